Background: an optimization exercise with open tools, aiming at small area and a short achievable clock period. Do not read the settings as production practice. RTL that was checked went through simulation tests only; none was proved equivalent to the original. Runs are listed by start time; runs that overlapped did not see each other's results, and the first one shown may already differ from the original design. Not every run is shown, and edits may drop behaviour that the tests do not exercise. Function not checked in runs 2 to 5, 12 to 17 and 25: the RTL went through the layout flow alone.

==> design.v <==
module synchronizer(
    input  logic clk,
    input  logic rst_n,
    input  logic data_in,
    output logic data_out
    );
    logic ff_1;
  always_ff @(posedge clk, negedge rst_n)
    if (~rst_n) ff_1 <= 1'b0;
    else        ff_1 <= data_in;
  always_ff @(posedge clk, negedge rst_n)
    if (~rst_n) data_out <= 1'b0;
    else        data_out <= ff_1;
endmodule
module edge_counter
  ( input  logic	    clk,
    input  logic	    rst_n,
    input  logic	    gpio_in,
    input  logic        enable,
    input  logic        trig_enable,
    input  logic	    trig_in,
    output logic	    trig_out,
    input  logic	    cfg_trig_out,
    input  logic	    cfg_in_inv,
    output logic [31:0] d1_count,
    output logic [31:0] d2_count,
    output logic [31:0] d3_count
    );
  logic gpio_in_pol_sync;
  logic gpio_in_pol;
  logic trig_done;
  logic non_trig_done;
  logic d1_count_done;
  logic d1_count_done_hold;
  logic d2_count_done;
  logic d2_count_done_hold;
  logic d3_count_done;
  logic d3_count_done_hold;
  logic pos_edge_trig_out;
  logic neg_edge_trig_out;
  logic trig_out_hold;
  assign gpio_in_pol = (cfg_in_inv) ? ~gpio_in : gpio_in;
  synchronizer u_synchronizer_gpio_in
    ( .clk      (clk),
      .rst_n    (rst_n),
      .data_in  (gpio_in_pol),
      .data_out (gpio_in_pol_sync)
     );
  assign trig_done     =   trig_enable  &&   gpio_in_pol_sync;
  assign non_trig_done = (!trig_enable) && (!gpio_in_pol_sync);
  assign d1_count_done = (d1_count != 32'd0) && (trig_done || non_trig_done);
  always_ff @(posedge clk, negedge rst_n)
    if (~rst_n)             d1_count_done_hold <= 1'b0;
    else if (!enable)       d1_count_done_hold <= 1'b0;
    else if (d1_count_done) d1_count_done_hold <= 1'b1;
  always_ff @(posedge clk, negedge rst_n)
    if (~rst_n)                                                                     d1_count <= 32'd0;
    else if (!enable)                                                               d1_count <= 32'd0;
    else if ((d1_count == '1) || d1_count_done || d1_count_done_hold)               d1_count <= d1_count;
    else if ((d1_count == 32'd0) && ((trig_in && trig_enable) || gpio_in_pol_sync)) d1_count <= 32'd1;
    else if ((d1_count != 32'd0) &&   trig_enable  && (!gpio_in_pol_sync))          d1_count <= d1_count + 32'd1;
    else if ((d1_count != 32'd0) && (!trig_enable) &&   gpio_in_pol_sync)           d1_count <= d1_count + 32'd1;
  assign d2_count_done = (d2_count != 32'd0) && ((trig_enable && (!gpio_in_pol_sync)) || ((!trig_enable) && gpio_in_pol_sync));
  always_ff @(posedge clk, negedge rst_n)
    if (~rst_n)             d2_count_done_hold <= 1'b0;
    else if (!enable)       d2_count_done_hold <= 1'b0;
    else if (d2_count_done) d2_count_done_hold <= 1'b1;
  always_ff @(posedge clk, negedge rst_n)
    if (~rst_n)                                                            d2_count <= 32'd0;
    else if (!enable)                                                      d2_count <= 32'd0;
    else if ((d2_count == '1) || d2_count_done || d2_count_done_hold)      d2_count <= d2_count;
    else if ((d2_count == 32'd0) && d1_count_done)                         d2_count <= 32'd1;
    else if ((d2_count != 32'd0) &&   trig_enable  &&   gpio_in_pol_sync)  d2_count <= d2_count + 32'd1;
    else if ((d2_count != 32'd0) && (!trig_enable) && (!gpio_in_pol_sync)) d2_count <= d2_count + 32'd1;
  assign d3_count_done = (d3_count != 32'd0) && ((trig_enable && gpio_in_pol_sync) || ((~trig_enable) && (~gpio_in_pol_sync)));
  always_ff @(posedge clk, negedge rst_n)
    if (~rst_n)             d3_count_done_hold <= 1'b0;
    else if (!enable)       d3_count_done_hold <= 1'b0;
    else if (d3_count_done) d3_count_done_hold <= 1'b1;
  always_ff @(posedge clk, negedge rst_n)
    if (~rst_n)                                                            d3_count <= 32'd0;
    else if (!enable)                                                      d3_count <= 32'd0;
    else if ((d3_count == '1) || d3_count_done || d3_count_done_hold)      d3_count <= d3_count;
    else if ((d3_count == 32'd0) && d2_count_done)                         d3_count <= 32'd1;
    else if ((d3_count != 32'd0) &&   trig_enable  && (!gpio_in_pol_sync)) d3_count <= d3_count + 32'd1;
    else if ((d3_count != 32'd0) && (!trig_enable) &&   gpio_in_pol_sync)  d3_count <= d3_count + 32'd1;
  assign pos_edge_trig_out = (!cfg_trig_out) && (d1_count == 32'd0) &&   gpio_in_pol_sync;
  assign neg_edge_trig_out =   cfg_trig_out  && (d1_count != 32'd0) && (!gpio_in_pol_sync);
  always_ff @(posedge clk, negedge rst_n)
    if (~rst_n)                                                          trig_out <= 1'b0;
    else if (!enable)                                                    trig_out <= 1'b0;
    else if (!trig_out_hold && (pos_edge_trig_out || neg_edge_trig_out)) trig_out <= 1'b1;
    else                                                                 trig_out <= 1'b0;
  always_ff @(posedge clk, negedge rst_n)
    if (~rst_n)        trig_out_hold <= 1'b0;
    else if (!enable)  trig_out_hold <= 1'b0;
    else if (trig_out) trig_out_hold <= 1'b1;
endmodule
module scarf_regmap_2_edge_counters
  ( input  logic	    clk,
    input  logic	    rst_n_sync,
    input  logic  [7:0] data_in,
    input  logic	    data_in_valid,
    input  logic	    data_in_finished,
    input  logic  [6:0] slave_id,
    input  logic        rnw,
    output logic  [7:0] read_data_out,
    output logic  [3:0] cfg_trig_out,
    output logic  [3:0] cfg_in_inv,
    output logic  [3:0] enable,
    output logic  [3:0] trig_enable,
    input  logic [31:0] d1_count_0,
    input  logic [31:0] d2_count_0,
    input  logic [31:0] d3_count_0,
    input  logic [31:0] d1_count_1,
    input  logic [31:0] d2_count_1,
    input  logic [31:0] d3_count_1
    );
    parameter SLAVE_ID    = 7'h03;
    parameter MAX_ADDRESS = 6'd25;  
    parameter NUM_WRITE_REGS = 2;
    logic [7:0] registers [1:0];
    logic [5:0] address;
    logic       first_byte;
    logic       final_byte;
    logic       valid_slave;
    logic       valid_read;
    logic       valid_write;
    logic       first_byte_slave_id;
    assign valid_slave = (slave_id == SLAVE_ID);
    always_ff @(posedge clk, negedge rst_n_sync)
      if (~rst_n_sync)                       first_byte <= 1'd1;
      else if (data_in_finished)             first_byte <= 1'd1;
      else if (data_in_valid && valid_slave) first_byte <= 1'd0;
    always_ff @(posedge clk, negedge rst_n_sync)
        if (~rst_n_sync)                                                  address <= 'd0;
        else if (data_in_finished)                                        address <= 'd0;
        else if (valid_slave && data_in_valid && first_byte)              address <= data_in[5:0];
        else if (valid_slave && data_in_valid && (address < MAX_ADDRESS)) address <= address + 1'b1;
    always_ff @(posedge clk, negedge rst_n_sync)
        if (~rst_n_sync)                                                                    final_byte <= 1'b0;
        else if (data_in_finished)                                                          final_byte <= 1'b0;
        else if (valid_slave && data_in_valid && (!first_byte) && (address == MAX_ADDRESS)) final_byte <= 1'b1;
    assign valid_read = valid_slave && rnw && (!first_byte) && (!final_byte);
    assign first_byte_slave_id = valid_slave && rnw && first_byte;
    always_comb
      if (first_byte_slave_id)                   read_data_out[7:0] = {1'b0,SLAVE_ID};
      else if (valid_read && (address == 6'd0))  read_data_out[7:0] = registers[0][7:0];
      else if (valid_read && (address == 6'd1))  read_data_out[7:0] = registers[1][7:0];
      else if (valid_read && (address == 6'd2))  read_data_out[7:0] = d1_count_0[7:0];
      else if (valid_read && (address == 6'd3))  read_data_out[7:0] = d1_count_0[15:8];
      else if (valid_read && (address == 6'd4))  read_data_out[7:0] = d1_count_0[23:16];
      else if (valid_read && (address == 6'd5))  read_data_out[7:0] = d1_count_0[31:24];
      else if (valid_read && (address == 6'd6))  read_data_out[7:0] = d2_count_0[7:0];
      else if (valid_read && (address == 6'd7))  read_data_out[7:0] = d2_count_0[15:8];
      else if (valid_read && (address == 6'd8))  read_data_out[7:0] = d2_count_0[23:16];
      else if (valid_read && (address == 6'd9))  read_data_out[7:0] = d2_count_0[31:24];
      else if (valid_read && (address == 6'd10)) read_data_out[7:0] = d3_count_0[7:0];
      else if (valid_read && (address == 6'd11)) read_data_out[7:0] = d3_count_0[15:8];
      else if (valid_read && (address == 6'd12)) read_data_out[7:0] = d3_count_0[23:16];
      else if (valid_read && (address == 6'd13)) read_data_out[7:0] = d3_count_0[31:24];
      else if (valid_read && (address == 6'd14)) read_data_out[7:0] = d1_count_1[7:0];
      else if (valid_read && (address == 6'd15)) read_data_out[7:0] = d1_count_1[15:8];
      else if (valid_read && (address == 6'd16)) read_data_out[7:0] = d1_count_1[23:16];
      else if (valid_read && (address == 6'd17)) read_data_out[7:0] = d1_count_1[31:24];
      else if (valid_read && (address == 6'd18)) read_data_out[7:0] = d2_count_1[7:0];
      else if (valid_read && (address == 6'd19)) read_data_out[7:0] = d2_count_1[15:8];
      else if (valid_read && (address == 6'd20)) read_data_out[7:0] = d2_count_1[23:16];
      else if (valid_read && (address == 6'd21)) read_data_out[7:0] = d2_count_1[31:24];
      else if (valid_read && (address == 6'd22)) read_data_out[7:0] = d3_count_1[7:0];
      else if (valid_read && (address == 6'd23)) read_data_out[7:0] = d3_count_1[15:8];
      else if (valid_read && (address == 6'd24)) read_data_out[7:0] = d3_count_1[23:16];
      else if (valid_read && (address == 6'd25)) read_data_out[7:0] = d3_count_1[31:24];
      else                                       read_data_out[7:0] = 8'd0;
    assign valid_write = valid_slave && (!rnw) && data_in_valid && (!first_byte) && (!final_byte);
    integer i;
    always_ff @(posedge clk, negedge rst_n_sync)
      if (~rst_n_sync) for (i=0; i<NUM_WRITE_REGS; i=i+1) registers[i]       <= 8'h00;
      else if (valid_write && (address < 6'd2))           registers[address] <= data_in;
    always_comb begin
      enable       = registers[0][3:0];
      trig_enable  = registers[0][7:4];
      cfg_in_inv   = registers[1][3:0];
      cfg_trig_out = registers[1][7:4];
    end
endmodule
module scarf_2_edge_counters
  ( input  logic        clk,
    input  logic        rst_n_sync,
    input  logic  [7:0] data_in,
    input  logic        data_in_valid,
    input  logic        data_in_finished,
    input  logic  [6:0] slave_id,
    input  logic        rnw,
    output logic  [7:0] read_data_out,
    input  logic        gpio_0_in,
    input  logic        gpio_1_in
    );
   parameter SLAVE_ID = 7'd03;
   logic        trig_out_0;
   logic        trig_out_1;
   logic  [3:0] cfg_trig_out;
   logic  [3:0] cfg_in_inv;
   logic  [3:0] enable;
   logic  [3:0] trig_enable;
   logic [31:0] d1_count_0;
   logic [31:0] d2_count_0;
   logic [31:0] d3_count_0;
   logic [31:0] d1_count_1;
   logic [31:0] d2_count_1;
   logic [31:0] d3_count_1;
   scarf_regmap_2_edge_counters 
   # ( .SLAVE_ID( SLAVE_ID ) )
   u_scarf_regmap_4_edge_counters
     ( .clk,                    
       .rst_n_sync,             
       .data_in,                
       .data_in_valid,          
       .data_in_finished,       
       .slave_id,               
       .rnw,                    
       .read_data_out,          
       .cfg_trig_out,           
       .cfg_in_inv,             
       .enable,                 
       .trig_enable,            
       .d1_count_0,             
       .d2_count_0,             
       .d3_count_0,             
       .d1_count_1,             
       .d2_count_1,             
       .d3_count_1              
      );
   edge_counter u_edge_counter_0
     ( .clk,                                    
       .rst_n               (rst_n_sync),       
       .gpio_in             (gpio_0_in),        
       .enable              (enable[0]),        
       .trig_enable         (trig_enable[0]),   
       .trig_in             (trig_out_1),       
       .trig_out            (trig_out_0),       
       .cfg_trig_out        (cfg_trig_out[0]),  
       .cfg_in_inv          (cfg_in_inv[0]),    
       .d1_count            (d1_count_0),       
       .d2_count            (d2_count_0),       
       .d3_count            (d3_count_0)        
       );
   edge_counter u_edge_counter_1
     ( .clk,                                    
       .rst_n               (rst_n_sync),       
       .gpio_in             (gpio_1_in),        
       .enable              (enable[1]),        
       .trig_enable         (trig_enable[1]),   
       .trig_in             (trig_out_0),       
       .trig_out            (trig_out_1),       
       .cfg_trig_out        (cfg_trig_out[1]),  
       .cfg_in_inv          (cfg_in_inv[1]),    
       .d1_count            (d1_count_1),       
       .d2_count            (d2_count_1),       
       .d3_count            (d3_count_1)        
       );
   endmodule
==> run.sh <==
#!/bin/bash
# synth_recipe.tcl (not shown) runs the flow's synth.tcl, then flattens the netlist and writes it again
# the make line also repeats each setting of config.mk as NAME=value (left out here)
make -C /OpenROAD-flow-scripts/flow DESIGN_CONFIG=/design/flow/config.mk WORK_HOME=/design/flow/orfs CLKGATE_MAP_FILE= SYNTH_SCRIPT=/design/flow/synth_recipe.tcl finish
==> config.mk <==
export PLATFORM = sky130hd
export DESIGN_NAME = scarf_2_edge_counters
export DESIGN_NICKNAME = scarf_2_edge_counters
export VERILOG_FILES = /design/flow/design.v
export SDC_FILE = /design/flow/constraint.sdc
export NUM_CORES = 4
export LEC_CHECK = 0
export CAP_MARGIN = 20
export CORE_MARGIN = 2
export CORE_UTILIZATION = 40
export SLEW_MARGIN = 20
==> constraint.sdc <==
create_clock -name core_clock -period 6.0 [get_ports {clk}]
set_input_delay 1.2000 -clock core_clock [delete_from_list [all_inputs] [get_ports {clk}]]
set_output_delay 1.2000 -clock core_clock [all_outputs]
set_load 0.01 [all_outputs]
==> results of run 1 <==
-- Yosys cell counts, drive strengths merged, types with 5 or more instances --
| cell | instances | area share |
|---|---|---|
| o21ai | 302 | 0.10 |
| dfrtp | 229 | 0.38 |
| nand2 | 209 | 0.052 |
| nor2 | 197 | 0.050 |
| nand3 | 104 | 0.034 |
| clkbuf | 90 | 0.022 |
| a21oi | 87 | 0.029 |
| and3 | 78 | 0.032 |
| nand4 | 78 | 0.032 |
| nor4 | 51 | 0.027 |
| nor3 | 44 | 0.015 |
| a31oi | 42 | 0.018 |
| o31ai | 37 | 0.018 |
| inv | 36 | 0.0089 |
| and2 | 24 | 0.0099 |
| buf | 24 | 0.0081 |
| xor2 | 19 | 0.011 |
| and4 | 17 | 0.0098 |
| ha | 17 | 0.014 |
| o221ai | 16 | 0.0093 |
| mux2 | 14 | 0.010 |
| nand2b | 13 | 0.0054 |
| o41ai | 12 | 0.0069 |
| a221oi | 11 | 0.0064 |
| nor2b | 11 | 0.0045 |
| a211oi | 10 | 0.0053 |
| o211ai | 10 | 0.0050 |
| or3 | 10 | 0.0041 |
| a22oi | 9 | 0.0045 |
| o22ai | 9 | 0.0037 |
| nor4b | 8 | 0.0050 |
| or4 | 8 | 0.0040 |
| or2 | 7 | 0.0029 |
| a32o | 6 | 0.0040 |
| xnor2 | 6 | 0.0035 |
| a21o | 5 | 0.0025 |
| nand3b | 5 | 0.0025 |
| o2111ai | 5 | 0.0029 |
-- flip-flops by register name, indices dropped and copies added, names as in the netlist, 6 cells and up --
name,flops
u_edge_counter_0.d1_count,32
u_edge_counter_0.d2_count,32
u_edge_counter_0.d3_count,32
u_edge_counter_1.d1_count,32
u_edge_counter_1.d2_count,32
u_edge_counter_1.d3_count,32
u_scarf_regmap_4_edge_counters.registers,16
u_scarf_regmap_4_edge_counters.address,6
-- routing by layer --
layer | vias to the layer above | part of all wire | routed length (um)
met4 | 2 | 0.028 | 1483
li1 | 7305 | - | -
met2 | 662 | 0.43 | 22790
met3 | 111 | 0.077 | 4104
met1 | 7742 | 0.47 | 24790
met5 | - | 0.00024 | 13
-- metrics by stage --
step           cells  setup WS [ns]  utilization  area, um2
2_1_floorplan   1919          1.343            -      15140
3_3_place_gp    2440        0.01079       0.4362      16350
3_5_place_dp    2440        0.04042       0.4362      16350
4_1_cts         2494       0.008026       0.4627      17350
5_1_grt         2496       0.001565       0.4640      17390
6_report        2496        0.09464       0.4640      17390
-- path summary, 6_finish.rpt --
check	startpoint	end
max	slave_id[2]	read_data_out[7]
min	u_edge_counter_0.u_synchronizer_gpio_in.ff_1$_DFF_PN0_	u_edge_counter_0.u_synchronizer_gpio_in.data_out$_DFF_PN0_
max reg2reg	u_edge_counter_0.d1_count[1]$_DFFE_PN0P_	u_edge_counter_0.d1_count[23]$_DFFE_PN0P_
min reg2reg	u_edge_counter_0.u_synchronizer_gpio_in.ff_1$_DFF_PN0_	u_edge_counter_0.u_synchronizer_gpio_in.data_out$_DFF_PN0_
max in group asynchronous	rst_n_sync	u_edge_counter_0.d2_count[14]$_DFFE_PN0P_
min in group asynchronous	rst_n_sync	u_edge_counter_1.d3_count[14]$_DFFE_PN0P_
-- cell families after synthesis --
| logic type | synth area share |
|---|---|
| and+or+nand+nor | 0.2988 |
| AOI/OAI and AO/OA | 0.2404 |
| DFF | 0.3802 |
| buffers and inverters | 0.03959 |
| xor gates and xnor gates | 0.01446 |
| muxes | 0.01240 |
| adders and majority gates | 0.01405 |
-- cell type report --
type,instances,area share
Multi-Input combinational cell,1538,0.5074
Sequential cell,230,0.3310
Timing Repair Buffer,126,0.05970
Clock buffer,35,0.04532
Tap cell,511,0.03676
Clock inverter,19,0.01187
Inverter,37,0.007984
-- repair_timing --
action / CTS / global route
endpoints found under the setup margin: 0 / 6
setup buffers: 0 / 2
gates resized for setup: 0 / 9
==> summary.md, run 1 <==
| Metric | Value |
|---|---|
| Status | no timing/DRC/antenna violations |
| Slew HR | 0.3606 |
| Die area | 0.03942 mm2 |
| Area growth from synthesis to layout | 14.89% |
| Max Cap Viol | 0 |
| Via count | 15820 |
| Fmax | 169.3 MHz |
| R2r setup slk | 2.34 ns |
| Die Y-Extent | 198.5 um |
| Min-Delay Path Class | reg2reg |
| GPL Wtd Cong | 0.9392 |
| CTS tree | yes |
| Layout cell share with drive strength beyond 1 | 0.1033 |
| Number of global-route vias before repair | 14780 |
| Yosys reg bits | 230 |
| Hold_buf cts | 0 |
| Layout Nets | 2001 |
| Async SR Flop Fraction | 1.000 |
| Sink Count | 230 |
| DR pass1 iterations | 6 |
| Most frequent cells in the layout | 296 x o21ai_0, 229 x dfrtp_1, 208 x nand2_1 |
| Critical Path Source Type | primary input |
| Most crowded layer after global routing | met1 |
| WL final | 53170 um |
| Total CTS buffers | 29 |
| N_diodes | 0 |
| YS warnings | 4 |
| GR met1 Demand/Resource | 0.4015 |
| Hold Crit Depth | 0 |
| Post-detailed-route count of antenna-violating nets | 0 |
| CP Class | in2out |
| Minimum clock period | 5.905 ns |
| Hold Worst Slack | 0.3503 ns |
| GRT met2 Usage | 0.3953 |
| Synth Area per Inst | 7.889 um2 |
| Crit-path leading delay family | buffers and inverters |
| Core ar. | 0.03749 mm2 |
| Total track usage | 0.2707 |
| RSZ-0062 raised after global routing | false |
| Wirelength per Cell | 21.30 um |
| Crit-path slowest cell | clkdlybuf4s50_1 |
| Largest net degree at the start of global routing | 102 |
| Global-route wire length before repair | 84520 um |
| CP Data Required Time | 4.80 ns |
| Clock Latency Late Sink | 0.58 ns |
| Top_reg_cell synth | dfrtp_1 |
| DP HPWL | 38730 um |
| # DRC | 0 |
| CP Capture Type | output pin |
| Post-route setup TNS | 0 ns |
| Clk root buf | clkbuf_16 |
| Seq/Total Area, Yosys | 0.3802 |
| Mapped Cells | 1919 |
| Die width | 198.5 um |
| Final worst-path cycle share | 0.9842 |
| Worst slew pin tran | 0.9487 ns |
| WP data arrival | 4.71 ns |
| Clk_skew | 0.03350 ns |
| Post-synth EDFFs | 0 |
| Commonest non-fill, non-tap cell in the layout | o21ai_0 |
| Grt ovf | 0 |
| Multi-input logic area | 0.008826 mm2 |
| Mapped Area | 0.01514 mm2 |
| Final Max Tran Viols | 0 |
| First-iteration detailed-routing DRC count | 1623 |
| Vias per std cell | 6.339 |
| CTS Buffer Depth | 3 |
| Cell variety after synth | 84 |
| Num rows | 71 |
| Antenna violations before repair | 1 |
| CP peak stage delay | 0.58 ns |
| Reg clk slew, reported paths | 0.06 ns |
| Critical path peak fanout | 6 |
| I/O pins | 30 |
| IO Port Bufs | 29 |
| # H-tree levels | 1 |
| FF-to-FF path depth | 12 |
| Final Hold Viols | 0 |
| Post-Syn Nets | 1958 |
| Critical path depth in cells | 13 |
| Sequential cell area | 0.005757 mm2 |
| Grt met3 use | 0.04781 |
| Setup-failing EPs final | 0 |
| FILL cells | 3777 |
| Initial core utilization | 0.4038 |
| Crit path buf inv count | 4 |
| Worst path cell trace | clkdlybuf4s50_1, or4_1, buf_4, nor4_4, buf_4, a32oi_1, o221ai_1, a21boi_0, a21oi_1, o221ai_1, a221o_1, a21oi_1, clkdlybuf4s50_1 |
Power of run 1 is not shown: the default activity estimate is doubtful for this run.
==> run 2: changes to the inputs <==
==> design.v (replaced) <==
module synchronizer(
    input  logic clk,
    input  logic rst_n,
    input  logic data_in,
    output logic data_out
    );
  logic ff_1;
  always_ff @(posedge clk) begin
    ff_1     <= rst_n & data_in;
    data_out <= rst_n & ff_1;
  end
endmodule
module edge_counter
  #( parameter W = 32 )
  ( input  logic	    clk,
    input  logic	    rst_n,
    input  logic	    gpio_in,
    input  logic        enable,
    input  logic        trig_enable,
    input  logic	    trig_in,
    output logic	    trig_out,
    input  logic	    cfg_trig_out,
    input  logic	    cfg_in_inv,
    output logic [W-1:0] d1_count,
    output logic [W-1:0] d2_count,
    output logic [W-1:0] d3_count,
    output logic [W-1:0] d1_next,    
    output logic [W-1:0] d2_next,
    output logic [W-1:0] d3_next
    );
  logic s;           
  logic act;         
  logic nz1, nz2, nz3, h3, trig_out_hold;
  logic start1, done1, done2;
  logic inc1, inc2, inc3;
  synchronizer u_synchronizer_gpio_in
    ( .clk      (clk),
      .rst_n    (rst_n),
      .data_in  (cfg_in_inv ^ gpio_in),
      .data_out (s)
     );
  assign act    = s ^ trig_enable;
  assign start1 = (trig_in & trig_enable) | s;
  assign done1  = nz1 & ~act;
  assign done2  = nz2 & act;
  assign inc1 = nz1 ? (act  & ~nz2 & ~(&d1_count)) : start1;
  assign inc2 = nz2 ? (~act & ~nz3 & ~(&d2_count)) : done1;
  assign inc3 = nz3 ? (act  & ~h3  & ~(&d3_count)) : done2;
  function automatic [W-1:0] incr(input [W-1:0] q, input logic c);
    logic [W-1:0] r;
    logic         k;
    k = c;
    for (int i = 0; i < W; i++) begin
      r[i] = q[i] ^ k;
      k    = k & q[i];
    end
    incr = r;
  endfunction
  assign d1_next = enable ? incr(d1_count, inc1) : '0;
  assign d2_next = enable ? incr(d2_count, inc2) : '0;
  assign d3_next = enable ? incr(d3_count, inc3) : '0;
  always_ff @(posedge clk) begin
    d1_count      <= rst_n ? d1_next : '0;
    d2_count      <= rst_n ? d2_next : '0;
    d3_count      <= rst_n ? d3_next : '0;
    nz1           <= rst_n & enable & (nz1 | start1);
    nz2           <= rst_n & enable & (nz2 | done1);
    nz3           <= rst_n & enable & (nz3 | done2);
    h3            <= rst_n & enable & (h3 | (nz3 & ~act));
    trig_out      <= rst_n & enable & ~trig_out_hold &
                     ((~cfg_trig_out & ~nz1 & s) | (cfg_trig_out & nz1 & ~s));
    trig_out_hold <= rst_n & enable & (trig_out_hold | trig_out);
  end
endmodule
module scarf_regmap_2_edge_counters
  ( input  logic	    clk,
    input  logic	    rst_n_sync,
    input  logic  [7:0] data_in,
    input  logic	    data_in_valid,
    input  logic	    data_in_finished,
    input  logic  [6:0] slave_id,
    input  logic        rnw,
    output logic  [7:0] read_data_out,
    output logic  [3:0] cfg_trig_out,
    output logic  [3:0] cfg_in_inv,
    output logic  [3:0] enable,
    output logic  [3:0] trig_enable,
    input  logic [31:0] d1_next_0,
    input  logic [31:0] d2_next_0,
    input  logic [31:0] d3_next_0,
    input  logic [31:0] d1_next_1,
    input  logic [31:0] d2_next_1,
    input  logic [31:0] d3_next_1
    );
    parameter SLAVE_ID    = 7'h03;
    parameter MAX_ADDRESS = 6'd25;
    logic [7:0] reg0, reg1, reg0_n, reg1_n;
    logic [5:0] address, address_n;
    logic       first_byte, first_n;
    logic       final_byte, final_n;
    logic [7:0] rd_q, rd_n, byte_n;
    logic       valid_slave, vb, valid_write;
    assign valid_slave = (slave_id == SLAVE_ID);
    assign vb          = valid_slave && data_in_valid;
    assign valid_write = vb && (!rnw) && (!first_byte) && (!final_byte);
    always_comb begin
      first_n   = first_byte;
      final_n   = final_byte;
      address_n = address;
      if (data_in_finished) begin
        first_n   = 1'b1;
        final_n   = 1'b0;
        address_n = 6'd0;
      end else if (vb) begin
        first_n = 1'b0;
        if (first_byte)                  address_n = data_in[5:0];
        else if (address < MAX_ADDRESS)  address_n = address + 1'b1;
        if (!first_byte && (address == MAX_ADDRESS)) final_n = 1'b1;
      end
    end
    assign reg0_n = (valid_write && (address == 6'd0)) ? data_in : reg0;
    assign reg1_n = (valid_write && (address == 6'd1)) ? data_in : reg1;
    always_comb
      case (address_n)
        6'd0:    byte_n = reg0_n;
        6'd1:    byte_n = reg1_n;
        6'd2:    byte_n = d1_next_0[7:0];
        6'd3:    byte_n = d1_next_0[15:8];
        6'd4:    byte_n = d1_next_0[23:16];
        6'd5:    byte_n = d1_next_0[31:24];
        6'd6:    byte_n = d2_next_0[7:0];
        6'd7:    byte_n = d2_next_0[15:8];
        6'd8:    byte_n = d2_next_0[23:16];
        6'd9:    byte_n = d2_next_0[31:24];
        6'd10:   byte_n = d3_next_0[7:0];
        6'd11:   byte_n = d3_next_0[15:8];
        6'd12:   byte_n = d3_next_0[23:16];
        6'd13:   byte_n = d3_next_0[31:24];
        6'd14:   byte_n = d1_next_1[7:0];
        6'd15:   byte_n = d1_next_1[15:8];
        6'd16:   byte_n = d1_next_1[23:16];
        6'd17:   byte_n = d1_next_1[31:24];
        6'd18:   byte_n = d2_next_1[7:0];
        6'd19:   byte_n = d2_next_1[15:8];
        6'd20:   byte_n = d2_next_1[23:16];
        6'd21:   byte_n = d2_next_1[31:24];
        6'd22:   byte_n = d3_next_1[7:0];
        6'd23:   byte_n = d3_next_1[15:8];
        6'd24:   byte_n = d3_next_1[23:16];
        6'd25:   byte_n = d3_next_1[31:24];
        default: byte_n = 8'd0;
      endcase
    assign rd_n = first_n ? {1'b0, SLAVE_ID} : (final_n ? 8'd0 : byte_n);
    always_ff @(posedge clk) begin
      first_byte <= !rst_n_sync || first_n;
      final_byte <= rst_n_sync && final_n;
      address    <= rst_n_sync ? address_n : 6'd0;
      reg0       <= rst_n_sync ? reg0_n : 8'd0;
      reg1       <= rst_n_sync ? reg1_n : 8'd0;
    end
    always_ff @(posedge clk, negedge rst_n_sync)
      if (~rst_n_sync) rd_q <= {1'b0, SLAVE_ID};
      else             rd_q <= rd_n;
    assign read_data_out = (valid_slave && rnw) ? rd_q : 8'd0;
    always_comb begin
      enable       = reg0[3:0];
      trig_enable  = reg0[7:4];
      cfg_in_inv   = reg1[3:0];
      cfg_trig_out = reg1[7:4];
    end
endmodule
module scarf_2_edge_counters
  ( input  logic        clk,
    input  logic        rst_n_sync,
    input  logic  [7:0] data_in,
    input  logic        data_in_valid,
    input  logic        data_in_finished,
    input  logic  [6:0] slave_id,
    input  logic        rnw,
    output logic  [7:0] read_data_out,
    input  logic        gpio_0_in,
    input  logic        gpio_1_in
    );
   parameter SLAVE_ID = 7'd03;
   logic        trig_out_0;
   logic        trig_out_1;
   logic  [3:0] cfg_trig_out;
   logic  [3:0] cfg_in_inv;
   logic  [3:0] enable;
   logic  [3:0] trig_enable;
   logic [31:0] d1_count_0, d2_count_0, d3_count_0;
   logic [31:0] d1_count_1, d2_count_1, d3_count_1;
   logic [31:0] d1_next_0, d2_next_0, d3_next_0;
   logic [31:0] d1_next_1, d2_next_1, d3_next_1;
   scarf_regmap_2_edge_counters
   # ( .SLAVE_ID( SLAVE_ID ) )
   u_scarf_regmap_4_edge_counters
     ( .clk,
       .rst_n_sync,
       .data_in,
       .data_in_valid,
       .data_in_finished,
       .slave_id,
       .rnw,
       .read_data_out,
       .cfg_trig_out,
       .cfg_in_inv,
       .enable,
       .trig_enable,
       .d1_next_0,
       .d2_next_0,
       .d3_next_0,
       .d1_next_1,
       .d2_next_1,
       .d3_next_1
      );
   edge_counter u_edge_counter_0
     ( .clk,
       .rst_n               (rst_n_sync),
       .gpio_in             (gpio_0_in),
       .enable              (enable[0]),
       .trig_enable         (trig_enable[0]),
       .trig_in             (trig_out_1),
       .trig_out            (trig_out_0),
       .cfg_trig_out        (cfg_trig_out[0]),
       .cfg_in_inv          (cfg_in_inv[0]),
       .d1_count            (d1_count_0),
       .d2_count            (d2_count_0),
       .d3_count            (d3_count_0),
       .d1_next             (d1_next_0),
       .d2_next             (d2_next_0),
       .d3_next             (d3_next_0)
       );
   edge_counter u_edge_counter_1
     ( .clk,
       .rst_n               (rst_n_sync),
       .gpio_in             (gpio_1_in),
       .enable              (enable[1]),
       .trig_enable         (trig_enable[1]),
       .trig_in             (trig_out_0),
       .trig_out            (trig_out_1),
       .cfg_trig_out        (cfg_trig_out[1]),
       .cfg_in_inv          (cfg_in_inv[1]),
       .d1_count            (d1_count_1),
       .d2_count            (d2_count_1),
       .d3_count            (d3_count_1),
       .d1_next             (d1_next_1),
       .d2_next             (d2_next_1),
       .d3_next             (d3_next_1)
       );
endmodule
--- a/config.mk
+++ b/config.mk
@@ -10,2 +10,3 @@
 export CORE_UTILIZATION = 40
+export SETUP_SLACK_MARGIN = 2.9
 export SLEW_MARGIN = 20
==> summary.md, run 2 <==
| Metric | Value |
|---|---|
| Clk root buf | clkbuf_16 |
| RSZ-0062 raised after global routing | true |
| Die Y-Extent | 179.0 um |
| GPL Wtd Cong | 0.9863 |
| Clk_skew | 0.009707 ns |
| CTS tree | yes |
| Post-Syn Nets | 1450 |
| Num rows | 64 |
| Worst slew pin tran | 1.087 ns |
| Post-route setup TNS | -12.77 ns |
| FF-to-FF path depth | 40 |
| N_diodes | 0 |
| Die area | 0.03204 mm2 |
| Setup-failing EPs final | 30 |
| Antenna violations before repair | 0 |
| Final worst-path cycle share | 1.190 |
| Reg clk slew, reported paths | 0.06 ns |
| Reg2reg end | u_scarf_regmap_4_edge_counters.rd_q[6]$_DFF_PN0_ |
| Global-route wire length before repair | 66430 um |
| Commonest non-fill, non-tap cell in the layout | buf_4 |
| Max Cap Viol | 0 |
| Clock Latency Late Sink | 0.54 ns |
| Post-synth EDFFs | 0 |
| Grt ovf | 0 |
| CP Data Required Time | 6.40 ns |
| Mapped Cells | 1238 |
| Via count | 11180 |
| Status | complete, but fails checks |
| Hold_buf cts | 0 |
| Hold path start | u_edge_counter_1.trig_out_hold$_DFF_P_ |
| CP Capture Type | flop |
| Async SR Flop Fraction | 0.03333 |
| Largest net degree at the start of global routing | 98 |
| Final Hold Viols | 0 |
| Final instance area | 0.01846 mm2 |
| Most frequent cells after synthesis | 232 x dfxtp_1, 190 x ha_1, 189 x and3_1 |
| Critical path peak fanout | 2 |
| Die width | 179.0 um |
| Cell variety after synth | 81 |
| First-iteration detailed-routing DRC count | 1192 |
| Cell taking the most area after synthesis | dfxtp_1 |
| Core ar. | 0.03035 mm2 |
| Minimum clock period | 7.141 ns |
| Dpl cell area | 0.01691 mm2 |
| Seq/Total Area, Yosys | 0.3957 |
| Synth Area per Inst | 9.895 um2 |
| DP HPWL | 33050 um |
| WL final | 43990 um |
| Blocking Checks | setup timing |
| Fmax | 140.0 MHz |
| Top cell by count, worst path | ha_4 |
| Most crowded layer after global routing | met2 |
| Setup slack after layout | -1.141 ns |
| Synth top area cells | dfxtp_1 38%, ha_1 19%, and3_1 9.7%, mux2i_1 2.9%, nand4_1 2.8% |
| Post-detailed-route count of antenna-violating nets | 0 |
| Min-Delay Endpoint | u_edge_counter_1.trig_out$_DFF_P_ |
| IO Port Bufs | 29 |
| GR met1 Demand/Resource | 0.4070 |
| Synth top area share | 0.3791 |
| Layout Nets | 1683 |
| CTS Buffer Depth | 3 |
| Wirelength per Cell | 23.31 um |
| Final Max Tran Viols | 0 |
| Yosys reg bits | 240 |
| Layout cell share with drive strength beyond 1 | 0.4775 |
| # DRC | 0 |
| I/O pins | 30 |
| Number of global-route vias before repair | 10840 |
| Count leader, synth | dfxtp_1 |
| DR pass1 iterations | 6 |
| Most frequent cells in the layout | 241 x buf_4, 180 x and3_1, 180 x ha_4 |
| # H-tree levels | 1 |
| YS warnings | 3 |
| Top_reg_cell synth | dfxtp_1 |
| Min-Delay Path Class | reg2reg |
| WP data arrival | 7.54 ns |
| Total CTS buffers | 28 |
| Area growth from synthesis to layout | 50.72% |
| Grt met3 use | 0.03159 |
| Pre-CTS WS | -1.202 ns |
| Slew HR | 0.2565 |
| CP peak stage delay | 0.33 ns |
| GRT met2 Usage | 0.4237 |
| Total track usage | 0.2754 |
| Sink Count | 240 |
| Mapped Area | 0.01225 mm2 |
| Hold Crit Depth | 1 |
| Vias per std cell | 5.926 |
| Critical Path Source Type | flop |
| Crit-path slowest cell | dfxtp_2 |
| Initial core utilization | 0.4037 |
| R2r startpoint | u_edge_counter_1.d3_count[29]$_SDFF_PN0_ |
| R2r setup slk | -1.14 ns |
| CP Class | reg2reg |
[run 2: changes by cell type after synthesis, moves of 31 or more]
cell      change
o31ai_1      -32
a21oi_1      -55
nand3_1      -77
dfxtp_1     +232
and3_1      +111
ha_1        +173
o21ai_0     -279
mux2i_1      +32
nor3_1       -33
clkbuf_1     -31
dfrtp_1     -223
nand2_1     -145
nor2_1      -118
[run 2: how the worst max path moves through the flow]
stage                                             startpoint                                          endpoint  slack [ns]  depth (start not counted)
finish              u_edge_counter_1.d3_count[29]$_SDFF_PN0_  u_scarf_regmap_4_edge_counters.rd_q[6]$_DFF_PN0_       -1.14                         40
global route        u_edge_counter_1.d3_count[29]$_SDFF_PN0_  u_scarf_regmap_4_edge_counters.rd_q[6]$_DFF_PN0_       -1.23                         40
CTS                 u_edge_counter_1.d3_count[24]$_SDFF_PN0_  u_scarf_regmap_4_edge_counters.rd_q[6]$_DFF_PN0_       -1.10                         40
detailed placement  u_edge_counter_0.d3_count[11]$_SDFF_PN0_  u_scarf_regmap_4_edge_counters.rd_q[7]$_DFF_PN0_       -1.20                         40
global placement    u_edge_counter_0.d3_count[13]$_SDFF_PN0_  u_scarf_regmap_4_edge_counters.rd_q[7]$_DFF_PN0_       -1.12                         40
floorplan           u_edge_counter_1.d3_count[29]$_SDFF_PN0_  u_scarf_regmap_4_edge_counters.rd_q[6]$_DFF_PN0_       -0.55                         39
[run 2: per-stage QoR]
stage | utilization | instances | hold WS (ns)
3_3_place_gp | 0.5571 | 1818 | 0.4164
6_report | 0.6084 | 1887 | 0.4291
2_1_floorplan | - | 1238 | 0.4019
4_1_cts | 0.6011 | 1884 | 0.4302
5_1_grt | 0.6084 | 1887 | 0.4432
3_5_place_dp | 0.5571 | 1818 | 0.4219
[run 2: layer usage]
| layer | part of all wire | wire, um |
|---|---|---|
| met5 | 0 | 0 |
| met4 | 0.027 | 1208 |
| met3 | 0.070 | 3085 |
| met2 | 0.44 | 19200 |
| met1 | 0.47 | 20490 |
[run 2: logic make-up (layout without fill, tap and decap cells)]
group / Yosys count / count (layout) / share of synthesized area
buf+inv: 84 / 337 / 0.02849
mux: 44 / 44 / 0.03718
xor+xnor: 12 / 12 / 0.008579
compound gates: 172 / 172 / 0.1052
fa+ha+maj: 190 / 190 / 0.1941
flops: 240 / 240 / 0.3957
simple gates: 496 / 496 / 0.2308
[run 2: worst max-delay path: cells and delay by family, from the launching register on]
family	cells	cell delay, ns
adders and majority gates	31	4.84
AOI/OAI and AO/OA	4	0.85
and+or+nand+nor	3	0.54
DFF	1	0.33
buffers and inverters	1	0.18
muxes	1	0.16
[run 2: timing repair]
| item | CTS | global route |
|---|---|---|
| cloned | 0 | 0 |
| pin swaps | 34 | 22 |
| resized for setup | 105 | 40 |
| endpoints found under the hold margin | 0 | 0 |
| endpoints found under the setup margin | 169 | 160 |
| buffers inserted | 16 | 3 |
[run 2: layout make-up]
class	instances	area, um2
Timing Repair Buffer	281	2235
Fill cell	2472	11890
Inverter	6	22.52
Multi-Input combinational cell	914	9759
Clock buffer	44	852.1
Tap cell	396	495.5
Clock inverter	6	111.4
Sequential cell	240	4989
Power of run 2 is not shown: the default activity estimate is doubtful for this run.
==> run 3: changes to the inputs <==
--- a/config.mk
+++ b/config.mk
@@ -10,3 +10,2 @@
 export CORE_UTILIZATION = 40
-export SETUP_SLACK_MARGIN = 2.9
 export SLEW_MARGIN = 20
==> summary.md, run 3 <==
| Metric | Value |
|---|---|
| Status | complete, but fails checks |
| Blocking Checks | setup timing |
| Layout Nets | 1661 |
| Fin util | 0.5968 |
| Synth Area in Simple Gates | 0.2308 |
| Min-Delay Path Class | reg2reg |
| Synth top area cells | dfxtp_1 38%, ha_1 19%, and3_1 9.7%, mux2i_1 2.9%, nand4_1 2.8% |
| DP HPWL | 32520 um |
| DR pass1 iterations | 6 |
| Post-synthesis compound-gate area fraction | 0.1052 |
| Area growth from synthesis to layout | 47.85% |
| Clk root buf | clkbuf_16 |
| CP Data Required Time | 6.40 ns |
| Worst slew pin tran | 1.120 ns |
| Die area | 0.03204 mm2 |
| Post-route setup TNS | -11.40 ns |
| Post-Syn Nets | 1450 |
| Most frequent cells in the layout | 230 x buf_4, 187 x and3_1, 180 x ha_4 |
| RSZ-0062 raised after global routing | true |
| Global-route wire length before repair | 65050 um |
| Antenna violations before repair | 0 |
| Mapped Cells | 1238 |
| Top_reg_cell synth | dfxtp_1 |
| Slew HR | 0.2503 |
| Top cell by count, worst path | ha_4 |
| Largest family of logic cells by synthesized area | simple AND/OR/NAND/NOR gates |
| Clk_skew | 0.01467 ns |
| Wirelength per Cell | 23.15 um |
| YS warnings | 3 |
| GPL Wtd Cong | 0.9934 |
| Setup-failing EPs final | 29 |
| Setup slack after layout | -1.116 ns |
| Hold path start | u_edge_counter_0.trig_out_hold$_DFF_P_ |
| First-iteration detailed-routing DRC count | 1144 |
| Critical path peak fanout | 2 |
| Fmax | 140.5 MHz |
| Sink Count | 240 |
| Yosys reg bits | 240 |
| WL final | 43210 um |
| Vias per std cell | 5.952 |
| Cell variety after synth | 81 |
| CTS Buffer Depth | 3 |
| Total track usage | 0.2698 |
| Post-synth EDFFs | 0 |
| Num rows | 64 |
| WP data arrival | 7.52 ns |
| Synth Area in XOR/XNOR | 0.008579 |
| Hold_buf cts | 0 |
| Initial core utilization | 0.4037 |
| CP Capture Type | flop |
| Mapped Area | 0.01225 mm2 |
| Final Max Tran Viols | 0 |
| Hold Worst Slack | 0.4388 ns |
| CP peak stage delay | 0.37 ns |
| Post-detailed-route count of antenna-violating nets | 0 |
| # H-tree levels | 1 |
| Largest net degree at the start of global routing | 87 |
| Synth top area share | 0.3791 |
| Critical Path Source Type | flop |
| Final Hold Viols | 0 |
| Final worst-path cycle share | 1.186 |
| Total CTS buffers | 28 |
| Cell taking the most area after synthesis | dfxtp_1 |
| Via count | 11110 |
| Synth Area per Inst | 9.895 um2 |
| Reg clk slew, reported paths | 0.06 ns |
| Most frequent cells after synthesis | 232 x dfxtp_1, 190 x ha_1, 189 x and3_1 |
| Number of global-route vias before repair | 10840 |
| Count leader, synth | dfxtp_1 |
| Die width | 179.0 um |
| R2r startpoint | u_edge_counter_1.d2_count[13]$_SDFF_PN0_ |
| Async SR Flop Fraction | 0.03333 |
| Post-Synth Adder-Cell Area | 0.1941 |
| Core ar. | 0.03035 mm2 |
| Clock Latency Late Sink | 0.55 ns |
| CP startpoint | u_edge_counter_1.d2_count[13]$_SDFF_PN0_ |
| Max Cap Viol | 0 |
| Die Y-Extent | 179.0 um |
| Layout cell share with drive strength beyond 1 | 0.4462 |
| Crit-path slowest cell | dfxtp_1 |
| Commonest non-fill, non-tap cell in the layout | buf_4 |
| # DRC | 0 |
| Seq/Total Area, Yosys | 0.3957 |
| Minimum clock period | 7.116 ns |
| Mux cell area share after synthesis | 0.03718 |
| IO Port Bufs | 29 |
| CTS tree | yes |
| CP Class | reg2reg |
| Grt ovf | 0 |
| I/O pins | 30 |
==> run 3: routing by layer <==
layer | up-vias | part of all wire | global-route usage | routed length [um]
met5 | - | 0 | 0 | 0
met2 | 511 | 0.42 | 0.3994 | 18230
met1 | 5337 | 0.45 | 0.3897 | 19420
li1 | 5130 | - | - | -
met3 | 128 | 0.088 | 0.04644 | 3818
met4 | 0 | 0.040 | 0.1020 | 1735
==> run 3: kinds of logic after synthesis <==
logic type,Yosys count
AO/OA/AOI/OAI,172
multiplexers,44
adder cells (fa/ha/maj),190
buffers and inverters,84
XOR/XNOR,12
AND/OR/NAND/NOR,496
flip-flops,240
==> run 3: final cells by class <==
| type | instances | area [um2] |
|---|---|---|
| sequential | 240 | 4990 |
| clock inverter | 4 | 95.09 |
| inverter | 6 | 22.52 |
| clock buffer | 45 | 825.8 |
| tap | 396 | 495.5 |
| timing repair buffer | 259 | 2018 |
| antenna | 2 | 5.005 |
| multi-input combinational | 914 | 9661 |
| fill | 2537 | 12240 |
==> run 3: path summary, 6_finish.rpt <==
kind                                                                     to  slack [ns]  depth (start not counted)
max                        u_scarf_regmap_4_edge_counters.rd_q[7]$_DFF_PN0_       -1.12                         42
min                                       u_edge_counter_0.trig_out$_DFF_P_        0.44                          1
max reg2reg                u_scarf_regmap_4_edge_counters.rd_q[7]$_DFF_PN0_       -1.12                         42
min reg2reg                               u_edge_counter_0.trig_out$_DFF_P_        0.44                          1
max in group asynchronous  u_scarf_regmap_4_edge_counters.rd_q[5]$_DFF_PN0_        4.13                          2
min in group asynchronous  u_scarf_regmap_4_edge_counters.rd_q[6]$_DFF_PN0_        1.28                          2
==> run 3: metrics by stage <==
stage,worst slack (ns),instances,instance area (um2)
after floorplan,-0.5542,1238,14600
after global placement,-1.125,1810,16750
after detailed placement,-1.221,1810,16750
after CTS,-1.075,1861,17920
after global routing,-1.416,1864,18110
final,-1.116,1866,18110
==> run 3: worst max-delay path, delay by kind of cell (launching register included) <==
| kind | cells | cell delay (ns) |
|---|---|---|
| adder cells (fa/ha/maj) | 31 | 4.84 |
| AND/OR/NAND/NOR | 7 | 1.18 |
| flip-flops | 1 | 0.37 |
| AO/OA/AOI/OAI | 2 | 0.21 |
| XOR/XNOR | 1 | 0.19 |
| multiplexers | 1 | 0.14 |
==> run 3: repair_timing <==
| item | in CTS | in global routing |
|---|---|---|
| pin swaps | 22 | 26 |
| buffers inserted | 2 | 3 |
| endpoints found under the setup margin | 33 | 38 |
| gates resized for setup | 39 | 43 |
Power of run 3 is not shown: the default activity estimate is doubtful for this run.
==> run 4: changes to the inputs <==
--- a/design.v
+++ b/design.v
@@ -50,7 +50,7 @@
     logic [W-1:0] r;
-    logic         k;
-    k = c;
+    logic [W-1:0] m;
     for (int i = 0; i < W; i++) begin
-      r[i] = q[i] ^ k;
-      k    = k & q[i];
+      m = '0;
+      for (int j = 0; j < i; j++) m[j] = 1'b1;
+      r[i] = q[i] ^ (c & (&(q | ~m)));
     end
--- a/config.mk
+++ b/config.mk
@@ -10,2 +10,3 @@
 export CORE_UTILIZATION = 40
+export SETUP_SLACK_MARGIN = 2.9
 export SLEW_MARGIN = 20
==> summary.md, run 4 <==
| Metric | Value |
|---|---|
| Synth top area cells | dfxtp_1 36%, nor2_1 8.0%, xor2_1 7.1%, xnor2_1 5.2%, nand4_1 3.6% |
| Final worst-path cycle share | 0.6166 |
| Die Y-Extent | 182.5 um |
| Post-synth EDFFs | 0 |
| Number of global-route vias before repair | 11820 |
| Most frequent cells in the layout | 261 x nor2_1, 231 x dfxtp_1, 103 x xor2_1 |
| First-iteration detailed-routing DRC count | 1463 |
| Grt ovf | 0 |
| Hold path start | u_edge_counter_0.trig_out_hold$_DFF_P_ |
| Multi-input logic area | 0.008448 mm2 |
| CP Data Required Time | 6.45 ns |
| CP Class | in2reg |
| CP Capture Type | flop |
| Mapped Area | 0.01274 mm2 |
| # H-tree levels | 1 |
| Worst slew pin tran | 1.086 ns |
| N_diodes | 0 |
| DR pass1 iterations | 8 |
| Post-Syn Nets | 1581 |
| RSZ-0062 raised after global routing | true |
| Fmax | 270.3 MHz |
| Post-route setup TNS | 0 ns |
| Hold Crit Depth | 1 |
| Final Max Tran Viols | 0 |
| Wirelength per Cell | 24.10 um |
| Antenna violations before repair | 0 |
| Clock Latency Late Sink | 0.57 ns |
| Min-Delay Endpoint | u_edge_counter_0.trig_out$_DFF_P_ |
| # DRC | 0 |
| Commonest non-fill, non-tap cell in the layout | nor2_1 |
| Min-Delay Path Class | reg2reg |
| Sequential cell area | 0.004848 mm2 |
| Minimum clock period | 3.699 ns |
| Count leader, synth | nor2_1 |
| CTS Buffer Depth | 3 |
| Max Cap Viol | 0 |
| I/O pins | 30 |
| Layout Nets | 1684 |
| Mapped Cells | 1549 |
| Async SR Flop Fraction | 0.03333 |
| Initial core utilization | 0.4048 |
| Cell variety after synth | 86 |
| Hold Worst Slack | 0.4281 ns |
| Global-route wire length before repair | 74460 um |
| DP HPWL | 37260 um |
| Yosys reg bits | 240 |
| Die area | 0.03329 mm2 |
| YS warnings | 3 |
| Total CTS buffers | 28 |
| Clk_skew | 0.03111 ns |
| Cell taking the most area after synthesis | dfxtp_1 |
| Core ar. | 0.03147 mm2 |
| Total track usage | 0.2951 |
| GPL Wtd Cong | 1.025 |
| Area growth from synthesis to layout | 25.85% |
| Setup slack after layout | 2.301 ns |
| Clk root buf | clkbuf_16 |
| R2r setup slk | 2.39 ns |
| Reg clk slew, reported paths | 0.06 ns |
| FF-to-FF path depth | 9 |
| Status | no timing/DRC/antenna violations |
| Die width | 182.5 um |
| Critical Path Source Type | primary input |
| Num rows | 65 |
| Via count | 12610 |
| FILL cells | 3014 |
| Most frequent cells after synthesis | 273 x nor2_1, 232 x dfxtp_1, 104 x xor2_1 |
| Final Hold Viols | 0 |
| Seq/Total Area, Yosys | 0.3805 |
| Slew HR | 0.2758 |
| Layout cell share with drive strength beyond 1 | 0.1794 |
| Synth top area share | 0.3646 |
| IO Port Bufs | 29 |
| Top_reg_cell synth | dfxtp_1 |
| Synth Area per Inst | 8.224 um2 |
| Sink Count | 240 |
| Pre-CTS WS | 1.060 ns |
| CTS tree | yes |
| WP data arrival | 4.15 ns |
| WL final | 49990 um |
| Hold_buf cts | 0 |
| Critical path peak fanout | 6 |
| Setup-failing EPs final | 0 |
| Reg2reg end | u_scarf_regmap_4_edge_counters.rd_q[6]$_DFF_PN0_ |
| R2r startpoint | u_scarf_regmap_4_edge_counters.reg0[5]$_SDFF_PN0_ |
| Post-detailed-route count of antenna-violating nets | 0 |
| Largest net degree at the start of global routing | 98 |
| Vias per std cell | 6.081 |
## run 4: layer usage
metal	track usage	wire length, um	vias to the layer above	share of wire
li1	-	-	5784	-
met1	0.3951	21480	6051	0.43
met2	0.4716	21770	578	0.44
met3	0.05628	4126	198	0.083
met4	0.1110	2618	0	0.052
met5	0	0	-	0
## run 4: cell type report
cell class / count / area share
inverters: 31 / 0.007258
multi-input cells: 1223 / 0.5269
clock inverters: 7 / 0.003902
well taps: 402 / 0.03137
clock buffers: 43 / 0.05416
repair buffers: 128 / 0.07398
flip-flops and latches: 240 / 0.3024
## run 4: worst max path at each step
stage,startpoint,end,slack (ns),cells past startpoint
floorplan,slave_id[3],u_scarf_regmap_4_edge_counters.rd_q[1]$_DFF_PN1_,2.30,10
global placement,slave_id[5],u_scarf_regmap_4_edge_counters.rd_q[7]$_DFF_PN0_,1.07,10
detailed placement,slave_id[5],u_scarf_regmap_4_edge_counters.rd_q[3]$_DFF_PN0_,1.06,11
CTS,slave_id[6],read_data_out[1],2.37,6
global route,slave_id[6],u_scarf_regmap_4_edge_counters.rd_q[6]$_DFF_PN0_,2.29,14
finish,slave_id[6],u_scarf_regmap_4_edge_counters.rd_q[6]$_DFF_PN0_,2.30,14
## run 4: cell families after synthesis
group,after synthesis,share of synthesized area
AO/OA/AOI/OAI,209,0.1190
adder cells (fa/ha/maj),10,0.009821
multiplexers,22,0.01758
XOR/XNOR,179,0.1231
buffers and inverters,86,0.02632
flip-flops,240,0.3805
AND/OR/NAND/NOR,803,0.3237
## run 4: critical path, stage by stage
cell       delay (ns)
buf_8            0.09
or4_4            0.55
buf_4            0.18
nor4_4           0.34
a2111oi_4        0.06
buf_6            0.17
buf_12           0.12
nor3_2           0.18
buf_4            0.21
nand3_4          0.12
or3_4            0.35
nand4b_1         0.29
nor4_2           0.10
a41oi_1          0.19
## run 4: per-stage QoR
stage	area [um2]	instances	util
2_1_floorplan	12870	1549	-
3_3_place_gp	13550	1941	0.4305
3_5_place_dp	13550	1941	0.4305
4_1_cts	15410	2045	0.4895
5_1_grt	16030	2074	0.5094
6_report	16030	2074	0.5094
## run 4: timing repair
item                       4_1_cts  5_1_grt
gates cloned                     1        0
setup buffers                   53       29
resized for setup              170       72
pin swaps                       44       43
setup endpoints to repair       27       18
Power of run 4 is not shown: the default activity estimate is doubtful for this run.
==> run 5: changes to the inputs <==
--- a/config.mk
+++ b/config.mk
@@ -10,3 +10,2 @@
 export CORE_UTILIZATION = 40
-export SETUP_SLACK_MARGIN = 2.9
 export SLEW_MARGIN = 20
==> summary.md, run 5 <==
| Metric | Value |
|---|---|
| First-iteration detailed-routing DRC count | 1236 |
| Most frequent cells in the layout | 273 x nor2_1, 232 x dfxtp_1, 104 x xor2_1 |
| DP HPWL | 37210 um |
| Final Hold Viols | 0 |
| Mapped Area | 0.01274 mm2 |
| CTS Buffer Depth | 3 |
| Critical Path Source Type | primary input |
| Cell variety after synth | 86 |
| Most frequent cells after synthesis | 273 x nor2_1, 232 x dfxtp_1, 104 x xor2_1 |
| Critical path peak fanout | 8 |
| Count leader, synth | nor2_1 |
| Top cell by count, worst path | clkdlybuf4s50_1 |
| Num rows | 65 |
| Global-route wire length before repair | 71750 um |
| Clk_skew | 0.01970 ns |
| Clk root buf | clkbuf_16 |
| Crit-path slowest cell | nor2_1 |
| Seq/Total Area, Yosys | 0.3805 |
| Wirelength per Cell | 23.87 um |
| GPL Wtd Cong | 1.079 |
| Final Max Tran Viols | 0 |
| Hold_buf cts | 0 |
| Hold Crit Depth | 1 |
| Synth top area cells | dfxtp_1 36%, nor2_1 8.0%, xor2_1 7.1%, xnor2_1 5.2%, nand4_1 3.6% |
| # DRC | 0 |
| Antenna violations before repair | 2 |
| Largest net degree at the start of global routing | 98 |
| Via count | 12100 |
| Core ar. | 0.03147 mm2 |
| IO Port Bufs | 29 |
| Max Cap Viol | 0 |
| Worst slew pin tran | 1.065 ns |
| Slew HR | 0.2901 |
| YS warnings | 3 |
| Top_reg_cell synth | dfxtp_1 |
| Layout cell share with drive strength beyond 1 | 0.05916 |
| FILL cells | 3109 |
| Mapped Cells | 1549 |
| Cell taking the most area after synthesis | dfxtp_1 |
| Post-Syn Nets | 1581 |
| Worst path cell trace | clkdlybuf4s50_1, or4_1, nor2_1, and3_1, clkdlybuf4s50_1 |
| Number of global-route vias before repair | 11420 |
| Post-synth EDFFs | 0 |
| Synth Area in XOR/XNOR | 0.1231 |
| CTS tree | yes |
| Layout Nets | 1600 |
| Largest family of logic cells by synthesized area | simple AND/OR/NAND/NOR gates |
| Total track usage | 0.2844 |
| Post-synthesis compound-gate area fraction | 0.1190 |
| Die area | 0.03329 mm2 |
| # H-tree levels | 1 |
| Final worst-path cycle share | 0.8508 |
| Synth top area share | 0.3646 |
| Post_cts resized | 0 |
| Die Y-Extent | 182.5 um |
| Sink Count | 240 |
| CP Capture Type | output pin |
| WL final | 47550 um |
| Post-Synth Adder-Cell Area | 0.009821 |
| FF-to-FF path depth | 9 |
| Area growth from synthesis to layout | 12.92% |
| Post-CTS Setup Bufs | 0 |
| Yosys reg bits | 240 |
| Async SR Flop Fraction | 0.03333 |
| Min-Delay Path Class | reg2reg |
| Initial core utilization | 0.4048 |
| Post-route setup TNS | 0 ns |
| Reg clk slew, reported paths | 0.06 ns |
| Fmax | 195.9 MHz |
| Die width | 182.5 um |
| I/O pins | 30 |
| Status | no timing/DRC/antenna violations |
| CP peak stage delay | 0.82 ns |
| Commonest non-fill, non-tap cell in the layout | nor2_1 |
| Mux cell area share after synthesis | 0.01758 |
| Total CTS buffers | 28 |
| Synth Area per Inst | 8.224 um2 |
| CP Data Required Time | 4.80 ns |
| Post-detailed-route count of antenna-violating nets | 0 |
| CP Class | in2out |
| DR pass1 iterations | 6 |
| Vias per std cell | 6.076 |
| Clock Latency Late Sink | 0.56 ns |
| Minimum clock period | 5.105 ns |
| RSZ-0062 raised after global routing | false |
| Setup-failing EPs final | 0 |
| Synth Area in Simple Gates | 0.3237 |
| Grt ovf | 0 |
| WP data arrival | 3.90 ns |
[run 5: cell types whose count changed in the layout (fill, tap and decap cells not counted), moves of 9 or more]
cell             delta
buf_6              -19
buf_4              -63
nor2_1             +12
clkdlybuf4s50_1    +19
and3_4             -10
nor4_1              +9
o22ai_1            +15
o22ai_2            -11
and3_1             +10
buf_12              -9
[run 5: layout make-up]
cell class	count	area, um2	share of cell area
diodes	1	2.502	0.0001739
clock buffers	35	768.2	0.05340
clock inverters	16	172.7	0.01200
inverters	31	116.4	0.008088
multi-input cells	1223	7574	0.5264
flip-flops and latches	240	4847	0.3369
well taps	402	503.0	0.03496
repair buffers	44	402.9	0.02800
[run 5: logic make-up (layout without fill, tap and decap cells)]
| group | count (synthesis) | count (layout) |
|---|---|---|
| compound gates | 209 | 209 |
| fa+ha+maj | 10 | 10 |
| other cells | 0 | 1 |
| mux | 22 | 22 |
| buf+inv | 86 | 126 |
| xor+xnor | 179 | 179 |
| flops | 240 | 240 |
| simple gates | 803 | 803 |
[run 5: path summary, 6_finish.rpt]
| kind | start | end | slack, ns |
|---|---|---|---|
| max in group asynchronous | rst_n_sync | u_scarf_regmap_4_edge_counters.rd_q[0]$_DFF_PN1_ | 4.06 |
| min | u_edge_counter_0.trig_out_hold$_DFF_P_ | u_edge_counter_0.trig_out$_DFF_P_ | 0.42 |
| max reg2reg | u_edge_counter_1.u_synchronizer_gpio_in.data_out$_DFF_P_ | u_scarf_regmap_4_edge_counters.rd_q[3]$_DFF_PN0_ | 2.06 |
| max | slave_id[5] | read_data_out[1] | 0.90 |
| min in group asynchronous | rst_n_sync | u_scarf_regmap_4_edge_counters.rd_q[3]$_DFF_PN0_ | 1.67 |
| min reg2reg | u_edge_counter_0.trig_out_hold$_DFF_P_ | u_edge_counter_0.trig_out$_DFF_P_ | 0.42 |
[run 5: metal layers]
metal  wire length (um)  global-route usage
met3               3360             0.03871
met4               2072              0.1058
met1              21120              0.3913
met5                 12                   0
met2              20980              0.4541
[run 5: metrics by stage]
step | util | hold WS, ns | worst slack, ns | instances | area [um2]
2_1_floorplan | - | 0.4019 | 2.160 | 1549 | 12740
3_3_place_gp | 0.4271 | 0.4129 | 0.9435 | 1940 | 13440
3_5_place_dp | 0.4271 | 0.4107 | 0.9586 | 1940 | 13440
4_1_cts | 0.4570 | 0.4192 | 0.9589 | 1991 | 14380
5_1_grt | 0.4570 | 0.4232 | 0.8782 | 1991 | 14380
6_report | 0.4571 | 0.4168 | 0.8953 | 1992 | 14390
[run 5: worst max-delay path, delay by kind of cell]
| family | cells | cell delay, ns |
|---|---|---|
| buf+inv | 2 | 1.00 |
| simple gates | 3 | 1.69 |
Power of run 5 is not shown: the default activity estimate is doubtful for this run.
==> run 6: changes to the inputs <==
--- a/design.v
+++ b/design.v
@@ -58,16 +58,18 @@
   endfunction
-  assign d1_next = enable ? incr(d1_count, inc1) : '0;
-  assign d2_next = enable ? incr(d2_count, inc2) : '0;
-  assign d3_next = enable ? incr(d3_count, inc3) : '0;
+  logic clear_n;
+  assign clear_n = rst_n & enable;
+  assign d1_next = clear_n ? incr(d1_count, inc1) : '0;
+  assign d2_next = clear_n ? incr(d2_count, inc2) : '0;
+  assign d3_next = clear_n ? incr(d3_count, inc3) : '0;
   always_ff @(posedge clk) begin
-    d1_count      <= rst_n ? d1_next : '0;
-    d2_count      <= rst_n ? d2_next : '0;
-    d3_count      <= rst_n ? d3_next : '0;
-    nz1           <= rst_n & enable & (nz1 | start1);
-    nz2           <= rst_n & enable & (nz2 | done1);
-    nz3           <= rst_n & enable & (nz3 | done2);
-    h3            <= rst_n & enable & (h3 | (nz3 & ~act));
-    trig_out      <= rst_n & enable & ~trig_out_hold &
+    d1_count      <= d1_next;
+    d2_count      <= d2_next;
+    d3_count      <= d3_next;
+    nz1           <= clear_n & (nz1 | start1);
+    nz2           <= clear_n & (nz2 | done1);
+    nz3           <= clear_n & (nz3 | done2);
+    h3            <= clear_n & (h3 | (nz3 & ~act));
+    trig_out      <= clear_n & ~trig_out_hold &
                      ((~cfg_trig_out & ~nz1 & s) | (cfg_trig_out & nz1 & ~s));
-    trig_out_hold <= rst_n & enable & (trig_out_hold | trig_out);
+    trig_out_hold <= clear_n & (trig_out_hold | trig_out);
   end
@@ -120,4 +122,4 @@
     end
-    assign reg0_n = (valid_write && (address == 6'd0)) ? data_in : reg0;
-    assign reg1_n = (valid_write && (address == 6'd1)) ? data_in : reg1;
+    assign reg0_n = !rst_n_sync ? 8'd0 : (valid_write && (address == 6'd0)) ? data_in : reg0;
+    assign reg1_n = !rst_n_sync ? 8'd0 : (valid_write && (address == 6'd1)) ? data_in : reg1;
     always_comb
@@ -157,4 +159,4 @@
       address    <= rst_n_sync ? address_n : 6'd0;
-      reg0       <= rst_n_sync ? reg0_n : 8'd0;
-      reg1       <= rst_n_sync ? reg1_n : 8'd0;
+      reg0       <= reg0_n;
+      reg1       <= reg1_n;
     end
--- a/config.mk
+++ b/config.mk
@@ -10,2 +10,3 @@
 export CORE_UTILIZATION = 40
+export SETUP_SLACK_MARGIN = 2.9
 export SLEW_MARGIN = 20
==> summary.md, run 6 <==
| Metric | Value |
|---|---|
| Yosys reg bits | 240 |
| Placed Cells incl. Taps | 1954 |
| Num rows | 65 |
| Wirelength per Cell | 23.16 um |
| Number of global-route vias before repair | 11780 |
| Synth top area cells | dfxtp_1 37%, nor2_1 8.4%, xnor2_1 6.1%, xor2_1 5.3%, nand2_1 4.0% |
| # H-tree levels | 1 |
| Clk root buf | clkbuf_16 |
| Layout Nets | 1670 |
| Worst path cell trace | buf_8, or3_4, or4_4, a21o_4, o21ai_4, a211oi_2, buf_4, a22o_1, or4_4, or4_4, a211oi_2, a41oi_1 |
| Reg clk slew, reported paths | 0.07 ns |
| YS warnings | 3 |
| # DRC | 0 |
| Crit path buf inv count | 2 |
| Most frequent cells after synthesis | 283 x nor2_1, 232 x dfxtp_1, 135 x nand2_1 |
| Antenna violations before repair | 0 |
| Top cell by count, worst path | or4_4 |
| Minimum clock period | 3.896 ns |
| Die Y-Extent | 181.7 um |
| Initial core utilization | 0.4032 |
| Grt ovf | 0 |
| Fin util | 0.4905 |
| Fin cells | 2060 |
| Cell taking the most area after synthesis | dfxtp_1 |
| Status | no timing/DRC/antenna violations |
| Post-Syn Nets | 1579 |
| Layout cell share with drive strength beyond 1 | 0.1502 |
| First-iteration detailed-routing DRC count | 1225 |
| Min-Delay Path Class | reg2reg |
| Total track usage | 0.2855 |
| Post-route setup TNS | 0 ns |
| CTS Buffer Depth | 3 |
| Commonest non-fill, non-tap cell in the layout | nor2_1 |
| Largest net degree at the start of global routing | 67 |
| Most frequent cells in the layout | 273 x nor2_1, 231 x dfxtp_1, 129 x nand2_1 |
| WL final | 47700 um |
| N_diodes | 0 |
| Seq/Total Area, Yosys | 0.3839 |
| Mapped Area | 0.01263 mm2 |
| Vias per std cell | 5.990 |
| Via count | 12340 |
| Core ar. | 0.03131 mm2 |
| DR pass1 iterations | 6 |
| Clock Latency Late Sink | 0.58 ns |
| Critical path peak fanout | 3 |
| Sink Count | 240 |
| I/O pins | 30 |
| Die area | 0.03300 mm2 |
| CP peak stage delay | 0.56 ns |
| CP Capture Type | flop |
| Grt met3 use | 0.05154 |
| Synth Area per Inst | 8.162 um2 |
| Final worst-path cycle share | 0.6493 |
| Fmax | 256.7 MHz |
| Slew HR | 0.4165 |
| CP Data Required Time | 6.44 ns |
| Mapped Cells | 1547 |
| Clk_skew | 0.03830 ns |
| Post-detailed-route count of antenna-violating nets | 0 |
| Final Max Tran Viols | 0 |
| Post-synth EDFFs | 0 |
| Count leader, synth | nor2_1 |
| Die width | 181.7 um |
| Final instance area | 0.01536 mm2 |
| Most crowded layer after global routing | met2 |
| Cell variety after synth | 87 |
| Dpl cell area | 0.01345 mm2 |
| GRT met2 Usage | 0.4444 |
| Final Hold Viols | 0 |
| Setup-failing EPs final | 0 |
| Crit-path slowest cell | or4_4 |
| Async SR Flop Fraction | 0.03333 |
| Global-route wire length before repair | 72010 um |
| Worst slew pin tran | 0.8730 ns |
| CP Class | in2reg |
| Total CTS buffers | 28 |
| WP data arrival | 4.34 ns |
| DP HPWL | 36150 um |
| IO Port Bufs | 29 |
| Critical Path Source Type | primary input |
| CTS tree | yes |
| RSZ-0062 raised after global routing | true |
| Synth top area share | 0.3679 |
| Max Cap Viol | 0 |
| Top_reg_cell synth | dfxtp_1 |
| Area growth from synthesis to layout | 21.63% |
| GPL Wtd Cong | 1.031 |
| GR met1 Demand/Resource | 0.3944 |
| Crit-path leading delay family | simple AND/OR/NAND/NOR gates |
[run 6: cell types whose count changed after synthesis, sizes merged, moves of 11 or more]
cell,previous run,this run
clkbuf,45,32
nand2,102,135
nand3,87,76
nor2b,45,10
nor3,48,60
o22ai,39,10
xnor2,75,88
xor2,104,76
[run 6: worst paths after layout]
kind                                                                 startpoint                                               end  slack (ns)  cells past startpoint
max                                                                 slave_id[2]  u_scarf_regmap_4_edge_counters.rd_q[2]$_DFF_PN0_        2.10                     12
min in group asynchronous                                            rst_n_sync  u_scarf_regmap_4_edge_counters.rd_q[5]$_DFF_PN0_        1.48                      2
max reg2reg                u_scarf_regmap_4_edge_counters.address[0]$_SDFF_PN0_  u_scarf_regmap_4_edge_counters.rd_q[2]$_DFF_PN0_        2.26                     13
max in group asynchronous                                            rst_n_sync  u_scarf_regmap_4_edge_counters.rd_q[1]$_DFF_PN1_        4.26                      2
min                                      u_edge_counter_1.trig_out_hold$_DFF_P_                 u_edge_counter_1.trig_out$_DFF_P_        0.43                      1
min reg2reg                              u_edge_counter_1.trig_out_hold$_DFF_P_                 u_edge_counter_1.trig_out$_DFF_P_        0.43                      1
[run 6: cell type report]
class	instances	area [um2]
timing repair buffer	107	948.4
clock buffer	36	790.8
sequential	240	4848
inverter	35	131.4
clock inverter	14	116.4
tap	402	503.0
fill	2997	15950
multi-input combinational	1226	8019
[run 6: repair_timing]
item,CTS,global route
gates resized for setup,166,21
endpoints found under the setup margin,22,17
setup buffers,43,12
pin swaps,42,18
hold buffers,0,0
cloned,1,0
hold endpoints to repair,0,0
[run 6: per-stage QoR]
step / hold slack [ns] / setup WS [ns]
6_report: 0.4256 / 2.104
3_3_place_gp: 0.4127 / 0.8318
5_1_grt: 0.4360 / 2.054
4_1_cts: 0.4264 / 2.063
3_5_place_dp: 0.4153 / 0.7590
2_1_floorplan: 0.4019 / 1.865
[run 6: logic make-up (layout without fill, tap and decap cells)]
group                      count (synthesis)  count (layout)  synth area share
and+or+nand+nor                          820             821            0.3248
DFF                                      240             240            0.3839
AOI/OAI and AO/OA                        212             212            0.1274
xor gates and xnor gates                 164             164            0.1138
buffers and inverters                     82             192           0.02507
muxes                                     19              19           0.01506
adders and majority gates                 10              10          0.009910
[run 6: layer usage]
layer | share of wire | up-vias
met5 | 0 | -
met3 | 0.075 | 128
met2 | 0.44 | 497
li1 | - | 5771
met4 | 0.042 | 0
met1 | 0.45 | 5944
Power of run 6 is not shown: the default activity estimate is doubtful for this run.
==> run 7: changes to the inputs <==
--- a/config.mk
+++ b/config.mk
@@ -10,3 +10,3 @@
 export CORE_UTILIZATION = 40
-export SETUP_SLACK_MARGIN = 2.9
+export SETUP_SLACK_MARGIN = 3.2
 export SLEW_MARGIN = 20
==> summary.md, run 7 <==
| Metric | Value |
|---|---|
| Status | no timing/DRC/antenna violations |
| CP Class | in2reg |
| Worst slew pin tran | 0.7653 ns |
| CTS Buffer Depth | 3 |
| CP Capture Type | flop |
| Final Hold Viols | 0 |
| Yosys reg bits | 240 |
| R2r setup slk | 2.25 ns |
| Slew HR | 0.4867 |
| Most frequent cells in the layout | 271 x nor2_1, 228 x dfxtp_1, 125 x nand2_1 |
| Post-synth EDFFs | 0 |
| Die area | 0.03300 mm2 |
| Antenna violations before repair | 1 |
| RSZ-0062 raised after global routing | true |
| FILL cells | 3003 |
| Mapped Area | 0.01263 mm2 |
| Synth top area share | 0.3679 |
| Total track usage | 0.2865 |
| Layout cell share with drive strength beyond 1 | 0.1610 |
| Dpl cell area | 0.01346 mm2 |
| Wirelength per Cell | 23.38 um |
| Die Y-Extent | 181.7 um |
| WL final | 48180 um |
| Grt ovf | 0 |
| Setup-failing EPs final | 0 |
| WP data arrival | 4.32 ns |
| Hold_buf cts | 0 |
| I/O pins | 30 |
| Async SR Flop Fraction | 0.03333 |
| Hold Worst Slack | 0.4269 ns |
| Commonest non-fill, non-tap cell in the layout | nor2_1 |
| IO Port Bufs | 29 |
| Min-Delay Path Class | reg2reg |
| # DRC | 0 |
| Global-route wire length before repair | 71920 um |
| Sink Count | 240 |
| Vias per std cell | 6.013 |
| Cell variety after synth | 87 |
| Critical path peak fanout | 4 |
| Fmax | 256.4 MHz |
| Num rows | 65 |
| DR pass1 iterations | 5 |
| Post-route setup TNS | 0 ns |
| Via count | 12390 |
| Clk_skew | 0.02201 ns |
| Die width | 181.7 um |
| Final instance area | 0.01543 mm2 |
| Clock Latency Late Sink | 0.57 ns |
| Mapped Cells | 1547 |
| Number of global-route vias before repair | 11680 |
| Core ar. | 0.03131 mm2 |
| CTS tree | yes |
| Post-detailed-route count of antenna-violating nets | 0 |
| Cell taking the most area after synthesis | dfxtp_1 |
| Synth Area per Inst | 8.162 um2 |
| Post-Syn Nets | 1579 |
| First-iteration detailed-routing DRC count | 1194 |
| Seq/Total Area, Yosys | 0.3839 |
| Reg clk slew, reported paths | 0.06 ns |
| Setup slack after layout | 2.100 ns |
| Max Cap Viol | 0 |
| Total CTS buffers | 27 |
| Minimum clock period | 3.900 ns |
| YS warnings | 3 |
| Count leader, synth | nor2_1 |
| Most frequent cells after synthesis | 283 x nor2_1, 232 x dfxtp_1, 135 x nand2_1 |
| Final Max Tran Viols | 0 |
| Area growth from synthesis to layout | 22.18% |
| Largest net degree at the start of global routing | 44 |
| Final worst-path cycle share | 0.6500 |
| Layout Nets | 1669 |
| Clk root buf | clkbuf_16 |
| DP HPWL | 36590 um |
| # H-tree levels | 1 |
| GPL Wtd Cong | 1.011 |
| Top_reg_cell synth | dfxtp_1 |
| Pre-CTS WS | 0.7085 ns |
| CP Data Required Time | 6.42 ns |
| Critical Path Source Type | primary input |
| Initial core utilization | 0.4032 |
| Synth top area cells | dfxtp_1 37%, nor2_1 8.4%, xnor2_1 6.1%, xor2_1 5.3%, nand2_1 4.0% |
[run 7: changes by cell type in the layout (fill, tap and decap cells not counted), sizes merged]
| cell | change |
|---|---|
| clkdlybuf4s50 | -2 |
| buf | -1 |
| bufinv | +1 |
| clkbuf | +1 |
| clkinv | -1 |
| clkinvlp | +1 |
| diode | +1 |
| nand2 | +1 |
[run 7: final timing paths]
kind | startpoint | to | cells past startpoint
min in group asynchronous | rst_n_sync | u_scarf_regmap_4_edge_counters.rd_q[7]$_DFF_PN0_ | 3
worst max register to register | u_scarf_regmap_4_edge_counters.first_byte$_DFF_P_ | u_scarf_regmap_4_edge_counters.rd_q[2]$_DFF_PN0_ | 11
worst min-delay path | u_edge_counter_0.trig_out_hold$_DFF_P_ | u_edge_counter_0.trig_out$_DFF_P_ | 1
worst max-delay path | slave_id[3] | u_scarf_regmap_4_edge_counters.rd_q[2]$_DFF_PN0_ | 12
max in group asynchronous | rst_n_sync | u_scarf_regmap_4_edge_counters.rd_q[1]$_DFF_PN1_ | 3
worst min register to register | u_edge_counter_0.trig_out_hold$_DFF_P_ | u_edge_counter_0.trig_out$_DFF_P_ | 1
[run 7: worst max-delay path, stage by stage]
cell      delay (ns)
buf_6           0.10
or3_4           0.40
or4_4           0.51
a21o_4          0.24
o21ai_4         0.10
a211oi_2        0.06
buf_4           0.15
a22o_1          0.20
or4_4           0.51
or4_4           0.56
a211oi_2        0.18
a41oi_2         0.12
[run 7: timing repair]
action,CTS,global route
setup endpoints to repair,92,51
resized for setup,157,54
cloned,1,1
pin swaps,28,21
setup buffers,35,18
[run 7: cell families (layout without fill, tap and decap cells)]
logic type | Yosys count | in the layout | share of synthesized area
xor gates and xnor gates | 164 | 164 | 0.1138
and+or+nand+nor | 820 | 822 | 0.3248
other | 0 | 1 | 0
buffers and inverters | 82 | 191 | 0.02507
DFF | 240 | 240 | 0.3839
adders and majority gates | 10 | 10 | 0.009910
muxes | 19 | 19 | 0.01506
AOI/OAI and AO/OA | 212 | 212 | 0.1274
[run 7: per-layer routing]
metal,part of all wire,track usage
met3,0.078,0.05696
met1,0.44,0.3907
met5,0,0
met4,0.041,0.1011
met2,0.44,0.4510
[run 7: layout make-up]
class / count / area [um2] / area share
clock inverters: 15 / 147.6 / 0.009571
multi-input cells: 1227 / 8157 / 0.5288
flip-flops and latches: 240 / 4852 / 0.3145
diodes: 1 / 2.502 / 0.0001622
well taps: 402 / 503.0 / 0.03261
repair buffers: 106 / 887.1 / 0.05751
inverters: 35 / 131.4 / 0.008517
clock buffers: 35 / 745.7 / 0.04834
[run 7: stage by stage]
stage	instances	util
floorplan	1547	-
global placement	1955	0.4297
detailed placement	1955	0.4299
CTS	2041	0.4810
global route	2061	0.4927
finish	2061	0.4927
Power of run 7 is not shown: the default activity estimate is doubtful for this run.
==> run 8: changes to the inputs <==
==> flow/run.sh (new file) <==
#!/bin/bash
# Standard layout, with slow wide OR cells (and for some versions other
# stacked cells) added to the don't-use list so that synthesis maps the
# read-data logic to faster gates. Each tool's output stays in orfs/logs.
set -euo pipefail
EXTRA=" sky130_fd_sc_hd__or4_1 sky130_fd_sc_hd__or4_2 sky130_fd_sc_hd__or4_4 sky130_fd_sc_hd__or4b_1 sky130_fd_sc_hd__or4b_2 sky130_fd_sc_hd__or4b_4 sky130_fd_sc_hd__or4bb_1 sky130_fd_sc_hd__or4bb_2 sky130_fd_sc_hd__or4bb_4 sky130_fd_sc_hd__or3_1 sky130_fd_sc_hd__or3_2 sky130_fd_sc_hd__or3_4 sky130_fd_sc_hd__or3b_1 sky130_fd_sc_hd__or3b_2 sky130_fd_sc_hd__or3b_4 sky130_fd_sc_hd__nor4_1 sky130_fd_sc_hd__nor4_2 sky130_fd_sc_hd__nor4_4 sky130_fd_sc_hd__nor4b_1 sky130_fd_sc_hd__nor4b_2 sky130_fd_sc_hd__nor4b_4 sky130_fd_sc_hd__nor4bb_1 sky130_fd_sc_hd__nor4bb_2 sky130_fd_sc_hd__nor4bb_4 sky130_fd_sc_hd__o2111ai_1 sky130_fd_sc_hd__o2111ai_2 sky130_fd_sc_hd__o2111ai_4 sky130_fd_sc_hd__o2111a_1 sky130_fd_sc_hd__o2111a_2 sky130_fd_sc_hd__o2111a_4 sky130_fd_sc_hd__a2111oi_0 sky130_fd_sc_hd__a2111oi_1 sky130_fd_sc_hd__a2111oi_2 sky130_fd_sc_hd__a2111oi_4 sky130_fd_sc_hd__a2111o_1 sky130_fd_sc_hd__a2111o_2 sky130_fd_sc_hd__a2111o_4"
PLATFORM_DONT_USE="sky130_fd_sc_hd__probe_p_8 sky130_fd_sc_hd__probec_p_8 sky130_fd_sc_hd__lpflow_bleeder_1 sky130_fd_sc_hd__lpflow_clkbufkapwr_1 sky130_fd_sc_hd__lpflow_clkbufkapwr_16 sky130_fd_sc_hd__lpflow_clkbufkapwr_2 sky130_fd_sc_hd__lpflow_clkbufkapwr_4 sky130_fd_sc_hd__lpflow_clkbufkapwr_8 sky130_fd_sc_hd__lpflow_clkinvkapwr_1 sky130_fd_sc_hd__lpflow_clkinvkapwr_16 sky130_fd_sc_hd__lpflow_clkinvkapwr_2 sky130_fd_sc_hd__lpflow_clkinvkapwr_4 sky130_fd_sc_hd__lpflow_clkinvkapwr_8 sky130_fd_sc_hd__lpflow_decapkapwr_12 sky130_fd_sc_hd__lpflow_decapkapwr_3 sky130_fd_sc_hd__lpflow_decapkapwr_4 sky130_fd_sc_hd__lpflow_decapkapwr_6 sky130_fd_sc_hd__lpflow_decapkapwr_8 sky130_fd_sc_hd__lpflow_inputiso0n_1 sky130_fd_sc_hd__lpflow_inputiso0p_1 sky130_fd_sc_hd__lpflow_inputiso1n_1 sky130_fd_sc_hd__lpflow_inputiso1p_1 sky130_fd_sc_hd__lpflow_inputisolatch_1 sky130_fd_sc_hd__lpflow_isobufsrc_1 sky130_fd_sc_hd__lpflow_isobufsrc_16 sky130_fd_sc_hd__lpflow_isobufsrc_2 sky130_fd_sc_hd__lpflow_isobufsrc_4 sky130_fd_sc_hd__lpflow_isobufsrc_8 sky130_fd_sc_hd__lpflow_isobufsrckapwr_16 sky130_fd_sc_hd__lpflow_lsbuf_lh_hl_isowell_tap_1 sky130_fd_sc_hd__lpflow_lsbuf_lh_hl_isowell_tap_2 sky130_fd_sc_hd__lpflow_lsbuf_lh_hl_isowell_tap_4 sky130_fd_sc_hd__lpflow_lsbuf_lh_isowell_4 sky130_fd_sc_hd__lpflow_lsbuf_lh_isowell_tap_1 sky130_fd_sc_hd__lpflow_lsbuf_lh_isowell_tap_2 sky130_fd_sc_hd__lpflow_lsbuf_lh_isowell_tap_4 "
bash standard.sh DONT_USE_CELLS="$PLATFORM_DONT_USE $EXTRA" finish > standard.log 2>&1
==> standard.sh (new file) <==
#!/bin/bash
# synth_recipe.tcl (not shown) runs the flow's synth.tcl, then flattens the netlist and writes it again
# the make line also repeats each setting of config.mk as NAME=value (left out here)
make -C /OpenROAD-flow-scripts/flow DESIGN_CONFIG=/design/flow/config.mk WORK_HOME=/design/flow/orfs CLKGATE_MAP_FILE= SYNTH_SCRIPT=/design/flow/synth_recipe.tcl "${@:-finish}"
--- a/config.mk
+++ b/config.mk
@@ -10,3 +10,3 @@
 export CORE_UTILIZATION = 40
-export SETUP_SLACK_MARGIN = 3.2
+export SETUP_SLACK_MARGIN = 2.9
 export SLEW_MARGIN = 20
removed: run.sh
==> summary.md, run 8 <==
| Metric | Value |
|---|---|
| Most frequent cells in the layout | 240 x nor2_1, 232 x dfxtp_1, 99 x nand2_1 |
| Global-route wire length before repair | 70050 um |
| Clock Latency Late Sink | 0.56 ns |
| Multi-input logic area | 0.008676 mm2 |
| Die area | 0.03437 mm2 |
| Mapped Area | 0.01316 mm2 |
| CTS tree | yes |
| Critical path peak fanout | 3 |
| I/O pins | 30 |
| First-iteration detailed-routing DRC count | 1360 |
| Largest net degree at the start of global routing | 32 |
| Minimum clock period | 3.519 ns |
| Number of global-route vias before repair | 11470 |
| Final instance area | 0.01633 mm2 |
| Placed Cells incl. Taps | 1979 |
| Clk root buf | clkbuf_16 |
| Reg clk slew, reported paths | 0.06 ns |
| # DRC | 0 |
| Min-Delay Path Class | reg2reg |
| Area growth from synthesis to layout | 24.06% |
| Cell variety after synth | 97 |
| # H-tree levels | 1 |
| Hold_buf cts | 0 |
| Core ar. | 0.03245 mm2 |
| Vias per std cell | 6.013 |
| WP data arrival | 2.32 ns |
| Via count | 12730 |
| Clk_skew | 0.01988 ns |
| Num rows | 66 |
| Die width | 185.4 um |
| CP Capture Type | output pin |
| IO Port Bufs | 29 |
| Synth Area per Inst | 8.490 um2 |
| CTS Buffer Depth | 3 |
| GPL Wtd Cong | 1.015 |
| CP Data Required Time | 4.80 ns |
| Critical Path Source Type | primary input |
| Count leader, synth | nor2_1 |
| Most frequent cells after synthesis | 251 x nor2_1, 232 x dfxtp_1, 109 x nand2_1 |
| DP HPWL | 35960 um |
| Post-synth EDFFs | 0 |
| Post-Syn Nets | 1582 |
| Status | no timing/DRC/antenna violations |
| Synth top area cells | dfxtp_1 35%, nor2_1 7.2%, xnor2_1 6.1%, xor2_1 4.7%, and4_1 3.9% |
| Mapped Cells | 1550 |
| Seq/Total Area, Yosys | 0.3683 |
| Worst slew pin tran | 0.8477 ns |
| RSZ-0062 raised after global routing | true |
| FF-to-FF path depth | 11 |
| FILL cells | 3052 |
| Cell taking the most area after synthesis | dfxtp_1 |
| Grt ovf | 0 |
| WL final | 49110 um |
| Wirelength per Cell | 23.20 um |
| Sequential cell area | 0.004847 mm2 |
| Synth top area share | 0.3529 |
| Fin cells | 2117 |
| DR pass1 iterations | 5 |
| Setup-failing EPs final | 0 |
| Yosys reg bits | 240 |
| Async SR Flop Fraction | 0.03333 |
| Total CTS buffers | 28 |
| Layout cell share with drive strength beyond 1 | 0.1928 |
| Final Hold Viols | 0 |
| Post-detailed-route count of antenna-violating nets | 0 |
| Initial core utilization | 0.4055 |
| Sink Count | 240 |
| Top_reg_cell synth | dfxtp_1 |
| Commonest non-fill, non-tap cell in the layout | nor2_1 |
| Post-route setup TNS | 0 ns |
| Layout Nets | 1685 |
| Hold Crit Depth | 1 |
| CP Class | in2out |
| Fmax | 284.1 MHz |
| YS warnings | 3 |
| Final Max Tran Viols | 0 |
| N_diodes | 0 |
| Antenna violations before repair | 1 |
| Dpl cell area | 0.01389 mm2 |
| Final worst-path cycle share | 0.5865 |
| Max Cap Viol | 0 |
| Total track usage | 0.2694 |
| Slew HR | 0.4341 |
| Die Y-Extent | 185.4 um |
==> run 8: layout make-up <==
class                      instances  share of cell area
tap                              442             0.03387
timing repair buffer             128             0.07388
clock buffer                      39             0.04912
clock inverter                    13            0.009579
sequential                       240              0.2969
multi-input combinational       1233              0.5314
inverter                          22            0.005288
==> run 8: worst paths after layout <==
kind	startpoint	to	slack, ns
max	slave_id[4]	read_data_out[4]	2.48
min reg2reg	u_edge_counter_0.trig_out_hold$_DFF_P_	u_edge_counter_0.trig_out$_DFF_P_	0.43
max in group asynchronous	rst_n_sync	u_scarf_regmap_4_edge_counters.rd_q[0]$_DFF_PN1_	4.67
min	u_edge_counter_0.trig_out_hold$_DFF_P_	u_edge_counter_0.trig_out$_DFF_P_	0.43
min in group asynchronous	rst_n_sync	u_scarf_regmap_4_edge_counters.rd_q[7]$_DFF_PN0_	1.06
max reg2reg	u_scarf_regmap_4_edge_counters.first_byte$_DFF_P_	u_scarf_regmap_4_edge_counters.rd_q[4]$_DFF_PN0_	2.65
==> run 8: layer usage <==
metal  up-vias  wire [um]  track usage
met1      6081      21210       0.3727
met4         0       2221      0.07460
met3       154       4335      0.04660
met2       650      21350       0.4306
li1       5844          -            -
met5         -          0            0
==> run 8: cells by family after synthesis <==
group / count (synthesis) / synth area share
mux: 20 / 0.01597
simple gates: 819 / 0.3365
compound gates: 219 / 0.1341
fa+ha+maj: 10 / 0.009508
xor+xnor: 162 / 0.1084
flops: 240 / 0.3683
buf+inv: 80 / 0.02729
==> run 8: what timing repair did <==
item / CTS / global route
setup buffers: 19 / 61
setup endpoints to repair: 16 / 17
pin swaps: 14 / 42
gates cloned: 0 / 6
resized for setup: 113 / 119
hold endpoints to repair: 0 / 0
==> run 8: worst max-delay path, cell delays in order <==
cell and delay (ns):
buf_6 0.09, and4bb_4 0.33, and3_4 0.26, buf_6 0.14, buf_6 0.09, and2_4 0.13, buf_6 0.09
==> run 8: per-stage QoR <==
stage	hold WS, ns	setup slack, ns	util
2_1_floorplan	0.4019	2.537	-
3_3_place_gp	0.4111	1.428	0.4281
3_5_place_dp	0.4157	1.383	0.4281
4_1_cts	0.4273	2.469	0.4685
5_1_grt	0.4488	2.468	0.5031
6_report	0.4264	2.481	0.5031
Power of run 8 is not shown: the default activity estimate is doubtful for this run.
==> run 9: changes to the inputs <==
==> flow/run.sh (replaced) <==
#!/bin/bash
# Standard layout, with slow wide OR cells (and for some versions other
# stacked cells) added to the don't-use list so that synthesis maps the
# read-data logic to faster gates. Each tool's output stays in orfs/logs.
set -euo pipefail
EXTRA=" sky130_fd_sc_hd__or4_1 sky130_fd_sc_hd__or4_2 sky130_fd_sc_hd__or4_4 sky130_fd_sc_hd__or4b_1 sky130_fd_sc_hd__or4b_2 sky130_fd_sc_hd__or4b_4 sky130_fd_sc_hd__or4bb_1 sky130_fd_sc_hd__or4bb_2 sky130_fd_sc_hd__or4bb_4 sky130_fd_sc_hd__or3_1 sky130_fd_sc_hd__or3_2 sky130_fd_sc_hd__or3_4 sky130_fd_sc_hd__or3b_1 sky130_fd_sc_hd__or3b_2 sky130_fd_sc_hd__or3b_4"
PLATFORM_DONT_USE="sky130_fd_sc_hd__probe_p_8 sky130_fd_sc_hd__probec_p_8 sky130_fd_sc_hd__lpflow_bleeder_1 sky130_fd_sc_hd__lpflow_clkbufkapwr_1 sky130_fd_sc_hd__lpflow_clkbufkapwr_16 sky130_fd_sc_hd__lpflow_clkbufkapwr_2 sky130_fd_sc_hd__lpflow_clkbufkapwr_4 sky130_fd_sc_hd__lpflow_clkbufkapwr_8 sky130_fd_sc_hd__lpflow_clkinvkapwr_1 sky130_fd_sc_hd__lpflow_clkinvkapwr_16 sky130_fd_sc_hd__lpflow_clkinvkapwr_2 sky130_fd_sc_hd__lpflow_clkinvkapwr_4 sky130_fd_sc_hd__lpflow_clkinvkapwr_8 sky130_fd_sc_hd__lpflow_decapkapwr_12 sky130_fd_sc_hd__lpflow_decapkapwr_3 sky130_fd_sc_hd__lpflow_decapkapwr_4 sky130_fd_sc_hd__lpflow_decapkapwr_6 sky130_fd_sc_hd__lpflow_decapkapwr_8 sky130_fd_sc_hd__lpflow_inputiso0n_1 sky130_fd_sc_hd__lpflow_inputiso0p_1 sky130_fd_sc_hd__lpflow_inputiso1n_1 sky130_fd_sc_hd__lpflow_inputiso1p_1 sky130_fd_sc_hd__lpflow_inputisolatch_1 sky130_fd_sc_hd__lpflow_isobufsrc_1 sky130_fd_sc_hd__lpflow_isobufsrc_16 sky130_fd_sc_hd__lpflow_isobufsrc_2 sky130_fd_sc_hd__lpflow_isobufsrc_4 sky130_fd_sc_hd__lpflow_isobufsrc_8 sky130_fd_sc_hd__lpflow_isobufsrckapwr_16 sky130_fd_sc_hd__lpflow_lsbuf_lh_hl_isowell_tap_1 sky130_fd_sc_hd__lpflow_lsbuf_lh_hl_isowell_tap_2 sky130_fd_sc_hd__lpflow_lsbuf_lh_hl_isowell_tap_4 sky130_fd_sc_hd__lpflow_lsbuf_lh_isowell_4 sky130_fd_sc_hd__lpflow_lsbuf_lh_isowell_tap_1 sky130_fd_sc_hd__lpflow_lsbuf_lh_isowell_tap_2 sky130_fd_sc_hd__lpflow_lsbuf_lh_isowell_tap_4 "
bash standard.sh DONT_USE_CELLS="$PLATFORM_DONT_USE $EXTRA" finish > standard.log 2>&1
==> summary.md, run 9 <==
| Metric | Value |
|---|---|
| Routed wl met3 | 4032 um |
| Slew HR | 0.4352 |
| Die area | 0.03383 mm2 |
| Worst slew pin tran | 0.8472 ns |
| Final Hold Viols | 0 |
| Post-route setup TNS | 0 ns |
| Largest net degree at the start of global routing | 56 |
| Top_reg_cell synth | dfxtp_1 |
| Async SR Flop Fraction | 0.03333 |
| Dpl cell area | 0.01372 mm2 |
| CP Capture Type | output pin |
| Total CTS buffers | 28 |
| Most frequent cells after synthesis | 243 x nor2_1, 232 x dfxtp_1, 127 x nand2_1 |
| Final worst-path cycle share | 0.5669 |
| Top layer in use | met5 |
| CP Data Required Time | 4.80 ns |
| Seq/Total Area, Yosys | 0.3743 |
| WL final | 46880 um |
| Final Max Tran Viols | 0 |
| I/O pins | 30 |
| Layout cell share with drive strength beyond 1 | 0.1705 |
| YS warnings | 3 |
| DP HPWL | 35150 um |
| WP data arrival | 2.20 ns |
| Mapped Area | 0.01295 mm2 |
| Minimum clock period | 3.401 ns |
| First-iteration detailed-routing DRC count | 1474 |
| Via count | 12520 |
| Post-detailed-route count of antenna-violating nets | 0 |
| Final instance area | 0.01562 mm2 |
| Met2 WL | 19780 um |
| Critical path peak fanout | 4 |
| IO Port Bufs | 29 |
| Clk root buf | clkbuf_16 |
| CTS tree | yes |
| Post-synth EDFFs | 0 |
| Max Cap Viol | 0 |
| Synth top area share | 0.3586 |
| Reg clk slew, reported paths | 0.06 ns |
| Mapped Cells | 1544 |
| Global-route wire length before repair | 70970 um |
| CP Class | in2out |
| Initial core utilization | 0.4083 |
| Cell taking the most area after synthesis | dfxtp_1 |
| Count leader, synth | nor2_1 |
| Post-Syn Nets | 1576 |
| Yosys reg bits | 240 |
| GPL Wtd Cong | 1.094 |
| DR pass1 iterations | 6 |
| Layout Nets | 1649 |
| Core ar. | 0.03172 mm2 |
| CTS Buffer Depth | 3 |
| N_diodes | 0 |
| RSZ-0062 raised after global routing | true |
| Total track usage | 0.2750 |
| Fmax | 294.0 MHz |
| Area growth from synthesis to layout | 20.62% |
| Die width | 183.9 um |
| Cell variety after synth | 99 |
| Clk_skew | 0.01518 ns |
| Status | no timing/DRC/antenna violations |
| # DRC | 0 |
| Clock Latency Late Sink | 0.55 ns |
| Die Y-Extent | 183.9 um |
| Most frequent cells in the layout | 236 x nor2_1, 225 x dfxtp_1, 120 x nand2_1 |
| Min-Delay Path Class | reg2reg |
| Vias per std cell | 6.141 |
| Grt ovf | 0 |
| # H-tree levels | 1 |
| Setup-failing EPs final | 0 |
| Number of global-route vias before repair | 11760 |
| Critical Path Source Type | primary input |
| Antenna violations before repair | 1 |
| Wirelength per Cell | 23.00 um |
| Met1 WL | 20640 um |
| Synth Area per Inst | 8.387 um2 |
| Sink Count | 240 |
| Num rows | 65 |
| Synth top area cells | dfxtp_1 36%, nor2_1 7.0%, xor2_1 6.2%, xnor2_1 4.7%, nand2_1 3.7% |
| Commonest non-fill, non-tap cell in the layout | nor2_1 |
==> run 9: changes by cell type after synthesis, moves of 9 or more <==
cell | before | now
and2_1 | 55 | 39
and3_1 | 64 | 51
and4_1 | 59 | 29
nand2_1 | 109 | 127
nand2b_1 | 13 | 4
nand4_1 | 55 | 68
nor2b_1 | 3 | 20
nor4_1 | 0 | 23
xnor2_1 | 91 | 70
xor2_1 | 70 | 92
==> run 9: per-layer routing <==
metal | track usage | up-vias
met5 | 0 | -
met4 | 0.1174 | 2
met3 | 0.04834 | 162
met2 | 0.4198 | 612
met1 | 0.3810 | 6011
li1 | - | 5728
==> run 9: metrics by stage <==
step | util | setup slack, ns | cells | hold slack (ns)
2_1_floorplan | - | 2.665 | 1544 | 0.4019
3_3_place_gp | 0.4325 | 1.058 | 1930 | 0.4101
3_5_place_dp | 0.4325 | 1.042 | 1930 | 0.4201
4_1_cts | 0.4836 | 2.598 | 2026 | 0.4260
5_1_grt | 0.4925 | 2.561 | 2038 | 0.4600
6_report | 0.4925 | 2.599 | 2038 | 0.4237
==> run 9: logic make-up after synthesis <==
group,after synthesis,share of synthesized area
AND/OR/NAND/NOR,801,0.3234
flip-flops,240,0.3743
AO/OA/AOI/OAI,222,0.1369
XOR/XNOR,164,0.1121
buffers and inverters,86,0.02734
multiplexers,21,0.01633
adder cells (fa/ha/maj),10,0.009662
==> run 9: final timing paths <==
path | start | endpoint | slack [ns] | cells after the start
min | u_edge_counter_0.trig_out_hold$_DFF_P_ | u_edge_counter_0.trig_out$_DFF_P_ | 0.42 | 1
min in group asynchronous | rst_n_sync | u_scarf_regmap_4_edge_counters.rd_q[2]$_DFF_PN0_ | 0.65 | 1
max in group asynchronous | rst_n_sync | u_scarf_regmap_4_edge_counters.rd_q[1]$_DFF_PN1_ | 4.58 | 2
max | slave_id[4] | read_data_out[4] | 2.60 | 6
max reg2reg | u_scarf_regmap_4_edge_counters.reg0[4]$_DFF_P_ | u_scarf_regmap_4_edge_counters.rd_q[7]$_DFF_PN0_ | 2.74 | 10
min reg2reg | u_edge_counter_0.trig_out_hold$_DFF_P_ | u_edge_counter_0.trig_out$_DFF_P_ | 0.42 | 1
==> run 9: repair_timing <==
action	4_1_cts	5_1_grt
gates resized for setup	172	43
pin swaps	42	25
setup endpoints to repair	16	16
buffers inserted	46	12
hold buffers	0	0
gates cloned	1	0
==> run 9: area by class of cell <==
type | instances | area (um2)
inverters | 30 | 116.4
clock inverters | 6 | 55.05
clock buffers | 43 | 808.3
repair buffers | 98 | 850.8
fillers | 3085 | 16100
multi-input cells | 1219 | 8431
well taps | 402 | 503.0
flip-flops and latches | 240 | 4856
==> run 9: worst max-delay path: stages <==
cell      delay, ns
buf_6          0.09
and4bb_4       0.33
and3_4         0.22
buf_6          0.13
and2_4         0.14
buf_6          0.09
Power of run 9 is not shown: the default activity estimate is doubtful for this run.
==> run 10: changes to the inputs <==
--- a/config.mk
+++ b/config.mk
@@ -9,3 +9,4 @@
 export CORE_MARGIN = 2
-export CORE_UTILIZATION = 40
+export CORE_UTILIZATION = 55
+export CTS_BUF_LIST = sky130_fd_sc_hd__clkbuf_8
 export SETUP_SLACK_MARGIN = 2.9
==> summary.md, run 10 <==
| Metric | Value |
|---|---|
| CTS Buffer Depth | 3 |
| Slew HR | 0.2653 |
| Yosys reg bits | 240 |
| Cell variety after synth | 99 |
| Antenna violations before repair | 0 |
| Post-synth EDFFs | 0 |
| WP data arrival | 2.33 ns |
| # DRC | 0 |
| Layout cell share with drive strength beyond 1 | 0.2006 |
| Crit-path leading delay family | simple AND/OR/NAND/NOR gates |
| Crit-path slowest cell | and4bb_4 |
| Crit path buf inv count | 4 |
| Max Cap Viol | 0 |
| CP peak stage delay | 0.32 ns |
| Critical path peak fanout | 4 |
| Die width | 157.4 um |
| Post-detailed-route count of antenna-violating nets | 0 |
| Largest net degree at the start of global routing | 48 |
| Top_reg_cell synth | dfxtp_1 |
| Clock Latency Late Sink | 0.56 ns |
| Final worst-path cycle share | 0.5882 |
| FILL cells | 1985 |
| Final Max Tran Viols | 0 |
| Most frequent cells after synthesis | 243 x nor2_1, 232 x dfxtp_1, 127 x nand2_1 |
| Number of global-route vias before repair | 11480 |
| Die Y-Extent | 157.4 um |
| Vias per std cell | 6.279 |
| CP Capture Type | output pin |
| Global-route wire length before repair | 69430 um |
| FF-to-FF path depth | 13 |
| Total track usage | 0.3723 |
| Seq/Total Area, Yosys | 0.3743 |
| Core ar. | 0.02326 mm2 |
| Post-Syn Nets | 1576 |
| YS warnings | 3 |
| Post-route setup TNS | 0 ns |
| N_diodes | 0 |
| Worst path cell trace | buf_6, and4bb_4, and3_4, buf_6, buf_6, and2_4, buf_6 |
| Die area | 0.02479 mm2 |
| DR pass1 iterations | 5 |
| Critical path depth in cells | 7 |
| Cell taking the most area after synthesis | dfxtp_1 |
| Worst slew pin tran | 1.095 ns |
| Hold Crit Depth | 1 |
| Area growth from synthesis to layout | 21.36% |
| CP Data Required Time | 4.80 ns |
| IO Port Bufs | 29 |
| Mapped Area | 0.01295 mm2 |
| Fmax | 283.3 MHz |
| WL final | 46580 um |
| Count leader, synth | nor2_1 |
| Sink Count | 240 |
| Synth Area per Inst | 8.387 um2 |
| Most frequent cells in the layout | 232 x nor2_1, 226 x dfxtp_1, 117 x nand2_1 |
| Total CTS buffers | 41 |
| Wirelength per Cell | 23.30 um |
| Clk_skew | 0.01445 ns |
| Commonest non-fill, non-tap cell in the layout | nor2_1 |
| GPL Wtd Cong | 1.039 |
| Num rows | 56 |
| Mapped Cells | 1544 |
| Via count | 12550 |
| CP Class | in2out |
| Top cell by count, worst path | buf_6 |
| Clk root buf | clkbuf_8 |
| Synth top area share | 0.3586 |
| Async SR Flop Fraction | 0.03333 |
| Final Hold Viols | 0 |
| Status | no timing/DRC/antenna violations |
| Reg clk slew, reported paths | 0.06 ns |
| Critical Path Source Type | primary input |
| I/O pins | 30 |
| DP HPWL | 34660 um |
| Grt ovf | 0 |
| Hold_buf cts | 0 |
| CTS tree | yes |
| Synth top area cells | dfxtp_1 36%, nor2_1 7.0%, xor2_1 6.2%, xnor2_1 4.7%, nand2_1 3.7% |
| Layout Nets | 1682 |
| Setup-failing EPs final | 0 |
| First-iteration detailed-routing DRC count | 1157 |
| Minimum clock period | 3.529 ns |
| Initial core utilization | 0.5567 |
| RSZ-0062 raised after global routing | true |
| Min-Delay Path Class | reg2reg |
| # H-tree levels | 2 |
## run 10: path summary, 6_finish.rpt
| kind | startpoint | to | slack [ns] |
|---|---|---|---|
| max reg2reg | u_scarf_regmap_4_edge_counters.address[0]$_SDFF_PN0_ | u_scarf_regmap_4_edge_counters.rd_q[2]$_DFF_PN0_ | 2.73 |
| max in group asynchronous | rst_n_sync | u_scarf_regmap_4_edge_counters.rd_q[0]$_DFF_PN1_ | 4.46 |
| min reg2reg | u_edge_counter_0.trig_out_hold$_DFF_P_ | u_edge_counter_0.trig_out$_DFF_P_ | 0.43 |
| min | u_edge_counter_0.trig_out_hold$_DFF_P_ | u_edge_counter_0.trig_out$_DFF_P_ | 0.43 |
| min in group asynchronous | rst_n_sync | u_scarf_regmap_4_edge_counters.rd_q[6]$_DFF_PN0_ | 0.75 |
| max | slave_id[4] | read_data_out[1] | 2.47 |
## run 10: cell type report
cell class / count / area (um2) / share of cell area
multi-input cells: 1219 / 8484 / 0.5398
flip-flops and latches: 240 / 4855 / 0.3089
repair buffers: 118 / 1013 / 0.06449
clock buffers: 56 / 770.7 / 0.04904
well taps: 319 / 399.1 / 0.02540
inverters: 30 / 116.4 / 0.007404
clock inverters: 17 / 77.57 / 0.004936
## run 10: worst reg2reg max path, stage by stage, from the launching register on
cell       delay [ns]
dfxtp_2          0.37
inv_1            0.18
ha_1             0.25
nand2b_4         0.08
a31oi_1          0.41
o2111ai_4        0.22
buf_6            0.19
a21oi_4          0.19
a311o_1          0.21
o2111a_1         0.21
a2111oi_2        0.04
a31o_2           0.31
a211o_4          0.34
a31oi_1          0.19
## run 10: cell families after synthesis
logic type      count (synthesis)  synth area share
buf+inv                        86           0.02734
xor+xnor                      164            0.1121
compound gates                222            0.1369
simple gates                  801            0.3234
mux                            21           0.01633
flops                         240            0.3743
fa+ha+maj                      10          0.009662
## run 10: per-layer routing
metal | global-route usage | part of all wire | vias up
met5 | 0 | 0 | -
li1 | - | - | 5820
met4 | 0.1511 | 0.049 | 0
met2 | 0.5951 | 0.45 | 563
met1 | 0.4989 | 0.42 | 6029
met3 | 0.06525 | 0.080 | 139
## run 10: per-stage QoR
stage / utilization / instance area, um2 / hold WS (ns) / instances / setup slack (ns)
after floorplan: - / 13090 / 0.4019 / 1544 / 2.665
after global placement: 0.5848 / 13600 / 0.4123 / 1845 / 1.076
after detailed placement: 0.5848 / 13600 / 0.4202 / 1845 / 1.098
after CTS: 0.6633 / 15430 / 0.4341 / 1983 / 2.494
after global routing: 0.6756 / 15720 / 0.4531 / 1999 / 2.467
final: 0.6756 / 15720 / 0.4316 / 1999 / 2.471
## run 10: repair_timing
action / 4_1_cts / 5_1_grt
setup endpoints to repair: 27 / 16
endpoints found under the hold margin: 0 / 0
resized for setup: 192 / 42
cloned: 3 / 1
pin swaps: 39 / 26
buffers inserted: 62 / 15
Power of run 10 is not shown: the default activity estimate is doubtful for this run.
==> run 11: changes to the inputs <==
--- a/config.mk
+++ b/config.mk
@@ -9,4 +9,4 @@
 export CORE_MARGIN = 2
-export CORE_UTILIZATION = 55
-export CTS_BUF_LIST = sky130_fd_sc_hd__clkbuf_8
+export CORE_UTILIZATION = 40
+export CTS_BUF_LIST = sky130_fd_sc_hd__clkbuf_4
 export SETUP_SLACK_MARGIN = 2.9
==> summary.md, run 11 <==
| Metric | Value |
|---|---|
| Max Cap Viol | 0 |
| Mapped Area | 0.01295 mm2 |
| Grt ovf | 0 |
| Clk root buf | clkbuf_4 |
| Final Max Tran Viols | 0 |
| Layout cell share with drive strength beyond 1 | 0.2402 |
| Status | no timing/DRC/antenna violations |
| Antenna violations before repair | 1 |
| Final Hold Viols | 0 |
| Setup slack after layout | 2.616 ns |
| Commonest non-fill, non-tap cell in the layout | nor2_1 |
| Final instance area | 0.01617 mm2 |
| GPL Wtd Cong | 1.094 |
| Post-synth EDFFs | 0 |
| Clk_skew | 0.04909 ns |
| Number of global-route vias before repair | 12230 |
| IO Port Bufs | 29 |
| Mapped Cells | 1544 |
| YS warnings | 3 |
| Core ar. | 0.03172 mm2 |
| Largest net degree at the start of global routing | 56 |
| Global-route wire length before repair | 72190 um |
| CTS tree | yes |
| Minimum clock period | 3.384 ns |
| WP data arrival | 2.18 ns |
| Setup-failing EPs final | 0 |
| Pre-CTS WS | 1.042 ns |
| # DRC | 0 |
| Die width | 183.9 um |
| Hold_buf cts | 0 |
| Initial core utilization | 0.4083 |
| Area growth from synthesis to layout | 24.90% |
| Dpl cell area | 0.01372 mm2 |
| Via count | 13100 |
| WL final | 48080 um |
| Cell taking the most area after synthesis | dfxtp_1 |
| Yosys reg bits | 240 |
| Post-detailed-route count of antenna-violating nets | 0 |
| Clock Latency Late Sink | 0.74 ns |
| Count leader, synth | nor2_1 |
| Die area | 0.03383 mm2 |
| Post-Syn Nets | 1576 |
| CTS Buffer Depth | 3 |
| Synth Area per Inst | 8.387 um2 |
| Post-route setup TNS | 0 ns |
| Placed Cells incl. Taps | 1930 |
| Min-Delay Path Class | reg2reg |
| Sink Count | 240 |
| Most frequent cells in the layout | 236 x nor2_1, 221 x dfxtp_1, 116 x nand2_1 |
| Die Y-Extent | 183.9 um |
| Seq/Total Area, Yosys | 0.3743 |
| Async SR Flop Fraction | 0.03333 |
| Fin cells | 2156 |
| Slew HR | 0.4289 |
| R2r setup slk | 2.85 ns |
| I/O pins | 30 |
| CP startpoint | slave_id[4] |
| Critical Path End | read_data_out[4] |
| DR pass1 iterations | 6 |
| RSZ-0062 raised after global routing | true |
| Total CTS buffers | 69 |
| CP Data Required Time | 4.80 ns |
| Top_reg_cell synth | dfxtp_1 |
| Reg clk slew, reported paths | 0.08 ns |
| Critical path peak fanout | 4 |
| Vias per std cell | 6.075 |
| DP HPWL | 35150 um |
| Worst slew pin tran | 0.8566 ns |
| Final worst-path cycle share | 0.5639 |
| Critical Path Source Type | primary input |
| CP Capture Type | output pin |
| FF-to-FF path depth | 11 |
| Synth top area share | 0.3586 |
| R2r startpoint | u_scarf_regmap_4_edge_counters.address[3]$_SDFF_PN0_ |
| First-iteration detailed-routing DRC count | 1383 |
| Synth top area cells | dfxtp_1 36%, nor2_1 7.0%, xor2_1 6.2%, xnor2_1 4.7%, nand2_1 3.7% |
| Cell variety after synth | 99 |
| Wirelength per Cell | 22.30 um |
| Fmax | 295.5 MHz |
| Num rows | 65 |
| Layout Nets | 1734 |
| # H-tree levels | 3 |
| CP Class | in2out |
| Reg2reg end | u_scarf_regmap_4_edge_counters.rd_q[5]$_DFF_PN0_ |
| Total track usage | 0.2823 |
| Most frequent cells after synthesis | 243 x nor2_1, 232 x dfxtp_1, 127 x nand2_1 |
==> run 11: cell counts after synthesis <==
Identical to the previous run, type by type.
==> run 11: worst min path at each step <==
stage / from / end / cells past startpoint
floorplan: u_edge_counter_1.trig_out_hold$_DFF_P_ / u_edge_counter_1.trig_out$_DFF_P_ / 1
global placement: u_edge_counter_1.trig_out_hold$_DFF_P_ / u_edge_counter_1.trig_out$_DFF_P_ / 1
detailed placement: u_edge_counter_0.trig_out_hold$_DFF_P_ / u_edge_counter_0.trig_out$_DFF_P_ / 1
CTS: rst_n_sync / u_scarf_regmap_4_edge_counters.rd_q[3]$_DFF_PN0_ / 1
global route: rst_n_sync / u_scarf_regmap_4_edge_counters.rd_q[3]$_DFF_PN0_ / 1
finish: u_edge_counter_0.trig_out_hold$_DFF_P_ / u_edge_counter_0.trig_out$_DFF_P_ / 1
==> run 11: cell type report <==
cell class,instances,area (um2)
Fill cell,3047,15540
Clock buffer,104,780.7
Inverter,30,116.4
Timing Repair Buffer,142,1202
Tap cell,402,503.0
Antenna cell,1,2.502
Multi-Input combinational cell,1219,8601
Sequential cell,240,4873
Clock inverter,18,95.09
==> run 11: what timing repair did <==
action | CTS | global route
pin swaps | 38 | 45
buffers inserted | 60 | 42
gates cloned | 1 | 0
gates resized for setup | 175 | 74
setup endpoints to repair | 16 | 16
==> run 11: critical path, stage by stage <==
cell	delay, ns
buf_6	0.09
and4bb_4	0.32
and3_4	0.21
buf_6	0.13
and2_4	0.14
buf_6	0.09
==> run 11: logic make-up after synthesis <==
logic type      synth area share
fa+ha+maj               0.009662
simple gates              0.3234
buf+inv                  0.02734
mux                      0.01633
flops                     0.3743
compound gates            0.1369
xor+xnor                  0.1121
==> run 11: per-stage QoR <==
step / hold slack (ns) / utilization
after floorplan: 0.4019 / -
after global placement: 0.4101 / 0.4325
after detailed placement: 0.4201 / 0.4325
after CTS: 0.4359 / 0.4890
after global routing: 0.4198 / 0.5099
final: 0.4336 / 0.5099
==> run 11: layer usage <==
metal,global-route usage,part of all wire,vias up
met2,0.4258,0.43,719
met3,0.07231,0.096,190
met4,0.1331,0.052,0
met5,0,0,-
li1,-,-,5962
met1,0.3763,0.43,6227
Power of run 11 is not shown: the default activity estimate is doubtful for this run.
==> run 12: changes to the inputs <==
--- a/design.v
+++ b/design.v
@@ -101,3 +101,2 @@
     logic       first_byte, first_n;
-    logic       final_byte, final_n;
     logic [7:0] rd_q, rd_n, byte_n;
@@ -106,6 +105,7 @@
     assign vb          = valid_slave && data_in_valid;
-    assign valid_write = vb && (!rnw) && (!first_byte) && (!final_byte);
+    assign valid_write = vb && (!rnw) && (!first_byte);
+    logic       in_range;    
+    assign in_range = (address <= 6'd23) || (address[5:1] == 5'b11111);
     always_comb begin
       first_n   = first_byte;
-      final_n   = final_byte;
       address_n = address;
@@ -113,48 +113,36 @@
         first_n   = 1'b1;
-        final_n   = 1'b0;
-        address_n = 6'd0;
       end else if (vb) begin
         first_n = 1'b0;
-        if (first_byte)                  address_n = data_in[5:0];
-        else if (address < MAX_ADDRESS)  address_n = address + 1'b1;
-        if (!first_byte && (address == MAX_ADDRESS)) final_n = 1'b1;
+        if (first_byte)    address_n = data_in[5:0] - 6'd2;
+        else if (in_range) address_n = address + 1'b1;
       end
     end
-    assign reg0_n = !rst_n_sync ? 8'd0 : (valid_write && (address == 6'd0)) ? data_in : reg0;
-    assign reg1_n = !rst_n_sync ? 8'd0 : (valid_write && (address == 6'd1)) ? data_in : reg1;
-    always_comb
-      case (address_n)
-        6'd0:    byte_n = reg0_n;
-        6'd1:    byte_n = reg1_n;
-        6'd2:    byte_n = d1_next_0[7:0];
-        6'd3:    byte_n = d1_next_0[15:8];
-        6'd4:    byte_n = d1_next_0[23:16];
-        6'd5:    byte_n = d1_next_0[31:24];
-        6'd6:    byte_n = d2_next_0[7:0];
-        6'd7:    byte_n = d2_next_0[15:8];
-        6'd8:    byte_n = d2_next_0[23:16];
-        6'd9:    byte_n = d2_next_0[31:24];
-        6'd10:   byte_n = d3_next_0[7:0];
-        6'd11:   byte_n = d3_next_0[15:8];
-        6'd12:   byte_n = d3_next_0[23:16];
-        6'd13:   byte_n = d3_next_0[31:24];
-        6'd14:   byte_n = d1_next_1[7:0];
-        6'd15:   byte_n = d1_next_1[15:8];
-        6'd16:   byte_n = d1_next_1[23:16];
-        6'd17:   byte_n = d1_next_1[31:24];
-        6'd18:   byte_n = d2_next_1[7:0];
-        6'd19:   byte_n = d2_next_1[15:8];
-        6'd20:   byte_n = d2_next_1[23:16];
-        6'd21:   byte_n = d2_next_1[31:24];
-        6'd22:   byte_n = d3_next_1[7:0];
-        6'd23:   byte_n = d3_next_1[15:8];
-        6'd24:   byte_n = d3_next_1[23:16];
-        6'd25:   byte_n = d3_next_1[31:24];
-        default: byte_n = 8'd0;
+    assign reg0_n = !rst_n_sync ? 8'd0 : (valid_write && (address == 6'd62)) ? data_in : reg0;
+    assign reg1_n = !rst_n_sync ? 8'd0 : (valid_write && (address == 6'd63)) ? data_in : reg1;
+    logic [31:0] word_n;
+    logic [7:0]  cbyte_n;
+    always_comb begin
+      case (address_n[4:2])
+        3'd0:    word_n = d1_next_0;
+        3'd1:    word_n = d2_next_0;
+        3'd2:    word_n = d3_next_0;
+        3'd3:    word_n = d1_next_1;
+        3'd4:    word_n = d2_next_1;
+        3'd5:    word_n = d3_next_1;
+        default: word_n = 32'd0;
       endcase
-    assign rd_n = first_n ? {1'b0, SLAVE_ID} : (final_n ? 8'd0 : byte_n);
+      case (address_n[1:0])
+        2'd0:    cbyte_n = word_n[7:0];
+        2'd1:    cbyte_n = word_n[15:8];
+        2'd2:    cbyte_n = word_n[23:16];
+        default: cbyte_n = word_n[31:24];
+      endcase
+      if (!address_n[5])                 byte_n = cbyte_n;
+      else if (address_n[4:1] == 4'hF)   byte_n = address_n[0] ? reg1_n : reg0_n;
+      else                               byte_n = 8'd0;
+    end
+    assign rd_n = first_n ? {1'b0, SLAVE_ID} : byte_n;
     always_ff @(posedge clk) begin
       first_byte <= !rst_n_sync || first_n;
-      final_byte <= rst_n_sync && final_n;
-      address    <= rst_n_sync ? address_n : 6'd0;
+      address    <= rst_n_sync ? address_n : 6'd62;
       reg0       <= reg0_n;
--- a/config.mk
+++ b/config.mk
@@ -10,4 +10,3 @@
 export CORE_UTILIZATION = 40
-export CTS_BUF_LIST = sky130_fd_sc_hd__clkbuf_4
-export SETUP_SLACK_MARGIN = 2.9
+export SETUP_SLACK_MARGIN = 2.6
 export SLEW_MARGIN = 20
==> summary.md, run 12 <==
| Metric | Value |
|---|---|
| Status | no timing/DRC/antenna violations |
| First-iteration detailed-routing DRC count | 1308 |
| Synth top area cells | dfxtp_1 35%, nor2_1 6.9%, xor2_1 5.6%, xnor2_1 5.0%, nand2_1 3.6% |
| Count leader, synth | nor2_1 |
| Sequential cell area | 0.004828 mm2 |
| Slew HR | 0.4422 |
| Layout cell share with drive strength beyond 1 | 0.1767 |
| Setup-failing EPs final | 0 |
| I/O pins | 30 |
| Die area | 0.03417 mm2 |
| Final worst-path cycle share | 0.6089 |
| Vias per std cell | 5.863 |
| DP HPWL | 36830 um |
| WL final | 49240 um |
| Most frequent cells after synthesis | 242 x nor2_1, 231 x dfxtp_1, 126 x nand2_1 |
| Sink Count | 239 |
| Clk_skew | 0.02287 ns |
| Most frequent cells in the layout | 230 x dfxtp_1, 229 x nor2_1, 118 x nand2_1 |
| Seq/Total Area, Yosys | 0.3689 |
| Synth top area share | 0.3534 |
| Yosys reg bits | 239 |
| DR pass1 iterations | 5 |
| YS warnings | 3 |
| CP Class | in2out |
| CP Data Required Time | 4.80 ns |
| Max Cap Viol | 0 |
| Min-Delay Path Class | reg2reg |
| FILL cells | 3159 |
| Commonest non-fill, non-tap cell in the layout | dfxtp_1 |
| Antenna violations before repair | 1 |
| N_diodes | 0 |
| WP data arrival | 2.45 ns |
| Cell taking the most area after synthesis | dfxtp_1 |
| Top_reg_cell synth | dfxtp_1 |
| Global-route wire length before repair | 72460 um |
| Fmax | 273.7 MHz |
| Post-detailed-route count of antenna-violating nets | 0 |
| Total CTS buffers | 27 |
| Area growth from synthesis to layout | 21.60% |
| Mapped Area | 0.01308 mm2 |
| Die width | 184.9 um |
| CP Capture Type | output pin |
| Final Hold Viols | 0 |
| Die Y-Extent | 184.9 um |
| # DRC | 0 |
| Minimum clock period | 3.654 ns |
| Post-synth EDFFs | 0 |
| Num rows | 66 |
| Post-route setup TNS | 0 ns |
| GPL Wtd Cong | 1.011 |
| RSZ-0062 raised after global routing | true |
| Via count | 12310 |
| Multi-input logic area | 0.008376 mm2 |
| Mapped Cells | 1553 |
| Post-Syn Nets | 1585 |
| Final Max Tran Viols | 0 |
| Async SR Flop Fraction | 0.03347 |
| CTS tree | yes |
| Clk root buf | clkbuf_16 |
| Grt ovf | 0 |
| Layout Nets | 1672 |
| Initial core utilization | 0.4042 |
| Reg clk slew, reported paths | 0.05 ns |
| Cell variety after synth | 99 |
| IO Port Bufs | 29 |
| CTS Buffer Depth | 3 |
| # H-tree levels | 1 |
| Core ar. | 0.03237 mm2 |
| Synth Area per Inst | 8.425 um2 |
| Clock Latency Late Sink | 0.55 ns |
| Wirelength per Cell | 23.45 um |
| Hold_buf cts | 0 |
| Worst slew pin tran | 0.8367 ns |
| Total track usage | 0.2845 |
| Largest net degree at the start of global routing | 43 |
| Number of global-route vias before repair | 11360 |
| Critical Path Source Type | primary input |
| Critical path peak fanout | 4 |
[run 12: logic make-up after synthesis]
family | count (synthesis) | synth area share
fa+ha+maj | 10 | 0.009563
mux | 42 | 0.03299
simple gates | 743 | 0.2943
buf+inv | 94 | 0.03098
xor+xnor | 160 | 0.1083
flops | 239 | 0.3689
compound gates | 265 | 0.1550
[run 12: area by class of cell]
type                       count  share of cell area
inverter                      23            0.005426
clock inverter                 9            0.009594
clock buffer                  38             0.04884
timing repair buffer         126             0.07148
multi-input combinational   1223              0.5264
tap                          442             0.03476
sequential                   239              0.3035
[run 12: worst max-delay path: stages]
cell and delay, ns:
buf_6 0.10, nor4_4 0.31, nand3_2 0.15, nor3b_4 0.23
buf_4 0.15, buf_6 0.09, and2_1 0.10, buf_2 0.13
[run 12: stage by stage]
step / utilization / hold slack (ns) / setup WS, ns / cells / area (um2)
after floorplan: - / 0.4019 / 2.601 / 1553 / 13100
after global placement: 0.4276 / 0.4065 / 1.157 / 1980 / 13840
after detailed placement: 0.4276 / 0.4144 / 1.134 / 1980 / 13840
after CTS: 0.4763 / 0.4243 / 2.370 / 2071 / 15420
after global routing: 0.4915 / 0.4445 / 2.282 / 2100 / 15910
final: 0.4915 / 0.4197 / 2.346 / 2100 / 15910
[run 12: path summary, 6_finish.rpt]
path,from,endpoint,slack (ns),cells past startpoint
min in group asynchronous,rst_n_sync,u_scarf_regmap_4_edge_counters.rd_q[4]$_DFF_PN0_,0.98,2
worst max-delay path,slave_id[6],read_data_out[7],2.35,8
worst max register to register,u_scarf_regmap_4_edge_counters.address[1]$_SDFF_PN1_,u_scarf_regmap_4_edge_counters.rd_q[2]$_DFF_PN0_,2.66,13
worst min-delay path,u_edge_counter_0.trig_out_hold$_DFF_P_,u_edge_counter_0.trig_out$_DFF_P_,0.42,1
worst min register to register,u_edge_counter_0.trig_out_hold$_DFF_P_,u_edge_counter_0.trig_out$_DFF_P_,0.42,1
max in group asynchronous,rst_n_sync,u_scarf_regmap_4_edge_counters.rd_q[1]$_DFF_PN1_,4.75,2
[run 12: routing by layer]
layer / track usage / vias to the layer above / wire [um]
li1: - / 5794 / -
met1: 0.4020 / 5972 / 22250
met2: 0.4481 / 445 / 21590
met3: 0.03972 / 101 / 3533
met4: 0.08857 / 0 / 1875
met5: 0 / - / 0
[run 12: repair_timing]
item | CTS | global route
setup endpoints to repair | 16 | 16
buffers inserted | 41 | 27
pin swaps | 24 | 21
gates cloned | 3 | 2
gates resized for setup | 134 | 67
Power of run 12 is not shown: the default activity estimate is doubtful for this run.
==> run 13: changes to the inputs <==
--- a/config.mk
+++ b/config.mk
@@ -10,3 +10,3 @@
 export CORE_UTILIZATION = 40
-export SETUP_SLACK_MARGIN = 2.6
+export SETUP_SLACK_MARGIN = 2.9
 export SLEW_MARGIN = 20
==> summary.md, run 13 <==
| Metric | Value |
|---|---|
| Minimum clock period | 3.670 ns |
| CP Data Required Time | 4.80 ns |
| Total CTS buffers | 27 |
| Post-Syn Nets | 1585 |
| Crit-path slowest cell | nor4_4 |
| Initial core utilization | 0.4042 |
| Fin util | 0.5098 |
| Final Hold Viols | 0 |
| Setup slack after layout | 2.330 ns |
| Grt ovf | 0 |
| IO Port Bufs | 29 |
| Clk root buf | clkbuf_16 |
| Layout Nets | 1697 |
| Critical path peak fanout | 4 |
| Dpl cell area | 0.01383 mm2 |
| Status | no timing/DRC/antenna violations |
| Post-route setup TNS | 0 ns |
| DP HPWL | 35830 um |
| Post-synth EDFFs | 0 |
| FILL cells | 3071 |
| WL final | 49600 um |
| Crit path buf inv count | 4 |
| I/O pins | 30 |
| Critical Path End | read_data_out[2] |
| Clock Latency Late Sink | 0.56 ns |
| Total track usage | 0.2876 |
| Num rows | 66 |
| First-iteration detailed-routing DRC count | 1109 |
| Top_reg_cell synth | dfxtp_1 |
| Clk_skew | 0.01511 ns |
| Count leader, synth | nor2_1 |
| Via count | 12410 |
| Final instance area | 0.01650 mm2 |
| Mapped Cells | 1553 |
| Critical path depth in cells | 8 |
| Top layer in use | met4 |
| FF-to-FF path depth | 10 |
| Worst path cell trace | buf_6, nor4_4, nand3_2, nor3b_4, buf_4, buf_6, and2_4, buf_6 |
| Met2 WL | 20980 um |
| WP data arrival | 2.47 ns |
| Reg clk slew, reported paths | 0.05 ns |
| Seq/Total Area, Yosys | 0.3689 |
| CP peak stage delay | 0.31 ns |
| R2r startpoint | u_edge_counter_1.nz3$_DFF_P_ |
| CP Class | in2out |
| GPL Wtd Cong | 1.056 |
| Min-Delay Path Class | reg2reg |
| CTS Buffer Depth | 3 |
| # DRC | 0 |
| Wirelength per Cell | 23.32 um |
| Most frequent cells in the layout | 230 x nor2_1, 228 x dfxtp_1, 117 x nand2_1 |
| Setup-failing EPs final | 0 |
| Worst slew pin tran | 0.7050 ns |
| Area growth from synthesis to layout | 26.13% |
| Die Y-Extent | 184.9 um |
| Reg2reg end | u_scarf_regmap_4_edge_counters.rd_q[7]$_DFF_PN0_ |
| Routed wl met3 | 3686 um |
| R2r setup slk | 2.69 ns |
| Sink Count | 239 |
| Max Cap Viol | 0 |
| CP startpoint | slave_id[6] |
| Crit-path leading delay family | simple AND/OR/NAND/NOR gates |
| Largest net degree at the start of global routing | 59 |
| Commonest non-fill, non-tap cell in the layout | nor2_1 |
| Die area | 0.03417 mm2 |
| Synth Area per Inst | 8.425 um2 |
| Vias per std cell | 5.833 |
| Fmax | 272.5 MHz |
| Mapped Area | 0.01308 mm2 |
| Core ar. | 0.03237 mm2 |
| # H-tree levels | 1 |
| Most frequent cells after synthesis | 242 x nor2_1, 231 x dfxtp_1, 126 x nand2_1 |
| Cell variety after synth | 99 |
| Yosys reg bits | 239 |
| Top cell by count, worst path | buf_6 |
| Pre-CTS WS | 1.175 ns |
| Synth top area cells | dfxtp_1 35%, nor2_1 6.9%, xor2_1 5.6%, xnor2_1 5.0%, nand2_1 3.6% |
| CTS tree | yes |
| Antenna violations before repair | 2 |
| Slew HR | 0.5264 |
| YS warnings | 3 |
| Critical Path Source Type | primary input |
| RSZ-0062 raised after global routing | true |
| Layout cell share with drive strength beyond 1 | 0.2061 |
| CP Capture Type | output pin |
| Met1 WL | 22240 um |
| Async SR Flop Fraction | 0.03347 |
| Post-detailed-route count of antenna-violating nets | 0 |
| Synth top area share | 0.3534 |
| Global-route wire length before repair | 73770 um |
| Number of global-route vias before repair | 11730 |
| Die width | 184.9 um |
| Final worst-path cycle share | 0.6117 |
| DR pass1 iterations | 7 |
| Cell taking the most area after synthesis | dfxtp_1 |
| Final Max Tran Viols | 0 |
run 13: cell counts after synthesis:
Identical to the previous run, type by type.
run 13: worst min path at each step:
| stage | from | endpoint | slack (ns) | cells past startpoint |
|---|---|---|---|---|
| final | u_edge_counter_0.trig_out_hold$_DFF_P_ | u_edge_counter_0.trig_out$_DFF_P_ | 0.43 | 1 |
| after global routing | u_edge_counter_1.trig_out_hold$_DFF_P_ | u_edge_counter_1.trig_out$_DFF_P_ | 0.46 | 1 |
| after CTS | u_edge_counter_0.trig_out_hold$_DFF_P_ | u_edge_counter_0.trig_out$_DFF_P_ | 0.42 | 1 |
| after detailed placement | u_edge_counter_0.trig_out_hold$_DFF_P_ | u_edge_counter_0.trig_out$_DFF_P_ | 0.41 | 1 |
| after global placement | u_edge_counter_0.trig_out_hold$_DFF_P_ | u_edge_counter_0.trig_out$_DFF_P_ | 0.40 | 1 |
| after floorplan | u_edge_counter_1.trig_out_hold$_DFF_P_ | u_edge_counter_1.trig_out$_DFF_P_ | 0.40 | 1 |
run 13: per-layer routing:
metal  track usage  vias to the layer above
met5             0                        -
met4        0.1222                        0
met3       0.04699                      155
met2        0.4379                      481
met1        0.4020                     5925
li1              -                     5846
run 13: repair_timing:
item | in CTS | in global routing
setup buffers | 68 | 30
hold buffers | 0 | 0
cloned | 6 | 1
pin swaps | 57 | 43
setup endpoints to repair | 21 | 16
resized for setup | 234 | 53
run 13: final cells by class:
cell class	instances	area, um2	area share
Sequential cell	239	4831	0.2927
Multi-Input combinational cell	1224	8690	0.5266
Inverter	23	86.33	0.005232
Timing Repair Buffer	150	1439	0.08719
Clock buffer	38	767.0	0.04648
Clock inverter	10	133.9	0.008113
Tap cell	442	553.0	0.03351
Antenna cell	1	2.502	0.0001516
run 13: cells by family after synthesis:
kind of cell,Yosys count,share of synthesized area
AND/OR/NAND/NOR,743,0.2943
AO/OA/AOI/OAI,265,0.1550
flip-flops,239,0.3689
XOR/XNOR,160,0.1083
buffers and inverters,94,0.03098
multiplexers,42,0.03299
adder cells (fa/ha/maj),10,0.009563
run 13: through the flow:
step | hold slack [ns] | instances
floorplan | 0.4019 | 1553
global placement | 0.4039 | 1973
detailed placement | 0.4134 | 1973
CTS | 0.4226 | 2095
global route | 0.4601 | 2126
finish | 0.4262 | 2127
run 13: worst register-to-register path, delay by kind of cell, from the launching register on:
| family | cells | cell delay, ns |
|---|---|---|
| AOI/OAI and AO/OA | 4 | 0.80 |
| and+or+nand+nor | 5 | 1.76 |
| muxes | 1 | 0.16 |
| DFF | 1 | 0.51 |
Power of run 13 is not shown: the default activity estimate is doubtful for this run.
==> run 14: changes to the inputs <==
--- a/design.v
+++ b/design.v
@@ -50,7 +50,12 @@
     logic [W-1:0] r;
-    logic [W-1:0] m;
+    logic [W/4-1:0] grp;
+    logic         k;
+    for (int g = 0; g < W/4; g++) grp[g] = &q[g*4 +: 4];
     for (int i = 0; i < W; i++) begin
-      m = '0;
-      for (int j = 0; j < i; j++) m[j] = 1'b1;
-      r[i] = q[i] ^ (c & (&(q | ~m)));
+      if (i % 4 == 0) begin
+        k = c;
+        for (int g = 0; g < i/4; g++) k = k & grp[g];
+      end
+      r[i] = q[i] ^ k;
+      k    = k & q[i];
     end
@@ -101,2 +106,3 @@
     logic       first_byte, first_n;
+    logic       final_byte, final_n;
     logic [7:0] rd_q, rd_n, byte_n;
@@ -105,7 +111,6 @@
     assign vb          = valid_slave && data_in_valid;
-    assign valid_write = vb && (!rnw) && (!first_byte);
-    logic       in_range;    
-    assign in_range = (address <= 6'd23) || (address[5:1] == 5'b11111);
+    assign valid_write = vb && (!rnw) && (!first_byte) && (!final_byte);
     always_comb begin
       first_n   = first_byte;
+      final_n   = final_byte;
       address_n = address;
@@ -113,36 +118,48 @@
         first_n   = 1'b1;
+        final_n   = 1'b0;
+        address_n = 6'd0;
       end else if (vb) begin
         first_n = 1'b0;
-        if (first_byte)    address_n = data_in[5:0] - 6'd2;
-        else if (in_range) address_n = address + 1'b1;
+        if (first_byte)                  address_n = data_in[5:0];
+        else if (address < MAX_ADDRESS)  address_n = address + 1'b1;
+        if (!first_byte && (address == MAX_ADDRESS)) final_n = 1'b1;
       end
     end
-    assign reg0_n = !rst_n_sync ? 8'd0 : (valid_write && (address == 6'd62)) ? data_in : reg0;
-    assign reg1_n = !rst_n_sync ? 8'd0 : (valid_write && (address == 6'd63)) ? data_in : reg1;
-    logic [31:0] word_n;
-    logic [7:0]  cbyte_n;
-    always_comb begin
-      case (address_n[4:2])
-        3'd0:    word_n = d1_next_0;
-        3'd1:    word_n = d2_next_0;
-        3'd2:    word_n = d3_next_0;
-        3'd3:    word_n = d1_next_1;
-        3'd4:    word_n = d2_next_1;
-        3'd5:    word_n = d3_next_1;
-        default: word_n = 32'd0;
+    assign reg0_n = !rst_n_sync ? 8'd0 : (valid_write && (address == 6'd0)) ? data_in : reg0;
+    assign reg1_n = !rst_n_sync ? 8'd0 : (valid_write && (address == 6'd1)) ? data_in : reg1;
+    always_comb
+      case (address_n)
+        6'd0:    byte_n = reg0_n;
+        6'd1:    byte_n = reg1_n;
+        6'd2:    byte_n = d1_next_0[7:0];
+        6'd3:    byte_n = d1_next_0[15:8];
+        6'd4:    byte_n = d1_next_0[23:16];
+        6'd5:    byte_n = d1_next_0[31:24];
+        6'd6:    byte_n = d2_next_0[7:0];
+        6'd7:    byte_n = d2_next_0[15:8];
+        6'd8:    byte_n = d2_next_0[23:16];
+        6'd9:    byte_n = d2_next_0[31:24];
+        6'd10:   byte_n = d3_next_0[7:0];
+        6'd11:   byte_n = d3_next_0[15:8];
+        6'd12:   byte_n = d3_next_0[23:16];
+        6'd13:   byte_n = d3_next_0[31:24];
+        6'd14:   byte_n = d1_next_1[7:0];
+        6'd15:   byte_n = d1_next_1[15:8];
+        6'd16:   byte_n = d1_next_1[23:16];
+        6'd17:   byte_n = d1_next_1[31:24];
+        6'd18:   byte_n = d2_next_1[7:0];
+        6'd19:   byte_n = d2_next_1[15:8];
+        6'd20:   byte_n = d2_next_1[23:16];
+        6'd21:   byte_n = d2_next_1[31:24];
+        6'd22:   byte_n = d3_next_1[7:0];
+        6'd23:   byte_n = d3_next_1[15:8];
+        6'd24:   byte_n = d3_next_1[23:16];
+        6'd25:   byte_n = d3_next_1[31:24];
+        default: byte_n = 8'd0;
       endcase
-      case (address_n[1:0])
-        2'd0:    cbyte_n = word_n[7:0];
-        2'd1:    cbyte_n = word_n[15:8];
-        2'd2:    cbyte_n = word_n[23:16];
-        default: cbyte_n = word_n[31:24];
-      endcase
-      if (!address_n[5])                 byte_n = cbyte_n;
-      else if (address_n[4:1] == 4'hF)   byte_n = address_n[0] ? reg1_n : reg0_n;
-      else                               byte_n = 8'd0;
-    end
-    assign rd_n = first_n ? {1'b0, SLAVE_ID} : byte_n;
+    assign rd_n = first_n ? {1'b0, SLAVE_ID} : (final_n ? 8'd0 : byte_n);
     always_ff @(posedge clk) begin
       first_byte <= !rst_n_sync || first_n;
-      address    <= rst_n_sync ? address_n : 6'd62;
+      final_byte <= rst_n_sync && final_n;
+      address    <= rst_n_sync ? address_n : 6'd0;
       reg0       <= reg0_n;
==> summary.md, run 14 <==
| Metric | Value |
|---|---|
| Post-route setup TNS | 0 ns |
| Post-synth EDFFs | 0 |
| CTS Buffer Depth | 3 |
| Async SR Flop Fraction | 0.03333 |
| Grt ovf | 0 |
| Top_reg_cell synth | dfxtp_1 |
| Reg clk slew, reported paths | 0.06 ns |
| Synth top area cells | dfxtp_1 38%, ha_1 15%, and3_1 7.1%, nor2_1 3.7%, xnor2_1 3.6% |
| FF-to-FF path depth | 17 |
| Synth top area share | 0.3801 |
| Count leader, synth | dfxtp_1 |
| Reg2reg end | u_scarf_regmap_4_edge_counters.rd_q[7]$_DFF_PN0_ |
| WL final | 42720 um |
| Most frequent cells in the layout | 212 x dfxtp_1, 131 x ha_1, 128 x and3_1 |
| Num rows | 63 |
| Final worst-path cycle share | 0.5973 |
| N_diodes | 0 |
| Final Hold Viols | 0 |
| Initial core utilization | 0.4090 |
| Fmax | 279.0 MHz |
| Critical Path Source Type | flop |
| Largest net degree at the start of global routing | 75 |
| RSZ-0062 raised after global routing | true |
| Layout cell share with drive strength beyond 1 | 0.2907 |
| First-iteration detailed-routing DRC count | 1166 |
| Sink Count | 240 |
| # DRC | 0 |
| Number of global-route vias before repair | 10560 |
| # H-tree levels | 1 |
| Mapped Cells | 1300 |
| Min-Delay Path Class | reg2reg |
| Hold path start | u_edge_counter_1.trig_out_hold$_DFF_P_ |
| Total track usage | 0.2670 |
| Wirelength per Cell | 22.98 um |
| R2r setup slk | 2.42 ns |
| WP data arrival | 3.97 ns |
| CP Capture Type | flop |
| Global-route wire length before repair | 64380 um |
| IO Port Bufs | 29 |
| DR pass1 iterations | 7 |
| Slew HR | 0.4367 |
| Via count | 10860 |
| CP Class | reg2reg |
| Status | no timing/DRC/antenna violations |
| R2r startpoint | u_edge_counter_1.d1_count[3]$_DFF_P_ |
| CP Data Required Time | 6.39 ns |
| Hold Crit Depth | 1 |
| CTS tree | yes |
| Mapped Area | 0.01222 mm2 |
| Vias per std cell | 5.843 |
| Critical path peak fanout | 3 |
| Total CTS buffers | 28 |
| I/O pins | 30 |
| Synth Area per Inst | 9.399 um2 |
| Cell taking the most area after synthesis | dfxtp_1 |
| Yosys reg bits | 240 |
| Layout Nets | 1617 |
| YS warnings | 3 |
| Die area | 0.03196 mm2 |
| Cell variety after synth | 82 |
| Clock Latency Late Sink | 0.55 ns |
| Antenna violations before repair | 0 |
| GPL Wtd Cong | 1.020 |
| Seq/Total Area, Yosys | 0.3967 |
| Minimum clock period | 3.584 ns |
| CP startpoint | u_edge_counter_1.d1_count[3]$_DFF_P_ |
| Worst slew pin tran | 0.8399 ns |
| Die Y-Extent | 178.8 um |
| Final Max Tran Viols | 0 |
| DP HPWL | 30170 um |
| Max Cap Viol | 0 |
| Min-Delay Endpoint | u_edge_counter_1.trig_out$_DFF_P_ |
| Core ar. | 0.02987 mm2 |
| Post-detailed-route count of antenna-violating nets | 0 |
| Post-Syn Nets | 1470 |
| Clk root buf | clkbuf_16 |
| Die width | 178.8 um |
| Area growth from synthesis to layout | 31.18% |
| Most frequent cells after synthesis | 232 x dfxtp_1, 148 x ha_1, 138 x and3_1 |
| Setup-failing EPs final | 0 |
| Clk_skew | 0.02228 ns |
| Commonest non-fill, non-tap cell in the layout | dfxtp_1 |
run 14: worst max path at each step:
stage	end	slack (ns)	cells after the start
global route	u_scarf_regmap_4_edge_counters.rd_q[2]$_DFF_PN0_	2.32	19
floorplan	u_scarf_regmap_4_edge_counters.rd_q[7]$_DFF_PN0_	2.64	10
detailed placement	u_scarf_regmap_4_edge_counters.rd_q[7]$_DFF_PN0_	1.11	9
global placement	u_scarf_regmap_4_edge_counters.rd_q[1]$_DFF_PN1_	1.09	10
finish	u_scarf_regmap_4_edge_counters.rd_q[7]$_DFF_PN0_	2.42	17
CTS	read_data_out[5]	2.45	7
run 14: layer usage:
| metal | track usage | wire length [um] | vias to the layer above | part of all wire |
|---|---|---|---|---|
| li1 | - | - | 5042 | - |
| met1 | 0.3711 | 18700 | 5263 | 0.44 |
| met2 | 0.4128 | 18530 | 431 | 0.43 |
| met3 | 0.04347 | 3391 | 127 | 0.079 |
| met4 | 0.1043 | 2104 | 0 | 0.049 |
| met5 | 0 | 0 | - | 0 |
run 14: timing repair:
item | in CTS | in global routing
cloned | 1 | 0
endpoints found under the setup margin | 54 | 16
buffers inserted | 102 | 39
hold buffers | 0 | 0
resized for setup | 284 | 64
pin swaps | 96 | 52
run 14: cell families after synthesis:
| logic type | count (synthesis) | share of synthesized area |
|---|---|---|
| and+or+nand+nor | 560 | 0.2472 |
| DFF | 240 | 0.3967 |
| AOI/OAI and AO/OA | 171 | 0.1084 |
| adders and majority gates | 148 | 0.1515 |
| buffers and inverters | 98 | 0.03338 |
| xor gates and xnor gates | 53 | 0.03799 |
| muxes | 30 | 0.02478 |
run 14: cell type report:
| cell class | instances | area (um2) |
|---|---|---|
| fill | 2621 | 13850 |
| timing repair buffer | 182 | 1603 |
| inverter | 32 | 122.6 |
| tap | 390 | 488.0 |
| clock inverter | 13 | 98.84 |
| clock buffer | 39 | 773.2 |
| sequential | 240 | 4872 |
| multi-input combinational | 963 | 8071 |
run 14: worst max-delay path: stages, from the launching register on:
cell,delay (ns)
dfxtp_1,0.35
nand4_1,0.27
nor3_4,0.38
a221oi_2,0.11
nor2b_2,0.17
a21oi_4,0.07
nand2b_1,0.15
inv_1,0.06
ha_2,0.19
ha_4,0.16
ha_4,0.15
xnor2_2,0.19
nor2_4,0.08
mux2i_2,0.26
nor3_2,0.10
a2111oi_2,0.30
o2111a_1,0.30
a41oi_2,0.11
run 14: stage by stage:
step | setup slack, ns | hold WS [ns] | instances | instance area (um2) | utilization
after detailed placement | 1.113 | 0.4131 | 1665 | 12810 | 0.4289
after floorplan | 2.638 | 0.4019 | 1300 | 12250 | -
after global routing | 2.322 | 0.4537 | 1859 | 16030 | 0.5365
after CTS | 2.450 | 0.4215 | 1820 | 15440 | 0.5167
after global placement | 1.094 | 0.4105 | 1665 | 12810 | 0.4289
final | 2.416 | 0.4250 | 1859 | 16030 | 0.5365
Power of run 14 is not shown: the default activity estimate is doubtful for this run.
==> run 15: changes to the inputs <==
--- a/design.v
+++ b/design.v
@@ -106,3 +106,2 @@
     logic       first_byte, first_n;
-    logic       final_byte, final_n;
     logic [7:0] rd_q, rd_n, byte_n;
@@ -111,6 +110,7 @@
     assign vb          = valid_slave && data_in_valid;
-    assign valid_write = vb && (!rnw) && (!first_byte) && (!final_byte);
+    assign valid_write = vb && (!rnw) && (!first_byte);
+    logic       in_range;    
+    assign in_range = (address <= 6'd23) || (address[5:1] == 5'b11111);
     always_comb begin
       first_n   = first_byte;
-      final_n   = final_byte;
       address_n = address;
@@ -118,48 +118,36 @@
         first_n   = 1'b1;
-        final_n   = 1'b0;
-        address_n = 6'd0;
       end else if (vb) begin
         first_n = 1'b0;
-        if (first_byte)                  address_n = data_in[5:0];
-        else if (address < MAX_ADDRESS)  address_n = address + 1'b1;
-        if (!first_byte && (address == MAX_ADDRESS)) final_n = 1'b1;
+        if (first_byte)    address_n = data_in[5:0] - 6'd2;
+        else if (in_range) address_n = address + 1'b1;
       end
     end
-    assign reg0_n = !rst_n_sync ? 8'd0 : (valid_write && (address == 6'd0)) ? data_in : reg0;
-    assign reg1_n = !rst_n_sync ? 8'd0 : (valid_write && (address == 6'd1)) ? data_in : reg1;
-    always_comb
-      case (address_n)
-        6'd0:    byte_n = reg0_n;
-        6'd1:    byte_n = reg1_n;
-        6'd2:    byte_n = d1_next_0[7:0];
-        6'd3:    byte_n = d1_next_0[15:8];
-        6'd4:    byte_n = d1_next_0[23:16];
-        6'd5:    byte_n = d1_next_0[31:24];
-        6'd6:    byte_n = d2_next_0[7:0];
-        6'd7:    byte_n = d2_next_0[15:8];
-        6'd8:    byte_n = d2_next_0[23:16];
-        6'd9:    byte_n = d2_next_0[31:24];
-        6'd10:   byte_n = d3_next_0[7:0];
-        6'd11:   byte_n = d3_next_0[15:8];
-        6'd12:   byte_n = d3_next_0[23:16];
-        6'd13:   byte_n = d3_next_0[31:24];
-        6'd14:   byte_n = d1_next_1[7:0];
-        6'd15:   byte_n = d1_next_1[15:8];
-        6'd16:   byte_n = d1_next_1[23:16];
-        6'd17:   byte_n = d1_next_1[31:24];
-        6'd18:   byte_n = d2_next_1[7:0];
-        6'd19:   byte_n = d2_next_1[15:8];
-        6'd20:   byte_n = d2_next_1[23:16];
-        6'd21:   byte_n = d2_next_1[31:24];
-        6'd22:   byte_n = d3_next_1[7:0];
-        6'd23:   byte_n = d3_next_1[15:8];
-        6'd24:   byte_n = d3_next_1[23:16];
-        6'd25:   byte_n = d3_next_1[31:24];
-        default: byte_n = 8'd0;
+    assign reg0_n = !rst_n_sync ? 8'd0 : (valid_write && (address == 6'd62)) ? data_in : reg0;
+    assign reg1_n = !rst_n_sync ? 8'd0 : (valid_write && (address == 6'd63)) ? data_in : reg1;
+    logic [31:0] word_n;
+    logic [7:0]  cbyte_n;
+    always_comb begin
+      case (address_n[4:2])
+        3'd0:    word_n = d1_next_0;
+        3'd1:    word_n = d2_next_0;
+        3'd2:    word_n = d3_next_0;
+        3'd3:    word_n = d1_next_1;
+        3'd4:    word_n = d2_next_1;
+        3'd5:    word_n = d3_next_1;
+        default: word_n = 32'd0;
       endcase
-    assign rd_n = first_n ? {1'b0, SLAVE_ID} : (final_n ? 8'd0 : byte_n);
+      case (address_n[1:0])
+        2'd0:    cbyte_n = word_n[7:0];
+        2'd1:    cbyte_n = word_n[15:8];
+        2'd2:    cbyte_n = word_n[23:16];
+        default: cbyte_n = word_n[31:24];
+      endcase
+      if (!address_n[5])                 byte_n = cbyte_n;
+      else if (address_n[4:1] == 4'hF)   byte_n = address_n[0] ? reg1_n : reg0_n;
+      else                               byte_n = 8'd0;
+    end
+    assign rd_n = first_n ? {1'b0, SLAVE_ID} : byte_n;
     always_ff @(posedge clk) begin
       first_byte <= !rst_n_sync || first_n;
-      final_byte <= rst_n_sync && final_n;
-      address    <= rst_n_sync ? address_n : 6'd0;
+      address    <= rst_n_sync ? address_n : 6'd62;
       reg0       <= reg0_n;
==> summary.md, run 15 <==
| Metric | Value |
|---|---|
| Status | no timing/DRC/antenna violations |
| R2r startpoint | u_edge_counter_1.d1_count[15]$_DFF_P_ |
| Die Y-Extent | 179.6 um |
| Area growth from synthesis to layout | 30.51% |
| CP Capture Type | flop |
| Total CTS buffers | 27 |
| Reg clk slew, reported paths | 0.06 ns |
| Critical Path Source Type | flop |
| CP Class | reg2reg |
| Synth Area in Simple Gates | 0.2286 |
| Max Cap Viol | 0 |
| N_diodes | 0 |
| Hold_buf cts | 0 |
| Top cell by count, worst path | ha_4 |
| Fmax | 274.8 MHz |
| Reg2reg end | u_scarf_regmap_4_edge_counters.rd_q[7]$_DFF_PN0_ |
| Die area | 0.03225 mm2 |
| Hold path start | u_edge_counter_1.trig_out_hold$_DFF_P_ |
| Antenna violations before repair | 0 |
| Clock Latency Late Sink | 0.54 ns |
| Final Max Tran Viols | 0 |
| CP peak stage delay | 0.36 ns |
| # H-tree levels | 1 |
| Layout cell share with drive strength beyond 1 | 0.2974 |
| IO Port Bufs | 29 |
| Count leader, synth | dfxtp_1 |
| First-iteration detailed-routing DRC count | 1030 |
| Setup-failing EPs final | 0 |
| Commonest non-fill, non-tap cell in the layout | dfxtp_1 |
| Minimum clock period | 3.639 ns |
| FF-to-FF path depth | 19 |
| YS warnings | 3 |
| Most frequent cells after synthesis | 231 x dfxtp_1, 150 x and3_1, 147 x ha_1 |
| Post-route setup TNS | 0 ns |
| CP Data Required Time | 6.41 ns |
| Setup slack after layout | 2.361 ns |
| Initial core utilization | 0.4042 |
| WP data arrival | 4.05 ns |
| DP HPWL | 27930 um |
| Wirelength per Cell | 23.50 um |
| Worst path cell trace | nand4_1, nor2_2, inv_2, nor4_4, a221o_1, a21oi_4, and2_4, nand2_4, nor3_2, ha_2, ha_4, ha_4, xnor2_2, nor2_1, mux2i_1, o32ai_2, a21oi_2, o211ai_1, a41o_1 |
| Async SR Flop Fraction | 0.03347 |
| Cell taking the most area after synthesis | dfxtp_1 |
| CP startpoint | u_edge_counter_1.d1_count[15]$_DFF_P_ |
| Clk_skew | 0.02219 ns |
| Pre-CTS WS | 1.334 ns |
| Mux cell area share after synthesis | 0.05601 |
| Post-synth EDFFs | 0 |
| Synth top area cells | dfxtp_1 38%, ha_1 15%, and3_1 7.6%, mux2i_1 5.1%, xnor2_1 3.6% |
| Post-Syn Nets | 1468 |
| Sink Count | 239 |
| Slew HR | 0.3973 |
| RSZ-0062 raised after global routing | true |
| Mapped Area | 0.01233 mm2 |
| Seq/Total Area, Yosys | 0.3915 |
| CTS Buffer Depth | 3 |
| Worst slew pin tran | 0.9019 ns |
| # DRC | 0 |
| Via count | 10880 |
| Critical path peak fanout | 3 |
| Layout Nets | 1559 |
| Die width | 179.6 um |
| Mapped Cells | 1299 |
| Largest family of logic cells by synthesized area | simple AND/OR/NAND/NOR gates |
| Most frequent cells in the layout | 199 x dfxtp_1, 130 x and3_1, 117 x ha_1 |
| Largest net degree at the start of global routing | 75 |
| R2r setup slk | 2.36 ns |
| Post-synthesis compound-gate area fraction | 0.1008 |
| Grt ovf | 0 |
| Critical Path End | u_scarf_regmap_4_edge_counters.rd_q[7]$_DFF_PN0_ |
| Synth Area in XOR/XNOR | 0.03978 |
| Clk root buf | clkbuf_16 |
| Yosys reg bits | 239 |
| Post-Synth Adder-Cell Area | 0.1492 |
| Total track usage | 0.2489 |
| GPL Wtd Cong | 0.9824 |
| Global-route wire length before repair | 62690 um |
| Synth top area share | 0.3750 |
| WL final | 42410 um |
| Post-detailed-route count of antenna-violating nets | 0 |
| Fin util | 0.5275 |
| FILL cells | 2665 |
| Top_reg_cell synth | dfxtp_1 |
| Final worst-path cycle share | 0.6065 |
| Final Hold Viols | 0 |
| Min-Delay Path Class | reg2reg |
| Dpl cell area | 0.01302 mm2 |
| Core ar. | 0.03051 mm2 |
| Synth Area per Inst | 9.492 um2 |
| Vias per std cell | 6.030 |
| Crit-path slowest cell | nor4_4 |
| Cell variety after synth | 80 |
| DR pass1 iterations | 8 |
| Number of global-route vias before repair | 10540 |
| CTS tree | yes |
| I/O pins | 30 |
| Final instance area | 0.01609 mm2 |
| Num rows | 64 |
-- run 15: changes by cell type after synthesis, sizes merged, moves of 8 or more --
cell,before,now
inv,32,15
nor3,42,31
nor4,16,6
a22o,11,1
nand3,43,18
a22oi,20,7
a21oi,25,47
buf,17,34
and3,138,150
nor2b,20,29
o21ai,28,15
nand2,76,68
mux2i,28,63
-- run 15: critical path: cells and delay by family, from the launching register on --
family                     cells  cell delay (ns)
DFF                            1             0.34
xor gates and xnor gates       1             0.14
AOI/OAI and AO/OA              6             1.05
buffers and inverters          1             0.08
adders and majority gates      3             0.51
and+or+nand+nor                7             1.11
muxes                          1             0.26
-- run 15: final cells by class --
cell class / instances / area (um2) / area share
clock inverter: 10 / 150.1 / 0.009330
clock buffer: 38 / 757.0 / 0.04704
tap: 396 / 495.5 / 0.03079
timing repair buffer: 136 / 1383 / 0.08591
inverter: 15 / 56.30 / 0.003499
multi-input combinational: 971 / 8384 / 0.5210
sequential: 239 / 4867 / 0.3024
-- run 15: how the worst min path moves through the flow --
stage | slack, ns | end | cells past startpoint
2_1_floorplan | 0.40 | u_edge_counter_0.trig_out$_DFF_P_ | 1
3_3_place_gp | 0.41 | u_edge_counter_0.trig_out$_DFF_P_ | 1
3_5_place_dp | 0.41 | u_edge_counter_1.trig_out$_DFF_P_ | 1
4_1_cts | 0.43 | u_edge_counter_1.trig_out$_DFF_P_ | 1
5_1_grt | 0.44 | u_edge_counter_1.trig_out$_DFF_P_ | 1
6_report | 0.42 | u_edge_counter_1.trig_out$_DFF_P_ | 1
-- run 15: cell families after synthesis --
logic type | count (synthesis)
AOI/OAI and AO/OA | 175
adders and majority gates | 147
DFF | 239
xor gates and xnor gates | 56
muxes | 68
and+or+nand+nor | 520
buffers and inverters | 94
-- run 15: per-stage QoR --
step,hold WS (ns),std cells
2_1_floorplan,0.4019,1299
3_3_place_gp,0.4076,1662
3_5_place_dp,0.4142,1662
4_1_cts,0.4264,1760
5_1_grt,0.4449,1805
6_report,0.4244,1805
-- run 15: per-layer routing --
metal,up-vias,share of wire,GRT usage
li1,4922,-,-
met1,5254,0.41,0.3330
met2,556,0.45,0.3959
met3,152,0.091,0.04599
met4,0,0.051,0.1024
met5,-,0,0
-- run 15: what timing repair did --
action                                  4_1_cts  5_1_grt
pin swaps                                    94       80
gates resized for setup                     273      107
endpoints found under the setup margin       56       16
cloned                                        7        2
buffers inserted                             43       43
Power of run 15 is not shown: the default activity estimate is doubtful for this run.
==> run 16: changes to the inputs <==
==> design.v: back to that of run 14 <==
--- a/config.mk
+++ b/config.mk
@@ -10,3 +10,4 @@
 export CORE_UTILIZATION = 40
-export SETUP_SLACK_MARGIN = 2.9
+export SETUP_SLACK_MARGIN = 2.6
 export SLEW_MARGIN = 20
+export TNS_END_PERCENT = 5
==> summary.md, run 16 <==
| Metric | Value |
|---|---|
| Synth Area per Inst | 9.399 um2 |
| Die width | 178.8 um |
| Seq/Total Area, Yosys | 0.3967 |
| Fmax | 276.7 MHz |
| Vias per std cell | 5.797 |
| Area growth from synthesis to layout | 23.78% |
| CP Data Required Time | 6.38 ns |
| Min-Delay Endpoint | u_edge_counter_0.trig_out$_DFF_P_ |
| Fin util | 0.5063 |
| Antenna violations before repair | 1 |
| RSZ-0062 raised after global routing | true |
| CP Class | reg2reg |
| Die Y-Extent | 178.8 um |
| CTS tree | yes |
| Most frequent cells in the layout | 209 x dfxtp_1, 129 x and3_1, 128 x ha_1 |
| Setup-failing EPs final | 0 |
| Total CTS buffers | 27 |
| Clk_skew | 0.01409 ns |
| Hold path start | u_edge_counter_0.trig_out_hold$_DFF_P_ |
| CP peak stage delay | 0.39 ns |
| Post-Syn Nets | 1470 |
| Total track usage | 0.2589 |
| Async SR Flop Fraction | 0.03333 |
| R2r setup slk | 2.39 ns |
| Status | no timing/DRC/antenna violations |
| Global-route wire length before repair | 61850 um |
| # DRC | 0 |
| Yosys reg bits | 240 |
| Initial core utilization | 0.4090 |
| YS warnings | 3 |
| Minimum clock period | 3.615 ns |
| Final worst-path cycle share | 0.6024 |
| Placed Cells incl. Taps | 1671 |
| DP HPWL | 30470 um |
| Reg clk slew, reported paths | 0.06 ns |
| Mapped Area | 0.01222 mm2 |
| Clock Latency Late Sink | 0.54 ns |
| Hold Crit Depth | 1 |
| DR pass1 iterations | 5 |
| Hold_buf cts | 0 |
| Grt ovf | 0 |
| Crit-path slowest cell | nor4_2 |
| Critical Path Source Type | flop |
| Met1 WL | 17920 um |
| WP data arrival | 3.99 ns |
| Worst path cell trace | nand4_1, buf_4, buf_4, buf_4, buf_4, buf_4, buf_4, buf_4, buf_4, buf_4, buf_6, buf_6, nor2_4, ha_4, ha_4, ha_4, and3_4, a22oi_2, o211ai_1, nor4_2, a41oi_2 |
| Worst slew pin tran | 0.8987 ns |
| CP Capture Type | flop |
| Layout cell share with drive strength beyond 1 | 0.2281 |
| Number of global-route vias before repair | 10160 |
| Final Hold Viols | 0 |
| Via count | 10390 |
| Fin cells | 1793 |
| Cell taking the most area after synthesis | dfxtp_1 |
| Synth top area share | 0.3801 |
| Final Max Tran Viols | 0 |
| WL final | 41400 um |
| Cell variety after synth | 82 |
| Min-Delay Path Class | reg2reg |
| Count leader, synth | dfxtp_1 |
| Wirelength per Cell | 23.09 um |
| GPL Wtd Cong | 1.042 |
| Synth top area cells | dfxtp_1 38%, ha_1 15%, and3_1 7.1%, nor2_1 3.7%, xnor2_1 3.6% |
| First-iteration detailed-routing DRC count | 1069 |
| Sink Count | 240 |
| Num rows | 63 |
| Largest net degree at the start of global routing | 74 |
| Post-detailed-route count of antenna-violating nets | 0 |
| Top layer in use | met4 |
| FF-to-FF path depth | 21 |
| Routed wl met3 | 3535 um |
| Critical path peak fanout | 2 |
| Max Cap Viol | 0 |
| N_diodes | 0 |
| R2r startpoint | u_edge_counter_1.d1_count[6]$_DFF_P_ |
| Top cell by count, worst path | buf_4 |
| Most frequent cells after synthesis | 232 x dfxtp_1, 148 x ha_1, 138 x and3_1 |
| Clk root buf | clkbuf_16 |
| Mapped Cells | 1300 |
| I/O pins | 30 |
| Core ar. | 0.02987 mm2 |
| Post-synth EDFFs | 0 |
| IO Port Bufs | 29 |
| Layout Nets | 1556 |
| Met2 WL | 18270 um |
| Post-route setup TNS | 0 ns |
| Commonest non-fill, non-tap cell in the layout | dfxtp_1 |
| Reg2reg end | u_scarf_regmap_4_edge_counters.rd_q[2]$_DFF_PN0_ |
| Top_reg_cell synth | dfxtp_1 |
| CTS Buffer Depth | 3 |
| # H-tree levels | 1 |
| Die area | 0.03196 mm2 |
| Slew HR | 0.4001 |
-- run 16: cell count changes after synthesis, sizes merged, moves of 9 or more --
cell / previous run / this run
nor2b: 29 / 20
a22oi: 7 / 20
inv: 15 / 32
a22o: 1 / 11
o21ai: 15 / 28
a21oi: 47 / 25
and3: 150 / 138
nor3: 31 / 42
nand3: 18 / 43
mux2i: 63 / 28
nor4: 6 / 16
buf: 34 / 17
-- run 16: per-layer routing --
layer  GRT usage  vias up
met1      0.3445     4971
met5           0        -
met2      0.4063      402
met4     0.09654        0
met3     0.06192       99
li1            -     4922
-- run 16: worst max-delay path by stage --
stage | start | to | cells past startpoint
after global routing | u_edge_counter_1.d1_count[4]$_DFF_P_ | u_scarf_regmap_4_edge_counters.rd_q[2]$_DFF_PN0_ | 21
after detailed placement | slave_id[3] | u_scarf_regmap_4_edge_counters.rd_q[3]$_DFF_PN0_ | 10
final | u_edge_counter_1.d1_count[6]$_DFF_P_ | u_scarf_regmap_4_edge_counters.rd_q[2]$_DFF_PN0_ | 21
after global placement | slave_id[4] | u_scarf_regmap_4_edge_counters.rd_q[3]$_DFF_PN0_ | 11
after CTS | slave_id[5] | read_data_out[5] | 7
after floorplan | slave_id[3] | u_scarf_regmap_4_edge_counters.rd_q[2]$_DFF_PN0_ | 10
-- run 16: what timing repair did --
item                                    CTS  global route
cloned                                    1             0
gates resized for setup                 164            84
endpoints found under the setup margin   24            16
setup buffers                            53            22
pin swaps                                45            53
-- run 16: final cells by class --
cell class / instances / area [um2]
tap: 390 / 488.0
timing repair buffer: 122 / 1054
fill: 2771 / 14750
sequential: 240 / 4876
multi-input combinational: 963 / 7795
inverter: 32 / 120.1
clock inverter: 7 / 41.29
clock buffer: 39 / 750.7
-- run 16: worst max-delay path, delay by kind of cell, from the launching register on --
kind / cells / cell delay, ns
DFF: 1 / 0.33
and+or+nand+nor: 4 / 0.79
buffers and inverters: 11 / 1.33
AOI/OAI and AO/OA: 3 / 0.53
adders and majority gates: 3 / 0.46
-- run 16: metrics by stage --
step | worst slack, ns | area [um2] | hold slack [ns]
after floorplan | 2.574 | 12220 | 0.4019
after global placement | 0.9844 | 12850 | 0.4065
after detailed placement | 1.113 | 12850 | 0.4187
after CTS | 2.440 | 14590 | 0.4246
after global routing | 2.285 | 15120 | 0.4455
final | 2.385 | 15120 | 0.4215
-- run 16: cells by family after synthesis --
kind of cell / after synthesis / share of synthesized area
AOI/OAI and AO/OA: 171 / 0.1084
DFF: 240 / 0.3967
buffers and inverters: 98 / 0.03338
adders and majority gates: 148 / 0.1515
xor gates and xnor gates: 53 / 0.03799
muxes: 30 / 0.02478
and+or+nand+nor: 560 / 0.2472
Power of run 16 is not shown: the default activity estimate is doubtful for this run.
==> run 17: changes to the inputs <==
--- a/config.mk
+++ b/config.mk
@@ -10,3 +10,3 @@
 export CORE_UTILIZATION = 40
-export SETUP_SLACK_MARGIN = 2.6
+export SETUP_SLACK_MARGIN = 2.9
 export SLEW_MARGIN = 20
==> summary.md, run 17 <==
| Metric | Value |
|---|---|
| # DRC | 0 |
| Count leader, synth | dfxtp_1 |
| R2r setup slk | 2.36 ns |
| Min-Delay Path Class | reg2reg |
| Cell variety after synth | 82 |
| Most frequent cells after synthesis | 232 x dfxtp_1, 148 x ha_1, 138 x and3_1 |
| Commonest non-fill, non-tap cell in the layout | dfxtp_1 |
| Core ar. | 0.02987 mm2 |
| Worst path cell trace | nand4_1, nor3_2, nand2_1, or2_4, o21ai_2, a21o_2, buf_12, nor2_4, ha_4, ha_4, ha_4, and3_4, mux2i_4, nor3_4, a221oi_4, nand4_1, nor4_2, a31oi_1 |
| DR pass1 iterations | 5 |
| Number of global-route vias before repair | 10310 |
| IO Port Bufs | 29 |
| Synth top area share | 0.3801 |
| Initial core utilization | 0.4090 |
| YS warnings | 3 |
| Yosys reg bits | 240 |
| RSZ-0062 raised after global routing | true |
| Critical path peak fanout | 4 |
| Mapped Area | 0.01222 mm2 |
| Vias per std cell | 5.832 |
| CTS tree | yes |
| Sequential cell area | 0.004872 mm2 |
| Num rows | 63 |
| Sink Count | 240 |
| CP peak stage delay | 0.33 ns |
| Total track usage | 0.2622 |
| Most frequent cells in the layout | 212 x dfxtp_1, 130 x ha_1, 129 x and3_1 |
| FILL cells | 2686 |
| WL final | 41810 um |
| Synth top area cells | dfxtp_1 38%, ha_1 15%, and3_1 7.1%, nor2_1 3.7%, xnor2_1 3.6% |
| Fmax | 274.4 MHz |
| Total CTS buffers | 27 |
| Seq/Total Area, Yosys | 0.3967 |
| CP Data Required Time | 6.39 ns |
| Synth Area per Inst | 9.399 um2 |
| Clk_skew | 0.01656 ns |
| Worst slew pin tran | 0.9003 ns |
| Setup-failing EPs final | 0 |
| Reg clk slew, reported paths | 0.06 ns |
| GPL Wtd Cong | 0.9425 |
| # H-tree levels | 1 |
| Grt ovf | 0 |
| WP data arrival | 4.03 ns |
| I/O pins | 30 |
| Top cell by count, worst path | ha_4 |
| Post-detailed-route count of antenna-violating nets | 0 |
| Area growth from synthesis to layout | 25.59% |
| Final Hold Viols | 0 |
| Critical Path Source Type | flop |
| Final worst-path cycle share | 0.6074 |
| Die width | 178.8 um |
| Via count | 10530 |
| Crit-path slowest cell | dfxtp_2 |
| DP HPWL | 30110 um |
| N_diodes | 0 |
| Wirelength per Cell | 23.16 um |
| Largest net degree at the start of global routing | 59 |
| CTS Buffer Depth | 3 |
| Cell taking the most area after synthesis | dfxtp_1 |
| Minimum clock period | 3.644 ns |
| Top_reg_cell synth | dfxtp_1 |
| Post-route setup TNS | 0 ns |
| Final Max Tran Viols | 0 |
| Die Y-Extent | 178.8 um |
| Slew HR | 0.3990 |
| Post-synth EDFFs | 0 |
| Status | no timing/DRC/antenna violations |
| First-iteration detailed-routing DRC count | 861 |
| CP Capture Type | flop |
| Die area | 0.03196 mm2 |
| Async SR Flop Fraction | 0.03333 |
| Clk root buf | clkbuf_16 |
| Post-Syn Nets | 1470 |
| CP Class | reg2reg |
| Layout cell share with drive strength beyond 1 | 0.2389 |
| Global-route wire length before repair | 62720 um |
| Max Cap Viol | 0 |
| Clock Latency Late Sink | 0.54 ns |
| Multi-input logic area | 0.007805 mm2 |
| Layout Nets | 1565 |
| Mapped Cells | 1300 |
| Antenna violations before repair | 1 |
[run 17: logic make-up (layout without fill, tap and decap cells)]
kind of cell / after synthesis / in the layout / synth area share
AOI/OAI and AO/OA: 171 / 171 / 0.1084
xor gates and xnor gates: 53 / 53 / 0.03799
adders and majority gates: 148 / 148 / 0.1515
buffers and inverters: 98 / 211 / 0.03338
DFF: 240 / 240 / 0.3967
muxes: 30 / 30 / 0.02478
and+or+nand+nor: 560 / 562 / 0.2472
[run 17: worst paths after layout]
kind / startpoint / endpoint / cells past startpoint
worst max-delay path: u_edge_counter_0.d1_count[3]$_DFF_P_ / u_scarf_regmap_4_edge_counters.rd_q[6]$_DFF_PN0_ / 18
min in group asynchronous: rst_n_sync / u_scarf_regmap_4_edge_counters.rd_q[2]$_DFF_PN0_ / 1
max in group asynchronous: rst_n_sync / u_scarf_regmap_4_edge_counters.rd_q[1]$_DFF_PN1_ / 1
worst min register to register: u_edge_counter_1.trig_out_hold$_DFF_P_ / u_edge_counter_1.trig_out$_DFF_P_ / 1
worst max register to register: u_edge_counter_0.d1_count[3]$_DFF_P_ / u_scarf_regmap_4_edge_counters.rd_q[6]$_DFF_PN0_ / 18
worst min-delay path: u_edge_counter_1.trig_out_hold$_DFF_P_ / u_edge_counter_1.trig_out$_DFF_P_ / 1
[run 17: metal layers]
layer | wire (um) | global-route usage | vias to the layer above
met5 | 0 | 0 | -
met4 | 1383 | 0.08028 | 0
met2 | 18930 | 0.4220 | 350
li1 | - | - | 4935
met1 | 18970 | 0.3589 | 5167
met3 | 2520 | 0.04389 | 75
[run 17: worst max-delay path, delay by kind of cell (launching register included)]
kind                     cells  cell delay (ns)
AND/OR/NAND/NOR              9             1.66
AO/OA/AOI/OAI                4             0.64
adder cells (fa/ha/maj)      3             0.53
flip-flops                   1             0.33
multiplexers                 1             0.20
buffers and inverters        1             0.11
[run 17: what timing repair did]
action,in CTS,in global routing
hold buffers,0,0
gates resized for setup,176,77
pin swaps,51,56
setup buffers,68,18
cloned,2,0
endpoints found under the setup margin,60,18
[run 17: through the flow]
step	hold WS, ns	instance area (um2)	util	worst slack, ns	std cells
2_1_floorplan	0.4019	12240	-	2.638	1300
3_5_place_dp	0.4151	12830	0.4295	1.075	1668
4_1_cts	0.4270	14810	0.4958	2.441	1787
6_report	0.4262	15350	0.5137	2.356	1805
3_3_place_gp	0.4119	12830	0.4295	1.117	1668
5_1_grt	0.4459	15350	0.5137	2.234	1805
[run 17: area by class of cell]
type / instances / share of cell area
Multi-Input combinational cell: 964 / 0.5086
Sequential cell: 240 / 0.3175
Timing Repair Buffer: 130 / 0.07061
Clock buffer: 37 / 0.05234
Tap cell: 390 / 0.03180
Clock inverter: 12 / 0.01133
Inverter: 32 / 0.007827
Power of run 17 is not shown: the default activity estimate is doubtful for this run.
==> run 18: changes to the inputs <==
--- a/design.v
+++ b/design.v
@@ -50,12 +50,7 @@
     logic [W-1:0] r;
-    logic [W/4-1:0] grp;
-    logic         k;
-    for (int g = 0; g < W/4; g++) grp[g] = &q[g*4 +: 4];
+    logic [W-1:0] m;
     for (int i = 0; i < W; i++) begin
-      if (i % 4 == 0) begin
-        k = c;
-        for (int g = 0; g < i/4; g++) k = k & grp[g];
-      end
-      r[i] = q[i] ^ k;
-      k    = k & q[i];
+      m = '0;
+      for (int j = 0; j < i; j++) m[j] = 1'b1;
+      r[i] = q[i] ^ (c & (&(q | ~m)));
     end
--- a/config.mk
+++ b/config.mk
@@ -10,3 +10,3 @@
 export CORE_UTILIZATION = 40
-export SETUP_SLACK_MARGIN = 2.9
+export SETUP_SLACK_MARGIN = 2.6
 export SLEW_MARGIN = 20
==> summary.md, run 18 <==
| Metric | Value |
|---|---|
| Layout Nets | 1642 |
| Most frequent cells in the layout | 235 x nor2_1, 229 x dfxtp_1, 121 x nand2_1 |
| I/O pins | 30 |
| Hold path start | u_edge_counter_1.trig_out_hold$_DFF_P_ |
| Post-route setup TNS | 0 ns |
| R2r setup slk | 2.68 ns |
| Synth top area share | 0.3586 |
| Post-synth EDFFs | 0 |
| Antenna violations before repair | 0 |
| Clk root buf | clkbuf_16 |
| Crit path buf inv count | 3 |
| Worst path cell trace | buf_6, and4bb_4, and3_4, buf_6, and2_4, buf_6 |
| R2r startpoint | u_scarf_regmap_4_edge_counters.address[0]$_SDFF_PN0_ |
| Min-Delay Path Class | reg2reg |
| Die area | 0.03383 mm2 |
| # H-tree levels | 1 |
| Hold_buf cts | 0 |
| Wirelength per Cell | 23.10 um |
| Core ar. | 0.03172 mm2 |
| Sequential cell area | 0.004851 mm2 |
| DR pass1 iterations | 6 |
| Clock Latency Late Sink | 0.55 ns |
| CP Class | in2out |
| Worst slew pin tran | 1.035 ns |
| FF-to-FF path depth | 14 |
| Seq/Total Area, Yosys | 0.3743 |
| Yosys reg bits | 240 |
| Final worst-path cycle share | 0.5802 |
| Cell taking the most area after synthesis | dfxtp_1 |
| Grt ovf | 0 |
| Critical path peak fanout | 4 |
| Mapped Area | 0.01295 mm2 |
| Slew HR | 0.3056 |
| Hold Worst Slack | 0.4201 ns |
| Count leader, synth | nor2_1 |
| Synth top area cells | dfxtp_1 36%, nor2_1 7.0%, xor2_1 6.2%, xnor2_1 4.7%, nand2_1 3.7% |
| Commonest non-fill, non-tap cell in the layout | nor2_1 |
| CP Data Required Time | 4.80 ns |
| Top cell by count, worst path | buf_6 |
| Sink Count | 240 |
| CTS Buffer Depth | 3 |
| WL final | 46910 um |
| Multi-input logic area | 0.008319 mm2 |
| Total track usage | 0.2758 |
| Synth Area per Inst | 8.387 um2 |
| Cell variety after synth | 99 |
| Most frequent cells after synthesis | 243 x nor2_1, 232 x dfxtp_1, 127 x nand2_1 |
| Final Max Tran Viols | 0 |
| WP data arrival | 2.28 ns |
| IO Port Bufs | 29 |
| Status | no timing/DRC/antenna violations |
| Fmax | 287.2 MHz |
| GPL Wtd Cong | 1.005 |
| # DRC | 0 |
| RSZ-0062 raised after global routing | true |
| Critical Path Source Type | primary input |
| Vias per std cell | 6.059 |
| Num rows | 65 |
| Min-Delay Endpoint | u_edge_counter_1.trig_out$_DFF_P_ |
| Die width | 183.9 um |
| Post-Syn Nets | 1576 |
| First-iteration detailed-routing DRC count | 1329 |
| Layout cell share with drive strength beyond 1 | 0.1627 |
| CP startpoint | slave_id[5] |
| Number of global-route vias before repair | 11660 |
| Global-route wire length before repair | 71280 um |
| Setup-failing EPs final | 0 |
| Crit-path leading delay family | simple AND/OR/NAND/NOR gates |
| Die Y-Extent | 183.9 um |
| Post-detailed-route count of antenna-violating nets | 0 |
| Max Cap Viol | 0 |
| Initial core utilization | 0.4083 |
| CTS tree | yes |
| CP peak stage delay | 0.34 ns |
| Mapped Cells | 1544 |
| Largest net degree at the start of global routing | 60 |
| Reg2reg end | u_scarf_regmap_4_edge_counters.rd_q[3]$_DFF_PN0_ |
| Reg clk slew, reported paths | 0.06 ns |
| Via count | 12310 |
| Hold Crit Depth | 1 |
| Final Hold Viols | 0 |
| Area growth from synthesis to layout | 19.32% |
| N_diodes | 0 |
| DP HPWL | 35360 um |
| Minimum clock period | 3.481 ns |
| Async SR Flop Fraction | 0.03333 |
| Clk_skew | 0.01681 ns |
| Top_reg_cell synth | dfxtp_1 |
| Crit-path slowest cell | and4bb_4 |
| Total CTS buffers | 28 |
| CP Capture Type | output pin |
| FILL cells | 3044 |
| YS warnings | 3 |
[run 18: cell count changes after synthesis, sizes merged, moves of 22 or more]
cell / previous run / this run
nand2: 76 / 129
nand3: 43 / 81
xor2: 3 / 92
nor2: 124 / 245
and4: 5 / 29
xnor2: 50 / 72
and3: 138 / 51
ha: 148 / 10
[run 18: timing repair]
item / in CTS / in global routing
cloned: 1 / 0
endpoints found under the setup margin: 16 / 16
gates resized for setup: 135 / 51
setup buffers: 43 / 11
pin swaps: 29 / 18
[run 18: worst max path at each step]
| stage | endpoint | slack, ns | depth (start not counted) |
|---|---|---|---|
| global route | u_scarf_regmap_4_edge_counters.rd_q[3]$_DFF_PN0_ | 2.48 | 14 |
| detailed placement | u_scarf_regmap_4_edge_counters.rd_q[0]$_DFF_PN1_ | 1.07 | 11 |
| finish | read_data_out[7] | 2.52 | 6 |
| CTS | read_data_out[5] | 2.54 | 6 |
| global placement | u_scarf_regmap_4_edge_counters.rd_q[0]$_DFF_PN1_ | 1.05 | 11 |
| floorplan | u_scarf_regmap_4_edge_counters.rd_q[3]$_DFF_PN0_ | 2.58 | 12 |
[run 18: layout make-up]
class                           count  area share
Clock buffer                       40     0.05287
Clock inverter                      9    0.004858
Inverter                           30    0.007530
Multi-Input combinational cell   1219      0.5384
Sequential cell                   240      0.3139
Tap cell                          402     0.03255
Timing Repair Buffer               91     0.04988
[run 18: through the flow]
step / util / area, um2 / worst slack, ns / std cells
finish: 0.4872 / 15450 / 2.519 / 2031
global route: 0.4872 / 15450 / 2.477 / 2031
CTS: 0.4779 / 15160 / 2.544 / 2020
detailed placement: 0.4298 / 13630 / 1.071 / 1927
global placement: 0.4298 / 13630 / 1.053 / 1927
floorplan: - / 12990 / 2.582 / 1544
[run 18: logic make-up after synthesis]
kind of cell	after synthesis	synth area share
and+or+nand+nor	801	0.3234
adders and majority gates	10	0.009662
AOI/OAI and AO/OA	222	0.1369
buffers and inverters	86	0.02734
muxes	21	0.01633
xor gates and xnor gates	164	0.1121
DFF	240	0.3743
[run 18: layer usage]
metal / GRT usage / up-vias / share of wire
met4: 0.08544 / 0 / 0.040
met2: 0.4379 / 528 / 0.44
met5: 0 / - / 0
met1: 0.3815 / 5927 / 0.44
met3: 0.04715 / 129 / 0.077
li1: - / 5722 / -
Power of run 18 is not shown: the default activity estimate is doubtful for this run.
==> run 19: changes to the inputs <==
--- a/config.mk
+++ b/config.mk
@@ -10,3 +10,3 @@
 export CORE_UTILIZATION = 40
-export SETUP_SLACK_MARGIN = 2.6
+export SETUP_SLACK_MARGIN = 2.9
 export SLEW_MARGIN = 20
==> summary.md, run 19 <==
| Metric | Value |
|---|---|
| Worst path cell trace | buf_6, and4bb_4, and3_4, buf_6, buf_6, and2_4, buf_6 |
| DR pass1 iterations | 6 |
| Wirelength per Cell | 22.96 um |
| Final Max Tran Viols | 0 |
| Die Y-Extent | 183.9 um |
| Antenna violations before repair | 0 |
| IO Port Bufs | 29 |
| Clock Latency Late Sink | 0.55 ns |
| WP data arrival | 2.34 ns |
| Clk_skew | 0.009565 ns |
| CTS Buffer Depth | 3 |
| Hold_buf cts | 0 |
| Top_reg_cell synth | dfxtp_1 |
| Num rows | 65 |
| CP startpoint | slave_id[4] |
| Total CTS buffers | 28 |
| GPL Wtd Cong | 1.012 |
| YS warnings | 3 |
| Min-Delay Path Class | reg2reg |
| Hold path start | u_edge_counter_0.trig_out_hold$_DFF_P_ |
| Synth top area cells | dfxtp_1 36%, nor2_1 7.0%, xor2_1 6.2%, xnor2_1 4.7%, nand2_1 3.7% |
| FILL cells | 3101 |
| Total track usage | 0.2710 |
| Post-synth EDFFs | 0 |
| Setup-failing EPs final | 0 |
| Commonest non-fill, non-tap cell in the layout | nor2_1 |
| Synth top area share | 0.3586 |
| Minimum clock period | 3.538 ns |
| Most frequent cells after synthesis | 243 x nor2_1, 232 x dfxtp_1, 127 x nand2_1 |
| Status | no timing/DRC/antenna violations |
| Mapped Cells | 1544 |
| Largest net degree at the start of global routing | 65 |
| Number of global-route vias before repair | 11350 |
| R2r startpoint | u_scarf_regmap_4_edge_counters.first_byte$_DFF_P_ |
| CTS tree | yes |
| Critical Path Source Type | primary input |
| # DRC | 0 |
| Crit-path slowest cell | and4bb_4 |
| Layout Nets | 1621 |
| Most frequent cells in the layout | 238 x nor2_1, 232 x dfxtp_1, 122 x nand2_1 |
| Post-Syn Nets | 1576 |
| DP HPWL | 35700 um |
| CP peak stage delay | 0.32 ns |
| Via count | 12170 |
| Die area | 0.03383 mm2 |
| Reg clk slew, reported paths | 0.06 ns |
| Final Hold Viols | 0 |
| Worst slew pin tran | 0.9378 ns |
| Sink Count | 240 |
| Synth Area per Inst | 8.387 um2 |
| CP Class | in2out |
| WL final | 46210 um |
| Final worst-path cycle share | 0.5896 |
| Max Cap Viol | 0 |
| Die width | 183.9 um |
| Post-detailed-route count of antenna-violating nets | 0 |
| N_diodes | 0 |
| RSZ-0062 raised after global routing | true |
| Cell taking the most area after synthesis | dfxtp_1 |
| Initial core utilization | 0.4083 |
| Area growth from synthesis to layout | 16.78% |
| Async SR Flop Fraction | 0.03333 |
| Fmax | 282.7 MHz |
| Layout cell share with drive strength beyond 1 | 0.1266 |
| CP Data Required Time | 4.80 ns |
| Yosys reg bits | 240 |
| I/O pins | 30 |
| Vias per std cell | 6.047 |
| Global-route wire length before repair | 69720 um |
| First-iteration detailed-routing DRC count | 1181 |
| Post-route setup TNS | 0 ns |
| Clk root buf | clkbuf_16 |
| Slew HR | 0.3740 |
| Cell variety after synth | 99 |
| Mapped Area | 0.01295 mm2 |
| CP Capture Type | output pin |
| Count leader, synth | nor2_1 |
| Grt ovf | 0 |
| Critical path peak fanout | 4 |
| Fin cells | 2013 |
| Top cell by count, worst path | buf_6 |
| Placed Cells incl. Taps | 1928 |
| # H-tree levels | 1 |
| Seq/Total Area, Yosys | 0.3743 |
| Core ar. | 0.03172 mm2 |
[run 19: cell counts after synthesis]
Identical to the previous run, type by type.
[run 19: logic make-up (layout without fill, tap and decap cells)]
family / after synthesis / count (layout) / synth area share
and+or+nand+nor: 801 / 802 / 0.3234
DFF: 240 / 240 / 0.3743
AOI/OAI and AO/OA: 222 / 222 / 0.1369
muxes: 21 / 21 / 0.01633
xor gates and xnor gates: 164 / 164 / 0.1121
adders and majority gates: 10 / 10 / 0.009662
buffers and inverters: 86 / 152 / 0.02734
[run 19: area by class of cell]
class                           count  area (um2)  share of cell area
Clock inverter                      8       68.82            0.004550
Tap cell                          402       503.0             0.03326
Inverter                           30       112.6            0.007446
Multi-Input combinational cell   1219        8148              0.5388
Sequential cell                   240        4847              0.3205
Timing Repair Buffer               70       611.8             0.04046
Clock buffer                       44       832.0             0.05502
[run 19: worst max-delay path, delay by kind of cell]
family | cells | cell delay (ns)
and+or+nand+nor | 3 | 0.75
buffers and inverters | 4 | 0.39
[run 19: through the flow]
stage            util  area [um2]  setup slack, ns  hold WS, ns
6_report       0.4768       15120            2.462       0.4223
5_1_grt        0.4768       15120            2.461       0.4536
4_1_cts        0.4725       14990            2.485       0.4272
3_5_place_dp   0.4314       13680            1.157       0.4135
3_3_place_gp   0.4314       13680            1.188       0.4087
2_1_floorplan       -       13080            2.665       0.4019
[run 19: worst paths after layout]
kind	end	slack, ns	cells past startpoint
min in group asynchronous	u_scarf_regmap_4_edge_counters.rd_q[4]$_DFF_PN0_	0.62	1
worst max register to register	u_scarf_regmap_4_edge_counters.rd_q[7]$_DFF_PN0_	2.54	10
worst max-delay path	read_data_out[6]	2.46	7
worst min register to register	u_edge_counter_0.trig_out$_DFF_P_	0.42	1
worst min-delay path	u_edge_counter_0.trig_out$_DFF_P_	0.42	1
max in group asynchronous	u_scarf_regmap_4_edge_counters.rd_q[0]$_DFF_PN1_	5.01	1
[run 19: timing repair]
action,CTS,global route
pin swaps,21,6
buffers inserted,29,2
gates cloned,2,0
setup endpoints to repair,16,17
hold endpoints to repair,0,0
resized for setup,103,28
[run 19: routing by layer]
metal  routed length, um  up-vias  GRT usage  part of all wire
li1                    -     5677          -                 -
met3                3880      124    0.05309             0.084
met4                1821        0    0.08928             0.039
met5                   0        -          0                 0
met2               19920      511     0.4211              0.43
met1               20590     5860     0.3760              0.45
Power of run 19 is not shown: the default activity estimate is doubtful for this run.
==> run 20: changes to the inputs <==
--- a/config.mk
+++ b/config.mk
@@ -10,2 +10,5 @@
 export CORE_UTILIZATION = 40
+export CTS_BUF_LIST = sky130_fd_sc_hd__clkbuf_8
+export CTS_CLUSTER_DIAMETER = 60
+export CTS_CLUSTER_SIZE = 30
 export SETUP_SLACK_MARGIN = 2.9
==> summary.md, run 20 <==
| Metric | Value |
|---|---|
| Top cell by count, worst path | buf_6 |
| Layout cell share with drive strength beyond 1 | 0.1455 |
| Synth top area share | 0.3586 |
| Count leader, synth | nor2_1 |
| WL final | 46310 um |
| Multi-input logic area | 0.008224 mm2 |
| Area growth from synthesis to layout | 16.01% |
| Worst slew pin tran | 0.8266 ns |
| Clk root buf | clkbuf_8 |
| Grt ovf | 0 |
| N_diodes | 0 |
| Layout Nets | 1636 |
| CTS Buffer Depth | 3 |
| Via count | 12270 |
| Synth Area per Inst | 8.387 um2 |
| Final Max Tran Viols | 0 |
| First-iteration detailed-routing DRC count | 1239 |
| Cell taking the most area after synthesis | dfxtp_1 |
| Global-route wire length before repair | 69300 um |
| GPL Wtd Cong | 1.012 |
| RSZ-0062 raised after global routing | true |
| CTS tree | yes |
| Post-synth EDFFs | 0 |
| Synth top area cells | dfxtp_1 36%, nor2_1 7.0%, xor2_1 6.2%, xnor2_1 4.7%, nand2_1 3.7% |
| Total track usage | 0.2692 |
| Post-detailed-route count of antenna-violating nets | 0 |
| Antenna violations before repair | 0 |
| Die Y-Extent | 183.9 um |
| Crit-path leading delay family | simple AND/OR/NAND/NOR gates |
| Minimum clock period | 3.536 ns |
| Status | no timing/DRC/antenna violations |
| Fmax | 282.8 MHz |
| Setup-failing EPs final | 0 |
| Final worst-path cycle share | 0.5893 |
| Min-Delay Path Class | reg2reg |
| Final Hold Viols | 0 |
| Crit path buf inv count | 4 |
| Number of global-route vias before repair | 11340 |
| Total CTS buffers | 25 |
| Sink Count | 240 |
| Slew HR | 0.4489 |
| Most frequent cells after synthesis | 243 x nor2_1, 232 x dfxtp_1, 127 x nand2_1 |
| Vias per std cell | 6.060 |
| Cell variety after synth | 99 |
| Post-route setup TNS | 0 ns |
| Num rows | 65 |
| Sequential cell area | 0.004850 mm2 |
| # H-tree levels | 1 |
| Wirelength per Cell | 22.88 um |
| Mapped Area | 0.01295 mm2 |
| Largest net degree at the start of global routing | 65 |
| Reg clk slew, reported paths | 0.12 ns |
| Mapped Cells | 1544 |
| Clock Latency Late Sink | 0.60 ns |
| Worst path cell trace | buf_6, and4bb_4, and3_4, buf_6, buf_6, and2_4, buf_6 |
| Yosys reg bits | 240 |
| Initial core utilization | 0.4083 |
| Core ar. | 0.03172 mm2 |
| Die area | 0.03383 mm2 |
| Commonest non-fill, non-tap cell in the layout | nor2_1 |
| Post-Syn Nets | 1576 |
| # DRC | 0 |
| Top_reg_cell synth | dfxtp_1 |
| I/O pins | 30 |
| CP Data Required Time | 4.80 ns |
| Async SR Flop Fraction | 0.03333 |
| DR pass1 iterations | 8 |
| Critical path peak fanout | 4 |
| Clk_skew | 0.02976 ns |
| Hold_buf cts | 0 |
| DP HPWL | 35700 um |
| Die width | 183.9 um |
| CP peak stage delay | 0.32 ns |
| Max Cap Viol | 0 |
| YS warnings | 3 |
| FILL cells | 3099 |
| CP Capture Type | output pin |
| Critical Path Source Type | primary input |
| IO Port Bufs | 29 |
| WP data arrival | 2.34 ns |
| Crit-path slowest cell | and4bb_4 |
| Seq/Total Area, Yosys | 0.3743 |
| Most frequent cells in the layout | 236 x nor2_1, 230 x dfxtp_1, 121 x nand2_1 |
| CP Class | in2out |
## run 20: area by class of cell
cell class                      instances  share of cell area
Clock buffer                           25             0.02290
Clock inverter                         20             0.01691
Inverter                               30            0.007496
Multi-Input combinational cell       1219              0.5474
Sequential cell                       240              0.3228
Tap cell                              402             0.03348
Timing Repair Buffer                   88             0.04897
## run 20: repair_timing
| action | 4_1_cts | 5_1_grt |
|---|---|---|
| pin swaps | 20 | 13 |
| endpoints found under the setup margin | 16 | 17 |
| gates resized for setup | 102 | 42 |
| cloned | 1 | 0 |
| setup buffers | 38 | 12 |
## run 20: worst paths after layout
path	slack (ns)	startpoint	cells after the start	endpoint
max	2.46	slave_id[4]	7	read_data_out[6]
min	0.39	u_edge_counter_0.trig_out_hold$_DFF_P_	1	u_edge_counter_0.trig_out$_DFF_P_
max reg2reg	2.54	u_scarf_regmap_4_edge_counters.address[0]$_SDFF_PN0_	12	u_scarf_regmap_4_edge_counters.rd_q[2]$_DFF_PN0_
min reg2reg	0.39	u_edge_counter_0.trig_out_hold$_DFF_P_	1	u_edge_counter_0.trig_out$_DFF_P_
max in group asynchronous	5.07	rst_n_sync	1	u_scarf_regmap_4_edge_counters.rd_q[1]$_DFF_PN1_
min in group asynchronous	0.56	rst_n_sync	1	u_scarf_regmap_4_edge_counters.rd_q[6]$_DFF_PN0_
## run 20: per-stage QoR
step / hold WS [ns] / setup WS [ns] / cell area (um2) / util / cells
final: 0.3929 / 2.464 / 15020 / 0.4736 / 2024
after global routing: 0.4117 / 2.383 / 15020 / 0.4736 / 2024
after CTS: 0.3903 / 2.485 / 14750 / 0.4650 / 2012
after detailed placement: 0.4135 / 1.157 / 13680 / 0.4314 / 1928
after global placement: 0.4087 / 1.188 / 13680 / 0.4314 / 1928
after floorplan: 0.4019 / 2.665 / 13080 / - / 1544
## run 20: layer usage
layer,global-route usage,vias to the layer above,part of all wire
met5,0,-,0
met3,0.05408,114,0.088
met1,0.3751,5915,0.44
met4,0.09152,0,0.040
met2,0.4142,513,0.43
li1,-,5724,-
## run 20: logic make-up (layout without fill, tap and decap cells)
family          after synthesis  after routing  share of synthesized area
compound gates              222            222                     0.1369
xor+xnor                    164            164                     0.1121
fa+ha+maj                    10             10                   0.009662
buf+inv                      86            163                    0.02734
flops                       240            240                     0.3743
mux                          21             21                    0.01633
simple gates                801            802                     0.3234
Power of run 20 is not shown: the default activity estimate is doubtful for this run.
==> run 21: changes to the inputs <==
--- a/config.mk
+++ b/config.mk
@@ -9,6 +9,3 @@
 export CORE_MARGIN = 2
-export CORE_UTILIZATION = 40
-export CTS_BUF_LIST = sky130_fd_sc_hd__clkbuf_8
-export CTS_CLUSTER_DIAMETER = 60
-export CTS_CLUSTER_SIZE = 30
+export CORE_UTILIZATION = 60
 export SETUP_SLACK_MARGIN = 2.9
==> summary.md, run 21 <==
| Metric | Value |
|---|---|
| Seq/Total Area, Yosys | 0.3743 |
| FF-to-FF path depth | 12 |
| Clock Latency Late Sink | 0.56 ns |
| Commonest non-fill, non-tap cell in the layout | nor2_1 |
| Final worst-path cycle share | 0.5852 |
| GPL Wtd Cong | 1.075 |
| Min-Delay Path Class | reg2reg |
| Top cell by count, worst path | buf_4 |
| CP Data Required Time | 6.47 ns |
| Grt ovf | 0 |
| Critical Path End | u_scarf_regmap_4_edge_counters.rd_q[4]$_DFF_PN0_ |
| Worst slew pin tran | 0.8475 ns |
| Num rows | 53 |
| Total track usage | 0.3963 |
| Global-route wire length before repair | 68400 um |
| Cell variety after synth | 99 |
| YS warnings | 3 |
| GR met1 Demand/Resource | 0.5252 |
| Slew HR | 0.4350 |
| Mapped Area | 0.01295 mm2 |
| Worst path cell trace | buf_4, nor4b_4, buf_4, and2_4, o2111ai_4, a221oi_4, buf_4, nand4_1, nor3_1, nor4_1, o2111ai_1, nor3_2, a41oi_2 |
| Post-route setup TNS | 0 ns |
| Clk root buf | clkbuf_16 |
| Die width | 150.9 um |
| Async SR Flop Fraction | 0.03333 |
| CP Capture Type | flop |
| Synth top area share | 0.3586 |
| IO Port Bufs | 29 |
| Fmax | 284.8 MHz |
| Synth top area cells | dfxtp_1 36%, nor2_1 7.0%, xor2_1 6.2%, xnor2_1 4.7%, nand2_1 3.7% |
| Die Y-Extent | 150.9 um |
| Die area | 0.02277 mm2 |
| Synth Area per Inst | 8.387 um2 |
| CP Class | in2reg |
| Post-detailed-route count of antenna-violating nets | 0 |
| Cell taking the most area after synthesis | dfxtp_1 |
| Most frequent cells in the layout | 234 x nor2_1, 226 x dfxtp_1, 119 x nand2_1 |
| N_diodes | 0 |
| Core ar. | 0.02109 mm2 |
| Yosys reg bits | 240 |
| Final Hold Viols | 0 |
| Largest net degree at the start of global routing | 58 |
| Layout cell share with drive strength beyond 1 | 0.1743 |
| # DRC | 0 |
| R2r startpoint | u_scarf_regmap_4_edge_counters.address[0]$_SDFF_PN0_ |
| Grt met3 use | 0.07861 |
| WP data arrival | 3.98 ns |
| CTS Buffer Depth | 3 |
| Layout Nets | 1664 |
| CP peak stage delay | 0.45 ns |
| Sink Count | 240 |
| Hold_buf cts | 0 |
| GRT met2 Usage | 0.6202 |
| I/O pins | 30 |
| CTS tree | yes |
| Post-Syn Nets | 1576 |
| DP HPWL | 33750 um |
| DR pass1 iterations | 6 |
| Area growth from synthesis to layout | 19.35% |
| Count leader, synth | nor2_1 |
| Reg2reg end | u_scarf_regmap_4_edge_counters.rd_q[3]$_DFF_PN0_ |
| Most frequent cells after synthesis | 243 x nor2_1, 232 x dfxtp_1, 127 x nand2_1 |
| R2r setup slk | 2.54 ns |
| WL final | 47490 um |
| Number of global-route vias before repair | 11580 |
| Critical path peak fanout | 6 |
| Top_reg_cell synth | dfxtp_1 |
| Max Cap Viol | 0 |
| Final Max Tran Viols | 0 |
| Post-synth EDFFs | 0 |
| Initial core utilization | 0.6141 |
| CP startpoint | slave_id[3] |
| Mapped Cells | 1544 |
| Via count | 12960 |
| Most crowded layer after global routing | met2 |
| Setup-failing EPs final | 0 |
| Status | no timing/DRC/antenna violations |
| Wirelength per Cell | 24.64 um |
| Minimum clock period | 3.511 ns |
| Crit-path slowest cell | a221oi_4 |
| Antenna violations before repair | 0 |
| First-iteration detailed-routing DRC count | 1456 |
| RSZ-0062 raised after global routing | true |
| Reg clk slew, reported paths | 0.06 ns |
| # H-tree levels | 1 |
| Clk_skew | 0.02484 ns |
| Total CTS buffers | 26 |
| Critical Path Source Type | primary input |
| Vias per std cell | 6.725 |
-- run 21: cell count changes in the layout (fill, tap and decap cells not counted), sizes merged --
| cell | change |
|---|---|
| buf | +28 |
| clkbuf | +11 |
| clkdlybuf4s50 | -2 |
| clkinv | +2 |
| clkinvlp | +4 |
| dlygate4sd2 | -1 |
| inv | -13 |
| o211a | +1 |
-- run 21: cell families after synthesis --
logic type	count (synthesis)	synth area share
xor+xnor	164	0.1121
mux	21	0.01633
fa+ha+maj	10	0.009662
simple gates	801	0.3234
flops	240	0.3743
compound gates	222	0.1369
buf+inv	86	0.02734
-- run 21: stage by stage --
step / area, um2 / cells / worst slack [ns] / hold slack (ns) / utilization
global route: 15460 / 1927 / 2.369 / 0.4540 / 0.7329
CTS: 14970 / 1894 / 2.587 / 0.4378 / 0.7101
finish: 15460 / 1927 / 2.489 / 0.4288 / 0.7329
floorplan: 13080 / 1544 / 2.665 / 0.4019 / -
global placement: 13560 / 1805 / 1.250 / 0.4120 / 0.6431
detailed placement: 13560 / 1805 / 1.204 / 0.4192 / 0.6431
-- run 21: critical path: cells and delay by family --
kind            cells  cell delay (ns)
simple gates        6             1.28
compound gates      4             0.97
buf+inv             3             0.52
-- run 21: metal layers --
layer	part of all wire	vias to the layer above
li1	-	5786
met1	0.39	6222
met2	0.44	756
met3	0.10	195
met4	0.062	0
met5	0	-
-- run 21: what timing repair did --
action	CTS	global route
setup endpoints to repair	26	16
pin swaps	26	25
cloned	1	1
gates resized for setup	134	60
setup buffers	40	32
-- run 21: how the worst min path moves through the flow --
stage | startpoint | endpoint | slack [ns] | cells after the start
after floorplan | u_edge_counter_1.trig_out_hold$_DFF_P_ | u_edge_counter_1.trig_out$_DFF_P_ | 0.40 | 1
after global placement | u_edge_counter_1.trig_out_hold$_DFF_P_ | u_edge_counter_1.trig_out$_DFF_P_ | 0.41 | 1
after detailed placement | u_edge_counter_1.u_synchronizer_gpio_in.ff_1$_DFF_P_ | u_edge_counter_1.u_synchronizer_gpio_in.data_out$_DFF_P_ | 0.42 | 1
after CTS | u_edge_counter_0.trig_out_hold$_DFF_P_ | u_edge_counter_0.trig_out$_DFF_P_ | 0.44 | 1
after global routing | u_edge_counter_0.u_synchronizer_gpio_in.ff_1$_DFF_P_ | u_edge_counter_0.u_synchronizer_gpio_in.data_out$_DFF_P_ | 0.45 | 1
final | u_edge_counter_0.trig_out_hold$_DFF_P_ | u_edge_counter_0.trig_out$_DFF_P_ | 0.43 | 1
-- run 21: final cells by class --
class | instances | area (um2)
timing repair buffer | 114 | 917.1
fill | 1606 | 5632
multi-input combinational | 1220 | 8373
clock buffer | 35 | 754.5
clock inverter | 13 | 96.34
tap | 275 | 344.1
inverter | 30 | 116.4
sequential | 240 | 4855
Power of run 21 is not shown: the default activity estimate is doubtful for this run.
==> run 22: changes to the inputs <==
--- a/config.mk
+++ b/config.mk
@@ -10,2 +10,3 @@
 export CORE_UTILIZATION = 60
+export PLACE_DENSITY = 0.85
 export SETUP_SLACK_MARGIN = 2.9
==> summary.md, run 22 <==
| Metric | Value |
|---|---|
| Core ar. | 0.02109 mm2 |
| Layout Nets | 1654 |
| N_diodes | 0 |
| Status | no timing/DRC/antenna violations |
| Final Max Tran Viols | 0 |
| Commonest non-fill, non-tap cell in the layout | nor2_1 |
| I/O pins | 30 |
| Fin cells | 1917 |
| Crit-path slowest cell | clkdlybuf4s50_1 |
| Cell variety after synth | 99 |
| Seq/Total Area, Yosys | 0.3743 |
| Synth top area share | 0.3586 |
| R2r setup slk | 2.55 ns |
| Antenna violations before repair | 0 |
| Die Y-Extent | 150.9 um |
| Vias per std cell | 6.719 |
| Most frequent cells after synthesis | 243 x nor2_1, 232 x dfxtp_1, 127 x nand2_1 |
| First-iteration detailed-routing DRC count | 1785 |
| IO Port Bufs | 29 |
| Post-Synth Adder-Cell Area | 0.009662 |
| CP peak stage delay | 0.53 ns |
| Minimum clock period | 3.520 ns |
| YS warnings | 3 |
| Mux cell area share after synthesis | 0.01633 |
| Critical path peak fanout | 6 |
| Cell taking the most area after synthesis | dfxtp_1 |
| Die area | 0.02277 mm2 |
| Fin util | 0.7271 |
| Area growth from synthesis to layout | 18.40% |
| Min-Delay Path Class | reg2reg |
| Crit path buf inv count | 3 |
| Final instance area | 0.01533 mm2 |
| Crit-path leading delay family | compound AO/OA/AOI/OAI gates |
| Final worst-path cycle share | 0.5866 |
| Final Hold Viols | 0 |
| Number of global-route vias before repair | 11840 |
| Layout cell share with drive strength beyond 1 | 0.1608 |
| Grt ovf | 0 |
| Synth Area in Simple Gates | 0.3234 |
| Critical Path Source Type | primary input |
| Global-route wire length before repair | 68880 um |
| Hold path start | u_edge_counter_1.trig_out_hold$_DFF_P_ |
| Synth Area in XOR/XNOR | 0.1121 |
| Hold_buf cts | 0 |
| WL final | 46330 um |
| FF-to-FF path depth | 13 |
| Synth Area per Inst | 8.387 um2 |
| Initial core utilization | 0.6141 |
| Post-detailed-route count of antenna-violating nets | 0 |
| Mapped Cells | 1544 |
| Clk root buf | clkbuf_16 |
| Slew HR | 0.3097 |
| Largest net degree at the start of global routing | 38 |
| DR pass1 iterations | 9 |
| Min-Delay Endpoint | u_edge_counter_1.trig_out$_DFF_P_ |
| Worst path cell trace | clkdlybuf4s50_1, mux2i_2, o211ai_1, a221oi_4, buf_6, buf_4, nand2_1, o32ai_1, a211oi_1, a41oi_2 |
| Sink Count | 240 |
| Num rows | 53 |
| Yosys reg bits | 240 |
| Total track usage | 0.3984 |
| CP Class | in2reg |
| CP Capture Type | flop |
| Post-Syn Nets | 1576 |
| Max Cap Viol | 0 |
| CP Data Required Time | 6.46 ns |
| # DRC | 0 |
| Multi-input logic area | 0.008209 mm2 |
| Total CTS buffers | 26 |
| CTS tree | yes |
| Die width | 150.9 um |
| GPL Wtd Cong | 1.097 |
| Worst slew pin tran | 1.029 ns |
| FILL cells | 1596 |
| WP data arrival | 3.98 ns |
| Mapped Area | 0.01295 mm2 |
| Wirelength per Cell | 24.17 um |
| Hold Crit Depth | 1 |
| Post-route setup TNS | 0 ns |
| Async SR Flop Fraction | 0.03333 |
| CTS Buffer Depth | 3 |
| Fmax | 284.1 MHz |
| DP HPWL | 34300 um |
| Count leader, synth | nor2_1 |
| Clock Latency Late Sink | 0.54 ns |
| Sequential cell area | 0.004850 mm2 |
| Placed Cells incl. Taps | 1813 |
| Reg clk slew, reported paths | 0.07 ns |
| R2r startpoint | u_scarf_regmap_4_edge_counters.address[0]$_SDFF_PN0_ |
| Post-synth EDFFs | 0 |
| # H-tree levels | 1 |
| Largest family of logic cells by synthesized area | simple AND/OR/NAND/NOR gates |
| Most frequent cells in the layout | 235 x nor2_1, 230 x dfxtp_1, 120 x nand2_1 |
| Clk_skew | 0.01807 ns |
| Post-synthesis compound-gate area fraction | 0.1369 |
| Dpl cell area | 0.01363 mm2 |
| Setup-failing EPs final | 0 |
| Synth top area cells | dfxtp_1 36%, nor2_1 7.0%, xor2_1 6.2%, xnor2_1 4.7%, nand2_1 3.7% |
| Via count | 12880 |
| Top_reg_cell synth | dfxtp_1 |
| Reg2reg end | u_scarf_regmap_4_edge_counters.rd_q[7]$_DFF_PN0_ |
| RSZ-0062 raised after global routing | true |
## run 22: timing repair
| item | in CTS | in global routing |
|---|---|---|
| gates resized for setup | 114 | 41 |
| setup endpoints to repair | 17 | 16 |
| cloned | 3 | 0 |
| buffers inserted | 38 | 15 |
| pin swaps | 22 | 15 |
## run 22: final cells by class
cell class / count / share of cell area
clock inverter: 12 / 0.01085
clock buffer: 36 / 0.04953
tap: 275 / 0.02244
timing repair buffer: 105 / 0.05786
inverter: 30 / 0.007589
multi-input combinational: 1219 / 0.5354
sequential: 240 / 0.3163
## run 22: worst register-to-register path, cell delays in order (launching register included)
cell      delay, ns
dfxtp_1        0.53
inv_1          0.23
ha_1           0.29
nand2b_4       0.10
a31oi_2        0.18
o211ai_1       0.42
nand2_1        0.23
nor3_2         0.16
buf_4          0.18
nand2_1        0.17
nor4_2         0.30
a221oi_2       0.07
and4_1         0.25
a31oi_1        0.25
## run 22: how the worst max path moves through the flow
stage | cells past startpoint | to | from
floorplan | 11 | u_scarf_regmap_4_edge_counters.rd_q[4]$_DFF_PN0_ | slave_id[5]
global placement | 11 | u_scarf_regmap_4_edge_counters.rd_q[0]$_DFF_PN1_ | slave_id[6]
detailed placement | 11 | u_scarf_regmap_4_edge_counters.rd_q[0]$_DFF_PN1_ | slave_id[6]
CTS | 7 | read_data_out[6] | slave_id[4]
global route | 11 | u_scarf_regmap_4_edge_counters.rd_q[6]$_DFF_PN0_ | data_in[1]
finish | 10 | u_scarf_regmap_4_edge_counters.rd_q[4]$_DFF_PN0_ | data_in[1]
## run 22: kinds of logic (layout without fill, tap and decap cells)
kind of cell / count (synthesis) / after routing
xor+xnor: 164 / 164
flops: 240 / 240
compound gates: 222 / 222
buf+inv: 86 / 183
simple gates: 801 / 802
fa+ha+maj: 10 / 10
mux: 21 / 21
## run 22: routing by layer
metal | vias up | routed length (um) | GRT usage
li1 | 5769 | - | -
met1 | 6107 | 18670 | 0.5449
met2 | 824 | 20130 | 0.6220
met3 | 180 | 5240 | 0.07560
met4 | 0 | 2278 | 0.1598
met5 | - | 0 | 0
## run 22: metrics by stage
step | hold slack (ns) | setup slack [ns]
5_1_grt | 0.4627 | 2.470
3_3_place_gp | 0.4091 | 1.305
4_1_cts | 0.4247 | 2.534
6_report | 0.4243 | 2.480
2_1_floorplan | 0.4019 | 2.665
3_5_place_dp | 0.4161 | 1.230
Power of run 22 is not shown: the default activity estimate is doubtful for this run.
==> run 23: changes to the inputs <==
--- a/design.v
+++ b/design.v
@@ -50,7 +50,12 @@
     logic [W-1:0] r;
-    logic [W-1:0] m;
+    logic [W/4-1:0] grp;
+    logic         k;
+    for (int g = 0; g < W/4; g++) grp[g] = &q[g*4 +: 4];
     for (int i = 0; i < W; i++) begin
-      m = '0;
-      for (int j = 0; j < i; j++) m[j] = 1'b1;
-      r[i] = q[i] ^ (c & (&(q | ~m)));
+      if (i % 4 == 0) begin
+        k = c;
+        for (int g = 0; g < i/4; g++) k = k & grp[g];
+      end
+      r[i] = q[i] ^ k;
+      k    = k & q[i];
     end
@@ -98,19 +103,16 @@
     parameter MAX_ADDRESS = 6'd25;
-    logic [7:0] reg0, reg1, reg0_n, reg1_n;
-    logic [5:0] address, address_n;
-    logic       first_byte, first_n;
-    logic       final_byte, final_n;
-    logic [7:0] rd_q, rd_n, byte_n;
-    logic       valid_slave, vb, valid_write;
+    logic [7:0]  reg0, reg1, reg0_n, reg1_n;
+    logic [5:0]  address, address_n;
+    logic        first_byte, first_n;
+    logic [7:0]  rd_q, rd_n, byte_n;
+    logic        valid_slave, vb, valid_write;
+    logic [25:0] dec_a, dec_d, sel;
     assign valid_slave = (slave_id == SLAVE_ID);
     assign vb          = valid_slave && data_in_valid;
-    assign valid_write = vb && (!rnw) && (!first_byte) && (!final_byte);
+    assign valid_write = vb && (!rnw) && (!first_byte);
     always_comb begin
       first_n   = first_byte;
-      final_n   = final_byte;
       address_n = address;
       if (data_in_finished) begin
-        first_n   = 1'b1;
-        final_n   = 1'b0;
-        address_n = 6'd0;
+        first_n = 1'b1;
       end else if (vb) begin
@@ -118,4 +120,3 @@
         if (first_byte)                  address_n = data_in[5:0];
-        else if (address < MAX_ADDRESS)  address_n = address + 1'b1;
-        if (!first_byte && (address == MAX_ADDRESS)) final_n = 1'b1;
+        else if (address <= MAX_ADDRESS) address_n = address + 1'b1;
       end
@@ -124,36 +125,42 @@
     assign reg1_n = !rst_n_sync ? 8'd0 : (valid_write && (address == 6'd1)) ? data_in : reg1;
-    always_comb
-      case (address_n)
-        6'd0:    byte_n = reg0_n;
-        6'd1:    byte_n = reg1_n;
-        6'd2:    byte_n = d1_next_0[7:0];
-        6'd3:    byte_n = d1_next_0[15:8];
-        6'd4:    byte_n = d1_next_0[23:16];
-        6'd5:    byte_n = d1_next_0[31:24];
-        6'd6:    byte_n = d2_next_0[7:0];
-        6'd7:    byte_n = d2_next_0[15:8];
-        6'd8:    byte_n = d2_next_0[23:16];
-        6'd9:    byte_n = d2_next_0[31:24];
-        6'd10:   byte_n = d3_next_0[7:0];
-        6'd11:   byte_n = d3_next_0[15:8];
-        6'd12:   byte_n = d3_next_0[23:16];
-        6'd13:   byte_n = d3_next_0[31:24];
-        6'd14:   byte_n = d1_next_1[7:0];
-        6'd15:   byte_n = d1_next_1[15:8];
-        6'd16:   byte_n = d1_next_1[23:16];
-        6'd17:   byte_n = d1_next_1[31:24];
-        6'd18:   byte_n = d2_next_1[7:0];
-        6'd19:   byte_n = d2_next_1[15:8];
-        6'd20:   byte_n = d2_next_1[23:16];
-        6'd21:   byte_n = d2_next_1[31:24];
-        6'd22:   byte_n = d3_next_1[7:0];
-        6'd23:   byte_n = d3_next_1[15:8];
-        6'd24:   byte_n = d3_next_1[23:16];
-        6'd25:   byte_n = d3_next_1[31:24];
-        default: byte_n = 8'd0;
-      endcase
-    assign rd_n = first_n ? {1'b0, SLAVE_ID} : (final_n ? 8'd0 : byte_n);
+    always_comb begin
+      for (int k = 0; k < 26; k++) begin
+        dec_a[k] = (address == 6'(k));
+        dec_d[k] = (data_in[5:0] == 6'(k));
+      end
+      for (int k = 0; k < 26; k++)
+        sel[k] = vb ? (first_byte ? dec_d[k] : ((k == 0) ? 1'b0 : dec_a[(k == 0) ? 0 : k - 1])) : dec_a[k];
+    end
+    always_comb begin
+      byte_n = 8'd0;
+      if (sel[0]) byte_n = byte_n | reg0_n;
+      if (sel[1]) byte_n = byte_n | reg1_n;
+      if (sel[2]) byte_n = byte_n | d1_next_0[7:0];
+      if (sel[3]) byte_n = byte_n | d1_next_0[15:8];
+      if (sel[4]) byte_n = byte_n | d1_next_0[23:16];
+      if (sel[5]) byte_n = byte_n | d1_next_0[31:24];
+      if (sel[6]) byte_n = byte_n | d2_next_0[7:0];
+      if (sel[7]) byte_n = byte_n | d2_next_0[15:8];
+      if (sel[8]) byte_n = byte_n | d2_next_0[23:16];
+      if (sel[9]) byte_n = byte_n | d2_next_0[31:24];
+      if (sel[10]) byte_n = byte_n | d3_next_0[7:0];
+      if (sel[11]) byte_n = byte_n | d3_next_0[15:8];
+      if (sel[12]) byte_n = byte_n | d3_next_0[23:16];
+      if (sel[13]) byte_n = byte_n | d3_next_0[31:24];
+      if (sel[14]) byte_n = byte_n | d1_next_1[7:0];
+      if (sel[15]) byte_n = byte_n | d1_next_1[15:8];
+      if (sel[16]) byte_n = byte_n | d1_next_1[23:16];
+      if (sel[17]) byte_n = byte_n | d1_next_1[31:24];
+      if (sel[18]) byte_n = byte_n | d2_next_1[7:0];
+      if (sel[19]) byte_n = byte_n | d2_next_1[15:8];
+      if (sel[20]) byte_n = byte_n | d2_next_1[23:16];
+      if (sel[21]) byte_n = byte_n | d2_next_1[31:24];
+      if (sel[22]) byte_n = byte_n | d3_next_1[7:0];
+      if (sel[23]) byte_n = byte_n | d3_next_1[15:8];
+      if (sel[24]) byte_n = byte_n | d3_next_1[23:16];
+      if (sel[25]) byte_n = byte_n | d3_next_1[31:24];
+    end
+    assign rd_n = first_n ? {1'b0, SLAVE_ID} : byte_n;
     always_ff @(posedge clk) begin
       first_byte <= !rst_n_sync || first_n;
-      final_byte <= rst_n_sync && final_n;
       address    <= rst_n_sync ? address_n : 6'd0;
--- a/config.mk
+++ b/config.mk
@@ -9,6 +9,4 @@
 export CORE_MARGIN = 2
-export CORE_UTILIZATION = 60
-export PLACE_DENSITY = 0.85
+export CORE_UTILIZATION = 40
 export SETUP_SLACK_MARGIN = 2.9
 export SLEW_MARGIN = 20
-export TNS_END_PERCENT = 5
==> summary.md, run 23 <==
| Metric | Value |
|---|---|
| Final Max Tran Viols | 0 |
| CP Capture Type | output pin |
| Seq/Total Area, Yosys | 0.3756 |
| Mapped Area | 0.01285 mm2 |
| Layout cell share with drive strength beyond 1 | 0.2684 |
| Post-detailed-route count of antenna-violating nets | 0 |
| Cell taking the most area after synthesis | dfxtp_1 |
| Mapped Cells | 1370 |
| Largest net degree at the start of global routing | 113 |
| Number of global-route vias before repair | 11040 |
| Initial core utilization | 0.4062 |
| Via count | 11470 |
| Die width | 183.2 um |
| CP Class | in2out |
| IO Port Bufs | 29 |
| Dpl cell area | 0.01346 mm2 |
| YS warnings | 3 |
| Total CTS buffers | 27 |
| Hold_buf cts | 0 |
| Core ar. | 0.03164 mm2 |
| RSZ-0062 raised after global routing | true |
| Hold Worst Slack | 0.4121 ns |
| Area growth from synthesis to layout | 27.16% |
| Post-synth EDFFs | 0 |
| I/O pins | 30 |
| Total track usage | 0.2712 |
| Worst slew pin tran | 1.232 ns |
| Post-Syn Nets | 1541 |
| Count leader, synth | dfxtp_1 |
| CTS Buffer Depth | 3 |
| Slew HR | 0.1722 |
| Critical Path End | read_data_out[1] |
| Vias per std cell | 6.133 |
| R2r setup slk | 2.53 ns |
| Grt ovf | 0 |
| Num rows | 65 |
| Synth top area share | 0.3598 |
| CP Data Required Time | 4.80 ns |
| FF-to-FF path depth | 16 |
| Fmax | 278.1 MHz |
| Async SR Flop Fraction | 0.03347 |
| Sink Count | 239 |
| Top_reg_cell synth | dfxtp_1 |
| R2r startpoint | u_edge_counter_1.d3_count[25]$_DFF_P_ |
| WP data arrival | 2.40 ns |
| DR pass1 iterations | 5 |
| CTS tree | yes |
| Commonest non-fill, non-tap cell in the layout | dfxtp_1 |
| Status | no timing/DRC/antenna violations |
| Min-Delay Path Class | reg2reg |
| # DRC | 0 |
| Wirelength per Cell | 24.41 um |
| Reg2reg end | u_scarf_regmap_4_edge_counters.rd_q[3]$_DFF_PN0_ |
| N_diodes | 0 |
| Die area | 0.03358 mm2 |
| Clk root buf | clkbuf_16 |
| Minimum clock period | 3.596 ns |
| Final instance area | 0.01634 mm2 |
| # H-tree levels | 1 |
| WL final | 45640 um |
| Setup-failing EPs final | 0 |
| Global-route wire length before repair | 68780 um |
| Critical path peak fanout | 3 |
| Clk_skew | 0.01822 ns |
| Die Y-Extent | 183.2 um |
| Clock Latency Late Sink | 0.55 ns |
| Yosys reg bits | 239 |
| Max Cap Viol | 0 |
| Final Hold Viols | 0 |
| Placed Cells incl. Taps | 1744 |
| Most frequent cells in the layout | 180 x dfxtp_1, 119 x ha_1, 99 x nand2_1 |
| Final worst-path cycle share | 0.5994 |
| Antenna violations before repair | 0 |
| Cell variety after synth | 78 |
| Reg clk slew, reported paths | 0.06 ns |
| Post-route setup TNS | 0 ns |
| Fin cells | 1870 |
| Synth top area cells | dfxtp_1 36%, ha_1 15%, and3_1 5.0%, nand2_1 3.1%, xnor2_1 2.9% |
| First-iteration detailed-routing DRC count | 1057 |
| Synth Area per Inst | 9.380 um2 |
| Hold path start | u_edge_counter_1.trig_out_hold$_DFF_P_ |
| GPL Wtd Cong | 0.9813 |
| Most frequent cells after synthesis | 231 x dfxtp_1, 149 x ha_1, 106 x nand2_1 |
| Critical Path Source Type | primary input |
| Layout Nets | 1621 |
| DP HPWL | 33150 um |
| CP startpoint | slave_id[2] |
==> run 23: cell types whose count changed in the layout (fill, tap and decap cells not counted), sizes merged, moves of 39 or more <==
cell | before | now
and3 | 51 | 103
ha | 10 | 149
inv | 30 | 82
nand3 | 81 | 10
nor2 | 245 | 76
nor3 | 63 | 24
xor2 | 92 | 9
==> run 23: cells by family after synthesis <==
family | share of synthesized area
AND/OR/NAND/NOR | 0.2200
adder cells (fa/ha/maj) | 0.1451
XOR/XNOR | 0.03544
buffers and inverters | 0.05053
flip-flops | 0.3756
multiplexers | 0.01353
AO/OA/AOI/OAI | 0.1598
==> run 23: cell type report <==
| class | instances | area [um2] |
|---|---|---|
| inverter | 81 | 304.0 |
| multi-input combinational | 976 | 8655 |
| tap | 402 | 503.0 |
| timing repair buffer | 125 | 1147 |
| clock inverter | 11 | 92.59 |
| fill | 2829 | 15290 |
| clock buffer | 36 | 749.5 |
| sequential | 239 | 4891 |
==> run 23: stage by stage <==
stage            util  setup slack, ns
2_1_floorplan       -            2.598
3_3_place_gp   0.4255            1.465
3_5_place_dp   0.4255            1.437
4_1_cts        0.4995            2.405
5_1_grt        0.5166            2.339
6_report       0.5166            2.404
==> run 23: metal layers <==
layer  track usage  vias to the layer above  part of all wire
met5             0                        -                 0
met2        0.4314                      501              0.44
met4        0.1184                        0             0.049
met1        0.3610                     5583              0.43
met3       0.04825                      118             0.078
li1              -                     5266                 -
==> run 23: repair_timing <==
| action | 4_1_cts | 5_1_grt |
|---|---|---|
| setup buffers | 50 | 27 |
| endpoints found under the setup margin | 26 | 16 |
| resized for setup | 291 | 82 |
| cloned | 2 | 0 |
| pin swaps | 82 | 65 |
==> run 23: worst min path at each step <==
stage                                              to  slack (ns)  depth (start not counted)
floorplan           u_edge_counter_0.trig_out$_DFF_P_        0.40                          1
finish              u_edge_counter_1.trig_out$_DFF_P_        0.41                          1
global placement    u_edge_counter_0.trig_out$_DFF_P_        0.41                          1
detailed placement  u_edge_counter_1.trig_out$_DFF_P_        0.42                          1
global route        u_edge_counter_1.trig_out$_DFF_P_        0.43                          1
CTS                 u_edge_counter_1.trig_out$_DFF_P_        0.42                          1
==> run 23: worst max-delay path, cell delays in order <==
cell and delay, ns:
buf_6 0.09, nor4_4 0.30, buf_6 0.16, and3_4 0.21
buf_6 0.12, buf_6 0.10, and2_4 0.13, buf_6 0.09
Power of run 23 is not shown: the default activity estimate is doubtful for this run.
==> run 24: changes to the inputs <==
==> flow/run.sh (replaced) <==
#!/bin/bash
# Standard layout, with slow wide OR cells and two-stage AND/NOR cells with
# inverted inputs added to the don't-use list so that synthesis maps the
# read-data logic to faster gates. Each tool's output stays in orfs/logs.
set -euo pipefail
EXTRA="sky130_fd_sc_hd__and4bb_1 sky130_fd_sc_hd__and4bb_2 sky130_fd_sc_hd__and4bb_4 sky130_fd_sc_hd__and4b_1 sky130_fd_sc_hd__and4b_2 sky130_fd_sc_hd__and4b_4 sky130_fd_sc_hd__and3b_1 sky130_fd_sc_hd__and3b_2 sky130_fd_sc_hd__and3b_4 sky130_fd_sc_hd__nor4bb_1 sky130_fd_sc_hd__nor4bb_2 sky130_fd_sc_hd__nor4bb_4 sky130_fd_sc_hd__nor4b_1 sky130_fd_sc_hd__nor4b_2 sky130_fd_sc_hd__nor4b_4 sky130_fd_sc_hd__nor3b_1 sky130_fd_sc_hd__nor3b_2 sky130_fd_sc_hd__nor3b_4  sky130_fd_sc_hd__or4_1 sky130_fd_sc_hd__or4_2 sky130_fd_sc_hd__or4_4 sky130_fd_sc_hd__or4b_1 sky130_fd_sc_hd__or4b_2 sky130_fd_sc_hd__or4b_4 sky130_fd_sc_hd__or4bb_1 sky130_fd_sc_hd__or4bb_2 sky130_fd_sc_hd__or4bb_4 sky130_fd_sc_hd__or3_1 sky130_fd_sc_hd__or3_2 sky130_fd_sc_hd__or3_4 sky130_fd_sc_hd__or3b_1 sky130_fd_sc_hd__or3b_2 sky130_fd_sc_hd__or3b_4"
PLATFORM_DONT_USE="sky130_fd_sc_hd__probe_p_8 sky130_fd_sc_hd__probec_p_8 sky130_fd_sc_hd__lpflow_bleeder_1 sky130_fd_sc_hd__lpflow_clkbufkapwr_1 sky130_fd_sc_hd__lpflow_clkbufkapwr_16 sky130_fd_sc_hd__lpflow_clkbufkapwr_2 sky130_fd_sc_hd__lpflow_clkbufkapwr_4 sky130_fd_sc_hd__lpflow_clkbufkapwr_8 sky130_fd_sc_hd__lpflow_clkinvkapwr_1 sky130_fd_sc_hd__lpflow_clkinvkapwr_16 sky130_fd_sc_hd__lpflow_clkinvkapwr_2 sky130_fd_sc_hd__lpflow_clkinvkapwr_4 sky130_fd_sc_hd__lpflow_clkinvkapwr_8 sky130_fd_sc_hd__lpflow_decapkapwr_12 sky130_fd_sc_hd__lpflow_decapkapwr_3 sky130_fd_sc_hd__lpflow_decapkapwr_4 sky130_fd_sc_hd__lpflow_decapkapwr_6 sky130_fd_sc_hd__lpflow_decapkapwr_8 sky130_fd_sc_hd__lpflow_inputiso0n_1 sky130_fd_sc_hd__lpflow_inputiso0p_1 sky130_fd_sc_hd__lpflow_inputiso1n_1 sky130_fd_sc_hd__lpflow_inputiso1p_1 sky130_fd_sc_hd__lpflow_inputisolatch_1 sky130_fd_sc_hd__lpflow_isobufsrc_1 sky130_fd_sc_hd__lpflow_isobufsrc_16 sky130_fd_sc_hd__lpflow_isobufsrc_2 sky130_fd_sc_hd__lpflow_isobufsrc_4 sky130_fd_sc_hd__lpflow_isobufsrc_8 sky130_fd_sc_hd__lpflow_isobufsrckapwr_16 sky130_fd_sc_hd__lpflow_lsbuf_lh_hl_isowell_tap_1 sky130_fd_sc_hd__lpflow_lsbuf_lh_hl_isowell_tap_2 sky130_fd_sc_hd__lpflow_lsbuf_lh_hl_isowell_tap_4 sky130_fd_sc_hd__lpflow_lsbuf_lh_isowell_4 sky130_fd_sc_hd__lpflow_lsbuf_lh_isowell_tap_1 sky130_fd_sc_hd__lpflow_lsbuf_lh_isowell_tap_2 sky130_fd_sc_hd__lpflow_lsbuf_lh_isowell_tap_4 "
bash standard.sh DONT_USE_CELLS="$PLATFORM_DONT_USE $EXTRA" finish > standard.log 2>&1
==> summary.md, run 24 <==
| Metric | Value |
|---|---|
| Status | no timing/DRC/antenna violations |
| Total CTS buffers | 27 |
| # DRC | 0 |
| Yosys reg bits | 239 |
| Final Hold Viols | 0 |
| Synth top area cells | dfxtp_1 37%, ha_1 15%, and3_1 7.3%, nand3_1 5.9%, xnor2_1 3.7% |
| First-iteration detailed-routing DRC count | 1072 |
| Post-synth EDFFs | 0 |
| CTS tree | yes |
| Dpl cell area | 0.01307 mm2 |
| Post-route setup TNS | 0 ns |
| Clk_skew | 0.009593 ns |
| YS warnings | 3 |
| Layout cell share with drive strength beyond 1 | 0.2862 |
| Die area | 0.03262 mm2 |
| Mapped Cells | 1358 |
| CP Capture Type | output pin |
| # H-tree levels | 1 |
| Final Max Tran Viols | 0 |
| Crit-path leading delay family | simple AND/OR/NAND/NOR gates |
| Mapped Area | 0.01248 mm2 |
| Crit-path slowest cell | and4_4 |
| DR pass1 iterations | 6 |
| Most frequent cells after synthesis | 231 x dfxtp_1, 149 x ha_1, 147 x nand3_1 |
| N_diodes | 0 |
| Fin cells | 1853 |
| Final worst-path cycle share | 0.5872 |
| Top cell by count, worst path | buf_6 |
| WP data arrival | 2.32 ns |
| Reg clk slew, reported paths | 0.06 ns |
| Global-route wire length before repair | 67980 um |
| Worst slew pin tran | 1.009 ns |
| Clock Latency Late Sink | 0.54 ns |
| Hold_buf cts | 0 |
| Antenna violations before repair | 1 |
| Die width | 180.6 um |
| Cell taking the most area after synthesis | dfxtp_1 |
| Worst path cell trace | buf_6, nor4_4, and4_4, buf_6, buf_12, and2_4, buf_6 |
| Placed Cells incl. Taps | 1733 |
| Commonest non-fill, non-tap cell in the layout | dfxtp_1 |
| RSZ-0062 raised after global routing | true |
| Clk root buf | clkbuf_16 |
| Area growth from synthesis to layout | 27.71% |
| Critical path peak fanout | 7 |
| CP peak stage delay | 0.30 ns |
| Setup-failing EPs final | 0 |
| Min-Delay Path Class | reg2reg |
| Wirelength per Cell | 24.92 um |
| Num rows | 64 |
| GPL Wtd Cong | 1.061 |
| Count leader, synth | dfxtp_1 |
| Via count | 11170 |
| Vias per std cell | 6.028 |
| Post-detailed-route count of antenna-violating nets | 0 |
| CTS Buffer Depth | 3 |
| Top_reg_cell synth | dfxtp_1 |
| FILL cells | 2776 |
| Fmax | 283.8 MHz |
| Max Cap Viol | 0 |
| Initial core utilization | 0.4068 |
| Layout Nets | 1607 |
| Synth Area per Inst | 9.187 um2 |
| Total track usage | 0.2730 |
| Largest net degree at the start of global routing | 74 |
| Core ar. | 0.03067 mm2 |
| IO Port Bufs | 29 |
| Final instance area | 0.01593 mm2 |
| Slew HR | 0.3272 |
| WL final | 46180 um |
| CP Data Required Time | 4.80 ns |
| Cell variety after synth | 68 |
| Grt ovf | 0 |
| Fin util | 0.5195 |
| Die Y-Extent | 180.6 um |
| Critical Path Source Type | primary input |
| Minimum clock period | 3.523 ns |
| CP Class | in2out |
| Sink Count | 239 |
| Async SR Flop Fraction | 0.03347 |
| I/O pins | 30 |
| Number of global-route vias before repair | 10960 |
| Crit path buf inv count | 4 |
| Synth top area share | 0.3707 |
| DP HPWL | 33700 um |
| Most frequent cells in the layout | 193 x dfxtp_1, 133 x nand3_1, 119 x and3_1 |
| Post-Syn Nets | 1529 |
| Seq/Total Area, Yosys | 0.3869 |
[run 24: area by class of cell]
class                           instances  area, um2  share of cell area
Multi-Input combinational cell       1028       8589              0.5391
Inverter                               32      125.1            0.007853
Tap cell                              396      495.5             0.03110
Sequential cell                       239       4875              0.3060
Timing Repair Buffer                  108      924.6             0.05803
Clock buffer                           33      718.2             0.04508
Clock inverter                         17      205.2             0.01288
[run 24: per-stage QoR]
stage | setup WS (ns) | hold slack, ns
finish | 2.477 | 0.4192
global route | 2.432 | 0.4424
CTS | 2.482 | 0.4211
detailed placement | 1.196 | 0.4115
global placement | 1.158 | 0.4108
floorplan | 2.814 | 0.4019
[run 24: worst paths after layout]
check,cells after the start,from,slack [ns],to
min,1,u_edge_counter_1.trig_out_hold$_DFF_P_,0.42,u_edge_counter_1.trig_out$_DFF_P_
max,7,slave_id[2],2.48,read_data_out[4]
min reg2reg,1,u_edge_counter_1.trig_out_hold$_DFF_P_,0.42,u_edge_counter_1.trig_out$_DFF_P_
max in group asynchronous,2,rst_n_sync,4.55,u_scarf_regmap_4_edge_counters.rd_q[6]$_DFF_PN0_
max reg2reg,15,u_edge_counter_0.d2_count[22]$_DFF_P_,2.63,u_scarf_regmap_4_edge_counters.rd_q[3]$_DFF_PN0_
min in group asynchronous,2,rst_n_sync,0.95,u_scarf_regmap_4_edge_counters.rd_q[4]$_DFF_PN0_
[run 24: per-layer routing]
layer | vias to the layer above | routed length, um | global-route usage
li1 | 5167 | - | -
met1 | 5380 | 19560 | 0.3642
met2 | 483 | 20670 | 0.4405
met3 | 139 | 3385 | 0.04022
met4 | 0 | 2564 | 0.1165
met5 | - | 0 | 0
[run 24: logic make-up (layout without fill, tap and decap cells)]
group                    Yosys count  after routing  share of synthesized area
XOR/XNOR                          52             52                    0.03651
AND/OR/NAND/NOR                  661            661                     0.2811
flip-flops                       239            239                     0.3869
multiplexers                      24             24                    0.01936
buffers and inverters             91            190                    0.03109
adder cells (fa/ha/maj)          149            149                     0.1494
AO/OA/AOI/OAI                    142            142                    0.09558
[run 24: worst register-to-register path, delay by kind of cell (launching register included)]
family                     cells  cell delay, ns
AOI/OAI and AO/OA              4            0.69
adders and majority gates      3            0.54
xor gates and xnor gates       1            0.29
and+or+nand+nor                4            0.96
DFF                            1            0.35
buffers and inverters          3            0.42
[run 24: repair_timing]
item	in CTS	in global routing
setup buffers	46	24
resized for setup	224	148
setup endpoints to repair	33	16
pin swaps	68	97
Power of run 24 is not shown: the default activity estimate is doubtful for this run.
==> run 25: changes to the inputs <==
--- a/design.v
+++ b/design.v
@@ -106,3 +106,3 @@
     logic        first_byte, first_n;
-    logic [7:0]  rd_q, rd_n, byte_n;
+    logic [7:0]  rd_qn, rd_n, byte_n;
     logic        valid_slave, vb, valid_write;
@@ -170,5 +170,5 @@
     always_ff @(posedge clk, negedge rst_n_sync)
-      if (~rst_n_sync) rd_q <= {1'b0, SLAVE_ID};
-      else             rd_q <= rd_n;
-    assign read_data_out = (valid_slave && rnw) ? rd_q : 8'd0;
+      if (~rst_n_sync) rd_qn <= ~{1'b0, SLAVE_ID};
+      else             rd_qn <= ~rd_n;
+    assign read_data_out = ~(rd_qn | {8{~(valid_slave && rnw)}});
     always_comb begin
==> flow/run.sh (replaced) <==
#!/bin/bash
# Standard layout, with slow wide OR cells and AND cells (two-stage, inverting
# inside) added to the don't-use list so that synthesis maps the
# read-data logic to faster gates. Each tool's output stays in orfs/logs.
set -euo pipefail
EXTRA="sky130_fd_sc_hd__and4bb_1 sky130_fd_sc_hd__and4bb_2 sky130_fd_sc_hd__and4bb_4 sky130_fd_sc_hd__and4b_1 sky130_fd_sc_hd__and4b_2 sky130_fd_sc_hd__and4b_4 sky130_fd_sc_hd__and3b_1 sky130_fd_sc_hd__and3b_2 sky130_fd_sc_hd__and3b_4 sky130_fd_sc_hd__nor4bb_1 sky130_fd_sc_hd__nor4bb_2 sky130_fd_sc_hd__nor4bb_4 sky130_fd_sc_hd__nor4b_1 sky130_fd_sc_hd__nor4b_2 sky130_fd_sc_hd__nor4b_4 sky130_fd_sc_hd__nor3b_1 sky130_fd_sc_hd__nor3b_2 sky130_fd_sc_hd__nor3b_4 sky130_fd_sc_hd__and4_1 sky130_fd_sc_hd__and4_2 sky130_fd_sc_hd__and4_4 sky130_fd_sc_hd__and3_1 sky130_fd_sc_hd__and3_2 sky130_fd_sc_hd__and3_4 sky130_fd_sc_hd__or4_1 sky130_fd_sc_hd__or4_2 sky130_fd_sc_hd__or4_4 sky130_fd_sc_hd__or4b_1 sky130_fd_sc_hd__or4b_2 sky130_fd_sc_hd__or4b_4 sky130_fd_sc_hd__or4bb_1 sky130_fd_sc_hd__or4bb_2 sky130_fd_sc_hd__or4bb_4 sky130_fd_sc_hd__or3_1 sky130_fd_sc_hd__or3_2 sky130_fd_sc_hd__or3_4 sky130_fd_sc_hd__or3b_1 sky130_fd_sc_hd__or3b_2 sky130_fd_sc_hd__or3b_4"
PLATFORM_DONT_USE="sky130_fd_sc_hd__probe_p_8 sky130_fd_sc_hd__probec_p_8 sky130_fd_sc_hd__lpflow_bleeder_1 sky130_fd_sc_hd__lpflow_clkbufkapwr_1 sky130_fd_sc_hd__lpflow_clkbufkapwr_16 sky130_fd_sc_hd__lpflow_clkbufkapwr_2 sky130_fd_sc_hd__lpflow_clkbufkapwr_4 sky130_fd_sc_hd__lpflow_clkbufkapwr_8 sky130_fd_sc_hd__lpflow_clkinvkapwr_1 sky130_fd_sc_hd__lpflow_clkinvkapwr_16 sky130_fd_sc_hd__lpflow_clkinvkapwr_2 sky130_fd_sc_hd__lpflow_clkinvkapwr_4 sky130_fd_sc_hd__lpflow_clkinvkapwr_8 sky130_fd_sc_hd__lpflow_decapkapwr_12 sky130_fd_sc_hd__lpflow_decapkapwr_3 sky130_fd_sc_hd__lpflow_decapkapwr_4 sky130_fd_sc_hd__lpflow_decapkapwr_6 sky130_fd_sc_hd__lpflow_decapkapwr_8 sky130_fd_sc_hd__lpflow_inputiso0n_1 sky130_fd_sc_hd__lpflow_inputiso0p_1 sky130_fd_sc_hd__lpflow_inputiso1n_1 sky130_fd_sc_hd__lpflow_inputiso1p_1 sky130_fd_sc_hd__lpflow_inputisolatch_1 sky130_fd_sc_hd__lpflow_isobufsrc_1 sky130_fd_sc_hd__lpflow_isobufsrc_16 sky130_fd_sc_hd__lpflow_isobufsrc_2 sky130_fd_sc_hd__lpflow_isobufsrc_4 sky130_fd_sc_hd__lpflow_isobufsrc_8 sky130_fd_sc_hd__lpflow_isobufsrckapwr_16 sky130_fd_sc_hd__lpflow_lsbuf_lh_hl_isowell_tap_1 sky130_fd_sc_hd__lpflow_lsbuf_lh_hl_isowell_tap_2 sky130_fd_sc_hd__lpflow_lsbuf_lh_hl_isowell_tap_4 sky130_fd_sc_hd__lpflow_lsbuf_lh_isowell_4 sky130_fd_sc_hd__lpflow_lsbuf_lh_isowell_tap_1 sky130_fd_sc_hd__lpflow_lsbuf_lh_isowell_tap_2 sky130_fd_sc_hd__lpflow_lsbuf_lh_isowell_tap_4 "
bash standard.sh DONT_USE_CELLS="$PLATFORM_DONT_USE $EXTRA" finish > standard.log 2>&1
==> summary.md, run 25 <==
| Metric | Value |
|---|---|
| Seq/Total Area, Yosys | 0.3901 |
| WL final | 42770 um |
| Critical path peak fanout | 4 |
| WP data arrival | 3.93 ns |
| Post-synth EDFFs | 0 |
| Top_reg_cell synth | dfxtp_1 |
| Total CTS buffers | 27 |
| Minimum clock period | 3.476 ns |
| Initial core utilization | 0.4060 |
| N_diodes | 0 |
| Via count | 10880 |
| Post-detailed-route count of antenna-violating nets | 0 |
| Post-Synth Adder-Cell Area | 0.1505 |
| Slew HR | 0.3432 |
| Layout Nets | 1634 |
| Post-route setup TNS | 0 ns |
| Synth Area in Simple Gates | 0.2464 |
| Async SR Flop Fraction | 0.03347 |
| Mapped Cells | 1337 |
| Count leader, synth | dfxtp_1 |
| Fin cells | 1879 |
| Min-Delay Path Class | reg2reg |
| CP Data Required Time | 6.45 ns |
| Max Cap Viol | 0 |
| CTS tree | yes |
| Clock Latency Late Sink | 0.55 ns |
| First-iteration detailed-routing DRC count | 993 |
| Final Max Tran Viols | 0 |
| Cell variety after synth | 61 |
| Hold Crit Depth | 1 |
| Reg clk slew, reported paths | 0.06 ns |
| Sequential cell area | 0.004913 mm2 |
| Clk root buf | clkbuf_16 |
| Most frequent cells after synthesis | 231 x dfxtp_1, 149 x ha_1, 141 x nor2_1 |
| Synth Area per Inst | 9.266 um2 |
| Setup slack after layout | 2.524 ns |
| Critical Path Source Type | flop |
| Largest family of logic cells by synthesized area | simple AND/OR/NAND/NOR gates |
| CP Capture Type | flop |
| Fmax | 287.7 MHz |
| Most frequent cells in the layout | 168 x dfxtp_1, 107 x nor2_1, 107 x and2_1 |
| Vias per std cell | 5.792 |
| Commonest non-fill, non-tap cell in the layout | dfxtp_1 |
| I/O pins | 30 |
| Mux cell area share after synthesis | 0.01404 |
| Layout cell share with drive strength beyond 1 | 0.3601 |
| Clk_skew | 0.01731 ns |
| # DRC | 0 |
| FF-to-FF path depth | 15 |
| Post-Syn Nets | 1508 |
| # H-tree levels | 1 |
| DR pass1 iterations | 5 |
| Num rows | 64 |
| Die area | 0.03239 mm2 |
| Sink Count | 239 |
| Wirelength per Cell | 22.76 um |
| Final worst-path cycle share | 0.5793 |
| Die Y-Extent | 180.0 um |
| Pre-CTS WS | 1.143 ns |
| Area growth from synthesis to layout | 34.68% |
| GPL Wtd Cong | 0.9834 |
| Grt ovf | 0 |
| Setup-failing EPs final | 0 |
| Final Hold Viols | 0 |
| Multi-input logic area | 0.008805 mm2 |
| Global-route wire length before repair | 63810 um |
| Hold Worst Slack | 0.4258 ns |
| Die width | 180.0 um |
| Post-synthesis compound-gate area fraction | 0.1230 |
| Hold_buf cts | 0 |
| FILL cells | 2605 |
| YS warnings | 3 |
| Synth top area share | 0.3733 |
| IO Port Bufs | 29 |
| CP Class | reg2reg |
| Largest net degree at the start of global routing | 36 |
| Total track usage | 0.2545 |
| Placed Cells incl. Taps | 1722 |
| Worst slew pin tran | 0.9777 ns |
| Synth Area in XOR/XNOR | 0.03747 |
| CTS Buffer Depth | 3 |
| Number of global-route vias before repair | 10510 |
| Core ar. | 0.03051 mm2 |
| Status | no timing/DRC/antenna violations |
| Antenna violations before repair | 0 |
| DP HPWL | 30340 um |
| RSZ-0062 raised after global routing | true |
| Cell taking the most area after synthesis | dfxtp_1 |
| Yosys reg bits | 239 |
| Mapped Area | 0.01239 mm2 |
| Synth top area cells | dfxtp_1 37%, ha_1 15%, and2_1 6.7%, nor2_1 4.3%, nand4_1 3.6% |
[run 25: final timing paths]
check,start,to,slack [ns]
worst max-delay path,u_edge_counter_1.d3_count[13]$_DFF_P_,u_scarf_regmap_4_edge_counters.rd_qn[2]$_DFF_PN1_,2.52
worst min-delay path,u_edge_counter_1.trig_out_hold$_DFF_P_,u_edge_counter_1.trig_out$_DFF_P_,0.43
worst max register to register,u_edge_counter_1.d3_count[13]$_DFF_P_,u_scarf_regmap_4_edge_counters.rd_qn[2]$_DFF_PN1_,2.52
worst min register to register,u_edge_counter_1.trig_out_hold$_DFF_P_,u_edge_counter_1.trig_out$_DFF_P_,0.43
max in group asynchronous,rst_n_sync,u_scarf_regmap_4_edge_counters.rd_qn[7]$_DFF_PN1_,4.67
min in group asynchronous,rst_n_sync,u_scarf_regmap_4_edge_counters.rd_qn[0]$_DFF_PN0_,1.05
[run 25: area by class of cell]
type | count | area share
inverters | 59 | 0.01372
clock buffers | 38 | 0.04477
well taps | 396 | 0.02970
repair buffers | 148 | 0.07979
flip-flops and latches | 239 | 0.2945
clock inverters | 11 | 0.009824
multi-input cells | 988 | 0.5277
[run 25: critical path, cell delays in order, from the launching register on]
cell and delay, ns:
dfxtp_2 0.35, nand4_1 0.25, nor4_2 0.43, a31oi_1 0.17, mux2i_1 0.28, nor2_4 0.07
nand2_4 0.12, nor3_1 0.06, ha_1 0.19, ha_2 0.18, ha_1 0.26, and2_1 0.16
nor2b_4 0.15, a2111oi_4 0.29, nand4b_1 0.16, o31ai_1 0.26
[run 25: logic make-up after synthesis]
| logic type | count (synthesis) |
|---|---|
| AOI/OAI and AO/OA | 193 |
| xor gates and xnor gates | 53 |
| adders and majority gates | 149 |
| buffers and inverters | 113 |
| DFF | 239 |
| muxes | 17 |
| and+or+nand+nor | 573 |
[run 25: timing repair]
| action | in CTS | in global routing |
|---|---|---|
| setup buffers | 77 | 27 |
| resized for setup | 402 | 111 |
| endpoints found under the hold margin | 0 | 0 |
| cloned | 4 | 0 |
| setup endpoints to repair | 24 | 16 |
| pin swaps | 125 | 70 |
[run 25: metrics by stage]
step | area, um2 | utilization
CTS | 15990 | 0.5240
finish | 16680 | 0.5469
floorplan | 12420 | -
global route | 16680 | 0.5469
global placement | 13070 | 0.4283
detailed placement | 13070 | 0.4285
[run 25: metal layers]
metal | track usage | routed length (um)
met4 | 0.08846 | 1785
met1 | 0.3501 | 18460
met3 | 0.03788 | 3218
met2 | 0.4070 | 19300
met5 | 0 | 0
Power of run 25 is not shown: the default activity estimate is doubtful for this run.
==> run 26: changes to the inputs <==
--- a/design.v
+++ b/design.v
@@ -106,3 +106,3 @@
     logic        first_byte, first_n;
-    logic [7:0]  rd_qn, rd_n, byte_n;
+    logic [7:0]  rd_q, rd_n, byte_n;
     logic        valid_slave, vb, valid_write;
@@ -170,5 +170,5 @@
     always_ff @(posedge clk, negedge rst_n_sync)
-      if (~rst_n_sync) rd_qn <= ~{1'b0, SLAVE_ID};
-      else             rd_qn <= ~rd_n;
-    assign read_data_out = ~(rd_qn | {8{~(valid_slave && rnw)}});
+      if (~rst_n_sync) rd_q <= {1'b0, SLAVE_ID};
+      else             rd_q <= rd_n;
+    assign read_data_out = (valid_slave && rnw) ? rd_q : 8'd0;
     always_comb begin
==> flow/run.sh (replaced) <==
#!/bin/bash
# Standard layout, with slow wide OR cells and AND cells (two-stage, inverting
# inside) and the delay cells added to the don't-use list so that synthesis maps the
# read-data logic to faster gates. Each tool's output stays in orfs/logs.
set -euo pipefail
EXTRA="sky130_fd_sc_hd__clkdlybuf4s15_1 sky130_fd_sc_hd__clkdlybuf4s15_2 sky130_fd_sc_hd__clkdlybuf4s18_1 sky130_fd_sc_hd__clkdlybuf4s18_2 sky130_fd_sc_hd__clkdlybuf4s25_1 sky130_fd_sc_hd__clkdlybuf4s25_2 sky130_fd_sc_hd__clkdlybuf4s50_1 sky130_fd_sc_hd__clkdlybuf4s50_2 sky130_fd_sc_hd__dlygate4sd1_1 sky130_fd_sc_hd__dlygate4sd2_1 sky130_fd_sc_hd__dlygate4sd3_1 sky130_fd_sc_hd__dlymetal6s2s_1 sky130_fd_sc_hd__dlymetal6s4s_1 sky130_fd_sc_hd__dlymetal6s6s_1 sky130_fd_sc_hd__and4bb_1 sky130_fd_sc_hd__and4bb_2 sky130_fd_sc_hd__and4bb_4 sky130_fd_sc_hd__and4b_1 sky130_fd_sc_hd__and4b_2 sky130_fd_sc_hd__and4b_4 sky130_fd_sc_hd__and3b_1 sky130_fd_sc_hd__and3b_2 sky130_fd_sc_hd__and3b_4 sky130_fd_sc_hd__nor4bb_1 sky130_fd_sc_hd__nor4bb_2 sky130_fd_sc_hd__nor4bb_4 sky130_fd_sc_hd__nor4b_1 sky130_fd_sc_hd__nor4b_2 sky130_fd_sc_hd__nor4b_4 sky130_fd_sc_hd__nor3b_1 sky130_fd_sc_hd__nor3b_2 sky130_fd_sc_hd__nor3b_4 sky130_fd_sc_hd__and4_1 sky130_fd_sc_hd__and4_2 sky130_fd_sc_hd__and4_4 sky130_fd_sc_hd__and3_1 sky130_fd_sc_hd__and3_2 sky130_fd_sc_hd__and3_4 sky130_fd_sc_hd__or4_1 sky130_fd_sc_hd__or4_2 sky130_fd_sc_hd__or4_4 sky130_fd_sc_hd__or4b_1 sky130_fd_sc_hd__or4b_2 sky130_fd_sc_hd__or4b_4 sky130_fd_sc_hd__or4bb_1 sky130_fd_sc_hd__or4bb_2 sky130_fd_sc_hd__or4bb_4 sky130_fd_sc_hd__or3_1 sky130_fd_sc_hd__or3_2 sky130_fd_sc_hd__or3_4 sky130_fd_sc_hd__or3b_1 sky130_fd_sc_hd__or3b_2 sky130_fd_sc_hd__or3b_4"
PLATFORM_DONT_USE="sky130_fd_sc_hd__probe_p_8 sky130_fd_sc_hd__probec_p_8 sky130_fd_sc_hd__lpflow_bleeder_1 sky130_fd_sc_hd__lpflow_clkbufkapwr_1 sky130_fd_sc_hd__lpflow_clkbufkapwr_16 sky130_fd_sc_hd__lpflow_clkbufkapwr_2 sky130_fd_sc_hd__lpflow_clkbufkapwr_4 sky130_fd_sc_hd__lpflow_clkbufkapwr_8 sky130_fd_sc_hd__lpflow_clkinvkapwr_1 sky130_fd_sc_hd__lpflow_clkinvkapwr_16 sky130_fd_sc_hd__lpflow_clkinvkapwr_2 sky130_fd_sc_hd__lpflow_clkinvkapwr_4 sky130_fd_sc_hd__lpflow_clkinvkapwr_8 sky130_fd_sc_hd__lpflow_decapkapwr_12 sky130_fd_sc_hd__lpflow_decapkapwr_3 sky130_fd_sc_hd__lpflow_decapkapwr_4 sky130_fd_sc_hd__lpflow_decapkapwr_6 sky130_fd_sc_hd__lpflow_decapkapwr_8 sky130_fd_sc_hd__lpflow_inputiso0n_1 sky130_fd_sc_hd__lpflow_inputiso0p_1 sky130_fd_sc_hd__lpflow_inputiso1n_1 sky130_fd_sc_hd__lpflow_inputiso1p_1 sky130_fd_sc_hd__lpflow_inputisolatch_1 sky130_fd_sc_hd__lpflow_isobufsrc_1 sky130_fd_sc_hd__lpflow_isobufsrc_16 sky130_fd_sc_hd__lpflow_isobufsrc_2 sky130_fd_sc_hd__lpflow_isobufsrc_4 sky130_fd_sc_hd__lpflow_isobufsrc_8 sky130_fd_sc_hd__lpflow_isobufsrckapwr_16 sky130_fd_sc_hd__lpflow_lsbuf_lh_hl_isowell_tap_1 sky130_fd_sc_hd__lpflow_lsbuf_lh_hl_isowell_tap_2 sky130_fd_sc_hd__lpflow_lsbuf_lh_hl_isowell_tap_4 sky130_fd_sc_hd__lpflow_lsbuf_lh_isowell_4 sky130_fd_sc_hd__lpflow_lsbuf_lh_isowell_tap_1 sky130_fd_sc_hd__lpflow_lsbuf_lh_isowell_tap_2 sky130_fd_sc_hd__lpflow_lsbuf_lh_isowell_tap_4 "
bash standard.sh DONT_USE_CELLS="$PLATFORM_DONT_USE $EXTRA" finish > standard.log 2>&1
==> summary.md, run 26 <==
| Metric | Value |
|---|---|
| Mapped Cells | 1394 |
| WL final | 44720 um |
| Cell variety after synth | 53 |
| Die area | 0.03218 mm2 |
| Synth top area cells | dfxtp_1 38%, ha_1 15%, and2_1 6.6%, nand3_1 5.9%, xnor2_1 3.6% |
| Clk root buf | clkbuf_16 |
| DP HPWL | 32390 um |
| IO Port Bufs | 29 |
| N_diodes | 0 |
| CP Capture Type | output pin |
| Crit path buf inv count | 4 |
| Reg clk slew, reported paths | 0.05 ns |
| Layout cell share with drive strength beyond 1 | 0.2750 |
| Commonest non-fill, non-tap cell in the layout | dfxtp_1 |
| Critical path peak fanout | 6 |
| Final Max Tran Viols | 0 |
| Clock Latency Late Sink | 0.54 ns |
| # DRC | 0 |
| Cell taking the most area after synthesis | dfxtp_1 |
| Area growth from synthesis to layout | 29.09% |
| Minimum clock period | 3.513 ns |
| YS warnings | 3 |
| CP Data Required Time | 4.80 ns |
| Worst slew pin tran | 1.069 ns |
| Async SR Flop Fraction | 0.03347 |
| Final worst-path cycle share | 0.5856 |
| CTS Buffer Depth | 3 |
| Top_reg_cell synth | dfxtp_1 |
| Die Y-Extent | 179.4 um |
| Grt ovf | 0 |
| Min-Delay Path Class | reg2reg |
| Total track usage | 0.2711 |
| First-iteration detailed-routing DRC count | 1258 |
| Sink Count | 239 |
| RSZ-0062 raised after global routing | true |
| Seq/Total Area, Yosys | 0.3924 |
| Most frequent cells in the layout | 174 x dfxtp_1, 123 x nand3_1, 105 x and2_1, 105 x nand2_1, 104 x ha_1 |
| Layout Nets | 1706 |
| Core ar. | 0.03043 mm2 |
| Synth Area per Inst | 8.826 um2 |
| CP peak stage delay | 0.27 ns |
| Number of global-route vias before repair | 11020 |
| Total CTS buffers | 27 |
| Post-detailed-route count of antenna-violating nets | 0 |
| Fmax | 284.6 MHz |
| Count leader, synth | dfxtp_1 |
| Max Cap Viol | 0 |
| Hold_buf cts | 0 |
| Vias per std cell | 5.840 |
| Crit-path slowest cell | nor4_4 |
| Post-Syn Nets | 1565 |
| Global-route wire length before repair | 65050 um |
| FILL cells | 2771 |
| Clk_skew | 0.01423 ns |
| Num rows | 64 |
| Setup-failing EPs final | 0 |
| # H-tree levels | 1 |
| Post-route setup TNS | 0 ns |
| Critical Path Source Type | primary input |
| Largest net degree at the start of global routing | 58 |
| Post-synth EDFFs | 0 |
| Top cell by count, worst path | buf_6 |
| DR pass1 iterations | 6 |
| Via count | 11380 |
| Yosys reg bits | 239 |
| Crit-path leading delay family | simple AND/OR/NAND/NOR gates |
| CTS tree | yes |
| R2r setup slk | 2.52 ns |
| WP data arrival | 2.31 ns |
| Die width | 179.4 um |
| Final Hold Viols | 0 |
| Worst path cell trace | buf_8, nor4_4, nand4b_1, buf_6, buf_6, nor2_4, buf_6 |
| Synth top area share | 0.3759 |
| Antenna violations before repair | 0 |
| GPL Wtd Cong | 1.093 |
| Most frequent cells after synthesis | 231 x dfxtp_1, 149 x ha_1, 145 x nand3_1 |
| Initial core utilization | 0.4043 |
| CP Class | in2out |
| Status | no timing/DRC/antenna violations |
| Slew HR | 0.2799 |
| I/O pins | 30 |
| Wirelength per Cell | 22.95 um |
| Mapped Area | 0.01230 mm2 |
-- run 26: cell types whose count changed in the layout (fill, tap and decap cells not counted), moves of 12 or more --
cell,change
nand4_1,-12
nor3_1,-14
a22oi_1,-25
buf_2,+54
a22oi_2,-12
nand3_1,+110
o21ai_0,+12
buf_4,-88
nand2_1,+52
buf_1,+66
nand3_2,+12
nor2_1,-21
o21ai_1,+14
-- run 26: worst register-to-register path: stages, from the launching register on --
cell	delay (ns)
dfxtp_2	0.33
nand4_1	0.15
nor4_2	0.35
a31oi_1	0.13
mux2i_1	0.24
buf_2	0.15
buf_2	0.09
buf_2	0.08
buf_2	0.09
buf_6	0.09
nor3_1	0.06
ha_1	0.21
ha_1	0.19
ha_1	0.19
xnor2_1	0.15
nor2_1	0.09
nand3_1	0.10
o31ai_1	0.11
nor4_2	0.34
a31oi_1	0.19
-- run 26: timing repair --
action / CTS / global route
setup endpoints to repair: 16 / 16
setup buffers: 68 / 46
pin swaps: 80 / 117
resized for setup: 208 / 184
cloned: 1 / 1
-- run 26: final timing paths --
kind                                                        startpoint                                          endpoint  depth (start not counted)
worst max register to register    u_edge_counter_1.d2_count[3]$_DFF_P_  u_scarf_regmap_4_edge_counters.rd_q[7]$_DFF_PN0_                         19
worst max-delay path                                       slave_id[2]                                  read_data_out[5]                          7
worst min-delay path            u_edge_counter_1.trig_out_hold$_DFF_P_                 u_edge_counter_1.trig_out$_DFF_P_                          1
worst min register to register  u_edge_counter_1.trig_out_hold$_DFF_P_                 u_edge_counter_1.trig_out$_DFF_P_                          1
min in group asynchronous                                   rst_n_sync  u_scarf_regmap_4_edge_counters.rd_q[4]$_DFF_PN0_                          1
max in group asynchronous                                   rst_n_sync  u_scarf_regmap_4_edge_counters.rd_q[7]$_DFF_PN0_                          1
-- run 26: cell families (layout without fill, tap and decap cells) --
logic type,Yosys count,count (layout),share of synthesized area
mux,20,20,0.01658
flops,239,239,0.3924
xor+xnor,53,53,0.03773
fa+ha+maj,149,149,0.1515
simple gates,676,678,0.2859
compound gates,150,150,0.08289
buf+inv,107,264,0.03305
-- run 26: stage by stage --
stage	hold slack, ns	setup WS [ns]	utilization	area, um2	instances
finish	0.4229	2.487	0.5219	15880	1949
global placement	0.4098	1.591	0.4209	12810	1786
floorplan	0.4019	2.790	-	12310	1394
CTS	0.4227	2.503	0.4882	14860	1902
global route	0.4493	2.442	0.5219	15880	1949
detailed placement	0.4148	1.578	0.4209	12810	1786
-- run 26: cell type report --
class	count	area [um2]	area share
Timing Repair Buffer	160	907.1	0.05712
Sequential cell	239	4898	0.3084
Tap cell	396	495.5	0.03120
Clock buffer	38	737.0	0.04640
Inverter	57	214.0	0.01347
Clock inverter	9	127.6	0.008036
Multi-Input combinational cell	1050	8502	0.5353
-- run 26: per-layer routing --
| layer | global-route usage | share of wire | routed length (um) |
|---|---|---|---|
| met4 | 0.1462 | 0.066 | 2939 |
| met5 | 0 | 0 | 0 |
| met1 | 0.3452 | 0.40 | 18000 |
| met2 | 0.4224 | 0.44 | 19540 |
| met3 | 0.06730 | 0.095 | 4249 |
Power of run 26 is not shown: the default activity estimate is doubtful for this run.
==> run 27: changes to the inputs <==
==> flow/run.sh: back to that of run 25 <==
==> summary.md, run 27 <==
| Metric | Value |
|---|---|
| Status | no timing/DRC/antenna violations |
| Commonest non-fill, non-tap cell in the layout | dfxtp_1 |
| Fin cells | 1888 |
| Placed Cells incl. Taps | 1783 |
| CTS Buffer Depth | 3 |
| Fin util | 0.5047 |
| Mapped Cells | 1394 |
| Final Max Tran Viols | 0 |
| Num rows | 64 |
| Max Cap Viol | 0 |
| Yosys reg bits | 239 |
| Reg clk slew, reported paths | 0.06 ns |
| Setup-failing EPs final | 0 |
| CP Capture Type | output pin |
| Core ar. | 0.03043 mm2 |
| Global-route wire length before repair | 64290 um |
| Total track usage | 0.2570 |
| Clk root buf | clkbuf_16 |
| Most frequent cells in the layout | 206 x dfxtp_1, 135 x nand3_1, 124 x ha_1 |
| Synth top area cells | dfxtp_1 38%, ha_1 15%, and2_1 6.5%, nand3_1 5.9%, xnor2_1 3.6% |
| Synth top area share | 0.3758 |
| Critical path peak fanout | 8 |
| Layout Nets | 1642 |
| Post-synth EDFFs | 0 |
| YS warnings | 3 |
| First-iteration detailed-routing DRC count | 983 |
| RSZ-0062 raised after global routing | true |
| Slew HR | 0.2181 |
| # H-tree levels | 1 |
| GPL Wtd Cong | 1.043 |
| Via count | 11010 |
| Post-route setup TNS | 0 ns |
| CP Data Required Time | 4.80 ns |
| DR pass1 iterations | 6 |
| Antenna violations before repair | 1 |
| IO Port Bufs | 29 |
| Crit-path slowest cell | nor4_4 |
| # DRC | 0 |
| Synth Area per Inst | 8.828 um2 |
| Die area | 0.03219 mm2 |
| CTS tree | yes |
| Count leader, synth | dfxtp_1 |
| Most frequent cells after synthesis | 231 x dfxtp_1, 149 x ha_1, 145 x nand3_1 |
| Post-detailed-route count of antenna-violating nets | 0 |
| Min-Delay Path Class | reg2reg |
| Grt ovf | 0 |
| CP peak stage delay | 0.30 ns |
| FF-to-FF path depth | 17 |
| Hold Crit Depth | 1 |
| I/O pins | 30 |
| Top cell by count, worst path | buf_6 |
| WP data arrival | 2.19 ns |
| Number of global-route vias before repair | 10700 |
| Area growth from synthesis to layout | 24.80% |
| Wirelength per Cell | 22.47 um |
| Top_reg_cell synth | dfxtp_1 |
| Minimum clock period | 3.395 ns |
| Vias per std cell | 5.833 |
| Largest net degree at the start of global routing | 73 |
| Final worst-path cycle share | 0.5658 |
| Hold_buf cts | 0 |
| Die width | 179.4 um |
| Sink Count | 239 |
| Total CTS buffers | 27 |
| Clk_skew | 0.02179 ns |
| Worst path cell trace | buf_6, nor4_4, nand4b_1, buf_6, nor2_1, buf_2 |
| Die Y-Extent | 179.4 um |
| CP Class | in2out |
| Seq/Total Area, Yosys | 0.3922 |
| Cell taking the most area after synthesis | dfxtp_1 |
| Mapped Area | 0.01231 mm2 |
| DP HPWL | 32160 um |
| Cell variety after synth | 52 |
| Worst slew pin tran | 1.171 ns |
| N_diodes | 0 |
| Final Hold Viols | 0 |
| Async SR Flop Fraction | 0.03347 |
| WL final | 42430 um |
| Fmax | 294.6 MHz |
| Clock Latency Late Sink | 0.56 ns |
| Critical Path Source Type | primary input |
| Layout cell share with drive strength beyond 1 | 0.2252 |
| Post-Syn Nets | 1565 |
| Initial core utilization | 0.4044 |
run 27: per-layer routing:
metal  share of wire  vias up  track usage
met2            0.45      490       0.4164
met5         0.00035        -            0
li1                -     5128            -
met4           0.049        2       0.1089
met3           0.085      122      0.04842
met1            0.41     5271       0.3355
run 27: final timing paths:
check,slack (ns),from,end
worst max-delay path,2.61,slave_id[2],read_data_out[6]
worst min-delay path,0.42,u_edge_counter_1.trig_out_hold$_DFF_P_,u_edge_counter_1.trig_out$_DFF_P_
worst max register to register,2.62,u_edge_counter_1.d2_count[23]$_DFF_P_,u_scarf_regmap_4_edge_counters.rd_q[7]$_DFF_PN0_
worst min register to register,0.42,u_edge_counter_1.trig_out_hold$_DFF_P_,u_edge_counter_1.trig_out$_DFF_P_
max in group asynchronous,5.02,rst_n_sync,u_scarf_regmap_4_edge_counters.rd_q[0]$_DFF_PN1_
min in group asynchronous,0.62,rst_n_sync,u_scarf_regmap_4_edge_counters.rd_q[6]$_DFF_PN0_
run 27: logic make-up (layout without fill, tap and decap cells):
family | count (synthesis) | after routing | synth area share
AO/OA/AOI/OAI | 150 | 150 | 0.08286
XOR/XNOR | 53 | 53 | 0.03772
adder cells (fa/ha/maj) | 149 | 149 | 0.1515
buffers and inverters | 107 | 205 | 0.03284
flip-flops | 239 | 239 | 0.3922
multiplexers | 20 | 20 | 0.01657
AND/OR/NAND/NOR | 676 | 676 | 0.2863
run 27: cell type report:
class | count | area [um2]
timing repair buffer | 98 | 817.0
fill | 2846 | 15070
inverter | 57 | 216.5
multi-input combinational | 1048 | 8095
tap | 396 | 495.5
sequential | 239 | 4858
clock inverter | 15 | 110.1
clock buffer | 35 | 765.7
run 27: what timing repair did:
item | CTS | global route
pin swaps | 77 | 41
setup endpoints to repair | 24 | 16
setup buffers | 39 | 15
cloned | 0 | 1
gates resized for setup | 223 | 82
run 27: through the flow:
stage                     area (um2)  setup WS [ns]  hold WS [ns]
after floorplan                12320          2.790        0.4019
after global placement         13030          1.197        0.4095
after detailed placement       13040          1.159        0.4185
after CTS                      14870          2.630        0.4297
after global routing           15360          2.526        0.4519
final                          15360          2.605        0.4228
run 27: critical path: cells and delay by family:
family / cells / cell delay, ns
buffers and inverters: 3 / 0.44
AND/OR/NAND/NOR: 3 / 0.55
Power of run 27 is not shown: the default activity estimate is doubtful for this run.
==> run 28: changes to the inputs <==
--- a/config.mk
+++ b/config.mk
@@ -12 +12,2 @@
 export SLEW_MARGIN = 20
+export TNS_END_PERCENT = 5
==> summary.md, run 28 <==
| Metric | Value |
|---|---|
| Initial core utilization | 0.4044 |
| Yosys reg bits | 239 |
| Hold path start | u_edge_counter_0.trig_out_hold$_DFF_P_ |
| Commonest non-fill, non-tap cell in the layout | dfxtp_1 |
| CTS tree | yes |
| Hold_buf cts | 0 |
| R2r startpoint | u_edge_counter_1.d3_count[26]$_DFF_P_ |
| Post-detailed-route count of antenna-violating nets | 0 |
| Die area | 0.03219 mm2 |
| Grt met3 use | 0.03363 |
| Seq/Total Area, Yosys | 0.3922 |
| Critical path peak fanout | 4 |
| Clock Latency Late Sink | 0.56 ns |
| Max Cap Viol | 0 |
| Synth Area per Inst | 8.828 um2 |
| Num rows | 64 |
| First-iteration detailed-routing DRC count | 825 |
| Grt ovf | 0 |
| Setup-failing EPs final | 0 |
| Die Y-Extent | 179.4 um |
| CP Data Required Time | 6.42 ns |
| Minimum clock period | 3.460 ns |
| WL final | 41810 um |
| Mapped Area | 0.01231 mm2 |
| Largest net degree at the start of global routing | 46 |
| IO Port Bufs | 29 |
| Post-Syn Nets | 1565 |
| CP startpoint | u_edge_counter_1.d3_count[26]$_DFF_P_ |
| CP Class | reg2reg |
| Clk root buf | clkbuf_16 |
| Post-synth EDFFs | 0 |
| # H-tree levels | 1 |
| Min-Delay Path Class | reg2reg |
| Worst slew pin tran | 0.9938 ns |
| # DRC | 0 |
| Total track usage | 0.2527 |
| Die width | 179.4 um |
| Number of global-route vias before repair | 10340 |
| Layout cell share with drive strength beyond 1 | 0.1230 |
| Cell taking the most area after synthesis | dfxtp_1 |
| WP data arrival | 3.88 ns |
| CTS Buffer Depth | 3 |
| CP Capture Type | flop |
| Placed Cells incl. Taps | 1787 |
| Fin cells | 1860 |
| Global-route wire length before repair | 62670 um |
| GPL Wtd Cong | 0.9688 |
| Critical Path Source Type | flop |
| Top_reg_cell synth | dfxtp_1 |
| Via count | 10610 |
| Vias per std cell | 5.705 |
| Reg clk slew, reported paths | 0.06 ns |
| Sink Count | 239 |
| YS warnings | 3 |
| Mapped Cells | 1394 |
| Fmax | 289.0 MHz |
| Post-route setup TNS | 0 ns |
| Async SR Flop Fraction | 0.03347 |
| Count leader, synth | dfxtp_1 |
| Final Max Tran Viols | 0 |
| Final Hold Viols | 0 |
| Hold Worst Slack | 0.4257 ns |
| DP HPWL | 32420 um |
| Slew HR | 0.3270 |
| Synth top area share | 0.3758 |
| Final worst-path cycle share | 0.5767 |
| N_diodes | 0 |
| Cell variety after synth | 52 |
| I/O pins | 30 |
| Wirelength per Cell | 22.48 um |
| Core ar. | 0.03043 mm2 |
| Area growth from synthesis to layout | 17.78% |
| Most frequent cells after synthesis | 231 x dfxtp_1, 149 x ha_1, 145 x nand3_1 |
| Clk_skew | 0.01604 ns |
| Antenna violations before repair | 0 |
| Most frequent cells in the layout | 227 x dfxtp_1, 148 x ha_1, 143 x nand3_1 |
| Fin util | 0.4764 |
| Total CTS buffers | 28 |
| RSZ-0062 raised after global routing | true |
| GRT met2 Usage | 0.4166 |
| Status | no timing/DRC/antenna violations |
| GR met1 Demand/Resource | 0.3367 |
| FILL cells | 2993 |
| Synth top area cells | dfxtp_1 38%, ha_1 15%, and2_1 6.5%, nand3_1 5.9%, xnor2_1 3.6% |
| Most crowded layer after global routing | met2 |
| DR pass1 iterations | 5 |
| Layout Nets | 1617 |
## run 28: cell counts after synthesis
No cell type changed its count.
## run 28: area by class of cell
class	count	area [um2]	area share
multi-input combinational	1048	7456	0.5144
sequential	239	4832	0.3334
clock buffer	39	802.0	0.05533
timing repair buffer	72	605.6	0.04178
tap	396	495.5	0.03418
inverter	57	214.0	0.01476
clock inverter	9	90.09	0.006215
## run 28: path summary, 6_finish.rpt
check	to	cells after the start	slack, ns
setup / recovery	u_scarf_regmap_4_edge_counters.rd_q[6]$_DFF_PN0_	17	2.54
hold / removal	u_edge_counter_0.trig_out$_DFF_P_	1	0.43
setup reg to reg	u_scarf_regmap_4_edge_counters.rd_q[6]$_DFF_PN0_	17	2.54
hold reg to reg	u_edge_counter_0.trig_out$_DFF_P_	1	0.43
max in group asynchronous	u_scarf_regmap_4_edge_counters.rd_q[0]$_DFF_PN1_	1	5.00
min in group asynchronous	u_scarf_regmap_4_edge_counters.rd_q[3]$_DFF_PN0_	1	0.62
## run 28: logic make-up after synthesis
logic type | Yosys count | synth area share
flops | 239 | 0.3922
simple gates | 676 | 0.2863
fa+ha+maj | 149 | 0.1515
compound gates | 150 | 0.08286
buf+inv | 107 | 0.03284
mux | 20 | 0.01657
xor+xnor | 53 | 0.03772
## run 28: critical path: stages (launching register included)
cell and delay, ns:
dfxtp_2 0.33, nand4_1 0.27, nor4_2 0.44, a31oi_1 0.13
mux2i_1 0.19, nor2_2 0.09, nand2_2 0.15, buf_6 0.11
buf_4 0.09, inv_1 0.03, ha_1 0.17, ha_2 0.16
ha_1 0.26, and2_4 0.15, nand3_2 0.06, nand4_1 0.18
nor4_4 0.38, a31oi_1 0.13
## run 28: what timing repair did
action                                  4_1_cts  5_1_grt
buffers inserted                             14       11
cloned                                        0        0
gates resized for setup                      85       57
endpoints found under the setup margin       23       17
pin swaps                                    12       33
## run 28: stage by stage
step / setup slack (ns) / instance area [um2]
5_1_grt: 2.441 / 14500
3_3_place_gp: 1.130 / 13040
3_5_place_dp: 1.097 / 13040
2_1_floorplan: 2.790 / 12310
4_1_cts: 2.538 / 14150
6_report: 2.540 / 14500
## run 28: metal layers
metal | wire length (um) | vias up | share of wire
li1 | - | 5075 | -
met1 | 17990 | 5064 | 0.43
met2 | 19410 | 378 | 0.46
met3 | 2739 | 95 | 0.066
met4 | 1669 | 0 | 0.040
met5 | 0 | - | 0
Power of run 28 is not shown: the default activity estimate is doubtful for this run.
==> run 29: changes to the inputs <==
--- a/config.mk
+++ b/config.mk
@@ -12,2 +12,2 @@
 export SLEW_MARGIN = 20
-export TNS_END_PERCENT = 5
+export TNS_END_PERCENT = 1
==> summary.md, run 29 <==
| Metric | Value |
|---|---|
| Status | no timing/DRC/antenna violations |
| Min-Delay Endpoint | u_edge_counter_0.trig_out$_DFF_P_ |
| Post-synthesis compound-gate area fraction | 0.08286 |
| Hold Crit Depth | 1 |
| Crit-path slowest cell | nor4_2 |
| FILL cells | 2993 |
| Count leader, synth | dfxtp_1 |
| Number of global-route vias before repair | 10340 |
| Layout cell share with drive strength beyond 1 | 0.1230 |
| Antenna violations before repair | 0 |
| Crit path buf inv count | 3 |
| Top_reg_cell synth | dfxtp_1 |
| Slew HR | 0.3270 |
| Post-synth EDFFs | 0 |
| Hold path start | u_edge_counter_0.trig_out_hold$_DFF_P_ |
| Reg2reg end | u_scarf_regmap_4_edge_counters.rd_q[6]$_DFF_PN0_ |
| Final Hold Viols | 0 |
| Post-detailed-route count of antenna-violating nets | 0 |
| CP Class | reg2reg |
| Total track usage | 0.2527 |
| RSZ-0062 raised after global routing | true |
| Synth top area share | 0.3758 |
| Worst slew pin tran | 0.9938 ns |
| Total CTS buffers | 28 |
| Synth Area per Inst | 8.828 um2 |
| Post-Synth Adder-Cell Area | 0.1515 |
| CP Capture Type | flop |
| Sink Count | 239 |
| GPL Wtd Cong | 0.9688 |
| First-iteration detailed-routing DRC count | 825 |
| Mapped Area | 0.01231 mm2 |
| Crit-path leading delay family | simple AND/OR/NAND/NOR gates |
| Mux cell area share after synthesis | 0.01657 |
| Clk_skew | 0.01604 ns |
| Placed Cells incl. Taps | 1787 |
| # H-tree levels | 1 |
| Clock Latency Late Sink | 0.56 ns |
| Post-route setup TNS | 0 ns |
| Initial core utilization | 0.4044 |
| Multi-input logic area | 0.007456 mm2 |
| Most frequent cells after synthesis | 231 x dfxtp_1, 149 x ha_1, 145 x nand3_1 |
| Largest family of logic cells by synthesized area | simple AND/OR/NAND/NOR gates |
| Cell taking the most area after synthesis | dfxtp_1 |
| Commonest non-fill, non-tap cell in the layout | dfxtp_1 |
| Sequential cell area | 0.004832 mm2 |
| Critical path peak fanout | 4 |
| Synth Area in XOR/XNOR | 0.03772 |
| CP peak stage delay | 0.44 ns |
| DR pass1 iterations | 5 |
| Final Max Tran Viols | 0 |
| Die width | 179.4 um |
| Hold Worst Slack | 0.4257 ns |
| CP Data Required Time | 6.42 ns |
| Final worst-path cycle share | 0.5767 |
| Core ar. | 0.03043 mm2 |
| Reg clk slew, reported paths | 0.06 ns |
| Mapped Cells | 1394 |
| Critical Path Source Type | flop |
| DP HPWL | 32420 um |
| CTS tree | yes |
| FF-to-FF path depth | 17 |
| Fmax | 289.0 MHz |
| Setup-failing EPs final | 0 |
| Clk root buf | clkbuf_16 |
| # DRC | 0 |
| WP data arrival | 3.88 ns |
| Via count | 10610 |
| Worst path cell trace | nand4_1, nor4_2, a31oi_1, mux2i_1, nor2_2, nand2_2, buf_6, buf_4, inv_1, ha_1, ha_2, ha_1, and2_4, nand3_2, nand4_1, nor4_4, a31oi_1 |
| Post-Syn Nets | 1565 |
| R2r startpoint | u_edge_counter_1.d3_count[26]$_DFF_P_ |
| Seq/Total Area, Yosys | 0.3922 |
| Die area | 0.03219 mm2 |
| Largest net degree at the start of global routing | 46 |
| Vias per std cell | 5.705 |
| Fin cells | 1860 |
| Fin util | 0.4764 |
| Synth Area in Simple Gates | 0.2863 |
| Global-route wire length before repair | 62670 um |
| Area growth from synthesis to layout | 17.78% |
| I/O pins | 30 |
| Die Y-Extent | 179.4 um |
| Layout Nets | 1617 |
| Wirelength per Cell | 22.48 um |
| Num rows | 64 |
| IO Port Bufs | 29 |
| CTS Buffer Depth | 3 |
| YS warnings | 3 |
| Cell variety after synth | 52 |
| Min-Delay Path Class | reg2reg |
| Synth top area cells | dfxtp_1 38%, ha_1 15%, and2_1 6.5%, nand3_1 5.9%, xnor2_1 3.6% |
| Async SR Flop Fraction | 0.03347 |
| Max Cap Viol | 0 |
| Most frequent cells in the layout | 227 x dfxtp_1, 148 x ha_1, 143 x nand3_1 |
| Minimum clock period | 3.460 ns |
| Yosys reg bits | 239 |
| WL final | 41810 um |
| R2r setup slk | 2.54 ns |
| Grt ovf | 0 |
| N_diodes | 0 |
-- run 29: cell counts in the layout (fill, tap and decap cells not counted) --
Identical to the previous run, type by type.
-- run 29: worst register-to-register path, delay by kind of cell (launching register included) --
kind            cells  cell delay [ns]
compound gates      2             0.26
fa+ha+maj           3             0.59
buf+inv             3             0.23
flops               1             0.33
mux                 1             0.19
simple gates        8             1.72
-- run 29: cells by family after synthesis --
logic type      count (synthesis)
simple gates                  676
fa+ha+maj                     149
compound gates                150
xor+xnor                       53
buf+inv                       107
flops                         239
mux                            20
-- run 29: how the worst max path moves through the flow --
stage               cells after the start                                                to                                   from  slack, ns
floorplan                               3                                  read_data_out[0]                            slave_id[3]       2.79
global placement                        5                                  read_data_out[5]                            slave_id[3]       1.13
detailed placement                      5                                  read_data_out[5]                            slave_id[3]       1.10
CTS                                     7                                  read_data_out[4]                            slave_id[4]       2.54
global route                           17  u_scarf_regmap_4_edge_counters.rd_q[6]$_DFF_PN0_  u_edge_counter_1.d3_count[26]$_DFF_P_       2.44
finish                                 17  u_scarf_regmap_4_edge_counters.rd_q[6]$_DFF_PN0_  u_edge_counter_1.d3_count[26]$_DFF_P_       2.54
-- run 29: final cells by class --
class,count,share of cell area
clock inverters,9,0.006215
clock buffers,39,0.05533
well taps,396,0.03418
flip-flops and latches,239,0.3334
inverters,57,0.01476
repair buffers,72,0.04178
multi-input cells,1048,0.5144
-- run 29: stage by stage --
step | setup WS [ns] | instance area [um2]
3_3_place_gp | 1.130 | 13040
3_5_place_dp | 1.097 | 13040
2_1_floorplan | 2.790 | 12310
4_1_cts | 2.538 | 14150
6_report | 2.540 | 14500
5_1_grt | 2.441 | 14500
-- run 29: layer usage --
layer | global-route usage | part of all wire | vias to the layer above
met1 | 0.3367 | 0.43 | 5064
met4 | 0.09724 | 0.040 | 0
met5 | 0 | 0 | -
met3 | 0.03363 | 0.066 | 95
li1 | - | - | 5075
met2 | 0.4166 | 0.46 | 378
-- run 29: timing repair --
item | 4_1_cts | 5_1_grt
hold endpoints to repair | 0 | 0
buffers inserted | 14 | 11
hold buffers | 0 | 0
setup endpoints to repair | 23 | 17
pin swaps | 12 | 33
resized for setup | 85 | 57
Power of run 29 is not shown: the default activity estimate is doubtful for this run.
==> run 30: changes to the inputs <==
--- a/flow/run.sh
+++ b/flow/run.sh
@@ -3,3 +3,5 @@
 # inside) added to the don't-use list so that synthesis maps the
-# read-data logic to faster gates. Each tool's output stays in orfs/logs.
+# read-data logic to faster gates. Every port still gets a buffer, as in the
+# standard flow, but a plain buf_4 rather than the resizer's pick (a slow
+# delay cell here). Each tool's output stays in orfs/logs.
 set -euo pipefail
@@ -7,2 +9,2 @@
 PLATFORM_DONT_USE="sky130_fd_sc_hd__probe_p_8 sky130_fd_sc_hd__probec_p_8 sky130_fd_sc_hd__lpflow_bleeder_1 sky130_fd_sc_hd__lpflow_clkbufkapwr_1 sky130_fd_sc_hd__lpflow_clkbufkapwr_16 sky130_fd_sc_hd__lpflow_clkbufkapwr_2 sky130_fd_sc_hd__lpflow_clkbufkapwr_4 sky130_fd_sc_hd__lpflow_clkbufkapwr_8 sky130_fd_sc_hd__lpflow_clkinvkapwr_1 sky130_fd_sc_hd__lpflow_clkinvkapwr_16 sky130_fd_sc_hd__lpflow_clkinvkapwr_2 sky130_fd_sc_hd__lpflow_clkinvkapwr_4 sky130_fd_sc_hd__lpflow_clkinvkapwr_8 sky130_fd_sc_hd__lpflow_decapkapwr_12 sky130_fd_sc_hd__lpflow_decapkapwr_3 sky130_fd_sc_hd__lpflow_decapkapwr_4 sky130_fd_sc_hd__lpflow_decapkapwr_6 sky130_fd_sc_hd__lpflow_decapkapwr_8 sky130_fd_sc_hd__lpflow_inputiso0n_1 sky130_fd_sc_hd__lpflow_inputiso0p_1 sky130_fd_sc_hd__lpflow_inputiso1n_1 sky130_fd_sc_hd__lpflow_inputiso1p_1 sky130_fd_sc_hd__lpflow_inputisolatch_1 sky130_fd_sc_hd__lpflow_isobufsrc_1 sky130_fd_sc_hd__lpflow_isobufsrc_16 sky130_fd_sc_hd__lpflow_isobufsrc_2 sky130_fd_sc_hd__lpflow_isobufsrc_4 sky130_fd_sc_hd__lpflow_isobufsrc_8 sky130_fd_sc_hd__lpflow_isobufsrckapwr_16 sky130_fd_sc_hd__lpflow_lsbuf_lh_hl_isowell_tap_1 sky130_fd_sc_hd__lpflow_lsbuf_lh_hl_isowell_tap_2 sky130_fd_sc_hd__lpflow_lsbuf_lh_hl_isowell_tap_4 sky130_fd_sc_hd__lpflow_lsbuf_lh_isowell_4 sky130_fd_sc_hd__lpflow_lsbuf_lh_isowell_tap_1 sky130_fd_sc_hd__lpflow_lsbuf_lh_isowell_tap_2 sky130_fd_sc_hd__lpflow_lsbuf_lh_isowell_tap_4 "
-bash standard.sh DONT_USE_CELLS="$PLATFORM_DONT_USE $EXTRA" finish > standard.log 2>&1
+bash standard.sh DONT_USE_CELLS="$PLATFORM_DONT_USE $EXTRA" BUFFER_PORTS_ARGS="-buffer_cell sky130_fd_sc_hd__buf_4" finish > standard.log 2>&1
--- a/config.mk
+++ b/config.mk
@@ -12,2 +12,2 @@
 export SLEW_MARGIN = 20
-export TNS_END_PERCENT = 1
+export TNS_END_PERCENT = 5
==> summary.md, run 30 <==
| Metric | Value |
|---|---|
| Synth top area cells | dfxtp_1 38%, ha_1 15%, and2_1 6.5%, nand3_1 5.9%, xnor2_1 3.6% |
| Final Hold Viols | 0 |
| CTS tree | yes |
| R2r startpoint | u_edge_counter_1.d1_count[19]$_DFF_P_ |
| Clk root buf | clkbuf_16 |
| Slew HR | 0.2238 |
| Critical Path End | u_scarf_regmap_4_edge_counters.rd_q[6]$_DFF_PN0_ |
| Most crowded layer after global routing | met2 |
| Mapped Area | 0.01231 mm2 |
| Most frequent cells in the layout | 228 x dfxtp_1, 148 x ha_1, 144 x nand3_1 |
| Post-detailed-route count of antenna-violating nets | 0 |
| Final Max Tran Viols | 0 |
| GR met1 Demand/Resource | 0.3443 |
| Count leader, synth | dfxtp_1 |
| Max Cap Viol | 0 |
| CP Class | reg2reg |
| Synth Area per Inst | 8.828 um2 |
| Grt met3 use | 0.03221 |
| Setup-failing EPs final | 0 |
| Async SR Flop Fraction | 0.03347 |
| DP HPWL | 32440 um |
| Layout cell share with drive strength beyond 1 | 0.1254 |
| Num rows | 64 |
| Crit-path slowest cell | nor4_1 |
| Hold_buf cts | 0 |
| Sink Count | 239 |
| Core ar. | 0.03043 mm2 |
| First-iteration detailed-routing DRC count | 948 |
| Post-route setup TNS | 0 ns |
| Total track usage | 0.2559 |
| Post-synth EDFFs | 0 |
| Area growth from synthesis to layout | 16.37% |
| Die Y-Extent | 179.4 um |
| FF-to-FF path depth | 16 |
| CP startpoint | u_edge_counter_1.d1_count[19]$_DFF_P_ |
| IO Port Bufs | 29 |
| CP Capture Type | flop |
| # H-tree levels | 1 |
| CTS Buffer Depth | 3 |
| Clk_skew | 0.03548 ns |
| N_diodes | 0 |
| Clock Latency Late Sink | 0.55 ns |
| FILL cells | 2993 |
| Worst slew pin tran | 1.132 ns |
| Synth top area share | 0.3758 |
| Status | no timing/DRC/antenna violations |
| Yosys reg bits | 239 |
| Mapped Cells | 1394 |
| Final worst-path cycle share | 0.5814 |
| Die width | 179.4 um |
| R2r setup slk | 2.51 ns |
| Worst path cell trace | nand4_1, or2_2, nor3_1, a211o_1, a21oi_1, nand2_2, buf_4, nor3_1, ha_1, ha_1, ha_1, and2_1, nand3_1, nand2_1, nor4_1, a31oi_1 |
| Grt ovf | 0 |
| YS warnings | 3 |
| Reg2reg end | u_scarf_regmap_4_edge_counters.rd_q[6]$_DFF_PN0_ |
| Largest net degree at the start of global routing | 73 |
| Min-Delay Path Class | reg2reg |
| CP Data Required Time | 6.39 ns |
| Top_reg_cell synth | dfxtp_1 |
| WP data arrival | 3.88 ns |
| Initial core utilization | 0.4044 |
| Top cell by count, worst path | ha_1 |
| Die area | 0.03219 mm2 |
| Commonest non-fill, non-tap cell in the layout | dfxtp_1 |
| DR pass1 iterations | 8 |
| Antenna violations before repair | 0 |
| Placed Cells incl. Taps | 1784 |
| Post-Syn Nets | 1565 |
| I/O pins | 30 |
| Via count | 10730 |
| # DRC | 0 |
| RSZ-0062 raised after global routing | true |
| Cell taking the most area after synthesis | dfxtp_1 |
| Critical Path Source Type | flop |
| WL final | 41930 um |
| Reg clk slew, reported paths | 0.07 ns |
| Most frequent cells after synthesis | 231 x dfxtp_1, 149 x ha_1, 145 x nand3_1 |
| Wirelength per Cell | 22.60 um |
| Global-route wire length before repair | 63620 um |
| Vias per std cell | 5.784 |
| Layout Nets | 1613 |
| GPL Wtd Cong | 1.010 |
| Cell variety after synth | 52 |
| Minimum clock period | 3.488 ns |
| Seq/Total Area, Yosys | 0.3922 |
| Fmax | 286.7 MHz |
| Critical path peak fanout | 3 |
| GRT met2 Usage | 0.4087 |
| Total CTS buffers | 26 |
| CP peak stage delay | 0.49 ns |
| Fin cells | 1855 |
| Number of global-route vias before repair | 10530 |
[run 30: cell counts after synthesis]
No cell type changed its count.
[run 30: layer usage]
| metal | wire length, um | vias up |
|---|---|---|
| met5 | 0 | - |
| met4 | 2296 | 0 |
| met3 | 2746 | 105 |
| met2 | 18600 | 422 |
| met1 | 18290 | 5131 |
| li1 | - | 5071 |
[run 30: how the worst min path moves through the flow]
stage | from | endpoint | slack (ns) | cells past startpoint
after global routing | u_edge_counter_0.trig_out_hold$_DFF_P_ | u_edge_counter_0.trig_out$_DFF_P_ | 0.43 | 1
after CTS | u_edge_counter_0.trig_out_hold$_DFF_P_ | u_edge_counter_0.trig_out$_DFF_P_ | 0.42 | 1
final | u_edge_counter_0.trig_out_hold$_DFF_P_ | u_edge_counter_0.trig_out$_DFF_P_ | 0.42 | 1
after detailed placement | u_edge_counter_0.trig_out_hold$_DFF_P_ | u_edge_counter_0.trig_out$_DFF_P_ | 0.42 | 1
after global placement | u_edge_counter_0.trig_out_hold$_DFF_P_ | u_edge_counter_0.trig_out$_DFF_P_ | 0.41 | 1
after floorplan | u_edge_counter_0.trig_out_hold$_DFF_P_ | u_edge_counter_0.trig_out$_DFF_P_ | 0.40 | 1
[run 30: cells by family after synthesis]
kind of cell | Yosys count | synth area share
AOI/OAI and AO/OA | 150 | 0.08286
xor gates and xnor gates | 53 | 0.03772
DFF | 239 | 0.3922
adders and majority gates | 149 | 0.1515
and+or+nand+nor | 676 | 0.2863
buffers and inverters | 107 | 0.03284
muxes | 20 | 0.01657
[run 30: layout make-up]
type	instances	area [um2]	share of cell area
multi-input combinational	1049	7378	0.5152
sequential	239	4831	0.3373
clock buffer	39	779.5	0.05443
timing repair buffer	69	556.8	0.03888
tap	396	495.5	0.03460
inverter	57	214.0	0.01494
clock inverter	6	66.31	0.004630
[run 30: metrics by stage]
stage / hold slack (ns) / setup WS (ns) / utilization / area (um2)
CTS: 0.4219 / 2.511 / 0.4608 / 14020
global route: 0.4277 / 2.395 / 0.4706 / 14320
detailed placement: 0.4161 / 1.257 / 0.4257 / 12950
global placement: 0.4124 / 1.075 / 0.4257 / 12950
finish: 0.4184 / 2.512 / 0.4706 / 14320
floorplan: 0.4019 / 2.790 / - / 12310
[run 30: critical path, delay by kind of cell, from the launching register on]
kind            cells  cell delay (ns)
simple gates        9             1.77
fa+ha+maj           3             0.62
compound gates      3             0.47
flops               1             0.35
buf+inv             1             0.13
[run 30: timing repair]
action | in CTS | in global routing
resized for setup | 31 | 42
endpoints found under the setup margin | 16 | 16
buffers inserted | 10 | 15
cloned | 1 | 0
pin swaps | 8 | 34
Power of run 30 is not shown: the default activity estimate is doubtful for this run.
==> run 31: changes to the inputs <==
--- a/flow/run.sh
+++ b/flow/run.sh
@@ -3,5 +3,3 @@
 # inside) added to the don't-use list so that synthesis maps the
-# read-data logic to faster gates. Every port still gets a buffer, as in the
-# standard flow, but a plain buf_4 rather than the resizer's pick (a slow
-# delay cell here). Each tool's output stays in orfs/logs.
+# read-data logic to faster gates. Each tool's output stays in orfs/logs.
 set -euo pipefail
@@ -9,2 +7,2 @@
 PLATFORM_DONT_USE="sky130_fd_sc_hd__probe_p_8 sky130_fd_sc_hd__probec_p_8 sky130_fd_sc_hd__lpflow_bleeder_1 sky130_fd_sc_hd__lpflow_clkbufkapwr_1 sky130_fd_sc_hd__lpflow_clkbufkapwr_16 sky130_fd_sc_hd__lpflow_clkbufkapwr_2 sky130_fd_sc_hd__lpflow_clkbufkapwr_4 sky130_fd_sc_hd__lpflow_clkbufkapwr_8 sky130_fd_sc_hd__lpflow_clkinvkapwr_1 sky130_fd_sc_hd__lpflow_clkinvkapwr_16 sky130_fd_sc_hd__lpflow_clkinvkapwr_2 sky130_fd_sc_hd__lpflow_clkinvkapwr_4 sky130_fd_sc_hd__lpflow_clkinvkapwr_8 sky130_fd_sc_hd__lpflow_decapkapwr_12 sky130_fd_sc_hd__lpflow_decapkapwr_3 sky130_fd_sc_hd__lpflow_decapkapwr_4 sky130_fd_sc_hd__lpflow_decapkapwr_6 sky130_fd_sc_hd__lpflow_decapkapwr_8 sky130_fd_sc_hd__lpflow_inputiso0n_1 sky130_fd_sc_hd__lpflow_inputiso0p_1 sky130_fd_sc_hd__lpflow_inputiso1n_1 sky130_fd_sc_hd__lpflow_inputiso1p_1 sky130_fd_sc_hd__lpflow_inputisolatch_1 sky130_fd_sc_hd__lpflow_isobufsrc_1 sky130_fd_sc_hd__lpflow_isobufsrc_16 sky130_fd_sc_hd__lpflow_isobufsrc_2 sky130_fd_sc_hd__lpflow_isobufsrc_4 sky130_fd_sc_hd__lpflow_isobufsrc_8 sky130_fd_sc_hd__lpflow_isobufsrckapwr_16 sky130_fd_sc_hd__lpflow_lsbuf_lh_hl_isowell_tap_1 sky130_fd_sc_hd__lpflow_lsbuf_lh_hl_isowell_tap_2 sky130_fd_sc_hd__lpflow_lsbuf_lh_hl_isowell_tap_4 sky130_fd_sc_hd__lpflow_lsbuf_lh_isowell_4 sky130_fd_sc_hd__lpflow_lsbuf_lh_isowell_tap_1 sky130_fd_sc_hd__lpflow_lsbuf_lh_isowell_tap_2 sky130_fd_sc_hd__lpflow_lsbuf_lh_isowell_tap_4 "
-bash standard.sh DONT_USE_CELLS="$PLATFORM_DONT_USE $EXTRA" BUFFER_PORTS_ARGS="-buffer_cell sky130_fd_sc_hd__buf_4" finish > standard.log 2>&1
+bash standard.sh DONT_USE_CELLS="$PLATFORM_DONT_USE $EXTRA" finish > standard.log 2>&1
--- a/config.mk
+++ b/config.mk
@@ -10,2 +10,5 @@
 export CORE_UTILIZATION = 40
+export CTS_BUF_LIST = sky130_fd_sc_hd__clkbuf_8
+export CTS_CLUSTER_DIAMETER = 45
+export CTS_CLUSTER_SIZE = 18
 export SETUP_SLACK_MARGIN = 2.9
==> summary.md, run 31 <==
| Metric | Value |
|---|---|
| WP data arrival | 2.27 ns |
| Clk root buf | clkbuf_8 |
| Critical path depth in cells | 7 |
| Top_reg_cell synth | dfxtp_1 |
| Status | no timing/DRC/antenna violations |
| Most frequent cells after synthesis | 231 x dfxtp_1, 149 x ha_1, 145 x nand3_1 |
| # H-tree levels | 2 |
| Core ar. | 0.03043 mm2 |
| CP Class | in2out |
| Most frequent cells in the layout | 229 x dfxtp_1, 149 x ha_1, 144 x nand3_1 |
| CTS tree | yes |
| Sequential cell area | 0.004830 mm2 |
| Synth top area share | 0.3758 |
| Post-detailed-route count of antenna-violating nets | 0 |
| Die area | 0.03219 mm2 |
| Post-route setup TNS | 0 ns |
| Layout cell share with drive strength beyond 1 | 0.1332 |
| Layout Nets | 1622 |
| Seq/Total Area, Yosys | 0.3922 |
| Cell variety after synth | 52 |
| CTS Buffer Depth | 3 |
| CP Capture Type | output pin |
| I/O pins | 30 |
| Commonest non-fill, non-tap cell in the layout | dfxtp_1 |
| WL final | 41820 um |
| Fmax | 288.6 MHz |
| Mapped Area | 0.01231 mm2 |
| Hold_buf cts | 0 |
| Cell taking the most area after synthesis | dfxtp_1 |
| Clock Latency Late Sink | 0.56 ns |
| N_diodes | 0 |
| Critical path peak fanout | 6 |
| RSZ-0062 raised after global routing | true |
| Area growth from synthesis to layout | 17.54% |
| Clk_skew | 0.02950 ns |
| Count leader, synth | dfxtp_1 |
| FILL cells | 2994 |
| DP HPWL | 32420 um |
| Initial core utilization | 0.4044 |
| Vias per std cell | 5.666 |
| Synth top area cells | dfxtp_1 38%, ha_1 15%, and2_1 6.5%, nand3_1 5.9%, xnor2_1 3.6% |
| Total track usage | 0.2549 |
| Global-route wire length before repair | 62930 um |
| YS warnings | 3 |
| CP Data Required Time | 4.80 ns |
| FF-to-FF path depth | 14 |
| IO Port Bufs | 29 |
| Critical Path Source Type | primary input |
| Worst path cell trace | buf_8, nor4_4, nand4b_1, buf_6, buf_8, nor2_2, buf_2 |
| Max Cap Viol | 0 |
| Post-Syn Nets | 1565 |
| Largest net degree at the start of global routing | 46 |
| Via count | 10620 |
| Setup-failing EPs final | 0 |
| Minimum clock period | 3.466 ns |
| Die width | 179.4 um |
| DR pass1 iterations | 5 |
| Crit-path leading delay family | buffers and inverters |
| Crit-path slowest cell | nor4_4 |
| Hold Crit Depth | 1 |
| Multi-input logic area | 0.007436 mm2 |
| GPL Wtd Cong | 0.9688 |
| Post-synth EDFFs | 0 |
| Final worst-path cycle share | 0.5776 |
| Num rows | 64 |
| Wirelength per Cell | 22.31 um |
| Top cell by count, worst path | buf_8 |
| Grt ovf | 0 |
| Worst slew pin tran | 0.9200 ns |
| Synth Area per Inst | 8.828 um2 |
| # DRC | 0 |
| Die Y-Extent | 179.4 um |
| Final Hold Viols | 0 |
| Total CTS buffers | 36 |
| Yosys reg bits | 239 |
| Final Max Tran Viols | 0 |
| Mapped Cells | 1394 |
| Number of global-route vias before repair | 10420 |
| Reg clk slew, reported paths | 0.07 ns |
| Slew HR | 0.3770 |
| Crit path buf inv count | 4 |
| Async SR Flop Fraction | 0.03347 |
| Min-Delay Path Class | reg2reg |
| First-iteration detailed-routing DRC count | 870 |
| Sink Count | 239 |
| CP peak stage delay | 0.29 ns |
| Antenna violations before repair | 0 |
## run 31: cells by family (layout without fill, tap and decap cells)
family	count (synthesis)	count (layout)	synth area share
multiplexers	20	20	0.01657
flip-flops	239	239	0.3922
AO/OA/AOI/OAI	150	150	0.08286
XOR/XNOR	53	53	0.03772
buffers and inverters	107	192	0.03284
AND/OR/NAND/NOR	676	676	0.2863
adder cells (fa/ha/maj)	149	149	0.1515
## run 31: worst register-to-register path: cells and delay by family, from the launching register on
kind,cells,cell delay (ns)
compound gates,4,0.75
fa+ha+maj,2,0.45
flops,1,0.36
mux,1,0.16
simple gates,7,1.58
## run 31: worst paths after layout
path,start,end,slack (ns)
max,slave_id[3],read_data_out[6],2.53
min,u_edge_counter_0.trig_out_hold$_DFF_P_,u_edge_counter_0.trig_out$_DFF_P_,0.43
max reg2reg,u_edge_counter_1.d3_count[27]$_DFF_P_,u_scarf_regmap_4_edge_counters.rd_q[5]$_DFF_PN0_,2.58
min reg2reg,u_edge_counter_0.trig_out_hold$_DFF_P_,u_edge_counter_0.trig_out$_DFF_P_,0.43
max in group asynchronous,rst_n_sync,u_scarf_regmap_4_edge_counters.rd_q[0]$_DFF_PN1_,4.99
min in group asynchronous,rst_n_sync,u_scarf_regmap_4_edge_counters.rd_q[3]$_DFF_PN0_,0.63
## run 31: stage by stage
stage                     std cells  utilization  setup slack, ns  cell area (um2)  hold WS [ns]
after floorplan                1394            -            2.790            12310        0.4019
after global placement         1787       0.4287            1.130            13040        0.4107
after detailed placement       1787       0.4287            1.097            13040        0.4204
after CTS                      1868       0.4660            2.538            14180        0.4333
after global routing           1875       0.4754            2.441            14470        0.4420
final                          1875       0.4754            2.534            14470        0.4267
## run 31: layout make-up
class	count	area share
well taps	396	0.03425
repair buffers	69	0.04022
inverters	57	0.01479
clock buffers	40	0.03806
multi-input cells	1048	0.5141
flip-flops and latches	239	0.3339
clock inverters	26	0.02474
## run 31: what timing repair did
action	4_1_cts	5_1_grt
pin swaps	14	24
endpoints found under the setup margin	23	17
buffers inserted	15	7
resized for setup	86	51
## run 31: per-layer routing
layer	wire [um]	part of all wire	GRT usage	up-vias
li1	-	-	-	5096
met1	18090	0.43	0.3350	5065
met2	19320	0.46	0.4161	367
met3	2390	0.057	0.03849	96
met4	2017	0.048	0.1109	0
met5	0	0	0	-
Power of run 31 is not shown: the default activity estimate is doubtful for this run.
==> run 32: changes to the inputs <==
==> flow/run.sh (replaced) <==
#!/bin/bash
# Standard layout, with slow wide OR cells, AND cells (two-stage, inverting
# inside) and NOR4 cells added to the don't-use list so that synthesis maps the
# read-data logic to faster gates. Each tool's output stays in orfs/logs.
set -euo pipefail
EXTRA="sky130_fd_sc_hd__and4bb_1 sky130_fd_sc_hd__and4bb_2 sky130_fd_sc_hd__and4bb_4 sky130_fd_sc_hd__and4b_1 sky130_fd_sc_hd__and4b_2 sky130_fd_sc_hd__and4b_4 sky130_fd_sc_hd__and3b_1 sky130_fd_sc_hd__and3b_2 sky130_fd_sc_hd__and3b_4 sky130_fd_sc_hd__nor4bb_1 sky130_fd_sc_hd__nor4bb_2 sky130_fd_sc_hd__nor4bb_4 sky130_fd_sc_hd__nor4b_1 sky130_fd_sc_hd__nor4b_2 sky130_fd_sc_hd__nor4b_4 sky130_fd_sc_hd__nor3b_1 sky130_fd_sc_hd__nor3b_2 sky130_fd_sc_hd__nor3b_4 sky130_fd_sc_hd__and4_1 sky130_fd_sc_hd__and4_2 sky130_fd_sc_hd__and4_4 sky130_fd_sc_hd__and3_1 sky130_fd_sc_hd__and3_2 sky130_fd_sc_hd__and3_4 sky130_fd_sc_hd__nor4_1 sky130_fd_sc_hd__nor4_2 sky130_fd_sc_hd__nor4_4 sky130_fd_sc_hd__or4_1 sky130_fd_sc_hd__or4_2 sky130_fd_sc_hd__or4_4 sky130_fd_sc_hd__or4b_1 sky130_fd_sc_hd__or4b_2 sky130_fd_sc_hd__or4b_4 sky130_fd_sc_hd__or4bb_1 sky130_fd_sc_hd__or4bb_2 sky130_fd_sc_hd__or4bb_4 sky130_fd_sc_hd__or3_1 sky130_fd_sc_hd__or3_2 sky130_fd_sc_hd__or3_4 sky130_fd_sc_hd__or3b_1 sky130_fd_sc_hd__or3b_2 sky130_fd_sc_hd__or3b_4"
PLATFORM_DONT_USE="sky130_fd_sc_hd__probe_p_8 sky130_fd_sc_hd__probec_p_8 sky130_fd_sc_hd__lpflow_bleeder_1 sky130_fd_sc_hd__lpflow_clkbufkapwr_1 sky130_fd_sc_hd__lpflow_clkbufkapwr_16 sky130_fd_sc_hd__lpflow_clkbufkapwr_2 sky130_fd_sc_hd__lpflow_clkbufkapwr_4 sky130_fd_sc_hd__lpflow_clkbufkapwr_8 sky130_fd_sc_hd__lpflow_clkinvkapwr_1 sky130_fd_sc_hd__lpflow_clkinvkapwr_16 sky130_fd_sc_hd__lpflow_clkinvkapwr_2 sky130_fd_sc_hd__lpflow_clkinvkapwr_4 sky130_fd_sc_hd__lpflow_clkinvkapwr_8 sky130_fd_sc_hd__lpflow_decapkapwr_12 sky130_fd_sc_hd__lpflow_decapkapwr_3 sky130_fd_sc_hd__lpflow_decapkapwr_4 sky130_fd_sc_hd__lpflow_decapkapwr_6 sky130_fd_sc_hd__lpflow_decapkapwr_8 sky130_fd_sc_hd__lpflow_inputiso0n_1 sky130_fd_sc_hd__lpflow_inputiso0p_1 sky130_fd_sc_hd__lpflow_inputiso1n_1 sky130_fd_sc_hd__lpflow_inputiso1p_1 sky130_fd_sc_hd__lpflow_inputisolatch_1 sky130_fd_sc_hd__lpflow_isobufsrc_1 sky130_fd_sc_hd__lpflow_isobufsrc_16 sky130_fd_sc_hd__lpflow_isobufsrc_2 sky130_fd_sc_hd__lpflow_isobufsrc_4 sky130_fd_sc_hd__lpflow_isobufsrc_8 sky130_fd_sc_hd__lpflow_isobufsrckapwr_16 sky130_fd_sc_hd__lpflow_lsbuf_lh_hl_isowell_tap_1 sky130_fd_sc_hd__lpflow_lsbuf_lh_hl_isowell_tap_2 sky130_fd_sc_hd__lpflow_lsbuf_lh_hl_isowell_tap_4 sky130_fd_sc_hd__lpflow_lsbuf_lh_isowell_4 sky130_fd_sc_hd__lpflow_lsbuf_lh_isowell_tap_1 sky130_fd_sc_hd__lpflow_lsbuf_lh_isowell_tap_2 sky130_fd_sc_hd__lpflow_lsbuf_lh_isowell_tap_4 "
bash standard.sh DONT_USE_CELLS="$PLATFORM_DONT_USE $EXTRA" finish > standard.log 2>&1
--- a/config.mk
+++ b/config.mk
@@ -10,5 +10,2 @@
 export CORE_UTILIZATION = 40
-export CTS_BUF_LIST = sky130_fd_sc_hd__clkbuf_8
-export CTS_CLUSTER_DIAMETER = 45
-export CTS_CLUSTER_SIZE = 18
 export SETUP_SLACK_MARGIN = 2.9
==> summary.md, run 32 <==
| Metric | Value |
|---|---|
| Grt ovf | 0 |
| First-iteration detailed-routing DRC count | 1221 |
| Worst slew pin tran | 0.9775 ns |
| Layout Nets | 1583 |
| Status | no timing/DRC/antenna violations |
| Final instance area | 0.01460 mm2 |
| IO Port Bufs | 29 |
| Die width | 180.5 um |
| Synth top area cells | dfxtp_1 37%, ha_1 15%, and2_1 7.4%, nor2_1 3.9%, xnor2_1 3.5% |
| CP peak stage delay | 0.25 ns |
| WP data arrival | 2.41 ns |
| Via count | 10650 |
| Total track usage | 0.2581 |
| Post-synth EDFFs | 0 |
| Crit-path leading delay family | simple AND/OR/NAND/NOR gates |
| Synth Area per Inst | 9.134 um2 |
| Antenna violations before repair | 0 |
| Total CTS buffers | 27 |
| Worst path cell trace | buf_6, or2_4, nor3_4, and2_4, buf_6, buf_6, and2_4, buf_6 |
| DR pass1 iterations | 6 |
| GPL Wtd Cong | 1.023 |
| Fmax | 277.2 MHz |
| Post-Syn Nets | 1535 |
| CTS tree | yes |
| Global-route wire length before repair | 63590 um |
| Largest net degree at the start of global routing | 59 |
| YS warnings | 3 |
| Top cell by count, worst path | buf_6 |
| Dpl cell area | 0.01309 mm2 |
| Synth top area share | 0.3712 |
| Post-detailed-route count of antenna-violating nets | 0 |
| Die Y-Extent | 180.5 um |
| Clock Latency Late Sink | 0.54 ns |
| CP Data Required Time | 4.80 ns |
| Max Cap Viol | 0 |
| Layout cell share with drive strength beyond 1 | 0.1422 |
| Async SR Flop Fraction | 0.03347 |
| # DRC | 0 |
| Final worst-path cycle share | 0.6013 |
| Final Hold Viols | 0 |
| Num rows | 64 |
| Area growth from synthesis to layout | 17.16% |
| Wirelength per Cell | 23.53 um |
| Hold Worst Slack | 0.4310 ns |
| Mapped Cells | 1364 |
| Final Max Tran Viols | 0 |
| Placed Cells incl. Taps | 1742 |
| Crit path buf inv count | 4 |
| Post-route setup TNS | 0 ns |
| Mapped Area | 0.01246 mm2 |
| Clk root buf | clkbuf_16 |
| Min-Delay Path Class | reg2reg |
| Cell variety after synth | 68 |
| Vias per std cell | 5.839 |
| Reg clk slew, reported paths | 0.05 ns |
| WL final | 42920 um |
| Seq/Total Area, Yosys | 0.3874 |
| FILL cells | 2925 |
| Critical path peak fanout | 3 |
| RSZ-0062 raised after global routing | true |
| Slew HR | 0.3483 |
| Number of global-route vias before repair | 10100 |
| Top_reg_cell synth | dfxtp_1 |
| N_diodes | 0 |
| Critical Path Source Type | primary input |
| Setup-failing EPs final | 0 |
| # H-tree levels | 1 |
| DP HPWL | 32650 um |
| Sink Count | 239 |
| Minimum clock period | 3.608 ns |
| CTS Buffer Depth | 3 |
| Most frequent cells in the layout | 224 x dfxtp_1, 140 x ha_1, 134 x and2_1 |
| CP Capture Type | output pin |
| Initial core utilization | 0.4063 |
| Cell taking the most area after synthesis | dfxtp_1 |
| CP Class | in2out |
| Commonest non-fill, non-tap cell in the layout | dfxtp_1 |
| Count leader, synth | dfxtp_1 |
| I/O pins | 30 |
| Die area | 0.03258 mm2 |
| Fin cells | 1824 |
| Yosys reg bits | 239 |
| Core ar. | 0.03067 mm2 |
| Crit-path slowest cell | or2_4 |
| Most frequent cells after synthesis | 231 x dfxtp_1, 149 x ha_1, 147 x and2_1 |
| Clk_skew | 0.01112 ns |
[run 32: cell families after synthesis]
group,synth area share
adder cells (fa/ha/maj),0.1496
AO/OA/AOI/OAI,0.1169
buffers and inverters,0.03635
AND/OR/NAND/NOR,0.2583
flip-flops,0.3874
multiplexers,0.01486
XOR/XNOR,0.03655
[run 32: final timing paths]
kind	start	endpoint	slack, ns	cells past startpoint
worst max-delay path	slave_id[4]	read_data_out[7]	2.39	8
worst min-delay path	u_edge_counter_1.trig_out_hold$_DFF_P_	u_edge_counter_1.trig_out$_DFF_P_	0.43	1
worst max register to register	u_edge_counter_0.d2_count[4]$_DFF_P_	u_scarf_regmap_4_edge_counters.rd_q[7]$_DFF_PN0_	2.48	17
worst min register to register	u_edge_counter_1.trig_out_hold$_DFF_P_	u_edge_counter_1.trig_out$_DFF_P_	0.43	1
max in group asynchronous	rst_n_sync	u_scarf_regmap_4_edge_counters.rd_q[7]$_DFF_PN0_	4.69	2
min in group asynchronous	rst_n_sync	u_scarf_regmap_4_edge_counters.rd_q[5]$_DFF_PN0_	0.57	1
[run 32: worst register-to-register path: cells and delay by family, from the launching register on]
kind	cells	cell delay, ns
compound gates	4	1.17
buf+inv	1	0.13
xor+xnor	1	0.16
flops	1	0.34
simple gates	8	1.10
fa+ha+maj	3	0.51
[run 32: layout make-up]
class | count | area, um2 | share of cell area
multi-input combinational | 1017 | 7604 | 0.5209
sequential | 239 | 4836 | 0.3313
clock buffer | 35 | 755.7 | 0.05177
timing repair buffer | 72 | 595.6 | 0.04080
tap | 396 | 495.5 | 0.03394
inverter | 55 | 206.4 | 0.01414
clock inverter | 10 | 105.1 | 0.007200
[run 32: what timing repair did]
item,CTS,global route
cloned,2,0
hold buffers,0,0
setup endpoints to repair,40,22
gates resized for setup,104,52
pin swaps,30,35
setup buffers,22,13
[run 32: through the flow]
step,utilization,setup slack [ns]
2_1_floorplan,-,2.856
3_3_place_gp,0.4269,1.293
3_5_place_dp,0.4269,1.241
4_1_cts,0.4649,2.412
5_1_grt,0.4760,2.318
6_report,0.4760,2.392
[run 32: per-layer routing]
layer / vias to the layer above / track usage / share of wire
met5: - / 0 / 0
li1: 4969 / - / -
met3: 117 / 0.03759 / 0.081
met4: 0 / 0.09806 / 0.047
met2: 483 / 0.3954 / 0.43
met1: 5081 / 0.3668 / 0.44
Power of run 32 is not shown: the default activity estimate is doubtful for this run.
==> run 33: changes to the inputs <==
==> flow/run.sh: back to that of run 25 <==
--- a/config.mk
+++ b/config.mk
@@ -10,2 +10,5 @@
 export CORE_UTILIZATION = 40
+export CTS_BUF_LIST = sky130_fd_sc_hd__clkbuf_8
+export CTS_CLUSTER_DIAMETER = 50
+export CTS_CLUSTER_SIZE = 24
 export SETUP_SLACK_MARGIN = 2.9
==> summary.md, run 33 <==
| Metric | Value |
|---|---|
| Total track usage | 0.2530 |
| Die area | 0.03219 mm2 |
| Largest net degree at the start of global routing | 46 |
| Min-Delay Path Class | reg2reg |
| Crit-path slowest cell | nor4_4 |
| Hold Worst Slack | 0.4311 ns |
| Grt ovf | 0 |
| Vias per std cell | 5.675 |
| CP Data Required Time | 4.80 ns |
| CP startpoint | slave_id[3] |
| Mapped Cells | 1394 |
| Cell taking the most area after synthesis | dfxtp_1 |
| DP HPWL | 32420 um |
| Mapped Area | 0.01231 mm2 |
| Synth top area share | 0.3758 |
| Slew HR | 0.3410 |
| Minimum clock period | 3.464 ns |
| Top_reg_cell synth | dfxtp_1 |
| Most frequent cells in the layout | 224 x dfxtp_1, 149 x ha_1, 144 x nand3_1 |
| Final worst-path cycle share | 0.5773 |
| Worst slew pin tran | 0.9732 ns |
| Max Cap Viol | 0 |
| Async SR Flop Fraction | 0.03347 |
| R2r startpoint | u_edge_counter_1.d2_count[4]$_DFF_P_ |
| Setup-failing EPs final | 0 |
| First-iteration detailed-routing DRC count | 810 |
| Clk root buf | clkbuf_8 |
| Synth top area cells | dfxtp_1 38%, ha_1 15%, and2_1 6.5%, nand3_1 5.9%, xnor2_1 3.6% |
| Yosys reg bits | 239 |
| Initial core utilization | 0.4044 |
| Status | no timing/DRC/antenna violations |
| Fmax | 288.7 MHz |
| Num rows | 64 |
| Antenna violations before repair | 0 |
| Placed Cells incl. Taps | 1787 |
| Seq/Total Area, Yosys | 0.3922 |
| CP Class | in2out |
| Final Hold Viols | 0 |
| Post-Syn Nets | 1565 |
| CP peak stage delay | 0.28 ns |
| Wirelength per Cell | 22.46 um |
| Sink Count | 239 |
| Number of global-route vias before repair | 10360 |
| Via count | 10560 |
| Commonest non-fill, non-tap cell in the layout | dfxtp_1 |
| Clk_skew | 0.04152 ns |
| Total CTS buffers | 28 |
| WL final | 41780 um |
| Post-detailed-route count of antenna-violating nets | 0 |
| RSZ-0062 raised after global routing | true |
| Final Max Tran Viols | 0 |
| I/O pins | 30 |
| Fin cells | 1860 |
| Post-route setup TNS | 0 ns |
| Synth Area per Inst | 8.828 um2 |
| Layout Nets | 1613 |
| Layout cell share with drive strength beyond 1 | 0.1250 |
| Core ar. | 0.03043 mm2 |
| Final instance area | 0.01424 mm2 |
| WP data arrival | 2.26 ns |
| CTS tree | yes |
| CP Capture Type | output pin |
| Area growth from synthesis to layout | 15.69% |
| Post-synth EDFFs | 0 |
| Top cell by count, worst path | buf_8 |
| # H-tree levels | 1 |
| Reg clk slew, reported paths | 0.09 ns |
| Clock Latency Late Sink | 0.63 ns |
| Die width | 179.4 um |
| Critical Path Source Type | primary input |
| Critical path peak fanout | 6 |
| DR pass1 iterations | 5 |
| Cell variety after synth | 52 |
| CTS Buffer Depth | 3 |
| Count leader, synth | dfxtp_1 |
| YS warnings | 3 |
| Global-route wire length before repair | 62710 um |
| Most frequent cells after synthesis | 231 x dfxtp_1, 149 x ha_1, 145 x nand3_1 |
| IO Port Bufs | 29 |
| Worst path cell trace | buf_8, nor4_4, nand4b_1, buf_6, buf_8, nor2_2, buf_2 |
| Die Y-Extent | 179.4 um |
| Dpl cell area | 0.01304 mm2 |
| N_diodes | 0 |
| GPL Wtd Cong | 0.9688 |
| # DRC | 0 |
| Hold path start | u_edge_counter_0.trig_out_hold$_DFF_P_ |
-- run 33: worst paths after layout --
| path | cells past startpoint | slack [ns] | endpoint |
|---|---|---|---|
| min reg2reg | 1 | 0.43 | u_edge_counter_0.trig_out$_DFF_P_ |
| min | 1 | 0.43 | u_edge_counter_0.trig_out$_DFF_P_ |
| max | 7 | 2.54 | read_data_out[6] |
| min in group asynchronous | 1 | 0.53 | u_scarf_regmap_4_edge_counters.rd_q[3]$_DFF_PN0_ |
| max in group asynchronous | 1 | 5.06 | u_scarf_regmap_4_edge_counters.rd_q[1]$_DFF_PN1_ |
| max reg2reg | 15 | 2.61 | u_scarf_regmap_4_edge_counters.rd_q[2]$_DFF_PN0_ |
-- run 33: metal layers --
layer	up-vias	wire [um]	track usage
li1	5065	-	-
met1	5038	18200	0.3374
met2	351	19150	0.4150
met3	102	2427	0.03079
met4	0	2006	0.1054
met5	-	0	0
-- run 33: critical path, delay by kind of cell --
family | cells | cell delay [ns]
buffers and inverters | 4 | 0.54
AND/OR/NAND/NOR | 3 | 0.52
-- run 33: metrics by stage --
stage	worst slack, ns	utilization
2_1_floorplan	2.790	-
3_3_place_gp	1.130	0.4287
3_5_place_dp	1.097	0.4287
4_1_cts	2.538	0.4592
5_1_grt	2.429	0.4679
6_report	2.536	0.4679
-- run 33: logic make-up after synthesis --
kind of cell               count (synthesis)  share of synthesized area
DFF                                      239                     0.3922
and+or+nand+nor                          676                     0.2863
buffers and inverters                    107                    0.03284
muxes                                     20                    0.01657
AOI/OAI and AO/OA                        150                    0.08286
adders and majority gates                149                     0.1515
xor gates and xnor gates                  53                    0.03772
-- run 33: cell type report --
type                            count  area, um2
Fill cell                        3017      16190
Multi-Input combinational cell   1048       7408
Sequential cell                   239       4836
Timing Repair Buffer               68      569.3
Tap cell                          396      495.5
Clock buffer                       29      399.1
Clock inverter                     23      315.3
Inverter                           57      214.0
-- run 33: repair_timing --
item,4_1_cts,5_1_grt
endpoints found under the hold margin,0,0
setup buffers,15,6
pin swaps,12,22
hold buffers,0,0
gates resized for setup,83,51
endpoints found under the setup margin,22,22
Power of run 33 is not shown: the default activity estimate is doubtful for this run.
==> run 34: changes to the inputs <==
--- a/config.mk
+++ b/config.mk
@@ -10,6 +10,3 @@
 export CORE_UTILIZATION = 40
-export CTS_BUF_LIST = sky130_fd_sc_hd__clkbuf_8
-export CTS_CLUSTER_DIAMETER = 50
-export CTS_CLUSTER_SIZE = 24
-export SETUP_SLACK_MARGIN = 2.9
+export SETUP_SLACK_MARGIN = 3.3
 export SLEW_MARGIN = 20
==> summary.md, run 34 <==
| Metric | Value |
|---|---|
| Post-Syn Nets | 1565 |
| Grt ovf | 0 |
| Cell taking the most area after synthesis | dfxtp_1 |
| N_diodes | 0 |
| FILL cells | 2968 |
| Clock Latency Late Sink | 0.56 ns |
| Async SR Flop Fraction | 0.03347 |
| Die width | 179.4 um |
| Slew HR | 0.3614 |
| Worst path cell trace | clkdlybuf4s50_1, nand3b_1, or2_2, nand3_1, a32oi_1, o221ai_1, nor4_1, a31oi_1 |
| Hold Crit Depth | 1 |
| CP Data Required Time | 6.43 ns |
| Mapped Cells | 1394 |
| Area growth from synthesis to layout | 19.38% |
| R2r startpoint | u_edge_counter_1.d3_count[27]$_DFF_P_ |
| Min-Delay Endpoint | u_edge_counter_0.trig_out$_DFF_P_ |
| Crit-path slowest cell | clkdlybuf4s50_1 |
| Total track usage | 0.2528 |
| Reg clk slew, reported paths | 0.07 ns |
| CP peak stage delay | 0.70 ns |
| Final Max Tran Viols | 0 |
| RSZ-0062 raised after global routing | true |
| Post-route setup TNS | 0 ns |
| DR pass1 iterations | 5 |
| Die Y-Extent | 179.4 um |
| Synth top area cells | dfxtp_1 38%, ha_1 15%, and2_1 6.5%, nand3_1 5.9%, xnor2_1 3.6% |
| FF-to-FF path depth | 14 |
| Count leader, synth | dfxtp_1 |
| Yosys reg bits | 239 |
| CP Class | in2reg |
| WL final | 42160 um |
| CP startpoint | data_in[3] |
| I/O pins | 30 |
| Top_reg_cell synth | dfxtp_1 |
| Reg2reg end | u_scarf_regmap_4_edge_counters.rd_q[5]$_DFF_PN0_ |
| Seq/Total Area, Yosys | 0.3922 |
| Min-Delay Path Class | reg2reg |
| Total CTS buffers | 28 |
| Vias per std cell | 5.723 |
| # DRC | 0 |
| Setup slack after layout | 2.553 ns |
| CTS Buffer Depth | 3 |
| # H-tree levels | 1 |
| CTS tree | yes |
| Synth Area per Inst | 8.828 um2 |
| Status | no timing/DRC/antenna violations |
| Core ar. | 0.03043 mm2 |
| Global-route wire length before repair | 62690 um |
| Clk root buf | clkbuf_16 |
| DP HPWL | 32420 um |
| Die area | 0.03219 mm2 |
| Num rows | 64 |
| Worst slew pin tran | 0.9430 ns |
| Mapped Area | 0.01231 mm2 |
| Hold path start | u_edge_counter_0.trig_out_hold$_DFF_P_ |
| R2r setup slk | 2.60 ns |
| Clk_skew | 0.02185 ns |
| Setup-failing EPs final | 0 |
| CP Capture Type | flop |
| Fmax | 290.1 MHz |
| Post-synth EDFFs | 0 |
| Critical path peak fanout | 8 |
| Sink Count | 239 |
| Max Cap Viol | 0 |
| Final worst-path cycle share | 0.5746 |
| Most frequent cells in the layout | 227 x dfxtp_1, 146 x ha_1, 142 x nand3_1 |
| Most frequent cells after synthesis | 231 x dfxtp_1, 149 x ha_1, 145 x nand3_1 |
| Layout cell share with drive strength beyond 1 | 0.1396 |
| WP data arrival | 3.88 ns |
| Cell variety after synth | 52 |
| Wirelength per Cell | 22.60 um |
| Post-detailed-route count of antenna-violating nets | 0 |
| Pre-CTS WS | 1.097 ns |
| Minimum clock period | 3.447 ns |
| Layout Nets | 1622 |
| Commonest non-fill, non-tap cell in the layout | dfxtp_1 |
| Largest net degree at the start of global routing | 46 |
| Critical Path Source Type | primary input |
| Number of global-route vias before repair | 10330 |
| Synth top area share | 0.3758 |
| YS warnings | 3 |
| IO Port Bufs | 29 |
| GPL Wtd Cong | 0.9688 |
| Final Hold Viols | 0 |
| First-iteration detailed-routing DRC count | 812 |
| Antenna violations before repair | 0 |
| Via count | 10670 |
| Initial core utilization | 0.4044 |
[run 34: cell counts after synthesis]
Identical to the previous run, type by type.
[run 34: cells by family after synthesis]
family | share of synthesized area
AND/OR/NAND/NOR | 0.2863
flip-flops | 0.3922
AO/OA/AOI/OAI | 0.08286
adder cells (fa/ha/maj) | 0.1515
buffers and inverters | 0.03284
XOR/XNOR | 0.03772
multiplexers | 0.01657
[run 34: what timing repair did]
action / CTS / global route
resized for setup: 87 / 88
setup buffers: 14 / 16
pin swaps: 12 / 39
endpoints found under the setup margin: 88 / 93
hold buffers: 0 / 0
[run 34: how the worst max path moves through the flow]
stage | endpoint | slack [ns] | depth (start not counted)
CTS | read_data_out[4] | 2.54 | 7
floorplan | read_data_out[0] | 2.79 | 3
finish | u_scarf_regmap_4_edge_counters.rd_q[5]$_DFF_PN0_ | 2.55 | 8
detailed placement | read_data_out[5] | 1.10 | 5
global placement | read_data_out[5] | 1.13 | 5
global route | u_scarf_regmap_4_edge_counters.rd_q[7]$_DFF_PN0_ | 2.44 | 17
[run 34: cell type report]
cell class	instances	area, um2	area share
multi-input combinational	1048	7611	0.5181
timing repair buffer	77	646.9	0.04403
clock inverter	9	90.09	0.006132
tap	396	495.5	0.03373
inverter	57	214.0	0.01456
sequential	239	4832	0.3289
clock buffer	39	802.0	0.05459
[run 34: critical path: cells and delay by family]
kind,cells,cell delay (ns)
compound gates,3,0.70
buf+inv,1,0.70
simple gates,4,1.27
[run 34: routing by layer]
layer	wire length, um	part of all wire	track usage
met4	1684	0.040	0.09691
met1	18540	0.44	0.3371
met5	0	0	0
met2	19420	0.46	0.4164
met3	2514	0.060	0.03363
[run 34: per-stage QoR]
step,hold WS [ns],utilization,cells,instance area (um2)
6_report,0.4324,0.4828,1865,14690
2_1_floorplan,0.4019,-,1394,12310
3_3_place_gp,0.4107,0.4287,1787,13040
4_1_cts,0.4311,0.4651,1849,14150
5_1_grt,0.4394,0.4828,1865,14690
3_5_place_dp,0.4204,0.4287,1787,13040
Power of run 34 is not shown: the default activity estimate is doubtful for this run.
==> run 35: changes to the inputs <==
--- a/config.mk
+++ b/config.mk
@@ -10,3 +10,7 @@
 export CORE_UTILIZATION = 40
-export SETUP_SLACK_MARGIN = 3.3
+export CTS_BUF_LIST = sky130_fd_sc_hd__clkbuf_8
+export CTS_CLUSTER_DIAMETER = 50
+export CTS_CLUSTER_SIZE = 24
+export PLACE_DENSITY = 0.75
+export SETUP_SLACK_MARGIN = 2.9
 export SLEW_MARGIN = 20
==> summary.md, run 35 <==
| Metric | Value |
|---|---|
| DP HPWL | 30430 um |
| Total track usage | 0.2409 |
| Final instance area | 0.01422 mm2 |
| Critical Path Source Type | primary input |
| Clk root buf | clkbuf_8 |
| Async SR Flop Fraction | 0.03347 |
| Fmax | 284.1 MHz |
| GPL Wtd Cong | 1.063 |
| Die width | 179.4 um |
| GRT met2 Usage | 0.3766 |
| Total CTS buffers | 29 |
| Hold_buf cts | 0 |
| Reg clk slew, reported paths | 0.09 ns |
| Layout Nets | 1622 |
| Crit-path leading delay family | compound AO/OA/AOI/OAI gates |
| CP Class | in2reg |
| Count leader, synth | dfxtp_1 |
| Yosys reg bits | 239 |
| Fin cells | 1870 |
| Critical path peak fanout | 11 |
| CP Capture Type | flop |
| Final Hold Viols | 0 |
| DR pass1 iterations | 7 |
| CP peak stage delay | 0.68 ns |
| Vias per std cell | 5.874 |
| # DRC | 0 |
| Grt met3 use | 0.05429 |
| YS warnings | 3 |
| I/O pins | 30 |
| IO Port Bufs | 29 |
| Final worst-path cycle share | 0.5866 |
| Status | no timing/DRC/antenna violations |
| # H-tree levels | 1 |
| Cell taking the most area after synthesis | dfxtp_1 |
| Synth Area per Inst | 8.828 um2 |
| Layout cell share with drive strength beyond 1 | 0.1290 |
| Worst slew pin tran | 0.9942 ns |
| Minimum clock period | 3.519 ns |
| Largest net degree at the start of global routing | 73 |
| First-iteration detailed-routing DRC count | 1232 |
| GR met1 Demand/Resource | 0.3160 |
| Most frequent cells after synthesis | 231 x dfxtp_1, 149 x ha_1, 145 x nand3_1 |
| Clock Latency Late Sink | 0.61 ns |
| Core ar. | 0.03043 mm2 |
| Critical path depth in cells | 7 |
| Area growth from synthesis to layout | 15.52% |
| CTS Buffer Depth | 3 |
| Seq/Total Area, Yosys | 0.3922 |
| Hold path start | u_edge_counter_0.trig_out_hold$_DFF_P_ |
| FF-to-FF path depth | 18 |
| Die area | 0.03219 mm2 |
| WP data arrival | 4.01 ns |
| Slew HR | 0.3372 |
| Most frequent cells in the layout | 225 x dfxtp_1, 144 x ha_1, 141 x nand3_1 |
| Mapped Cells | 1394 |
| CP Data Required Time | 6.49 ns |
| Crit-path slowest cell | clkdlybuf4s50_1 |
| Mapped Area | 0.01231 mm2 |
| Commonest non-fill, non-tap cell in the layout | dfxtp_1 |
| CTS tree | yes |
| Sink Count | 239 |
| Wirelength per Cell | 21.44 um |
| Min-Delay Endpoint | u_edge_counter_0.trig_out$_DFF_P_ |
| Num rows | 64 |
| Hold Crit Depth | 1 |
| Final Max Tran Viols | 0 |
| Post-detailed-route count of antenna-violating nets | 0 |
| Post-route setup TNS | 0 ns |
| Setup-failing EPs final | 0 |
| Grt ovf | 0 |
| WL final | 40100 um |
| Worst path cell trace | clkdlybuf4s50_1, nand4bb_1, o221ai_1, nand2_1, o21ai_0, nor4_4, a31oi_1 |
| Most crowded layer after global routing | met2 |
| Crit path buf inv count | 1 |
| Min-Delay Path Class | reg2reg |
| Synth top area share | 0.3758 |
| Post-synth EDFFs | 0 |
| R2r setup slk | 2.50 ns |
| RSZ-0062 raised after global routing | true |
| Reg2reg end | u_scarf_regmap_4_edge_counters.rd_q[7]$_DFF_PN0_ |
| Post-Syn Nets | 1565 |
| Number of global-route vias before repair | 10540 |
| Fin util | 0.4672 |
| Max Cap Viol | 0 |
| Via count | 10990 |
| Dpl cell area | 0.01302 mm2 |
| R2r startpoint | u_edge_counter_1.d2_count[6]$_DFF_P_ |
| Initial core utilization | 0.4044 |
| Clk_skew | 0.03363 ns |
| Top_reg_cell synth | dfxtp_1 |
| Synth top area cells | dfxtp_1 38%, ha_1 15%, and2_1 6.5%, nand3_1 5.9%, xnor2_1 3.6% |
| Global-route wire length before repair | 60430 um |
| Antenna violations before repair | 0 |
| Cell variety after synth | 52 |
| Placed Cells incl. Taps | 1783 |
| Die Y-Extent | 179.4 um |
run 35: cell counts after synthesis:
Identical to the previous run, type by type.
run 35: metal layers:
layer	wire, um	vias up	share of wire
li1	-	5071	-
met1	16530	5168	0.41
met5	0	-	0
met3	3710	161	0.093
met4	2345	0	0.058
met2	17520	585	0.44
run 35: kinds of logic (layout without fill, tap and decap cells):
family / count (synthesis) / in the layout / synth area share
and+or+nand+nor: 676 / 676 / 0.2863
xor gates and xnor gates: 53 / 53 / 0.03772
other: 0 / 1 / 0
adders and majority gates: 149 / 149 / 0.1515
DFF: 239 / 239 / 0.3922
buffers and inverters: 107 / 186 / 0.03284
muxes: 20 / 20 / 0.01657
AOI/OAI and AO/OA: 150 / 150 / 0.08286
run 35: worst max-delay path by stage:
stage                                    startpoint  slack, ns                                               end
2_1_floorplan                           slave_id[3]       2.79                                  read_data_out[0]
3_3_place_gp                            slave_id[3]       1.09                                  read_data_out[6]
3_5_place_dp                            slave_id[3]       1.04                                  read_data_out[6]
4_1_cts                                 slave_id[4]       2.54                                  read_data_out[3]
5_1_grt        u_edge_counter_1.d2_count[6]$_DFF_P_       2.35  u_scarf_regmap_4_edge_counters.rd_q[7]$_DFF_PN0_
6_report                                 data_in[1]       2.48  u_scarf_regmap_4_edge_counters.rd_q[2]$_DFF_PN0_
run 35: final cells by class:
| class | count | area [um2] |
|---|---|---|
| Fill cell | 2899 | 16210 |
| Multi-Input combinational cell | 1048 | 7385 |
| Sequential cell | 239 | 4835 |
| Timing Repair Buffer | 76 | 624.3 |
| Tap cell | 396 | 495.5 |
| Clock buffer | 31 | 426.7 |
| Clock inverter | 22 | 235.2 |
| Inverter | 57 | 214.0 |
| Antenna cell | 1 | 2.502 |
run 35: timing repair:
action,4_1_cts,5_1_grt
buffers inserted,23,9
pin swaps,15,20
setup endpoints to repair,38,23
resized for setup,86,36
run 35: through the flow:
stage / worst slack [ns] / hold WS, ns
after CTS: 2.539 / 0.4222
after floorplan: 2.790 / 0.4019
after detailed placement: 1.043 / 0.4094
after global routing: 2.349 / 0.4532
final: 2.481 / 0.4214
after global placement: 1.086 / 0.4081
run 35: worst register-to-register path, stage by stage, from the launching register on:
cell and delay [ns]:
dfxtp_2 0.35, nand4_1 0.22, nor4_4 0.38, a31oi_1 0.15, mux2i_2 0.20, buf_4 0.16
nor2_4 0.05, nand2_2 0.12, inv_2 0.05, and2_4 0.16, ha_4 0.16, ha_4 0.15
ha_4 0.15, xnor2_2 0.16, nor2_2 0.07, a32oi_1 0.19, nand2_1 0.12, nor4_4 0.38
a31oi_1 0.13
Power of run 35 is not shown: the default activity estimate is doubtful for this run.
==> run 36: changes to the inputs <==
--- a/config.mk
+++ b/config.mk
@@ -13,3 +13,3 @@
 export CTS_CLUSTER_SIZE = 24
-export PLACE_DENSITY = 0.75
+export GPL_ROUTABILITY_DRIVEN = 0
 export SETUP_SLACK_MARGIN = 2.9
==> summary.md, run 36 <==
| Metric | Value |
|---|---|
| Status | no timing/DRC/antenna violations |
| Worst slew pin tran | 1.107 ns |
| # DRC | 0 |
| RSZ-0062 raised after global routing | true |
| I/O pins | 30 |
| Post-route setup TNS | 0 ns |
| Clock Latency Late Sink | 0.61 ns |
| Post-synth EDFFs | 0 |
| Global-route wire length before repair | 60530 um |
| YS warnings | 3 |
| Top_reg_cell synth | dfxtp_1 |
| CTS Buffer Depth | 3 |
| CTS tree | yes |
| Crit-path leading delay family | compound AO/OA/AOI/OAI gates |
| Final Hold Viols | 0 |
| Num rows | 64 |
| IO Port Bufs | 29 |
| Hold Crit Depth | 1 |
| N_diodes | 0 |
| Commonest non-fill, non-tap cell in the layout | dfxtp_1 |
| Yosys reg bits | 239 |
| Wirelength per Cell | 21.12 um |
| Worst path cell trace | clkdlybuf4s50_1, nor2_1, nand3_1, o221ai_1, nand2_1, o22ai_1, nor4_2, a31oi_1 |
| Area growth from synthesis to layout | 14.37% |
| Slew HR | 0.2602 |
| Number of global-route vias before repair | 10390 |
| WP data arrival | 4.05 ns |
| Setup-failing EPs final | 0 |
| Count leader, synth | dfxtp_1 |
| Crit path buf inv count | 1 |
| CP Data Required Time | 6.52 ns |
| Fmax | 283.7 MHz |
| Crit-path slowest cell | o221ai_1 |
| DR pass1 iterations | 6 |
| Synth top area cells | dfxtp_1 38%, ha_1 15%, and2_1 6.5%, nand3_1 5.9%, xnor2_1 3.6% |
| Initial core utilization | 0.4044 |
| Clk_skew | 0.02186 ns |
| FF-to-FF path depth | 17 |
| Layout Nets | 1619 |
| Via count | 10720 |
| Critical Path Source Type | primary input |
| Total track usage | 0.2407 |
| Post-detailed-route count of antenna-violating nets | 0 |
| Post-Syn Nets | 1565 |
| CP Class | in2reg |
| Sink Count | 239 |
| Most frequent cells in the layout | 219 x dfxtp_1, 145 x ha_1, 144 x nand3_1 |
| Reg clk slew, reported paths | 0.07 ns |
| Final Max Tran Viols | 0 |
| Total CTS buffers | 31 |
| Die Y-Extent | 179.4 um |
| Synth Area per Inst | 8.828 um2 |
| CP peak stage delay | 0.80 ns |
| Layout cell share with drive strength beyond 1 | 0.1232 |
| First-iteration detailed-routing DRC count | 1028 |
| WL final | 39380 um |
| Max Cap Viol | 0 |
| Clk root buf | clkbuf_8 |
| R2r setup slk | 2.58 ns |
| Vias per std cell | 5.747 |
| CP Capture Type | flop |
| # H-tree levels | 1 |
| Final worst-path cycle share | 0.5875 |
| Async SR Flop Fraction | 0.03347 |
| Synth top area share | 0.3758 |
| Seq/Total Area, Yosys | 0.3922 |
| Die area | 0.03219 mm2 |
| Critical path depth in cells | 8 |
| Core ar. | 0.03043 mm2 |
| Largest net degree at the start of global routing | 57 |
| DP HPWL | 30380 um |
| Most frequent cells after synthesis | 231 x dfxtp_1, 149 x ha_1, 145 x nand3_1 |
| Grt ovf | 0 |
| Mapped Cells | 1394 |
| Mapped Area | 0.01231 mm2 |
| Cell variety after synth | 52 |
| Hold_buf cts | 0 |
| Critical path peak fanout | 8 |
| FILL cells | 3006 |
| Minimum clock period | 3.525 ns |
| Antenna violations before repair | 0 |
| Die width | 179.4 um |
| Cell taking the most area after synthesis | dfxtp_1 |
| Min-Delay Path Class | reg2reg |
==> run 36: cell counts after synthesis <==
No cell type changed its count.
==> run 36: cell type report <==
class | count | area [um2] | share of cell area
Sequential cell | 239 | 4842 | 0.3440
Clock inverter | 18 | 133.9 | 0.009512
Inverter | 57 | 214.0 | 0.01520
Multi-Input combinational cell | 1048 | 7315 | 0.5197
Clock buffer | 36 | 495.5 | 0.03520
Tap cell | 396 | 495.5 | 0.03520
Timing Repair Buffer | 71 | 579.3 | 0.04116
==> run 36: what timing repair did <==
item | in CTS | in global routing
hold endpoints to repair | 0 | 0
setup buffers | 15 | 12
endpoints found under the setup margin | 31 | 18
gates resized for setup | 83 | 44
pin swaps | 12 | 33
cloned | 0 | 0
==> run 36: path summary, 6_finish.rpt <==
kind                                                              from                                                to
worst max-delay path                                        data_in[5]  u_scarf_regmap_4_edge_counters.rd_q[5]$_DFF_PN0_
worst min-delay path            u_edge_counter_0.trig_out_hold$_DFF_P_                 u_edge_counter_0.trig_out$_DFF_P_
worst max register to register    u_edge_counter_0.d3_count[2]$_DFF_P_  u_scarf_regmap_4_edge_counters.rd_q[7]$_DFF_PN0_
worst min register to register  u_edge_counter_0.trig_out_hold$_DFF_P_                 u_edge_counter_0.trig_out$_DFF_P_
max in group asynchronous                                   rst_n_sync  u_scarf_regmap_4_edge_counters.rd_q[0]$_DFF_PN1_
min in group asynchronous                                   rst_n_sync  u_scarf_regmap_4_edge_counters.rd_q[4]$_DFF_PN0_
==> run 36: kinds of logic after synthesis <==
family / Yosys count / share of synthesized area
AOI/OAI and AO/OA: 150 / 0.08286
xor gates and xnor gates: 53 / 0.03772
and+or+nand+nor: 676 / 0.2863
buffers and inverters: 107 / 0.03284
DFF: 239 / 0.3922
muxes: 20 / 0.01657
adders and majority gates: 149 / 0.1515
==> run 36: metal layers <==
metal | share of wire | global-route usage | vias to the layer above | wire [um]
met3 | 0.086 | 0.05146 | 114 | 3394
met5 | 0 | 0 | - | 0
met2 | 0.45 | 0.3896 | 491 | 17860
met1 | 0.42 | 0.3133 | 5032 | 16370
met4 | 0.045 | 0.09528 | 0 | 1763
li1 | - | - | 5082 | -
==> run 36: stage by stage <==
step | std cells | instance area [um2] | hold slack, ns | setup slack [ns] | util
6_report | 1865 | 14070 | 0.4227 | 2.475 | 0.4625
4_1_cts | 1853 | 13860 | 0.4247 | 2.543 | 0.4555
3_3_place_gp | 1784 | 13020 | 0.4105 | 1.145 | 0.4279
5_1_grt | 1865 | 14070 | 0.4488 | 2.442 | 0.4625
3_5_place_dp | 1784 | 13020 | 0.4161 | 1.120 | 0.4279
2_1_floorplan | 1394 | 12310 | 0.4019 | 2.790 | -
Power of run 36 is not shown: the default activity estimate is doubtful for this run.
==> run 37: changes to the inputs <==
--- a/flow/run.sh
+++ b/flow/run.sh
@@ -3,3 +3,5 @@
 # inside) added to the don't-use list so that synthesis maps the
-# read-data logic to faster gates. Each tool's output stays in orfs/logs.
+# read-data logic to faster gates. Every port still gets a buffer, as in the
+# standard flow, but a plain buf_4 rather than the resizer's pick (a slow
+# delay cell here). Each tool's output stays in orfs/logs.
 set -euo pipefail
@@ -7,2 +9,2 @@
 PLATFORM_DONT_USE="sky130_fd_sc_hd__probe_p_8 sky130_fd_sc_hd__probec_p_8 sky130_fd_sc_hd__lpflow_bleeder_1 sky130_fd_sc_hd__lpflow_clkbufkapwr_1 sky130_fd_sc_hd__lpflow_clkbufkapwr_16 sky130_fd_sc_hd__lpflow_clkbufkapwr_2 sky130_fd_sc_hd__lpflow_clkbufkapwr_4 sky130_fd_sc_hd__lpflow_clkbufkapwr_8 sky130_fd_sc_hd__lpflow_clkinvkapwr_1 sky130_fd_sc_hd__lpflow_clkinvkapwr_16 sky130_fd_sc_hd__lpflow_clkinvkapwr_2 sky130_fd_sc_hd__lpflow_clkinvkapwr_4 sky130_fd_sc_hd__lpflow_clkinvkapwr_8 sky130_fd_sc_hd__lpflow_decapkapwr_12 sky130_fd_sc_hd__lpflow_decapkapwr_3 sky130_fd_sc_hd__lpflow_decapkapwr_4 sky130_fd_sc_hd__lpflow_decapkapwr_6 sky130_fd_sc_hd__lpflow_decapkapwr_8 sky130_fd_sc_hd__lpflow_inputiso0n_1 sky130_fd_sc_hd__lpflow_inputiso0p_1 sky130_fd_sc_hd__lpflow_inputiso1n_1 sky130_fd_sc_hd__lpflow_inputiso1p_1 sky130_fd_sc_hd__lpflow_inputisolatch_1 sky130_fd_sc_hd__lpflow_isobufsrc_1 sky130_fd_sc_hd__lpflow_isobufsrc_16 sky130_fd_sc_hd__lpflow_isobufsrc_2 sky130_fd_sc_hd__lpflow_isobufsrc_4 sky130_fd_sc_hd__lpflow_isobufsrc_8 sky130_fd_sc_hd__lpflow_isobufsrckapwr_16 sky130_fd_sc_hd__lpflow_lsbuf_lh_hl_isowell_tap_1 sky130_fd_sc_hd__lpflow_lsbuf_lh_hl_isowell_tap_2 sky130_fd_sc_hd__lpflow_lsbuf_lh_hl_isowell_tap_4 sky130_fd_sc_hd__lpflow_lsbuf_lh_isowell_4 sky130_fd_sc_hd__lpflow_lsbuf_lh_isowell_tap_1 sky130_fd_sc_hd__lpflow_lsbuf_lh_isowell_tap_2 sky130_fd_sc_hd__lpflow_lsbuf_lh_isowell_tap_4 "
-bash standard.sh DONT_USE_CELLS="$PLATFORM_DONT_USE $EXTRA" finish > standard.log 2>&1
+bash standard.sh DONT_USE_CELLS="$PLATFORM_DONT_USE $EXTRA" BUFFER_PORTS_ARGS="-buffer_cell sky130_fd_sc_hd__buf_4" finish > standard.log 2>&1
--- a/config.mk
+++ b/config.mk
@@ -13,3 +13,2 @@
 export CTS_CLUSTER_SIZE = 24
-export GPL_ROUTABILITY_DRIVEN = 0
 export SETUP_SLACK_MARGIN = 2.9
==> summary.md, run 37 <==
| Metric | Value |
|---|---|
| # DRC | 0 |
| Core ar. | 0.03043 mm2 |
| Largest net degree at the start of global routing | 73 |
| # H-tree levels | 1 |
| First-iteration detailed-routing DRC count | 967 |
| GR met1 Demand/Resource | 0.3329 |
| Global-route wire length before repair | 63620 um |
| IO Port Bufs | 29 |
| Vias per std cell | 5.735 |
| Mapped Area | 0.01231 mm2 |
| Mapped Cells | 1394 |
| Clk_skew | 0.05416 ns |
| Hold Crit Depth | 1 |
| WL final | 42020 um |
| Num rows | 64 |
| Layout Nets | 1624 |
| Minimum clock period | 3.458 ns |
| Setup-failing EPs final | 0 |
| Most frequent cells after synthesis | 231 x dfxtp_1, 149 x ha_1, 145 x nand3_1 |
| Critical path peak fanout | 3 |
| Seq/Total Area, Yosys | 0.3922 |
| Worst slew pin tran | 1.157 ns |
| Reg clk slew, reported paths | 0.10 ns |
| YS warnings | 3 |
| Final Hold Viols | 0 |
| Cell variety after synth | 52 |
| Min-Delay Path Class | reg2reg |
| Final worst-path cycle share | 0.5763 |
| Slew HR | 0.2067 |
| Die width | 179.4 um |
| Wirelength per Cell | 22.47 um |
| Total track usage | 0.2566 |
| Commonest non-fill, non-tap cell in the layout | dfxtp_1 |
| Setup slack after layout | 2.542 ns |
| GPL Wtd Cong | 1.010 |
| Count leader, synth | dfxtp_1 |
| Max Cap Viol | 0 |
| CP Capture Type | flop |
| Sink Count | 239 |
| Post-detailed-route count of antenna-violating nets | 0 |
| CTS Buffer Depth | 3 |
| FF-to-FF path depth | 16 |
| Clock Latency Late Sink | 0.61 ns |
| I/O pins | 30 |
| Hold path start | u_edge_counter_0.trig_out_hold$_DFF_P_ |
| CP Data Required Time | 6.47 ns |
| Area growth from synthesis to layout | 16.04% |
| Die area | 0.03219 mm2 |
| Via count | 10730 |
| WP data arrival | 3.93 ns |
| CTS tree | yes |
| DP HPWL | 32440 um |
| Status | no timing/DRC/antenna violations |
| N_diodes | 0 |
| Layout cell share with drive strength beyond 1 | 0.1547 |
| Most crowded layer after global routing | met2 |
| Post-synth EDFFs | 0 |
| Grt met3 use | 0.05065 |
| Synth Area per Inst | 8.828 um2 |
| Clk root buf | clkbuf_8 |
| Grt ovf | 0 |
| Synth top area share | 0.3758 |
| Post-route setup TNS | 0 ns |
| Pre-CTS WS | 1.257 ns |
| Most frequent cells in the layout | 212 x dfxtp_1, 145 x ha_1, 144 x nand3_1 |
| Min-Delay Endpoint | u_edge_counter_0.trig_out$_DFF_P_ |
| Sequential cell area | 0.004851 mm2 |
| Async SR Flop Fraction | 0.03347 |
| Synth top area cells | dfxtp_1 38%, ha_1 15%, and2_1 6.5%, nand3_1 5.9%, xnor2_1 3.6% |
| Initial core utilization | 0.4044 |
| Number of global-route vias before repair | 10660 |
| Yosys reg bits | 239 |
| Critical Path Source Type | flop |
| Post-Syn Nets | 1565 |
| FILL cells | 3003 |
| Top_reg_cell synth | dfxtp_1 |
| Cell taking the most area after synthesis | dfxtp_1 |
| GRT met2 Usage | 0.4041 |
| Total CTS buffers | 27 |
| Multi-input logic area | 0.007412 mm2 |
| R2r startpoint | u_edge_counter_1.d1_count[19]$_DFF_P_ |
| R2r setup slk | 2.54 ns |
| Die Y-Extent | 179.4 um |
| Reg2reg end | u_scarf_regmap_4_edge_counters.rd_q[6]$_DFF_PN0_ |
| Antenna violations before repair | 1 |
| RSZ-0062 raised after global routing | true |
| Final Max Tran Viols | 0 |
| Fmax | 289.2 MHz |
| CP Class | reg2reg |
| DR pass1 iterations | 6 |
| Hold_buf cts | 0 |
run 37: cell types whose count changed in the layout (fill, tap and decap cells not counted), moves of 5 or more:
cell / delta
buf_4: +31
clkdlybuf4s50_1: -12
buf_2: -9
clkbuf_8: -9
dfxtp_1: -7
dfxtp_2: +7
inv_1: -6
buf_6: +5
inv_6: +5
nor2_1: -5
run 37: how the worst max path moves through the flow:
stage	start	to	slack, ns	depth (start not counted)
after floorplan	slave_id[3]	read_data_out[0]	2.79	3
after global placement	slave_id[3]	u_scarf_regmap_4_edge_counters.rd_q[1]$_DFF_PN1_	1.07	8
after detailed placement	slave_id[3]	u_scarf_regmap_4_edge_counters.rd_q[1]$_DFF_PN1_	1.26	8
after CTS	slave_id[2]	read_data_out[3]	2.54	7
after global routing	u_edge_counter_0.d3_count[1]$_DFF_P_	u_scarf_regmap_4_edge_counters.rd_q[7]$_DFF_PN0_	2.41	20
final	u_edge_counter_1.d1_count[19]$_DFF_P_	u_scarf_regmap_4_edge_counters.rd_q[6]$_DFF_PN0_	2.54	16
run 37: area by class of cell:
cell class | count | share of cell area
multi-input combinational | 1049 | 0.5190
sequential | 239 | 0.3397
clock inverter | 23 | 0.02138
tap | 396 | 0.03469
timing repair buffer | 79 | 0.04424
inverter | 57 | 0.01498
clock buffer | 27 | 0.02602
run 37: what timing repair did:
item | CTS | global route
cloned | 1 | 0
setup buffers | 18 | 17
endpoints found under the setup margin | 16 | 16
resized for setup | 35 | 66
pin swaps | 8 | 45
run 37: stage by stage:
stage / util / hold slack, ns / area [um2] / cells
global placement: 0.4257 / 0.4124 / 12950 / 1784
finish: 0.4693 / 0.4265 / 14280 / 1870
detailed placement: 0.4257 / 0.4161 / 12950 / 1784
floorplan: - / 0.4019 / 12310 / 1394
global route: 0.4693 / 0.4376 / 14280 / 1870
CTS: 0.4579 / 0.4286 / 13930 / 1853
run 37: per-layer routing:
layer,wire [um],up-vias
li1,-,5095
met1,17940,5103
met2,18730,408
met3,2883,117
met4,2454,2
met5,9,-
run 37: worst max-delay path, cell delays in order, from the launching register on:
cell	delay, ns
dfxtp_1	0.36
nand4_1	0.14
or2_2	0.36
nor3_1	0.28
a211o_1	0.19
a21oi_2	0.10
nand2_2	0.15
buf_4	0.12
nor3_1	0.04
ha_1	0.18
ha_1	0.19
ha_1	0.27
and2_1	0.16
nand3_1	0.07
nand2_1	0.07
nor4_1	0.50
a31oi_1	0.15
run 37: kinds of logic after synthesis:
| kind of cell | count (synthesis) | share of synthesized area |
|---|---|---|
| flops | 239 | 0.3922 |
| mux | 20 | 0.01657 |
| xor+xnor | 53 | 0.03772 |
| fa+ha+maj | 149 | 0.1515 |
| buf+inv | 107 | 0.03284 |
| compound gates | 150 | 0.08286 |
| simple gates | 676 | 0.2863 |
Power of run 37 is not shown: the default activity estimate is doubtful for this run.
==> run 38: changes to the inputs <==
--- a/flow/run.sh
+++ b/flow/run.sh
@@ -4,3 +4,3 @@
 # read-data logic to faster gates. Every port still gets a buffer, as in the
-# standard flow, but a plain buf_4 rather than the resizer's pick (a slow
+# standard flow, but a plain buf_8 rather than the resizer's pick (a slow
 # delay cell here). Each tool's output stays in orfs/logs.
@@ -9,2 +9,2 @@
 PLATFORM_DONT_USE="sky130_fd_sc_hd__probe_p_8 sky130_fd_sc_hd__probec_p_8 sky130_fd_sc_hd__lpflow_bleeder_1 sky130_fd_sc_hd__lpflow_clkbufkapwr_1 sky130_fd_sc_hd__lpflow_clkbufkapwr_16 sky130_fd_sc_hd__lpflow_clkbufkapwr_2 sky130_fd_sc_hd__lpflow_clkbufkapwr_4 sky130_fd_sc_hd__lpflow_clkbufkapwr_8 sky130_fd_sc_hd__lpflow_clkinvkapwr_1 sky130_fd_sc_hd__lpflow_clkinvkapwr_16 sky130_fd_sc_hd__lpflow_clkinvkapwr_2 sky130_fd_sc_hd__lpflow_clkinvkapwr_4 sky130_fd_sc_hd__lpflow_clkinvkapwr_8 sky130_fd_sc_hd__lpflow_decapkapwr_12 sky130_fd_sc_hd__lpflow_decapkapwr_3 sky130_fd_sc_hd__lpflow_decapkapwr_4 sky130_fd_sc_hd__lpflow_decapkapwr_6 sky130_fd_sc_hd__lpflow_decapkapwr_8 sky130_fd_sc_hd__lpflow_inputiso0n_1 sky130_fd_sc_hd__lpflow_inputiso0p_1 sky130_fd_sc_hd__lpflow_inputiso1n_1 sky130_fd_sc_hd__lpflow_inputiso1p_1 sky130_fd_sc_hd__lpflow_inputisolatch_1 sky130_fd_sc_hd__lpflow_isobufsrc_1 sky130_fd_sc_hd__lpflow_isobufsrc_16 sky130_fd_sc_hd__lpflow_isobufsrc_2 sky130_fd_sc_hd__lpflow_isobufsrc_4 sky130_fd_sc_hd__lpflow_isobufsrc_8 sky130_fd_sc_hd__lpflow_isobufsrckapwr_16 sky130_fd_sc_hd__lpflow_lsbuf_lh_hl_isowell_tap_1 sky130_fd_sc_hd__lpflow_lsbuf_lh_hl_isowell_tap_2 sky130_fd_sc_hd__lpflow_lsbuf_lh_hl_isowell_tap_4 sky130_fd_sc_hd__lpflow_lsbuf_lh_isowell_4 sky130_fd_sc_hd__lpflow_lsbuf_lh_isowell_tap_1 sky130_fd_sc_hd__lpflow_lsbuf_lh_isowell_tap_2 sky130_fd_sc_hd__lpflow_lsbuf_lh_isowell_tap_4 "
-bash standard.sh DONT_USE_CELLS="$PLATFORM_DONT_USE $EXTRA" BUFFER_PORTS_ARGS="-buffer_cell sky130_fd_sc_hd__buf_4" finish > standard.log 2>&1
+bash standard.sh DONT_USE_CELLS="$PLATFORM_DONT_USE $EXTRA" BUFFER_PORTS_ARGS="-buffer_cell sky130_fd_sc_hd__buf_8" finish > standard.log 2>&1
==> summary.md, run 38 <==
| Metric | Value |
|---|---|
| Minimum clock period | 3.515 ns |
| Die width | 179.4 um |
| DR pass1 iterations | 5 |
| Synth top area share | 0.3758 |
| Post-Syn Nets | 1565 |
| Top cell by count, worst path | ha_1 |
| Core ar. | 0.03043 mm2 |
| CP peak stage delay | 0.42 ns |
| Commonest non-fill, non-tap cell in the layout | dfxtp_1 |
| Post-detailed-route count of antenna-violating nets | 0 |
| Status | no timing/DRC/antenna violations |
| IO Port Bufs | 29 |
| Synth Area per Inst | 8.828 um2 |
| CTS Buffer Depth | 3 |
| Min-Delay Path Class | reg2reg |
| N_diodes | 0 |
| WL final | 41980 um |
| Post-synth EDFFs | 0 |
| Most frequent cells in the layout | 221 x dfxtp_1, 144 x nand3_1, 143 x ha_1 |
| Worst slew pin tran | 0.9688 ns |
| Yosys reg bits | 239 |
| Cell variety after synth | 52 |
| CP Data Required Time | 6.46 ns |
| Antenna violations before repair | 0 |
| Global-route wire length before repair | 63240 um |
| Critical path depth in cells | 15 |
| GPL Wtd Cong | 1.057 |
| Most frequent cells after synthesis | 231 x dfxtp_1, 149 x ha_1, 145 x nand3_1 |
| YS warnings | 3 |
| Final Max Tran Viols | 0 |
| Cell taking the most area after synthesis | dfxtp_1 |
| Wirelength per Cell | 22.53 um |
| Crit-path leading delay family | simple AND/OR/NAND/NOR gates |
| Fmax | 284.5 MHz |
| Clock Latency Late Sink | 0.61 ns |
| DP HPWL | 33060 um |
| Final worst-path cycle share | 0.5858 |
| Top_reg_cell synth | dfxtp_1 |
| Clk root buf | clkbuf_8 |
| Mapped Cells | 1394 |
| CP Class | reg2reg |
| Final Hold Viols | 0 |
| Area growth from synthesis to layout | 17.08% |
| Layout Nets | 1619 |
| Clk_skew | 0.04460 ns |
| Setup-failing EPs final | 0 |
| Grt ovf | 0 |
| First-iteration detailed-routing DRC count | 953 |
| Synth top area cells | dfxtp_1 38%, ha_1 15%, and2_1 6.5%, nand3_1 5.9%, xnor2_1 3.6% |
| CP Capture Type | flop |
| Worst path cell trace | nand4_1, nor4_4, a31oi_1, mux2i_1, nor2_2, nand2_2, buf_4, nor3_1, ha_1, ha_1, ha_1, and2_1, a32o_1, nor4_1, a31oi_1 |
| Crit-path slowest cell | nor4_1 |
| Via count | 10650 |
| Num rows | 64 |
| # DRC | 0 |
| Reg clk slew, reported paths | 0.10 ns |
| FF-to-FF path depth | 15 |
| I/O pins | 30 |
| RSZ-0062 raised after global routing | true |
| Critical path peak fanout | 3 |
| R2r startpoint | u_edge_counter_1.d2_count[5]$_DFF_P_ |
| Critical Path End | u_scarf_regmap_4_edge_counters.rd_q[2]$_DFF_PN0_ |
| Critical Path Source Type | flop |
| Largest net degree at the start of global routing | 49 |
| Number of global-route vias before repair | 10450 |
| Sink Count | 239 |
| Crit path buf inv count | 1 |
| Layout cell share with drive strength beyond 1 | 0.1425 |
| Count leader, synth | dfxtp_1 |
| Hold_buf cts | 0 |
| Slew HR | 0.3439 |
| Seq/Total Area, Yosys | 0.3922 |
| Die Y-Extent | 179.4 um |
| Reg2reg end | u_scarf_regmap_4_edge_counters.rd_q[2]$_DFF_PN0_ |
| Async SR Flop Fraction | 0.03347 |
| # H-tree levels | 1 |
| CP startpoint | u_edge_counter_1.d2_count[5]$_DFF_P_ |
| Total track usage | 0.2554 |
| CTS tree | yes |
| WP data arrival | 3.98 ns |
| Max Cap Viol | 0 |
| Initial core utilization | 0.4044 |
| Total CTS buffers | 27 |
| Vias per std cell | 5.717 |
| R2r setup slk | 2.49 ns |
| Post-route setup TNS | 0 ns |
| Mapped Area | 0.01231 mm2 |
| Die area | 0.03219 mm2 |
-- run 38: cell counts after synthesis --
No cell type changed its count.
-- run 38: kinds of logic after synthesis --
| kind of cell | count (synthesis) | synth area share |
|---|---|---|
| buffers and inverters | 107 | 0.03284 |
| muxes | 20 | 0.01657 |
| adders and majority gates | 149 | 0.1515 |
| and+or+nand+nor | 676 | 0.2863 |
| xor gates and xnor gates | 53 | 0.03772 |
| AOI/OAI and AO/OA | 150 | 0.08286 |
| DFF | 239 | 0.3922 |
-- run 38: worst register-to-register path, stage by stage, from the launching register on --
cell and delay (ns):
dfxtp_2 0.34, nand4_1 0.22, nor4_4 0.36, a31oi_1 0.12
mux2i_1 0.24, nor2_2 0.10, nand2_2 0.13, buf_4 0.13
nor3_1 0.06, ha_1 0.20, ha_1 0.18, ha_1 0.26
and2_1 0.20, a32o_1 0.26, nor4_1 0.42, a31oi_1 0.14
-- run 38: per-layer routing --
metal,up-vias,share of wire,global-route usage
met5,-,0,0
met1,5031,0.43,0.3287
met4,0,0.056,0.1259
met2,428,0.45,0.4153
met3,111,0.067,0.04254
li1,5080,-,-
-- run 38: worst min path at each step --
| stage | start | to | slack, ns | depth (start not counted) |
|---|---|---|---|---|
| 6_report | u_edge_counter_0.trig_out_hold$_DFF_P_ | u_edge_counter_0.trig_out$_DFF_P_ | 0.42 | 1 |
| 5_1_grt | rst_n_sync | u_scarf_regmap_4_edge_counters.rd_q[6]$_DFF_PN0_ | 0.45 | 1 |
| 4_1_cts | u_edge_counter_0.trig_out_hold$_DFF_P_ | u_edge_counter_0.trig_out$_DFF_P_ | 0.43 | 1 |
| 3_5_place_dp | u_edge_counter_0.trig_out_hold$_DFF_P_ | u_edge_counter_0.trig_out$_DFF_P_ | 0.41 | 1 |
| 3_3_place_gp | u_edge_counter_0.trig_out_hold$_DFF_P_ | u_edge_counter_0.trig_out$_DFF_P_ | 0.41 | 1 |
| 2_1_floorplan | u_edge_counter_0.trig_out_hold$_DFF_P_ | u_edge_counter_0.trig_out$_DFF_P_ | 0.40 | 1 |
-- run 38: layout make-up --
class                   instances  area (um2)
clock buffers                  29       399.1
well taps                     396       495.5
clock inverters                19       210.2
multi-input cells            1048        7453
fillers                      2987       16020
repair buffers                 75       797.0
inverters                      57       214.0
flip-flops and latches        239        4840
-- run 38: metrics by stage --
step                      hold WS (ns)  area, um2  std cells  worst slack (ns)  utilization
after floorplan                 0.4019      12310       1394             2.790            -
after global placement          0.4106      13170       1784             1.037       0.4329
after detailed placement        0.4121      13180       1784             1.345       0.4331
after CTS                       0.4272      14090       1849             2.541       0.4629
after global routing            0.4472      14410       1863             2.413       0.4735
final                           0.4229      14410       1863             2.485       0.4735
-- run 38: what timing repair did --
item / in CTS / in global routing
resized for setup: 37 / 50
pin swaps: 15 / 33
setup buffers: 17 / 14
gates cloned: 0 / 0
setup endpoints to repair: 18 / 18
Power of run 38 is not shown: the default activity estimate is doubtful for this run.
==> run 39: changes to the inputs <==
--- a/flow/run.sh
+++ b/flow/run.sh
@@ -3,5 +3,3 @@
 # inside) added to the don't-use list so that synthesis maps the
-# read-data logic to faster gates. Every port still gets a buffer, as in the
-# standard flow, but a plain buf_8 rather than the resizer's pick (a slow
-# delay cell here). Each tool's output stays in orfs/logs.
+# read-data logic to faster gates. Each tool's output stays in orfs/logs.
 set -euo pipefail
@@ -9,2 +7,2 @@
 PLATFORM_DONT_USE="sky130_fd_sc_hd__probe_p_8 sky130_fd_sc_hd__probec_p_8 sky130_fd_sc_hd__lpflow_bleeder_1 sky130_fd_sc_hd__lpflow_clkbufkapwr_1 sky130_fd_sc_hd__lpflow_clkbufkapwr_16 sky130_fd_sc_hd__lpflow_clkbufkapwr_2 sky130_fd_sc_hd__lpflow_clkbufkapwr_4 sky130_fd_sc_hd__lpflow_clkbufkapwr_8 sky130_fd_sc_hd__lpflow_clkinvkapwr_1 sky130_fd_sc_hd__lpflow_clkinvkapwr_16 sky130_fd_sc_hd__lpflow_clkinvkapwr_2 sky130_fd_sc_hd__lpflow_clkinvkapwr_4 sky130_fd_sc_hd__lpflow_clkinvkapwr_8 sky130_fd_sc_hd__lpflow_decapkapwr_12 sky130_fd_sc_hd__lpflow_decapkapwr_3 sky130_fd_sc_hd__lpflow_decapkapwr_4 sky130_fd_sc_hd__lpflow_decapkapwr_6 sky130_fd_sc_hd__lpflow_decapkapwr_8 sky130_fd_sc_hd__lpflow_inputiso0n_1 sky130_fd_sc_hd__lpflow_inputiso0p_1 sky130_fd_sc_hd__lpflow_inputiso1n_1 sky130_fd_sc_hd__lpflow_inputiso1p_1 sky130_fd_sc_hd__lpflow_inputisolatch_1 sky130_fd_sc_hd__lpflow_isobufsrc_1 sky130_fd_sc_hd__lpflow_isobufsrc_16 sky130_fd_sc_hd__lpflow_isobufsrc_2 sky130_fd_sc_hd__lpflow_isobufsrc_4 sky130_fd_sc_hd__lpflow_isobufsrc_8 sky130_fd_sc_hd__lpflow_isobufsrckapwr_16 sky130_fd_sc_hd__lpflow_lsbuf_lh_hl_isowell_tap_1 sky130_fd_sc_hd__lpflow_lsbuf_lh_hl_isowell_tap_2 sky130_fd_sc_hd__lpflow_lsbuf_lh_hl_isowell_tap_4 sky130_fd_sc_hd__lpflow_lsbuf_lh_isowell_4 sky130_fd_sc_hd__lpflow_lsbuf_lh_isowell_tap_1 sky130_fd_sc_hd__lpflow_lsbuf_lh_isowell_tap_2 sky130_fd_sc_hd__lpflow_lsbuf_lh_isowell_tap_4 "
-bash standard.sh DONT_USE_CELLS="$PLATFORM_DONT_USE $EXTRA" BUFFER_PORTS_ARGS="-buffer_cell sky130_fd_sc_hd__buf_8" finish > standard.log 2>&1
+bash standard.sh DONT_USE_CELLS="$PLATFORM_DONT_USE $EXTRA" finish > standard.log 2>&1
--- a/config.mk
+++ b/config.mk
@@ -9,3 +9,3 @@
 export CORE_MARGIN = 2
-export CORE_UTILIZATION = 40
+export CORE_UTILIZATION = 35
 export CTS_BUF_LIST = sky130_fd_sc_hd__clkbuf_8
==> summary.md, run 39 <==
| Metric | Value |
|---|---|
| RSZ-0062 raised after global routing | true |
| CTS tree | yes |
| Slew HR | 0.3523 |
| R2r startpoint | u_edge_counter_1.d1_count[3]$_DFF_P_ |
| Antenna violations before repair | 0 |
| CP Data Required Time | 6.46 ns |
| Fmax | 287.2 MHz |
| Critical Path Source Type | primary input |
| Mapped Cells | 1394 |
| Hold Crit Depth | 1 |
| CTS Buffer Depth | 3 |
| YS warnings | 3 |
| Total CTS buffers | 30 |
| Most frequent cells after synthesis | 231 x dfxtp_1, 149 x ha_1, 145 x nand3_1 |
| Sink Count | 239 |
| I/O pins | 30 |
| Synth Area in XOR/XNOR | 0.03772 |
| Via count | 10740 |
| R2r setup slk | 2.59 ns |
| N_diodes | 0 |
| Critical path peak fanout | 8 |
| Num rows | 68 |
| Reg clk slew, reported paths | 0.09 ns |
| Commonest non-fill, non-tap cell in the layout | dfxtp_1 |
| Grt ovf | 0 |
| Seq/Total Area, Yosys | 0.3922 |
| Count leader, synth | dfxtp_1 |
| Post-Synth Adder-Cell Area | 0.1515 |
| Top_reg_cell synth | dfxtp_1 |
| Die Y-Extent | 191.5 um |
| Largest net degree at the start of global routing | 73 |
| First-iteration detailed-routing DRC count | 984 |
| Clk root buf | clkbuf_8 |
| Fin util | 0.4272 |
| Clock Latency Late Sink | 0.60 ns |
| DP HPWL | 32160 um |
| Layout Nets | 1640 |
| FF-to-FF path depth | 15 |
| # DRC | 0 |
| Post-route setup TNS | 0 ns |
| Area growth from synthesis to layout | 19.91% |
| Total track usage | 0.2258 |
| Final Hold Viols | 0 |
| GPL Wtd Cong | 0.9691 |
| Post-Syn Nets | 1565 |
| Clk_skew | 0.02315 ns |
| WL final | 42420 um |
| Min-Delay Endpoint | u_edge_counter_1.trig_out$_DFF_P_ |
| Post-synth EDFFs | 0 |
| Largest family of logic cells by synthesized area | simple AND/OR/NAND/NOR gates |
| Most frequent cells in the layout | 209 x dfxtp_1, 142 x nand3_1, 131 x ha_1 |
| Min-Delay Path Class | reg2reg |
| Minimum clock period | 3.482 ns |
| Layout cell share with drive strength beyond 1 | 0.1768 |
| Reg2reg end | u_scarf_regmap_4_edge_counters.rd_q[5]$_DFF_PN0_ |
| WP data arrival | 3.94 ns |
| Final Max Tran Viols | 0 |
| Post-detailed-route count of antenna-violating nets | 0 |
| Setup-failing EPs final | 0 |
| Worst slew pin tran | 0.9692 ns |
| CP Class | in2reg |
| Synth Area in Simple Gates | 0.2863 |
| Core ar. | 0.03454 mm2 |
| Vias per std cell | 5.513 |
| Cell taking the most area after synthesis | dfxtp_1 |
| Async SR Flop Fraction | 0.03347 |
| CP Capture Type | flop |
| DR pass1 iterations | 5 |
| Synth Area per Inst | 8.828 um2 |
| Mux cell area share after synthesis | 0.01657 |
| IO Port Bufs | 29 |
| Die area | 0.03668 mm2 |
| Status | no timing/DRC/antenna violations |
| Cell variety after synth | 52 |
| Number of global-route vias before repair | 10410 |
| Hold path start | u_edge_counter_1.trig_out_hold$_DFF_P_ |
| Global-route wire length before repair | 61840 um |
| Die width | 191.5 um |
| Max Cap Viol | 0 |
| Hold_buf cts | 0 |
| Post-synthesis compound-gate area fraction | 0.08286 |
| Synth top area share | 0.3758 |
| Yosys reg bits | 239 |
| Synth top area cells | dfxtp_1 38%, ha_1 15%, and2_1 6.5%, nand3_1 5.9%, xnor2_1 3.6% |
| # H-tree levels | 1 |
| Mapped Area | 0.01231 mm2 |
| Final worst-path cycle share | 0.5803 |
| Initial core utilization | 0.3563 |
| Wirelength per Cell | 21.78 um |
## run 39: cell counts after synthesis
Identical to the previous run, type by type.
## run 39: stage by stage
stage	instance area, um2	hold slack, ns	cells	setup slack [ns]
5_1_grt	14760	0.4616	1948	2.415
3_3_place_gp	13120	0.4054	1846	1.454
2_1_floorplan	12310	0.4019	1394	2.790
6_report	14760	0.4324	1948	2.518
4_1_cts	14160	0.4384	1927	2.584
3_5_place_dp	13130	0.4253	1846	1.375
## run 39: cells by family after synthesis
family,Yosys count
AND/OR/NAND/NOR,676
buffers and inverters,107
flip-flops,239
XOR/XNOR,53
adder cells (fa/ha/maj),149
multiplexers,20
AO/OA/AOI/OAI,150
## run 39: repair_timing
action	in CTS	in global routing
pin swaps	21	60
endpoints found under the setup margin	24	16
setup buffers	25	21
gates resized for setup	93	99
## run 39: metal layers
layer,global-route usage,routed length (um),vias to the layer above
li1,-,-,5118
met4,0.08964,1976,0
met5,0,0,-
met3,0.05067,3306,107
met1,0.2908,18010,5079
met2,0.3653,19120,436
## run 39: area by class of cell
cell class                 count  area, um2
inverter                      57      214.0
timing repair buffer          93      740.7
sequential                   239       4855
clock inverter                22      266.5
fill                        3455      19790
tap                          455      569.3
multi-input combinational   1048       7644
clock buffer                  34      467.9
## run 39: worst max path at each step
stage	from	end	slack [ns]	depth (start not counted)
4_1_cts	slave_id[4]	read_data_out[6]	2.58	6
5_1_grt	u_edge_counter_1.d3_count[26]$_DFF_P_	u_scarf_regmap_4_edge_counters.rd_q[7]$_DFF_PN0_	2.41	17
2_1_floorplan	slave_id[3]	read_data_out[0]	2.79	3
3_3_place_gp	slave_id[3]	u_scarf_regmap_4_edge_counters.rd_q[7]$_DFF_PN0_	1.45	9
6_report	data_in[5]	u_scarf_regmap_4_edge_counters.rd_q[5]$_DFF_PN0_	2.52	9
3_5_place_dp	slave_id[3]	u_scarf_regmap_4_edge_counters.rd_q[3]$_DFF_PN0_	1.37	8
## run 39: worst max-delay path: stages
cell             delay (ns)
clkdlybuf4s50_1        0.78
nand4bb_1              0.38
o2111a_1               0.28
a22oi_1                0.08
buf_4                  0.20
a22oi_1                0.27
o211ai_1               0.19
nor4_2                 0.39
a31oi_1                0.16
Power of run 39 is not shown: the default activity estimate is doubtful for this run.
==> run 40: changes to the inputs <==
--- a/config.mk
+++ b/config.mk
@@ -9,3 +9,3 @@
 export CORE_MARGIN = 2
-export CORE_UTILIZATION = 35
+export CORE_UTILIZATION = 40
 export CTS_BUF_LIST = sky130_fd_sc_hd__clkbuf_8
@@ -13,3 +13,3 @@
 export CTS_CLUSTER_SIZE = 24
-export SETUP_SLACK_MARGIN = 2.9
+export SETUP_SLACK_MARGIN = 3.1
 export SLEW_MARGIN = 20
==> summary.md, run 40 <==
| Metric | Value |
|---|---|
| Area growth from synthesis to layout | 15.69% |
| I/O pins | 30 |
| Async SR Flop Fraction | 0.03347 |
| Synth top area share | 0.3758 |
| Grt ovf | 0 |
| Setup-failing EPs final | 0 |
| RSZ-0062 raised after global routing | true |
| Layout Nets | 1613 |
| DP HPWL | 32420 um |
| Antenna violations before repair | 0 |
| CP Class | in2out |
| Vias per std cell | 5.675 |
| Post-Syn Nets | 1565 |
| Min-Delay Path Class | reg2reg |
| CTS Buffer Depth | 3 |
| Worst slew pin tran | 0.9732 ns |
| Final worst-path cycle share | 0.5773 |
| Clock Latency Late Sink | 0.63 ns |
| Commonest non-fill, non-tap cell in the layout | dfxtp_1 |
| # DRC | 0 |
| Wirelength per Cell | 22.46 um |
| CP Capture Type | output pin |
| Number of global-route vias before repair | 10360 |
| WL final | 41780 um |
| Reg clk slew, reported paths | 0.09 ns |
| Synth Area per Inst | 8.828 um2 |
| Most frequent cells after synthesis | 231 x dfxtp_1, 149 x ha_1, 145 x nand3_1 |
| Die area | 0.03219 mm2 |
| FILL cells | 3017 |
| IO Port Bufs | 29 |
| Cell taking the most area after synthesis | dfxtp_1 |
| Num rows | 64 |
| Seq/Total Area, Yosys | 0.3922 |
| Multi-input logic area | 0.007408 mm2 |
| Largest net degree at the start of global routing | 46 |
| Final Max Tran Viols | 0 |
| Status | no timing/DRC/antenna violations |
| Sequential cell area | 0.004836 mm2 |
| WP data arrival | 2.26 ns |
| CP Data Required Time | 4.80 ns |
| Fmax | 288.7 MHz |
| Die width | 179.4 um |
| CTS tree | yes |
| Core ar. | 0.03043 mm2 |
| Final Hold Viols | 0 |
| Post-synth EDFFs | 0 |
| Minimum clock period | 3.464 ns |
| Yosys reg bits | 239 |
| Synth top area cells | dfxtp_1 38%, ha_1 15%, and2_1 6.5%, nand3_1 5.9%, xnor2_1 3.6% |
| Sink Count | 239 |
| Cell variety after synth | 52 |
| FF-to-FF path depth | 15 |
| Most frequent cells in the layout | 224 x dfxtp_1, 149 x ha_1, 144 x nand3_1 |
| Top_reg_cell synth | dfxtp_1 |
| Hold Crit Depth | 1 |
| First-iteration detailed-routing DRC count | 810 |
| Total track usage | 0.2530 |
| GPL Wtd Cong | 0.9688 |
| Fin util | 0.4679 |
| Via count | 10560 |
| # H-tree levels | 1 |
| Post-detailed-route count of antenna-violating nets | 0 |
| Mapped Cells | 1394 |
| Critical Path Source Type | primary input |
| Clk root buf | clkbuf_8 |
| DR pass1 iterations | 5 |
| Total CTS buffers | 28 |
| Initial core utilization | 0.4044 |
| Critical path peak fanout | 6 |
| Global-route wire length before repair | 62710 um |
| Slew HR | 0.3410 |
| Clk_skew | 0.04152 ns |
| Die Y-Extent | 179.4 um |
| Post-route setup TNS | 0 ns |
| Mapped Area | 0.01231 mm2 |
| N_diodes | 0 |
| Max Cap Viol | 0 |
| Count leader, synth | dfxtp_1 |
| Layout cell share with drive strength beyond 1 | 0.1250 |
| YS warnings | 3 |
| Hold_buf cts | 0 |
## run 40: cell counts after synthesis
Identical to the previous run, type by type.
## run 40: logic make-up (layout without fill, tap and decap cells)
| logic type | after synthesis | count (layout) | synth area share |
|---|---|---|---|
| adders and majority gates | 149 | 149 | 0.1515 |
| DFF | 239 | 239 | 0.3922 |
| buffers and inverters | 107 | 177 | 0.03284 |
| AOI/OAI and AO/OA | 150 | 150 | 0.08286 |
| muxes | 20 | 20 | 0.01657 |
| xor gates and xnor gates | 53 | 53 | 0.03772 |
| and+or+nand+nor | 676 | 676 | 0.2863 |
## run 40: layout make-up
type	instances	share of cell area
clock buffers	29	0.02803
clock inverters	23	0.02215
inverters	57	0.01503
multi-input cells	1048	0.5203
flip-flops and latches	239	0.3397
well taps	396	0.03480
repair buffers	68	0.03999
## run 40: path summary, 6_finish.rpt
check	from	to	slack [ns]
worst max-delay path	slave_id[3]	read_data_out[6]	2.54
worst min-delay path	u_edge_counter_0.trig_out_hold$_DFF_P_	u_edge_counter_0.trig_out$_DFF_P_	0.43
worst max register to register	u_edge_counter_1.d2_count[4]$_DFF_P_	u_scarf_regmap_4_edge_counters.rd_q[2]$_DFF_PN0_	2.61
worst min register to register	u_edge_counter_0.trig_out_hold$_DFF_P_	u_edge_counter_0.trig_out$_DFF_P_	0.43
max in group asynchronous	rst_n_sync	u_scarf_regmap_4_edge_counters.rd_q[1]$_DFF_PN1_	5.06
min in group asynchronous	rst_n_sync	u_scarf_regmap_4_edge_counters.rd_q[3]$_DFF_PN0_	0.53
## run 40: repair_timing
item	in CTS	in global routing
buffers inserted	15	6
hold endpoints to repair	0	0
setup endpoints to repair	38	28
pin swaps	12	22
gates resized for setup	83	51
## run 40: critical path, cell delays in order
cell,delay (ns)
buf_8,0.10
nor4_4,0.28
nand4b_1,0.15
buf_6,0.17
buf_8,0.15
nor2_2,0.09
buf_2,0.12
## run 40: layer usage
metal  wire [um]  global-route usage  part of all wire
met5           0                   0                 0
met4        2006              0.1054             0.048
met3        2427             0.03079             0.058
met2       19150              0.4150              0.46
met1       18200              0.3374              0.44
## run 40: through the flow
| stage | hold slack, ns | cell area (um2) | setup WS, ns | instances |
|---|---|---|---|---|
| 2_1_floorplan | 0.4019 | 12310 | 2.790 | 1394 |
| 3_3_place_gp | 0.4107 | 13040 | 1.130 | 1787 |
| 3_5_place_dp | 0.4204 | 13040 | 1.097 | 1787 |
| 4_1_cts | 0.4367 | 13970 | 2.538 | 1854 |
| 5_1_grt | 0.4453 | 14240 | 2.429 | 1860 |
| 6_report | 0.4311 | 14240 | 2.536 | 1860 |
Power of run 40 is not shown: the default activity estimate is doubtful for this run.

-- port drivers added, routing unchanged --
Ports are ideal in the flow. The routed layouts listed here were re-timed in OpenROAD. Step 1 (the two cells are an assumption about what drives the block):
set clk [get_ports {clk}]
set_driving_cell -lib_cell sky130_fd_sc_hd__clkbuf_16 $clk
set_driving_cell -lib_cell sky130_fd_sc_hd__buf_2 [delete_from_list [all_inputs] $clk]
Step 2, shift: input delay + t, output delay - t, t = (earliest + latest rising clock arrival at the registers) / 2. This alone moves slack from input paths to output paths. a / b / c = no drivers / after step 1 / after step 2; a / b = the first two.
| run | t (ns) | setup slack, ns | worst setup path at the end | worst slew at a driven data input, ns |
|---|---|---|---|---|
| run 1 | 0.625 | 0.095 / 0.070 / 0.070 | input to output | 0.10 |
| run 2 | 0.595 | -1.141 / -1.141 / -1.141 | register to register | 0.04 |
| run 3 | 0.595 | -1.116 / -1.116 / -1.116 | register to register | 0.03 |
| run 4 | 0.603 | 2.301 / 2.306 / 1.710 | input to register | 0.05 |
| run 5 | 0.599 | 0.895 / 0.873 / 0.811 | input to register | 0.04 |
| run 6 | 0.607 | 2.104 / 2.092 / 1.503 | input to register | 0.07 |
| run 7 | 0.607 | 2.100 / 2.115 / 1.508 | input to register | 0.06 |
| run 8 | 0.603 | 2.481 / 2.448 / 1.947 | input to register | 0.05 |
| run 9 | 0.603 | 2.599 / 2.567 / 2.060 | input to register | 0.04 |
| run 10 | 0.599 | 2.471 / 2.436 / 1.951 | input to register | 0.04 |
| run 11 | 0.756 | 2.616 / 2.584 / 1.997 | input to register | 0.04 |
| run 12 | 0.595 | 2.346 / 2.316 / 1.880 | input to register | 0.04 |
| run 13 | 0.603 | 2.330 / 2.299 / 1.990 | input to register | 0.04 |
| run 14 | 0.587 | 2.416 / 2.416 / 2.016 | input to register | 0.06 |
| run 15 | 0.581 | 2.361 / 2.361 / 2.039 | input to register | 0.04 |
| run 16 | 0.589 | 2.385 / 2.385 / 1.830 | input to register | 0.05 |
| run 17 | 0.583 | 2.356 / 2.356 / 1.835 | input to register | 0.05 |
| run 18 | 0.599 | 2.519 / 2.486 / 1.944 | input to register | 0.05 |
| run 19 | 0.593 | 2.462 / 2.432 / 1.942 | input to register | 0.06 |
| run 20 | 0.634 | 2.464 / 2.434 / 1.889 | input to register | 0.06 |
| run 21 | 0.595 | 2.489 / 2.505 / 1.910 | input to register | 0.04 |
| run 22 | 0.583 | 2.480 / 2.459 / 1.914 | input to register | 0.04 |
| run 23 | 0.598 | 2.404 / 2.372 / 2.135 | input to register | 0.04 |
| run 24 | 0.593 | 2.477 / 2.445 / 2.223 | input to register | 0.04 |
| run 25 | 0.591 | 2.524 / 2.524 / 2.172 | input to register | 0.04 |
| run 26 | 0.586 | 2.487 / 2.448 / 2.183 | input to register | 0.05 |
| run 27 | 0.605 | 2.605 / 2.573 / 2.229 | input to register | 0.05 |
| run 28 | 0.604 | 2.540 / 2.510 / 2.009 | input to register | 0.05 |
| run 29 | 0.604 | 2.540 / 2.510 / 2.009 | input to register | 0.05 |
| run 30 | 0.588 | 2.512 / 2.509 / 2.048 | input to register | 0.04 |
| run 31 | 0.592 | 2.534 / 2.494 / 1.997 | input to register | 0.05 |
| run 32 | 0.585 | 2.392 / 2.360 / 1.858 | input to register | 0.04 |
| run 33 | 0.660 | 2.536 / 2.496 / 1.961 | input to register | 0.05 |
| run 34 | 0.605 | 2.553 / 2.513 / 1.978 | input to register | 0.05 |
| run 35 | 0.635 | 2.481 / 2.496 / 1.866 | input to register | 0.05 |
| run 36 | 0.643 | 2.475 / 2.495 / 1.852 | input to register | 0.05 |
| run 37 | 0.630 | 2.542 / 2.528 / 2.036 | input to register | 0.04 |
| run 38 | 0.639 | 2.485 / 2.485 / 1.953 | input to register | 0.06 |
| run 39 | 0.639 | 2.518 / 2.537 / 1.904 | input to register | 0.05 |
| run 40 | 0.660 | 2.536 / 2.496 / 1.961 | input to register | 0.05 |
The setup slack of run 36, which loses most, moves by +0.020 ns with the drivers and by -0.623 ns with both steps.
